What follows belongs to an exercise in optimizing a design on an open flow for small area; a production flow would make more cautious choices. At most, simulation tests tie the RTL to the original design; equivalence was not proved. Order is by start time. A run may have started before the one above it ended, and the first run may already hold edits. The series may have gaps, and a smaller design here may also do less where the tests do not look. Only the layout flow was run in runs 17 to 19; the RTL was not checked for function there. Power figures rest on the tool's default switching activity, not on a simulated workload.

==> flow/design.v <==
`timescale 1ns / 1ps 
`default_nettype none 
module HardwareSubunit #(
	parameter DELAY = 25
) (
	clk,
	reset,
	in_data,
	next_ready,
	out_data,
	completion_status
);
	input	[34:0] 	in_data;
	input 	clk,
		reset,
		next_ready;
	output reg [31:0] out_data; 	
	output reg [3:0] completion_status;
	reg [63:0]	address; 
	reg [31:0]	middle_in_data,
			old_data;
	reg [9:0]		payload_length; 
	reg [7:0]		TLP_TFMT,	
						delay_counter;	
	reg [1:0]		TLP_counter;	
	reg 	middle_next_ready,
		broken,
		middle_reset,
		size;		
	reg [31:0] out_data_v;
	reg [3:0] completion_status_v;
	reg [63:0] address_v;
	reg [31:0] middle_in_data_v;
	reg [31:0] old_data_v;
	reg [9:0] payload_length_v;
	reg [7:0] TLP_TFMT_v;
	reg [7:0] delay_counter_v;
	reg [1:0] TLP_counter_v;
	reg  middle_next_ready_v;
	reg  broken_v;
	reg  middle_reset_v;
	reg  size_v;
always @(posedge clk)
	begin
		out_data_v = out_data;
		completion_status_v = completion_status;
		address_v = address;
		middle_in_data_v = middle_in_data;
		old_data_v = old_data;
		payload_length_v = payload_length;
		TLP_TFMT_v = TLP_TFMT;
		delay_counter_v = delay_counter;
		TLP_counter_v = TLP_counter;
		middle_next_ready_v = middle_next_ready;
		broken_v = broken;
		middle_reset_v = middle_reset;
		size_v = size;
		middle_in_data_v = in_data[31:0];
		middle_next_ready_v = next_ready;
		middle_reset_v = reset;
		if (middle_reset_v == 1'b1)
		begin
			address_v = 64'b0;
			middle_in_data_v = 32'b0;
			old_data_v = 32'b0;
			payload_length_v = 10'b0;
			TLP_TFMT_v = 8'b0;
			delay_counter_v = 0;
			TLP_counter_v = 2'b0;
			middle_next_ready_v = 1'b0;
			size_v = 1'b0;
			out_data_v = 32'b0;
			completion_status_v = 4'b0;
			broken_v = 1'b0;
		end
		else 
		begin
			if (middle_in_data_v != 0 && payload_length_v == 0 && TLP_counter_v == 0 && delay_counter_v == 0) 
			begin
				TLP_TFMT_v = middle_in_data_v[31:24];
				if (TLP_TFMT_v[4:0] == 5'b00000) 
				begin
					if (TLP_TFMT_v[7:5] == 3'b000) 
					begin
						TLP_counter_v = 2'b10;
						size_v = 1'b0;
					end
					else if (TLP_TFMT_v[7:5] == 3'b001) 
					begin
						TLP_counter_v = 2'b11;
						size_v = 1'b1;
					end
					else if (TLP_TFMT_v[7:5] == 3'b010) 
					begin
						TLP_counter_v = 2'b10;
						size_v = 1'b0;
					end
					else if (TLP_TFMT_v[7:5] == 3'b011) 
					begin
						TLP_counter_v = 2'b11;
						size_v = 1'b1;
					end
					payload_length_v = middle_in_data_v[9:0]; 
				end
				else if (TLP_TFMT_v[4:0] == 5'b00010) 
				begin
					size_v = 1'b0;
					TLP_counter_v = 2'b10;
					payload_length_v = 0;
				end
				else if (TLP_TFMT_v[4:0] == 5'b00100 || TLP_TFMT_v[4:0] == 5'b00101) 
				begin
					size_v = 1'b0;
					TLP_counter_v = 2'b10;
					payload_length_v = 0;
				end
				else 
				begin
					broken_v = 1'b1;
				end
			end
			else if (old_data_v != middle_in_data_v && middle_in_data_v != 0 && TLP_counter_v != 0) 
			begin
				TLP_counter_v = TLP_counter_v - 1'b1;
				if (TLP_TFMT_v[4:0] != 5'b00100 && TLP_TFMT_v[4:0] != 5'b00101) 
				begin
					if (size_v == 1'b1 && TLP_counter_v == 2'b01) 
					begin
						address_v[63:32] = middle_in_data_v;
					end
					if (TLP_counter_v == 2'b00)
					begin
							address_v[31:0] = middle_in_data_v;
							delay_counter_v = DELAY; 
					end
				end
				else 
				begin
					delay_counter_v = DELAY; 
				end
			end
			else if (TLP_counter_v == 0 && (payload_length_v != 0 || delay_counter_v !=0)) 
			begin
				if (TLP_TFMT_v[4:0] == 5'b00000 && (TLP_TFMT_v[7:5] == 3'b000 || TLP_TFMT_v[7:5] == 3'b001)) 
				begin
					if (delay_counter_v != 0)
					begin
						delay_counter_v = delay_counter_v - 1; 
					end
					else if (delay_counter_v == 0 && payload_length_v != 0 && middle_next_ready_v == 1 && out_data_v == 0)
					begin
						out_data_v = ~(address_v[47:16]);
						payload_length_v = payload_length_v - 1'b1;
						completion_status_v = 4'b1000;
					end
					if (payload_length_v == 0)
					begin
						address_v = 64'b0;
						TLP_TFMT_v = 8'b0;
						TLP_counter_v = 2'b0;
						size_v = 1'b0;
					end
				end
				else if ((TLP_TFMT_v[4:0] == 5'b00000 && (TLP_TFMT_v[7:5] == 3'b010 || TLP_TFMT_v[7:5] == 3'b011)) || TLP_TFMT_v[4:0] == 5'b00010 || TLP_TFMT_v[4:0] == 5'b00100 || TLP_TFMT_v[4:0] == 5'b00101) 
				begin
					if (old_data_v != middle_in_data_v && middle_in_data_v != 0 && delay_counter_v == DELAY && payload_length_v != 0)
					begin
						payload_length_v = payload_length_v - 1'b1;
					end
					else if (payload_length_v == 0)
					begin
						delay_counter_v = delay_counter_v - 1; 
					end
					if (middle_next_ready_v == 1 && delay_counter_v == 0)
					begin
						out_data_v = 32'b0;
						completion_status_v = 4'b1000;
						address_v = 64'b0;
						TLP_TFMT_v = 8'b0;
						TLP_counter_v = 2'b0;
						size_v = 1'b0;
					end
				end
			end
			if (old_data_v != middle_in_data_v)
			begin
				old_data_v = middle_in_data_v;
			end
			if (middle_next_ready_v == 0)
			begin
				out_data_v = 32'b0;
				completion_status_v = 4'b0;
			end
		end
		out_data <= out_data_v;
		completion_status <= completion_status_v;
		address <= address_v;
		middle_in_data <= middle_in_data_v;
		old_data <= old_data_v;
		payload_length <= payload_length_v;
		TLP_TFMT <= TLP_TFMT_v;
		delay_counter <= delay_counter_v;
		TLP_counter <= TLP_counter_v;
		middle_next_ready <= middle_next_ready_v;
		broken <= broken_v;
		middle_reset <= middle_reset_v;
		size <= size_v;
	end
endmodule
`timescale 1ns / 1ps 
`default_nettype none 
module OLR_Ingress(
	header_out,
	payload_out,
	ready1,
	ready2,
	payload_in,
	header_in,
	completionstatus_in,
	clk,
	reset,
	sorter_ready
);
	input [34:0] 	header_in;	
	input [31:0]	payload_in;	
	input [3:0]	completionstatus_in;	
	input		clk,	
			reset,	
			sorter_ready;	
	output reg [135:0]	header_out;		
	output reg [39:0]	payload_out;	
	output reg 		ready1,		
				ready2;			
	reg [135:0]	header_register;
	reg [39:0]	header_temp_register,
			payload_register;	
	reg [31:0]	payload_temp_register;
	reg [9:0]	payload_counter,
			mem_write_ready_counter;
	reg [3:0]	completionstatus_temp_register;
	reg [2:0]	header_counter;
	reg		reset_register,
			sorter_ready_register,
			header_control,
			payload_control,
			mem_write_ready_control,
			mem_write_compstatus_wait,
			ready_to_depart;
	reg [135:0] header_out_v;
	reg [39:0] payload_out_v;
	reg  ready1_v;
	reg  ready2_v;
	reg [135:0] header_register_v;
	reg [39:0] header_temp_register_v;
	reg [39:0] payload_register_v;
	reg [31:0] payload_temp_register_v;
	reg [9:0] payload_counter_v;
	reg [9:0] mem_write_ready_counter_v;
	reg [3:0] completionstatus_temp_register_v;
	reg [2:0] header_counter_v;
	reg  reset_register_v;
	reg  sorter_ready_register_v;
	reg  header_control_v;
	reg  payload_control_v;
	reg  mem_write_ready_control_v;
	reg  mem_write_compstatus_wait_v;
	reg  ready_to_depart_v;
always @(posedge clk)
begin
		header_out_v = header_out;
		payload_out_v = payload_out;
		ready1_v = ready1;
		ready2_v = ready2;
		header_register_v = header_register;
		header_temp_register_v = header_temp_register;
		payload_register_v = payload_register;
		payload_temp_register_v = payload_temp_register;
		payload_counter_v = payload_counter;
		mem_write_ready_counter_v = mem_write_ready_counter;
		completionstatus_temp_register_v = completionstatus_temp_register;
		header_counter_v = header_counter;
		reset_register_v = reset_register;
		sorter_ready_register_v = sorter_ready_register;
		header_control_v = header_control;
		payload_control_v = payload_control;
		mem_write_ready_control_v = mem_write_ready_control;
		mem_write_compstatus_wait_v = mem_write_compstatus_wait;
		ready_to_depart_v = ready_to_depart;
	reset_register_v = reset;
	sorter_ready_register_v = sorter_ready;
	header_temp_register_v = header_in;
	payload_temp_register_v = payload_in;
	completionstatus_temp_register_v = completionstatus_in;
	if(reset_register_v == 1'b1)
	begin
		header_out_v = 136'b0;
		payload_out_v = 40'b0;
		ready1_v = 1'b1;
		ready2_v = 1'b0;
		header_register_v = 136'b0;
		payload_register_v = 32'b0;
		payload_counter_v = 10'b0;
		completionstatus_temp_register_v = 3'b0;
		header_counter_v = 3'b0;
		reset_register_v = 1'b0;
		sorter_ready_register_v = 1'b0;
		header_control_v = 1'b0;
		payload_control_v = 1'b0;
		ready_to_depart_v = 1'b0;
		mem_write_ready_counter_v = 10'b0;
		mem_write_ready_control_v = 1'b0;
		mem_write_compstatus_wait_v = 1'b0;
	end	
	else
	begin
		if(header_control_v == 1'b0 && payload_control_v == 1'b0 && ready1_v == 1'b1 && header_temp_register_v != 1'b0 && mem_write_ready_control_v == 0)
		begin
			header_register_v [31:0] = header_temp_register_v[31:0];				
			header_register_v [135] = header_temp_register_v[34];				
			header_register_v [129:128] = header_temp_register_v[33:32];			
			header_counter_v = 3'b01;
			header_control_v = 1'b1;
			ready1_v = 1'b0;
			if(header_register_v [28:24] == 5'b00000 && (header_register_v [31:29] == 3'b000 || header_register_v [31:29] == 3'b001))
			begin
				payload_control_v = 1'b1;
				payload_counter_v = header_register_v[9:0];
			end
		end
		else if (header_control_v == 1'b1 && header_counter_v > 3'b0 && ready1_v == 1'b1 && header_temp_register_v != 1'b0)
		begin
			if(header_counter_v == 3'b001)
			begin
				header_register_v [63:32] = header_temp_register_v[31:0];
				header_counter_v = header_counter_v + 1'b1;
				ready1_v = 1;
			end
			else if(header_counter_v == 3'b010)
			begin
				header_register_v [95:64] = header_temp_register_v[31:0];
				if(header_register_v[29] == 1'b0)
				begin
					ready1_v = 1'b0;
					header_counter_v = 2'b0;
				end
				else if(header_register_v[29] == 1'b1)
				begin
					ready1_v = 1'b1;
					header_counter_v = header_counter_v + 1'b1;
				end
			end
			else if (header_counter_v == 2'b11)
			begin
				header_register_v [127:96] = header_temp_register_v[31:0];
				header_counter_v = 1'b0;
				ready1_v = 1'b0;
			end
			if (header_counter_v == 2'b00 && mem_write_ready_control_v == 1'b0)
			begin
				 ready2_v = 1'b1;
			end
		end
		if (mem_write_ready_control_v == 1'b1 && ready1_v == 1'b0 && mem_write_ready_counter_v != 10'b0)
		begin
			ready1_v = 1'b1;
			mem_write_ready_counter_v = mem_write_ready_counter_v - 1'b1;
			if(mem_write_ready_counter_v == 1'b0)
			begin
				mem_write_ready_control_v = 1'b0;
				mem_write_compstatus_wait_v = 1'b1;
				ready1_v = 1'b0;
			end
		end
		else if (mem_write_ready_control_v == 1'b1 && ready1_v == 1'b1 && header_temp_register_v != 40'b0)
		begin
			ready1_v = 1'b0;
		end
		else if(header_register_v [28:24] == 5'b00000 && (header_register_v [31:29] == 3'b010 || header_register_v [31:29] == 3'b011) && header_counter_v == 3'b0 && mem_write_ready_control_v == 1'b0 && mem_write_ready_counter_v == 10'b0 && mem_write_compstatus_wait_v == 1'b0)
		begin
			mem_write_ready_control_v = 1'b1;
			mem_write_ready_counter_v = header_register_v[9:0] + 1'b1;
		end
		if (completionstatus_temp_register_v != 4'b0 && ready2_v == 1'b1 && header_control_v == 1'b1)
		begin
			header_register_v[132:130] = completionstatus_temp_register_v[2:0];
			ready2_v = 1'b0;
			ready_to_depart_v = 1'b1;
			mem_write_compstatus_wait_v = 1'b0;
			if (payload_control_v == 1'b1)
			begin
				payload_register_v[31:0] = payload_temp_register_v;
				payload_register_v[33:32] = header_register_v[129:128];		
				payload_counter_v = payload_counter_v - 1'b1;
			end
		end
		else if (payload_temp_register_v != 32'b0 && payload_control_v == 1'b1 && ready2_v == 1'b1 && header_control_v == 1'b0)
		begin
			payload_register_v[31:0] = payload_temp_register_v;
			payload_register_v[33:32] = header_register_v[129:128];		
			payload_counter_v = payload_counter_v - 1'b1;
			ready_to_depart_v = 1'b1;
			if (payload_counter_v > 1'b0)
			begin
				payload_register_v[39] = 1'b1;
			end
			else if (payload_counter_v == 1'b0)
			begin
				payload_register_v[39] = 1'b0;
			end
		end
		if (ready_to_depart_v == 1'b1 && sorter_ready_register_v == 1'b1 && header_control_v == 1'b1)
		begin
			header_out_v = header_register_v;
			header_control_v = 1'b0;
			if(payload_control_v == 1'b1)
			begin
				ready_to_depart_v = 1'b1;
			end
			else if(payload_control_v == 1'b0)
			begin
				ready_to_depart_v = 1'b0;
				header_register_v = 1'b0;
				ready1_v = 1'b1;
			end
		end
		else if (ready_to_depart_v == 1'b1 && sorter_ready_register_v == 1'b1 && payload_control_v == 1'b1 && header_control_v == 1'b0 && header_out_v == 136'b0)
		begin
			payload_out_v = payload_register_v;
			payload_register_v = 0;
			ready_to_depart_v = 1'b0;
			if (payload_counter_v > 10'b0)
			begin
				ready2_v = 1'b1;
			end
			else if (payload_counter_v == 10'b0)
			begin
				payload_control_v = 1'b0;
				ready1_v = 1'b1;
				header_register_v = 1'b0;
			end
		end
		if (sorter_ready_register_v == 1'b0)
		begin
			header_out_v = 136'b0;
			payload_out_v = 40'b0;
		end
		if (ready1_v == 1'b1 && (header_counter_v > 0 || ready_to_depart_v == 1'b1) && header_temp_register_v != 40'b0)
		begin
			ready1_v = 1'b0;
		end
		else if(ready1_v == 1'b0 && header_counter_v > 0 && header_temp_register_v == 40'b0)
		begin
			ready1_v = 1'b1;
		end
		if (ready2_v == 1'b1 && payload_temp_register_v != 32'b0)
		begin
			ready2_v = 1'b0;
		end
	end
		header_out <= header_out_v;
		payload_out <= payload_out_v;
		ready1 <= ready1_v;
		ready2 <= ready2_v;
		header_register <= header_register_v;
		header_temp_register <= header_temp_register_v;
		payload_register <= payload_register_v;
		payload_temp_register <= payload_temp_register_v;
		payload_counter <= payload_counter_v;
		mem_write_ready_counter <= mem_write_ready_counter_v;
		completionstatus_temp_register <= completionstatus_temp_register_v;
		header_counter <= header_counter_v;
		reset_register <= reset_register_v;
		sorter_ready_register <= sorter_ready_register_v;
		header_control <= header_control_v;
		payload_control <= payload_control_v;
		mem_write_ready_control <= mem_write_ready_control_v;
		mem_write_compstatus_wait <= mem_write_compstatus_wait_v;
		ready_to_depart <= ready_to_depart_v;
	end
endmodule
`timescale 1ns / 1ps 
`default_nettype none 
module OLR_Sorter (
	sorted_header,
	pass_through_payload,
	ready,
	in_data_header,
	in_data_payload,
	next_ready,
	reset,
	clk
); 
	input [135:0]	in_data_header;		
	input [39:0]	in_data_payload;  
	input 		next_ready, 	  		
	      		reset,
	      		clk; 
	output reg [103:0]	sorted_header; 		
	output reg [39:0]	pass_through_payload;  	 
	output reg 		ready; 
	reg [135:0]	temporary_reg;
	reg [127:0]	header_holder;
	reg [103:0]	adjusted_completion_header; 		
	reg [39:0]	payload_holder,
		  	payload_register;
	reg [9:0]	payload_counter; 		
	reg 		reset_register; 
	reg 		use_next_ready,			
	    		payload_control,			
	    		header_control,
	    		ready_to_depart;						 
	reg [103:0] sorted_header_v;
	reg [39:0] pass_through_payload_v;
	reg  ready_v;
	reg [135:0] temporary_reg_v;
	reg [127:0] header_holder_v;
	reg [103:0] adjusted_completion_header_v;
	reg [39:0] payload_holder_v;
	reg [39:0] payload_register_v;
	reg [9:0] payload_counter_v;
	reg  reset_register_v;
	reg  use_next_ready_v;
	reg  payload_control_v;
	reg  header_control_v;
	reg  ready_to_depart_v;
always @(posedge clk)
	begin
		sorted_header_v = sorted_header;
		pass_through_payload_v = pass_through_payload;
		ready_v = ready;
		temporary_reg_v = temporary_reg;
		header_holder_v = header_holder;
		adjusted_completion_header_v = adjusted_completion_header;
		payload_holder_v = payload_holder;
		payload_register_v = payload_register;
		payload_counter_v = payload_counter;
		reset_register_v = reset_register;
		use_next_ready_v = use_next_ready;
		payload_control_v = payload_control;
		header_control_v = header_control;
		ready_to_depart_v = ready_to_depart;
		temporary_reg_v = in_data_header; 
		payload_holder_v = in_data_payload;
		use_next_ready_v = next_ready; 
		reset_register_v = reset; 
		if (reset_register_v)
		begin 
		sorted_header_v = 104'b0; 		
		pass_through_payload_v = 40'b0; 
		ready_v = 1'b1; 
		temporary_reg_v = 136'b0; 
		header_holder_v = 128'b0;
		adjusted_completion_header_v = 104'b0; 		 
		payload_holder_v = 40'b0;
		payload_register_v = 40'b0;
		payload_counter_v = 10'b0; 		
		reset_register_v = 1'b0;
		use_next_ready_v = 1'b0;			 
	   	payload_control_v = 1'b0;			
	    	header_control_v = 1'b0;
	   	ready_to_depart_v = 1'b0;
		end 
		if (temporary_reg_v != 1'b0 && ready_v == 1'b1 && header_control_v == 1'b0 && payload_control_v == 1'b0) 
		begin 
			header_holder_v = temporary_reg_v[127:0];
			header_control_v = 1'b1;  
			adjusted_completion_header_v[103] = temporary_reg_v[135];
			adjusted_completion_header_v[100:98] = temporary_reg_v[132:130]; 
			adjusted_completion_header_v[97:96] = temporary_reg_v[129:128];
			if (header_holder_v [28:24] == 5'b00000 && (header_holder_v [31:29] == 3'b000 || header_holder_v [31:29] == 3'b001))
			begin
				payload_control_v = 1'b1; 
				payload_counter_v[9:0] = header_holder_v[9:0]; 
				adjusted_completion_header_v [28:0] = header_holder_v [28:0];
				adjusted_completion_header_v [11:10] = 2'b00;
				adjusted_completion_header_v [31:29] = 3'b010; 
				casex (header_holder_v [39:32])
					8'b00001xx1: adjusted_completion_header_v [44:32] = 13'd4;
 					8'b000001x1: adjusted_completion_header_v [44:32] = 13'd3;
					8'b00001x10: adjusted_completion_header_v [44:32] = 13'd3;
					8'b00000011: adjusted_completion_header_v [44:32] = 13'd2;
					8'b00000110: adjusted_completion_header_v [44:32] = 13'd2;
					8'b00001100: adjusted_completion_header_v [44:32] = 13'd2;
					8'b00000001: adjusted_completion_header_v [44:32] = 13'd1;
					8'b00000010: adjusted_completion_header_v [44:32] = 13'd1;
					8'b00000100: adjusted_completion_header_v [44:32] = 13'd1;
					8'b00001000: adjusted_completion_header_v [44:32] = 13'd1;
					8'b00000000: adjusted_completion_header_v [44:32] = 13'd1;
					8'b1xxxxxx1: adjusted_completion_header_v [44:32] = (header_holder_v [9:0] * 3'd4);
					8'b01xxxxx1: adjusted_completion_header_v [44:32] = (header_holder_v [9:0] * 3'd4) - 13'd1;
					8'b001xxxx1: adjusted_completion_header_v [44:32] = (header_holder_v [9:0] * 3'd4) - 13'd2;
					8'b0001xxx1: adjusted_completion_header_v [44:32] = (header_holder_v [9:0] * 3'd4) - 13'd3;
					8'b1xxxxx10: adjusted_completion_header_v [44:32] = (header_holder_v [9:0] * 3'd4) - 13'd1;
					8'b01xxxx10: adjusted_completion_header_v [44:32] = (header_holder_v [9:0] * 3'd4) - 13'd2;
					8'b001xxx10: adjusted_completion_header_v [44:32] = (header_holder_v [9:0] * 3'd4) - 13'd3;
					8'b0001xx10: adjusted_completion_header_v [44:32] = (header_holder_v [9:0] * 3'd4) - 13'd4;
					8'b1xxxx100: adjusted_completion_header_v [44:32] = (header_holder_v [9:0] * 3'd4) - 13'd2;
					8'b01xxx100: adjusted_completion_header_v [44:32] = (header_holder_v [9:0] * 3'd4) - 13'd3;
					8'b001xx100: adjusted_completion_header_v [44:32] = (header_holder_v [9:0] * 3'd4) - 13'd4;
					8'b0001x100: adjusted_completion_header_v [44:32] = (header_holder_v [9:0] * 3'd4) - 13'd5;
					8'b1xxx1000: adjusted_completion_header_v [44:32] = (header_holder_v [9:0] * 3'd4) - 13'd3;
					8'b01xx1000: adjusted_completion_header_v [44:32] = (header_holder_v [9:0] * 3'd4) - 13'd4;
					8'b001x1000: adjusted_completion_header_v [44:32] = (header_holder_v [9:0] * 3'd4) - 13'd5;
					8'b00011000: adjusted_completion_header_v [44:32] = (header_holder_v [9:0] * 3'd4) - 13'd6;
					default: adjusted_completion_header_v [44:32] = 0;
				endcase
				adjusted_completion_header_v [47:45] = adjusted_completion_header_v [100:98];
				adjusted_completion_header_v [63:48] = 16'b1111111111111111;
				casex (header_holder_v [35:32])
					4'b0000: adjusted_completion_header_v [65:64] = 2'b00;  
					4'bxxx1: adjusted_completion_header_v [65:64] = 2'b00; 
					4'bxx10: adjusted_completion_header_v [65:64] = 2'b01; 
					4'bx100: adjusted_completion_header_v [65:64] = 2'b10;
					4'b1000: adjusted_completion_header_v [65:64] = 2'b11;
					default: adjusted_completion_header_v [65:64] = 2'b00; 
 				endcase 
				if (header_holder_v [29] == 1'b0) 
					begin
						adjusted_completion_header_v [70:66] = header_holder_v [70:66]; 
					end 	
				else 
					begin
						adjusted_completion_header_v [70:66] = header_holder_v [102:98]; 
					end 
				adjusted_completion_header_v [71] = 1'b0;
 				adjusted_completion_header_v [79:72] = header_holder_v [47:40];
				adjusted_completion_header_v [95:80] = header_holder_v [63:48];
				end
			else if (header_holder_v [28:24] == 5'b00000 && (header_holder_v [31:29] == 3'b010 || header_holder_v [31:29] == 3'b011))
			begin
				adjusted_completion_header_v [9:0] = header_holder_v [9:0];
				adjusted_completion_header_v [11:10] = 2'b00;
				adjusted_completion_header_v [28:12] = header_holder_v [28:12]; 
				adjusted_completion_header_v [31:29] = 3'b000; 
				adjusted_completion_header_v [44:32] = 13'b0000000000011;
				adjusted_completion_header_v [47:45] = adjusted_completion_header_v [100:98];
				adjusted_completion_header_v [63:48] = 16'b1111111111111111;
				adjusted_completion_header_v [70:64] = 7'b0000000;
				adjusted_completion_header_v [71] = 1'b0;
 				adjusted_completion_header_v [79:72] = header_holder_v [47:40];
				adjusted_completion_header_v [95:80] = header_holder_v [63:48];
			end 
			else if (header_holder_v [28:24] == 5'b00010)
			begin 
				adjusted_completion_header_v [9:0] = header_holder_v [9:0];
				adjusted_completion_header_v [11:10] = 2'b00;
				adjusted_completion_header_v [28:12] = header_holder_v [28:12]; 
				adjusted_completion_header_v [31:29] = 3'b000; 
				adjusted_completion_header_v [44:32] = 13'b0000000111111;
				adjusted_completion_header_v [47:45] = adjusted_completion_header_v [100:98];
				adjusted_completion_header_v [63:48] = 16'b1111111111111111;
				adjusted_completion_header_v [70:64] = 7'b0000000; 
				adjusted_completion_header_v [71] = 1'b0; 
 				adjusted_completion_header_v [79:72] = header_holder_v [47:40];
				adjusted_completion_header_v [95:80] = header_holder_v [63:48];
			end 
		        else if (header_holder_v [28:24] == 5'b00100 || header_holder_v [28:24] == 5'b00101) 
			begin 
				adjusted_completion_header_v [9:0] = header_holder_v [9:0];
				adjusted_completion_header_v [11:10] = 2'b00;
				adjusted_completion_header_v [28:12] = header_holder_v [28:12]; 
				adjusted_completion_header_v [31:29] = 3'b000; 
				adjusted_completion_header_v [44:32] = 13'b000000000011;
				adjusted_completion_header_v [47:45] = adjusted_completion_header_v [100:98];
				adjusted_completion_header_v [63:48] = 16'b1111111111111111;
				adjusted_completion_header_v [70:64] = 7'b0000000; 
				adjusted_completion_header_v [71] = 1'b0; 
	 			adjusted_completion_header_v [79:72] = header_holder_v [47:40];
				adjusted_completion_header_v [95:80] = header_holder_v [63:48];
			end
			ready_to_depart_v = 1'b1; 
			adjusted_completion_header_v[102:98] = 5'b0;
		end 
		if (ready_to_depart_v == 1'b1 && use_next_ready_v == 1'b1 && header_control_v == 1'b1)
		begin 
			sorted_header_v = adjusted_completion_header_v;
			adjusted_completion_header_v = 104'b0; 
			header_holder_v = 127'b0;
			header_control_v = 1'b0;
			ready_to_depart_v = 1'b0;
			ready_v = 1'b1; 
		end 
		if(payload_control_v == 1'b1 && payload_holder_v != 1'b0 && ready_v == 1'b1 && header_control_v == 1'b0)
		begin 
			payload_register_v = payload_holder_v; 
			ready_to_depart_v = 1'b1;  
			payload_counter_v = payload_counter_v - 1'b1; 
			ready_v = 1'b0;
		end 
		if (ready_to_depart_v == 1'b1 && use_next_ready_v == 1'b1 && payload_control_v == 1'b1 && header_control_v == 1'b0)
		begin 
			pass_through_payload_v = payload_register_v; 
			payload_register_v = 1'b0;
			ready_to_depart_v = 1'b0;
			ready_v = 1'b1; 
			if (payload_counter_v == 1'b0)
			begin 
				payload_control_v = 1'b0;
			end 
		end 
		if(ready_v == 1'b1 && (temporary_reg_v != 1'b0 || payload_holder_v != 1'b0))
		begin
			ready_v = 1'b0;
		end
		if(ready_v == 1'b0 && temporary_reg_v == 1'b0 && payload_holder_v == 1'b0 && payload_register_v == 1'b0 && adjusted_completion_header_v == 0)
		begin
			ready_v = 1'b1;
		end
		if(use_next_ready_v == 1'b0)
		begin
			sorted_header_v = 104'b0;
			pass_through_payload_v = 40'b0;
		end
		sorted_header <= sorted_header_v;
		pass_through_payload <= pass_through_payload_v;
		ready <= ready_v;
		temporary_reg <= temporary_reg_v;
		header_holder <= header_holder_v;
		adjusted_completion_header <= adjusted_completion_header_v;
		payload_holder <= payload_holder_v;
		payload_register <= payload_register_v;
		payload_counter <= payload_counter_v;
		reset_register <= reset_register_v;
		use_next_ready <= use_next_ready_v;
		payload_control <= payload_control_v;
		header_control <= header_control_v;
		ready_to_depart <= ready_to_depart_v;
	end 
endmodule
`timescale 1ns / 1ps 
`default_nettype none 
module OLR_Egress (
	data_out0,
	data_out1,
	data_out2,
	data_out3,
	ready,
	header_in,
	payload_in,
	clk,
	reset,
	buffer_ready0,
	buffer_ready1,
	buffer_ready2,
	buffer_ready3
);
	input [103:0] 	header_in;		
	input [39:0]	payload_in;		
	input		clk,				
			reset,					
			buffer_ready0,			
			buffer_ready1,			
			buffer_ready2,			
			buffer_ready3;			
	output reg [34:0]	data_out0,	
				data_out1,			
				data_out2,			
				data_out3;			
	output reg 		ready;			
	reg [103:0]	header_register,
			header_temp_register;	
	reg [39:0]	payload_temp_register,
			payload_register;
	reg [9:0]	payload_counter;
	reg [1:0]	header_counter,
			lane_number;
	reg		reset_register,
			header_control,
			payload_control,
			ready_to_depart,
			buffer0_register,
			buffer1_register,
			buffer2_register,
			buffer3_register,
			buffer_ready_stale0,
			buffer_ready_stale1,
			buffer_ready_stale2,
			buffer_ready_stale3;	
	reg [34:0] data_out0_v;
	reg [34:0] data_out1_v;
	reg [34:0] data_out2_v;
	reg [34:0] data_out3_v;
	reg  ready_v;
	reg [103:0] header_register_v;
	reg [103:0] header_temp_register_v;
	reg [39:0] payload_temp_register_v;
	reg [39:0] payload_register_v;
	reg [9:0] payload_counter_v;
	reg [1:0] header_counter_v;
	reg [1:0] lane_number_v;
	reg  reset_register_v;
	reg  header_control_v;
	reg  payload_control_v;
	reg  ready_to_depart_v;
	reg  buffer0_register_v;
	reg  buffer1_register_v;
	reg  buffer2_register_v;
	reg  buffer3_register_v;
	reg  buffer_ready_stale0_v;
	reg  buffer_ready_stale1_v;
	reg  buffer_ready_stale2_v;
	reg  buffer_ready_stale3_v;
always @(posedge clk)
begin
		data_out0_v = data_out0;
		data_out1_v = data_out1;
		data_out2_v = data_out2;
		data_out3_v = data_out3;
		ready_v = ready;
		header_register_v = header_register;
		header_temp_register_v = header_temp_register;
		payload_temp_register_v = payload_temp_register;
		payload_register_v = payload_register;
		payload_counter_v = payload_counter;
		header_counter_v = header_counter;
		lane_number_v = lane_number;
		reset_register_v = reset_register;
		header_control_v = header_control;
		payload_control_v = payload_control;
		ready_to_depart_v = ready_to_depart;
		buffer0_register_v = buffer0_register;
		buffer1_register_v = buffer1_register;
		buffer2_register_v = buffer2_register;
		buffer3_register_v = buffer3_register;
		buffer_ready_stale0_v = buffer_ready_stale0;
		buffer_ready_stale1_v = buffer_ready_stale1;
		buffer_ready_stale2_v = buffer_ready_stale2;
		buffer_ready_stale3_v = buffer_ready_stale3;
	reset_register_v = reset;
	buffer0_register_v = buffer_ready0;
	buffer1_register_v = buffer_ready1;
	buffer2_register_v = buffer_ready2;
	buffer3_register_v = buffer_ready3;
	header_temp_register_v = header_in;
	payload_temp_register_v = payload_in;
	if(reset_register_v == 1'b1)
	begin
		data_out0_v = 35'b0;
		data_out1_v = 35'b0;
		data_out2_v = 35'b0;
		data_out3_v = 35'b0;
		ready_v = 1'b0;
		header_register_v = 104'b0;
		payload_register_v = 40'b0;
		buffer0_register_v = 1'b0;
		buffer1_register_v = 1'b0;
		buffer2_register_v = 1'b0;
		buffer3_register_v = 1'b0;
		buffer_ready_stale0_v = 1'b0;
		buffer_ready_stale1_v = 1'b0;
		buffer_ready_stale2_v = 1'b0;
		buffer_ready_stale3_v = 1'b0;
		header_control_v = 1'b0;
		payload_control_v = 1'b0;
		ready_to_depart_v = 1'b0;
		ready_v = 1'b1;
		lane_number_v = 2'b0;
		header_counter_v = 2'b0;
		payload_counter_v = 10'b0;
	end
	else	
	begin	
		if(header_control_v == 1'b0 && payload_control_v == 1'b0 && ready_v == 1'b1 && header_temp_register_v != 104'b0)
		begin
			header_register_v = header_temp_register_v;
			lane_number_v = header_register_v[97:96];
			header_control_v = 1'b1;
			header_counter_v = 2'b11;
			ready_to_depart_v = 1'b1;
			if(header_register_v [28:24] == 5'b00000 && (header_register_v [31:29] == 3'b010 || header_register_v [31:29] == 3'b011))
			begin
				payload_counter_v = header_register_v[9:0];
				payload_control_v = 1'b1;
			end 
		end
		if (payload_temp_register_v != 32'b0 && payload_control_v == 1'b1 && ready_v == 1'b1)
		begin
			payload_register_v[31:0] = payload_temp_register_v[31:0];
			payload_register_v[33:32] = lane_number_v;		
			ready_to_depart_v = 1'b1;
		end
		if(buffer0_register_v == 1'b1 && ready_to_depart_v == 1'b1 && lane_number_v == 2'b00 && buffer_ready_stale0_v == 0)
		begin
			if (header_counter_v == 2'b11)
			begin
				data_out0_v = {3'b100, header_register_v[31:0]};
				header_counter_v = header_counter_v - 1'b1;
			end
			else if (header_counter_v == 2'b10)
			begin
				data_out0_v = {3'b100, header_register_v[63:32]};
				header_counter_v = header_counter_v - 1'b1;
			end
			else if (header_counter_v == 2'b01 && payload_control_v == 1'b1)
			begin
				data_out0_v = {3'b100, header_register_v[95:64]};
				header_counter_v = header_counter_v - 1'b1;
			end
			else if (header_counter_v == 2'b01 && payload_control_v == 1'b0)
			begin
				data_out0_v = {3'b0, header_register_v[95:64]};
				header_counter_v = header_counter_v - 1'b1;
			end
			else if (payload_control_v == 1'b1 && payload_counter_v > 0)
			begin
				payload_counter_v = payload_counter_v - 1'b1;
				if (payload_counter_v > 0)
				begin
					data_out0_v = {3'b100, payload_register_v[31:0]};
				end
				else if (payload_counter_v == 0)
				begin
					data_out0_v = {3'b0, payload_register_v[31:0]};
				end
				payload_register_v = 40'b0;
			end
			if (header_counter_v == 3'b0 && payload_counter_v != 10'b0)
			begin
				header_control_v = 1'b0;
				header_register_v = 104'b0;
				ready_to_depart_v = 1'b0;
				ready_v = 1;
			end
			else if (header_counter_v == 3'b0 && payload_counter_v == 10'b0)
			begin
				header_control_v = 1'b0;
				payload_control_v = 1'b0;
				lane_number_v = 2'b0;
				payload_register_v = 40'b0;
				ready_to_depart_v = 1'b0;
				ready_v = 1;
			end
		end
		if(buffer1_register_v == 1'b1 && ready_to_depart_v == 1'b1 && lane_number_v == 2'b01 && buffer_ready_stale1_v == 0)
		begin
			if (header_counter_v == 2'b11)
			begin
				data_out1_v = {3'b100, header_register_v[31:0]};
				header_counter_v = header_counter_v - 1'b1;
			end
			else if (header_counter_v == 2'b10)
			begin
				data_out1_v = {3'b100, header_register_v[63:32]};
				header_counter_v = header_counter_v - 1'b1;
			end
			else if (header_counter_v == 2'b01 && payload_control_v == 1'b1)
			begin
				data_out1_v = {3'b100, header_register_v[95:64]};
				header_counter_v = header_counter_v - 1'b1;
			end
			else if (header_counter_v == 2'b01 && payload_control_v == 1'b0)
			begin
				data_out1_v = {3'b0, header_register_v[95:64]};
				header_counter_v = header_counter_v - 1'b1;
			end
			else if (payload_control_v == 1'b1 && payload_counter_v > 0)
			begin
				payload_counter_v = payload_counter_v - 1'b1;
				if (payload_counter_v > 0)
				begin
					data_out1_v = {3'b100, payload_register_v[31:0]};
				end
				else if (payload_counter_v == 0)
				begin
					data_out1_v = {3'b0, payload_register_v[31:0]};
				end
				payload_register_v = 40'b0;
			end
			if (header_counter_v == 3'b0 && payload_counter_v != 10'b0)
			begin
				header_control_v = 1'b0;
				header_register_v = 104'b0;
				ready_to_depart_v = 1'b0;
				ready_v = 1;
			end
			else if (header_counter_v == 3'b0 && payload_counter_v == 10'b0)
			begin
				header_control_v = 1'b0;
				payload_control_v = 1'b0;
				lane_number_v = 2'b0;
				payload_register_v = 40'b0;
				ready_to_depart_v = 1'b0;
				ready_v = 1;
			end	
		end
		if(buffer2_register_v == 1'b1 && ready_to_depart_v == 1'b1 && lane_number_v == 2'b10 && buffer_ready_stale2_v == 0)
		begin
			if (header_counter_v == 2'b11)
			begin
				data_out2_v = {3'b100, header_register_v[31:0]};
				header_counter_v = header_counter_v - 1'b1;
			end
			else if (header_counter_v == 2'b10)
			begin
				data_out2_v = {3'b100, header_register_v[63:32]};
				header_counter_v = header_counter_v - 1'b1;
			end
			else if (header_counter_v == 2'b01 && payload_control_v == 1'b1)
			begin
				data_out2_v = {3'b100, header_register_v[95:64]};
				header_counter_v = header_counter_v - 1'b1;
			end
			else if (header_counter_v == 2'b01 && payload_control_v == 1'b0)
			begin
				data_out2_v = {3'b0, header_register_v[95:64]};
				header_counter_v = header_counter_v - 1'b1;
			end
			else if (payload_control_v == 1'b1 && payload_counter_v > 0)
			begin
				payload_counter_v = payload_counter_v - 1'b1;
				if (payload_counter_v > 0)
				begin
					data_out2_v = {3'b100, payload_register_v[31:0]};
				end
				else if (payload_counter_v == 0)
				begin
					data_out2_v = {3'b0, payload_register_v[31:0]};
				end
				payload_register_v = 40'b0;
			end
			if (header_counter_v == 3'b0 && payload_counter_v != 10'b0)
			begin
				header_control_v = 1'b0;
				header_register_v = 104'b0;
				ready_to_depart_v = 1'b0;
				ready_v = 1;
			end
			else if (header_counter_v == 3'b0 && payload_counter_v == 10'b0)
			begin
				header_control_v = 1'b0;
				payload_control_v = 1'b0;
				lane_number_v = 2'b0;
				payload_register_v = 40'b0;
				ready_to_depart_v = 1'b0;
				ready_v = 1;
			end	
		end
		if(buffer3_register_v == 1'b1 && ready_to_depart_v == 1'b1 && lane_number_v == 2'b11 && buffer_ready_stale3_v == 0)
		begin
			if (header_counter_v == 2'b11)
			begin
				data_out3_v = {3'b100, header_register_v[31:0]};
				header_counter_v = header_counter_v - 1'b1;
			end
			else if (header_counter_v == 2'b10)
			begin
				data_out3_v = {3'b100, header_register_v[63:32]};
				header_counter_v = header_counter_v - 1'b1;
			end
			else if (header_counter_v == 2'b01 && payload_control_v == 1'b1)
			begin
				data_out3_v = {3'b100, header_register_v[95:64]};
				header_counter_v = header_counter_v - 1'b1;
			end
			else if (header_counter_v == 2'b01 && payload_control_v == 1'b0)
			begin
				data_out3_v = {3'b0, header_register_v[95:64]};
				header_counter_v = header_counter_v - 1'b1;
			end
			else if (payload_control_v == 1'b1 && payload_counter_v > 0)
			begin
				payload_counter_v = payload_counter_v - 1'b1;
				if (payload_counter_v > 0)
				begin
					data_out3_v = {3'b100, payload_register_v[31:0]};
				end
				else if (payload_counter_v == 0)
				begin
					data_out3_v = {3'b0, payload_register_v[31:0]};
				end
				payload_register_v = 40'b0;
			end
			if (header_counter_v == 3'b0 && payload_counter_v != 10'b0)
			begin
				header_control_v = 1'b0;
				header_register_v = 104'b0;
				ready_to_depart_v = 1'b0;
				ready_v = 1;
			end
			else if (header_counter_v == 3'b0 && payload_counter_v == 10'b0)
			begin
				header_control_v = 1'b0;
				payload_control_v = 1'b0;
				lane_number_v = 2'b0;
				payload_register_v = 40'b0;
				ready_to_depart_v = 1'b0;
				ready_v = 1;
			end	
		end
		if(buffer0_register_v == 1'b0)
		begin
			data_out0_v = 35'b0;
		end
		if(buffer1_register_v == 1'b0)
		begin
			data_out1_v = 35'b0;
		end
		if(buffer2_register_v == 1'b0)
		begin
			data_out2_v = 35'b0;
		end
		if(buffer3_register_v == 1'b0)
		begin
			data_out3_v = 35'b0;
		end
		if(buffer0_register_v == 1'b1)
		begin
			buffer_ready_stale0_v = 1'b1;
		end
		else
		begin
			buffer_ready_stale0_v = 1'b0;
		end
		if(buffer1_register_v == 1'b1)
		begin
			buffer_ready_stale1_v = 1'b1;
		end
		else
		begin
			buffer_ready_stale1_v = 1'b0;
		end
		if(buffer2_register_v == 1'b1)
		begin
			buffer_ready_stale2_v = 1'b1;
		end
		else
		begin
			buffer_ready_stale2_v = 1'b0;
		end
		if(buffer3_register_v == 1'b1)
		begin
			buffer_ready_stale3_v = 1'b1;
		end
		else
		begin
			buffer_ready_stale3_v = 1'b0;
		end
		if(ready_v == 1'b1 && ready_to_depart_v == 1'b1)
		begin
			ready_v = 1'b0;
		end
		if(ready_to_depart_v == 1'b1 && header_control_v == 1'b1 && (data_out0_v != 0 || data_out1_v != 0 || data_out2_v != 0 || data_out3_v != 0))
		begin
			ready_to_depart_v = 1'b0;
		end
		else if(ready_to_depart_v == 1'b0 && header_control_v == 1'b1)
		begin
			ready_to_depart_v = 1'b1;
		end
	end
		data_out0 <= data_out0_v;
		data_out1 <= data_out1_v;
		data_out2 <= data_out2_v;
		data_out3 <= data_out3_v;
		ready <= ready_v;
		header_register <= header_register_v;
		header_temp_register <= header_temp_register_v;
		payload_temp_register <= payload_temp_register_v;
		payload_register <= payload_register_v;
		payload_counter <= payload_counter_v;
		header_counter <= header_counter_v;
		lane_number <= lane_number_v;
		reset_register <= reset_register_v;
		header_control <= header_control_v;
		payload_control <= payload_control_v;
		ready_to_depart <= ready_to_depart_v;
		buffer0_register <= buffer0_register_v;
		buffer1_register <= buffer1_register_v;
		buffer2_register <= buffer2_register_v;
		buffer3_register <= buffer3_register_v;
		buffer_ready_stale0 <= buffer_ready_stale0_v;
		buffer_ready_stale1 <= buffer_ready_stale1_v;
		buffer_ready_stale2 <= buffer_ready_stale2_v;
		buffer_ready_stale3 <= buffer_ready_stale3_v;
	end
endmodule
`timescale 1ns / 1ps
module OLR (
	clk,
	reset,
	header_in,
	payload_in,
	completion_status,
	buffer_ready0,
	buffer_ready1,
	buffer_ready2,
	buffer_ready3,
	data_out0,
	data_out1,
	data_out2,
	data_out3,
	ready_buffer,
	ready_subunit
);
	input [34:0]	header_in;
	input [31:0]	payload_in;
	input [3:0]	completion_status;
	input		clk,
			reset,
			buffer_ready0,
			buffer_ready1,
			buffer_ready2,
			buffer_ready3;
	output [34:0] 	data_out0,
			data_out1,
			data_out2,
			data_out3;
	output		ready_buffer,
			ready_subunit;
	wire [135:0]	header_data_IS;
	wire [39:0]	payload_data_IS;
	wire		sorter_ready;
	wire [103:0]	header_data_SE;
	wire [39:0]	payload_data_SE;
	wire		egress_ready;
	OLR_Ingress ingress(
		.header_out(header_data_IS),
		.payload_out(payload_data_IS),
		.ready1(ready_buffer),
		.ready2(ready_subunit),
		.payload_in(payload_in),
		.header_in(header_in),
		.completionstatus_in(completion_status),
		.clk(clk),
		.reset(reset),
		.sorter_ready(sorter_ready)
	);
	OLR_Sorter sorter(
		.sorted_header(header_data_SE),
		.pass_through_payload(payload_data_SE),
		.ready(sorter_ready),
		.in_data_header(header_data_IS),
		.in_data_payload(payload_data_IS),
		.next_ready(egress_ready),
		.reset(reset),
		.clk(clk)
	);
   	OLR_Egress egress(
		.data_out0(data_out0),
		.data_out1(data_out1),
		.data_out2(data_out2),
		.data_out3(data_out3),
		.ready(egress_ready),
		.header_in(header_data_SE),
		.payload_in(payload_data_SE),
		.clk(clk),
		.reset(reset),
		.buffer_ready0(buffer_ready0),
		.buffer_ready1(buffer_ready1),
		.buffer_ready2(buffer_ready2),
		.buffer_ready3(buffer_ready3)
	);
endmodule
`timescale 1ns / 1ps
`default_nettype none
module TLP_Completer (
	clk,
	reset,
	in_data,
	in_ready,
	buffer_ready0,
	buffer_ready1,
	buffer_ready2,
	buffer_ready3,
	out_data0,
	out_data1,
	out_data2,
	out_data3
);
	input		clk,
			reset,
			buffer_ready0,
			buffer_ready1,
			buffer_ready2,
			buffer_ready3;
	input [34:0]	in_data;		 
	output		in_ready;		 
	output [34:0]	out_data0,		 
			out_data1,
			out_data2,
			out_data3;
	wire [31:0]	payload;
	wire [3:0]	completion_status;
	wire		ready_subunit;
	HardwareSubunit #(
		25
	) HardwareSubunit1 (
		.clk(clk),
		.reset(reset),
		.in_data(in_data),
		.next_ready(ready_subunit),
		.out_data(payload),
		.completion_status(completion_status)
	);
	OLR OLR1 (
		.clk(clk),
		.reset(reset),
		.header_in(in_data),
		.payload_in(payload),
		.completion_status(completion_status),
		.buffer_ready0(buffer_ready0),
		.buffer_ready1(buffer_ready1),
		.buffer_ready2(buffer_ready2),
		.buffer_ready3(buffer_ready3),
		.data_out0(out_data0),
		.data_out1(out_data1),
		.data_out2(out_data2),
		.data_out3(out_data3),
		.ready_buffer(in_ready),
		.ready_subunit(ready_subunit)
	);
endmodule
==> flow/run.sh <==
#!/bin/bash
# synth_recipe.tcl (not shown) runs the flow's synth.tcl, then flattens the netlist and writes it again
# the make line also repeats each setting of config.mk as NAME=value (left out here)
make -C /OpenROAD-flow-scripts/flow DESIGN_CONFIG=/design/flow/config.mk WORK_HOME=/design/flow/orfs CLKGATE_MAP_FILE= SYNTH_SCRIPT=/design/flow/synth_recipe.tcl finish
==> flow/config.mk <==
export PLATFORM = sky130hd
export DESIGN_NAME = TLP_Completer
export DESIGN_NICKNAME = TLP_Completer
export VERILOG_FILES = /design/flow/design.v
export SDC_FILE = /design/flow/constraint.sdc
export NUM_CORES = 8
export LEC_CHECK = 0
export CAP_MARGIN = 20
export CORE_MARGIN = 2
export CORE_UTILIZATION = 40
export SLEW_MARGIN = 20
==> flow/constraint.sdc <==
create_clock -name core_clock -period 10.0 [get_ports {clk}]
set_input_delay 2.0000 -clock core_clock [delete_from_list [all_inputs] [get_ports {clk}]]
set_output_delay 2.0000 -clock core_clock [all_outputs]
set_load 0.01 [all_outputs]
==> results of run 1 <==
-- power by group --
| part | internal [uW] | switching [uW] | leakage, uW | total, uW |
|---|---|---|---|---|
| Sequential | 4470 | 146 | 0.00876 | 4610 |
| Combinational | 1830 | 4530 | 0.0121 | 6360 |
| Clock | 2660 | 1950 | 0.00197 | 4610 |
-- cells in the mapped netlist, types with 13 or more instances --
library cell  count  area (um2)
a21o_1           25         188
ha_1             31         388
a222oi_1         16         160
a22oi_1          63         473
o31ai_1          30         225
a221oi_1         58         508
nand2_1         585        2200
or4_1            27         203
nand4_1          64         400
mux2i_1         385        3850
nor3_1          155         776
o211ai_1         36         270
a31oi_1          40         250
clkbuf_1        414        1550
o221ai_1         25         219
xor2_1           57         499
a311oi_1         21         184
and2_1          105         657
or3_1            40         250
inv_1            53         199
o21ai_1          18        90.1
and3_1           50         313
nand2b_1         23         144
nor2_1         1125        4220
o31a_1           17         149
buf_2            22         110
mux2_2           23         259
xnor2_1          56         490
dfxtp_1        1085       21700
a211oi_1        296        2220
nor2b_1          62         388
a221o_1          22         220
a21oi_1         423        2120
nand3_1         115         576
buf_1            49         184
nor4_1          175        1090
o21ai_0         215        1080
o22ai_1          21         131
or2_2            20         125
o21a_1           13        97.6
-- flip-flops by register name (all words and copies together), names as in the netlist, 40 cells and up --
| name | cells |
|---|---|
| OLR1.sorter.adjusted_completion_header | 104 |
| OLR1.sorter.sorted_header | 104 |
| OLR1.ingress.header_out | 134 |
| OLR1.sorter.pass_through_payload | 40 |
| OLR1.egress.header_register | 96 |
| OLR1.ingress.header_register | 134 |
| OLR1.sorter.payload_register | 40 |
-- worst min-delay path, stage by stage, from the launching register on --
cell     delay, ps
dfxtp_1        310
nand2_1         50
nor2_1          30
-- cell families after synthesis --
family,Yosys count
multiplexers,414
buffers and inverters,557
AND/OR/NAND/NOR,2637
XOR/XNOR,114
AO/OA/AOI/OAI,1501
flip-flops,1085
adder cells (fa/ha/maj),33
-- layout make-up --
type,instances,area (um2),share of cell area [%]
inverters,56,211,0.349
diodes,10,25.0,0.0413
repair buffers,486,4170,6.88
well taps,1742,2180,3.60
clock inverters,47,661,1.09
multi-input cells,4699,28200,46.6
flip-flops and latches,1085,21700,35.9
clock buffers,169,3400,5.62
-- cells in the final DEF, fill, tap and decap left out, drive strengths merged, types with 59 or more instances in the layout --
cell type         n
and2            106
clkdlybuf4s50   180
a22oi            63
nor2b            68
buf             306
o21ai           236
clkbuf          169
inv              59
a21oi           428
nor3            168
nand4            65
nor2           1128
mux2i           388
dfxtp          1085
nand3           115
nor4            177
nand2           586
a211oi          296
-- per-stage QoR --
stage	hold slack, ps	std cells	power (uW)
after floorplan	410	6341	8440
after global placement	417	8067	10800
after detailed placement	419	8068	10700
after CTS	429	8284	15300
after global routing	457	8286	16000
final	429	8294	15600
-- path summary, 6_finish.rpt --
kind / end / cells past startpoint / slack (ps)
worst max-delay path: OLR1.egress.header_register[82]$_SDFF_PP0_ / 30 / 610
worst min-delay path: OLR1.ingress.header_register[130]$_SDFF_PP0_ / 2 / 430
worst max register to register: OLR1.egress.header_register[82]$_SDFF_PP0_ / 31 / 640
worst min register to register: OLR1.ingress.header_register[130]$_SDFF_PP0_ / 2 / 430
-- metal layers --
metal / up-vias / routed length, um
met2: 2796 / 106000
met4: 12 / 21300
met3: 798 / 22200
met1: 24700 / 98900
li1: 23100 / -
met5: - / 90
==> summary.txt, run 1 <==
Outcome
  • Status: no timing/DRC/antenna violations

GRT
  • GR peak layer: met2
  • Global Route Usage Sum: 36.6%
  • GR Util met1: 46.3%
  • Largest net degree at the start of global routing: 266
  • Vias in the first global route: 47700
  • Grt met2 use: 55.1%
  • Grt total ovfl: 0
  • Initial antenna violation count: 19
  • First-pass GRT wire length: ~350000 um
  • Met3 Use GR: 7.64%

Clocking
  • H-tree depth: 3
  • CTS Buffer Depth: 3
  • Clock Tree Root: clkbuf_16
  • Clock sinks: roughly 1100
  • CTS tree: built
  • Resized cells post-CTS: 0
  • Clock-pin slew on the worst setup and hold paths: 60 ps
  • TritonCTS buffer count: 117
  • CTS Hold Bufs: 0
  • Setup Buffers After CTS: 0
  • Clock Latency Late Sink: a little under 800 ps

Route
  • Initial DRC Count: approximately 6300
  • Vias per cell: roughly 6.2
  • Via count: slightly above 50000
  • DRT antenna net count: 0
  • Routed length per instance: 30.0 um
  • DRC Markers: 0
  • Overall routed net length: 249000 um
  • Pre-antenna DRT Iters: 6

Critical path
  • CP required: roughly 11000 ps
  • Worst Path Buf+Inv: 5
  • Slowest stage delay, CP: 570 ps
  • Worst r2r src: OLR1.egress.payload_control$_SDFF_PP0_
  • Worst Path Arrival: roughly 10000 ps
  • Critical Path Most Common Cell: a21oi_1
  • CP top delay family: compound AO/OA/AOI/OAI gates
  • CP Class: input pin to register
  • Worst setup path startpoint: buffer_ready0
  • CP startpoint kind: input pin
  • CP Max Fanout: 24
  • Crit. End Element: register
  • Crit-path slowest cell: or3_2

Synthesis
  • Xor/xnor share of the synthesized area: 1.94%
  • Largest family of logic cells by synthesized area: simple AND/OR/NAND/NOR gates
  • Post-synthesis sequential area ratio: 41.9%
  • Ys flop type: dfxtp_1
  • Post-Syn Area per Cell: ~8 um2
  • Warnings, synthesis: 4
  • Mapped Area: 0.0518 mm2
  • Async set or reset register ratio after synthesis: 0%
  • Yosys cell types: 112
  • Fraction of synthesized area in multiplexers: 8.13%
  • Synth Area in Adders: 0.787%
  • Syn Inst Count: roughly 6300
  • Simple-Gate Fraction of Synth Area: 23.5%
  • Compound-cell area share of the yosys netlist: 19.5%
  • EDFF count, synth: 0
  • #FFs+latches synth: between 1000 and 1500

Die
  • Core box area: 0.129 mm2
  • Cell Rows: 132
  • Die Width: 364 um
  • IO Pins: 182
  • Die area: 0.132 mm2
  • Initial core utilization: 40.2%
  • Die Y: 364 um

Power and ir drop
  • LEAKAGE: 0.0228 uW
  • Maximum vdd ir drop: 0.000471 V
  • Total power per unit cell area: 257 mW/mm2

Timing
  • Final Cycle Share: a little over nine tenths
  • Max transition margin: 11.2%
  • Final Max Tran Viols: 0
  • Setup_tns: 0 ps
  • Minimum clock period: about 9400 ps
  • Hold Fails Final Rpt: 0
  • RSZ-0062 raised after global routing: false
  • Setup violators final: 0
  • Highest Clock Rate: ~110 MHz
  • Slew @ Worst Pin: roughly 1300 ps
  • Post-route worst setup slack: 613 ps
  • Clock Skews: 71.5 ps

Placement
  • Post-DP HPWL: 185000 um
  • Gp weighted congestion: 1.06
  • Port Buffers: 181
  • Pre-CTS setup slack: 153 ps
  • Placed cell areas: 0.0565 mm2

Final layout
  • # nets final: 6517
  • Fillers: 12800
  • Final Core Density: 47.0%
  • Layout area overhead: 16.9%
  • Fin area: between 0.06 and 0.07 mm2
  • Layout cells sized above 1: approximately 10%

Hold path
  • Hold Crit Start: OLR1.ingress.header_register[130]$_SDFF_PP0_
  • Hold WC Path Type: register to register

Run
  • MaxCap Viol Count: 0
==> run 2: changes to the inputs <==
==> flow/design.v (replaced) <==
`timescale 1ns / 1ps 
`default_nettype none 
module HardwareSubunit #(
	parameter DELAY = 25
) (
	clk,
	reset,
	in_data,
	next_ready,
	out_data,
	completion_status
);
	input	[34:0] 	in_data;
	input 	clk,
		reset,
		next_ready;
	output reg [31:0] out_data; 	
	output reg [3:0] completion_status;
	reg [63:0]	address; 
	reg [31:0]	middle_in_data,
			old_data;
	reg [9:0]		payload_length; 
	reg [7:0]		TLP_TFMT,	
						delay_counter;	
	reg [1:0]		TLP_counter;	
	reg 	middle_next_ready,
		broken,
		middle_reset,
		size;		
	reg [31:0] out_data_v;
	reg [3:0] completion_status_v;
	reg [63:0] address_v;
	reg [31:0] middle_in_data_v;
	reg [31:0] old_data_v;
	reg [9:0] payload_length_v;
	reg [7:0] TLP_TFMT_v;
	reg [7:0] delay_counter_v;
	reg [1:0] TLP_counter_v;
	reg  middle_next_ready_v;
	reg  broken_v;
	reg  middle_reset_v;
	reg  size_v;
always @(posedge clk)
	begin
		out_data_v = out_data;
		completion_status_v = completion_status;
		address_v = address;
		middle_in_data_v = middle_in_data;
		old_data_v = old_data;
		payload_length_v = payload_length;
		TLP_TFMT_v = TLP_TFMT;
		delay_counter_v = delay_counter;
		TLP_counter_v = TLP_counter;
		middle_next_ready_v = middle_next_ready;
		broken_v = broken;
		middle_reset_v = middle_reset;
		size_v = size;
		middle_in_data_v = in_data[31:0];
		middle_next_ready_v = next_ready;
		middle_reset_v = reset;
		if (middle_reset_v == 1'b1)
		begin
			address_v = 64'b0;
			middle_in_data_v = 32'b0;
			old_data_v = 32'b0;
			payload_length_v = 10'b0;
			TLP_TFMT_v = 8'b0;
			delay_counter_v = 0;
			TLP_counter_v = 2'b0;
			middle_next_ready_v = 1'b0;
			size_v = 1'b0;
			out_data_v = 32'b0;
			completion_status_v = 4'b0;
			broken_v = 1'b0;
		end
		else 
		begin
			if (middle_in_data_v != 0 && payload_length_v == 0 && TLP_counter_v == 0 && delay_counter_v == 0) 
			begin
				TLP_TFMT_v = middle_in_data_v[31:24];
				if (TLP_TFMT_v[4:0] == 5'b00000) 
				begin
					if (TLP_TFMT_v[7:5] == 3'b000) 
					begin
						TLP_counter_v = 2'b10;
						size_v = 1'b0;
					end
					else if (TLP_TFMT_v[7:5] == 3'b001) 
					begin
						TLP_counter_v = 2'b11;
						size_v = 1'b1;
					end
					else if (TLP_TFMT_v[7:5] == 3'b010) 
					begin
						TLP_counter_v = 2'b10;
						size_v = 1'b0;
					end
					else if (TLP_TFMT_v[7:5] == 3'b011) 
					begin
						TLP_counter_v = 2'b11;
						size_v = 1'b1;
					end
					payload_length_v = middle_in_data_v[9:0]; 
				end
				else if (TLP_TFMT_v[4:0] == 5'b00010) 
				begin
					size_v = 1'b0;
					TLP_counter_v = 2'b10;
					payload_length_v = 0;
				end
				else if (TLP_TFMT_v[4:0] == 5'b00100 || TLP_TFMT_v[4:0] == 5'b00101) 
				begin
					size_v = 1'b0;
					TLP_counter_v = 2'b10;
					payload_length_v = 0;
				end
				else 
				begin
					broken_v = 1'b1;
				end
			end
			else if (old_data_v != middle_in_data_v && middle_in_data_v != 0 && TLP_counter_v != 0) 
			begin
				TLP_counter_v = TLP_counter_v - 1'b1;
				if (TLP_TFMT_v[4:0] != 5'b00100 && TLP_TFMT_v[4:0] != 5'b00101) 
				begin
					if (size_v == 1'b1 && TLP_counter_v == 2'b01) 
					begin
						address_v[63:32] = middle_in_data_v;
					end
					if (TLP_counter_v == 2'b00)
					begin
							address_v[31:0] = middle_in_data_v;
							delay_counter_v = DELAY; 
					end
				end
				else 
				begin
					delay_counter_v = DELAY; 
				end
			end
			else if (TLP_counter_v == 0 && (payload_length_v != 0 || delay_counter_v !=0)) 
			begin
				if (TLP_TFMT_v[4:0] == 5'b00000 && (TLP_TFMT_v[7:5] == 3'b000 || TLP_TFMT_v[7:5] == 3'b001)) 
				begin
					if (delay_counter_v != 0)
					begin
						delay_counter_v = delay_counter_v - 1; 
					end
					else if (delay_counter_v == 0 && payload_length_v != 0 && middle_next_ready_v == 1 && out_data_v == 0)
					begin
						out_data_v = ~(address_v[47:16]);
						payload_length_v = payload_length_v - 1'b1;
						completion_status_v = 4'b1000;
					end
					if (payload_length_v == 0)
					begin
						address_v = 64'b0;
						TLP_TFMT_v = 8'b0;
						TLP_counter_v = 2'b0;
						size_v = 1'b0;
					end
				end
				else if ((TLP_TFMT_v[4:0] == 5'b00000 && (TLP_TFMT_v[7:5] == 3'b010 || TLP_TFMT_v[7:5] == 3'b011)) || TLP_TFMT_v[4:0] == 5'b00010 || TLP_TFMT_v[4:0] == 5'b00100 || TLP_TFMT_v[4:0] == 5'b00101) 
				begin
					if (old_data_v != middle_in_data_v && middle_in_data_v != 0 && delay_counter_v == DELAY && payload_length_v != 0)
					begin
						payload_length_v = payload_length_v - 1'b1;
					end
					else if (payload_length_v == 0)
					begin
						delay_counter_v = delay_counter_v - 1; 
					end
					if (middle_next_ready_v == 1 && delay_counter_v == 0)
					begin
						out_data_v = 32'b0;
						completion_status_v = 4'b1000;
						address_v = 64'b0;
						TLP_TFMT_v = 8'b0;
						TLP_counter_v = 2'b0;
						size_v = 1'b0;
					end
				end
			end
			if (old_data_v != middle_in_data_v)
			begin
				old_data_v = middle_in_data_v;
			end
			if (middle_next_ready_v == 0)
			begin
				out_data_v = 32'b0;
				completion_status_v = 4'b0;
			end
		end
		out_data <= out_data_v;
		completion_status <= completion_status_v;
		address <= address_v;
		middle_in_data <= middle_in_data_v;
		old_data <= old_data_v;
		payload_length <= payload_length_v;
		TLP_TFMT <= TLP_TFMT_v;
		delay_counter <= delay_counter_v;
		TLP_counter <= TLP_counter_v;
		middle_next_ready <= middle_next_ready_v;
		broken <= broken_v;
		middle_reset <= middle_reset_v;
		size <= size_v;
	end
endmodule
`timescale 1ns / 1ps
`default_nettype none
module OLR_Ingress (
	clk,
	reset,
	header_in,
	payload_in,
	cs_in,
	sorter_ready,
	ready1,
	ready2,
	ho_valid,
	po_nz,
	h_w1,
	h_len,
	h_w2,
	h_la,
	h_b135,
	h_link,
	p_data
);
	input		clk, reset, cs_in, sorter_ready;
	input [34:0]	header_in;
	input [31:0]	payload_in;
	output reg	ready1, ready2, ho_valid, po_nz;
	output reg [19:0] h_w1;		 
	output reg [9:0] h_len;		 
	output reg [31:0] h_w2;
	output reg [4:0] h_la;		 
	output reg	h_b135;
	output reg [1:0] h_link;
	output reg [31:0] p_data;
	reg		hctl, pctl, rtd, mwctl, mww, hr_valid, p_lk, p_39;
	reg [1:0]	hcnt;
	reg [9:0]	pcnt, mwc;
	reg		r1_v, r2_v, ho_v, po_v, hctl_v, pctl_v, rtd_v, mwctl_v, mww_v, hrv_v, plk_v, p39_v;
	reg [19:0]	w1_v;
	reg [9:0]	len_v;
	reg [31:0]	w2_v, pd_v;
	reg [4:0]	la_v;
	reg		b135_v;
	reg [1:0]	link_v, hcnt_v;
	reg [9:0]	pcnt_v, mwc_v;
	wire		tnz = |header_in;
	wire		pnz = |payload_in;
	always @(posedge clk) begin
		r1_v = ready1; r2_v = ready2; ho_v = ho_valid; po_v = po_nz;
		hctl_v = hctl; pctl_v = pctl; rtd_v = rtd; mwctl_v = mwctl; mww_v = mww;
		hrv_v = hr_valid; plk_v = p_lk; p39_v = p_39;
		w1_v = h_w1; len_v = h_len; w2_v = h_w2; la_v = h_la; b135_v = h_b135; link_v = h_link;
		pd_v = p_data; hcnt_v = hcnt; pcnt_v = pcnt; mwc_v = mwc;
		if (reset) begin
			r1_v = 1'b1; r2_v = 1'b0; ho_v = 1'b0; po_v = 1'b0;
			hctl_v = 1'b0; pctl_v = 1'b0; rtd_v = 1'b0; mwctl_v = 1'b0; mww_v = 1'b0;
			hrv_v = 1'b0; p39_v = 1'b0; hcnt_v = 2'd0; pcnt_v = 10'd0; mwc_v = 10'd0;
		end else begin
			if (!hctl_v && !pctl_v && r1_v && tnz && !mwctl_v) begin
				w1_v = header_in[31:12];
				len_v = header_in[9:0];
				b135_v = header_in[34];
				link_v = header_in[33:32];
				hrv_v = 1'b1;
				hcnt_v = 2'd1;
				hctl_v = 1'b1;
				r1_v = 1'b0;
				if (header_in[28:24] == 5'b00000 && header_in[31:30] == 2'b00) begin
					pctl_v = 1'b1;
					pcnt_v = header_in[9:0];
				end
			end else if (hctl_v && hcnt_v != 2'd0 && r1_v && tnz) begin
				if (hcnt_v == 2'd1) begin
					w2_v = header_in[31:0];
					hcnt_v = 2'd2;
					r1_v = 1'b1;
				end else if (hcnt_v == 2'd2) begin
					if (w1_v[29-12] == 1'b0) begin
						la_v = header_in[6:2];
						r1_v = 1'b0;
						hcnt_v = 2'd0;
					end else begin
						la_v = 5'd0;
						r1_v = 1'b1;
						hcnt_v = 2'd3;
					end
				end else begin
					la_v = header_in[6:2];
					hcnt_v = 2'd0;
					r1_v = 1'b0;
				end
				if (hcnt_v == 2'd0 && !mwctl_v)
					r2_v = 1'b1;
			end
			if (mwctl_v && !r1_v && mwc_v != 10'd0) begin
				r1_v = 1'b1;
				mwc_v = mwc_v - 1'b1;
				if (mwc_v == 10'd0) begin
					mwctl_v = 1'b0;
					mww_v = 1'b1;
					r1_v = 1'b0;
				end
			end else if (mwctl_v && r1_v && tnz) begin
				r1_v = 1'b0;
			end else if (hrv_v && w1_v[28-12:24-12] == 5'b00000 && w1_v[31-12:30-12] == 2'b01 &&
				     hcnt_v == 2'd0 && !mwctl_v && mwc_v == 10'd0 && !mww_v) begin
				mwctl_v = 1'b1;
				mwc_v = len_v + 1'b1;
			end
			if (cs_in && r2_v && hctl_v) begin
				r2_v = 1'b0;
				rtd_v = 1'b1;
				mww_v = 1'b0;
				if (pctl_v) begin
					pd_v = payload_in;
					plk_v = |link_v;
					pcnt_v = pcnt_v - 1'b1;
				end
			end else if (pnz && pctl_v && r2_v && !hctl_v) begin
				pd_v = payload_in;
				plk_v = |link_v;
				pcnt_v = pcnt_v - 1'b1;
				rtd_v = 1'b1;
				p39_v = (pcnt_v != 10'd0);
			end
			if (rtd_v && sorter_ready && hctl_v) begin
				ho_v = 1'b1;
				hctl_v = 1'b0;
				if (!pctl_v) begin
					rtd_v = 1'b0;
					hrv_v = 1'b0;
					r1_v = 1'b1;
				end
			end else if (rtd_v && sorter_ready && pctl_v && !hctl_v && !ho_v) begin
				po_v = (|pd_v) | plk_v | p39_v;
				p39_v = 1'b0;
				rtd_v = 1'b0;
				if (pcnt_v != 10'd0)
					r2_v = 1'b1;
				else begin
					pctl_v = 1'b0;
					r1_v = 1'b1;
					hrv_v = 1'b0;
				end
			end
			if (!sorter_ready) begin
				ho_v = 1'b0;
				po_v = 1'b0;
			end
			if (r1_v && (hcnt_v != 2'd0 || rtd_v) && tnz)
				r1_v = 1'b0;
			else if (!r1_v && hcnt_v != 2'd0 && !tnz)
				r1_v = 1'b1;
			if (r2_v && pnz)
				r2_v = 1'b0;
		end
		ready1 <= r1_v; ready2 <= r2_v; ho_valid <= ho_v; po_nz <= po_v;
		hctl <= hctl_v; pctl <= pctl_v; rtd <= rtd_v; mwctl <= mwctl_v; mww <= mww_v;
		hr_valid <= hrv_v; p_lk <= plk_v; p_39 <= p39_v;
		h_w1 <= w1_v; h_len <= len_v; h_w2 <= w2_v; h_la <= la_v; h_b135 <= b135_v; h_link <= link_v;
		p_data <= pd_v; hcnt <= hcnt_v; pcnt <= pcnt_v; mwc <= mwc_v;
	end
endmodule
`timescale 1ns / 1ps
`default_nettype none
module OLR_Sorter (
	clk,
	reset,
	ho_valid,
	po_nz,
	h_w1,
	h_len,
	h_w2,
	h_la,
	h_b135,
	h_link,
	p_data,
	next_ready,
	ready,
	sorted_nz,
	pass_valid,
	c_known,
	c_mr,
	c_t,
	c_len,
	c_mid,
	c_be,
	c_la,
	c_tag,
	c_rid,
	c_link,
	q_data
);
	input		clk, reset, ho_valid, po_nz, next_ready;
	input [19:0]	h_w1;
	input [9:0]	h_len;
	input [31:0]	h_w2;
	input [4:0]	h_la;
	input		h_b135;
	input [1:0]	h_link;
	input [31:0]	p_data;
	output reg	ready;
	output		sorted_nz;
	output reg	pass_valid;
	output reg	c_known, c_mr;
	output reg [2:0] c_t;
	output reg [9:0] c_len;
	output reg [11:0] c_mid;
	output reg [7:0] c_be;
	output reg [4:0] c_la;
	output reg [7:0] c_tag;
	output reg [15:0] c_rid;
	output reg [1:0] c_link;
	output reg [31:0] q_data;
	reg		hc, pc, rtd, adj_held, anz, sorted_valid, q_nz;
	reg [9:0]	pcount;
	reg		ready_v, pass_v, hc_v, pc_v, rtd_v, held_v, anz_v, sv_v, qnz_v;
	reg		known_v, mr_v;
	reg [2:0]	t_v;
	reg [9:0]	len_v, pcount_v;
	reg [11:0]	mid_v;
	reg [7:0]	be_v, tag_v;
	reg [4:0]	la_v;
	reg [15:0]	rid_v;
	reg [1:0]	link_v;
	reg [31:0]	q_v;
	wire [4:0]	typ = h_w1[28-12:24-12];
	wire [2:0]	fmt = h_w1[31-12:29-12];
	wire		is_mr = typ == 5'b00000 && fmt[2:1] == 2'b00;
	wire		is_known = (typ == 5'b00000 && fmt[2] == 1'b0) || typ == 5'b00010 ||
				   typ == 5'b00100 || typ == 5'b00101;
	assign sorted_nz = sorted_valid & anz;
	always @(posedge clk) begin
		ready_v = ready; pass_v = pass_valid; hc_v = hc; pc_v = pc; rtd_v = rtd;
		held_v = adj_held; anz_v = anz; sv_v = sorted_valid; qnz_v = q_nz;
		known_v = c_known; mr_v = c_mr; t_v = c_t; len_v = c_len; pcount_v = pcount;
		mid_v = c_mid; be_v = c_be; tag_v = c_tag; la_v = c_la; rid_v = c_rid; link_v = c_link;
		q_v = q_data;
		if (reset) begin
			ready_v = 1'b1; pass_v = 1'b0; hc_v = 1'b0; pc_v = 1'b0; rtd_v = 1'b0;
			held_v = 1'b0; sv_v = 1'b0; qnz_v = 1'b0; pcount_v = 10'd0;
		end else begin
			if (ho_valid && ready_v && !hc_v && !pc_v) begin
				known_v = is_known;
				mr_v = is_mr;
				t_v = is_known ? typ[2:0] : 3'd0;
				len_v = is_known ? h_len : 10'd0;
				mid_v = is_known ? h_w1[23-12:12-12] : 12'd0;
				be_v = h_w2[7:0];
				la_v = h_la;
				tag_v = is_known ? h_w2[15:8] : 8'd0;
				rid_v = is_known ? h_w2[31:16] : 16'd0;
				link_v = h_link;
				anz_v = is_known | h_b135 | (|h_link);
				held_v = 1'b1;
				hc_v = 1'b1;
				if (is_mr) begin
					pc_v = 1'b1;
					pcount_v = h_len;
				end
				rtd_v = 1'b1;
			end
			if (rtd_v && next_ready && hc_v) begin
				sv_v = 1'b1;
				held_v = 1'b0;
				hc_v = 1'b0;
				rtd_v = 1'b0;
				ready_v = 1'b1;
			end
			if (pc_v && po_nz && ready_v && !hc_v) begin
				q_v = p_data;
				qnz_v = 1'b1;
				rtd_v = 1'b1;
				pcount_v = pcount_v - 1'b1;
				ready_v = 1'b0;
			end
			if (rtd_v && next_ready && pc_v && !hc_v) begin
				pass_v = 1'b1;
				qnz_v = 1'b0;
				rtd_v = 1'b0;
				ready_v = 1'b1;
				if (pcount_v == 10'd0)
					pc_v = 1'b0;
			end
			if (ready_v && (ho_valid || po_nz))
				ready_v = 1'b0;
			if (!ready_v && !ho_valid && !po_nz && !qnz_v && !(held_v && anz_v))
				ready_v = 1'b1;
			if (!next_ready) begin
				sv_v = 1'b0;
				pass_v = 1'b0;
			end
		end
		ready <= ready_v; pass_valid <= pass_v; hc <= hc_v; pc <= pc_v; rtd <= rtd_v;
		adj_held <= held_v; anz <= anz_v; sorted_valid <= sv_v; q_nz <= qnz_v;
		c_known <= known_v; c_mr <= mr_v; c_t <= t_v; c_len <= len_v; pcount <= pcount_v;
		c_mid <= mid_v; c_be <= be_v; c_tag <= tag_v; c_la <= la_v; c_rid <= rid_v; c_link <= link_v;
		q_data <= q_v;
	end
endmodule
`timescale 1ns / 1ps
`default_nettype none
module OLR_Egress (
	clk,
	reset,
	sorted_nz,
	pass_valid,
	c_known,
	c_mr,
	c_t,
	c_len,
	c_mid,
	c_be,
	c_la,
	c_tag,
	c_rid,
	c_link,
	q_data,
	buffer_ready0,
	buffer_ready1,
	buffer_ready2,
	buffer_ready3,
	ready,
	data_out0,
	data_out1,
	data_out2,
	data_out3
);
	input		clk, reset, sorted_nz, pass_valid;
	input		c_known, c_mr;
	input [2:0]	c_t;
	input [9:0]	c_len;
	input [11:0]	c_mid;
	input [7:0]	c_be;
	input [4:0]	c_la;
	input [7:0]	c_tag;
	input [15:0]	c_rid;
	input [1:0]	c_link;
	input [31:0]	q_data;
	input		buffer_ready0, buffer_ready1, buffer_ready2, buffer_ready3;
	output reg	ready;
	output [34:0]	data_out0, data_out1, data_out2, data_out3;
	reg [32:0]	out0, out1, out2, out3;	 
	assign data_out0 = {out0[32], 2'b00, out0[31:0]};
	assign data_out1 = {out1[32], 2'b00, out1[31:0]};
	assign data_out2 = {out2[32], 2'b00, out2[31:0]};
	assign data_out3 = {out3[32], 2'b00, out3[31:0]};
	reg		known, mr;
	reg [2:0]	t;
	reg [9:0]	len;
	reg [11:0]	mid;
	reg [7:0]	be, tag;
	reg [4:0]	la;
	reg [15:0]	rid;
	reg [31:0]	preg;
	reg [9:0]	pcnt;
	reg [1:0]	hcnt, lane;
	reg		hc, pc, rtd;
	reg [3:0]	stale;
	wire [3:0]	br = {buffer_ready3, buffer_ready2, buffer_ready1, buffer_ready0};
	function [12:0] f_bc;
		input [7:0] be;
		input [9:0] len;
		begin
			casex (be)
				8'b00001xx1: f_bc = 13'd4;
				8'b000001x1: f_bc = 13'd3;
				8'b00001x10: f_bc = 13'd3;
				8'b00000011: f_bc = 13'd2;
				8'b00000110: f_bc = 13'd2;
				8'b00001100: f_bc = 13'd2;
				8'b00000001: f_bc = 13'd1;
				8'b00000010: f_bc = 13'd1;
				8'b00000100: f_bc = 13'd1;
				8'b00001000: f_bc = 13'd1;
				8'b00000000: f_bc = 13'd1;
				8'b1xxxxxx1: f_bc = (len * 3'd4);
				8'b01xxxxx1: f_bc = (len * 3'd4) - 13'd1;
				8'b001xxxx1: f_bc = (len * 3'd4) - 13'd2;
				8'b0001xxx1: f_bc = (len * 3'd4) - 13'd3;
				8'b1xxxxx10: f_bc = (len * 3'd4) - 13'd1;
				8'b01xxxx10: f_bc = (len * 3'd4) - 13'd2;
				8'b001xxx10: f_bc = (len * 3'd4) - 13'd3;
				8'b0001xx10: f_bc = (len * 3'd4) - 13'd4;
				8'b1xxxx100: f_bc = (len * 3'd4) - 13'd2;
				8'b01xxx100: f_bc = (len * 3'd4) - 13'd3;
				8'b001xx100: f_bc = (len * 3'd4) - 13'd4;
				8'b0001x100: f_bc = (len * 3'd4) - 13'd5;
				8'b1xxx1000: f_bc = (len * 3'd4) - 13'd3;
				8'b01xx1000: f_bc = (len * 3'd4) - 13'd4;
				8'b001x1000: f_bc = (len * 3'd4) - 13'd5;
				8'b00011000: f_bc = (len * 3'd4) - 13'd6;
				default: f_bc = 13'd0;
			endcase
		end
	endfunction
	function [1:0] f_lo2;
		input [3:0] be;
		begin
			casex (be)
				4'b0000: f_lo2 = 2'b00;
				4'bxxx1: f_lo2 = 2'b00;
				4'bxx10: f_lo2 = 2'b01;
				4'bx100: f_lo2 = 2'b10;
				4'b1000: f_lo2 = 2'b11;
				default: f_lo2 = 2'b00;
			endcase
		end
	endfunction
	reg [32:0]	o0_v, o1_v, o2_v, o3_v, w_v;
	reg [12:0]	bcount;
	reg [31:0]	word1, word2, word3;
	reg		known_v, mr_v;
	reg [2:0]	t_v;
	reg [9:0]	len_v;
	reg [11:0]	mid_v;
	reg [7:0]	be_v, tag_v;
	reg [4:0]	la_v;
	reg [15:0]	rid_v;
	reg		ready_v, hc_v, pc_v, rtd_v, fire, wr;
	reg [1:0]	hcnt_v, lane_v, fl;
	reg [9:0]	pcnt_v;
	reg [31:0]	preg_v;
	always @(posedge clk) begin
		o0_v = out0; o1_v = out1; o2_v = out2; o3_v = out3;
		ready_v = ready; hc_v = hc; pc_v = pc; rtd_v = rtd;
		hcnt_v = hcnt; lane_v = lane; pcnt_v = pcnt; preg_v = preg;
		w_v = 33'd0; wr = 1'b0;
		known_v = known; mr_v = mr; t_v = t; len_v = len; mid_v = mid;
		be_v = be; la_v = la; tag_v = tag; rid_v = rid;
		if (reset) begin
			o0_v = 33'd0; o1_v = 33'd0; o2_v = 33'd0; o3_v = 33'd0;
			ready_v = 1'b1; hc_v = 1'b0; pc_v = 1'b0; rtd_v = 1'b0;
			hcnt_v = 2'd0; lane_v = 2'd0; pcnt_v = 10'd0; preg_v = 32'd0;
			stale <= 4'd0;
		end else begin
			if (!hc_v && !pc_v && ready_v && sorted_nz) begin
				known_v = c_known; mr_v = c_mr; t_v = c_t; len_v = c_len; mid_v = c_mid;
				be_v = c_be; la_v = c_la; tag_v = c_tag; rid_v = c_rid;
				lane_v = c_link;
				hc_v = 1'b1;
				hcnt_v = 2'd3;
				rtd_v = 1'b1;
				if (c_mr) begin
					pcnt_v = c_len;
					pc_v = 1'b1;
				end
			end
			if (pass_valid && pc_v && ready_v) begin
				preg_v = q_data;
				rtd_v = 1'b1;
			end
			bcount = mr_v ? f_bc(be_v, len_v) : (known_v ? ((t_v == 3'b010) ? 13'd63 : 13'd3) : 13'd0);
			word1 = {1'b0, mr_v, 3'b000, t_v, mid_v, 2'b00, len_v};
			word2 = {{16{known_v}}, 3'b000, bcount};
			word3 = {rid_v, tag_v, 1'b0, mr_v ? la_v : 5'd0, mr_v ? f_lo2(be_v[3:0]) : 2'b00};
			fl = lane_v;
			fire = br[lane_v] && rtd_v && !stale[lane_v];
			if (fire) begin
				if (hcnt_v == 2'd3) begin
					w_v = {1'b1, word1}; wr = 1'b1;
					hcnt_v = 2'd2;
				end else if (hcnt_v == 2'd2) begin
					w_v = {1'b1, word2}; wr = 1'b1;
					hcnt_v = 2'd1;
				end else if (hcnt_v == 2'd1) begin
					w_v = {pc_v, word3}; wr = 1'b1;
					hcnt_v = 2'd0;
				end else if (pc_v && pcnt_v != 10'd0) begin
					pcnt_v = pcnt_v - 1'b1;
					w_v = {pcnt_v != 10'd0, preg_v}; wr = 1'b1;
					preg_v = 32'd0;
				end
				if (hcnt_v == 2'd0 && pcnt_v != 10'd0) begin
					hc_v = 1'b0;
					rtd_v = 1'b0;
					ready_v = 1'b1;
				end else if (hcnt_v == 2'd0 && pcnt_v == 10'd0) begin
					hc_v = 1'b0;
					pc_v = 1'b0;
					lane_v = 2'd0;
					preg_v = 32'd0;
					rtd_v = 1'b0;
					ready_v = 1'b1;
				end
			end
			if (wr) begin
				case (fl)
				2'd0: o0_v = w_v;
				2'd1: o1_v = w_v;
				2'd2: o2_v = w_v;
				default: o3_v = w_v;
				endcase
			end
			o0_v = br[0] ? o0_v : 33'd0;
			o1_v = br[1] ? o1_v : 33'd0;
			o2_v = br[2] ? o2_v : 33'd0;
			o3_v = br[3] ? o3_v : 33'd0;
			stale <= br;
			if (ready_v && rtd_v)
				ready_v = 1'b0;
			if (rtd_v && hc_v && ((|o0_v) || (|o1_v) || (|o2_v) || (|o3_v)))
				rtd_v = 1'b0;
			else if (!rtd_v && hc_v)
				rtd_v = 1'b1;
		end
		out0 <= o0_v; out1 <= o1_v; out2 <= o2_v; out3 <= o3_v;
		ready <= ready_v; hc <= hc_v; pc <= pc_v; rtd <= rtd_v;
		hcnt <= hcnt_v; lane <= lane_v; pcnt <= pcnt_v; preg <= preg_v;
		known <= known_v; mr <= mr_v; t <= t_v; len <= len_v; mid <= mid_v;
		be <= be_v; la <= la_v; tag <= tag_v; rid <= rid_v;
	end
endmodule
`timescale 1ns / 1ps
`default_nettype none
module OLR (
	clk,
	reset,
	header_in,
	payload_in,
	completion_status,
	buffer_ready0,
	buffer_ready1,
	buffer_ready2,
	buffer_ready3,
	data_out0,
	data_out1,
	data_out2,
	data_out3,
	ready_buffer,
	ready_subunit
);
	input [34:0]	header_in;
	input [31:0]	payload_in;
	input [3:0]	completion_status;
	input		clk, reset, buffer_ready0, buffer_ready1, buffer_ready2, buffer_ready3;
	output [34:0]	data_out0, data_out1, data_out2, data_out3;
	output		ready_buffer, ready_subunit;
	wire		ho_valid, po_nz, sorter_ready, sorted_nz, pass_valid, egress_ready;
	wire [19:0]	h_w1;
	wire [9:0]	h_len;
	wire [31:0]	h_w2, p_data, q_data;
	wire [4:0]	h_la;
	wire		h_b135;
	wire [1:0]	h_link;
	wire		c_known, c_mr;
	wire [2:0]	c_t;
	wire [9:0]	c_len;
	wire [11:0]	c_mid;
	wire [7:0]	c_be, c_tag;
	wire [4:0]	c_la;
	wire [15:0]	c_rid;
	wire [1:0]	c_link;
	OLR_Ingress ingress (
		.clk(clk), .reset(reset),
		.header_in(header_in), .payload_in(payload_in), .cs_in(|completion_status),
		.sorter_ready(sorter_ready),
		.ready1(ready_buffer), .ready2(ready_subunit),
		.ho_valid(ho_valid), .po_nz(po_nz),
		.h_w1(h_w1), .h_len(h_len), .h_w2(h_w2), .h_la(h_la), .h_b135(h_b135), .h_link(h_link),
		.p_data(p_data)
	);
	OLR_Sorter sorter (
		.clk(clk), .reset(reset),
		.ho_valid(ho_valid), .po_nz(po_nz),
		.h_w1(h_w1), .h_len(h_len), .h_w2(h_w2), .h_la(h_la), .h_b135(h_b135), .h_link(h_link),
		.p_data(p_data),
		.next_ready(egress_ready),
		.ready(sorter_ready), .sorted_nz(sorted_nz), .pass_valid(pass_valid),
		.c_known(c_known), .c_mr(c_mr), .c_t(c_t), .c_len(c_len), .c_mid(c_mid), .c_be(c_be),
		.c_la(c_la), .c_tag(c_tag), .c_rid(c_rid), .c_link(c_link), .q_data(q_data)
	);
	OLR_Egress egress (
		.clk(clk), .reset(reset),
		.sorted_nz(sorted_nz), .pass_valid(pass_valid),
		.c_known(c_known), .c_mr(c_mr), .c_t(c_t), .c_len(c_len), .c_mid(c_mid), .c_be(c_be),
		.c_la(c_la), .c_tag(c_tag), .c_rid(c_rid), .c_link(c_link), .q_data(q_data),
		.buffer_ready0(buffer_ready0), .buffer_ready1(buffer_ready1),
		.buffer_ready2(buffer_ready2), .buffer_ready3(buffer_ready3),
		.ready(egress_ready),
		.data_out0(data_out0), .data_out1(data_out1), .data_out2(data_out2), .data_out3(data_out3)
	);
endmodule
`timescale 1ns / 1ps
`default_nettype none
module TLP_Completer (
	clk,
	reset,
	in_data,
	in_ready,
	buffer_ready0,
	buffer_ready1,
	buffer_ready2,
	buffer_ready3,
	out_data0,
	out_data1,
	out_data2,
	out_data3
);
	input		clk,
			reset,
			buffer_ready0,
			buffer_ready1,
			buffer_ready2,
			buffer_ready3;
	input [34:0]	in_data;		 
	output		in_ready;		 
	output [34:0]	out_data0,		 
			out_data1,
			out_data2,
			out_data3;
	wire [31:0]	payload;
	wire [3:0]	completion_status;
	wire		ready_subunit;
	HardwareSubunit #(
		25
	) HardwareSubunit1 (
		.clk(clk),
		.reset(reset),
		.in_data(in_data),
		.next_ready(ready_subunit),
		.out_data(payload),
		.completion_status(completion_status)
	);
	OLR OLR1 (
		.clk(clk),
		.reset(reset),
		.header_in(in_data),
		.payload_in(payload),
		.completion_status(completion_status),
		.buffer_ready0(buffer_ready0),
		.buffer_ready1(buffer_ready1),
		.buffer_ready2(buffer_ready2),
		.buffer_ready3(buffer_ready3),
		.data_out0(out_data0),
		.data_out1(out_data1),
		.data_out2(out_data2),
		.data_out3(out_data3),
		.ready_buffer(in_ready),
		.ready_subunit(ready_subunit)
	);
endmodule
==> run 2 against run 1 <==
  * Still clean on timing, DRC and antenna
  * Clock skew shrank 34 ps
  * Critical path depth shrank 16
  * Maximum frequency grew 52%
  * Non-clock buffer count shrank 253
  * Sequential power shrank 36%
  * Sequential share of layout area grew 7.2 points
  * Synthesized cell count shrank 46%
  * Wire length shrank 58%
  * Total power shrank 55%
  * Clock-buffer cell count shrank 70
  * Die area shrank 41%
  * Clock power shrank 42%
  * Critical endpoint is now OLR1.egress.rtd$_SDFF_PP0_
  * Highest routed layer is now met4
==> summary.txt, run 2 <==
Die
  • Die area: a little under 0.08 mm2
  • Die Width: 280 um
  • Cell Rows: 101
  • Initial core utilization: 40.2%
  • IO Pins: between 150 and 200
  • Die Y: 280 um
  • Core box area: 0.0757 mm2

Placement
  • Placed cell areas: roughly 0.033 mm2
  • Port Buffers: roughly 170
  • Gp weighted congestion: just under 1
  • Pre-CTS setup slack: 3500 ps
  • Post-DP HPWL: 72500 um

Synthesis
  • Synth cell count leaders: nand2_1 (636), dfxtp_1 (362), nor2_1 (329)
  • Most frequent cell after synthesis: nand2_1
  • Syn Inst Count: roughly 3400
  • #FFs+latches synth: 628
  • Post-synthesis sequential area ratio: 50.0%
  • Largest area contributor in the netlist: edfxtp_1
  • Yosys cell types: 94
  • Mapped Area: ~0.03 mm2
  • Largest cells by area after synthesis: edfxtp_1 (26%), dfxtp_1 (24%), nand2_1 (7.8%)
  • Warnings, synthesis: 4
  • Yosys top cell area share: about a quarter
  • EDFF count, synth: roughly 270
  • Async set or reset register ratio after synthesis: 0%
  • Ys flop type: dfxtp_1
  • Post-Syn Area per Cell: between 8 and 9 um2

Clocking
  • Setup Buffers After CTS: 0
  • Clock-pin slew on the worst setup and hold paths: 60 ps
  • Clock Latency Late Sink: 630 ps
  • H-tree depth: 3
  • TritonCTS buffer count: 70
  • Clock Tree Root: clkbuf_16
  • CTS tree: built
  • Resized cells post-CTS: 0
  • Clock sinks: 628
  • CTS Buffer Depth: 3
  • CTS Hold Bufs: 0

Timing
  • Final Max Tran Viols: 0
  • Post-route worst setup slack: 3840 ps
  • RSZ-0062 raised after global routing: false
  • Final Cycle Share: 61.6%
  • Hold Fails Final Rpt: 0
  • Setup violators final: 0
  • Setup_tns: 0 ps
  • Clock Skews: approximately 37 ps
  • Highest Clock Rate: between 150 and 200 MHz
  • Max transition margin: around 22%
  • Minimum clock period: 6160 ps
  • Slew @ Worst Pin: between 1000 and 1500 ps
  • Worst hold slack: 418 ps

Route
  • DRT antenna net count: 0
  • Overall routed net length: 104000 um
  • DRC Markers: 0
  • Routed length per instance: 23.0 um
  • Via count: 26300
  • Vias per cell: just under 6
  • Pre-antenna DRT Iters: 9
  • Initial DRC Count: 2877

GRT
  • Initial antenna violation count: 1
  • Vias in the first global route: approximately 25000
  • First-pass GRT wire length: roughly 160000 um
  • Largest net degree at the start of global routing: 85
  • Global Route Usage Sum: 26.0%
  • Grt total ovfl: 0

Final layout
  • Fin area: around 0.035 mm2
  • Layout area overhead: 16.3%
  • Layout cells sized above 1: under 10%
  • Commonest non-fill, non-tap cell in the layout: nand2_1
  • Most frequent cells in the layout: nand2_1 (633), dfxtp_1 (361), nor2_1 (324)
  • # nets final: 3531

Critical path
  • Crit. End Element: register
  • Slowest stage delay, CP: 580 ps
  • Worst Path Arrival: between 6000 and 7000 ps
  • CP top delay family: compound AO/OA/AOI/OAI gates
  • Crit-path slowest cell: dfxtp_1
  • CP startpoint kind: register
  • Worst Path Buf+Inv: 0
  • CP Cell Sequence: nor2b_2 > nand2_1 > mux2i_1 > ha_1 > nor3b_1 > a311o_1 > a21o_1 > o221ai_1 > o311ai_1 > o311ai_0 > a2111oi_0 > nand4_1 > or4_1 > o31ai_1
  • CP Max Fanout: 19
  • CP Class: register to register
  • CP required: 10520 ps

Power and ir drop
  • Overall Power: just over 7000 uW
  • Maximum vdd ir drop: between 0.0002 and 0.0003 V
  • Total power per unit cell area: 199 mW/mm2
  • LEAKAGE: 0.0128 uW

Run
  • MaxCap Viol Count: 0

Outcome
  • Status: no timing/DRC/antenna violations

Hold path
  • Hold WC Path Type: register to register
==> run 2: per-stage QoR <==
stage	util (%)	cells
floorplan	-	3401
CTS	46.7	4509
detailed placement	43.5	4381
finish	46.8	4510
global route	46.8	4510
global placement	43.5	4381
==> run 2: per-layer routing <==
metal | track usage [%] | share of wire (%) | up-vias
met1 | 35.8 | 43 | 12700
li1 | - | - | 12300
met4 | 9.38 | 3.7 | 0
met3 | 4.26 | 7.6 | 218
met2 | 41.2 | 46 | 1081
met5 | 0 | 0 | -
==> run 2: cell families after synthesis <==
group                    after synthesis  synth area share [%]
AO/OA/AOI/OAI                        710                  15.0
XOR/XNOR                              86                  2.47
adder cells (fa/ha/maj)               17                 0.682
buffers and inverters                282                  3.93
flip-flops                           628                  50.0
multiplexers                          99                  3.41
other                                  1                0.0123
AND/OR/NAND/NOR                     1571                  24.5
==> run 2: final timing paths <==
kind / endpoint / depth (start not counted) / startpoint / slack (ps)
worst max register to register: OLR1.egress.rtd$_SDFF_PP0_ / 14 / OLR1.egress.ready$_SDFF_PP1_ / 3840
worst max-delay path: OLR1.egress.rtd$_SDFF_PP0_ / 14 / OLR1.egress.ready$_SDFF_PP1_ / 3840
worst min-delay path: OLR1.sorter.c_be[7]$_DFFE_PP_ / 0 / OLR1.ingress.h_w2[7]$_DFFE_PP_ / 420
worst min register to register: OLR1.sorter.c_be[7]$_DFFE_PP_ / 0 / OLR1.ingress.h_w2[7]$_DFFE_PP_ / 420
==> run 2: cell type report <==
type,count,area (um2)
antenna,1,2.50
clock buffer,99,2080
timing repair buffer,233,2180
clock inverter,29,339
fill,7256,40300
tap,978,1220
inverter,51,196
multi-input combinational,2491,14100
sequential,628,15200
==> run 2: worst register-to-register path, delay by kind of cell (launching register included) <==
kind,cells,cell delay (ps)
AOI/OAI and AO/OA,7,2720
and+or+nand+nor,5,1980
DFF,1,580
muxes,1,440
adders and majority gates,1,360
==> run 2: report_power, final <==
group	internal [uW]	switching, uW
Combinational	443	954
Sequential	2840	124
Clock	1590	1090
Total	4870	2170
==> run 3: changes to the inputs <==
--- a/flow/design.v
+++ b/flow/design.v
@@ -1,5 +1,5 @@
-`timescale 1ns / 1ps 
-`default_nettype none 
+`timescale 1ns / 1ps
+`default_nettype none
 module HardwareSubunit #(
 	parameter DELAY = 25
 ) (
@@ -10,201 +10,114 @@
 	out_data,
 	completion_status
 );
-	input	[34:0] 	in_data;
-	input 	clk,
-		reset,
-		next_ready;
-	output reg [31:0] out_data; 	
-	output reg [3:0] completion_status;
-	reg [63:0]	address; 
-	reg [31:0]	middle_in_data,
-			old_data;
-	reg [9:0]		payload_length; 
-	reg [7:0]		TLP_TFMT,	
-						delay_counter;	
-	reg [1:0]		TLP_counter;	
-	reg 	middle_next_ready,
-		broken,
-		middle_reset,
-		size;		
-	reg [31:0] out_data_v;
-	reg [3:0] completion_status_v;
-	reg [63:0] address_v;
-	reg [31:0] middle_in_data_v;
-	reg [31:0] old_data_v;
-	reg [9:0] payload_length_v;
-	reg [7:0] TLP_TFMT_v;
-	reg [7:0] delay_counter_v;
-	reg [1:0] TLP_counter_v;
-	reg  middle_next_ready_v;
-	reg  broken_v;
-	reg  middle_reset_v;
-	reg  size_v;
-always @(posedge clk)
-	begin
-		out_data_v = out_data;
-		completion_status_v = completion_status;
-		address_v = address;
-		middle_in_data_v = middle_in_data;
-		old_data_v = old_data;
-		payload_length_v = payload_length;
-		TLP_TFMT_v = TLP_TFMT;
-		delay_counter_v = delay_counter;
-		TLP_counter_v = TLP_counter;
-		middle_next_ready_v = middle_next_ready;
-		broken_v = broken;
-		middle_reset_v = middle_reset;
-		size_v = size;
-		middle_in_data_v = in_data[31:0];
-		middle_next_ready_v = next_ready;
-		middle_reset_v = reset;
-		if (middle_reset_v == 1'b1)
-		begin
-			address_v = 64'b0;
-			middle_in_data_v = 32'b0;
-			old_data_v = 32'b0;
-			payload_length_v = 10'b0;
-			TLP_TFMT_v = 8'b0;
-			delay_counter_v = 0;
-			TLP_counter_v = 2'b0;
-			middle_next_ready_v = 1'b0;
-			size_v = 1'b0;
-			out_data_v = 32'b0;
-			completion_status_v = 4'b0;
-			broken_v = 1'b0;
-		end
-		else 
-		begin
-			if (middle_in_data_v != 0 && payload_length_v == 0 && TLP_counter_v == 0 && delay_counter_v == 0) 
-			begin
-				TLP_TFMT_v = middle_in_data_v[31:24];
-				if (TLP_TFMT_v[4:0] == 5'b00000) 
-				begin
-					if (TLP_TFMT_v[7:5] == 3'b000) 
-					begin
-						TLP_counter_v = 2'b10;
-						size_v = 1'b0;
-					end
-					else if (TLP_TFMT_v[7:5] == 3'b001) 
-					begin
-						TLP_counter_v = 2'b11;
-						size_v = 1'b1;
-					end
-					else if (TLP_TFMT_v[7:5] == 3'b010) 
-					begin
-						TLP_counter_v = 2'b10;
-						size_v = 1'b0;
-					end
-					else if (TLP_TFMT_v[7:5] == 3'b011) 
-					begin
-						TLP_counter_v = 2'b11;
-						size_v = 1'b1;
-					end
-					payload_length_v = middle_in_data_v[9:0]; 
-				end
-				else if (TLP_TFMT_v[4:0] == 5'b00010) 
-				begin
+	input	[34:0]	in_data;
+	input		clk, reset, next_ready;
+	output	[31:0]	out_data;
+	output	[3:0]	completion_status;
+	localparam [1:0] C_MR = 2'd0, C_MW = 2'd1, C_CFG = 2'd2, C_OTHER = 2'd3;
+	reg		cs, ov, ohv, hiv, size;
+	reg [15:0]	hi, lo;			 
+	reg [31:0]	old_data;
+	reg [9:0]	pl;
+	reg [1:0]	cls;			 
+	reg [7:0]	dc;
+	reg [1:0]	tc;
+	assign out_data = ov ? ~{ohv ? hi : 16'h0000, lo} : 32'h0;
+	assign completion_status = {cs, 3'b000};
+	wire [31:0]	d = in_data[31:0];
+	wire		dnz = |d;
+	wire		chg = old_data != d;
+	wire		onz = |out_data;
+	wire [4:0]	typ = d[28:24];
+	wire [2:0]	fmt = d[31:29];
+	reg		cs_v, ov_v, ohv_v, hiv_v, size_v;
+	reg [15:0]	hi_v, lo_v;
+	reg [9:0]	pl_v;
+	reg [1:0]	cls_v, tc_v;
+	reg [7:0]	dc_v;
+	always @(posedge clk) begin
+		cs_v = cs; ov_v = ov; ohv_v = ohv; hiv_v = hiv; size_v = size;
+		hi_v = hi; lo_v = lo; pl_v = pl; cls_v = cls; tc_v = tc; dc_v = dc;
+		if (reset) begin
+			cs_v = 1'b0; ov_v = 1'b0; hiv_v = 1'b0; size_v = 1'b0;
+			pl_v = 10'd0; cls_v = C_MR; tc_v = 2'd0; dc_v = 8'd0;
+			old_data <= 32'd0;
+		end else begin
+			if (dnz && pl_v == 10'd0 && tc_v == 2'd0 && dc_v == 8'd0) begin
+				if (typ == 5'b00000) begin
+					cls_v = (fmt[2:1] == 2'b00) ? C_MR : ((fmt[2:1] == 2'b01) ? C_MW : C_OTHER);
+					if (fmt[2] == 1'b0) begin
+						tc_v = fmt[0] ? 2'd3 : 2'd2;
+						size_v = fmt[0];
+					end
+					pl_v = d[9:0];
+				end else if (typ == 5'b00010) begin
+					cls_v = C_MW;
 					size_v = 1'b0;
-					TLP_counter_v = 2'b10;
-					payload_length_v = 0;
-				end
-				else if (TLP_TFMT_v[4:0] == 5'b00100 || TLP_TFMT_v[4:0] == 5'b00101) 
-				begin
+					tc_v = 2'd2;
+					pl_v = 10'd0;
+				end else if (typ == 5'b00100 || typ == 5'b00101) begin
+					cls_v = C_CFG;
 					size_v = 1'b0;
-					TLP_counter_v = 2'b10;
-					payload_length_v = 0;
+					tc_v = 2'd2;
+					pl_v = 10'd0;
+				end else begin
+					cls_v = C_OTHER;
 				end
-				else 
-				begin
-					broken_v = 1'b1;
-				end
-			end
-			else if (old_data_v != middle_in_data_v && middle_in_data_v != 0 && TLP_counter_v != 0) 
-			begin
-				TLP_counter_v = TLP_counter_v - 1'b1;
-				if (TLP_TFMT_v[4:0] != 5'b00100 && TLP_TFMT_v[4:0] != 5'b00101) 
-				begin
-					if (size_v == 1'b1 && TLP_counter_v == 2'b01) 
-					begin
-						address_v[63:32] = middle_in_data_v;
-					end
-					if (TLP_counter_v == 2'b00)
-					begin
-							address_v[31:0] = middle_in_data_v;
-							delay_counter_v = DELAY; 
+			end else if (chg && dnz && tc_v != 2'd0) begin
+				tc_v = tc_v - 1'b1;
+				if (cls_v != C_CFG) begin
+					if (size_v && tc_v == 2'd1) begin
+						hi_v = d[15:0];
+						hiv_v = 1'b1;
+					end
+					if (tc_v == 2'd0) begin
+						lo_v = d[31:16];
+						dc_v = DELAY;
 					end
+				end else begin
+					dc_v = DELAY;
 				end
-				else 
-				begin
-					delay_counter_v = DELAY; 
-				end
-			end
-			else if (TLP_counter_v == 0 && (payload_length_v != 0 || delay_counter_v !=0)) 
-			begin
-				if (TLP_TFMT_v[4:0] == 5'b00000 && (TLP_TFMT_v[7:5] == 3'b000 || TLP_TFMT_v[7:5] == 3'b001)) 
-				begin
-					if (delay_counter_v != 0)
-					begin
-						delay_counter_v = delay_counter_v - 1; 
-					end
-					else if (delay_counter_v == 0 && payload_length_v != 0 && middle_next_ready_v == 1 && out_data_v == 0)
-					begin
-						out_data_v = ~(address_v[47:16]);
-						payload_length_v = payload_length_v - 1'b1;
-						completion_status_v = 4'b1000;
-					end
-					if (payload_length_v == 0)
-					begin
-						address_v = 64'b0;
-						TLP_TFMT_v = 8'b0;
-						TLP_counter_v = 2'b0;
+			end else if (tc_v == 2'd0 && (pl_v != 10'd0 || dc_v != 8'd0)) begin
+				if (cls_v == C_MR) begin
+					if (dc_v != 8'd0) begin
+						dc_v = dc_v - 1'b1;
+					end else if (pl_v != 10'd0 && next_ready && !onz) begin
+						ov_v = ~&{hiv_v ? hi_v : 16'h0000, lo_v};
+						ohv_v = hiv_v;
+						pl_v = pl_v - 1'b1;
+						cs_v = 1'b1;
+					end
+					if (pl_v == 10'd0) begin
+						hiv_v = 1'b0;
+						cls_v = C_MR;
+						tc_v = 2'd0;
 						size_v = 1'b0;
 					end
-				end
-				else if ((TLP_TFMT_v[4:0] == 5'b00000 && (TLP_TFMT_v[7:5] == 3'b010 || TLP_TFMT_v[7:5] == 3'b011)) || TLP_TFMT_v[4:0] == 5'b00010 || TLP_TFMT_v[4:0] == 5'b00100 || TLP_TFMT_v[4:0] == 5'b00101) 
-				begin
-					if (old_data_v != middle_in_data_v && middle_in_data_v != 0 && delay_counter_v == DELAY && payload_length_v != 0)
-					begin
-						payload_length_v = payload_length_v - 1'b1;
-					end
-					else if (payload_length_v == 0)
-					begin
-						delay_counter_v = delay_counter_v - 1; 
-					end
-					if (middle_next_ready_v == 1 && delay_counter_v == 0)
-					begin
-						out_data_v = 32'b0;
-						completion_status_v = 4'b1000;
-						address_v = 64'b0;
-						TLP_TFMT_v = 8'b0;
-						TLP_counter_v = 2'b0;
+				end else if (cls_v != C_OTHER) begin
+					if (chg && dnz && dc_v == DELAY && pl_v != 10'd0) begin
+						pl_v = pl_v - 1'b1;
+					end else if (pl_v == 10'd0) begin
+						dc_v = dc_v - 1'b1;
+					end
+					if (next_ready && dc_v == 8'd0) begin
+						ov_v = 1'b0;
+						cs_v = 1'b1;
+						hiv_v = 1'b0;
+						cls_v = C_MR;
+						tc_v = 2'd0;
 						size_v = 1'b0;
 					end
 				end
 			end
-			if (old_data_v != middle_in_data_v)
-			begin
-				old_data_v = middle_in_data_v;
-			end
-			if (middle_next_ready_v == 0)
-			begin
-				out_data_v = 32'b0;
-				completion_status_v = 4'b0;
+			if (!next_ready) begin
+				ov_v = 1'b0;
+				cs_v = 1'b0;
 			end
+			old_data <= d;
 		end
-		out_data <= out_data_v;
-		completion_status <= completion_status_v;
-		address <= address_v;
-		middle_in_data <= middle_in_data_v;
-		old_data <= old_data_v;
-		payload_length <= payload_length_v;
-		TLP_TFMT <= TLP_TFMT_v;
-		delay_counter <= delay_counter_v;
-		TLP_counter <= TLP_counter_v;
-		middle_next_ready <= middle_next_ready_v;
-		broken <= broken_v;
-		middle_reset <= middle_reset_v;
-		size <= size_v;
+		cs <= cs_v; ov <= ov_v; ohv <= ohv_v; hiv <= hiv_v; size <= size_v;
+		hi <= hi_v; lo <= lo_v; pl <= pl_v; cls <= cls_v; tc <= tc_v; dc <= dc_v;
 	end
 endmodule
 `timescale 1ns / 1ps
@@ -563,7 +476,7 @@
 	reg [9:0]	pcnt;
 	reg [1:0]	hcnt, lane;
 	reg		hc, pc, rtd;
-	reg [3:0]	stale;
+	reg [3:0]	stale, onz, onz_v;
 	wire [3:0]	br = {buffer_ready3, buffer_ready2, buffer_ready1, buffer_ready0};
 	function [12:0] f_bc;
 		input [7:0] be;
@@ -632,13 +545,13 @@
 		o0_v = out0; o1_v = out1; o2_v = out2; o3_v = out3;
 		ready_v = ready; hc_v = hc; pc_v = pc; rtd_v = rtd;
 		hcnt_v = hcnt; lane_v = lane; pcnt_v = pcnt; preg_v = preg;
-		w_v = 33'd0; wr = 1'b0;
+		w_v = 33'd0; wr = 1'b0; onz_v = onz;
 		known_v = known; mr_v = mr; t_v = t; len_v = len; mid_v = mid;
 		be_v = be; la_v = la; tag_v = tag; rid_v = rid;
 		if (reset) begin
-			o0_v = 33'd0; o1_v = 33'd0; o2_v = 33'd0; o3_v = 33'd0;
+			o0_v = 33'd0; o1_v = 33'd0; o2_v = 33'd0; o3_v = 33'd0; onz_v = 4'd0;
 			ready_v = 1'b1; hc_v = 1'b0; pc_v = 1'b0; rtd_v = 1'b0;
-			hcnt_v = 2'd0; lane_v = 2'd0; pcnt_v = 10'd0; preg_v = 32'd0;
+			hcnt_v = 2'd0; lane_v = 2'd0; pcnt_v = 10'd0;
 			stale <= 4'd0;
 		end else begin
 			if (!hc_v && !pc_v && ready_v && sorted_nz) begin
@@ -676,7 +589,6 @@
 				end else if (pc_v && pcnt_v != 10'd0) begin
 					pcnt_v = pcnt_v - 1'b1;
 					w_v = {pcnt_v != 10'd0, preg_v}; wr = 1'b1;
-					preg_v = 32'd0;
 				end
 				if (hcnt_v == 2'd0 && pcnt_v != 10'd0) begin
 					hc_v = 1'b0;
@@ -686,34 +598,34 @@
 					hc_v = 1'b0;
 					pc_v = 1'b0;
 					lane_v = 2'd0;
-					preg_v = 32'd0;
 					rtd_v = 1'b0;
 					ready_v = 1'b1;
 				end
 			end
 			if (wr) begin
 				case (fl)
-				2'd0: o0_v = w_v;
-				2'd1: o1_v = w_v;
-				2'd2: o2_v = w_v;
-				default: o3_v = w_v;
+				2'd0: begin o0_v = w_v; onz_v[0] = |w_v; end
+				2'd1: begin o1_v = w_v; onz_v[1] = |w_v; end
+				2'd2: begin o2_v = w_v; onz_v[2] = |w_v; end
+				default: begin o3_v = w_v; onz_v[3] = |w_v; end
 				endcase
 			end
 			o0_v = br[0] ? o0_v : 33'd0;
 			o1_v = br[1] ? o1_v : 33'd0;
 			o2_v = br[2] ? o2_v : 33'd0;
 			o3_v = br[3] ? o3_v : 33'd0;
+			onz_v = onz_v & br;
 			stale <= br;
 			if (ready_v && rtd_v)
 				ready_v = 1'b0;
-			if (rtd_v && hc_v && ((|o0_v) || (|o1_v) || (|o2_v) || (|o3_v)))
+			if (rtd_v && hc_v && (|onz_v))
 				rtd_v = 1'b0;
 			else if (!rtd_v && hc_v)
 				rtd_v = 1'b1;
 		end
 		out0 <= o0_v; out1 <= o1_v; out2 <= o2_v; out3 <= o3_v;
 		ready <= ready_v; hc <= hc_v; pc <= pc_v; rtd <= rtd_v;
-		hcnt <= hcnt_v; lane <= lane_v; pcnt <= pcnt_v; preg <= preg_v;
+		hcnt <= hcnt_v; lane <= lane_v; pcnt <= pcnt_v; preg <= preg_v; onz <= onz_v;
 		known <= known_v; mr <= mr_v; t <= t_v; len <= len_v; mid <= mid_v;
 		be <= be_v; la <= la_v; tag <= tag_v; rid <= rid_v;
 	end
==> run 3 against run 2 <==
  * Still clean
  * Combinational power fell by 33%
  * First-iteration DRC count fell by 27%
  * Wire length down 15%
  * Maximum frequency is 11% lower
  * Via count decreased by 14%
  * Worst setup slack worse by 760 ps
  * Worst hold slack worse by 6.3 ps
  * Clock skew fell by 14 ps
  * Non-clock buffer count is 13 lower
  * Sequential power decreased by 3%
  * Register-to-register slack worse by 110 ps
  * Critical path type is now input pin to register
  * Largest power group unchanged
==> summary.txt, run 3 <==
Outcome
  • Status: no timing/DRC/antenna violations

Final layout
  • Ant. Diodes: 0
  • Final Non-Filler Cells: 4024
  • # nets final: approximately 3100
  • Fillers: 6545
  • Layout area overhead: 16.4%
  • Commonest non-fill, non-tap cell in the layout: nand2_1
  • Layout cells sized above 1: 7.65%
  • Most frequent cells in the layout: nand2_1 (618), edfxtp_1 (331), dfxtp_1 (267)

Clocking
  • Resized cells post-CTS: 0
  • Clock Latency Late Sink: roughly 620 ps
  • H-tree depth: 3
  • Setup Buffers After CTS: 0
  • CTS Hold Bufs: 0
  • Clock-pin slew on the worst setup and hold paths: 60 ps
  • CTS Buffer Depth: 3
  • Clock Tree Root: clkbuf_16
  • TritonCTS buffer count: between 60 and 70
  • CTS tree: built
  • Clock sinks: 598

Power and ir drop
  • Clock power share: 38.6%
  • Sequential fraction of design power: 46.2%
  • Switch Pwr: 1750 uW
  • Maximum vdd ir drop: 0.000141 V
  • Overall Power: ~6200 uW
  • Switching part of the total power: roughly 28%
  • Comb pwr share: 15.2%
  • Internal power: approximately 4500 uW
  • Total power per unit cell area: 189 mW/mm2
  • LEAKAGE: around 0.012 uW

Critical path
  • Slowest stage delay, CP: 980 ps
  • CP Max Fanout: 22
  • Critical Path Most Common Cell: nand2_1
  • Worst Path Buf+Inv: 1
  • Worst setup path startpoint: in_data[2]
  • Worst r2r src: OLR1.egress.ready$_SDFF_PP1_
  • CP startpoint kind: input pin
  • Crit-path slowest cell: nand2_1
  • Crit. End Element: register
  • CP required: 10460 ps
  • CP Cell Sequence: clkdlybuf4s50_1 > nor3_4 > and4_1 > nand4_1 > nand2_1 > nand2_1 > nand2_1 > or4b_2 > o21ai_2 > o21ai_0 > a22oi_1 > nor2_1
  • Worst Path Arrival: 7380 ps
  • CP top delay family: simple AND/OR/NAND/NOR gates
  • CP Class: input pin to register

GRT
  • Vias in the first global route: 21800
  • Global Route Usage Sum: 23.7%
  • Initial antenna violation count: 0
  • First-pass GRT wire length: 135000 um
  • Grt total ovfl: 0
  • Largest net degree at the start of global routing: 112

Route
  • Via count: 22700
  • Vias per cell: approximately 5.6
  • DRC Markers: 0
  • DRT antenna net count: 0
  • Pre-antenna DRT Iters: 5
  • Initial DRC Count: 2097
  • Routed length per instance: roughly 22 um
  • Overall routed net length: 88000 um

Synthesis
  • Largest cells by area after synthesis: edfxtp_1 (35%), dfxtp_1 (19%), nand2_1 (8.2%)
  • Fraction of synthesized area in multiplexers: 3.98%
  • Largest family of logic cells by synthesized area: simple AND/OR/NAND/NOR gates
  • Ys flop type: edfxtp_1
  • EDFF count, synth: 331
  • Post-Syn Area per Cell: 9.70 um2
  • Async set or reset register ratio after synthesis: 0%
  • Warnings, synthesis: 4
  • Largest area contributor in the netlist: edfxtp_1
  • Mapped Area: between 0.02 and 0.03 mm2
  • Yosys cell types: ~110
  • Compound-cell area share of the yosys netlist: 13.5%
  • Syn Inst Count: ~2900
  • Yosys top cell area share: 35.2%
  • #FFs+latches synth: between 500 and 600
  • Post-synthesis sequential area ratio: ~54%
  • Synth cell count leaders: nand2_1 (618), edfxtp_1 (331), dfxtp_1 (267)
  • Simple-Gate Fraction of Synth Area: 21.0%
  • Most frequent cell after synthesis: nand2_1
  • Xor/xnor share of the synthesized area: 2.85%
  • Synth Area in Adders: 0.789%

Timing
  • Minimum clock period: 6920 ps
  • Setup_tns: 0 ps
  • RSZ-0062 raised after global routing: false
  • Clock Skews: between 20 and 25 ps
  • Setup violators final: 0
  • Highest Clock Rate: 144 MHz
  • Max transition margin: 23.0%
  • Final Cycle Share: roughly 70%
  • Post-route worst setup slack: 3080 ps
  • Final Max Tran Viols: 0
  • Hold Fails Final Rpt: 0
  • Slew @ Worst Pin: 1140 ps

Die
  • Die area: 0.0727 mm2
  • Initial core utilization: between 40% and 50%
  • Die Width: 270 um
  • IO Pins: about 180
  • Die Y: 270 um
  • Cell Rows: 97
  • Core box area: 0.0699 mm2

Placement
  • Port Buffers: 173
  • Gp weighted congestion: 0.947
  • Pre-CTS setup slack: 2480 ps
  • Post-DP HPWL: 62900 um
  • Dpl cells: 3905

Hold path
  • Hold WC Path Type: register to register
  • Hold Crit Start: OLR1.ingress.h_w2[3]$_DFFE_PP_

Run
  • MaxCap Viol Count: 0
[run 3: cell type report]
| cell class | instances | area (um2) | share of cell area [%] |
|---|---|---|---|
| sequential | 598 | 15300 | 46.5 |
| multi-input combinational | 2081 | 12000 | 36.4 |
| timing repair buffer | 220 | 2090 | 6.37 |
| clock buffer | 102 | 1880 | 5.72 |
| tap | 940 | 1180 | 3.58 |
| inverter | 66 | 253 | 0.769 |
| clock inverter | 17 | 208 | 0.632 |
[run 3: cell families (layout without fill, tap and decap cells)]
family / after synthesis / in the layout
xor gates and xnor gates: 92 / 92
buffers and inverters: 239 / 405
and+or+nand+nor: 1260 / 1260
adders and majority gates: 18 / 18
AOI/OAI and AO/OA: 599 / 599
other: 1 / 8
muxes: 104 / 104
DFF: 598 / 598
[run 3: power groups by stage]
stage / registers, uW / clock network, uW / logic [uW]
CTS: 2870 / 2440 / 937
global placement: 2920 / 0 / 910
floorplan: 2870 / 0 / 695
finish: 2870 / 2390 / 944
detailed placement: 2920 / 0 / 930
global route: 2890 / 2540 / 1040
[run 3: worst paths after layout]
check / cells after the start / to / slack, ps
min reg2reg: 0 / OLR1.sorter.c_be[3]$_DFFE_PP_ / 410
max reg2reg: 16 / OLR1.egress.rtd$_SDFF_PP0_ / 3730
max: 12 / OLR1.ingress.mwc[2]$_SDFFE_PP0P_ / 3080
min: 0 / OLR1.sorter.c_be[3]$_DFFE_PP_ / 410
[run 3: metal layers]
metal	vias up	global-route usage (%)	part of all wire, %
met5	-	0	0
met2	886	38.8	47
li1	10600	-	-
met4	0	8.55	3.5
met1	11000	31.7	43
met3	166	3.74	6.1
[run 3: worst reg2reg max path, cell delays in order, from the launching register on]
cell       delay, ps
dfxtp_1          660
and2b_1          740
nand2_4          420
mux2i_1          420
ha_1             500
nor4b_2          320
nand3_1          330
a22oi_1          340
buf_4            270
o41ai_1          240
a2111oi_0        370
nand4_1          210
o41ai_1          400
nand4b_1         360
nor3_1           330
o22ai_1          140
a21oi_1          150
[run 3: through the flow]
stage / utilization, % / cell area, um2 / hold slack, ps
after floorplan: - / 28300 / 400
after global placement: 44.0 / 30800 / 405
after detailed placement: 44.0 / 30800 / 408
after CTS: 47.0 / 32900 / 413
after global routing: 47.0 / 32900 / 430
final: 47.0 / 32900 / 412
==> run 4: changes to the inputs <==
--- a/flow/config.mk
+++ b/flow/config.mk
@@ -5,6 +5,7 @@
 export SDC_FILE = /design/flow/constraint.sdc
 export NUM_CORES = 8
 export LEC_CHECK = 0
+export ABC_AREA = 1
 export CAP_MARGIN = 20
 export CORE_MARGIN = 2
 export CORE_UTILIZATION = 40
==> run 4 against run 3 <==
  * Maximum frequency up 5.8%
  * Clock-buffer cell count shrank 8
  * Combinational power rose by 42%
  * Sequential power shrank 2%
  * Worst setup slack better by 380 ps
  * Sequential share of layout area rose by 0.35 points
  * Non-clock buffer count decreased by 20
  * Area after synthesis is 1.0% lower
  * Largest cell class unchanged
  * Global-route usage down 1.5 points
  * Total power up 7.5%
  * Final cell count grew 7.5%
  * Critical endpoint is now OLR1.ingress.po_nz$_SDFFE_PP0P_
==> summary.txt, run 4 <==
Outcome
  • Status: no timing/DRC/antenna violations

Timing
  • Post-route worst setup slack: 3460 ps
  • Hold Fails Final Rpt: 0
  • Worst hold slack: approximately 420 ps
  • Highest Clock Rate: 153 MHz
  • Final Cycle Share: approximately 65%
  • Max transition margin: 35.7%
  • Final Max Tran Viols: 0
  • RSZ-0062 raised after global routing: false
  • Setup_tns: 0 ps
  • Slew @ Worst Pin: 962 ps
  • Minimum clock period: approximately 6500 ps
  • Clock Skews: 21.0 ps
  • Setup violators final: 0

Clocking
  • CTS Hold Bufs: 0
  • H-tree depth: 3
  • Clock Tree Root: clkbuf_16
  • Clock-pin slew on the worst setup and hold paths: 60 ps
  • CTS tree: built
  • CTS Buffer Depth: 3
  • Clock Latency Late Sink: 610 ps
  • Setup Buffers After CTS: 0
  • Clock sinks: 598
  • Resized cells post-CTS: 0
  • TritonCTS buffer count: 68

Critical path
  • CP Max Fanout: 61
  • Slowest stage delay, CP: 560 ps
  • CP Cell Sequence: clkdlybuf4s50_1 > nor2_1 > nand3_1 > nor2_1 > nand2_1 > nor2_2 > nand2_1 > nand3_2 > buf_4 > nand2_1 > inv_1 > nand2_1 > nor2_2 > inv_1 > nand2_2 > buf_4 > nand2_1 > o21ai_0 > nand4_1 > nor3b_1 > nand3_1 > nor2_1 > nor2_1
  • Worst Path Arrival: 7040 ps
  • Critical Path Most Common Cell: nand2_1
  • CP required: 10500 ps
  • Crit-path slowest cell: clkdlybuf4s50_1
  • Crit. End Element: register
  • CP startpoint kind: input pin
  • Flop-to-flop setup slack: 5160 ps
  • CP Class: input pin to register

Route
  • DRT antenna net count: 0
  • Via count: 22100
  • Initial DRC Count: 1893
  • Vias per cell: slightly above 5
  • Routed length per instance: around 19 um
  • Overall routed net length: 80100 um
  • DRC Markers: 0
  • Pre-antenna DRT Iters: 5

GRT
  • GR peak layer: met2
  • Largest net degree at the start of global routing: 143
  • Met3 Use GR: 4.23%
  • First-pass GRT wire length: 122000 um
  • Global Route Usage Sum: 22.1%
  • Vias in the first global route: 20600
  • Grt met2 use: 34.6%
  • Grt total ovfl: 0
  • GR Util met1: a little over 30%
  • Initial antenna violation count: 2

Synthesis
  • Syn Inst Count: 3210
  • Post-synthesis sequential area ratio: 54.7%
  • Yosys cell types: ~60
  • Largest cells by area after synthesis: edfxtp_1 (36%), dfxtp_1 (19%), nand2_1 (8.8%)
  • Most frequent cell after synthesis: nand2_1
  • Yosys top cell area share: 35.6%
  • Post-Syn Area per Cell: 8.71 um2
  • #FFs+latches synth: 598
  • EDFF count, synth: 331
  • Largest area contributor in the netlist: edfxtp_1
  • Ys flop type: edfxtp_1
  • Async set or reset register ratio after synthesis: 0%
  • Synth cell count leaders: nand2_1 (652), inv_1 (372), nor2_1 (339)
  • Mapped Area: 0.0280 mm2
  • Warnings, synthesis: 4

Final layout
  • Ant. Diodes: 0
  • Fin area: 0.0326 mm2
  • Final Non-Filler Cells: around 4300
  • Layout cells sized above 1: 8.16%
  • Most frequent cells in the layout: nand2_1 (651), inv_1 (367), nor2_1 (333)
  • # nets final: 3400
  • Layout area overhead: 16.8%
  • Commonest non-fill, non-tap cell in the layout: nand2_1

Die
  • Cell Rows: 96
  • IO Pins: 182
  • Core box area: 0.0689 mm2
  • Initial core utilization: about 40%
  • Die Y: about 270 um
  • Die area: 0.0720 mm2
  • Die Width: 268 um

Power and ir drop
  • Total power per unit cell area: 204 mW/mm2
  • Maximum vdd ir drop: 0.000194 V
  • LEAKAGE: between 0.01 and 0.015 uW

Run
  • MaxCap Viol Count: 0

Placement
  • Pre-CTS setup slack: 2960 ps
  • Post-DP HPWL: ~58000 um
  • Gp weighted congestion: 0.927
  • Port Buffers: between 150 and 200
  • Dpl cells: 4202
  • Placed cell areas: 0.0304 mm2

Hold path
  • Hold WC Path Type: register to register
run 4: cell types whose count changed in the layout (fill, tap and decap cells not counted), sizes merged, moves of 43 or more:
| cell | previous run | this run |
|---|---|---|
| and2 | 83 | 9 |
| inv | 71 | 385 |
| mux2i | 60 | 8 |
| nand2 | 620 | 684 |
| nand3 | 49 | 126 |
| nor2 | 188 | 364 |
| nor2b | 43 | 0 |
| nor3 | 85 | 41 |
| o21ai | 122 | 299 |
| xnor2 | 70 | 19 |
run 4: metal layers:
metal	vias to the layer above	wire, um
li1	10900	-
met1	10300	36400
met2	756	35600
met3	135	5520
met4	0	2570
met5	-	0
run 4: layout make-up:
type	count	area, um2
flip-flops and latches	598	15300
fillers	6746	36300
clock inverters	28	335
repair buffers	200	1960
multi-input cells	2089	10500
clock buffers	94	1900
inverters	385	1450
well taps	931	1160
run 4: critical path: cells and delay by family:
kind,cells,cell delay [ps]
buffers and inverters,5,1720
AND/OR/NAND/NOR,17,3180
AO/OA/AOI/OAI,1,110
run 4: cell families (layout without fill, tap and decap cells):
kind of cell             after synthesis  count (layout)  synth area share [%]
AND/OR/NAND/NOR                     1342            1342                  21.0
other                                  1               8                0.0134
buffers and inverters                530             707                  7.87
adder cells (fa/ha/maj)               17              17                 0.761
XOR/XNOR                              74              74                  2.32
flip-flops                           598             598                  54.7
multiplexers                          27              27                  1.05
AO/OA/AOI/OAI                        621             621                  12.3
run 4: where the power goes:
| group | total [uW] | internal [uW] | switching [uW] | leakage (uW) |
|---|---|---|---|---|
| logic | 1340 | 432 | 909 | 0.00720 |
| clock network | 2520 | 1490 | 1030 | 0.00109 |
| registers | 2810 | 2730 | 79.0 | 0.00528 |
run 4: through the flow:
step,power (uW),utilization [%]
2_1_floorplan,3830,-
3_3_place_gp,4180,44.1
3_5_place_dp,4180,44.1
4_1_cts,6700,47.3
5_1_grt,7000,47.3
6_report,6670,47.3
run 4: path summary, 6_finish.rpt:
check                                      start                               to  depth (start not counted)
hold / removal    OLR1.ingress.h_w2[1]$_DFFE_PP_    OLR1.sorter.c_be[1]$_DFFE_PP_                          0
hold reg to reg   OLR1.ingress.h_w2[1]$_DFFE_PP_    OLR1.sorter.c_be[1]$_DFFE_PP_                          0
setup / recovery                     in_data[30]  OLR1.ingress.po_nz$_SDFFE_PP0P_                         23
setup reg to reg       OLR1.egress.pc$_SDFF_PP0_       OLR1.egress.rtd$_SDFF_PP0_                         24
==> run 5: changes to the inputs <==
--- a/flow/design.v
+++ b/flow/design.v
@@ -8,42 +8,43 @@
 	in_data,
 	next_ready,
 	out_data,
-	completion_status
+	completion_status,
+	out_nz
 );
 	input	[34:0]	in_data;
 	input		clk, reset, next_ready;
 	output	[31:0]	out_data;
 	output	[3:0]	completion_status;
+	output		out_nz;
 	localparam [1:0] C_MR = 2'd0, C_MW = 2'd1, C_CFG = 2'd2, C_OTHER = 2'd3;
 	reg		cs, ov, ohv, hiv, size;
 	reg [15:0]	hi, lo;			 
 	reg [31:0]	old_data;
 	reg [9:0]	pl;
 	reg [1:0]	cls;			 
-	reg [7:0]	dc;
+	reg [4:0]	dc;			 
 	reg [1:0]	tc;
 	assign out_data = ov ? ~{ohv ? hi : 16'h0000, lo} : 32'h0;
 	assign completion_status = {cs, 3'b000};
+	assign out_nz = ov;			 
 	wire [31:0]	d = in_data[31:0];
 	wire		dnz = |d;
 	wire		chg = old_data != d;
-	wire		onz = |out_data;
 	wire [4:0]	typ = d[28:24];
 	wire [2:0]	fmt = d[31:29];
 	reg		cs_v, ov_v, ohv_v, hiv_v, size_v;
 	reg [15:0]	hi_v, lo_v;
 	reg [9:0]	pl_v;
 	reg [1:0]	cls_v, tc_v;
-	reg [7:0]	dc_v;
+	reg [4:0]	dc_v;
 	always @(posedge clk) begin
 		cs_v = cs; ov_v = ov; ohv_v = ohv; hiv_v = hiv; size_v = size;
 		hi_v = hi; lo_v = lo; pl_v = pl; cls_v = cls; tc_v = tc; dc_v = dc;
 		if (reset) begin
 			cs_v = 1'b0; ov_v = 1'b0; hiv_v = 1'b0; size_v = 1'b0;
-			pl_v = 10'd0; cls_v = C_MR; tc_v = 2'd0; dc_v = 8'd0;
-			old_data <= 32'd0;
+			pl_v = 10'd0; cls_v = C_MR; tc_v = 2'd0; dc_v = 5'd0;
 		end else begin
-			if (dnz && pl_v == 10'd0 && tc_v == 2'd0 && dc_v == 8'd0) begin
+			if (dnz && pl_v == 10'd0 && tc_v == 2'd0 && dc_v == 5'd0) begin
 				if (typ == 5'b00000) begin
 					cls_v = (fmt[2:1] == 2'b00) ? C_MR : ((fmt[2:1] == 2'b01) ? C_MW : C_OTHER);
 					if (fmt[2] == 1'b0) begin
@@ -78,11 +79,11 @@
 				end else begin
 					dc_v = DELAY;
 				end
-			end else if (tc_v == 2'd0 && (pl_v != 10'd0 || dc_v != 8'd0)) begin
+			end else if (tc_v == 2'd0 && (pl_v != 10'd0 || dc_v != 5'd0)) begin
 				if (cls_v == C_MR) begin
-					if (dc_v != 8'd0) begin
+					if (dc_v != 5'd0) begin
 						dc_v = dc_v - 1'b1;
-					end else if (pl_v != 10'd0 && next_ready && !onz) begin
+					end else if (pl_v != 10'd0 && next_ready && !ov) begin
 						ov_v = ~&{hiv_v ? hi_v : 16'h0000, lo_v};
 						ohv_v = hiv_v;
 						pl_v = pl_v - 1'b1;
@@ -100,7 +101,7 @@
 					end else if (pl_v == 10'd0) begin
 						dc_v = dc_v - 1'b1;
 					end
-					if (next_ready && dc_v == 8'd0) begin
+					if (next_ready && dc_v == 5'd0) begin
 						ov_v = 1'b0;
 						cs_v = 1'b1;
 						hiv_v = 1'b0;
@@ -114,8 +115,8 @@
 				ov_v = 1'b0;
 				cs_v = 1'b0;
 			end
-			old_data <= d;
 		end
+		old_data <= d;
 		cs <= cs_v; ov <= ov_v; ohv <= ohv_v; hiv <= hiv_v; size <= size_v;
 		hi <= hi_v; lo <= lo_v; pl <= pl_v; cls <= cls_v; tc <= tc_v; dc <= dc_v;
 	end
@@ -127,6 +128,7 @@
 	reset,
 	header_in,
 	payload_in,
+	payload_nz,
 	cs_in,
 	sorter_ready,
 	ready1,
@@ -141,7 +143,7 @@
 	h_link,
 	p_data
 );
-	input		clk, reset, cs_in, sorter_ready;
+	input		clk, reset, cs_in, sorter_ready, payload_nz;
 	input [34:0]	header_in;
 	input [31:0]	payload_in;
 	output reg	ready1, ready2, ho_valid, po_nz;
@@ -154,7 +156,7 @@
 	output reg [31:0] p_data;
 	reg		hctl, pctl, rtd, mwctl, mww, hr_valid, p_lk, p_39;
 	reg [1:0]	hcnt;
-	reg [9:0]	pcnt, mwc;
+	reg [9:0]	pcnt, mwc;		 
 	reg		r1_v, r2_v, ho_v, po_v, hctl_v, pctl_v, rtd_v, mwctl_v, mww_v, hrv_v, plk_v, p39_v;
 	reg [19:0]	w1_v;
 	reg [9:0]	len_v;
@@ -164,7 +166,7 @@
 	reg [1:0]	link_v, hcnt_v;
 	reg [9:0]	pcnt_v, mwc_v;
 	wire		tnz = |header_in;
-	wire		pnz = |payload_in;
+	wire		pnz = payload_nz;
 	always @(posedge clk) begin
 		r1_v = ready1; r2_v = ready2; ho_v = ho_valid; po_v = po_nz;
 		hctl_v = hctl; pctl_v = pctl; rtd_v = rtd; mwctl_v = mwctl; mww_v = mww;
@@ -174,7 +176,7 @@
 		if (reset) begin
 			r1_v = 1'b1; r2_v = 1'b0; ho_v = 1'b0; po_v = 1'b0;
 			hctl_v = 1'b0; pctl_v = 1'b0; rtd_v = 1'b0; mwctl_v = 1'b0; mww_v = 1'b0;
-			hrv_v = 1'b0; p39_v = 1'b0; hcnt_v = 2'd0; pcnt_v = 10'd0; mwc_v = 10'd0;
+			hrv_v = 1'b0; p39_v = 1'b0; hcnt_v = 2'd0; pcnt_v = 10'd0; mwc_v = 10'h3ff;
 		end else begin
 			if (!hctl_v && !pctl_v && r1_v && tnz && !mwctl_v) begin
 				w1_v = header_in[31:12];
@@ -212,10 +214,10 @@
 				if (hcnt_v == 2'd0 && !mwctl_v)
 					r2_v = 1'b1;
 			end
-			if (mwctl_v && !r1_v && mwc_v != 10'd0) begin
+			if (mwctl_v && !r1_v && mwc_v != 10'h3ff) begin
 				r1_v = 1'b1;
 				mwc_v = mwc_v - 1'b1;
-				if (mwc_v == 10'd0) begin
+				if (mwc_v == 10'h3ff) begin
 					mwctl_v = 1'b0;
 					mww_v = 1'b1;
 					r1_v = 1'b0;
@@ -223,9 +225,9 @@
 			end else if (mwctl_v && r1_v && tnz) begin
 				r1_v = 1'b0;
 			end else if (hrv_v && w1_v[28-12:24-12] == 5'b00000 && w1_v[31-12:30-12] == 2'b01 &&
-				     hcnt_v == 2'd0 && !mwctl_v && mwc_v == 10'd0 && !mww_v) begin
+				     hcnt_v == 2'd0 && !mwctl_v && mwc_v == 10'h3ff && !mww_v) begin
 				mwctl_v = 1'b1;
-				mwc_v = len_v + 1'b1;
+				mwc_v = len_v;
 			end
 			if (cs_in && r2_v && hctl_v) begin
 				r2_v = 1'b0;
@@ -233,12 +235,12 @@
 				mww_v = 1'b0;
 				if (pctl_v) begin
 					pd_v = payload_in;
-					plk_v = |link_v;
+					plk_v = pnz | (|link_v);
 					pcnt_v = pcnt_v - 1'b1;
 				end
 			end else if (pnz && pctl_v && r2_v && !hctl_v) begin
 				pd_v = payload_in;
-				plk_v = |link_v;
+				plk_v = 1'b1;
 				pcnt_v = pcnt_v - 1'b1;
 				rtd_v = 1'b1;
 				p39_v = (pcnt_v != 10'd0);
@@ -252,7 +254,7 @@
 					r1_v = 1'b1;
 				end
 			end else if (rtd_v && sorter_ready && pctl_v && !hctl_v && !ho_v) begin
-				po_v = (|pd_v) | plk_v | p39_v;
+				po_v = plk_v | p39_v;
 				p39_v = 1'b0;
 				rtd_v = 1'b0;
 				if (pcnt_v != 10'd0)
@@ -363,13 +365,13 @@
 			if (ho_valid && ready_v && !hc_v && !pc_v) begin
 				known_v = is_known;
 				mr_v = is_mr;
-				t_v = is_known ? typ[2:0] : 3'd0;
-				len_v = is_known ? h_len : 10'd0;
-				mid_v = is_known ? h_w1[23-12:12-12] : 12'd0;
+				t_v = typ[2:0];
+				len_v = h_len;
+				mid_v = h_w1[23-12:12-12];
 				be_v = h_w2[7:0];
 				la_v = h_la;
-				tag_v = is_known ? h_w2[15:8] : 8'd0;
-				rid_v = is_known ? h_w2[31:16] : 16'd0;
+				tag_v = h_w2[15:8];
+				rid_v = h_w2[31:16];
 				link_v = h_link;
 				anz_v = is_known | h_b135 | (|h_link);
 				held_v = 1'b1;
@@ -476,7 +478,7 @@
 	reg [9:0]	pcnt;
 	reg [1:0]	hcnt, lane;
 	reg		hc, pc, rtd;
-	reg [3:0]	stale, onz, onz_v;
+	reg [3:0]	stale, onz;
 	wire [3:0]	br = {buffer_ready3, buffer_ready2, buffer_ready1, buffer_ready0};
 	function [12:0] f_bc;
 		input [7:0] be;
@@ -527,107 +529,103 @@
 			endcase
 		end
 	endfunction
-	reg [32:0]	o0_v, o1_v, o2_v, o3_v, w_v;
+	reg [32:0]	w_v;
+	reg [3:0]	wr_v, onz_v;
 	reg [12:0]	bcount;
 	reg [31:0]	word1, word2, word3;
-	reg		known_v, mr_v;
+	reg		ld, pld, known_v, mr_v;
 	reg [2:0]	t_v;
 	reg [9:0]	len_v;
 	reg [11:0]	mid_v;
-	reg [7:0]	be_v, tag_v;
-	reg [4:0]	la_v;
-	reg [15:0]	rid_v;
 	reg		ready_v, hc_v, pc_v, rtd_v, fire, wr;
-	reg [1:0]	hcnt_v, lane_v, fl;
+	reg [1:0]	hcnt_v, lane_v;
 	reg [9:0]	pcnt_v;
 	reg [31:0]	preg_v;
-	always @(posedge clk) begin
-		o0_v = out0; o1_v = out1; o2_v = out2; o3_v = out3;
+	always @(*) begin
 		ready_v = ready; hc_v = hc; pc_v = pc; rtd_v = rtd;
 		hcnt_v = hcnt; lane_v = lane; pcnt_v = pcnt; preg_v = preg;
-		w_v = 33'd0; wr = 1'b0; onz_v = onz;
-		known_v = known; mr_v = mr; t_v = t; len_v = len; mid_v = mid;
-		be_v = be; la_v = la; tag_v = tag; rid_v = rid;
-		if (reset) begin
-			o0_v = 33'd0; o1_v = 33'd0; o2_v = 33'd0; o3_v = 33'd0; onz_v = 4'd0;
-			ready_v = 1'b1; hc_v = 1'b0; pc_v = 1'b0; rtd_v = 1'b0;
-			hcnt_v = 2'd0; lane_v = 2'd0; pcnt_v = 10'd0;
-			stale <= 4'd0;
-		end else begin
-			if (!hc_v && !pc_v && ready_v && sorted_nz) begin
-				known_v = c_known; mr_v = c_mr; t_v = c_t; len_v = c_len; mid_v = c_mid;
-				be_v = c_be; la_v = c_la; tag_v = c_tag; rid_v = c_rid;
-				lane_v = c_link;
-				hc_v = 1'b1;
-				hcnt_v = 2'd3;
-				rtd_v = 1'b1;
-				if (c_mr) begin
-					pcnt_v = c_len;
-					pc_v = 1'b1;
-				end
-			end
-			if (pass_valid && pc_v && ready_v) begin
-				preg_v = q_data;
-				rtd_v = 1'b1;
+		w_v = 33'd0; wr = 1'b0; wr_v = 4'd0; onz_v = onz;
+		ld = !hc_v && !pc_v && ready_v && sorted_nz;
+		if (ld) begin
+			lane_v = c_link;
+			hc_v = 1'b1;
+			hcnt_v = 2'd3;
+			rtd_v = 1'b1;
+			if (c_mr) begin
+				pcnt_v = c_len;
+				pc_v = 1'b1;
 			end
-			bcount = mr_v ? f_bc(be_v, len_v) : (known_v ? ((t_v == 3'b010) ? 13'd63 : 13'd3) : 13'd0);
-			word1 = {1'b0, mr_v, 3'b000, t_v, mid_v, 2'b00, len_v};
-			word2 = {{16{known_v}}, 3'b000, bcount};
-			word3 = {rid_v, tag_v, 1'b0, mr_v ? la_v : 5'd0, mr_v ? f_lo2(be_v[3:0]) : 2'b00};
-			fl = lane_v;
-			fire = br[lane_v] && rtd_v && !stale[lane_v];
-			if (fire) begin
-				if (hcnt_v == 2'd3) begin
-					w_v = {1'b1, word1}; wr = 1'b1;
-					hcnt_v = 2'd2;
-				end else if (hcnt_v == 2'd2) begin
-					w_v = {1'b1, word2}; wr = 1'b1;
-					hcnt_v = 2'd1;
-				end else if (hcnt_v == 2'd1) begin
-					w_v = {pc_v, word3}; wr = 1'b1;
-					hcnt_v = 2'd0;
-				end else if (pc_v && pcnt_v != 10'd0) begin
-					pcnt_v = pcnt_v - 1'b1;
-					w_v = {pcnt_v != 10'd0, preg_v}; wr = 1'b1;
-				end
-				if (hcnt_v == 2'd0 && pcnt_v != 10'd0) begin
-					hc_v = 1'b0;
-					rtd_v = 1'b0;
-					ready_v = 1'b1;
-				end else if (hcnt_v == 2'd0 && pcnt_v == 10'd0) begin
-					hc_v = 1'b0;
-					pc_v = 1'b0;
-					lane_v = 2'd0;
-					rtd_v = 1'b0;
-					ready_v = 1'b1;
-				end
+		end
+		known_v = ld ? c_known : known;
+		mr_v = ld ? c_mr : mr;
+		t_v = ld ? c_t : t;
+		len_v = ld ? c_len : len;
+		mid_v = ld ? c_mid : mid;
+		pld = pass_valid && pc_v && ready_v;
+		if (pld) begin
+			preg_v = q_data;
+			rtd_v = 1'b1;
+		end
+		bcount = mr ? f_bc(be, len) : ((t == 3'b010) ? 13'd63 : 13'd3);
+		word1 = {1'b0, mr_v, 3'b000, t_v, mid_v, 2'b00, len_v};
+		word2 = {16'hffff, 3'b000, bcount};
+		word3 = {rid, tag, 1'b0, mr ? la : 5'd0, mr ? f_lo2(be[3:0]) : 2'b00};
+		fire = br[lane_v] && rtd_v && !stale[lane_v];
+		case (hcnt_v)
+		2'd3: w_v = {1'b1, word1 & {32{known_v}}};
+		2'd2: w_v = {1'b1, word2 & {32{known}}};
+		2'd1: w_v = {pc_v, word3 & {32{known}}};
+		default: w_v = {pcnt_v != 10'd1, preg_v};
+		endcase
+		if (fire) begin
+			if (hcnt_v != 2'd0) begin
+				wr = 1'b1;
+				hcnt_v = hcnt_v - 1'b1;
+			end else if (pc_v && pcnt_v != 10'd0) begin
+				pcnt_v = pcnt_v - 1'b1;
+				wr = 1'b1;
 			end
-			if (wr) begin
-				case (fl)
-				2'd0: begin o0_v = w_v; onz_v[0] = |w_v; end
-				2'd1: begin o1_v = w_v; onz_v[1] = |w_v; end
-				2'd2: begin o2_v = w_v; onz_v[2] = |w_v; end
-				default: begin o3_v = w_v; onz_v[3] = |w_v; end
-				endcase
-			end
-			o0_v = br[0] ? o0_v : 33'd0;
-			o1_v = br[1] ? o1_v : 33'd0;
-			o2_v = br[2] ? o2_v : 33'd0;
-			o3_v = br[3] ? o3_v : 33'd0;
-			onz_v = onz_v & br;
-			stale <= br;
-			if (ready_v && rtd_v)
-				ready_v = 1'b0;
-			if (rtd_v && hc_v && (|onz_v))
+			wr_v[lane_v] = wr;
+			if (hcnt_v == 2'd0 && pcnt_v != 10'd0) begin
+				hc_v = 1'b0;
 				rtd_v = 1'b0;
-			else if (!rtd_v && hc_v)
-				rtd_v = 1'b1;
+				ready_v = 1'b1;
+			end else if (hcnt_v == 2'd0 && pcnt_v == 10'd0) begin
+				hc_v = 1'b0;
+				pc_v = 1'b0;
+				lane_v = 2'd0;
+				rtd_v = 1'b0;
+				ready_v = 1'b1;
+			end
+		end
+		onz_v = ((wr_v & {4{|w_v}}) | (~wr_v & onz)) & br;
+		if (ready_v && rtd_v)
+			ready_v = 1'b0;
+		if (rtd_v && hc_v && (|onz_v))
+			rtd_v = 1'b0;
+		else if (!rtd_v && hc_v)
+			rtd_v = 1'b1;
+	end
+	wire [3:0]	keep = br & ~wr_v & {4{~reset}};
+	wire [3:0]	put = br & wr_v & {4{~reset}};
+	always @(posedge clk) begin
+		out0 <= ({33{put[0]}} & w_v) | ({33{keep[0]}} & out0);
+		out1 <= ({33{put[1]}} & w_v) | ({33{keep[1]}} & out1);
+		out2 <= ({33{put[2]}} & w_v) | ({33{keep[2]}} & out2);
+		out3 <= ({33{put[3]}} & w_v) | ({33{keep[3]}} & out3);
+		if (reset) begin
+			ready <= 1'b1; hc <= 1'b0; pc <= 1'b0; rtd <= 1'b0;
+			hcnt <= 2'd0; lane <= 2'd0; pcnt <= 10'd0; onz <= 4'd0; stale <= 4'd0;
+		end else begin
+			ready <= ready_v; hc <= hc_v; pc <= pc_v; rtd <= rtd_v;
+			hcnt <= hcnt_v; lane <= lane_v; pcnt <= pcnt_v; onz <= onz_v; stale <= br;
+		end
+		if (pld)
+			preg <= q_data;
+		if (ld) begin
+			known <= c_known; mr <= c_mr; t <= c_t; len <= c_len; mid <= c_mid;
+			be <= c_be; la <= c_la; tag <= c_tag; rid <= c_rid;
 		end
-		out0 <= o0_v; out1 <= o1_v; out2 <= o2_v; out3 <= o3_v;
-		ready <= ready_v; hc <= hc_v; pc <= pc_v; rtd <= rtd_v;
-		hcnt <= hcnt_v; lane <= lane_v; pcnt <= pcnt_v; preg <= preg_v; onz <= onz_v;
-		known <= known_v; mr <= mr_v; t <= t_v; len <= len_v; mid <= mid_v;
-		be <= be_v; la <= la_v; tag <= tag_v; rid <= rid_v;
 	end
 endmodule
 `timescale 1ns / 1ps
@@ -637,6 +635,7 @@
 	reset,
 	header_in,
 	payload_in,
+	payload_nz,
 	completion_status,
 	buffer_ready0,
 	buffer_ready1,
@@ -652,6 +651,7 @@
 	input [34:0]	header_in;
 	input [31:0]	payload_in;
 	input [3:0]	completion_status;
+	input		payload_nz;
 	input		clk, reset, buffer_ready0, buffer_ready1, buffer_ready2, buffer_ready3;
 	output [34:0]	data_out0, data_out1, data_out2, data_out3;
 	output		ready_buffer, ready_subunit;
@@ -672,7 +672,7 @@
 	wire [1:0]	c_link;
 	OLR_Ingress ingress (
 		.clk(clk), .reset(reset),
-		.header_in(header_in), .payload_in(payload_in), .cs_in(|completion_status),
+		.header_in(header_in), .payload_in(payload_in), .payload_nz(payload_nz), .cs_in(|completion_status),
 		.sorter_ready(sorter_ready),
 		.ready1(ready_buffer), .ready2(ready_subunit),
 		.ho_valid(ho_valid), .po_nz(po_nz),
@@ -731,6 +731,7 @@
 	wire [31:0]	payload;
 	wire [3:0]	completion_status;
 	wire		ready_subunit;
+	wire		payload_nz;
 	HardwareSubunit #(
 		25
 	) HardwareSubunit1 (
@@ -739,13 +740,15 @@
 		.in_data(in_data),
 		.next_ready(ready_subunit),
 		.out_data(payload),
-		.completion_status(completion_status)
+		.completion_status(completion_status),
+		.out_nz(payload_nz)
 	);
 	OLR OLR1 (
 		.clk(clk),
 		.reset(reset),
 		.header_in(in_data),
 		.payload_in(payload),
+		.payload_nz(payload_nz),
 		.completion_status(completion_status),
 		.buffer_ready0(buffer_ready0),
 		.buffer_ready1(buffer_ready1),
--- a/flow/config.mk
+++ b/flow/config.mk
@@ -5,7 +5,6 @@
 export SDC_FILE = /design/flow/constraint.sdc
 export NUM_CORES = 8
 export LEC_CHECK = 0
-export ABC_AREA = 1
 export CAP_MARGIN = 20
 export CORE_MARGIN = 2
 export CORE_UTILIZATION = 40
==> run 5 against run 4 <==
  * Combinational power fell by 29%
  * Flip-flop and latch count decreased by 3
  * Critical path depth shrank 7
  * Highest routed layer unchanged
  * First-iteration DRC count shrank 16%
  * Sequential share of layout area increased by 1.8 points
  * Still clean on timing, DRC and antenna
  * Total power decreased by 6.1%
  * Worst hold slack lost 3.4 ps
  * Via count down 14%
  * Wire length fell by 9.7%
  * Maximum frequency increased by 12%
  * Clock skew barely moved
==> summary.txt, run 5 <==
Run
  • MaxCap Viol Count: 0

Placement
  • Dpl cells: 3375
  • Port Buffers: 173
  • Post-DP HPWL: 51100 um
  • Gp weighted congestion: between 0.9 and 1

Critical path
  • Critical Path Most Common Cell: mux2i_1
  • RR Endpoint: OLR1.egress.onz[2]$_SDFF_PP0_
  • Crit-path slowest cell: nor4_1
  • CP required: around 11000 ps
  • Worst r2r src: OLR1.egress.ready$_SDFF_PP1_
  • CP startpoint kind: input pin
  • CP Class: input pin to register
  • Slowest stage delay, CP: 680 ps
  • Worst Path Arrival: 6360 ps
  • CP Cell Sequence: clkdlybuf4s50_1 > buf_4 > nor4_1 > nand4_1 > o21bai_2 > buf_4 > mux2i_1 > ha_1 > nor2b_1 > nand2_1 > mux2i_1 > nand3_1 > mux2i_1 > nand4_1 > nor3_2 > o32a_1
  • Worst Reg-to-Reg Cells: 13
  • CP Max Fanout: 26
  • Crit. End Element: register
  • Flop-to-flop setup slack: between 4000 and 5000 ps

Hold path
  • Hold WC Path Type: register to register
  • Worst Hold End: OLR1.egress.tag[0]$_DFFE_PP_
  • Hold Path Stages: 0
  • Hold Crit Start: OLR1.sorter.c_tag[0]$_DFFE_PP_

Synthesis
  • Largest area contributor in the netlist: edfxtp_1
  • Mapped Area: 0.0252 mm2
  • Post-synthesis sequential area ratio: 58.0%
  • Yosys cell types: 97
  • Yosys top cell area share: 32.4%
  • Async set or reset register ratio after synthesis: 0%
  • EDFF count, synth: 272
  • Largest cells by area after synthesis: edfxtp_1 (32%), dfxtp_1 (26%), nand2_1 (5.2%)
  • #FFs+latches synth: 595
  • Post-Syn Area per Cell: 10.3 um2
  • Syn Inst Count: 2445
  • Synth cell count leaders: nand2_1 (352), dfxtp_1 (323), edfxtp_1 (272)
  • Warnings, synthesis: 4
  • Most frequent cell after synthesis: nand2_1
  • Ys flop type: dfxtp_1

GRT
  • Vias in the first global route: 18100
  • Grt total ovfl: 0
  • Largest net degree at the start of global routing: 60
  • Global Route Usage Sum: 22.0%
  • First-pass GRT wire length: 110000 um
  • Initial antenna violation count: 1

Timing
  • Highest Clock Rate: 172 MHz
  • Worst hold slack: 413 ps
  • Slew @ Worst Pin: approximately 1100 ps
  • Clock Skews: roughly 21 ps
  • Final Cycle Share: 58.2%
  • RSZ-0062 raised after global routing: false
  • Setup_tns: 0 ps
  • Final Max Tran Viols: 0
  • Max transition margin: 25.3%
  • Setup violators final: 0
  • Minimum clock period: 5820 ps
  • Hold Fails Final Rpt: 0

Route
  • Pre-antenna DRT Iters: 5
  • DRT antenna net count: 0
  • Routed length per instance: 20.7 um
  • Initial DRC Count: 1593
  • Vias per cell: 5.44
  • DRC Markers: 0
  • Overall routed net length: between 70000 and 80000 um
  • Via count: 19000

Final layout
  • Layout cells sized above 1: 8.26%
  • Final Core Density: 47.9%
  • Layout area overhead: 19.2%
  • Most frequent cells in the layout: nand2_1 (351), dfxtp_1 (323), edfxtp_1 (272)
  • Fillers: 5668
  • Final Non-Filler Cells: 3497
  • # nets final: roughly 2700
  • Commonest non-fill, non-tap cell in the layout: nand2_1

Power and ir drop
  • Switch Pwr: approximately 1700 uW
  • Internal power: between 4000 and 5000 uW
  • Comb pwr share: 15.1%
  • Sequential fraction of design power: 44.3%
  • Clock power share: ~41%
  • Maximum vdd ir drop: 0.000251 V
  • Switching part of the total power: 26.8%
  • LEAKAGE: 0.0108 uW
  • Total power per unit cell area: between 200 and 250 mW/mm2

Die
  • Cell Rows: 92
  • IO Pins: 182
  • Die Width: ~260 um
  • Die area: about 0.065 mm2
  • Die Y: ~260 um
  • Core box area: 0.0627 mm2
  • Initial core utilization: 40.2%

Clocking
  • Clock-pin slew on the worst setup and hold paths: 60 ps
  • CTS Buffer Depth: 3
  • Clock Latency Late Sink: between 600 and 700 ps
  • CTS tree: built
  • CTS Hold Bufs: 0
  • Clock sinks: 595
  • TritonCTS buffer count: 66
  • Clock Tree Root: clkbuf_16
  • H-tree depth: 3
  • Setup Buffers After CTS: 0
  • Resized cells post-CTS: 0

Outcome
  • Status: no timing/DRC/antenna violations
-- run 5: changes by cell type in the layout (fill, tap and decap cells not counted), sizes merged, moves of 73 or more --
cell | before | now
nand3 | 126 | 46
nor2 | 364 | 215
nand2 | 684 | 353
inv | 385 | 77
o21ai | 299 | 68
mux2i | 8 | 81
-- run 5: layout make-up --
cell class              instances  area, um2  area share, %
multi-input cells            1644       9740           32.4
diodes                          1       2.50        0.00832
flip-flops and latches        595      14600           48.7
well taps                     846       1060           3.52
repair buffers                220       2090           6.94
clock inverters                28        413           1.37
inverters                      71        267          0.886
clock buffers                  92       1870           6.23
-- run 5: how the worst max path moves through the flow --
stage,end,start
5_1_grt,OLR1.ingress.ready1$_SDFF_PP1_,in_data[9]
3_3_place_gp,OLR1.ingress.ready1$_SDFF_PP1_,in_data[9]
4_1_cts,OLR1.ingress.ready1$_SDFF_PP1_,in_data[9]
3_5_place_dp,OLR1.ingress.ready1$_SDFF_PP1_,in_data[9]
6_report,OLR1.ingress.ready1$_SDFF_PP1_,in_data[9]
2_1_floorplan,OLR1.ingress.h_w2[0]$_DFFE_PP_,in_data[2]
-- run 5: cells by family (layout without fill, tap and decap cells) --
family                   after synthesis  count (layout)  share of synthesized area (%)
multiplexers                         106             106                           4.34
buffers and inverters                213             411                           3.66
flip-flops                           595             595                           58.0
adder cells (fa/ha/maj)               19              19                          0.942
AO/OA/AOI/OAI                        495             495                           12.5
AND/OR/NAND/NOR                      940             940                           17.9
XOR/XNOR                              76              76                           2.64
other                                  1               9                         0.0149
-- run 5: per-stage QoR --
step / cell area (um2) / power, uW / setup slack [ps]
floorplan: 25300 / 3500 / 4190
global placement: 27800 / 3750 / 3720
detailed placement: 27800 / 3760 / 3660
CTS: 30100 / 6310 / 4290
global route: 30100 / 6520 / 3910
finish: 30100 / 6260 / 4180
-- run 5: power groups by stage --
stage	clock network, uW	registers, uW	logic [uW]
2_1_floorplan	0	2780	719
3_3_place_gp	0	2820	923
3_5_place_dp	0	2830	931
4_1_cts	2590	2770	939
5_1_grt	2680	2790	1050
6_report	2540	2770	945
-- run 5: per-layer routing --
metal  up-vias  global-route usage [%]  share of wire, %
met5         -                       0                 0
met4         0                    7.30               3.0
met3       126                    3.57               6.1
met2       648                    36.0                47
met1      9170                    29.8                44
li1       9064                       -                 -
-- run 5: worst max-delay path: cells and delay by family --
family                     cells  cell delay (ps)
and+or+nand+nor                7             1940
buffers and inverters          3              960
muxes                          3              760
AOI/OAI and AO/OA              2              380
adders and majority gates      1              290
==> run 6: changes to the inputs <==
--- a/flow/config.mk
+++ b/flow/config.mk
@@ -5,7 +5,9 @@
 export SDC_FILE = /design/flow/constraint.sdc
 export NUM_CORES = 8
 export LEC_CHECK = 0
+export ABC_AREA = 1
 export CAP_MARGIN = 20
 export CORE_MARGIN = 2
 export CORE_UTILIZATION = 40
+export CTS_BUF_LIST = sky130_fd_sc_hd__clkbuf_4
 export SLEW_MARGIN = 20
==> run 6 against run 5 <==
  * Still clean on timing, DRC and antenna
  * Via count rose by 6.2%
  * Final cell count rose by 12%
  * Clock power is 13% lower
  * Critical path depth rose by 2
  * Worst hold slack lost 33 ps
  * Sequential power decreased by 3%
  * Combinational power is 21% lower
  * Synthesized cell count increased by 11%
  * Global-route usage increased by 0.29 points
  * Worst setup slack better by 620 ps
  * Clock skew is 39 ps higher
  * Critical path type unchanged
==> summary.txt, run 6 <==
Critical path
  • Worst Path Arrival: 6040 ps
  • CP Class: input pin to register
  • Crit-path slowest cell: clkdlybuf4s50_1
  • CP startpoint kind: input pin
  • Crit. End Element: register
  • Slowest stage delay, CP: 600 ps
  • CP Cell Sequence: clkdlybuf4s50_1 > nor2_2 > nand2_1 > nor2_1 > nand2_1 > nor2_2 > nand2_2 > nand2_2 > buf_4 > inv_1 > nand2_1 > o21ai_0 > nor4_1 > nand3_1 > nand2_2 > inv_1 > nand2_1 > nand3_1
  • CP required: 10840 ps
  • Critical Path Most Common Cell: nand2_1
  • CP Max Fanout: 49

Route
  • Routed length per instance: approximately 18 um
  • Vias per cell: about 5
  • Via count: 20200
  • DRT antenna net count: 0
  • Overall routed net length: 72100 um
  • Pre-antenna DRT Iters: 7
  • DRC Markers: 0
  • Initial DRC Count: about 1500

Power and ir drop
  • Maximum vdd ir drop: 0.000128 V
  • Total power per unit cell area: 191 mW/mm2
  • Overall Power: between 5000 and 6000 uW
  • LEAKAGE: 0.0121 uW

Clocking
  • CTS Hold Bufs: 0
  • H-tree depth: 4
  • Clock sinks: between 500 and 600
  • Clock Latency Late Sink: 1010 ps
  • CTS tree: built
  • Resized cells post-CTS: 0
  • CTS Buffer Depth: 3
  • Clock Tree Root: clkbuf_4
  • Clock-pin slew on the worst setup and hold paths: 60 ps
  • TritonCTS buffer count: 157
  • Setup Buffers After CTS: 0

Timing
  • Final Max Tran Viols: 0
  • Minimum clock period: just over 5000 ps
  • Slew @ Worst Pin: 980 ps
  • Highest Clock Rate: a little under 200 MHz
  • RSZ-0062 raised after global routing: false
  • Setup_tns: 0 ps
  • Final Cycle Share: 52.0%
  • Max transition margin: 34.4%
  • Clock Skews: between 60 and 70 ps
  • Hold Fails Final Rpt: 0
  • Setup violators final: 0

Outcome
  • Status: no timing/DRC/antenna violations

Final layout
  • # nets final: 3024
  • Fillers: between 5000 and 6000
  • Layout cells sized above 1: 13.4%
  • Fin area: 0.0295 mm2
  • Commonest non-fill, non-tap cell in the layout: nand2_1
  • Final Core Density: 47.9%
  • Layout area overhead: 18.2%
  • Most frequent cells in the layout: nand2_1 (512), dfxtp_1 (323), nand3_1 (278)

GRT
  • Largest net degree at the start of global routing: 57
  • Grt total ovfl: 0
  • Initial antenna violation count: 3
  • Vias in the first global route: 19500
  • First-pass GRT wire length: 110000 um
  • Global Route Usage Sum: between 20 and 25%

Synthesis
  • Async set or reset register ratio after synthesis: 0%
  • Yosys cell types: 66
  • Syn Inst Count: 2708
  • Yosys top cell area share: 32.7%
  • EDFF count, synth: 272
  • Post-synthesis sequential area ratio: 58.6%
  • Most frequent cell after synthesis: nand2_1
  • #FFs+latches synth: 595
  • Post-Syn Area per Cell: 9.22 um2
  • Largest cells by area after synthesis: edfxtp_1 (33%), dfxtp_1 (26%), nand2_1 (7.7%)
  • Mapped Area: 0.0250 mm2
  • Largest area contributor in the netlist: edfxtp_1
  • Warnings, synthesis: 4
  • Synth cell count leaders: nand2_1 (515), dfxtp_1 (323), nand3_1 (278)
  • Ys flop type: dfxtp_1

Placement
  • Port Buffers: about 170
  • Gp weighted congestion: 0.906
  • Placed cell areas: 0.0274 mm2
  • Post-DP HPWL: about 50000 um

Die
  • Die area: 0.0645 mm2
  • IO Pins: 182
  • Initial core utilization: 40.5%
  • Die Y: 254 um
  • Cell Rows: 91
  • Core box area: 0.0617 mm2
  • Die Width: 254 um

Hold path
  • Hold WC Path Type: register to register

Run
  • MaxCap Viol Count: 0
run 6: layer usage:
layer | wire length [um] | track usage [%] | part of all wire (%) | vias up
met5 | 13 | 0 | 0.018 | -
met4 | 1710 | 9.04 | 2.4 | 2
met3 | 5210 | 4.35 | 7.2 | 120
met2 | 33600 | 36.3 | 47 | 782
met1 | 31600 | 29.2 | 44 | 9606
li1 | - | - | - | 9683
run 6: logic make-up (layout without fill, tap and decap cells):
| family | count (synthesis) | in the layout | share of synthesized area (%) |
|---|---|---|---|
| and+or+nand+nor | 1218 | 1218 | 22.0 |
| DFF | 595 | 595 | 58.6 |
| AOI/OAI and AO/OA | 406 | 406 | 8.94 |
| buffers and inverters | 390 | 764 | 6.64 |
| xor gates and xnor gates | 70 | 70 | 2.45 |
| adders and majority gates | 19 | 19 | 0.952 |
| muxes | 9 | 9 | 0.431 |
| other | 1 | 15 | 0.0150 |
run 6: layout make-up:
class	count	area (um2)	area share, %
flip-flops and latches	595	14600	49.6
well taps	837	1050	3.55
repair buffers	191	1870	6.33
diodes	7	17.5	0.0593
clock buffers	252	1890	6.41
clock inverters	32	213	0.720
multi-input cells	1730	8760	29.7
inverters	289	1090	3.71
run 6: worst paths after layout:
kind | from | end | slack [ps] | cells after the start
worst min-delay path | OLR1.ingress.p_data[21]$_SDFFCE_PN0P_ | OLR1.sorter.q_data[21]$_DFFE_PP_ | 380 | 0
worst max-delay path | in_data[26] | OLR1.ingress.mwc[3]$_SDFFE_PP1P_ | 4800 | 18
worst max register to register | OLR1.egress.ready$_SDFF_PP1_ | OLR1.egress.out0[12]$_DFF_P_ | 5680 | 15
worst min register to register | OLR1.ingress.p_data[21]$_SDFFCE_PN0P_ | OLR1.sorter.q_data[21]$_DFFE_PP_ | 380 | 0
run 6: worst max-delay path: cells and delay by family:
family / cells / cell delay, ps
AOI/OAI and AO/OA: 1 / 120
and+or+nand+nor: 13 / 2400
buffers and inverters: 4 / 1510
run 6: through the flow:
stage	hold WS (ps)	worst slack (ps)	std cells
CTS	370	4870	3925
global placement	405	3980	3641
global route	375	4580	3933
finish	380	4800	3933
detailed placement	405	3800	3641
floorplan	400	4110	2715
run 6: power by group:
part	switching (uW)	internal (uW)
logic	520	223
clock network	1020	1200
registers	59.8	2630
==> run 7: changes to the inputs <==
==> flow/flow/run.sh (new file) <==
#!/bin/bash
# The standard layout, with single-strength port buffers and a clock tree
# without dummy loads. Each tool's output goes to standard.log.
set -euo pipefail
export BUFFER_PORTS_ARGS="-buffer_cell sky130_fd_sc_hd__buf_1"
export CTS_ARGS="-sink_clustering_enable -repair_clock_nets -dont_use_dummy_load"
bash standard.sh finish > standard.log 2>&1
==> flow/standard.sh (new file) <==
#!/bin/bash
# synth_recipe.tcl (not shown) runs the flow's synth.tcl, then flattens the netlist and writes it again
# the make line also repeats each setting of config.mk as NAME=value (left out here)
make -C /OpenROAD-flow-scripts/flow DESIGN_CONFIG=/design/flow/config.mk WORK_HOME=/design/flow/orfs CLKGATE_MAP_FILE= SYNTH_SCRIPT=/design/flow/synth_recipe.tcl "${@:-finish}"
--- a/flow/config.mk
+++ b/flow/config.mk
@@ -9,5 +9,4 @@
 export CAP_MARGIN = 20
 export CORE_MARGIN = 2
 export CORE_UTILIZATION = 40
-export CTS_BUF_LIST = sky130_fd_sc_hd__clkbuf_4
 export SLEW_MARGIN = 20
removed: flow/run.sh
==> run 7 against run 6 <==
  * Critical path depth did not move
  * Die area did not move
  * Clock skew rose by 16 ps
  * Worst hold slack got worse by 0.98 ps
==> summary.txt, run 7 <==
Die
  • Core box area: between 0.06 and 0.07 mm2
  • IO Pins: 182
  • Die Y: 254 um
  • Die Width: 254 um
  • Die area: 0.0645 mm2
  • Initial core utilization: between 40% and 50%
  • Cell Rows: 91

Hold path
  • Hold Crit Start: OLR1.ingress.h_w2[29]$_DFFE_PP_
  • Hold WC Path Type: register to register
  • Hold Path Stages: 0
  • Worst Hold End: OLR1.sorter.c_rid[13]$_DFFE_PP_

Clocking
  • CTS Buffer Depth: 3
  • Setup Buffers After CTS: 0
  • CTS Hold Bufs: 0
  • CTS tree: built
  • TritonCTS buffer count: 66
  • Clock-pin slew on the worst setup and hold paths: roughly 60 ps
  • Resized cells post-CTS: 0
  • Clock Tree Root: clkbuf_16
  • Clock sinks: 595
  • H-tree depth: 3
  • Clock Latency Late Sink: 620 ps

Synthesis
  • Largest cells by area after synthesis: edfxtp_1 (33%), dfxtp_1 (26%), nand2_1 (7.7%)
  • Syn Inst Count: 2708
  • Yosys top cell area share: 32.7%
  • Async set or reset register ratio after synthesis: 0%
  • Post-Syn Area per Cell: 9.22 um2
  • Ys flop type: dfxtp_1
  • EDFF count, synth: 272
  • Yosys cell types: 66
  • Post-synthesis sequential area ratio: slightly below 60%
  • Most frequent cell after synthesis: nand2_1
  • #FFs+latches synth: 595
  • Warnings, synthesis: 4
  • Synth cell count leaders: nand2_1 (515), dfxtp_1 (323), nand3_1 (278)
  • Mapped Area: 0.0250 mm2
  • Largest area contributor in the netlist: edfxtp_1

Route
  • Overall routed net length: 70200 um
  • Via count: 19300
  • Pre-antenna DRT Iters: 5
  • DRT antenna net count: 0
  • Initial DRC Count: 1621
  • DRC Markers: 0
  • Routed length per instance: 18.9 um
  • Max Used Layer: met5
  • WL met3: between 4000 and 5000 um
  • Met2 routed WL: 32500 um
  • Vias per cell: 5.21
  • Met1 WL: 31400 um

GRT
  • Grt total ovfl: 0
  • Initial antenna violation count: 1
  • Largest net degree at the start of global routing: 53
  • First-pass GRT wire length: 108000 um
  • Vias in the first global route: 18500
  • Global Route Usage Sum: 21.7%

Power and ir drop
  • Overall Power: 5440 uW
  • LEAKAGE: approximately 0.011 uW
  • Total power per unit cell area: approximately 200 mW/mm2
  • Maximum vdd ir drop: roughly 0.00016 V

Final layout
  • # nets final: between 2000 and 3000
  • Fillers: between 5000 and 6000
  • Layout cells sized above 1: 7.38%
  • Final Core Density: between 40% and 50%
  • Final Non-Filler Cells: approximately 3700
  • Layout area overhead: 12.2%
  • Commonest non-fill, non-tap cell in the layout: nand2_1
  • Ant. Diodes: 0
  • Most frequent cells in the layout: nand2_1 (512), dfxtp_1 (323), nand3_1 (278)

Timing
  • RSZ-0062 raised after global routing: false
  • Worst hold slack: between 300 and 400 ps
  • Clock Skews: 76.6 ps
  • Max transition margin: a little under two fifths
  • Final Cycle Share: 50.9%
  • Setup violators final: 0
  • Final Max Tran Viols: 0
  • Setup_tns: 0 ps
  • Slew @ Worst Pin: 941 ps
  • Highest Clock Rate: about 200 MHz
  • Minimum clock period: about 5100 ps
  • Hold Fails Final Rpt: 0

Critical path
  • Crit-path slowest cell: buf_4
  • CP Cell Sequence: buf_1 > nor2_1 > nand2_1 > nor2_1 > nand2_1 > nor2_2 > nand2_2 > nand2_2 > buf_4 > inv_1 > nand2_1 > o21ai_0 > nor4_1 > nand3_1 > nand2_2 > inv_1 > nand2_1 > nand3_1
  • CP required: 10450 ps
  • CP startpoint kind: input pin
  • Flop-to-flop setup slack: a little under 6000 ps
  • Critical Path Most Common Cell: nand2_1
  • Slowest stage delay, CP: 500 ps
  • Crit. End Element: register
  • Worst Reg-to-Reg Cells: 15
  • Worst r2r src: OLR1.egress.ready$_SDFF_PP1_
  • Worst Path Arrival: 5540 ps
  • RR Endpoint: OLR1.egress.out0[25]$_DFF_P_
  • CP Class: input pin to register
  • CP Max Fanout: 49

Placement
  • Dpl cells: 3645
  • Port Buffers: 173
  • Post-DP HPWL: roughly 50000 um
  • Gp weighted congestion: 0.921

Run
  • MaxCap Viol Count: 0

Outcome
  • Status: no timing/DRC/antenna violations
[run 7: cell counts after synthesis]
Identical to the previous run, type by type.
[run 7: critical path: cells and delay by family]
| kind | cells | cell delay, ps |
|---|---|---|
| AOI/OAI and AO/OA | 1 | 110 |
| buffers and inverters | 4 | 1020 |
| and+or+nand+nor | 13 | 2380 |
[run 7: metrics by stage]
stage | area (um2) | worst slack (ps)
after global placement | 26300 | 4370
after CTS | 28000 | 4880
after detailed placement | 26400 | 4250
after global routing | 28000 | 4570
after floorplan | 25000 | 4110
final | 28000 | 4910
[run 7: routing by layer]
metal	vias up	global-route usage [%]
met5	-	0
met4	2	7.36
met3	135	3.79
met2	591	35.6
met1	9255	29.1
li1	9335	-
[run 7: how the worst max path moves through the flow]
| stage | startpoint | end | slack, ps |
|---|---|---|---|
| 6_report | in_data[19] | OLR1.ingress.mwc[3]$_SDFFE_PP1P_ | 4910 |
| 3_5_place_dp | in_data[19] | OLR1.ingress.mwc[9]$_SDFFE_PP1P_ | 4250 |
| 2_1_floorplan | reset | OLR1.sorter.c_be[0]$_DFFE_PP_ | 4110 |
| 3_3_place_gp | in_data[21] | OLR1.ingress.mwc[9]$_SDFFE_PP1P_ | 4370 |
| 4_1_cts | in_data[19] | OLR1.ingress.mwc[9]$_SDFFE_PP1P_ | 4880 |
| 5_1_grt | in_data[2] | OLR1.ingress.mwc[3]$_SDFFE_PP1P_ | 4570 |
[run 7: cell families (layout without fill, tap and decap cells)]
logic type / after synthesis / in the layout / synth area share, %
fa+ha+maj: 19 / 19 / 0.952
compound gates: 406 / 406 / 8.94
mux: 9 / 9 / 0.431
buf+inv: 390 / 549 / 6.64
other cells: 1 / 8 / 0.0150
flops: 595 / 595 / 58.6
xor+xnor: 70 / 70 / 2.45
simple gates: 1218 / 1218 / 22.0
[run 7: power breakdown]
| part | internal [uW] | switching [uW] |
|---|---|---|
| sequential | 2630 | 60.2 |
| combinational | 212 | 510 |
| clock | 1160 | 873 |
[run 7: final cells by class]
| type | instances | area [um2] | area share, % |
|---|---|---|---|
| timing repair buffer | 194 | 828 | 2.96 |
| clock buffer | 66 | 1650 | 5.89 |
| tap | 837 | 1050 | 3.74 |
| sequential | 595 | 14600 | 52.2 |
| multi-input combinational | 1730 | 8760 | 31.3 |
| inverter | 289 | 1090 | 3.91 |
==> run 8: changes to the inputs <==
==> flow/run.sh (new file) <==
#!/bin/bash
# synth_recipe.tcl (not shown) runs the flow's synth.tcl, then flattens the netlist and writes it again
# the make line also repeats each setting of config.mk as NAME=value (left out here)
make -C /OpenROAD-flow-scripts/flow DESIGN_CONFIG=/design/flow/config.mk WORK_HOME=/design/flow/orfs CLKGATE_MAP_FILE= SYNTH_SCRIPT=/design/flow/synth_recipe.tcl finish
--- a/flow/config.mk
+++ b/flow/config.mk
@@ -9,4 +9,7 @@
 export CAP_MARGIN = 20
 export CORE_MARGIN = 2
 export CORE_UTILIZATION = 40
+export CTS_BUF_LIST = sky130_fd_sc_hd__clkbuf_16
+export CTS_CLUSTER_DIAMETER = 60
+export CTS_CLUSTER_SIZE = 30
 export SLEW_MARGIN = 20
removed: flow/flow/run.sh
removed: flow/standard.sh
==> run 8 against run 7 <==
  * Sequential power barely moved
  * Still clean on timing, DRC and antenna
  * Utilization increased by 1.8 points
  * Worst setup slack got worse by 470 ps
  * Worst hold slack better by 26 ps
  * Flip-flop and latch count stayed put
  * Highest routed layer unchanged
  * Clock-buffer cell count fell by 20
  * Maximum frequency shrank 8.5%
==> summary.txt, run 8 <==
Critical path
  • CP startpoint kind: input pin
  • Worst Path Arrival: 6030 ps
  • Worst Reg-to-Reg Cells: 15
  • CP Max Fanout: 49
  • Crit-path slowest cell: clkdlybuf4s50_1
  • Crit. End Element: register
  • Critical Path Most Common Cell: nand2_1
  • CP Cell Sequence: clkdlybuf4s50_1 > nor2_2 > nand2_1 > nor2_1 > nand2_1 > nor2_2 > nand2_2 > nand2_2 > buf_4 > inv_1 > nand2_1 > o21ai_0 > nor4_1 > nand3_1 > nand2_2 > inv_1 > nand2_1 > nand3_1
  • RR Endpoint: OLR1.egress.out0[12]$_DFF_P_
  • Worst r2r src: OLR1.egress.ready$_SDFF_PP1_
  • CP required: about 10000 ps
  • Flop-to-flop setup slack: 5720 ps
  • CP Class: input pin to register
  • Slowest stage delay, CP: just over 600 ps

Power and ir drop
  • Internal power: 3850 uW
  • Comb pwr share: 13.6%
  • Switching part of the total power: ~30%
  • Sequential fraction of design power: 49.0%
  • Total power per unit cell area: 188 mW/mm2
  • Maximum vdd ir drop: 0.000215 V
  • Clock power share: 37.4%
  • LEAKAGE: around 0.012 uW
  • Switch Pwr: 1640 uW

Hold path
  • Hold Path Stages: 0
  • Hold WC Path Type: register to register
  • Hold Crit Start: OLR1.ingress.p_data[11]$_SDFFCE_PN0P_
  • Worst Hold End: OLR1.sorter.q_data[11]$_DFFE_PP_

Route
  • Initial DRC Count: 1661
  • Routed length per instance: 18.9 um
  • Vias per cell: 5.21
  • DRC Markers: 0
  • Via count: 19400
  • DRT antenna net count: 0
  • Overall routed net length: 70500 um
  • Pre-antenna DRT Iters: 8

Final layout
  • Layout cells sized above 1: between 7 and 8%
  • Multi-input gate area: just under 0.009 mm2
  • Reg area: 0.0146 mm2
  • Layout area overhead: 16.6%
  • Final Core Density: 47.2%
  • Fillers: 5872
  • # nets final: 2910
  • Ant. Diodes: 0
  • Most frequent cells in the layout: nand2_1 (511), dfxtp_1 (323), nand3_1 (278)
  • Commonest non-fill, non-tap cell in the layout: nand2_1
  • Final Non-Filler Cells: 3721

Timing
  • Slew @ Worst Pin: 1020 ps
  • RSZ-0062 raised after global routing: false
  • Highest Clock Rate: 180 MHz
  • Hold Fails Final Rpt: 0
  • Max transition margin: 31.6%
  • Setup violators final: 0
  • Minimum clock period: 5570 ps
  • Clock Skews: 31.2 ps
  • Worst hold slack: 406 ps
  • Final Max Tran Viols: 0
  • Setup_tns: 0 ps
  • Final Cycle Share: 55.7%

Synthesis
  • #FFs+latches synth: between 500 and 600
  • Syn Inst Count: 2708
  • Warnings, synthesis: 4
  • Post-synthesis sequential area ratio: between 50% and 60%
  • Ys flop type: dfxtp_1
  • Yosys top cell area share: between 30 and 40%
  • Post-Syn Area per Cell: 9.22 um2
  • Largest cells by area after synthesis: edfxtp_1 (33%), dfxtp_1 (26%), nand2_1 (7.7%)
  • Async set or reset register ratio after synthesis: 0%
  • EDFF count, synth: around 270
  • Mapped Area: between 0.02 and 0.025 mm2
  • Yosys cell types: 66
  • Synth cell count leaders: nand2_1 (515), dfxtp_1 (323), nand3_1 (278)
  • Most frequent cell after synthesis: nand2_1
  • Largest area contributor in the netlist: edfxtp_1

Die
  • Die Width: 254 um
  • Die area: between 0.06 and 0.07 mm2
  • Core box area: 0.0617 mm2
  • Initial core utilization: 40.5%
  • Die Y: between 200 and 300 um
  • Cell Rows: 91
  • IO Pins: 182

Clocking
  • Clock Tree Root: clkbuf_16
  • CTS tree: built
  • H-tree depth: 2
  • TritonCTS buffer count: 43
  • CTS Hold Bufs: 0
  • Setup Buffers After CTS: 0
  • Resized cells post-CTS: 0
  • Clock-pin slew on the worst setup and hold paths: 100 ps
  • Clock sinks: 595
  • Clock Latency Late Sink: roughly 610 ps
  • CTS Buffer Depth: 3

GRT
  • Grt total ovfl: 0
  • Vias in the first global route: 18300
  • Initial antenna violation count: 1
  • First-pass GRT wire length: 108000 um
  • Global Route Usage Sum: 21.6%
  • Largest net degree at the start of global routing: 57

Run
  • MaxCap Viol Count: 0

Placement
  • Post-DP HPWL: 51300 um
  • Port Buffers: 173
  • Gp weighted congestion: a little over 0.9
  • Dpl cells: around 3600

Outcome
  • Status: no timing/DRC/antenna violations
[run 8: layer usage]
layer | vias to the layer above | track usage (%) | wire length [um] | share of wire (%)
met4 | 2 | 6.00 | 1770 | 2.5
met3 | 90 | 3.10 | 4600 | 6.5
met5 | - | 0 | 13 | 0.018
met1 | 9297 | 29.7 | 31100 | 44
li1 | 9324 | - | - | -
met2 | 668 | 35.5 | 33000 | 47
[run 8: logic make-up after synthesis]
family / share of synthesized area, %
buf+inv: 6.64
mux: 0.431
compound gates: 8.94
fa+ha+maj: 0.952
simple gates: 22.0
other cells: 0.0150
flops: 58.6
xor+xnor: 2.45
[run 8: area by class of cell]
type,instances,share of cell area [%]
clock inverters,33,1.89
well taps,837,3.60
flip-flops and latches,595,50.2
inverters,289,3.76
clock buffers,46,3.95
repair buffers,191,6.46
multi-input cells,1730,30.1
[run 8: power groups by stage]
| stage | registers [uW] | logic (uW) | clock network, uW |
|---|---|---|---|
| 2_1_floorplan | 2720 | 532 | 0 |
| 3_3_place_gp | 2740 | 710 | 0 |
| 5_1_grt | 2700 | 832 | 2180 |
| 3_5_place_dp | 2740 | 730 | 0 |
| 6_report | 2690 | 745 | 2050 |
| 4_1_cts | 2690 | 734 | 2090 |
[run 8: through the flow]
| step | total power (uW) | setup WS [ps] | cell area (um2) |
|---|---|---|---|
| after floorplan | 3250 | 4110 | 25000 |
| after global placement | 3450 | 3980 | 27400 |
| after detailed placement | 3470 | 3800 | 27400 |
| after CTS | 5510 | 4430 | 29100 |
| after global routing | 5710 | 4150 | 29100 |
| final | 5480 | 4430 | 29100 |
[run 8: how the worst max path moves through the flow]
stage                           start                          endpoint  slack [ps]  cells after the start
after floorplan                 reset     OLR1.sorter.c_be[0]$_DFFE_PP_        4110                      4
after global placement    in_data[26]  OLR1.ingress.mwc[9]$_SDFFE_PP1P_        3980                     18
after detailed placement  in_data[26]  OLR1.ingress.mwc[3]$_SDFFE_PP1P_        3800                     18
after CTS                 in_data[26]  OLR1.ingress.mwc[3]$_SDFFE_PP1P_        4430                     18
after global routing      in_data[26]  OLR1.ingress.mwc[3]$_SDFFE_PP1P_        4150                     18
final                     in_data[26]  OLR1.ingress.mwc[3]$_SDFFE_PP1P_        4430                     18
[run 8: critical path: cells and delay by family]
family,cells,cell delay [ps]
AOI/OAI and AO/OA,1,120
buffers and inverters,4,1520
and+or+nand+nor,13,2370
==> run 9: changes to the inputs <==
--- a/flow/config.mk
+++ b/flow/config.mk
@@ -9,7 +9,7 @@
 export CAP_MARGIN = 20
 export CORE_MARGIN = 2
 export CORE_UTILIZATION = 40
-export CTS_BUF_LIST = sky130_fd_sc_hd__clkbuf_16
-export CTS_CLUSTER_DIAMETER = 60
-export CTS_CLUSTER_SIZE = 30
+export CTS_BUF_LIST = sky130_fd_sc_hd__clkbuf_8
+export CTS_CLUSTER_DIAMETER = 50
+export CTS_CLUSTER_SIZE = 18
 export SLEW_MARGIN = 20
==> run 9 against run 8 <==
  * Register-to-register slack worse by 20 ps
  * Still clean
  * Total power decreased by 5.8%
  * Critical path depth unchanged
  * Die area did not move
==> summary.txt, run 9 <==
Outcome
  • Status: no timing/DRC/antenna violations

Die
  • IO Pins: 182
  • Initial core utilization: 40.5%
  • Die Y: 254 um
  • Core box area: 0.0617 mm2
  • Die Width: between 200 and 300 um
  • Die area: 0.0645 mm2
  • Cell Rows: between 90 and 100

Final layout
  • Commonest non-fill, non-tap cell in the layout: nand2_1
  • Most frequent cells in the layout: nand2_1 (511), dfxtp_1 (323), nand3_1 (278)
  • Layout cells sized above 1: 8.55%
  • # nets final: about 3000
  • Layout area overhead: 15.3%

Clocking
  • H-tree depth: 2
  • Setup Buffers After CTS: 0
  • Clock Latency Late Sink: just over 700 ps
  • Clock sinks: 595
  • Resized cells post-CTS: 0
  • CTS Buffer Depth: 3
  • Clock Tree Root: clkbuf_8
  • TritonCTS buffer count: 58
  • CTS tree: built
  • Clock-pin slew on the worst setup and hold paths: 110 ps
  • CTS Hold Bufs: 0

Timing
  • Minimum clock period: 5480 ps
  • Setup_tns: 0 ps
  • Max transition margin: around a third
  • RSZ-0062 raised after global routing: false
  • Final Cycle Share: a little over half
  • Setup violators final: 0
  • Slew @ Worst Pin: 1000 ps
  • Final Max Tran Viols: 0
  • Post-route worst setup slack: 4520 ps
  • Hold Fails Final Rpt: 0
  • Highest Clock Rate: 183 MHz
  • Clock Skews: 40.8 ps

Synthesis
  • EDFF count, synth: 272
  • Largest area contributor in the netlist: edfxtp_1
  • Most frequent cell after synthesis: nand2_1
  • Async set or reset register ratio after synthesis: 0%
  • Syn Inst Count: 2708
  • Largest cells by area after synthesis: edfxtp_1 (33%), dfxtp_1 (26%), nand2_1 (7.7%)
  • Mapped Area: 0.0250 mm2
  • Post-synthesis sequential area ratio: 58.6%
  • Ys flop type: dfxtp_1
  • Yosys cell types: between 60 and 70
  • Synth cell count leaders: nand2_1 (515), dfxtp_1 (323), nand3_1 (278)
  • Warnings, synthesis: 4
  • #FFs+latches synth: 595
  • Yosys top cell area share: 32.7%
  • Post-Syn Area per Cell: roughly 9.2 um2

Critical path
  • Critical Path Most Common Cell: nand2_1
  • CP startpoint kind: input pin
  • CP Max Fanout: 49
  • Slowest stage delay, CP: 620 ps
  • CP required: approximately 11000 ps
  • CP Cell Sequence: clkdlybuf4s50_1 > nor2_2 > nand2_1 > nor2_1 > nand2_1 > nor2_2 > nand2_2 > nand2_2 > buf_4 > inv_1 > nand2_1 > o21ai_0 > nor4_1 > nand3_1 > nand2_2 > inv_1 > nand2_1 > nand3_1
  • Crit. End Element: register
  • Worst Path Arrival: 6050 ps
  • Crit-path slowest cell: clkdlybuf4s50_1
  • CP Class: input pin to register

Placement
  • Gp weighted congestion: 0.906
  • Post-DP HPWL: 51300 um
  • Pre-CTS setup slack: 3800 ps
  • Port Buffers: 173

GRT
  • Initial antenna violation count: 2
  • Global Route Usage Sum: 21.6%
  • Grt total ovfl: 0
  • Largest net degree at the start of global routing: 57
  • First-pass GRT wire length: 108000 um
  • Vias in the first global route: 18400

Power and ir drop
  • Total power per unit cell area: 179 mW/mm2
  • Maximum vdd ir drop: 0.000196 V
  • LEAKAGE: 0.0115 uW

Route
  • Via count: 19400
  • Overall routed net length: 70500 um
  • Vias per cell: about 5.2
  • Routed length per instance: ~19 um
  • Initial DRC Count: 1668
  • DRC Markers: 0
  • DRT antenna net count: 0
  • Pre-antenna DRT Iters: 6

Hold path
  • Hold WC Path Type: register to register

Run
  • MaxCap Viol Count: 0
run 9: cell types whose count changed in the layout (fill, tap and decap cells not counted), moves of 4 or more:
cell / delta
clkbuf_16: -46
clkbuf_8: +62
clkinv_2: +4
clkinv_8: +6
clkinvlp_4: +7
inv_12: -6
inv_16: -7
inv_6: +4
inv_8: +4
run 9: report_power, final:
group | switching (uW) | total [uW] | internal [uW]
registers | 59.2 | 2690 | 2630
clock network | 987 | 1730 | 747
logic | 520 | 744 | 223
run 9: worst max-delay path: cells and delay by family:
family / cells / cell delay, ps
compound gates: 1 / 120
buf+inv: 4 / 1530
simple gates: 13 / 2400
run 9: final cells by class:
type | count | area (um2)
multi-input combinational | 1730 | 8770
clock inverter | 47 | 546
tap | 837 | 1050
timing repair buffer | 190 | 1850
antenna | 2 | 5.00
sequential | 595 | 14600
fill | 5915 | 32900
inverter | 289 | 1090
clock buffer | 62 | 853
run 9: per-stage QoR:
step | power, uW | std cells | utilization, % | hold slack [ps] | area (um2)
2_1_floorplan | 3250 | 2715 | - | 400 | 25000
3_3_place_gp | 3450 | 3641 | 44.4 | 405 | 27400
3_5_place_dp | 3470 | 3641 | 44.4 | 405 | 27400
4_1_cts | 5180 | 3750 | 46.7 | 414 | 28800
5_1_grt | 5390 | 3752 | 46.7 | 424 | 28800
6_report | 5160 | 3752 | 46.7 | 415 | 28800
run 9: cells by family (layout without fill, tap and decap cells):
family,count (synthesis),count (layout),synth area share [%]
AND/OR/NAND/NOR,1218,1218,22.0
flip-flops,595,595,58.6
AO/OA/AOI/OAI,406,406,8.94
buffers and inverters,390,588,6.64
XOR/XNOR,70,70,2.45
adder cells (fa/ha/maj),19,19,0.952
multiplexers,9,9,0.431
other,1,10,0.0150
run 9: routing by layer:
metal | up-vias | share of wire, % | GRT usage [%]
li1 | 9354 | - | -
met1 | 9295 | 44 | 29.6
met2 | 671 | 47 | 35.6
met3 | 104 | 6.5 | 2.87
met4 | 2 | 2.5 | 6.54
met5 | - | 0.018 | 0
run 9: path summary, 6_finish.rpt:
| check | from | endpoint | slack (ps) | cells after the start |
|---|---|---|---|---|
| max | in_data[26] | OLR1.ingress.mwc[3]$_SDFFE_PP1P_ | 4520 | 18 |
| min | OLR1.sorter.c_rid[15]$_DFFE_PP_ | OLR1.egress.rid[15]$_DFFE_PP_ | 420 | 0 |
| max reg2reg | OLR1.egress.ready$_SDFF_PP1_ | OLR1.egress.out0[12]$_DFF_P_ | 5700 | 15 |
| min reg2reg | OLR1.sorter.c_rid[15]$_DFFE_PP_ | OLR1.egress.rid[15]$_DFFE_PP_ | 420 | 0 |
==> run 10: changes to the inputs <==
==> flow/flow/run.sh (new file) <==
#!/bin/bash
# The standard layout, with single-strength port buffers and a clock tree
# without dummy loads. Each tool's output goes to standard.log.
set -euo pipefail
export BUFFER_PORTS_ARGS="-buffer_cell sky130_fd_sc_hd__buf_1"
export CTS_ARGS="-sink_clustering_enable -repair_clock_nets -dont_use_dummy_load -buf_list sky130_fd_sc_hd__clkbuf_16 -sink_clustering_size 30 -sink_clustering_max_diameter 100"
bash standard.sh finish > standard.log 2>&1
==> flow/standard.sh (new file) <==
#!/bin/bash
# synth_recipe.tcl (not shown) runs the flow's synth.tcl, then flattens the netlist and writes it again
# the make line also repeats each setting of config.mk as NAME=value (left out here)
make -C /OpenROAD-flow-scripts/flow DESIGN_CONFIG=/design/flow/config.mk WORK_HOME=/design/flow/orfs CLKGATE_MAP_FILE= SYNTH_SCRIPT=/design/flow/synth_recipe.tcl "${@:-finish}"
--- a/flow/config.mk
+++ b/flow/config.mk
@@ -9,7 +9,4 @@
 export CAP_MARGIN = 20
 export CORE_MARGIN = 2
 export CORE_UTILIZATION = 40
-export CTS_BUF_LIST = sky130_fd_sc_hd__clkbuf_8
-export CTS_CLUSTER_DIAMETER = 50
-export CTS_CLUSTER_SIZE = 18
 export SLEW_MARGIN = 20
removed: flow/run.sh
==> run 10 against run 9 <==
  * Sequential share of layout area up 3.3 points
  * Total power down 11%
  * Sequential power about the same
  * Area after synthesis unchanged
  * Still clean on timing, DRC and antenna
  * Worst setup slack better by 370 ps
  * Maximum frequency up 7.3%
  * Via count down 1.9%
  * Synthesized cell count unchanged
  * Worst hold slack worse by 27 ps
  * Clock power down 31%
  * Wire length down 1.8%
==> summary.txt, run 10 <==
Critical path
  • Worst Reg-to-Reg Cells: 15
  • CP Cell Sequence: buf_1 > nor2_1 > nand2_1 > nor2_1 > nand2_1 > nor2_2 > nand2_2 > nand2_2 > buf_4 > inv_1 > nand2_1 > o21ai_0 > nor4_1 > nand3_1 > nand2_2 > inv_1 > nand2_1 > nand3_1
  • CP Class: input pin to register
  • Crit. End Element: register
  • Worst Path Buf+Inv: 4
  • Slowest stage delay, CP: 490 ps
  • Worst r2r src: OLR1.egress.ready$_SDFF_PP1_
  • Critical Path Most Common Cell: nand2_1
  • Crit-path slowest cell: buf_4
  • CP top delay family: simple AND/OR/NAND/NOR gates
  • Flop-to-flop setup slack: 5760 ps
  • CP Max Fanout: 49
  • CP required: 10470 ps
  • CP startpoint kind: input pin
  • Worst Path Arrival: 5570 ps
  • RR Endpoint: OLR1.egress.out0[2]$_DFF_P_

Timing
  • Slew @ Worst Pin: 922 ps
  • Final Cycle Share: 51.1%
  • Hold Fails Final Rpt: 0
  • Clock Skews: 48.3 ps
  • Highest Clock Rate: 196 MHz
  • Setup violators final: 0
  • Final Max Tran Viols: 0
  • Minimum clock period: 5110 ps
  • Setup_tns: 0 ps
  • RSZ-0062 raised after global routing: false
  • Max transition margin: a little under two fifths

Synthesis
  • Largest area contributor in the netlist: edfxtp_1
  • Mapped Area: 0.0250 mm2
  • Synth cell count leaders: nand2_1 (515), dfxtp_1 (323), nand3_1 (278)
  • Syn Inst Count: roughly 2700
  • Post-synthesis sequential area ratio: 58.6%
  • Yosys cell types: 66
  • EDFF count, synth: 272
  • Post-Syn Area per Cell: 9.22 um2
  • Warnings, synthesis: 4
  • Ys flop type: dfxtp_1
  • Async set or reset register ratio after synthesis: 0%
  • Largest cells by area after synthesis: edfxtp_1 (33%), dfxtp_1 (26%), nand2_1 (7.7%)
  • Most frequent cell after synthesis: nand2_1
  • Yosys top cell area share: 32.7%
  • #FFs+latches synth: 595

Run
  • MaxCap Viol Count: 0

Power and ir drop
  • Overall Power: 4600 uW
  • Maximum vdd ir drop: 0.000115 V
  • Total power per unit cell area: around 170 mW/mm2
  • LEAKAGE: 0.0108 uW

Route
  • Pre-antenna DRT Iters: 6
  • Routed length per instance: 18.9 um
  • Overall routed net length: 69200 um
  • DRC Markers: 0
  • Initial DRC Count: 1592
  • Vias per cell: between 5 and 6
  • DRT antenna net count: 0
  • Via count: 19100

Die
  • Die Width: 254 um
  • Cell Rows: a little over 90
  • IO Pins: 182
  • Initial core utilization: between 40% and 50%
  • Core box area: 0.0617 mm2
  • Die Y: 254 um
  • Die area: 0.0645 mm2

Hold path
  • Hold Crit Start: OLR1.ingress.h_w2[1]$_DFFE_PP_
  • Worst Hold End: OLR1.sorter.c_be[1]$_DFFE_PP_
  • Hold Path Stages: 0
  • Hold WC Path Type: register to register

Placement
  • Port Buffers: 173
  • Gp weighted congestion: 0.921
  • Post-DP HPWL: a little over 50000 um
  • Placed cell areas: about 0.026 mm2
  • Dpl cells: approximately 3600

Final layout
  • Most frequent cells in the layout: nand2_1 (512), dfxtp_1 (323), nand3_1 (278)
  • Layout area overhead: 8.28%
  • Fin area: 0.0270 mm2
  • # nets final: roughly 2900
  • Final Non-Filler Cells: 3672
  • Fillers: ~6100
  • Ant. Diodes: 0
  • Commonest non-fill, non-tap cell in the layout: nand2_1
  • Layout cells sized above 1: 6.07%

GRT
  • Largest net degree at the start of global routing: 53
  • Global Route Usage Sum: 21.2%
  • Grt total ovfl: 0
  • First-pass GRT wire length: 106000 um
  • Initial antenna violation count: 1
  • Vias in the first global route: ~18000

Clocking
  • Setup Buffers After CTS: 0
  • Clock Tree Root: clkbuf_16
  • CTS tree: built
  • Resized cells post-CTS: 0
  • CTS Buffer Depth: 3
  • Clock sinks: 595
  • Clock-pin slew on the worst setup and hold paths: 120 ps
  • H-tree depth: 1
  • CTS Hold Bufs: 0
  • Clock Latency Late Sink: 600 ps
  • TritonCTS buffer count: 26

Outcome
  • Status: no timing/DRC/antenna violations
-- run 10: cell counts after synthesis --
No cell type changed its count.
-- run 10: area by class of cell --
| type | instances | area [um2] | share of cell area, % |
|---|---|---|---|
| timing repair buffer | 195 | 856 | 3.16 |
| sequential | 595 | 14600 | 54.1 |
| inverter | 289 | 1090 | 4.05 |
| multi-input combinational | 1730 | 8760 | 32.4 |
| clock buffer | 26 | 651 | 2.41 |
| tap | 837 | 1050 | 3.87 |
-- run 10: stage by stage --
stage,hold slack (ps),worst slack (ps),utilization (%)
floorplan,400,4110,-
global placement,403,4370,42.7
detailed placement,405,4250,42.7
CTS,387,4890,43.8
global route,387,4590,43.8
finish,388,4890,43.8
-- run 10: cell families after synthesis --
| family | share of synthesized area, % |
|---|---|
| and+or+nand+nor | 22.0 |
| DFF | 58.6 |
| AOI/OAI and AO/OA | 8.94 |
| buffers and inverters | 6.64 |
| xor gates and xnor gates | 2.45 |
| adders and majority gates | 0.952 |
| muxes | 0.431 |
| other | 0.0150 |
-- run 10: worst max-delay path by stage --
stage,start,end,cells past startpoint
floorplan,reset,OLR1.sorter.c_be[0]$_DFFE_PP_,4
global route,in_data[2],OLR1.ingress.mwc[3]$_SDFFE_PP1P_,18
global placement,in_data[21],OLR1.ingress.mwc[9]$_SDFFE_PP1P_,18
finish,in_data[19],OLR1.ingress.mwc[9]$_SDFFE_PP1P_,18
CTS,in_data[19],OLR1.ingress.mwc[9]$_SDFFE_PP1P_,18
detailed placement,in_data[19],OLR1.ingress.mwc[9]$_SDFFE_PP1P_,18
-- run 10: report_power, final --
group	internal [uW]	total [uW]	switching, uW
logic	212	723	510
registers	2630	2690	60.2
clock network	467	1190	720
-- run 10: per-layer routing --
layer  vias to the layer above  track usage, %  wire, um
met5                         -               0        11
met4                         2            4.30      1390
met3                        70            2.88      4060
met2                       564            35.4     32300
met1                      9175            29.4     31400
li1                       9247               -         -
==> run 11: changes to the inputs <==
--- a/flow/design.v
+++ b/flow/design.v
@@ -483,37 +483,21 @@
 	function [12:0] f_bc;
 		input [7:0] be;
 		input [9:0] len;
+		reg [1:0] fz, lz;
 		begin
-			casex (be)
-				8'b00001xx1: f_bc = 13'd4;
-				8'b000001x1: f_bc = 13'd3;
-				8'b00001x10: f_bc = 13'd3;
-				8'b00000011: f_bc = 13'd2;
-				8'b00000110: f_bc = 13'd2;
-				8'b00001100: f_bc = 13'd2;
-				8'b00000001: f_bc = 13'd1;
-				8'b00000010: f_bc = 13'd1;
-				8'b00000100: f_bc = 13'd1;
-				8'b00001000: f_bc = 13'd1;
-				8'b00000000: f_bc = 13'd1;
-				8'b1xxxxxx1: f_bc = (len * 3'd4);
-				8'b01xxxxx1: f_bc = (len * 3'd4) - 13'd1;
-				8'b001xxxx1: f_bc = (len * 3'd4) - 13'd2;
-				8'b0001xxx1: f_bc = (len * 3'd4) - 13'd3;
-				8'b1xxxxx10: f_bc = (len * 3'd4) - 13'd1;
-				8'b01xxxx10: f_bc = (len * 3'd4) - 13'd2;
-				8'b001xxx10: f_bc = (len * 3'd4) - 13'd3;
-				8'b0001xx10: f_bc = (len * 3'd4) - 13'd4;
-				8'b1xxxx100: f_bc = (len * 3'd4) - 13'd2;
-				8'b01xxx100: f_bc = (len * 3'd4) - 13'd3;
-				8'b001xx100: f_bc = (len * 3'd4) - 13'd4;
-				8'b0001x100: f_bc = (len * 3'd4) - 13'd5;
-				8'b1xxx1000: f_bc = (len * 3'd4) - 13'd3;
-				8'b01xx1000: f_bc = (len * 3'd4) - 13'd4;
-				8'b001x1000: f_bc = (len * 3'd4) - 13'd5;
-				8'b00011000: f_bc = (len * 3'd4) - 13'd6;
-				default: f_bc = 13'd0;
-			endcase
+			fz = be[0] ? 2'd0 : (be[1] ? 2'd1 : (be[2] ? 2'd2 : 2'd3));
+			lz = be[7] ? 2'd0 : (be[6] ? 2'd1 : (be[5] ? 2'd2 : 2'd3));
+			if (be[7:4] == 4'b0000) begin
+				casex (be[3:0])
+					4'b1xx1: f_bc = 13'd4;
+					4'b01x1, 4'b1x10: f_bc = 13'd3;
+					4'b0011, 4'b0110, 4'b1100: f_bc = 13'd2;
+					default: f_bc = 13'd1;
+				endcase
+			end else if (be[3:0] == 4'b0000)
+				f_bc = 13'd0;
+			else
+				f_bc = {1'b0, len, 2'b00} - (fz + lz);
 		end
 	endfunction
 	function [1:0] f_lo2;
@@ -613,12 +597,13 @@
 		out1 <= ({33{put[1]}} & w_v) | ({33{keep[1]}} & out1);
 		out2 <= ({33{put[2]}} & w_v) | ({33{keep[2]}} & out2);
 		out3 <= ({33{put[3]}} & w_v) | ({33{keep[3]}} & out3);
+		stale <= br;
 		if (reset) begin
 			ready <= 1'b1; hc <= 1'b0; pc <= 1'b0; rtd <= 1'b0;
-			hcnt <= 2'd0; lane <= 2'd0; pcnt <= 10'd0; onz <= 4'd0; stale <= 4'd0;
+			hcnt <= 2'd0; lane <= 2'd0; pcnt <= 10'd0; onz <= 4'd0;
 		end else begin
 			ready <= ready_v; hc <= hc_v; pc <= pc_v; rtd <= rtd_v;
-			hcnt <= hcnt_v; lane <= lane_v; pcnt <= pcnt_v; onz <= onz_v; stale <= br;
+			hcnt <= hcnt_v; lane <= lane_v; pcnt <= pcnt_v; onz <= onz_v;
 		end
 		if (pld)
 			preg <= q_data;
==> flow/flow/run.sh (replaced) <==
#!/bin/bash
# The standard layout, with single-strength port buffers and a clock tree
# without dummy loads. Each tool's output goes to standard.log.
set -euo pipefail
export BUFFER_PORTS_ARGS="-buffer_cell sky130_fd_sc_hd__buf_1"
export CTS_ARGS="-sink_clustering_enable -repair_clock_nets -dont_use_dummy_load -buf_list sky130_fd_sc_hd__clkbuf_16 -sink_clustering_size 24 -sink_clustering_max_diameter 100"
bash standard.sh finish > standard.log 2>&1
==> run 11 against run 10 <==
  * Total power grew 3.5%
  * Maximum frequency fell by 5.2%
  * Sequential share of layout area rose by 1.3 points
  * Highest routed layer unchanged
  * Non-clock buffer count decreased by 3
  * Wire length decreased by 7.6%
  * Global-route usage down 1.3 points
  * Critical path depth fell by 3
  * Final cell count is 4.8% lower
  * Flip-flop and latch count did not move
==> summary.txt, run 11 <==
Timing
  • Minimum clock period: around 5400 ps
  • Hold Fails Final Rpt: 0
  • Final Max Tran Viols: 0
  • Setup_tns: 0 ps
  • Final Cycle Share: a little over half
  • Post-route worst setup slack: 4620 ps
  • Max transition margin: 28.1%
  • RSZ-0062 raised after global routing: false
  • Highest Clock Rate: 186 MHz
  • Clock Skews: 26.0 ps
  • Slew @ Worst Pin: 1080 ps
  • Setup violators final: 0

Route
  • Vias per cell: 5.16
  • Routed length per instance: 18.3 um
  • Initial DRC Count: 1340
  • DRT antenna net count: 0
  • Via count: 18000
  • Pre-antenna DRT Iters: 7
  • DRC Markers: 0
  • Overall routed net length: 64000 um

Synthesis
  • Synth cell count leaders: nand2_1 (520), dfxtp_1 (323), inv_1 (288)
  • Xor/xnor share of the synthesized area: 2.40%
  • Yosys cell types: 67
  • Async set or reset register ratio after synthesis: 0%
  • Post-synthesis sequential area ratio: 60.0%
  • #FFs+latches synth: 595
  • Post-Syn Area per Cell: 9.46 um2
  • Yosys top cell area share: about a third
  • Mapped Area: 0.0244 mm2
  • Synth Area in Adders: 1.06%
  • Simple-Gate Fraction of Synth Area: 19.5%
  • EDFF count, synth: between 200 and 300
  • Largest cells by area after synthesis: edfxtp_1 (33%), dfxtp_1 (26%), nand2_1 (8.0%)
  • Largest family of logic cells by synthesized area: simple AND/OR/NAND/NOR gates
  • Fraction of synthesized area in multiplexers: less than 1%
  • Warnings, synthesis: 4
  • Largest area contributor in the netlist: edfxtp_1
  • Ys flop type: dfxtp_1
  • Most frequent cell after synthesis: nand2_1
  • Syn Inst Count: 2580
  • Compound-cell area share of the yosys netlist: 9.58%

Die
  • Core box area: 0.0604 mm2
  • Initial core utilization: 40.4%
  • Cell Rows: 90
  • Die area: 0.0630 mm2
  • Die Width: 251 um
  • Die Y: 251 um
  • IO Pins: 182

Hold path
  • Hold Crit Start: OLR1.ingress.p_data[0]$_SDFFCE_PN0P_
  • Hold WC Path Type: register to register

Clocking
  • CTS tree: built
  • TritonCTS buffer count: 29
  • Setup Buffers After CTS: 0
  • H-tree depth: 1
  • Clock sinks: 595
  • CTS Buffer Depth: 3
  • Clock-pin slew on the worst setup and hold paths: 100 ps
  • Clock Tree Root: clkbuf_16
  • CTS Hold Bufs: 0
  • Clock Latency Late Sink: 610 ps
  • Resized cells post-CTS: 0

Placement
  • Port Buffers: 173
  • Post-DP HPWL: 46100 um
  • Gp weighted congestion: 0.901
  • Pre-CTS setup slack: 4140 ps

Critical path
  • Worst r2r src: OLR1.egress.pc$_SDFF_PP0_
  • Crit. End Element: register
  • CP Class: register to register
  • CP startpoint kind: register
  • Worst setup path startpoint: OLR1.egress.pc$_SDFF_PP0_
  • CP Max Fanout: 40
  • CP required: 10500 ps
  • Worst Path Arrival: between 5000 and 6000 ps

GRT
  • Largest net degree at the start of global routing: 59
  • Initial antenna violation count: 7
  • Grt total ovfl: 0
  • First-pass GRT wire length: 99200 um
  • Vias in the first global route: 17300
  • Global Route Usage Sum: 19.9%

Run
  • MaxCap Viol Count: 0

Final layout
  • Commonest non-fill, non-tap cell in the layout: nand2_1
  • Layout cells sized above 1: 6.31%
  • Most frequent cells in the layout: nand2_1 (519), dfxtp_1 (323), inv_1 (287)
  • Fillers: between 5000 and 6000
  • Layout area overhead: 8.32%
  • # nets final: approximately 2800

Power and ir drop
  • LEAKAGE: 0.0103 uW
  • Maximum vdd ir drop: 0.000115 V
  • Total power per unit cell area: around 180 mW/mm2

Outcome
  • Status: no timing/DRC/antenna violations
-- run 11: cells by family after synthesis --
logic type | after synthesis
AOI/OAI and AO/OA | 404
xor gates and xnor gates | 67
adders and majority gates | 20
buffers and inverters | 411
DFF | 595
muxes | 10
other | 1
and+or+nand+nor | 1072
-- run 11: area by class of cell --
cell class / count / area [um2] / area share (%)
Clock buffer: 29 / 726 / 2.75
Tap cell: 782 / 978 / 3.70
Multi-Input combinational cell: 1581 / 8110 / 30.7
Sequential cell: 595 / 14600 / 55.4
Timing Repair Buffer: 192 / 801 / 3.03
Inverter: 314 / 1180 / 4.47
Antenna cell: 2 / 5.00 / 0.0189
-- run 11: where the power goes --
part / switching, uW / leakage (uW) / internal (uW)
logic: 564 / 0.00487 / 250
registers: 59.3 / 0.00511 / 2630
clock network: 736 / 0.000357 / 516
-- run 11: layer usage --
metal  global-route usage (%)  vias up  wire [um]
met5                        0        -         40
met4                     4.06        6       1180
met3                     2.57       70       3680
met2                     33.1      554      29600
met1                     27.9     8585      29500
li1                         -     8815          -
-- run 11: final timing paths --
check	endpoint	slack (ps)	cells after the start
max	OLR1.egress.out0[7]$_DFF_P_	4620	15
min	OLR1.sorter.q_data[0]$_DFFE_PP_	410	0
max reg2reg	OLR1.egress.out0[7]$_DFF_P_	4620	15
min reg2reg	OLR1.sorter.q_data[0]$_DFFE_PP_	410	0
-- run 11: metrics by stage --
stage               area [um2]  power [uW]  hold WS (ps)  utilization (%)  std cells
floorplan                24400        3340           400                -       2587
global placement         25700        3530           402             42.6       3463
detailed placement       25700        3550           405             42.6       3463
CTS                      26400        4780           421             43.8       3492
global route             26400        4990           432             43.8       3493
finish                   26400        4760           413             43.8       3495
-- run 11: critical path, stage by stage (launching register included) --
cell and delay [ps]:
dfxtp_1 340, nor2_2 180, nand4_4 80, buf_4 300
nor2_4 430, nor2_4 110, nor2_8 440, inv_4 280
nand2_1 200, nand3_1 570, nor2_1 370, and3_1 220
nand2_2 420, inv_2 210, nand2_1 640, o21ai_0 470
==> run 12: changes to the inputs <==
==> flow/flow/run.sh (replaced) <==
#!/bin/bash
# The standard layout, with single-strength port buffers and a clock tree
# without dummy loads. Each tool's output goes to standard.log.
set -euo pipefail
export BUFFER_PORTS_ARGS="-buffer_cell sky130_fd_sc_hd__buf_1"
export CTS_ARGS="-sink_clustering_enable -repair_clock_nets -dont_use_dummy_load -buf_list sky130_fd_sc_hd__clkbuf_8 -sink_clustering_size 14 -sink_clustering_max_diameter 80"
bash standard.sh finish > standard.log 2>&1
--- a/flow/config.mk
+++ b/flow/config.mk
@@ -6,6 +6,7 @@
 export NUM_CORES = 8
 export LEC_CHECK = 0
 export ABC_AREA = 1
+export ABC_CLOCK_PERIOD_IN_PS = 10000
 export CAP_MARGIN = 20
 export CORE_MARGIN = 2
 export CORE_UTILIZATION = 40
==> run 12 against run 11 <==
  * Still clean on timing, DRC and antenna
  * Register-to-register slack barely moved
  * Sequential share of layout area rose by 0.16 points
  * Global-route usage rose by 0.22 points
  * Die area did not move
  * Synthesized cell count did not move
  * Flip-flop and latch count did not move
  * Cell area fell by 0.29%
==> summary.txt, run 12 <==
Outcome
  • Status: no timing/DRC/antenna violations

Placement
  • Placed cell areas: roughly 0.026 mm2
  • Gp weighted congestion: 0.901
  • Port Buffers: around 170
  • Pre-CTS setup slack: 4140 ps
  • Post-DP HPWL: 46100 um

Critical path
  • CP required: 10490 ps
  • CP startpoint kind: register
  • Crit. End Element: register
  • CP Max Fanout: 40
  • CP Class: register to register
  • Worst Path Arrival: 5880 ps

Clocking
  • Resized cells post-CTS: 0
  • CTS Buffer Depth: 3
  • CTS Hold Bufs: 0
  • Clock-pin slew on the worst setup and hold paths: around 90 ps
  • CTS tree: built
  • Clock Latency Late Sink: 660 ps
  • Setup Buffers After CTS: 0
  • TritonCTS buffer count: 48
  • Clock sinks: around 600
  • Clock Tree Root: clkbuf_8
  • H-tree depth: 2

Timing
  • Worst hold slack: 413 ps
  • Final Max Tran Viols: 0
  • Setup_tns: 0 ps
  • Slew @ Worst Pin: 1060 ps
  • Final Cycle Share: a little over half
  • Setup violators final: 0
  • Clock Skews: 75.4 ps
  • Post-route worst setup slack: 4610 ps
  • Minimum clock period: about 5400 ps
  • RSZ-0062 raised after global routing: false
  • Highest Clock Rate: 185 MHz
  • Hold Fails Final Rpt: 0
  • Max transition margin: 29.4%

Die
  • Initial core utilization: 40.4%
  • Die Y: 251 um
  • Die Width: approximately 250 um
  • Cell Rows: 90
  • IO Pins: 182
  • Die area: approximately 0.063 mm2
  • Core box area: about 0.06 mm2

Final layout
  • Most frequent cells in the layout: nand2_1 (519), dfxtp_1 (323), inv_1 (287)
  • Layout cells sized above 1: 6.96%
  • Layout area overhead: 8.00%
  • Final Core Density: 43.7%
  • # nets final: approximately 2800
  • Fin area: 0.0264 mm2
  • Reg area: about 0.015 mm2
  • Multi-input gate area: 0.00811 mm2
  • Fillers: 5856
  • Commonest non-fill, non-tap cell in the layout: nand2_1

Synthesis
  • Mapped Area: 0.0244 mm2
  • Ys flop type: dfxtp_1
  • Largest area contributor in the netlist: edfxtp_1
  • EDFF count, synth: 272
  • #FFs+latches synth: 595
  • Syn Inst Count: 2580
  • Largest cells by area after synthesis: edfxtp_1 (33%), dfxtp_1 (26%), nand2_1 (8.0%)
  • Yosys cell types: 67
  • Warnings, synthesis: 4
  • Post-synthesis sequential area ratio: 60.0%
  • Most frequent cell after synthesis: nand2_1
  • Yosys top cell area share: 33.5%
  • Async set or reset register ratio after synthesis: 0%
  • Post-Syn Area per Cell: 9.46 um2
  • Synth cell count leaders: nand2_1 (520), dfxtp_1 (323), inv_1 (288)

Hold path
  • Hold WC Path Type: register to register

GRT
  • Grt met2 use: 33.1%
  • GR peak layer: met2
  • Vias in the first global route: 17500
  • Met3 Use GR: under 10%
  • Largest net degree at the start of global routing: 59
  • Grt total ovfl: 0
  • GR Util met1: between 20% and 30%
  • Global Route Usage Sum: 20.1%
  • Initial antenna violation count: 8
  • First-pass GRT wire length: 99700 um

Route
  • Vias per cell: 5.15
  • Initial DRC Count: 1364
  • Pre-antenna DRT Iters: 5
  • Via count: 18100
  • Routed length per instance: 18.3 um
  • DRT antenna net count: 0
  • DRC Markers: 0
  • Overall routed net length: 64300 um

Run
  • MaxCap Viol Count: 0

Power and ir drop
  • Maximum vdd ir drop: 0.000126 V
  • Total power per unit cell area: between 150 and 200 mW/mm2
  • LEAKAGE: 0.0103 uW
run 12: cell counts after synthesis:
No cell type changed its count.
run 12: area by class of cell:
type,count,area share [%]
diodes,3,0.0285
inverters,314,4.48
multi-input cells,1581,30.8
clock buffers,48,2.51
well taps,782,3.71
flip-flops and latches,595,55.5
repair buffers,191,2.98
run 12: logic make-up after synthesis:
kind of cell	share of synthesized area, %
XOR/XNOR	2.40
adder cells (fa/ha/maj)	1.06
flip-flops	60.0
other	0.0154
AO/OA/AOI/OAI	9.58
AND/OR/NAND/NOR	19.5
buffers and inverters	7.07
multiplexers	0.431
run 12: through the flow:
stage / instances / total power, uW
after global placement: 3463 / 3530
after CTS: 3511 / 4710
final: 3514 / 4680
after global routing: 3513 / 4920
after floorplan: 2587 / 3340
after detailed placement: 3463 / 3550
run 12: layer usage:
layer,share of wire (%),vias to the layer above,wire (um)
met4,2.0,6,1260
met1,46,8609,29400
met2,46,548,29600
met3,6.1,92,3950
met5,0.059,-,38
li1,-,8838,-
run 12: path summary, 6_finish.rpt:
path,from,to,slack (ps),cells past startpoint
hold / removal,OLR1.ingress.p_data[26]$_SDFFCE_PN0P_,OLR1.sorter.q_data[26]$_DFFE_PP_,410,0
hold reg to reg,OLR1.ingress.p_data[26]$_SDFFCE_PN0P_,OLR1.sorter.q_data[26]$_DFFE_PP_,410,0
setup / recovery,OLR1.egress.pc$_SDFF_PP0_,OLR1.egress.out0[1]$_DFF_P_,4610,15
setup reg to reg,OLR1.egress.pc$_SDFF_PP0_,OLR1.egress.out0[1]$_DFF_P_,4610,15
run 12: worst max-delay path, stage by stage, from the launching register on:
cell and delay (ps):
dfxtp_1 350, nor2_2 180, nand4_4 80, buf_4 300, nor2_4 430, nor2_4 110
nor2_8 430, inv_4 280, nand2_1 200, nand3_1 570, nor2_1 360, and3_1 220
nand2_2 430, inv_2 220, nand2_1 630, o21ai_0 450
run 12: where the power goes:
| group | switching, uW | total (uW) | internal, uW |
|---|---|---|---|
| Clock | 743 | 1170 | 430 |
| Sequential | 59.2 | 2690 | 2630 |
| Combinational | 564 | 814 | 250 |
| Total | 1370 | 4680 | 3310 |
==> run 13: changes to the inputs <==
--- a/flow/config.mk
+++ b/flow/config.mk
@@ -5,7 +5,7 @@
 export SDC_FILE = /design/flow/constraint.sdc
 export NUM_CORES = 8
 export LEC_CHECK = 0
-export ABC_AREA = 1
+export ABC_AREA = 0
 export ABC_CLOCK_PERIOD_IN_PS = 10000
 export CAP_MARGIN = 20
 export CORE_MARGIN = 2
==> run 13 against run 12 <==
  * Still clean
  * Synthesized cell count down 6.6%
  * Clock skew fell by 17 ps
  * Wire length is 9.9% higher
  * Non-clock buffer count up 23
  * Worst setup slack got worse by 1800 ps
  * Clock power about the same
  * Global-route usage rose by 1.6 points
  * Largest cell class unchanged
==> summary.txt, run 13 <==
Outcome
  • Status: no timing/DRC/antenna violations

Synthesis
  • Syn Inst Count: 2410
  • Yosys top cell area share: 32.7%
  • Synth cell count leaders: dfxtp_1 (323), nand2_1 (300), nor2_1 (275)
  • EDFF count, synth: between 200 and 300
  • Async set or reset register ratio after synthesis: 0%
  • Synth Area in Adders: 1.07%
  • Ys flop type: dfxtp_1
  • Yosys cell types: 95
  • Post-synthesis sequential area ratio: 58.6%
  • Compound-cell area share of the yosys netlist: 11.6%
  • Post-Syn Area per Cell: 10.4 um2
  • Simple-Gate Fraction of Synth Area: 18.6%
  • Xor/xnor share of the synthesized area: 3.05%
  • Largest family of logic cells by synthesized area: simple AND/OR/NAND/NOR gates
  • Largest area contributor in the netlist: edfxtp_1
  • Fraction of synthesized area in multiplexers: 3.96%
  • Mapped Area: approximately 0.025 mm2
  • Largest cells by area after synthesis: edfxtp_1 (33%), dfxtp_1 (26%), nand2_1 (4.5%)
  • #FFs+latches synth: about 600
  • Most frequent cell after synthesis: dfxtp_1
  • Warnings, synthesis: 4

Timing
  • Minimum clock period: about 7200 ps
  • Final Max Tran Viols: 0
  • Setup_tns: 0 ps
  • Max transition margin: a little over a quarter
  • Hold Fails Final Rpt: 0
  • RSZ-0062 raised after global routing: false
  • Final Cycle Share: 72.4%
  • Clock Skews: 58.4 ps
  • Highest Clock Rate: around 140 MHz
  • Setup violators final: 0
  • Slew @ Worst Pin: 1080 ps

Die
  • Cell Rows: 91
  • Die Y: 254 um
  • Die Width: 254 um
  • IO Pins: 182
  • Initial core utilization: 40.5%
  • Core box area: 0.0617 mm2
  • Die area: 0.0645 mm2

Critical path
  • CP Cell Sequence: buf_1 > or4_1 > or3_1 > nand4bb_1 > o2111ai_2 > buf_4 > mux2_2 > inv_1 > ha_1 > nor3b_1 > nand2b_1 > or4_1 > o41a_1 > nand2_1 > o21ai_0 > o22a_1 > a311oi_1 > nand4_1 > nor3b_1
  • CP Max Fanout: 24
  • CP top delay family: simple AND/OR/NAND/NOR gates
  • CP startpoint kind: input pin
  • Worst Path Arrival: 7770 ps
  • CP Class: input pin to register
  • Crit. End Element: register
  • CP required: 10540 ps
  • Worst Path Buf+Inv: 3
  • Slowest stage delay, CP: 620 ps
  • Crit-path slowest cell: or4_1

Run
  • MaxCap Viol Count: 0

Clocking
  • Clock-pin slew on the worst setup and hold paths: 100 ps
  • Clock Latency Late Sink: 670 ps
  • Clock Tree Root: clkbuf_8
  • Clock sinks: ~600
  • Setup Buffers After CTS: 0
  • TritonCTS buffer count: 49
  • CTS Buffer Depth: 3
  • Resized cells post-CTS: 0
  • CTS tree: built
  • H-tree depth: 2
  • CTS Hold Bufs: 0

GRT
  • Initial antenna violation count: 1
  • First-pass GRT wire length: 107000 um
  • Global Route Usage Sum: a little over a fifth
  • Grt total ovfl: 0
  • Vias in the first global route: 17500
  • Largest net degree at the start of global routing: 64

Power and ir drop
  • Maximum vdd ir drop: 0.000273 V
  • Total power per unit cell area: 182 mW/mm2
  • LEAKAGE: 0.00921 uW

Route
  • Pre-antenna DRT Iters: 5
  • Via count: about 18000
  • DRC Markers: 0
  • Routed length per instance: 20.9 um
  • Initial DRC Count: 1679
  • Vias per cell: 5.46
  • Overall routed net length: 70600 um
  • DRT antenna net count: 0

Placement
  • Gp weighted congestion: roughly 0.9
  • Post-DP HPWL: between 50000 and 60000 um
  • Port Buffers: 173

Final layout
  • Layout area overhead: 8.60%
  • Final Core Density: 44.0%
  • # nets final: 2598
  • Layout cells sized above 1: just under 7%
  • Commonest non-fill, non-tap cell in the layout: dfxtp_1
  • Most frequent cells in the layout: dfxtp_1 (322), nand2_1 (300), nor2_1 (274)
  • Fillers: roughly 6000

Hold path
  • Hold WC Path Type: register to register
-- run 13: cell types whose count changed after synthesis, sizes merged, moves of 71 or more --
cell	delta
clkbuf	+84
o22ai	-71
a21oi	+82
o21ai	-134
nand3	-138
nand2	-233
inv	-267
nor3	+86
-- run 13: worst paths after layout --
path                                                      startpoint                               to  slack [ps]  depth (start not counted)
worst min register to register  OLR1.ingress.p_data[9]$_SDFFCE_PN0P_  OLR1.sorter.q_data[9]$_DFFE_PP_         420                          0
worst min-delay path            OLR1.ingress.p_data[9]$_SDFFCE_PN0P_  OLR1.sorter.q_data[9]$_DFFE_PP_         420                          0
worst max-delay path                                      in_data[9]     OLR1.ingress.pctl$_SDFF_PP0_        2760                         19
worst max register to register          OLR1.ingress.hctl$_SDFF_PP0_     OLR1.ingress.pctl$_SDFF_PP0_        5310                         16
-- run 13: per-stage QoR --
step	setup slack [ps]	total power (uW)	hold slack [ps]	instance area, um2	cells
global placement	2240	3760	404	26500	3323
floorplan	3270	3500	400	25000	2417
detailed placement	2120	3770	405	26500	3323
CTS	2840	4960	422	27100	3372
finish	2760	4940	422	27100	3373
global route	2400	5170	426	27100	3373
-- run 13: cells by family after synthesis --
| kind of cell | Yosys count |
|---|---|
| mux | 93 |
| fa+ha+maj | 21 |
| other cells | 1 |
| compound gates | 453 |
| buf+inv | 188 |
| xor+xnor | 87 |
| simple gates | 972 |
| flops | 595 |
-- run 13: where the power goes --
| group | internal [uW] | leakage [uW] | total (uW) | switching [uW] |
|---|---|---|---|---|
| Clock | 438 | 0.000352 | 1200 | 761 |
| Combinational | 366 | 0.00379 | 960 | 594 |
| Sequential | 2670 | 0.00507 | 2780 | 112 |
-- run 13: area by class of cell --
cell class / count / area [um2] / area share [%]
Antenna cell: 1 / 2.50 / 0.00922
Sequential cell: 595 / 14600 / 53.9
Timing Repair Buffer: 214 / 958 / 3.53
Tap cell: 837 / 1050 / 3.86
Multi-Input combinational cell: 1634 / 9660 / 35.6
Clock buffer: 49 / 674 / 2.48
Inverter: 43 / 163 / 0.599
-- run 13: layer usage --
| layer | GRT usage, % | vias up | part of all wire [%] |
|---|---|---|---|
| li1 | - | 8819 | - |
| met1 | 30.6 | 8876 | 45 |
| met2 | 34.9 | 612 | 46 |
| met3 | 2.63 | 106 | 6.0 |
| met4 | 6.54 | 0 | 2.7 |
| met5 | 0 | - | 0 |
==> run 14: changes to the inputs <==
--- a/flow/config.mk
+++ b/flow/config.mk
@@ -5,8 +5,7 @@
 export SDC_FILE = /design/flow/constraint.sdc
 export NUM_CORES = 8
 export LEC_CHECK = 0
-export ABC_AREA = 0
-export ABC_CLOCK_PERIOD_IN_PS = 10000
+export ABC_AREA = 1
 export CAP_MARGIN = 20
 export CORE_MARGIN = 2
 export CORE_UTILIZATION = 40
==> run 14 against run 13 <==
  * Largest cell class unchanged
  * Global-route usage down 1.6 points
  * Die area down 2.3%
  * Via count down 1.7%
  * Worst setup slack better by 1800 ps
  * Worst hold slack worse by 8.3 ps
  * Clock-buffer cell count down 1
  * Still clean on timing, DRC and antenna
  * Register-to-register slack worse by 700 ps
==> summary.txt, run 14 <==
Power and ir drop
  • Total power per unit cell area: 178 mW/mm2
  • LEAKAGE: 0.0103 uW
  • Overall Power: roughly 4700 uW
  • Maximum vdd ir drop: approximately 0.00013 V

GRT
  • Global Route Usage Sum: 20.1%
  • Largest net degree at the start of global routing: 59
  • First-pass GRT wire length: 99700 um
  • Grt total ovfl: 0
  • Vias in the first global route: about 18000
  • Initial antenna violation count: 8

Placement
  • Port Buffers: 173
  • Gp weighted congestion: about 0.9
  • Post-DP HPWL: 46100 um
  • Pre-CTS setup slack: 4140 ps

Critical path
  • CP Class: register to register
  • CP required: 10490 ps
  • Flop-to-flop setup slack: 4610 ps
  • Worst Path Arrival: just under 6000 ps
  • CP Max Fanout: 40
  • Crit. End Element: register
  • CP startpoint kind: register

Timing
  • Clock Skews: 75.4 ps
  • Slew @ Worst Pin: ~1100 ps
  • Max transition margin: between 20% and 30%
  • RSZ-0062 raised after global routing: false
  • Final Max Tran Viols: 0
  • Final Cycle Share: 53.9%
  • Highest Clock Rate: ~190 MHz
  • Hold Fails Final Rpt: 0
  • Post-route worst setup slack: 4610 ps
  • Setup_tns: 0 ps
  • Minimum clock period: between 5000 and 6000 ps
  • Setup violators final: 0

Route
  • DRT antenna net count: 0
  • Routed length per instance: 18.3 um
  • Pre-antenna DRT Iters: 5
  • Vias per cell: 5.15
  • Initial DRC Count: 1364
  • Via count: 18100
  • DRC Markers: 0
  • Overall routed net length: 64300 um

Die
  • Die area: 0.0630 mm2
  • Cell Rows: 90
  • Die Y: 251 um
  • IO Pins: 182
  • Initial core utilization: 40.4%
  • Die Width: 251 um
  • Core box area: about 0.060 mm2

Final layout
  • Commonest non-fill, non-tap cell in the layout: nand2_1
  • Layout area overhead: 8.00%
  • Layout cells sized above 1: 6.96%
  • # nets final: ~2800
  • Multi-input gate area: just over 0.008 mm2
  • Most frequent cells in the layout: nand2_1 (519), dfxtp_1 (323), inv_1 (287)
  • Reg area: about 0.015 mm2
  • Fillers: 5856

Synthesis
  • #FFs+latches synth: 595
  • Fraction of synthesized area in multiplexers: 0.431%
  • Compound-cell area share of the yosys netlist: 9.58%
  • Async set or reset register ratio after synthesis: 0%
  • Yosys cell types: 67
  • Largest cells by area after synthesis: edfxtp_1 (33%), dfxtp_1 (26%), nand2_1 (8.0%)
  • Mapped Area: roughly 0.024 mm2
  • EDFF count, synth: 272
  • Largest family of logic cells by synthesized area: simple AND/OR/NAND/NOR gates
  • Synth Area in Adders: 1.06%
  • Xor/xnor share of the synthesized area: between 2 and 2.5%
  • Yosys top cell area share: between 30% and 40%
  • Most frequent cell after synthesis: nand2_1
  • Post-synthesis sequential area ratio: 60.0%
  • Simple-Gate Fraction of Synth Area: 19.5%
  • Warnings, synthesis: 4
  • Ys flop type: dfxtp_1
  • Largest area contributor in the netlist: edfxtp_1
  • Synth cell count leaders: nand2_1 (520), dfxtp_1 (323), inv_1 (288)
  • Post-Syn Area per Cell: between 9 and 10 um2
  • Syn Inst Count: 2580

Clocking
  • Clock Latency Late Sink: approximately 660 ps
  • Clock sinks: 595
  • H-tree depth: 2
  • Clock-pin slew on the worst setup and hold paths: roughly 90 ps
  • CTS Hold Bufs: 0
  • Setup Buffers After CTS: 0
  • Resized cells post-CTS: 0
  • Clock Tree Root: clkbuf_8
  • CTS tree: built
  • CTS Buffer Depth: 3
  • TritonCTS buffer count: 48

Hold path
  • Hold WC Path Type: register to register

Run
  • MaxCap Viol Count: 0

Outcome
  • Status: no timing/DRC/antenna violations
-- run 14: cell count changes after synthesis, moves of 53 or more --
cell      previous run  this run
a21oi_1            158        70
nand3_1             39       171
nand2_1            300       520
nor2_1             275       218
clkbuf_1           116        34
o21ai_0             68       145
inv_1               41       288
a211oi_1            55         2
nor3_1             108        22
o22ai_1              4        73
-- run 14: kinds of logic after synthesis --
group | after synthesis
other | 1
buffers and inverters | 411
muxes | 10
AOI/OAI and AO/OA | 404
DFF | 595
adders and majority gates | 20
and+or+nand+nor | 1072
xor gates and xnor gates | 67
-- run 14: routing by layer --
metal | share of wire (%) | vias to the layer above | GRT usage [%] | routed length [um]
met5 | 0.059 | - | 0 | 38
met1 | 46 | 8609 | 27.9 | 29400
li1 | - | 8838 | - | -
met4 | 2.0 | 6 | 5.15 | 1260
met3 | 6.1 | 92 | 3.02 | 3950
met2 | 46 | 548 | 33.1 | 29600
-- run 14: worst paths after layout --
check,from,end,cells past startpoint
worst max-delay path,OLR1.egress.pc$_SDFF_PP0_,OLR1.egress.out0[1]$_DFF_P_,15
worst min-delay path,OLR1.ingress.p_data[26]$_SDFFCE_PN0P_,OLR1.sorter.q_data[26]$_DFFE_PP_,0
worst max register to register,OLR1.egress.pc$_SDFF_PP0_,OLR1.egress.out0[1]$_DFF_P_,15
worst min register to register,OLR1.ingress.p_data[26]$_SDFFCE_PN0P_,OLR1.sorter.q_data[26]$_DFFE_PP_,0
-- run 14: where the power goes --
group	switching [uW]	internal [uW]	total (uW)	leakage (uW)
clock	743	430	1170	0.000345
sequential	59.2	2630	2690	0.00511
combinational	564	250	814	0.00486
total	1370	3310	4680	0.0103
-- run 14: stage by stage --
stage	instances	utilization, %	cell area [um2]	hold WS [ps]
after floorplan	2587	-	24400	400
after global placement	3463	42.6	25700	402
after detailed placement	3463	42.6	25700	405
after CTS	3511	43.7	26300	419
after global routing	3513	43.7	26400	432
final	3514	43.7	26400	413
-- run 14: worst max-delay path, stage by stage, from the launching register on --
cell and delay (ps):
dfxtp_1 350, nor2_2 180, nand4_4 80, buf_4 300, nor2_4 430, nor2_4 110, nor2_8 430, inv_4 280
nand2_1 200, nand3_1 570, nor2_1 360, and3_1 220, nand2_2 430, inv_2 220, nand2_1 630, o21ai_0 450
-- run 14: final cells by class --
class	instances	area share (%)
Clock buffer	48	2.51
Inverter	314	4.48
Tap cell	782	3.71
Sequential cell	595	55.5
Antenna cell	3	0.0285
Timing Repair Buffer	191	2.98
Multi-Input combinational cell	1581	30.8
==> run 15: changes to the inputs <==
==> flow/run.sh (new file) <==
#!/bin/bash
# synth_recipe.tcl (not shown) runs the flow's synth.tcl, then flattens the netlist and writes it again
# the make line also repeats each setting of config.mk as NAME=value (left out here)
make -C /OpenROAD-flow-scripts/flow DESIGN_CONFIG=/design/flow/config.mk WORK_HOME=/design/flow/orfs CLKGATE_MAP_FILE= SYNTH_SCRIPT=/design/flow/synth_recipe.tcl finish
--- a/flow/config.mk
+++ b/flow/config.mk
@@ -9,4 +9,7 @@
 export CAP_MARGIN = 20
 export CORE_MARGIN = 2
 export CORE_UTILIZATION = 40
+export CTS_BUF_LIST = sky130_fd_sc_hd__clkbuf_8
+export CTS_CLUSTER_DIAMETER = 80
+export CTS_CLUSTER_SIZE = 14
 export SLEW_MARGIN = 20
removed: flow/flow/run.sh
removed: flow/standard.sh
==> run 15 against run 14 <==
  * Clock power rose by 8%
  * Area after synthesis did not move
  * Synthesized cell count unchanged
  * Flip-flop and latch count did not move
  * Worst hold slack improved by 5.1 ps
  * Sequential share of layout area down 2.5 points
  * Die area is the same
  * Maximum frequency down 3.3%
  * Worst setup slack got worse by 180 ps
==> summary.txt, run 15 <==
Clocking
  • CTS Hold Bufs: 0
  • CTS Buffer Depth: 3
  • Resized cells post-CTS: 0
  • Clock sinks: 595
  • TritonCTS buffer count: 48
  • CTS tree: built
  • Clock Latency Late Sink: 670 ps
  • Clock-pin slew on the worst setup and hold paths: 90 ps
  • H-tree depth: 2
  • Setup Buffers After CTS: 0
  • Clock Tree Root: clkbuf_8

Critical path
  • Critical Path Most Common Cell: nand2_1
  • CP Cell Sequence: clkdlybuf4s50_1 > nor2_1 > nand2_1 > nor2_1 > nand2_1 > nor2_4 > nand2_4 > nand3_4 > inv_2 > nand2_1 > o21ai_2 > inv_2 > ha_1 > nand3_1 > nor2_1 > nand3_1 > nand2_1 > nand2_1 > a21oi_1 > nand3_1 > nor2_2 > nand3_1 > and3_1
  • Crit-path slowest cell: clkdlybuf4s50_1
  • CP required: 10560 ps
  • Slowest stage delay, CP: 520 ps
  • Worst setup path startpoint: in_data[21]
  • Worst r2r src: OLR1.egress.ready$_SDFF_PP1_
  • CP Max Fanout: between 50 and 60
  • Worst Path Arrival: between 6000 and 7000 ps
  • CP startpoint kind: input pin
  • CP Class: input pin to register
  • Crit. End Element: register

Synthesis
  • Async set or reset register ratio after synthesis: 0%
  • Largest area contributor in the netlist: edfxtp_1
  • Yosys cell types: 67
  • Yosys top cell area share: 33.5%
  • Largest cells by area after synthesis: edfxtp_1 (33%), dfxtp_1 (26%), nand2_1 (8.0%)
  • Mapped Area: 0.0244 mm2
  • Post-synthesis sequential area ratio: between 50% and 60%
  • EDFF count, synth: approximately 270
  • Synth cell count leaders: nand2_1 (520), dfxtp_1 (323), inv_1 (288)
  • Syn Inst Count: 2580
  • Ys flop type: dfxtp_1
  • #FFs+latches synth: 595
  • Post-Syn Area per Cell: roughly 9.5 um2
  • Warnings, synthesis: 4
  • Most frequent cell after synthesis: nand2_1

GRT
  • Initial antenna violation count: 2
  • Global Route Usage Sum: 20.2%
  • Vias in the first global route: between 15000 and 20000
  • Largest net degree at the start of global routing: 67
  • Grt total ovfl: 0
  • First-pass GRT wire length: 100000 um

Timing
  • Max transition margin: 29.8%
  • Hold Fails Final Rpt: 0
  • Setup_tns: 0 ps
  • Slew @ Worst Pin: 1050 ps
  • RSZ-0062 raised after global routing: false
  • Final Max Tran Viols: 0
  • Final Cycle Share: 55.7%
  • Highest Clock Rate: 179 MHz
  • Setup violators final: 0
  • Minimum clock period: 5570 ps
  • Clock Skews: 26.5 ps

Route
  • Routed length per instance: 18.2 um
  • DRC Markers: 0
  • Via count: 18200
  • Vias per cell: 5.13
  • Pre-antenna DRT Iters: 5
  • Initial DRC Count: 1559
  • DRT antenna net count: 0
  • Overall routed net length: 64500 um

Die
  • Initial core utilization: about two fifths
  • Die Y: ~250 um
  • IO Pins: 182
  • Core box area: 0.0604 mm2
  • Die Width: 251 um
  • Die area: 0.0630 mm2
  • Cell Rows: 90

Placement
  • Gp weighted congestion: 0.897
  • Port Buffers: 173
  • Post-DP HPWL: 46600 um
  • Placed cell areas: 0.0268 mm2

Power and ir drop
  • Maximum vdd ir drop: 0.000167 V
  • LEAKAGE: 0.0109 uW
  • Switch Pwr: roughly 1400 uW
  • Switching part of the total power: 29.4%
  • Total power per unit cell area: 173 mW/mm2
  • Sequential fraction of design power: 56.4%
  • Clock power share: between 20% and 30%
  • Internal power: 3370 uW
  • Comb pwr share: between 10% and 20%

Final layout
  • Layout cells sized above 1: 7.02%
  • Multi-input gate area: between 0.008 and 0.009 mm2
  • Fin area: approximately 0.028 mm2
  • Fillers: 5775
  • Commonest non-fill, non-tap cell in the layout: nand2_1
  • # nets final: 2793
  • Final Core Density: between 40% and 50%
  • Most frequent cells in the layout: nand2_1 (519), dfxtp_1 (323), inv_1 (315)
  • Layout area overhead: 13.1%
  • Reg area: 0.0146 mm2

Hold path
  • Hold Crit Start: OLR1.ingress.h_w2[12]$_DFFE_PP_
  • Hold WC Path Type: register to register

Run
  • MaxCap Viol Count: 0

Outcome
  • Status: no timing/DRC/antenna violations
==> run 15: worst paths after layout <==
path                                                       end  slack [ps]  cells after the start
worst max-delay path              OLR1.ingress.pctl$_SDFF_PP0_        4430                     23
worst min register to register  OLR1.sorter.c_tag[4]$_DFFE_PP_         420                      0
worst max register to register    OLR1.egress.out0[24]$_DFF_P_        4560                     15
worst min-delay path            OLR1.sorter.c_tag[4]$_DFFE_PP_         420                      0
==> run 15: cell type report <==
class / count / share of cell area [%]
well taps: 782 / 3.55
multi-input cells: 1581 / 29.4
flip-flops and latches: 595 / 53.0
clock buffers: 48 / 2.39
diodes: 2 / 0.0181
clock inverters: 32 / 0.567
inverters: 314 / 4.28
repair buffers: 192 / 6.77
==> run 15: power groups by stage <==
stage / registers (uW) / logic [uW] / clock network (uW)
after CTS: 2690 / 815 / 1300
final: 2690 / 823 / 1260
after global placement: 2750 / 793 / 0
after detailed placement: 2750 / 813 / 0
after global routing: 2700 / 935 / 1380
after floorplan: 2730 / 618 / 0
==> run 15: cell families after synthesis <==
logic type / Yosys count / synth area share (%)
mux: 10 / 0.431
compound gates: 404 / 9.58
fa+ha+maj: 20 / 1.06
flops: 595 / 60.0
buf+inv: 411 / 7.07
other cells: 1 / 0.0154
xor+xnor: 67 / 2.40
simple gates: 1072 / 19.5
==> run 15: worst max-delay path: cells and delay by family <==
family                   cells  cell delay (ps)
AO/OA/AOI/OAI                2              280
AND/OR/NAND/NOR             17             2730
adder cells (fa/ha/maj)      1              200
buffers and inverters        3              870
==> run 15: routing by layer <==
layer / track usage (%) / share of wire [%]
met1: 27.7 / 45
met2: 33.5 / 47
met3: 3.69 / 6.4
met4: 4.51 / 1.7
met5: 0 / 0.020
==> run 15: per-stage QoR <==
stage | power (uW) | setup slack [ps] | instances | hold WS [ps]
floorplan | 3340 | 4170 | 2587 | 400
global placement | 3540 | 3810 | 3464 | 401
detailed placement | 3560 | 3680 | 3464 | 405
CTS | 4800 | 4390 | 3544 | 421
global route | 5020 | 4050 | 3545 | 423
finish | 4770 | 4430 | 3546 | 418
==> run 16: changes to the inputs <==
==> flow/flow/run.sh (new file) <==
#!/bin/bash
# The standard layout with three changes: the combinational logic is re-mapped
# for area after the floorplan, the port buffers are single strength, and the
# clock tree has no dummy loads. Each tool writes its output to a log here.
set -euo pipefail
export BUFFER_PORTS_ARGS="-buffer_cell sky130_fd_sc_hd__buf_1"
export CTS_ARGS="-sink_clustering_enable -repair_clock_nets -dont_use_dummy_load -buf_list sky130_fd_sc_hd__clkbuf_8 -sink_clustering_size 14 -sink_clustering_max_diameter 80"
bash standard.sh floorplan > standard_floorplan.log 2>&1
export RES_DIR=$PWD/orfs/results/sky130hd/TLP_Completer/base
export RMP_DIR=$PWD/rmp
export RMP_LIB=$PWD/rmp/cells.lib
mkdir -p rmp
python3 flow/filter_lib.py "$FLOW_HOME/platforms/sky130hd/config.mk" \
	"$FLOW_HOME/platforms/sky130hd/lib/sky130_fd_sc_hd__tt_025C_1v80.lib" "$RMP_LIB" > filter_lib.log 2>&1
openroad -no_init -exit flow/restructure.tcl > restructure.log 2>&1
rm -f "$RMP_LIB"
bash standard.sh finish > standard_finish.log 2>&1
==> flow/flow/filter_lib.py (new file) <==
#!/usr/bin/env python3
"""Copy a liberty file without the cells the platform marks don't-use.

usage: filter_lib.py platform_config.mk in.lib out.lib
"""
import re
import sys

cfg, src, dst = sys.argv[1:4]
text = open(cfg).read()
m = re.search(r"DONT_USE_CELLS\s*\+?=((?:[^\n]*\\\n)*[^\n]*)", text)
dont = set(m.group(1).replace("\\", " ").split())
lines = open(src).read().split("\n")
out = []
skip = 0
depth = 0
for line in lines:
    if skip:
        depth += line.count("{") - line.count("}")
        if depth <= 0:
            skip = 0
        continue
    c = re.match(r'\s*cell\s*\(\s*"?([\w]+)"?\s*\)', line)
    if c and (c.group(1) in dont or "lpflow" in c.group(1) or "probe" in c.group(1)):
        depth = line.count("{") - line.count("}")
        skip = 1
        continue
    out.append(line)
open(dst, "w").write("\n".join(out))
==> flow/flow/restructure.tcl (new file) <==
# Re-map the combinational logic of the floorplanned design for area.
# Registers, ports, tap cells and the power grid are left as they are.
set res $::env(RES_DIR)
read_db $res/2_floorplan.odb
read_liberty $::env(FLOW_HOME)/platforms/sky130hd/lib/sky130_fd_sc_hd__tt_025C_1v80.lib
read_sdc $res/2_floorplan.sdc
report_design_area
restructure -target area -liberty_file $::env(RMP_LIB) \
	-tielo_port sky130_fd_sc_hd__conb_1/LO -tiehi_port sky130_fd_sc_hd__conb_1/HI \
	-work_dir $::env(RMP_DIR) -abc_logfile $::env(RMP_DIR)/abc.log
report_design_area
write_db $res/2_floorplan.odb
==> flow/standard.sh (new file) <==
#!/bin/bash
# synth_recipe.tcl (not shown) runs the flow's synth.tcl, then flattens the netlist and writes it again
# the make line also repeats each setting of config.mk as NAME=value (left out here)
make -C /OpenROAD-flow-scripts/flow DESIGN_CONFIG=/design/flow/config.mk WORK_HOME=/design/flow/orfs CLKGATE_MAP_FILE= SYNTH_SCRIPT=/design/flow/synth_recipe.tcl "${@:-finish}"
--- a/flow/config.mk
+++ b/flow/config.mk
@@ -9,7 +9,4 @@
 export CAP_MARGIN = 20
 export CORE_MARGIN = 2
 export CORE_UTILIZATION = 40
-export CTS_BUF_LIST = sky130_fd_sc_hd__clkbuf_8
-export CTS_CLUSTER_DIAMETER = 80
-export CTS_CLUSTER_SIZE = 14
 export SLEW_MARGIN = 20
removed: flow/run.sh
==> run 16 against run 15 <==
  * Maximum frequency shrank 31%
  * Register-to-register slack lost 1000 ps
  * Highest routed layer unchanged
  * Cell area shrank 13%
  * Wire length shrank 4.2%
  * Die area is the same
  * Largest power group unchanged
==> summary.txt, run 16 <==
Outcome
  • Status: no timing/DRC/antenna violations

Synthesis
  • Ys flop type: dfxtp_1
  • Mapped Area: 0.0244 mm2
  • Largest area contributor in the netlist: edfxtp_1
  • Warnings, synthesis: 4
  • Post-Syn Area per Cell: 9.46 um2
  • Synth cell count leaders: nand2_1 (520), dfxtp_1 (323), inv_1 (288)
  • Async set or reset register ratio after synthesis: 0%
  • Yosys cell types: 67
  • Largest cells by area after synthesis: edfxtp_1 (33%), dfxtp_1 (26%), nand2_1 (8.0%)
  • Yosys top cell area share: around a third
  • Most frequent cell after synthesis: nand2_1
  • Syn Inst Count: around 2600
  • EDFF count, synth: 272
  • #FFs+latches synth: 595
  • Post-synthesis sequential area ratio: 60.0%

Timing
  • Final Cycle Share: 80.8%
  • RSZ-0062 raised after global routing: false
  • Clock Skews: 36.9 ps
  • Hold Fails Final Rpt: 0
  • Minimum clock period: between 8000 and 9000 ps
  • Setup violators final: 0
  • Highest Clock Rate: roughly 120 MHz
  • Final Max Tran Viols: 0
  • Setup_tns: 0 ps
  • Max transition margin: 24.4%
  • Slew @ Worst Pin: about 1100 ps
  • Post-route worst setup slack: 1920 ps

Placement
  • Pre-CTS setup slack: approximately 1400 ps
  • Port Buffers: 173
  • Post-DP HPWL: 44000 um
  • Gp weighted congestion: 0.912

GRT
  • Grt met2 use: 30.6%
  • GR peak layer: met2
  • GR Util met1: 27.2%
  • Vias in the first global route: 14900
  • Largest net degree at the start of global routing: 67
  • Initial antenna violation count: 3
  • Grt total ovfl: 0
  • First-pass GRT wire length: between 90000 and 100000 um
  • Met3 Use GR: 3.69%
  • Global Route Usage Sum: 19.3%

Final layout
  • Most frequent cells in the layout: dfxtp_1 (323), clkinv_1 (283), edfxtp_1 (272)
  • Layout cells sized above 1: 4.36%
  • Layout area overhead: -1.32%
  • # nets final: 2130
  • Commonest non-fill, non-tap cell in the layout: dfxtp_1

Route
  • Routed length per instance: approximately 22 um
  • Vias per cell: 5.47
  • Pre-antenna DRT Iters: 6
  • Initial DRC Count: between 1500 and 2000
  • DRC Markers: 0
  • Overall routed net length: 61800 um
  • Via count: 15700
  • DRT antenna net count: 0

Run
  • MaxCap Viol Count: 0

Clocking
  • Clock Tree Root: clkbuf_8
  • Clock Latency Late Sink: 660 ps
  • CTS tree: built
  • Clock-pin slew on the worst setup and hold paths: 90 ps
  • H-tree depth: 2
  • Setup Buffers After CTS: 0
  • Clock sinks: between 500 and 600
  • CTS Buffer Depth: 3
  • Resized cells post-CTS: 0
  • CTS Hold Bufs: 0
  • TritonCTS buffer count: 49

Critical path
  • Worst Path Buf+Inv: 6
  • Slowest stage delay, CP: 580 ps
  • CP Max Fanout: 8
  • Flop-to-flop setup slack: 3530 ps
  • CP required: 10580 ps
  • CP Class: input pin to register
  • Crit. End Element: register
  • Crit-path slowest cell: or4_1
  • Worst Reg-to-Reg Cells: 20
  • CP top delay family: simple AND/OR/NAND/NOR gates
  • Worst r2r src: OLR1.sorter.anz$_DFFE_PN_
  • CP startpoint kind: input pin
  • Worst Path Arrival: just under 9000 ps
  • RR Endpoint: OLR1.egress.rtd$_SDFF_PP0_

Hold path
  • Hold Path Stages: 0
  • Hold WC Path Type: register to register
  • Worst Hold End: OLR1.sorter.q_data[29]$_DFFE_PP_
  • Hold Crit Start: OLR1.ingress.p_data[29]$_SDFFCE_PN0P_

Power and ir drop
  • Maximum vdd ir drop: 0.0000911 V
  • Total power per unit cell area: ~190 mW/mm2
  • Overall Power: 4490 uW
  • LEAKAGE: 0.00774 uW

Die
  • Cell Rows: 90
  • Core box area: between 0.06 and 0.07 mm2
  • Initial core utilization: 40.4%
  • Die area: roughly 0.063 mm2
  • Die Y: between 200 and 300 um
  • IO Pins: 182
  • Die Width: roughly 250 um
[run 16: changes by cell type in the layout (fill, tap and decap cells not counted), sizes merged, moves of 26 or more]
| cell | previous run | this run |
|---|---|---|
| nand2 | 534 | 43 |
| inv | 339 | 1 |
| clkinv | 5 | 283 |
| buf | 20 | 203 |
| clkdlybuf4s50 | 172 | 0 |
| nand3 | 177 | 21 |
| o21ai | 207 | 62 |
| o22ai | 75 | 201 |
| nor2 | 240 | 157 |
| xor2 | 46 | 4 |
| a22o | 3 | 43 |
| o21a | 2 | 31 |
| o22a | 0 | 26 |
[run 16: area by class of cell]
type / instances / area (um2)
Antenna cell: 1 / 2.50
Clock buffer: 49 / 674
Fill cell: 5803 / 36300
Inverter: 284 / 1070
Multi-Input combinational cell: 955 / 5840
Sequential cell: 595 / 14600
Tap cell: 782 / 978
Timing Repair Buffer: 204 / 883
[run 16: power by group]
part	switching (uW)	total [uW]	internal, uW
combinational	400	602	202
clock	754	1190	438
sequential	70.1	2700	2630
[run 16: worst max-delay path by stage]
stage	start	to	slack [ps]	cells after the start
floorplan	reset	OLR1.sorter.c_be[0]$_DFFE_PP_	4170	4
global placement	in_data[24]	OLR1.ingress.ready1$_SDFF_PP1_	1620	26
detailed placement	in_data[24]	OLR1.ingress.ready1$_SDFF_PP1_	1440	26
CTS	in_data[24]	OLR1.ingress.ready1$_SDFF_PP1_	2140	26
global route	in_data[27]	OLR1.ingress.ready1$_SDFF_PP1_	1290	26
finish	in_data[24]	OLR1.ingress.ready1$_SDFF_PP1_	1920	26
[run 16: cells by family (layout without fill, tap and decap cells)]
group                      Yosys count  in the layout  synth area share, %
and+or+nand+nor                   1072            364                 19.5
xor gates and xnor gates            67              4                 2.40
AOI/OAI and AO/OA                  404            571                 9.58
adders and majority gates           20              0                 1.06
other                                1             17               0.0154
muxes                               10              0                0.431
buffers and inverters              411            537                 7.07
DFF                                595            595                 60.0
[run 16: worst reg2reg max path, delay by kind of cell, from the launching register on]
kind	cells	cell delay (ps)
and+or+nand+nor	11	2430
AOI/OAI and AO/OA	4	1590
buffers and inverters	5	1980
DFF	1	410
[run 16: layer usage]
layer | vias to the layer above | routed length [um]
li1 | 7323 | -
met1 | 7625 | 27700
met2 | 626 | 28100
met3 | 107 | 4430
met4 | 4 | 1510
met5 | - | 25
[run 16: per-stage QoR]
stage	hold slack [ps]	util, %	std cells	area (um2)
2_1_floorplan	400	-	2587	24400
3_3_place_gp	405	38.8	2820	23400
3_5_place_dp	405	38.8	2820	23400
4_1_cts	419	39.9	2869	24100
5_1_grt	425	39.9	2870	24100
6_report	418	39.9	2870	24100
==> run 17: changes to the inputs <==
--- a/flow/design.v
+++ b/flow/design.v
@@ -135,7 +135,8 @@
 	ready2,
 	ho_valid,
 	po_nz,
-	h_w1,
+	h_kind,
+	h_mid,
 	h_len,
 	h_w2,
 	h_la,
@@ -147,49 +148,57 @@
 	input [34:0]	header_in;
 	input [31:0]	payload_in;
 	output reg	ready1, ready2, ho_valid, po_nz;
-	output reg [19:0] h_w1;		 
+	output reg [2:0] h_kind;		 
+	output reg [11:0] h_mid;		 
 	output reg [9:0] h_len;		 
 	output reg [31:0] h_w2;
 	output reg [4:0] h_la;		 
 	output reg	h_b135;
 	output reg [1:0] h_link;
 	output reg [31:0] p_data;
-	reg		hctl, pctl, rtd, mwctl, mww, hr_valid, p_lk, p_39;
+	reg		hctl, pctl, rtd, mwctl, mww, p_lk, p_39, h_4dw;
 	reg [1:0]	hcnt;
-	reg [9:0]	pcnt, mwc;		 
-	reg		r1_v, r2_v, ho_v, po_v, hctl_v, pctl_v, rtd_v, mwctl_v, mww_v, hrv_v, plk_v, p39_v;
-	reg [19:0]	w1_v;
+	reg [9:0]	cnt;
+	reg		r1_v, r2_v, ho_v, po_v, hctl_v, pctl_v, rtd_v, mwctl_v, mww_v, plk_v, p39_v, dw4_v;
+	reg [2:0]	kind_v;
+	reg [11:0]	mid_v;
 	reg [9:0]	len_v;
 	reg [31:0]	w2_v, pd_v;
 	reg [4:0]	la_v;
 	reg		b135_v;
 	reg [1:0]	link_v, hcnt_v;
-	reg [9:0]	pcnt_v, mwc_v;
+	reg [9:0]	cnt_v;
 	wire		tnz = |header_in;
+	localparam [2:0] K_OTHER = 3'd0, K_MR = 3'd1, K_MW = 3'd2, K_IO = 3'd3, K_CFG0 = 3'd4, K_CFG1 = 3'd5;
+	wire [4:0]	typ = header_in[28:24];
+	wire [2:0]	fmt = header_in[31:29];
+	wire [2:0]	in_kind = (typ == 5'b00000) ? ((fmt[2:1] == 2'b00) ? K_MR : ((fmt[2:1] == 2'b01) ? K_MW : K_OTHER)) :
+				  (typ == 5'b00010) ? K_IO : (typ == 5'b00100) ? K_CFG0 : (typ == 5'b00101) ? K_CFG1 : K_OTHER;
 	wire		pnz = payload_nz;
 	always @(posedge clk) begin
 		r1_v = ready1; r2_v = ready2; ho_v = ho_valid; po_v = po_nz;
 		hctl_v = hctl; pctl_v = pctl; rtd_v = rtd; mwctl_v = mwctl; mww_v = mww;
-		hrv_v = hr_valid; plk_v = p_lk; p39_v = p_39;
-		w1_v = h_w1; len_v = h_len; w2_v = h_w2; la_v = h_la; b135_v = h_b135; link_v = h_link;
-		pd_v = p_data; hcnt_v = hcnt; pcnt_v = pcnt; mwc_v = mwc;
+		plk_v = p_lk; p39_v = p_39; dw4_v = h_4dw;
+		kind_v = h_kind; mid_v = h_mid; len_v = h_len; w2_v = h_w2; la_v = h_la; b135_v = h_b135; link_v = h_link;
+		pd_v = p_data; hcnt_v = hcnt; cnt_v = cnt;
 		if (reset) begin
 			r1_v = 1'b1; r2_v = 1'b0; ho_v = 1'b0; po_v = 1'b0;
 			hctl_v = 1'b0; pctl_v = 1'b0; rtd_v = 1'b0; mwctl_v = 1'b0; mww_v = 1'b0;
-			hrv_v = 1'b0; p39_v = 1'b0; hcnt_v = 2'd0; pcnt_v = 10'd0; mwc_v = 10'h3ff;
+			p39_v = 1'b0; hcnt_v = 2'd0;
 		end else begin
 			if (!hctl_v && !pctl_v && r1_v && tnz && !mwctl_v) begin
-				w1_v = header_in[31:12];
+				kind_v = in_kind;
+				dw4_v = header_in[29];
+				mid_v = header_in[23:12];
 				len_v = header_in[9:0];
 				b135_v = header_in[34];
 				link_v = header_in[33:32];
-				hrv_v = 1'b1;
 				hcnt_v = 2'd1;
 				hctl_v = 1'b1;
 				r1_v = 1'b0;
-				if (header_in[28:24] == 5'b00000 && header_in[31:30] == 2'b00) begin
+				if (in_kind == K_MR) begin
 					pctl_v = 1'b1;
-					pcnt_v = header_in[9:0];
+					cnt_v = header_in[9:0];
 				end
 			end else if (hctl_v && hcnt_v != 2'd0 && r1_v && tnz) begin
 				if (hcnt_v == 2'd1) begin
@@ -197,7 +206,7 @@
 					hcnt_v = 2'd2;
 					r1_v = 1'b1;
 				end else if (hcnt_v == 2'd2) begin
-					if (w1_v[29-12] == 1'b0) begin
+					if (!dw4_v) begin
 						la_v = header_in[6:2];
 						r1_v = 1'b0;
 						hcnt_v = 2'd0;
@@ -214,20 +223,20 @@
 				if (hcnt_v == 2'd0 && !mwctl_v)
 					r2_v = 1'b1;
 			end
-			if (mwctl_v && !r1_v && mwc_v != 10'h3ff) begin
+			if (mwctl_v && !r1_v && cnt_v != 10'h3ff) begin
 				r1_v = 1'b1;
-				mwc_v = mwc_v - 1'b1;
-				if (mwc_v == 10'h3ff) begin
+				cnt_v = cnt_v - 1'b1;
+				if (cnt_v == 10'h3ff) begin
 					mwctl_v = 1'b0;
 					mww_v = 1'b1;
 					r1_v = 1'b0;
 				end
 			end else if (mwctl_v && r1_v && tnz) begin
 				r1_v = 1'b0;
-			end else if (hrv_v && w1_v[28-12:24-12] == 5'b00000 && w1_v[31-12:30-12] == 2'b01 &&
-				     hcnt_v == 2'd0 && !mwctl_v && mwc_v == 10'h3ff && !mww_v) begin
+			end else if ((hctl_v || pctl_v) && kind_v == K_MW &&
+				     hcnt_v == 2'd0 && !mwctl_v && !mww_v) begin
 				mwctl_v = 1'b1;
-				mwc_v = len_v;
+				cnt_v = len_v;
 			end
 			if (cs_in && r2_v && hctl_v) begin
 				r2_v = 1'b0;
@@ -236,33 +245,31 @@
 				if (pctl_v) begin
 					pd_v = payload_in;
 					plk_v = pnz | (|link_v);
-					pcnt_v = pcnt_v - 1'b1;
+					cnt_v = cnt_v - 1'b1;
 				end
 			end else if (pnz && pctl_v && r2_v && !hctl_v) begin
 				pd_v = payload_in;
 				plk_v = 1'b1;
-				pcnt_v = pcnt_v - 1'b1;
+				cnt_v = cnt_v - 1'b1;
 				rtd_v = 1'b1;
-				p39_v = (pcnt_v != 10'd0);
+				p39_v = (cnt_v != 10'd0);
 			end
 			if (rtd_v && sorter_ready && hctl_v) begin
 				ho_v = 1'b1;
 				hctl_v = 1'b0;
 				if (!pctl_v) begin
 					rtd_v = 1'b0;
-					hrv_v = 1'b0;
 					r1_v = 1'b1;
 				end
 			end else if (rtd_v && sorter_ready && pctl_v && !hctl_v && !ho_v) begin
 				po_v = plk_v | p39_v;
 				p39_v = 1'b0;
 				rtd_v = 1'b0;
-				if (pcnt_v != 10'd0)
+				if (cnt_v != 10'd0)
 					r2_v = 1'b1;
 				else begin
 					pctl_v = 1'b0;
 					r1_v = 1'b1;
-					hrv_v = 1'b0;
 				end
 			end
 			if (!sorter_ready) begin
@@ -278,9 +285,9 @@
 		end
 		ready1 <= r1_v; ready2 <= r2_v; ho_valid <= ho_v; po_nz <= po_v;
 		hctl <= hctl_v; pctl <= pctl_v; rtd <= rtd_v; mwctl <= mwctl_v; mww <= mww_v;
-		hr_valid <= hrv_v; p_lk <= plk_v; p_39 <= p39_v;
-		h_w1 <= w1_v; h_len <= len_v; h_w2 <= w2_v; h_la <= la_v; h_b135 <= b135_v; h_link <= link_v;
-		p_data <= pd_v; hcnt <= hcnt_v; pcnt <= pcnt_v; mwc <= mwc_v;
+		p_lk <= plk_v; p_39 <= p39_v; h_4dw <= dw4_v;
+		h_kind <= kind_v; h_mid <= mid_v; h_len <= len_v; h_w2 <= w2_v; h_la <= la_v; h_b135 <= b135_v; h_link <= link_v;
+		p_data <= pd_v; hcnt <= hcnt_v; cnt <= cnt_v;
 	end
 endmodule
 `timescale 1ns / 1ps
@@ -290,7 +297,8 @@
 	reset,
 	ho_valid,
 	po_nz,
-	h_w1,
+	h_kind,
+	h_mid,
 	h_len,
 	h_w2,
 	h_la,
@@ -301,9 +309,7 @@
 	ready,
 	sorted_nz,
 	pass_valid,
-	c_known,
-	c_mr,
-	c_t,
+	c_kind,
 	c_len,
 	c_mid,
 	c_be,
@@ -314,7 +320,8 @@
 	q_data
 );
 	input		clk, reset, ho_valid, po_nz, next_ready;
-	input [19:0]	h_w1;
+	input [2:0]	h_kind;
+	input [11:0]	h_mid;
 	input [9:0]	h_len;
 	input [31:0]	h_w2;
 	input [4:0]	h_la;
@@ -324,8 +331,7 @@
 	output reg	ready;
 	output		sorted_nz;
 	output reg	pass_valid;
-	output reg	c_known, c_mr;
-	output reg [2:0] c_t;
+	output reg [2:0] c_kind;
 	output reg [9:0] c_len;
 	output reg [11:0] c_mid;
 	output reg [7:0] c_be;
@@ -334,11 +340,10 @@
 	output reg [15:0] c_rid;
 	output reg [1:0] c_link;
 	output reg [31:0] q_data;
-	reg		hc, pc, rtd, adj_held, anz, sorted_valid, q_nz;
+	reg		hc, pc, rtd, anz, sorted_valid;
 	reg [9:0]	pcount;
-	reg		ready_v, pass_v, hc_v, pc_v, rtd_v, held_v, anz_v, sv_v, qnz_v;
-	reg		known_v, mr_v;
-	reg [2:0]	t_v;
+	reg		ready_v, pass_v, hc_v, pc_v, rtd_v, anz_v, sv_v;
+	reg [2:0]	kind_v;
 	reg [9:0]	len_v, pcount_v;
 	reg [11:0]	mid_v;
 	reg [7:0]	be_v, tag_v;
@@ -346,35 +351,29 @@
 	reg [15:0]	rid_v;
 	reg [1:0]	link_v;
 	reg [31:0]	q_v;
-	wire [4:0]	typ = h_w1[28-12:24-12];
-	wire [2:0]	fmt = h_w1[31-12:29-12];
-	wire		is_mr = typ == 5'b00000 && fmt[2:1] == 2'b00;
-	wire		is_known = (typ == 5'b00000 && fmt[2] == 1'b0) || typ == 5'b00010 ||
-				   typ == 5'b00100 || typ == 5'b00101;
+	wire		is_mr = h_kind == 3'd1;
+	wire		is_known = h_kind != 3'd0;
 	assign sorted_nz = sorted_valid & anz;
 	always @(posedge clk) begin
 		ready_v = ready; pass_v = pass_valid; hc_v = hc; pc_v = pc; rtd_v = rtd;
-		held_v = adj_held; anz_v = anz; sv_v = sorted_valid; qnz_v = q_nz;
-		known_v = c_known; mr_v = c_mr; t_v = c_t; len_v = c_len; pcount_v = pcount;
+		anz_v = anz; sv_v = sorted_valid;
+		kind_v = c_kind; len_v = c_len; pcount_v = pcount;
 		mid_v = c_mid; be_v = c_be; tag_v = c_tag; la_v = c_la; rid_v = c_rid; link_v = c_link;
 		q_v = q_data;
 		if (reset) begin
 			ready_v = 1'b1; pass_v = 1'b0; hc_v = 1'b0; pc_v = 1'b0; rtd_v = 1'b0;
-			held_v = 1'b0; sv_v = 1'b0; qnz_v = 1'b0; pcount_v = 10'd0;
+			sv_v = 1'b0; pcount_v = 10'd0;
 		end else begin
 			if (ho_valid && ready_v && !hc_v && !pc_v) begin
-				known_v = is_known;
-				mr_v = is_mr;
-				t_v = typ[2:0];
+				kind_v = h_kind;
 				len_v = h_len;
-				mid_v = h_w1[23-12:12-12];
+				mid_v = h_mid;
 				be_v = h_w2[7:0];
 				la_v = h_la;
 				tag_v = h_w2[15:8];
 				rid_v = h_w2[31:16];
 				link_v = h_link;
 				anz_v = is_known | h_b135 | (|h_link);
-				held_v = 1'b1;
 				hc_v = 1'b1;
 				if (is_mr) begin
 					pc_v = 1'b1;
@@ -384,21 +383,18 @@
 			end
 			if (rtd_v && next_ready && hc_v) begin
 				sv_v = 1'b1;
-				held_v = 1'b0;
 				hc_v = 1'b0;
 				rtd_v = 1'b0;
 				ready_v = 1'b1;
 			end
 			if (pc_v && po_nz && ready_v && !hc_v) begin
 				q_v = p_data;
-				qnz_v = 1'b1;
 				rtd_v = 1'b1;
 				pcount_v = pcount_v - 1'b1;
 				ready_v = 1'b0;
 			end
 			if (rtd_v && next_ready && pc_v && !hc_v) begin
 				pass_v = 1'b1;
-				qnz_v = 1'b0;
 				rtd_v = 1'b0;
 				ready_v = 1'b1;
 				if (pcount_v == 10'd0)
@@ -406,7 +402,7 @@
 			end
 			if (ready_v && (ho_valid || po_nz))
 				ready_v = 1'b0;
-			if (!ready_v && !ho_valid && !po_nz && !qnz_v && !(held_v && anz_v))
+			if (!ready_v && !ho_valid && !po_nz && !(rtd_v && !hc_v) && !(hc_v && anz_v))
 				ready_v = 1'b1;
 			if (!next_ready) begin
 				sv_v = 1'b0;
@@ -414,8 +410,8 @@
 			end
 		end
 		ready <= ready_v; pass_valid <= pass_v; hc <= hc_v; pc <= pc_v; rtd <= rtd_v;
-		adj_held <= held_v; anz <= anz_v; sorted_valid <= sv_v; q_nz <= qnz_v;
-		c_known <= known_v; c_mr <= mr_v; c_t <= t_v; c_len <= len_v; pcount <= pcount_v;
+		anz <= anz_v; sorted_valid <= sv_v;
+		c_kind <= kind_v; c_len <= len_v; pcount <= pcount_v;
 		c_mid <= mid_v; c_be <= be_v; c_tag <= tag_v; c_la <= la_v; c_rid <= rid_v; c_link <= link_v;
 		q_data <= q_v;
 	end
@@ -427,9 +423,7 @@
 	reset,
 	sorted_nz,
 	pass_valid,
-	c_known,
-	c_mr,
-	c_t,
+	c_kind,
 	c_len,
 	c_mid,
 	c_be,
@@ -449,8 +443,7 @@
 	data_out3
 );
 	input		clk, reset, sorted_nz, pass_valid;
-	input		c_known, c_mr;
-	input [2:0]	c_t;
+	input [2:0]	c_kind;		 
 	input [9:0]	c_len;
 	input [11:0]	c_mid;
 	input [7:0]	c_be;
@@ -467,15 +460,16 @@
 	assign data_out1 = {out1[32], 2'b00, out1[31:0]};
 	assign data_out2 = {out2[32], 2'b00, out2[31:0]};
 	assign data_out3 = {out3[32], 2'b00, out3[31:0]};
-	reg		known, mr;
-	reg [2:0]	t;
+	reg [2:0]	kind;
+	wire		known = kind != 3'd0;
+	wire		mr = kind == 3'd1;
+	wire [2:0]	t = {kind[2], kind == 3'd3, kind[2] & kind[0]};	 
 	reg [9:0]	len;
 	reg [11:0]	mid;
 	reg [7:0]	be, tag;
 	reg [4:0]	la;
 	reg [15:0]	rid;
 	reg [31:0]	preg;
-	reg [9:0]	pcnt;
 	reg [1:0]	hcnt, lane;
 	reg		hc, pc, rtd;
 	reg [3:0]	stale, onz;
@@ -518,16 +512,17 @@
 	reg [12:0]	bcount;
 	reg [31:0]	word1, word2, word3;
 	reg		ld, pld, known_v, mr_v;
-	reg [2:0]	t_v;
+	reg [2:0]	t_v, kind_v;
 	reg [9:0]	len_v;
 	reg [11:0]	mid_v;
 	reg		ready_v, hc_v, pc_v, rtd_v, fire, wr;
 	reg [1:0]	hcnt_v, lane_v;
-	reg [9:0]	pcnt_v;
+	reg [9:0]	pcnt_v, len_n;
 	reg [31:0]	preg_v;
 	always @(*) begin
 		ready_v = ready; hc_v = hc; pc_v = pc; rtd_v = rtd;
-		hcnt_v = hcnt; lane_v = lane; pcnt_v = pcnt; preg_v = preg;
+		hcnt_v = hcnt; lane_v = lane; pcnt_v = pc ? len : 10'd0; preg_v = preg;
+		len_n = len;
 		w_v = 33'd0; wr = 1'b0; wr_v = 4'd0; onz_v = onz;
 		ld = !hc_v && !pc_v && ready_v && sorted_nz;
 		if (ld) begin
@@ -535,15 +530,18 @@
 			hc_v = 1'b1;
 			hcnt_v = 2'd3;
 			rtd_v = 1'b1;
-			if (c_mr) begin
+			if (c_kind == 3'd1) begin
 				pcnt_v = c_len;
 				pc_v = 1'b1;
 			end
 		end
-		known_v = ld ? c_known : known;
-		mr_v = ld ? c_mr : mr;
-		t_v = ld ? c_t : t;
+		kind_v = ld ? c_kind : kind;
+		known_v = kind_v != 3'd0;
+		mr_v = kind_v == 3'd1;
+		t_v = {kind_v[2], kind_v == 3'd3, kind_v[2] & kind_v[0]};
 		len_v = ld ? c_len : len;
+		if (ld)
+			len_n = c_len;
 		mid_v = ld ? c_mid : mid;
 		pld = pass_valid && pc_v && ready_v;
 		if (pld) begin
@@ -567,6 +565,7 @@
 				hcnt_v = hcnt_v - 1'b1;
 			end else if (pc_v && pcnt_v != 10'd0) begin
 				pcnt_v = pcnt_v - 1'b1;
+				len_n = pcnt_v;
 				wr = 1'b1;
 			end
 			wr_v[lane_v] = wr;
@@ -590,7 +589,7 @@
 		else if (!rtd_v && hc_v)
 			rtd_v = 1'b1;
 	end
-	wire [3:0]	keep = br & ~wr_v & {4{~reset}};
+	wire [3:0]	keep = br & {4{~reset}};
 	wire [3:0]	put = br & wr_v & {4{~reset}};
 	always @(posedge clk) begin
 		out0 <= ({33{put[0]}} & w_v) | ({33{keep[0]}} & out0);
@@ -600,15 +599,16 @@
 		stale <= br;
 		if (reset) begin
 			ready <= 1'b1; hc <= 1'b0; pc <= 1'b0; rtd <= 1'b0;
-			hcnt <= 2'd0; lane <= 2'd0; pcnt <= 10'd0; onz <= 4'd0;
+			hcnt <= 2'd0; lane <= 2'd0; onz <= 4'd0;
 		end else begin
 			ready <= ready_v; hc <= hc_v; pc <= pc_v; rtd <= rtd_v;
-			hcnt <= hcnt_v; lane <= lane_v; pcnt <= pcnt_v; onz <= onz_v;
+			hcnt <= hcnt_v; lane <= lane_v; onz <= onz_v;
 		end
 		if (pld)
 			preg <= q_data;
+		len <= len_n;
 		if (ld) begin
-			known <= c_known; mr <= c_mr; t <= c_t; len <= c_len; mid <= c_mid;
+			kind <= c_kind; mid <= c_mid;
 			be <= c_be; la <= c_la; tag <= c_tag; rid <= c_rid;
 		end
 	end
@@ -641,14 +641,13 @@
 	output [34:0]	data_out0, data_out1, data_out2, data_out3;
 	output		ready_buffer, ready_subunit;
 	wire		ho_valid, po_nz, sorter_ready, sorted_nz, pass_valid, egress_ready;
-	wire [19:0]	h_w1;
+	wire [2:0]	h_kind, c_kind;
+	wire [11:0]	h_mid;
 	wire [9:0]	h_len;
 	wire [31:0]	h_w2, p_data, q_data;
 	wire [4:0]	h_la;
 	wire		h_b135;
 	wire [1:0]	h_link;
-	wire		c_known, c_mr;
-	wire [2:0]	c_t;
 	wire [9:0]	c_len;
 	wire [11:0]	c_mid;
 	wire [7:0]	c_be, c_tag;
@@ -661,23 +660,23 @@
 		.sorter_ready(sorter_ready),
 		.ready1(ready_buffer), .ready2(ready_subunit),
 		.ho_valid(ho_valid), .po_nz(po_nz),
-		.h_w1(h_w1), .h_len(h_len), .h_w2(h_w2), .h_la(h_la), .h_b135(h_b135), .h_link(h_link),
+		.h_kind(h_kind), .h_mid(h_mid), .h_len(h_len), .h_w2(h_w2), .h_la(h_la), .h_b135(h_b135), .h_link(h_link),
 		.p_data(p_data)
 	);
 	OLR_Sorter sorter (
 		.clk(clk), .reset(reset),
 		.ho_valid(ho_valid), .po_nz(po_nz),
-		.h_w1(h_w1), .h_len(h_len), .h_w2(h_w2), .h_la(h_la), .h_b135(h_b135), .h_link(h_link),
+		.h_kind(h_kind), .h_mid(h_mid), .h_len(h_len), .h_w2(h_w2), .h_la(h_la), .h_b135(h_b135), .h_link(h_link),
 		.p_data(p_data),
 		.next_ready(egress_ready),
 		.ready(sorter_ready), .sorted_nz(sorted_nz), .pass_valid(pass_valid),
-		.c_known(c_known), .c_mr(c_mr), .c_t(c_t), .c_len(c_len), .c_mid(c_mid), .c_be(c_be),
+		.c_kind(c_kind), .c_len(c_len), .c_mid(c_mid), .c_be(c_be),
 		.c_la(c_la), .c_tag(c_tag), .c_rid(c_rid), .c_link(c_link), .q_data(q_data)
 	);
 	OLR_Egress egress (
 		.clk(clk), .reset(reset),
 		.sorted_nz(sorted_nz), .pass_valid(pass_valid),
-		.c_known(c_known), .c_mr(c_mr), .c_t(c_t), .c_len(c_len), .c_mid(c_mid), .c_be(c_be),
+		.c_kind(c_kind), .c_len(c_len), .c_mid(c_mid), .c_be(c_be),
 		.c_la(c_la), .c_tag(c_tag), .c_rid(c_rid), .c_link(c_link), .q_data(q_data),
 		.buffer_ready0(buffer_ready0), .buffer_ready1(buffer_ready1),
 		.buffer_ready2(buffer_ready2), .buffer_ready3(buffer_ready3),
==> run 17 against run 16 <==
  * Clock skew grew 12 ps
  * Cell area fell by 3.1%
  * Wire length is 4.2% lower
  * Maximum frequency down 7.7%
  * Utilization is 0.78 points higher
  * Total power grew 5.8%
  * Sequential share of layout area is 0.55 points lower
  * Clock-buffer cell count shrank 3
  * Worst hold slack got worse by 35 ps
  * Worst setup slack worse by 670 ps
  * Critical endpoint unchanged
  * Global-route usage about the same
  * Critical path type unchanged
==> summary.txt, run 17 <==
Synthesis
  • Largest area contributor in the netlist: edfxtp_1
  • Syn Inst Count: roughly 2400
  • Most frequent cell after synthesis: nand2_1
  • Yosys top cell area share: between 30% and 40%
  • EDFF count, synth: 276
  • Mapped Area: around 0.023 mm2
  • Warnings, synthesis: 4
  • Largest cells by area after synthesis: edfxtp_1 (36%), dfxtp_1 (25%), nand2_1 (7.9%)
  • Synth cell count leaders: nand2_1 (484), dfxtp_1 (288), edfxtp_1 (276)
  • Async set or reset register ratio after synthesis: 0%
  • Ys flop type: dfxtp_1
  • Post-synthesis sequential area ratio: 60.9%
  • Post-Syn Area per Cell: 9.50 um2
  • Yosys cell types: 63
  • #FFs+latches synth: 564

Final layout
  • Fin area: 0.0233 mm2
  • Layout area overhead: 1.12%
  • Fillers: 5515
  • Commonest non-fill, non-tap cell in the layout: dfxtp_1
  • Layout cells sized above 1: 4.44%
  • Final Core Density: between 40% and 50%
  • # nets final: 2091
  • Most frequent cells in the layout: dfxtp_1 (288), edfxtp_1 (276), clkinv_1 (225)

Critical path
  • CP Max Fanout: 27
  • Worst Path Buf+Inv: 7
  • Critical Path Most Common Cell: clkinv_1
  • CP Class: input pin to register
  • CP top delay family: simple AND/OR/NAND/NOR gates
  • Slowest stage delay, CP: 570 ps
  • Worst Path Arrival: 9240 ps
  • CP required: approximately 10000 ps
  • Crit-path slowest cell: or4_1
  • Crit. End Element: register
  • CP startpoint kind: input pin

GRT
  • Vias in the first global route: 14300
  • First-pass GRT wire length: 89000 um
  • Largest net degree at the start of global routing: 65
  • Global Route Usage Sum: 19.4%
  • Grt total ovfl: 0
  • Initial antenna violation count: 1

Timing
  • Final Cycle Share: 87.5%
  • Post-route worst setup slack: around 1200 ps
  • Setup_tns: 0 ps
  • Slew @ Worst Pin: 1160 ps
  • RSZ-0062 raised after global routing: false
  • Hold Fails Final Rpt: 0
  • Setup violators final: 0
  • Highest Clock Rate: 114 MHz
  • Max transition margin: 21.9%
  • Final Max Tran Viols: 0
  • Clock Skews: roughly 49 ps
  • Minimum clock period: 8750 ps

Run
  • MaxCap Viol Count: 0

Clocking
  • Clock Latency Late Sink: 650 ps
  • Clock sinks: roughly 560
  • Resized cells post-CTS: 0
  • CTS Hold Bufs: 0
  • CTS Buffer Depth: 3
  • CTS tree: built
  • H-tree depth: 2
  • Clock Tree Root: clkbuf_8
  • Setup Buffers After CTS: 0
  • Clock-pin slew on the worst setup and hold paths: 100 ps
  • TritonCTS buffer count: 46

Route
  • Max Used Layer: met4
  • Via count: 15300
  • Pre-antenna DRT Iters: 6
  • Routed length per instance: 21.0 um
  • WL met3: 4580 um
  • DRC Markers: 0
  • Met2 routed WL: 26100 um
  • DRT antenna net count: 0
  • Initial DRC Count: 1570
  • Vias per cell: ~5.4
  • Met1 WL: 27200 um
  • Overall routed net length: roughly 60000 um

Power and ir drop
  • Comb pwr share: a little over a fifth
  • Total power per unit cell area: 204 mW/mm2
  • Switching part of the total power: 30.6%
  • Maximum vdd ir drop: 0.000173 V
  • Switch Pwr: 1450 uW
  • Internal power: 3300 uW
  • LEAKAGE: 0.00745 uW
  • Overall Power: 4750 uW
  • Clock power share: between 20% and 30%
  • Sequential fraction of design power: 55.3%

Placement
  • Post-DP HPWL: 42800 um
  • Pre-CTS setup slack: 792 ps
  • Port Buffers: approximately 170
  • Gp weighted congestion: 0.943
  • Placed cell areas: roughly 0.023 mm2

Die
  • Initial core utilization: 40.2%
  • Cell Rows: 88
  • Die area: around 0.06 mm2
  • Die Y: 244 um
  • Die Width: 244 um
  • IO Pins: 182
  • Core box area: 0.0574 mm2

Outcome
  • Status: no timing/DRC/antenna violations

Hold path
  • Hold WC Path Type: register to register
run 17: cell types whose count changed in the layout (fill, tap and decap cells not counted), sizes merged, moves of 16 or more:
cell    before  now
o22ai      201  113
nor2       157  225
clkinv     283  225
a21oi       60  112
dfxtp      323  288
a32o         0   22
nand3       21   37
run 17: path summary, 6_finish.rpt:
path,to,slack (ps),cells after the start,startpoint
max,OLR1.ingress.ready1$_SDFF_PP1_,1250,28,in_data[13]
max reg2reg,OLR1.ingress.ready1$_SDFF_PP1_,3940,23,OLR1.ingress.ready1$_SDFF_PP1_
min,OLR1.egress.be[3]$_DFFE_PP_,380,0,OLR1.sorter.c_be[3]$_DFFE_PP_
min reg2reg,OLR1.egress.be[3]$_DFFE_PP_,380,0,OLR1.sorter.c_be[3]$_DFFE_PP_
run 17: kinds of logic (layout without fill, tap and decap cells):
group,after synthesis,in the layout,synth area share [%]
other cells,1,17,0.0163
fa+ha+maj,20,0,1.12
simple gates,1072,446,20.5
flops,564,564,60.9
compound gates,379,543,9.04
xor+xnor,63,1,2.39
buf+inv,321,478,5.69
mux,8,0,0.347
run 17: power groups by stage:
stage	registers, uW	clock network, uW	logic [uW]
floorplan	2620	0	840
global placement	2680	0	980
detailed placement	2680	0	985
CTS	2620	1150	989
global route	2640	1230	1110
finish	2630	1120	1010
run 17: area by class of cell:
type / instances / area (um2) / area share [%]
antenna: 1 / 2.50 / 0.0107
timing repair buffer: 206 / 898 / 3.85
inverter: 226 / 848 / 3.64
clock buffer: 46 / 633 / 2.71
sequential: 564 / 14100 / 60.2
tap: 765 / 957 / 4.10
multi-input combinational: 1006 / 5940 / 25.5
run 17: metal layers:
metal  up-vias  GRT usage (%)
met5         -              0
li1       7208              -
met4         0           5.33
met3        82           3.51
met2       611           29.8
met1      7418           28.0
run 17: per-stage QoR:
step / cells / hold WS [ps]
global placement: 2767 / 402
global route: 2814 / 396
CTS: 2813 / 386
detailed placement: 2767 / 405
finish: 2814 / 383
floorplan: 2435 / 400
==> run 18: changes to the inputs <==
--- a/flow/config.mk
+++ b/flow/config.mk
@@ -6,7 +6,7 @@
 export NUM_CORES = 8
 export LEC_CHECK = 0
 export ABC_AREA = 1
-export CAP_MARGIN = 20
+export CAP_MARGIN = 0
 export CORE_MARGIN = 2
 export CORE_UTILIZATION = 40
-export SLEW_MARGIN = 20
+export SLEW_MARGIN = 0
==> run 18 against run 17 <==
  * Wire length did not move
  * Largest cell class unchanged
  * Highest routed layer unchanged
  * Largest power group unchanged
  * Synthesized cell count did not move
  * Worst hold slack did not move
==> summary.txt, run 18 <==
Outcome
  • Status: no timing/DRC/antenna violations

Timing
  • Setup_tns: 0 ps
  • Final Max Tran Viols: 0
  • Hold Fails Final Rpt: 0
  • Highest Clock Rate: approximately 110 MHz
  • Minimum clock period: 8750 ps
  • Setup violators final: 0
  • Slew @ Worst Pin: 1160 ps
  • Clock Skews: slightly below 50 ps
  • Worst hold slack: 383 ps
  • RSZ-0062 raised after global routing: false
  • Final Cycle Share: ~88%
  • Max transition margin: 21.9%
  • Post-route worst setup slack: approximately 1200 ps

Synthesis
  • #FFs+latches synth: 564
  • EDFF count, synth: 276
  • Largest area contributor in the netlist: edfxtp_1
  • Post-synthesis sequential area ratio: 60.9%
  • Syn Inst Count: 2428
  • Ys flop type: dfxtp_1
  • Most frequent cell after synthesis: nand2_1
  • Warnings, synthesis: 4
  • Synth cell count leaders: nand2_1 (484), dfxtp_1 (288), edfxtp_1 (276)
  • Post-Syn Area per Cell: 9.50 um2
  • Async set or reset register ratio after synthesis: 0%
  • Yosys top cell area share: 35.9%
  • Mapped Area: 0.0231 mm2
  • Largest cells by area after synthesis: edfxtp_1 (36%), dfxtp_1 (25%), nand2_1 (7.9%)
  • Yosys cell types: 63

Route
  • DRC Markers: 0
  • DRT antenna net count: 0
  • Overall routed net length: 59200 um
  • Via count: 15300
  • Routed length per instance: 21.0 um
  • Pre-antenna DRT Iters: 6
  • Initial DRC Count: approximately 1600
  • Vias per cell: 5.44

Final layout
  • Layout cells sized above 1: ~4.4%
  • Most frequent cells in the layout: dfxtp_1 (288), edfxtp_1 (276), clkinv_1 (225)
  • Fillers: 5515
  • Commonest non-fill, non-tap cell in the layout: dfxtp_1
  • Reg area: 0.0141 mm2
  • Fin area: roughly 0.023 mm2
  • Multi-input gate area: 0.00594 mm2
  • Layout area overhead: 1.12%
  • # nets final: between 2000 and 2500

Critical path
  • CP startpoint kind: input pin
  • Crit. End Element: register
  • Flop-to-flop setup slack: 3940 ps
  • CP Class: input pin to register
  • Worst Path Arrival: 9240 ps
  • CP required: ~10000 ps
  • CP Max Fanout: 27

Clocking
  • Clock-pin slew on the worst setup and hold paths: 100 ps
  • Clock Tree Root: clkbuf_8
  • Clock sinks: 564
  • CTS Hold Bufs: 0
  • Clock Latency Late Sink: between 600 and 700 ps
  • CTS Buffer Depth: 3
  • Setup Buffers After CTS: 0
  • CTS tree: built
  • Resized cells post-CTS: 0
  • H-tree depth: 2
  • TritonCTS buffer count: 46

GRT
  • Largest net degree at the start of global routing: 65
  • Global Route Usage Sum: around a fifth
  • Initial antenna violation count: 1
  • Grt total ovfl: 0
  • First-pass GRT wire length: about 90000 um
  • Vias in the first global route: 14300

Placement
  • Port Buffers: 173
  • Post-DP HPWL: 42800 um
  • Gp weighted congestion: 0.943
  • Placed cell areas: 0.0227 mm2
  • Pre-CTS setup slack: 792 ps

Die
  • IO Pins: 182
  • Die area: slightly below 0.06 mm2
  • Cell Rows: 88
  • Initial core utilization: 40.2%
  • Die Width: 244 um
  • Core box area: 0.0574 mm2
  • Die Y: ~240 um

Power and ir drop
  • Maximum vdd ir drop: 0.000173 V
  • Total power per unit cell area: 204 mW/mm2
  • LEAKAGE: roughly 0.0074 uW

Hold path
  • Hold WC Path Type: register to register

Run
  • MaxCap Viol Count: 0
[run 18: cell counts after synthesis]
Identical to the previous run, type by type.
[run 18: worst max-delay path: stages]
cell and delay (ps):
buf_1 140, or4_1 560, or4_1 570, or4_1 560, nor4_1 350, clkinv_1 190, nand2_1 100, buf_4 270
clkinv_1 470, a221oi_1 490, nand2_1 160, nor3_1 220, nand2_1 300, clkinv_1 300, o22ai_1 110, o21ai_0 420
nand3b_1 240, nor2_1 160, nand2_1 110, or3_1 430, nor2_1 160, clkinv_1 100, nor2_1 160, clkinv_1 100
o21ai_0 150, nor4_1 120, nor4_1 180, o21ai_0 100
[run 18: layer usage]
metal	routed length (um)	share of wire [%]	global-route usage (%)
met5	0	0	0
met4	1350	2.3	5.33
met3	4580	7.7	3.51
met2	26100	44	29.8
met1	27200	46	28.0
[run 18: path summary, 6_finish.rpt]
path,from,endpoint,depth (start not counted)
hold / removal,OLR1.sorter.c_be[3]$_DFFE_PP_,OLR1.egress.be[3]$_DFFE_PP_,0
setup / recovery,in_data[13],OLR1.ingress.ready1$_SDFF_PP1_,28
hold reg to reg,OLR1.sorter.c_be[3]$_DFFE_PP_,OLR1.egress.be[3]$_DFFE_PP_,0
setup reg to reg,OLR1.ingress.ready1$_SDFF_PP1_,OLR1.ingress.ready1$_SDFF_PP1_,23
[run 18: report_power, final]
part	total (uW)	internal, uW	switching, uW
Sequential	2630	2540	85.9
Combinational	1010	347	661
Clock	1120	412	705
Total	4750	3300	1450
[run 18: kinds of logic after synthesis]
| family | after synthesis | synth area share (%) |
|---|---|---|
| other | 1 | 0.0163 |
| multiplexers | 8 | 0.347 |
| buffers and inverters | 321 | 5.69 |
| XOR/XNOR | 63 | 2.39 |
| AND/OR/NAND/NOR | 1072 | 20.5 |
| AO/OA/AOI/OAI | 379 | 9.04 |
| adder cells (fa/ha/maj) | 20 | 1.12 |
| flip-flops | 564 | 60.9 |
[run 18: final cells by class]
class / count / area share, %
sequential: 564 / 60.2
multi-input combinational: 1006 / 25.5
tap: 765 / 4.10
timing repair buffer: 206 / 3.85
inverter: 226 / 3.64
clock buffer: 46 / 2.71
antenna: 1 / 0.0107
[run 18: per-stage QoR]
stage               total power (uW)  std cells  utilization (%)
CTS                             4770       2813             40.7
floorplan                       3460       2435                -
detailed placement              3660       2767             39.6
finish                          4750       2814             40.7
global placement                3660       2767             39.6
global route                    4990       2814             40.7
==> run 19: changes to the inputs <==
--- a/flow/design.v
+++ b/flow/design.v
@@ -156,10 +156,10 @@
 	output reg	h_b135;
 	output reg [1:0] h_link;
 	output reg [31:0] p_data;
-	reg		hctl, pctl, rtd, mwctl, mww, p_lk, p_39, h_4dw;
+	reg		hctl, pctl, rtd, mwctl, mww, p_lk, h_4dw;
 	reg [1:0]	hcnt;
 	reg [9:0]	cnt;
-	reg		r1_v, r2_v, ho_v, po_v, hctl_v, pctl_v, rtd_v, mwctl_v, mww_v, plk_v, p39_v, dw4_v;
+	reg		r1_v, r2_v, ho_v, po_v, hctl_v, pctl_v, rtd_v, mwctl_v, mww_v, plk_v, dw4_v;
 	reg [2:0]	kind_v;
 	reg [11:0]	mid_v;
 	reg [9:0]	len_v;
@@ -178,13 +178,13 @@
 	always @(posedge clk) begin
 		r1_v = ready1; r2_v = ready2; ho_v = ho_valid; po_v = po_nz;
 		hctl_v = hctl; pctl_v = pctl; rtd_v = rtd; mwctl_v = mwctl; mww_v = mww;
-		plk_v = p_lk; p39_v = p_39; dw4_v = h_4dw;
+		plk_v = p_lk; dw4_v = h_4dw;
 		kind_v = h_kind; mid_v = h_mid; len_v = h_len; w2_v = h_w2; la_v = h_la; b135_v = h_b135; link_v = h_link;
 		pd_v = p_data; hcnt_v = hcnt; cnt_v = cnt;
 		if (reset) begin
 			r1_v = 1'b1; r2_v = 1'b0; ho_v = 1'b0; po_v = 1'b0;
 			hctl_v = 1'b0; pctl_v = 1'b0; rtd_v = 1'b0; mwctl_v = 1'b0; mww_v = 1'b0;
-			p39_v = 1'b0; hcnt_v = 2'd0;
+			hcnt_v = 2'd0;
 		end else begin
 			if (!hctl_v && !pctl_v && r1_v && tnz && !mwctl_v) begin
 				kind_v = in_kind;
@@ -252,7 +252,6 @@
 				plk_v = 1'b1;
 				cnt_v = cnt_v - 1'b1;
 				rtd_v = 1'b1;
-				p39_v = (cnt_v != 10'd0);
 			end
 			if (rtd_v && sorter_ready && hctl_v) begin
 				ho_v = 1'b1;
@@ -262,8 +261,7 @@
 					r1_v = 1'b1;
 				end
 			end else if (rtd_v && sorter_ready && pctl_v && !hctl_v && !ho_v) begin
-				po_v = plk_v | p39_v;
-				p39_v = 1'b0;
+				po_v = plk_v;
 				rtd_v = 1'b0;
 				if (cnt_v != 10'd0)
 					r2_v = 1'b1;
@@ -285,7 +283,7 @@
 		end
 		ready1 <= r1_v; ready2 <= r2_v; ho_valid <= ho_v; po_nz <= po_v;
 		hctl <= hctl_v; pctl <= pctl_v; rtd <= rtd_v; mwctl <= mwctl_v; mww <= mww_v;
-		p_lk <= plk_v; p_39 <= p39_v; h_4dw <= dw4_v;
+		p_lk <= plk_v; h_4dw <= dw4_v;
 		h_kind <= kind_v; h_mid <= mid_v; h_len <= len_v; h_w2 <= w2_v; h_la <= la_v; h_b135 <= b135_v; h_link <= link_v;
 		p_data <= pd_v; hcnt <= hcnt_v; cnt <= cnt_v;
 	end
--- a/flow/config.mk
+++ b/flow/config.mk
@@ -6,7 +6,7 @@
 export NUM_CORES = 8
 export LEC_CHECK = 0
 export ABC_AREA = 1
-export CAP_MARGIN = 0
+export CAP_MARGIN = 20
 export CORE_MARGIN = 2
 export CORE_UTILIZATION = 40
-export SLEW_MARGIN = 0
+export SLEW_MARGIN = 20
==> run 19 against run 18 <==
  * Cell area down 0.53%
  * Die area is 0.34% higher
  * Final cell count rose by 0.68%
  * Still clean on timing, DRC and antenna
  * Clock-buffer cell count unchanged
  * Combinational power shrank 11%
  * Total power fell by 2.4%
  * Wire length up 2.5%
  * Non-clock buffer count grew 5
  * Register-to-register slack worse by 1000 ps
  * Highest routed layer unchanged
  * Sequential power hardly changed
  * Largest cell class unchanged
==> summary.txt, run 19 <==
Final layout
  • Fin area: 0.0232 mm2
  • Reg area: between 0.01 and 0.015 mm2
  • Layout area overhead: 0.249%
  • Layout cells sized above 1: between 4 and 5%
  • Multi-input gate area: 0.00600 mm2
  • Most frequent cells in the layout: nor2_1 (302), dfxtp_1 (287), edfxtp_1 (276)
  • Fillers: approximately 5600
  • # nets final: 2110
  • Commonest non-fill, non-tap cell in the layout: nor2_1

Critical path
  • Crit. End Element: register
  • Critical Path Most Common Cell: nor4_1
  • Flop-to-flop setup slack: 2920 ps
  • Worst Path Arrival: about 8900 ps
  • Crit-path slowest cell: nor4_1
  • CP Cell Sequence: buf_1 > nor4_1 > nand4_1 > nor4_1 > clkinv_1 > nor4_1 > nor2_1 > nand2_1 > clkinv_1 > a22oi_1 > nor4_1 > a311oi_1 > buf_4 > clkinv_1 > o22a_1 > or2_0 > or3_1 > or3_1 > or3_1 > a21o_1 > nor4_1 > nor4_1 > o21ai_0
  • Slowest stage delay, CP: between 500 and 600 ps
  • CP required: ~11000 ps
  • CP Max Fanout: 14
  • CP startpoint kind: input pin
  • CP Class: input pin to register

Route
  • Via count: ~15000
  • DRT antenna net count: 0
  • Initial DRC Count: 1585
  • Vias per cell: around 5.5
  • Overall routed net length: 60700 um
  • Pre-antenna DRT Iters: 5
  • DRC Markers: 0
  • Routed length per instance: 21.4 um

Power and ir drop
  • Internal power: 3240 uW
  • Total power per unit cell area: 200 mW/mm2
  • Switch Pwr: 1390 uW
  • Comb pwr share: 19.5%
  • Switching part of the total power: 30.1%
  • Sequential fraction of design power: 56.4%
  • LEAKAGE: 0.00763 uW
  • Maximum vdd ir drop: roughly 0.00012 V
  • Clock power share: 24.1%

Synthesis
  • Largest area contributor in the netlist: edfxtp_1
  • #FFs+latches synth: 563
  • Mapped Area: around 0.023 mm2
  • Warnings, synthesis: 4
  • Yosys cell types: 66
  • Largest cells by area after synthesis: edfxtp_1 (36%), dfxtp_1 (25%), nand2_1 (7.0%)
  • Most frequent cell after synthesis: nand2_1
  • Synth cell count leaders: nand2_1 (429), dfxtp_1 (287), edfxtp_1 (276)
  • Async set or reset register ratio after synthesis: 0%
  • Ys flop type: dfxtp_1
  • Post-synthesis sequential area ratio: roughly 61%
  • Syn Inst Count: about 2400
  • EDFF count, synth: about 280
  • Post-Syn Area per Cell: a little under 10 um2
  • Yosys top cell area share: between 30% and 40%

GRT
  • Largest net degree at the start of global routing: 65
  • Grt total ovfl: 0
  • First-pass GRT wire length: 90000 um
  • Global Route Usage Sum: 19.7%
  • Vias in the first global route: 14500
  • Initial antenna violation count: 0

Timing
  • Setup_tns: 0 ps
  • Clock Skews: roughly 25 ps
  • Slew @ Worst Pin: about 1000 ps
  • Max transition margin: 30.3%
  • RSZ-0062 raised after global routing: false
  • Minimum clock period: 8300 ps
  • Setup violators final: 0
  • Final Cycle Share: just over 80%
  • Highest Clock Rate: 120 MHz
  • Final Max Tran Viols: 0
  • Hold Fails Final Rpt: 0

Die
  • Initial core utilization: 40.3%
  • Die area: roughly 0.06 mm2
  • Die Y: 245 um
  • Die Width: 245 um
  • Cell Rows: 88
  • IO Pins: roughly 180
  • Core box area: 0.0575 mm2

Placement
  • Port Buffers: 173
  • Gp weighted congestion: 0.971
  • Post-DP HPWL: between 40000 and 50000 um
  • Placed cell areas: approximately 0.023 mm2

Clocking
  • CTS tree: built
  • Setup Buffers After CTS: 0
  • CTS Hold Bufs: 0
  • Clock sinks: 563
  • H-tree depth: 2
  • Clock-pin slew on the worst setup and hold paths: 90 ps
  • Clock Tree Root: clkbuf_8
  • CTS Buffer Depth: 3
  • Resized cells post-CTS: 0
  • Clock Latency Late Sink: around 630 ps
  • TritonCTS buffer count: 46

Hold path
  • Hold WC Path Type: register to register

Outcome
  • Status: no timing/DRC/antenna violations

Run
  • MaxCap Viol Count: 0
run 19: cell type report:
type | instances | share of cell area (%)
Sequential cell | 563 | 60.5
Clock buffer | 46 | 2.73
Tap cell | 765 | 4.12
Inverter | 174 | 2.81
Multi-Input combinational cell | 1073 | 25.8
Antenna cell | 1 | 0.0108
Timing Repair Buffer | 211 | 4.03
run 19: power groups by stage:
stage | Clock [uW] | Sequential (uW) | Combinational [uW]
finish | 1120 | 2620 | 903
global route | 1240 | 2630 | 971
CTS | 1150 | 2620 | 877
detailed placement | 0 | 2670 | 873
global placement | 0 | 2670 | 869
floorplan | 0 | 2700 | 1140
run 19: critical path: cells and delay by family:
kind	cells	cell delay (ps)
buffers and inverters	5	1270
and+or+nand+nor	13	4230
AOI/OAI and AO/OA	5	1360
run 19: through the flow:
step / total power (uW) / hold slack, ps / std cells / utilization [%] / setup slack (ps)
CTS: 4650 / 403 / 2831 / 40.4 / 1930
floorplan: 3830 / 400 / 2390 / - / 4410
detailed placement: 3540 / 405 / 2785 / 39.3 / 1260
global placement: 3540 / 406 / 2785 / 39.3 / 1440
global route: 4840 / 433 / 2832 / 40.4 / 1100
finish: 4640 / 409 / 2833 / 40.4 / 1700
run 19: path summary, 6_finish.rpt:
| check | cells past startpoint | endpoint | startpoint |
|---|---|---|---|
| hold / removal | 0 | OLR1.egress.be[6]$_DFFE_PP_ | OLR1.sorter.c_be[6]$_DFFE_PP_ |
| setup / recovery | 23 | OLR1.ingress.ready1$_SDFF_PP1_ | in_data[31] |
| setup reg to reg | 19 | OLR1.egress.rtd$_SDFF_PP0_ | OLR1.egress.ready$_SDFF_PP1_ |
| hold reg to reg | 0 | OLR1.egress.be[6]$_DFFE_PP_ | OLR1.sorter.c_be[6]$_DFFE_PP_ |
run 19: cell families after synthesis:
kind of cell / synth area share (%)
AOI/OAI and AO/OA: 9.62
xor gates and xnor gates: 2.45
adders and majority gates: 1.06
buffers and inverters: 5.88
DFF: 60.6
muxes: 0.875
other: 0.0162
and+or+nand+nor: 19.5
run 19: metal layers:
| metal | part of all wire [%] | vias to the layer above | routed length [um] | track usage, % |
|---|---|---|---|---|
| met1 | 45 | 7448 | 27000 | 27.9 |
| met2 | 44 | 711 | 26900 | 30.8 |
| met3 | 8.2 | 119 | 4950 | 3.08 |
| met5 | 0 | - | 0 | 0 |
| met4 | 3.0 | 0 | 1810 | 6.76 |
| li1 | - | 7181 | - | - |
==> run 20: changes to the inputs <==
--- a/flow/design.v
+++ b/flow/design.v
@@ -467,7 +467,6 @@
 	reg [7:0]	be, tag;
 	reg [4:0]	la;
 	reg [15:0]	rid;
-	reg [31:0]	preg;
 	reg [1:0]	hcnt, lane;
 	reg		hc, pc, rtd;
 	reg [3:0]	stale, onz;
@@ -519,7 +518,8 @@
 	reg [31:0]	preg_v;
 	always @(*) begin
 		ready_v = ready; hc_v = hc; pc_v = pc; rtd_v = rtd;
-		hcnt_v = hcnt; lane_v = lane; pcnt_v = pc ? len : 10'd0; preg_v = preg;
+		hcnt_v = hcnt; lane_v = lane; pcnt_v = pc ? len : 10'd0;
+		preg_v = {rid, tag, be};
 		len_n = len;
 		w_v = 33'd0; wr = 1'b0; wr_v = 4'd0; onz_v = onz;
 		ld = !hc_v && !pc_v && ready_v && sorted_nz;
@@ -602,8 +602,8 @@
 			ready <= ready_v; hc <= hc_v; pc <= pc_v; rtd <= rtd_v;
 			hcnt <= hcnt_v; lane <= lane_v; onz <= onz_v;
 		end
-		if (pld)
-			preg <= q_data;
+		if (pld && !ld)
+			{rid, tag, be} <= q_data;
 		len <= len_n;
 		if (ld) begin
 			kind <= c_kind; mid <= c_mid;
==> run 20 against run 19 <==
  * Worst hold slack improved by 8.2 ps
  * Maximum frequency fell by 1.3%
  * Cell area fell by 2.4%
  * Area after synthesis shrank 1.7%
  * Die area decreased by 1.7%
  * Utilization shrank 0.13 points
  * Synthesized cell count increased by 2.8%
  * Flip-flop and latch count fell by 32
  * Total power decreased by 9.1%
  * First-iteration DRC count is 12% lower
  * Critical endpoint unchanged
==> summary.txt, run 20 <==
Outcome
  • Status: no timing/DRC/antenna violations

Timing
  • Clock Skews: 47.7 ps
  • Setup_tns: 0 ps
  • Post-route worst setup slack: roughly 1600 ps
  • Highest Clock Rate: 119 MHz
  • Max transition margin: 26.0%
  • Setup violators final: 0
  • RSZ-0062 raised after global routing: false
  • Hold Fails Final Rpt: 0
  • Minimum clock period: 8410 ps
  • Final Max Tran Viols: 0
  • Slew @ Worst Pin: 1100 ps
  • Final Cycle Share: 84.1%

Final layout
  • Commonest non-fill, non-tap cell in the layout: nor2_1
  • # nets final: 2088
  • Layout cells sized above 1: 4.50%
  • Layout area overhead: -0.434%
  • Most frequent cells in the layout: nor2_1 (291), edfxtp_1 (276), dfxtp_1 (255)

Clocking
  • TritonCTS buffer count: 44
  • Resized cells post-CTS: 0
  • Clock Tree Root: clkbuf_8
  • Clock sinks: roughly 530
  • CTS Hold Bufs: 0
  • Clock-pin slew on the worst setup and hold paths: around 90 ps
  • Clock Latency Late Sink: 660 ps
  • H-tree depth: 2
  • CTS Buffer Depth: 3
  • CTS tree: built
  • Setup Buffers After CTS: 0

Die
  • Initial core utilization: 40.4%
  • Die area: just under 0.06 mm2
  • Core box area: 0.0563 mm2
  • Die Width: 242 um
  • Cell Rows: between 80 and 90
  • IO Pins: 182
  • Die Y: between 200 and 250 um

Synthesis
  • Post-synthesis sequential area ratio: between 50% and 60%
  • Yosys cell types: 70
  • Ys flop type: edfxtp_1
  • Synth cell count leaders: nand2_1 (495), edfxtp_1 (276), dfxtp_1 (255)
  • Largest cells by area after synthesis: edfxtp_1 (36%), dfxtp_1 (22%), nand2_1 (8.2%)
  • Mapped Area: 0.0228 mm2
  • Syn Inst Count: between 2000 and 2500
  • Yosys top cell area share: between 30% and 40%
  • #FFs+latches synth: roughly 530
  • Most frequent cell after synthesis: nand2_1
  • Async set or reset register ratio after synthesis: 0%
  • Largest area contributor in the netlist: edfxtp_1
  • Warnings, synthesis: 4
  • EDFF count, synth: roughly 280
  • Post-Syn Area per Cell: 9.29 um2

GRT
  • Initial antenna violation count: 2
  • First-pass GRT wire length: 91100 um
  • Vias in the first global route: 14500
  • Largest net degree at the start of global routing: 65
  • Grt total ovfl: 0
  • Global Route Usage Sum: 20.0%

Placement
  • Gp weighted congestion: 0.977
  • Post-DP HPWL: around 43000 um
  • Pre-CTS setup slack: roughly 1300 ps
  • Port Buffers: 173

Route
  • DRC Markers: 0
  • Routed length per instance: about 22 um
  • Via count: 15300
  • DRT antenna net count: 0
  • Initial DRC Count: 1387
  • Vias per cell: 5.48
  • Pre-antenna DRT Iters: 5
  • Overall routed net length: between 60000 and 70000 um

Hold path
  • Hold Crit Start: OLR1.sorter.c_la[1]$_DFFE_PP_
  • Hold Path Stages: 0
  • Hold WC Path Type: register to register
  • Worst Hold End: OLR1.egress.la[1]$_DFFE_PP_

Run
  • MaxCap Viol Count: 0

Critical path
  • CP startpoint kind: input pin
  • Crit. End Element: register
  • CP Max Fanout: 21
  • Worst r2r src: OLR1.ingress.ready1$_SDFF_PP1_
  • Flop-to-flop setup slack: 3080 ps
  • Worst setup path startpoint: in_data[8]
  • CP required: about 11000 ps
  • Worst Reg-to-Reg Cells: 24
  • RR Endpoint: OLR1.ingress.ready1$_SDFF_PP1_
  • Worst Path Arrival: between 8000 and 9000 ps
  • CP Class: input pin to register

Power and ir drop
  • LEAKAGE: 0.00736 uW
  • Maximum vdd ir drop: 0.000146 V
  • Total power per unit cell area: 186 mW/mm2
## run 20: layer usage
layer | track usage, % | share of wire (%) | vias to the layer above
met1 | 29.0 | 46 | 7409
met3 | 3.26 | 7.2 | 107
met2 | 30.7 | 44 | 646
met5 | 0 | 0.020 | -
met4 | 6.01 | 2.8 | 2
li1 | - | - | 7183
## run 20: report_power, final
part           internal (uW)  leakage, uW  switching (uW)
logic                    226      0.00241             457
registers               2390      0.00463            69.9
clock network            395     0.000316             678
total                   3010      0.00736            1210
## run 20: worst max-delay path by stage
stage / to / cells after the start
final: OLR1.ingress.ready1$_SDFF_PP1_ / 28
after detailed placement: OLR1.ingress.ready1$_SDFF_PP1_ / 28
after CTS: OLR1.ingress.ready1$_SDFF_PP1_ / 28
after global placement: OLR1.ingress.ready1$_SDFF_PP1_ / 28
after global routing: OLR1.ingress.ready1$_SDFF_PP1_ / 28
after floorplan: OLR1.sorter.c_be[0]$_DFFE_PP_ / 3
## run 20: area by class of cell
type	instances	area, um2
diodes	1	2.50
clock buffers	44	606
fillers	5509	33600
inverters	145	544
multi-input cells	1116	6240
flip-flops and latches	531	13400
well taps	756	946
repair buffers	209	921
## run 20: logic make-up (layout without fill, tap and decap cells)
logic type      count (synthesis)  in the layout  share of synthesized area, %
compound gates                430            574                          10.5
xor+xnor                       59              5                          2.27
fa+ha+maj                      19              0                          1.08
buf+inv                       343            398                          6.09
flops                         531            531                          58.9
mux                             5              0                         0.220
other cells                     1             17                        0.0165
simple gates                 1061            521                          20.9
## run 20: per-stage QoR
step / util, % / instance area [um2] / hold slack [ps] / std cells / power (uW)
floorplan: - / 22800 / 400 / 2456 / 3900
CTS: 40.2 / 22700 / 424 / 2801 / 4240
finish: 40.3 / 22700 / 417 / 2802 / 4210
global placement: 39.2 / 22000 / 408 / 2757 / 3170
global route: 40.2 / 22700 / 435 / 2801 / 4400
detailed placement: 39.2 / 22000 / 405 / 2757 / 3180
## run 20: critical path: stages
cell	delay, ps
buf_1	160
clkinv_1	320
nand3_1	180
nor4_1	80
nand4b_1	260
nor4_1	130
nor2_1	160
clkinv_1	480
nor2_1	710
clkinv_1	430
a22oi_1	430
nor3_1	110
nand4_1	100
nor4_1	60
nor3_1	170
buf_4	220
clkinv_1	240
o22a_1	290
or3_1	400
or2_0	270
or3_1	390
or2_0	260
nand2_1	70
nand2_1	80
nor4_1	470
nor2b_1	250
nor3_1	60
o21ai_0	170
==> run 21: changes to the inputs <==
--- a/flow/config.mk
+++ b/flow/config.mk
@@ -9,4 +9,5 @@
 export CAP_MARGIN = 20
 export CORE_MARGIN = 2
 export CORE_UTILIZATION = 40
+export GPL_TIMING_DRIVEN = 0
 export SLEW_MARGIN = 20
==> run 21 against run 20 <==
  * Still clean on timing, DRC and antenna
  * Critical path depth is 1 lower
  * Maximum frequency shrank 10%
  * Combinational power is 1% lower
  * Synthesized cell count stayed put
  * Clock-buffer cell count is the same
  * Clock skew grew 42 ps
==> summary.txt, run 21 <==
Outcome
  • Status: no timing/DRC/antenna violations

Synthesis
  • Syn Inst Count: 2449
  • Ys flop type: edfxtp_1
  • #FFs+latches synth: approximately 530
  • Post-Syn Area per Cell: 9.29 um2
  • Post-synthesis sequential area ratio: 58.9%
  • Warnings, synthesis: 4
  • Largest area contributor in the netlist: edfxtp_1
  • Yosys cell types: 70
  • Most frequent cell after synthesis: nand2_1
  • Largest cells by area after synthesis: edfxtp_1 (36%), dfxtp_1 (22%), nand2_1 (8.2%)
  • Mapped Area: about 0.023 mm2
  • Synth cell count leaders: nand2_1 (495), edfxtp_1 (276), dfxtp_1 (255)
  • EDFF count, synth: 276
  • Async set or reset register ratio after synthesis: 0%
  • Yosys top cell area share: ~36%

Placement
  • Gp weighted congestion: 0.893
  • Post-DP HPWL: around 42000 um
  • Placed cell areas: about 0.022 mm2
  • Port Buffers: 173
  • Pre-CTS setup slack: -858 ps

Power and ir drop
  • Comb pwr share: 16.1%
  • Clock power share: 25.4%
  • Switch Pwr: 1180 uW
  • Maximum vdd ir drop: 0.0000925 V
  • Sequential fraction of design power: 58.5%
  • Overall Power: approximately 4200 uW
  • LEAKAGE: 0.00745 uW
  • Total power per unit cell area: 182 mW/mm2
  • Internal power: 3000 uW
  • Switching part of the total power: 28.2%

Clocking
  • CTS Buffer Depth: 3
  • Clock Latency Late Sink: 650 ps
  • Clock Tree Root: clkbuf_8
  • H-tree depth: 2
  • TritonCTS buffer count: 44
  • Clock-pin slew on the worst setup and hold paths: 90 ps
  • Clock sinks: ~530
  • CTS tree: built

GRT
  • Global Route Usage Sum: between 10% and 20%
  • First-pass GRT wire length: 88500 um
  • Initial antenna violation count: 2
  • Vias in the first global route: 14500
  • Largest net degree at the start of global routing: 38
  • Grt total ovfl: 0

Final layout
  • Multi-input gate area: about 0.0063 mm2
  • Fillers: 5473
  • Most frequent cells in the layout: nor2_1 (286), edfxtp_1 (276), dfxtp_1 (255)
  • Fin area: 0.0229 mm2
  • Layout cells sized above 1: 5.33%
  • # nets final: 2088
  • Commonest non-fill, non-tap cell in the layout: nor2_1
  • Reg area: 0.0134 mm2
  • Layout area overhead: 0.797%

Route
  • Initial DRC Count: 1305
  • Routed length per instance: 20.9 um
  • Pre-antenna DRT Iters: 7
  • Overall routed net length: 58600 um
  • Via count: 15400
  • DRC Markers: 0
  • DRT antenna net count: 0
  • Vias per cell: 5.49

Timing
  • Slew @ Worst Pin: between 1000 and 1500 ps
  • Max transition margin: between 20% and 30%
  • Post-route worst setup slack: 624 ps
  • Setup violators final: 0
  • Hold Fails Final Rpt: 0
  • Final Cycle Share: 93.8%
  • Setup_tns: 0 ps
  • Clock Skews: 89.6 ps
  • Highest Clock Rate: 107 MHz
  • RSZ-0062 raised after global routing: false
  • Minimum clock period: 9380 ps
  • Final Max Tran Viols: 0
  • Worst hold slack: 377 ps

Die
  • Die Width: 242 um
  • IO Pins: 182
  • Cell Rows: 87
  • Core box area: 0.0563 mm2
  • Die area: 0.0588 mm2
  • Die Y: 242 um
  • Initial core utilization: 40.4%

Critical path
  • Critical Path Most Common Cell: nor4_1
  • CP Max Fanout: 21
  • Slowest stage delay, CP: 640 ps
  • Crit-path slowest cell: nor3_2
  • CP Class: input pin to register
  • CP top delay family: simple AND/OR/NAND/NOR gates
  • Critical path depth: 27
  • Worst Path Buf+Inv: 5
  • Crit. End Element: register
  • CP startpoint kind: input pin
  • Worst Reg-to-Reg Cells: 19
  • Worst Path Arrival: 9950 ps
  • CP required: 10570 ps

Run
  • MaxCap Viol Count: 0

Hold path
  • Hold Path Stages: 0
  • Hold WC Path Type: register to register
run 21: power groups by stage:
stage	Combinational, uW	Clock, uW	Sequential [uW]
global route	750	1180	2460
finish	674	1060	2450
floorplan	1350	0	2560
global placement	631	0	2490
CTS	664	1100	2450
detailed placement	661	0	2500
run 21: cells by family (layout without fill, tap and decap cells):
family | after synthesis | after routing | share of synthesized area [%]
flops | 531 | 531 | 58.9
other cells | 1 | 17 | 0.0165
buf+inv | 343 | 398 | 6.09
mux | 5 | 0 | 0.220
simple gates | 1061 | 521 | 20.9
compound gates | 430 | 574 | 10.5
xor+xnor | 59 | 5 | 2.27
fa+ha+maj | 19 | 0 | 1.08
run 21: worst paths after layout:
kind,endpoint,slack (ps),start
max,OLR1.ingress.ready1$_SDFF_PP1_,620,in_data[5]
min,OLR1.sorter.q_data[21]$_DFFE_PP_,380,OLR1.ingress.p_data[21]$_SDFFCE_PN0P_
max reg2reg,OLR1.egress.rtd$_SDFF_PP0_,1570,OLR1.egress.ready$_SDFF_PP1_
min reg2reg,OLR1.sorter.q_data[21]$_DFFE_PP_,380,OLR1.ingress.p_data[21]$_SDFFCE_PN0P_
run 21: metal layers:
| layer | vias to the layer above | wire, um | global-route usage [%] |
|---|---|---|---|
| met4 | 0 | 1250 | 5.46 |
| met1 | 7510 | 26200 | 27.3 |
| li1 | 7188 | - | - |
| met5 | - | 0 | 0 |
| met3 | 78 | 4410 | 3.16 |
| met2 | 596 | 26700 | 30.8 |
run 21: stage by stage:
step / utilization (%) / instances
after CTS: 40.7 / 2800
after detailed placement: 39.6 / 2756
final: 40.8 / 2802
after global placement: 38.6 / 2722
after floorplan: - / 2456
after global routing: 40.8 / 2802
run 21: layout make-up:
type	instances	area share, %
Tap cell	756	4.12
Sequential cell	531	58.4
Inverter	145	2.39
Antenna cell	1	0.0109
Timing Repair Buffer	208	4.85
Clock buffer	44	2.64
Multi-Input combinational cell	1116	27.6
Buffer	1	0.0164
run 21: what timing repair did:
item,in CTS,in global routing
resized for setup,1,2
setup endpoints to repair,4,6
setup buffers,0,0
hold buffers,0,0
pin swaps,0,0
==> run 22: changes to the inputs <==
--- a/flow/config.mk
+++ b/flow/config.mk
@@ -8,6 +8,5 @@
 export ABC_AREA = 1
 export CAP_MARGIN = 20
 export CORE_MARGIN = 2
-export CORE_UTILIZATION = 40
-export GPL_TIMING_DRIVEN = 0
+export CORE_UTILIZATION = 60
 export SLEW_MARGIN = 20
==> run 22 against run 21 <==
  * Cell area fell by 2.6%
  * Critical path type unchanged
  * First-iteration DRC count up 18%
  * Maximum frequency increased by 19%
  * Via count is 0.16% lower
  * Global-route usage increased by 9.6 points
  * Die area down 33%
  * Sequential share of layout area rose by 1.6 points
  * Largest power group unchanged
  * Worst setup slack improved by 1500 ps
  * Register-to-register slack gained 1800 ps
  * Synthesized cell count is the same
==> summary.txt, run 22 <==
Final layout
  • Final Core Density: 59.6%
  • Most frequent cells in the layout: nor2_1 (291), edfxtp_1 (276), dfxtp_1 (255)
  • Layout area overhead: -1.85%
  • Layout cells sized above 1: under 10%
  • Ant. Diodes: 0
  • Commonest non-fill, non-tap cell in the layout: nor2_1
  • # nets final: between 2000 and 2500

Placement
  • Port Buffers: 173
  • Post-DP HPWL: 41500 um
  • Gp weighted congestion: 0.910
  • Pre-CTS setup slack: around 1700 ps

Run
  • MaxCap Viol Count: 0

Clocking
  • Clock Latency Late Sink: 640 ps
  • Clock Tree Root: clkbuf_8
  • Clock sinks: 531
  • CTS Buffer Depth: 3
  • TritonCTS buffer count: 43
  • Setup Buffers After CTS: 0
  • Resized cells post-CTS: 0
  • Clock-pin slew on the worst setup and hold paths: about 90 ps
  • CTS Hold Bufs: 0
  • CTS tree: built
  • H-tree depth: 2

Timing
  • Final Max Tran Viols: 0
  • Setup_tns: 0 ps
  • Minimum clock period: 7880 ps
  • Setup violators final: 0
  • Clock Skews: approximately 56 ps
  • Slew @ Worst Pin: 1060 ps
  • Max transition margin: 28.7%
  • RSZ-0062 raised after global routing: false
  • Final Cycle Share: 78.8%
  • Highest Clock Rate: 127 MHz
  • Post-route worst setup slack: approximately 2100 ps
  • Hold Fails Final Rpt: 0

Die
  • Die Width: approximately 200 um
  • Core box area: approximately 0.037 mm2
  • Die Y: 199 um
  • Initial core utilization: 60.7%
  • Cell Rows: just over 70
  • Die area: 0.0395 mm2
  • IO Pins: 182

GRT
  • Initial antenna violation count: 0
  • First-pass GRT wire length: 86100 um
  • Largest net degree at the start of global routing: 65
  • Met3 Use GR: 4.66%
  • GR peak layer: met2
  • Vias in the first global route: 14200
  • Grt total ovfl: 0
  • Global Route Usage Sum: 28.9%
  • GR Util met1: between 40% and 50%
  • Grt met2 use: approximately 46%

Route
  • Overall routed net length: roughly 57000 um
  • Via count: 15300
  • Routed length per instance: 22.3 um
  • Pre-antenna DRT Iters: 6
  • Vias per cell: 6.01
  • DRC Markers: 0
  • DRT antenna net count: 0
  • Initial DRC Count: 1543

Synthesis
  • Post-synthesis sequential area ratio: 58.9%
  • #FFs+latches synth: 531
  • Post-Syn Area per Cell: 9.29 um2
  • Mapped Area: 0.0228 mm2
  • Compound-cell area share of the yosys netlist: 10.5%
  • Xor/xnor share of the synthesized area: between 2 and 2.5%
  • Largest family of logic cells by synthesized area: simple AND/OR/NAND/NOR gates
  • Yosys top cell area share: 36.4%
  • Warnings, synthesis: 4
  • Yosys cell types: 70
  • Most frequent cell after synthesis: nand2_1
  • Ys flop type: edfxtp_1
  • Synth cell count leaders: nand2_1 (495), edfxtp_1 (276), dfxtp_1 (255)
  • EDFF count, synth: 276
  • Fraction of synthesized area in multiplexers: 0.220%
  • Largest cells by area after synthesis: edfxtp_1 (36%), dfxtp_1 (22%), nand2_1 (8.2%)
  • Synth Area in Adders: 1.08%
  • Simple-Gate Fraction of Synth Area: 20.9%
  • Syn Inst Count: 2449
  • Async set or reset register ratio after synthesis: 0%
  • Largest area contributor in the netlist: edfxtp_1

Critical path
  • Worst r2r src: OLR1.egress.ready$_SDFF_PP1_
  • Crit path capture: OLR1.ingress.ready1$_SDFF_PP1_
  • Worst setup path startpoint: in_data[27]
  • CP Max Fanout: 13
  • CP required: 10550 ps
  • Worst Reg-to-Reg Cells: 19
  • RR Endpoint: OLR1.egress.rtd$_SDFF_PP0_
  • Worst Path Arrival: around 8400 ps
  • CP Class: input pin to register
  • Crit. End Element: register
  • CP startpoint kind: input pin
  • Flop-to-flop setup slack: 3350 ps

Power and ir drop
  • Total power per unit cell area: 188 mW/mm2
  • Comb pwr share: approximately 17%
  • Sequential fraction of design power: 58.5%
  • Switching part of the total power: 28.4%
  • Maximum vdd ir drop: 0.000162 V
  • Switch Pwr: 1190 uW
  • Internal power: 3000 uW
  • Clock power share: roughly 25%
  • LEAKAGE: 0.00736 uW

Hold path
  • Hold WC Path Type: register to register
  • Hold Path Stages: 0

Outcome
  • Status: no timing/DRC/antenna violations
==> run 22: cell counts after synthesis <==
No cell type changed its count.
==> run 22: logic make-up (layout without fill, tap and decap cells) <==
family                     after synthesis  in the layout
and+or+nand+nor                       1061            521
DFF                                    531            531
AOI/OAI and AO/OA                      430            574
buffers and inverters                  343            397
xor gates and xnor gates                59              5
adders and majority gates               19              0
muxes                                    5              0
other                                    1             16
==> run 22: worst min path at each step <==
stage / startpoint / end / slack [ps]
floorplan: OLR1.sorter.c_la[0]$_DFFE_PP_ / OLR1.egress.la[0]$_DFFE_PP_ / 400
global placement: OLR1.ingress.h_w2[22]$_DFFE_PP_ / OLR1.sorter.c_rid[6]$_DFFE_PP_ / 400
detailed placement: OLR1.ingress.h_la[2]$_DFFE_PP_ / OLR1.sorter.c_la[2]$_DFFE_PP_ / 400
CTS: OLR1.ingress.h_w2[17]$_DFFE_PP_ / OLR1.sorter.c_rid[1]$_DFFE_PP_ / 420
global route: OLR1.ingress.p_data[7]$_SDFFCE_PN0P_ / OLR1.sorter.q_data[7]$_DFFE_PP_ / 430
finish: OLR1.ingress.p_data[7]$_SDFFCE_PN0P_ / OLR1.sorter.q_data[7]$_DFFE_PP_ / 420
==> run 22: power by group through the flow <==
stage | Sequential (uW) | Clock [uW] | Combinational, uW
after floorplan | 2560 | 0 | 1350
after global placement | 2500 | 0 | 680
after detailed placement | 2500 | 0 | 682
after CTS | 2450 | 1070 | 685
after global routing | 2460 | 1140 | 764
final | 2450 | 1040 | 698
==> run 22: area by class of cell <==
cell class / instances / area (um2)
clock buffers: 43 / 592
repair buffers: 209 / 921
well taps: 511 / 639
flip-flops and latches: 531 / 13400
multi-input cells: 1116 / 6240
fillers: 3276 / 15200
inverters: 145 / 544
==> run 22: stage by stage <==
step                      hold WS (ps)  instance area (um2)  total power [uW]  std cells
after floorplan                    400                22800              3900       2456
after global placement             404                21700              3180       2512
after detailed placement           405                21700              3190       2512
after CTS                          423                22300              4210       2555
after global routing               432                22300              4370       2555
final                              424                22300              4190       2555
==> run 22: per-layer routing <==
metal / vias to the layer above / part of all wire, %
li1: 7192 / -
met1: 7391 / 44
met2: 655 / 46
met3: 109 / 7.2
met4: 0 / 3.1
met5: - / 0
==> run 22: worst max-delay path, cell delays in order <==
cell and delay [ps]:
buf_1 180, nor4_1 550, nand3_1 220, nor2_1 320
clkinv_1 220, nor2_1 530, clkinv_1 440, a22oi_1 440
nor3_1 110, nand4_1 110, nor4_1 60, nor3_1 220
buf_4 240, clkinv_1 240, o22a_1 310, or3_1 400
or2_0 280, or3_1 380, or2_0 260, nand2_1 70
nand2_1 60, nor4_1 370, nor2b_1 240, nor3_1 60
o21ai_0 130
==> run 23: changes to the inputs <==
--- a/flow/config.mk
+++ b/flow/config.mk
@@ -8,5 +8,5 @@
 export ABC_AREA = 1
 export CAP_MARGIN = 20
 export CORE_MARGIN = 2
-export CORE_UTILIZATION = 60
+export CORE_UTILIZATION = 70
 export SLEW_MARGIN = 20
==> run 23 against run 22 <==
  * Critical path depth decreased by 4
  * Highest routed layer unchanged
  * Critical path type unchanged
  * Non-clock buffer count decreased by 2
  * Cell area decreased by 0.45%
==> summary.txt, run 23 <==
Critical path
  • Critical Path Most Common Cell: or3_1
  • CP Cell Sequence: buf_1 > nor4_1 > nand3_1 > nor2_1 > clkinv_1 > nor2_1 > clkinv_1 > a22oi_1 > nor3_1 > nand4_1 > nor4_1 > nor3_1 > buf_4 > clkinv_1 > o22a_1 > or3_1 > or2_0 > or3_1 > or3_1 > or3_1 > xnor2_1
  • CP startpoint kind: input pin
  • Crit-path slowest cell: nor4_1
  • Slowest stage delay, CP: 530 ps
  • Worst Path Arrival: 8110 ps
  • CP Class: input pin to register
  • CP required: 10310 ps
  • CP Max Fanout: 13
  • Crit. End Element: register

Power and ir drop
  • LEAKAGE: 0.00735 uW
  • Total power per unit cell area: 188 mW/mm2
  • Maximum vdd ir drop: 0.000182 V

Placement
  • Post-DP HPWL: 39300 um
  • Port Buffers: about 170
  • Dpl cells: 2441
  • Gp weighted congestion: 0.986

Synthesis
  • Mapped Area: 0.0228 mm2
  • Yosys cell types: 70
  • Post-synthesis sequential area ratio: 58.9%
  • Async set or reset register ratio after synthesis: 0%
  • Largest area contributor in the netlist: edfxtp_1
  • Yosys top cell area share: 36.4%
  • Post-Syn Area per Cell: 9.29 um2
  • Ys flop type: edfxtp_1
  • Synth cell count leaders: nand2_1 (495), edfxtp_1 (276), dfxtp_1 (255)
  • Syn Inst Count: 2449
  • Largest cells by area after synthesis: edfxtp_1 (36%), dfxtp_1 (22%), nand2_1 (8.2%)
  • Warnings, synthesis: 4
  • Most frequent cell after synthesis: nand2_1
  • #FFs+latches synth: 531
  • EDFF count, synth: 276

Run
  • MaxCap Viol Count: 0

Route
  • Routed length per instance: 21.9 um
  • Vias per cell: roughly 6.3
  • Via count: 15600
  • DRC Markers: 0
  • Pre-antenna DRT Iters: 5
  • Initial DRC Count: 1650
  • DRT antenna net count: 0
  • Overall routed net length: ~54000 um

Die
  • Core box area: 0.0323 mm2
  • Die area: 0.0340 mm2
  • Die Width: 184 um
  • Initial core utilization: a little over two thirds
  • Die Y: 184 um
  • Cell Rows: 66
  • IO Pins: 182

Timing
  • Highest Clock Rate: 128 MHz
  • Setup_tns: 0 ps
  • Final Max Tran Viols: 0
  • Minimum clock period: 7790 ps
  • Clock Skews: 46.5 ps
  • Slew @ Worst Pin: about 1100 ps
  • RSZ-0062 raised after global routing: false
  • Final Cycle Share: just under 80%
  • Max transition margin: between 20% and 30%
  • Hold Fails Final Rpt: 0
  • Setup violators final: 0

GRT
  • Initial antenna violation count: 0
  • Met3 Use GR: under 10%
  • GR Util met1: 44.6%
  • Global Route Usage Sum: about a third
  • Grt total ovfl: 0
  • Largest net degree at the start of global routing: 69
  • First-pass GRT wire length: 82700 um
  • Grt met2 use: between 50% and 60%
  • Vias in the first global route: about 14000
  • GR peak layer: met2

Clocking
  • Clock sinks: 531
  • Clock Tree Root: clkbuf_8
  • Clock-pin slew on the worst setup and hold paths: 90 ps
  • H-tree depth: 2
  • CTS tree: built
  • TritonCTS buffer count: 43
  • Setup Buffers After CTS: 0
  • Resized cells post-CTS: 0
  • CTS Buffer Depth: 3
  • Clock Latency Late Sink: 590 ps
  • CTS Hold Bufs: 0

Final layout
  • # nets final: 2085
  • Final Non-Filler Cells: 2484
  • Most frequent cells in the layout: nor2_1 (291), edfxtp_1 (276), dfxtp_1 (255)
  • Layout area overhead: -2.30%
  • Commonest non-fill, non-tap cell in the layout: nor2_1
  • Ant. Diodes: 0
  • Layout cells sized above 1: 4.36%
  • Final Core Density: 68.8%

Outcome
  • Status: no timing/DRC/antenna violations

Hold path
  • Hold WC Path Type: register to register
-- run 23: worst max-delay path: cells and delay by family --
family / cells / cell delay, ps
AND/OR/NAND/NOR: 13 / 3960
buffers and inverters: 5 / 1260
AO/OA/AOI/OAI: 2 / 720
XOR/XNOR: 1 / 150
-- run 23: path summary, 6_finish.rpt --
kind	from	end	slack, ps	cells after the start
min reg2reg	OLR1.ingress.h_w2[1]$_DFFE_PP_	OLR1.sorter.c_be[1]$_DFFE_PP_	420	0
min	OLR1.ingress.h_w2[1]$_DFFE_PP_	OLR1.sorter.c_be[1]$_DFFE_PP_	420	0
max	in_data[26]	OLR1.ingress.cnt[9]$_DFFE_PN_	2210	21
max reg2reg	OLR1.egress.ready$_SDFF_PP1_	OLR1.egress.rtd$_SDFF_PP0_	2720	18
-- run 23: cell families (layout without fill, tap and decap cells) --
family	after synthesis	after routing	synth area share, %
adders and majority gates	19	0	1.08
DFF	531	531	58.9
AOI/OAI and AO/OA	430	574	10.5
and+or+nand+nor	1061	521	20.9
muxes	5	0	0.220
buffers and inverters	343	395	6.09
xor gates and xnor gates	59	5	2.27
other	1	16	0.0165
-- run 23: area by class of cell --
cell class              count  area (um2)
well taps                 442         553
multi-input cells        1116        6240
flip-flops and latches    531       13400
inverters                 145         544
fillers                  2465       10100
clock buffers              43         592
repair buffers            207         906
-- run 23: metrics by stage --
step           total power, uW  instance area, um2  setup WS (ps)  hold slack, ps
2_1_floorplan             3900               22800           4410             400
3_3_place_gp              3170               21600           1990             403
3_5_place_dp              3180               21600           1790             405
4_1_cts                   4180               22200           2370             418
5_1_grt                   4340               22200           1710             420
6_report                  4170               22200           2210             419
-- run 23: metal layers --
layer	vias up	wire (um)
met5	-	0
met4	0	1890
met3	131	4460
met2	819	25200
met1	7505	22900
li1	7187	-
-- run 23: where the power goes --
part / internal [uW] / switching [uW] / leakage [uW]
registers: 2390 / 69.4 / 0.00463
logic: 228 / 463 / 0.00240
clock network: 386 / 639 / 0.000309
==> run 24: changes to the inputs <==
==> flow/flow/run.sh (replaced) <==
#!/bin/bash
# The standard layout with three changes. After the standard synthesis, its
# combinational logic is re-mapped for area by Yosys and ABC (the registers
# keep their names and cells); the port buffers are single strength; and the
# clock tree has no dummy loads. Each tool writes its output to a log here.
set -euo pipefail
export BUFFER_PORTS_ARGS="-buffer_cell sky130_fd_sc_hd__buf_1"
export CTS_ARGS="-sink_clustering_enable -repair_clock_nets -dont_use_dummy_load -buf_list sky130_fd_sc_hd__clkbuf_8 -sink_clustering_size 14 -sink_clustering_max_diameter 80"
bash standard.sh synth > standard_synth.log 2>&1
RES=$PWD/orfs/results/sky130hd/TLP_Completer/base
mkdir -p resyn
python3 flow/filter_lib.py "$FLOW_HOME/platforms/sky130hd/config.mk" \
	"$FLOW_HOME/platforms/sky130hd/lib/sky130_fd_sc_hd__tt_025C_1v80.lib" resyn/cells.lib > filter_lib.log 2>&1
python3 flow/split_lib.py resyn/cells.lib resyn/comb.lib resyn/seq.lib > split_lib.log 2>&1
cp "$RES/1_2_yosys.v" resyn/standard.v
sed "s/@T@/${RESYN_SECONDS:-60}/" flow/abc.script > resyn/abc.script
sed -e "s|@SEQLIB@|resyn/seq.lib|g" -e "s|@COMBLIB@|resyn/comb.lib|g" -e "s|@IN@|resyn/standard.v|" \
	-e "s|@OUT@|resyn/remapped.v|" -e "s|@STAT0@|resyn/stat0.txt|" -e "s|@SCRIPT@|resyn/abc.script|" \
	flow/resyn.ys.in > resyn/resyn.ys
YOSYS=$(command -v yosys || echo "$FLOW_HOME/../tools/install/yosys/bin/yosys")
"$YOSYS" -l resyn.log -s resyn/resyn.ys > /dev/null 2>&1
cp resyn/remapped.v "$RES/1_2_yosys.v"
rm -f resyn/cells.lib resyn/comb.lib resyn/seq.lib
bash standard.sh finish > standard_finish.log 2>&1
==> flow/flow/abc.script (new file) <==
strash
&get -n
&deepsyn -T @T@
&put
dch -f
amap
topo
==> flow/flow/resyn.ys.in (new file) <==
# Re-map the combinational logic of the standard synthesis for area. The
# registers are black boxes here, so they keep their names and cells.
read_liberty -lib @SEQLIB@
read_liberty -ignore_miss_func @COMBLIB@
read_verilog @IN@
hierarchy -top TLP_Completer
flatten
delete t:$scopeinfo
rename -hide w:*.*
opt_clean
tee -o @STAT0@ stat
abc -liberty @COMBLIB@ -script @SCRIPT@
opt_clean -purge
hilomap -hicell sky130_fd_sc_hd__conb_1 HI -locell sky130_fd_sc_hd__conb_1 LO
splitnets
opt_clean -purge
select TLP_Completer
write_verilog -noattr -nohex -nodec -selected @OUT@
==> flow/flow/split_lib.py (new file) <==
#!/usr/bin/env python3
"""Split a liberty file into its combinational cells and its sequential cells.

usage: split_lib.py in.lib comb.lib seq.lib
"""
import re
import sys

src, comb_out, seq_out = sys.argv[1:4]
lines = open(src).read().split("\n")
head, cells, tail = [], [], []
i = 0
while i < len(lines) and not re.match(r'\s*cell\s*\(', lines[i]):
    head.append(lines[i])
    i += 1
while i < len(lines):
    if re.match(r'\s*cell\s*\(', lines[i]):
        depth = 0
        body = []
        while True:
            body.append(lines[i])
            depth += lines[i].count("{") - lines[i].count("}")
            i += 1
            if depth <= 0:
                break
        cells.append(body)
    else:
        tail.append(lines[i])
        i += 1
def is_seq(body):
    return any(re.match(r'\s*(ff|latch|statetable)\s*\(', l) for l in body)
for out, want in ((comb_out, False), (seq_out, True)):
    with open(out, "w") as f:
        f.write("\n".join(head) + "\n")
        for b in cells:
            if is_seq(b) == want:
                f.write("\n".join(b) + "\n")
        f.write("\n".join(tail) + "\n")
--- a/flow/config.mk
+++ b/flow/config.mk
@@ -8,5 +8,5 @@
 export ABC_AREA = 1
 export CAP_MARGIN = 20
 export CORE_MARGIN = 2
-export CORE_UTILIZATION = 70
+export CORE_UTILIZATION = 40
 export SLEW_MARGIN = 20
removed: flow/flow/restructure.tcl
==> run 24 against run 23 <==
  * Global-route usage is 10 points lower
  * Worst hold slack got worse by 11 ps
  * Largest power group unchanged
  * Clock-buffer cell count up 1
  * Still clean on timing, DRC and antenna
==> summary.txt, run 24 <==
Critical path
  • Worst Path Buf+Inv: 5
  • Crit. End Element: register
  • CP required: 10600 ps
  • Worst Path Arrival: 9230 ps
  • CP startpoint kind: input pin
  • CP top delay family: simple AND/OR/NAND/NOR gates
  • CP Max Fanout: 30
  • Critical Path Most Common Cell: nand2_1
  • Crit-path slowest cell: clkinv_1
  • Slowest stage delay, CP: 690 ps
  • CP Class: input pin to register

Final layout
  • # nets final: 2044
  • Layout cells sized above 1: between 4 and 5%
  • Commonest non-fill, non-tap cell in the layout: edfxtp_1
  • Layout area overhead: 11.9%
  • Most frequent cells in the layout: edfxtp_1 (276), clkinv_1 (259), dfxtp_1 (255)
  • Final Core Density: 45.5%
  • Fin area: 0.0218 mm2

Timing
  • Slew @ Worst Pin: 1070 ps
  • Setup_tns: 0 ps
  • Clock Skews: 76.2 ps
  • Max transition margin: 28.3%
  • Hold Fails Final Rpt: 0
  • Worst hold slack: 408 ps
  • Minimum clock period: 8630 ps
  • Setup violators final: 0
  • Post-route worst setup slack: between 1000 and 1500 ps
  • RSZ-0062 raised after global routing: false
  • Final Max Tran Viols: 0
  • Final Cycle Share: 86.3%
  • Highest Clock Rate: 116 MHz

Hold path
  • Hold WC Path Type: register to register

Clocking
  • Setup Buffers After CTS: 0
  • H-tree depth: 2
  • CTS tree: built
  • CTS Hold Bufs: 0
  • Resized cells post-CTS: 0
  • Clock Latency Late Sink: approximately 660 ps
  • TritonCTS buffer count: 44
  • Clock sinks: 531
  • Clock-pin slew on the worst setup and hold paths: around 90 ps
  • CTS Buffer Depth: 3
  • Clock Tree Root: clkbuf_8

Placement
  • Port Buffers: 173
  • Pre-CTS setup slack: 879 ps
  • Post-DP HPWL: ~39000 um
  • Placed cell areas: 0.0212 mm2
  • Gp weighted congestion: 0.941

Run
  • MaxCap Viol Count: 0

Power and ir drop
  • LEAKAGE: around 0.0070 uW
  • Clock power share: 27.3%
  • Maximum vdd ir drop: ~0.00011 V
  • Comb pwr share: 9.1%
  • Switch Pwr: approximately 990 uW
  • Sequential fraction of design power: 63.6%
  • Internal power: between 2000 and 3000 uW
  • Switching part of the total power: about a quarter
  • Total power per unit cell area: 178 mW/mm2

Die
  • Die Width: 225 um
  • IO Pins: 182
  • Die Y: 225 um
  • Initial core utilization: roughly two fifths
  • Cell Rows: 80
  • Die area: 0.0506 mm2
  • Core box area: roughly 0.048 mm2

GRT
  • Grt total ovfl: 0
  • Initial antenna violation count: 4
  • First-pass GRT wire length: 82200 um
  • Global Route Usage Sum: 21.5%
  • Largest net degree at the start of global routing: 83
  • Vias in the first global route: 13500

Synthesis
  • Warnings, synthesis: 4
  • Post-Syn Area per Cell: 11.1 um2
  • Mapped Area: between 0.015 and 0.02 mm2
  • Syn Inst Count: 1752

Outcome
  • Status: no timing/DRC/antenna violations

Route
  • DRT antenna net count: 0
  • Overall routed net length: approximately 55000 um
  • Via count: 14300
  • Pre-antenna DRT Iters: 7
  • Vias per cell: 5.45
  • Initial DRC Count: roughly 1200
  • DRC Markers: 0
  • Routed length per instance: 20.8 um
run 24: path summary, 6_finish.rpt:
check / from / end / slack [ps] / cells after the start
hold / removal: OLR1.ingress.h_w2[27]$_DFFE_PP_ / OLR1.sorter.c_rid[11]$_DFFE_PP_ / 410 / 0
hold reg to reg: OLR1.ingress.h_w2[27]$_DFFE_PP_ / OLR1.sorter.c_rid[11]$_DFFE_PP_ / 410 / 0
setup reg to reg: OLR1.egress.ready$_SDFF_PP1_ / OLR1.egress.rtd$_SDFF_PP0_ / 3590 / 24
setup / recovery: in_data[27] / OLR1.ingress.ready1$_SDFF_PP1_ / 1370 / 31
run 24: cell type report:
cell class	count	area (um2)
Antenna cell	1	2.50
Clock buffer	44	606
Fill cell	4468	26100
Inverter	260	976
Multi-Input combinational cell	961	5200
Sequential cell	531	13400
Tap cell	615	769
Timing Repair Buffer	205	891
run 24: metrics by stage:
stage               cells  power, uW
finish               2617       3880
global route         2617       4040
CTS                  2616       3920
detailed placement   2572       2870
global placement     2572       2860
floorplan            1752       2720
run 24: power by group through the flow:
stage          Sequential (uW)  Combinational (uW)  Clock, uW
2_1_floorplan             2480                 239          0
3_3_place_gp              2520                 345          0
3_5_place_dp              2520                 352          0
4_1_cts                   2470                 353       1100
5_1_grt                   2480                 398       1160
6_report                  2470                 354       1060
run 24: per-layer routing:
metal	vias up	global-route usage, %	wire length, um
met5	-	0	9
met2	532	32.1	23600
met1	6801	30.6	24700
li1	6823	-	-
met3	97	5.04	4510
met4	2	7.43	1750
==> run 25: changes to the inputs <==
--- a/flow/config.mk
+++ b/flow/config.mk
@@ -8,5 +8,5 @@
 export ABC_AREA = 1
 export CAP_MARGIN = 20
 export CORE_MARGIN = 2
-export CORE_UTILIZATION = 40
+export CORE_UTILIZATION = 60
 export SLEW_MARGIN = 20
==> run 25 against run 24 <==
  * Still clean
  * Critical path depth is 7 higher
  * Register-to-register slack got worse by 150 ps
  * Non-clock buffer count is the same
  * Clock power fell by 4%
  * Worst hold slack lost 14 ps
==> summary.txt, run 25 <==
Critical path
  • Crit-path slowest cell: nor4_1
  • Slowest stage delay, CP: between 400 and 500 ps
  • Worst Path Arrival: 8890 ps
  • CP Class: input pin to register
  • CP required: 10500 ps
  • Crit. End Element: register
  • CP Max Fanout: 11
  • CP top delay family: simple AND/OR/NAND/NOR gates
  • CP startpoint kind: input pin
  • Worst Path Buf+Inv: 9

Power and ir drop
  • Maximum vdd ir drop: 0.000133 V
  • Overall Power: 3850 uW
  • Total power per unit cell area: 178 mW/mm2
  • LEAKAGE: 0.00700 uW

Outcome
  • Status: no timing/DRC/antenna violations

Final layout
  • # nets final: ~2000
  • Final Non-Filler Cells: around 2400
  • Most frequent cells in the layout: edfxtp_1 (276), clkinv_1 (259), dfxtp_1 (255)
  • Layout cells sized above 1: around 4.4%
  • Commonest non-fill, non-tap cell in the layout: edfxtp_1
  • Layout area overhead: 10.7%
  • Fin area: 0.0216 mm2
  • Ant. Diodes: 0

Clocking
  • CTS Buffer Depth: 3
  • Clock Tree Root: clkbuf_8
  • CTS tree: built
  • Clock sinks: roughly 530
  • Clock Latency Late Sink: 610 ps
  • Setup Buffers After CTS: 0
  • CTS Hold Bufs: 0
  • TritonCTS buffer count: 43
  • H-tree depth: 2
  • Clock-pin slew on the worst setup and hold paths: 90 ps
  • Resized cells post-CTS: 0

Timing
  • Highest Clock Rate: 119 MHz
  • Final Max Tran Viols: 0
  • Slew @ Worst Pin: between 1000 and 1500 ps
  • Max transition margin: 31.5%
  • Hold Fails Final Rpt: 0
  • Post-route worst setup slack: 1610 ps
  • Minimum clock period: between 8000 and 9000 ps
  • RSZ-0062 raised after global routing: false
  • Clock Skews: around 65 ps
  • Setup violators final: 0
  • Setup_tns: 0 ps
  • Final Cycle Share: 83.9%

Die
  • IO Pins: 182
  • Die Y: approximately 180 um
  • Die Width: 184 um
  • Cell Rows: 66
  • Die area: 0.0340 mm2
  • Initial core utilization: between 60% and 70%
  • Core box area: 0.0323 mm2

Placement
  • Placed cell areas: 0.0210 mm2
  • Pre-CTS setup slack: 1170 ps
  • Post-DP HPWL: between 30000 and 40000 um
  • Dpl cells: 2399
  • Port Buffers: 173
  • Gp weighted congestion: 0.972

Run
  • MaxCap Viol Count: 0

Synthesis
  • Post-Syn Area per Cell: about 11 um2
  • Syn Inst Count: 1752
  • Warnings, synthesis: 4
  • Mapped Area: 0.0195 mm2

Route
  • Pre-antenna DRT Iters: 5
  • Overall routed net length: roughly 50000 um
  • DRT antenna net count: 0
  • Via count: 14300
  • Initial DRC Count: 1402
  • Vias per cell: between 5 and 6
  • Routed length per instance: a little over 20 um
  • DRC Markers: 0

Hold path
  • Hold WC Path Type: register to register

GRT
  • Vias in the first global route: 13300
  • Global Route Usage Sum: 29.7%
  • First-pass GRT wire length: 76700 um
  • Largest net degree at the start of global routing: 63
  • Grt total ovfl: 0
  • Initial antenna violation count: 0
run 25: cell types whose count changed in the layout (fill, tap and decap cells not counted), sizes merged:
cell and change:
clkbuf -1, diode -1
run 25: stage by stage:
stage               hold slack [ps]  util (%)
CTS                             405      66.9
finish                          394      66.9
global route                    422      66.9
global placement                401      65.0
detailed placement              405      65.0
floorplan                       400         -
run 25: worst reg2reg max path: cells and delay by family (launching register included):
| kind | cells | cell delay, ps |
|---|---|---|
| AO/OA/AOI/OAI | 4 | 1400 |
| buffers and inverters | 9 | 2250 |
| flip-flops | 1 | 380 |
| AND/OR/NAND/NOR | 11 | 2460 |
run 25: per-layer routing:
layer	track usage (%)	vias up	part of all wire (%)
met5	0	-	0
met4	8.29	0	2.6
met3	5.30	76	8.2
met2	46.6	648	45
met1	42.8	6786	44
li1	-	6817	-
run 25: final timing paths:
check / endpoint / slack, ps / cells after the start / start
setup / recovery: OLR1.ingress.ready1$_SDFF_PP1_ / 1610 / 38 / in_data[28]
hold / removal: OLR1.sorter.q_data[24]$_DFFE_PP_ / 390 / 0 / OLR1.ingress.p_data[24]$_SDFFCE_PN0P_
setup reg to reg: OLR1.egress.rtd$_SDFF_PP0_ / 3440 / 24 / OLR1.egress.ready$_SDFF_PP1_
hold reg to reg: OLR1.sorter.q_data[24]$_DFFE_PP_ / 390 / 0 / OLR1.ingress.p_data[24]$_SDFFCE_PN0P_
run 25: final cells by class:
class	instances	area [um2]
flip-flops and latches	531	13400
repair buffers	205	891
well taps	442	553
clock buffers	43	592
inverters	260	976
multi-input cells	961	5190
fillers	2583	10700
run 25: report_power, final:
| part | switching [uW] | internal, uW |
|---|---|---|
| Sequential | 73.0 | 2390 |
| Clock | 638 | 386 |
| Combinational | 252 | 109 |
==> run 26: changes to the inputs <==
--- a/flow/flow/run.sh
+++ b/flow/flow/run.sh
@@ -12,13 +12,16 @@
 python3 flow/filter_lib.py "$FLOW_HOME/platforms/sky130hd/config.mk" \
 	"$FLOW_HOME/platforms/sky130hd/lib/sky130_fd_sc_hd__tt_025C_1v80.lib" resyn/cells.lib > filter_lib.log 2>&1
 python3 flow/split_lib.py resyn/cells.lib resyn/comb.lib resyn/seq.lib > split_lib.log 2>&1
+# the cells ABC maps to: o22ai is left out, as ABC then maps the lane registers'
+# hold logic to a22o instead of o22ai with an inverter on the register output
+python3 flow/mklib.py resyn/comb.lib resyn/map.lib 'sky130_fd_sc_hd__o22ai_' > mklib.log 2>&1
 cp "$RES/1_2_yosys.v" resyn/standard.v
 sed "s/@T@/${RESYN_SECONDS:-60}/" flow/abc.script > resyn/abc.script
-sed -e "s|@SEQLIB@|resyn/seq.lib|g" -e "s|@COMBLIB@|resyn/comb.lib|g" -e "s|@IN@|resyn/standard.v|" \
+sed -e "s|@SEQLIB@|resyn/seq.lib|g" -e "s|@COMBLIB@|resyn/comb.lib|g" -e "s|@MAPLIB@|resyn/map.lib|g" -e "s|@IN@|resyn/standard.v|" \
 	-e "s|@OUT@|resyn/remapped.v|" -e "s|@STAT0@|resyn/stat0.txt|" -e "s|@SCRIPT@|resyn/abc.script|" \
 	flow/resyn.ys.in > resyn/resyn.ys
 YOSYS=$(command -v yosys || echo "$FLOW_HOME/../tools/install/yosys/bin/yosys")
 "$YOSYS" -l resyn.log -s resyn/resyn.ys > /dev/null 2>&1
 cp resyn/remapped.v "$RES/1_2_yosys.v"
-rm -f resyn/cells.lib resyn/comb.lib resyn/seq.lib
+rm -f resyn/cells.lib resyn/comb.lib resyn/seq.lib resyn/map.lib
 bash standard.sh finish > standard_finish.log 2>&1
==> flow/flow/abc.script (replaced) <==
strash
&get -n
&deepsyn -T @T@
&put
dch -f
amap
topo
strash
dch -f
amap
topo
==> flow/flow/mklib.py (new file) <==
#!/usr/bin/env python3
"""Copy a liberty file without the cells whose names match any of the patterns.

usage: mklib.py in.lib out.lib pattern...
"""
import re
import sys

src, dst = sys.argv[1:3]
pats = sys.argv[3:]
out = []
skip = 0
depth = 0
for line in open(src).read().split("\n"):
    if skip:
        depth += line.count("{") - line.count("}")
        if depth <= 0:
            skip = 0
        continue
    m = re.match(r'\s*cell\s*\(\s*"?(\w+)"?\s*\)', line)
    if m and any(re.match(p, m.group(1)) for p in pats):
        depth = line.count("{") - line.count("}")
        skip = 1
        continue
    out.append(line)
open(dst, "w").write("\n".join(out))
--- a/flow/flow/resyn.ys.in
+++ b/flow/flow/resyn.ys.in
@@ -9,7 +9,7 @@
 rename -hide w:*.*
 opt_clean
 tee -o @STAT0@ stat
-abc -liberty @COMBLIB@ -script @SCRIPT@
+abc -liberty @MAPLIB@ -script @SCRIPT@
 opt_clean -purge
 hilomap -hicell sky130_fd_sc_hd__conb_1 HI -locell sky130_fd_sc_hd__conb_1 LO
 splitnets
==> run 26 against run 25 <==
  * Sequential power about the same
  * Global-route usage hardly changed
  * Wire length grew 0.51%
  * Utilization increased by 0.66 points
  * Critical path depth down 8
  * Clock-buffer cell count rose by 1
  * Critical endpoint unchanged
==> summary.txt, run 26 <==
Outcome
  • Status: no timing/DRC/antenna violations

Run
  • MaxCap Viol Count: 0

Final layout
  • Fin area: approximately 0.021 mm2
  • Final Core Density: 67.5%
  • # nets final: between 1500 and 2000
  • Fillers: 2449
  • Layout cells sized above 1: 4.39%
  • Final Non-Filler Cells: 2272
  • Layout area overhead: 10.4%
  • Commonest non-fill, non-tap cell in the layout: edfxtp_1
  • Most frequent cells in the layout: edfxtp_1 (276), dfxtp_1 (255), nor2_1 (247)

Placement
  • Port Buffers: 173
  • Placed cell areas: 0.0208 mm2
  • Gp weighted congestion: a little over 0.9
  • Post-DP HPWL: around 36000 um
  • Dpl cells: 2227

Critical path
  • Flop-to-flop setup slack: 3580 ps
  • Slowest stage delay, CP: between 500 and 600 ps
  • Crit. End Element: register
  • CP required: 10490 ps
  • Crit-path slowest cell: or4_1
  • Worst setup path startpoint: in_data[28]
  • Worst r2r src: OLR1.egress.ready$_SDFF_PP1_
  • Worst Reg-to-Reg Cells: 22
  • CP Class: input pin to register
  • Critical Path Most Common Cell: o21ai_0
  • CP Max Fanout: 12
  • CP startpoint kind: input pin
  • RR Endpoint: OLR1.egress.rtd$_SDFF_PP0_
  • Worst Path Arrival: 9030 ps

GRT
  • Global Route Usage Sum: 29.7%
  • First-pass GRT wire length: 76400 um
  • Largest net degree at the start of global routing: 57
  • Vias in the first global route: 13100
  • Grt total ovfl: 0
  • Initial antenna violation count: 3

Power and ir drop
  • Switch Pwr: 984 uW
  • Maximum vdd ir drop: 0.000149 V
  • Comb pwr share: 9.7%
  • Total power per unit cell area: approximately 180 mW/mm2
  • LEAKAGE: 0.00725 uW
  • Sequential fraction of design power: 63.6%
  • Switching part of the total power: 25.3%
  • Internal power: 2900 uW
  • Clock power share: about a quarter

Die
  • Die Y: around 180 um
  • Core box area: 0.0317 mm2
  • Die Width: 184 um
  • Die area: 0.0338 mm2
  • IO Pins: 182
  • Initial core utilization: 61.2%
  • Cell Rows: 65

Hold path
  • Worst Hold End: OLR1.sorter.c_rid[1]$_DFFE_PP_
  • Hold WC Path Type: register to register
  • Hold Crit Start: OLR1.ingress.h_w2[17]$_DFFE_PP_
  • Hold Path Stages: 0

Timing
  • Max transition margin: approximately a third
  • Setup_tns: 0 ps
  • Final Cycle Share: 85.4%
  • Final Max Tran Viols: 0
  • RSZ-0062 raised after global routing: false
  • Setup violators final: 0
  • Highest Clock Rate: 117 MHz
  • Hold Fails Final Rpt: 0
  • Minimum clock period: ~8500 ps
  • Clock Skews: 55.0 ps
  • Slew @ Worst Pin: a little under 1000 ps

Synthesis
  • Warnings, synthesis: 4
  • Post-Syn Area per Cell: roughly 12 um2
  • Mapped Area: 0.0194 mm2
  • Syn Inst Count: 1631

Clocking
  • Clock Latency Late Sink: 590 ps
  • CTS Hold Bufs: 0
  • Clock-pin slew on the worst setup and hold paths: around 90 ps
  • CTS Buffer Depth: 3
  • Clock sinks: 531
  • Clock Tree Root: clkbuf_8
  • Setup Buffers After CTS: 0
  • H-tree depth: 2
  • CTS tree: built
  • Resized cells post-CTS: 0
  • TritonCTS buffer count: between 40 and 50

Route
  • Initial DRC Count: between 1000 and 1500
  • DRT antenna net count: 0
  • Pre-antenna DRT Iters: 8
  • Vias per cell: 6.22
  • Routed length per instance: ~22 um
  • Overall routed net length: 50100 um
  • DRC Markers: 0
  • Via count: ~14000
==> run 26: worst max-delay path, delay by kind of cell <==
family                 cells  cell delay [ps]
AO/OA/AOI/OAI             12             2410
buffers and inverters      4              800
AND/OR/NAND/NOR           14             3820
==> run 26: cell type report <==
| cell class | count | area, um2 | share of cell area, % |
|---|---|---|---|
| clock buffers | 44 | 606 | 2.83 |
| multi-input cells | 966 | 5610 | 26.2 |
| well taps | 402 | 503 | 2.35 |
| diodes | 1 | 2.50 | 0.0117 |
| flip-flops and latches | 531 | 13400 | 62.5 |
| inverters | 134 | 503 | 2.35 |
| repair buffers | 194 | 808 | 3.77 |
==> run 26: stage by stage <==
step	setup WS (ps)	power [uW]	hold slack, ps
detailed placement	1040	2890	405
CTS	1600	3890	392
global placement	1310	2880	401
floorplan	1210	2730	400
finish	1460	3880	393
global route	927	4030	416
==> run 26: metal layers <==
metal / part of all wire, % / track usage, % / vias up
li1: - / - / 6557
met5: 0 / 0 / -
met1: 44 / 43.7 / 6810
met4: 3.1 / 9.47 / 0
met2: 44 / 45.2 / 653
met3: 8.4 / 5.05 / 102
==> run 26: how the worst max path moves through the flow <==
| stage | to | slack [ps] | cells after the start |
|---|---|---|---|
| 2_1_floorplan | OLR1.ingress.ready1$_SDFF_PP1_ | 1210 | 26 |
| 3_3_place_gp | OLR1.ingress.ready1$_SDFF_PP1_ | 1310 | 30 |
| 3_5_place_dp | OLR1.ingress.ready1$_SDFF_PP1_ | 1040 | 30 |
| 4_1_cts | OLR1.ingress.ready1$_SDFF_PP1_ | 1600 | 30 |
| 5_1_grt | OLR1.ingress.ready1$_SDFF_PP1_ | 930 | 30 |
| 6_report | OLR1.ingress.ready1$_SDFF_PP1_ | 1460 | 30 |
==> run 26: power by group through the flow <==
stage	logic [uW]	clock network, uW	registers, uW
detailed placement	371	0	2520
floorplan	244	0	2480
global route	425	1130	2480
finish	377	1040	2470
global placement	367	0	2520
CTS	373	1050	2470
==> run 27: changes to the inputs <==
--- a/flow/flow/run.sh
+++ b/flow/flow/run.sh
@@ -5,7 +5,7 @@
 # clock tree has no dummy loads. Each tool writes its output to a log here.
 set -euo pipefail
 export BUFFER_PORTS_ARGS="-buffer_cell sky130_fd_sc_hd__buf_1"
-export CTS_ARGS="-sink_clustering_enable -repair_clock_nets -dont_use_dummy_load -buf_list sky130_fd_sc_hd__clkbuf_8 -sink_clustering_size 14 -sink_clustering_max_diameter 80"
+export CTS_ARGS="-sink_clustering_enable -repair_clock_nets -dont_use_dummy_load -buf_list sky130_fd_sc_hd__clkbuf_4 -sink_clustering_size 9 -sink_clustering_max_diameter 60"
 bash standard.sh synth > standard_synth.log 2>&1
 RES=$PWD/orfs/results/sky130hd/TLP_Completer/base
 mkdir -p resyn
==> run 27 against run 26 <==
  * Still clean
  * Area after synthesis unchanged
  * Maximum frequency increased by 1.9%
  * Sequential power about the same
  * Synthesized cell count stayed put
==> summary.txt, run 27 <==
Outcome
  • Status: no timing/DRC/antenna violations

Clocking
  • TritonCTS buffer count: 70
  • H-tree depth: 3
  • Clock sinks: 531
  • Clock Latency Late Sink: approximately 730 ps
  • CTS Buffer Depth: 3
  • Setup Buffers After CTS: 0
  • Clock Tree Root: clkbuf_4
  • CTS Hold Bufs: 0
  • Resized cells post-CTS: 0
  • CTS tree: built
  • Clock-pin slew on the worst setup and hold paths: ~100 ps

Final layout
  • Most frequent cells in the layout: edfxtp_1 (276), dfxtp_1 (255), nor2_1 (247)
  • Commonest non-fill, non-tap cell in the layout: edfxtp_1
  • Layout area overhead: 9.97%
  • Fin area: approximately 0.021 mm2
  • Fillers: approximately 2500
  • # nets final: 1938
  • Layout cells sized above 1: under 10%

Route
  • Vias per cell: 6.21
  • Pre-antenna DRT Iters: 5
  • DRT antenna net count: 0
  • Routed length per instance: 21.9 um
  • Via count: 14300
  • Initial DRC Count: ~1400
  • Overall routed net length: between 50000 and 60000 um
  • DRC Markers: 0

Placement
  • Port Buffers: 173
  • Gp weighted congestion: 0.934
  • Post-DP HPWL: 35900 um
  • Placed cell areas: between 0.02 and 0.025 mm2

Critical path
  • CP Class: input pin to register
  • Critical Path Most Common Cell: o21ai_0
  • Slowest stage delay, CP: 560 ps
  • Worst Path Arrival: 9040 ps
  • Crit. End Element: register
  • Crit-path slowest cell: nor3_1
  • CP startpoint kind: input pin
  • CP required: between 10000 and 15000 ps
  • CP Max Fanout: 12

Run
  • MaxCap Viol Count: 0

Synthesis
  • Warnings, synthesis: 4
  • Mapped Area: 0.0194 mm2
  • Post-Syn Area per Cell: ~12 um2
  • Syn Inst Count: around 1600

Die
  • Die area: around 0.034 mm2
  • Die Y: 184 um
  • IO Pins: 182
  • Initial core utilization: 61.2%
  • Core box area: 0.0317 mm2
  • Cell Rows: 65
  • Die Width: 184 um

Timing
  • Max transition margin: between 20% and 30%
  • Final Cycle Share: 83.8%
  • Hold Fails Final Rpt: 0
  • Final Max Tran Viols: 0
  • RSZ-0062 raised after global routing: false
  • Setup_tns: 0 ps
  • Worst hold slack: approximately 370 ps
  • Setup violators final: 0
  • Slew @ Worst Pin: about 1100 ps
  • Clock Skews: 104 ps
  • Highest Clock Rate: between 100 and 150 MHz
  • Minimum clock period: 8380 ps

GRT
  • Global Route Usage Sum: 30.0%
  • Vias in the first global route: 13300
  • Grt total ovfl: 0
  • Largest net degree at the start of global routing: 57
  • Initial antenna violation count: 3
  • First-pass GRT wire length: 77000 um

Power and ir drop
  • Overall Power: between 3000 and 4000 uW
  • Total power per unit cell area: 179 mW/mm2
  • LEAKAGE: roughly 0.0073 uW
  • Maximum vdd ir drop: 0.000137 V

Hold path
  • Hold WC Path Type: register to register
-- run 27: through the flow --
stage	utilization, %	setup WS [ps]	std cells
2_1_floorplan	-	1210	1631
3_3_place_gp	65.6	1310	2227
3_5_place_dp	65.6	1040	2227
4_1_cts	67.3	1800	2297
5_1_grt	67.3	1120	2298
6_report	67.3	1620	2299
-- run 27: cell type report --
class / instances / area [um2] / area share, %
multi-input combinational: 966 / 5610 / 26.3
antenna: 2 / 5.00 / 0.0234
inverter: 134 / 503 / 2.36
clock buffer: 70 / 526 / 2.46
sequential: 531 / 13400 / 62.7
tap: 402 / 503 / 2.36
timing repair buffer: 194 / 808 / 3.79
-- run 27: worst paths after layout --
kind / from / endpoint / slack, ps / depth (start not counted)
setup reg to reg: OLR1.egress.ready$_SDFF_PP1_ / OLR1.egress.rtd$_SDFF_PP0_ / 3660 / 22
hold reg to reg: OLR1.ingress.h_mid[7]$_DFFE_PP_ / OLR1.sorter.c_mid[7]$_DFFE_PP_ / 370 / 0
hold / removal: OLR1.ingress.h_mid[7]$_DFFE_PP_ / OLR1.sorter.c_mid[7]$_DFFE_PP_ / 370 / 0
setup / recovery: in_data[28] / OLR1.ingress.ready1$_SDFF_PP1_ / 1620 / 30
-- run 27: worst max-delay path, delay by kind of cell --
family / cells / cell delay (ps)
simple gates: 14 / 3830
compound gates: 12 / 2400
buf+inv: 4 / 790
-- run 27: routing by layer --
layer	GRT usage, %	share of wire (%)	vias up
li1	-	-	6643
met1	43.7	44	6838
met2	45.6	45	698
met3	5.65	9.0	98
met5	0	0	-
met4	10.1	2.7	0
-- run 27: where the power goes --
| group | switching, uW | internal [uW] |
|---|---|---|
| combinational | 264 | 112 |
| sequential | 76.7 | 2390 |
| clock | 654 | 323 |
| total | 995 | 2830 |
==> run 28: changes to the inputs <==
--- a/flow/flow/run.sh
+++ b/flow/flow/run.sh
@@ -5,7 +5,7 @@
 # clock tree has no dummy loads. Each tool writes its output to a log here.
 set -euo pipefail
 export BUFFER_PORTS_ARGS="-buffer_cell sky130_fd_sc_hd__buf_1"
-export CTS_ARGS="-sink_clustering_enable -repair_clock_nets -dont_use_dummy_load -buf_list sky130_fd_sc_hd__clkbuf_4 -sink_clustering_size 9 -sink_clustering_max_diameter 60"
+export CTS_ARGS="-sink_clustering_enable -repair_clock_nets -dont_use_dummy_load -buf_list sky130_fd_sc_hd__clkbuf_4 -sink_clustering_size 8 -sink_clustering_max_diameter 50"
 bash standard.sh synth > standard_synth.log 2>&1
 RES=$PWD/orfs/results/sky130hd/TLP_Completer/base
 mkdir -p resyn
==> run 28 against run 27 <==
  * Die area unchanged
  * Critical path type unchanged
  * Worst setup slack worse by 21 ps
  * Largest cell class unchanged
  * Via count decreased by 0.26%
  * Wire length up 0.11%
  * First-iteration DRC count increased by 0.42%
  * Clock-buffer cell count rose by 7
==> summary.txt, run 28 <==
Die
  • Initial core utilization: about three fifths
  • Core box area: 0.0317 mm2
  • Die Width: 184 um
  • IO Pins: roughly 180
  • Cell Rows: 65
  • Die area: ~0.034 mm2
  • Die Y: approximately 180 um

Route
  • Initial DRC Count: between 1000 and 1500
  • Overall routed net length: approximately 51000 um
  • Routed length per instance: 21.9 um
  • Pre-antenna DRT Iters: 6
  • DRC Markers: 0
  • Via count: 14200
  • DRT antenna net count: 0
  • Vias per cell: between 6 and 7

Placement
  • Gp weighted congestion: around 0.93
  • Port Buffers: 173
  • Post-DP HPWL: approximately 36000 um

Clocking
  • Clock Latency Late Sink: 730 ps
  • Resized cells post-CTS: 0
  • Setup Buffers After CTS: 0
  • CTS tree: built
  • H-tree depth: 3
  • Clock-pin slew on the worst setup and hold paths: 80 ps
  • TritonCTS buffer count: 77
  • Clock sinks: around 530
  • CTS Hold Bufs: 0
  • Clock Tree Root: clkbuf_4
  • CTS Buffer Depth: 3

Final layout
  • Most frequent cells in the layout: edfxtp_1 (276), dfxtp_1 (255), nor2_1 (247)
  • Reg area: 0.0134 mm2
  • Fillers: roughly 2500
  • # nets final: a little under 2000
  • Multi-input gate area: between 0.005 and 0.006 mm2
  • Layout cells sized above 1: 6.05%
  • Commonest non-fill, non-tap cell in the layout: edfxtp_1
  • Final Core Density: 67.5%
  • Layout area overhead: 10.2%

Synthesis
  • Mapped Area: about 0.019 mm2
  • Post-Syn Area per Cell: 11.9 um2
  • Syn Inst Count: 1631
  • Warnings, synthesis: 4

Power and ir drop
  • Maximum vdd ir drop: between 0.00015 and 0.0002 V
  • LEAKAGE: approximately 0.0073 uW
  • Total power per unit cell area: 181 mW/mm2

Critical path
  • Crit. End Element: register
  • CP startpoint kind: input pin
  • Crit-path slowest cell: or4_1
  • Flop-to-flop setup slack: roughly 3600 ps
  • Worst Path Buf+Inv: 4
  • Worst setup path startpoint: in_data[28]
  • CP top delay family: simple AND/OR/NAND/NOR gates
  • Slowest stage delay, CP: 560 ps
  • Worst Path Arrival: ~9000 ps
  • Crit path capture: OLR1.ingress.ready1$_SDFF_PP1_
  • RR Endpoint: OLR1.egress.rtd$_SDFF_PP0_
  • CP Max Fanout: 12
  • CP required: roughly 11000 ps
  • Worst r2r src: OLR1.egress.ready$_SDFF_PP1_
  • CP Class: input pin to register
  • Critical Path Most Common Cell: o21ai_0
  • Critical path depth: 30
  • Worst Reg-to-Reg Cells: 22

GRT
  • Largest net degree at the start of global routing: 57
  • Global Route Usage Sum: 30.0%
  • Met3 Use GR: 5.27%
  • Grt met2 use: 45.2%
  • First-pass GRT wire length: 77100 um
  • Initial antenna violation count: 3
  • Grt total ovfl: 0
  • Vias in the first global route: 13400
  • GR peak layer: met2
  • GR Util met1: 43.8%

Timing
  • Worst hold slack: 414 ps
  • Minimum clock period: around 8400 ps
  • Max transition margin: 25.6%
  • Setup violators final: 0
  • Setup_tns: 0 ps
  • Slew @ Worst Pin: 1100 ps
  • Clock Skews: 113 ps
  • Final Cycle Share: 84.0%
  • Final Max Tran Viols: 0
  • Hold Fails Final Rpt: 0
  • RSZ-0062 raised after global routing: false
  • Highest Clock Rate: ~120 MHz

Hold path
  • Hold WC Path Type: register to register
  • Hold Path Stages: 0

Outcome
  • Status: no timing/DRC/antenna violations

Run
  • MaxCap Viol Count: 0
==> run 28: metrics by stage <==
stage | std cells | area [um2] | setup WS (ps) | total power, uW
global route | 2305 | 21400 | 1070 | 4030
finish | 2306 | 21400 | 1600 | 3870
floorplan | 1631 | 19400 | 1210 | 2730
global placement | 2227 | 20800 | 1310 | 2880
detailed placement | 2227 | 20800 | 1040 | 2890
CTS | 2304 | 21400 | 1740 | 3880
==> run 28: area by class of cell <==
type	count	share of cell area (%)
multi-input cells	966	26.2
inverters	134	2.35
diodes	2	0.0234
well taps	402	2.35
repair buffers	194	3.78
clock buffers	77	2.70
flip-flops and latches	531	62.6
==> run 28: per-layer routing <==
layer  vias up  part of all wire [%]
met5         -                     0
met4         0                   3.0
met3       100                   8.8
met2       698                    44
met1      6776                    44
li1       6666                     -
==> run 28: report_power, final <==
part	internal [uW]	leakage, uW	total, uW	switching, uW
sequential	2390	0.00459	2470	77.2
clock	355	0.000354	1020	666
combinational	112	0.00235	378	266
total	2860	0.00729	3870	1010
==> run 28: how the worst min path moves through the flow <==
stage	start	end	slack (ps)
floorplan	OLR1.sorter.c_la[0]$_DFFE_PP_	OLR1.egress.la[0]$_DFFE_PP_	400
global placement	OLR1.ingress.p_data[10]$_SDFFCE_PN0P_	OLR1.sorter.q_data[10]$_DFFE_PP_	400
detailed placement	OLR1.ingress.h_w2[5]$_DFFE_PP_	OLR1.sorter.c_be[5]$_DFFE_PP_	400
CTS	OLR1.ingress.p_data[12]$_SDFFCE_PN0P_	OLR1.sorter.q_data[12]$_DFFE_PP_	410
global route	OLR1.ingress.h_la[1]$_DFFE_PP_	OLR1.sorter.c_la[1]$_DFFE_PP_	420
finish	OLR1.ingress.h_w2[13]$_DFFE_PP_	OLR1.sorter.c_tag[5]$_DFFE_PP_	410
==> run 29: changes to the inputs <==
--- a/flow/design.v
+++ b/flow/design.v
@@ -18,28 +18,29 @@
 	output		out_nz;
 	localparam [1:0] C_MR = 2'd0, C_MW = 2'd1, C_CFG = 2'd2, C_OTHER = 2'd3;
 	reg		cs, ov, ohv, hiv, size;
-	reg [15:0]	hi, lo;			 
-	reg [31:0]	old_data;
+	reg [15:0]	hi, lw;
+	reg [15:0]	old_lo;			 
 	reg [9:0]	pl;
 	reg [1:0]	cls;			 
 	reg [4:0]	dc;			 
 	reg [1:0]	tc;
-	assign out_data = ov ? ~{ohv ? hi : 16'h0000, lo} : 32'h0;
+	assign out_data = ov ? ~{ohv ? hi : 16'h0000, lw} : 32'h0;
 	assign completion_status = {cs, 3'b000};
 	assign out_nz = ov;			 
 	wire [31:0]	d = in_data[31:0];
 	wire		dnz = |d;
-	wire		chg = old_data != d;
+	wire		chg = {lw, old_lo} != d;
 	wire [4:0]	typ = d[28:24];
 	wire [2:0]	fmt = d[31:29];
 	reg		cs_v, ov_v, ohv_v, hiv_v, size_v;
-	reg [15:0]	hi_v, lo_v;
+	reg [15:0]	hi_v;
+	reg		lo_wr, emit, hold;
 	reg [9:0]	pl_v;
 	reg [1:0]	cls_v, tc_v;
 	reg [4:0]	dc_v;
 	always @(posedge clk) begin
 		cs_v = cs; ov_v = ov; ohv_v = ohv; hiv_v = hiv; size_v = size;
-		hi_v = hi; lo_v = lo; pl_v = pl; cls_v = cls; tc_v = tc; dc_v = dc;
+		hi_v = hi; lo_wr = 1'b0; emit = 1'b0; pl_v = pl; cls_v = cls; tc_v = tc; dc_v = dc;
 		if (reset) begin
 			cs_v = 1'b0; ov_v = 1'b0; hiv_v = 1'b0; size_v = 1'b0;
 			pl_v = 10'd0; cls_v = C_MR; tc_v = 2'd0; dc_v = 5'd0;
@@ -73,7 +74,7 @@
 						hiv_v = 1'b1;
 					end
 					if (tc_v == 2'd0) begin
-						lo_v = d[31:16];
+						lo_wr = 1'b1;
 						dc_v = DELAY;
 					end
 				end else begin
@@ -84,8 +85,9 @@
 					if (dc_v != 5'd0) begin
 						dc_v = dc_v - 1'b1;
 					end else if (pl_v != 10'd0 && next_ready && !ov) begin
-						ov_v = ~&{hiv_v ? hi_v : 16'h0000, lo_v};
+						ov_v = ~&{hiv_v ? hi_v : 16'h0000, lw};
 						ohv_v = hiv_v;
+						emit = 1'b1;
 						pl_v = pl_v - 1'b1;
 						cs_v = 1'b1;
 					end
@@ -116,9 +118,12 @@
 				cs_v = 1'b0;
 			end
 		end
-		old_data <= d;
+		hold = !reset && !lo_wr && (emit || (tc_v == 2'd0 && cls_v == C_MR && (pl_v != 10'd0 || dc_v != 5'd0)));
+		if (!hold)
+			lw <= d[31:16];
+		old_lo <= d[15:0];
 		cs <= cs_v; ov <= ov_v; ohv <= ohv_v; hiv <= hiv_v; size <= size_v;
-		hi <= hi_v; lo <= lo_v; pl <= pl_v; cls <= cls_v; tc <= tc_v; dc <= dc_v;
+		hi <= hi_v; pl <= pl_v; cls <= cls_v; tc <= tc_v; dc <= dc_v;
 	end
 endmodule
 `timescale 1ns / 1ps
==> run 29 against run 28 <==
  * Maximum frequency grew 16%
  * Area after synthesis shrank 1.4%
  * First-iteration DRC count shrank 4.6%
  * Flip-flop and latch count shrank 16
  * Final cell count shrank 0.95%
  * Utilization shrank 0.32 points
  * Still clean on timing, DRC and antenna
  * Sequential power shrank 3%
  * Non-clock buffer count grew 4
  * Global-route usage grew 0.74 points
  * Clock power is essentially flat
  * Cell area shrank 1.2%
  * Combinational power shrank about 10%
==> summary.txt, run 29 <==
Die
  • IO Pins: 182
  • Core box area: around 0.031 mm2
  • Cell Rows: 65
  • Die Width: ~180 um
  • Initial core utilization: roughly three fifths
  • Die Y: 183 um
  • Die area: about 0.033 mm2

Critical path
  • Flop-to-flop setup slack: 4060 ps
  • Worst Path Arrival: 7690 ps
  • CP Max Fanout: 10
  • Worst Reg-to-Reg Cells: 15
  • CP required: between 10000 and 15000 ps
  • Critical Path Most Common Cell: nand2_1
  • Crit. End Element: register
  • CP startpoint kind: input pin
  • CP Class: input pin to register
  • Slowest stage delay, CP: ~540 ps
  • Crit-path slowest cell: or4_1

GRT
  • Vias in the first global route: 13700
  • Initial antenna violation count: 2
  • First-pass GRT wire length: 78500 um
  • Grt total ovfl: 0
  • Largest net degree at the start of global routing: 65
  • Global Route Usage Sum: 30.7%

Timing
  • Post-route worst setup slack: around 2700 ps
  • Setup violators final: 0
  • RSZ-0062 raised after global routing: false
  • Hold Fails Final Rpt: 0
  • Max transition margin: 28.5%
  • Slew @ Worst Pin: 1070 ps
  • Setup_tns: 0 ps
  • Clock Skews: 106 ps
  • Highest Clock Rate: 138 MHz
  • Final Max Tran Viols: 0
  • Minimum clock period: approximately 7300 ps
  • Final Cycle Share: 72.6%

Hold path
  • Hold Path Stages: 0
  • Hold WC Path Type: register to register

Route
  • DRT antenna net count: 0
  • Initial DRC Count: 1374
  • Max Used Layer: met4
  • Vias per cell: 6.22
  • Pre-antenna DRT Iters: 5
  • Met1 WL: 21900 um
  • DRC Markers: 0
  • Overall routed net length: 51000 um
  • WL met3: 5030 um
  • Via count: about 14000
  • Met2 routed WL: 22200 um
  • Routed length per instance: 22.3 um

Clocking
  • CTS tree: built
  • CTS Hold Bufs: 0
  • Clock sinks: around 520
  • TritonCTS buffer count: between 70 and 80
  • Clock Latency Late Sink: about 720 ps
  • CTS Buffer Depth: 3
  • Resized cells post-CTS: 0
  • Clock-pin slew on the worst setup and hold paths: ~90 ps
  • Clock Tree Root: clkbuf_4
  • Setup Buffers After CTS: 0
  • H-tree depth: 3

Synthesis
  • Post-Syn Area per Cell: ~12 um2
  • Syn Inst Count: ~1600
  • Mapped Area: 0.0191 mm2
  • Warnings, synthesis: 4

Power and ir drop
  • Comb pwr share: 9.1%
  • Maximum vdd ir drop: 0.000142 V
  • Total power per unit cell area: 177 mW/mm2
  • Internal power: ~2800 uW
  • Switch Pwr: 971 uW
  • Overall Power: 3740 uW
  • LEAKAGE: around 0.0073 uW
  • Sequential fraction of design power: 64.0%
  • Clock power share: 27.0%
  • Switching part of the total power: 25.9%

Final layout
  • Layout cells sized above 1: 6.38%
  • Commonest non-fill, non-tap cell in the layout: edfxtp_1
  • Reg area: between 0.01 and 0.015 mm2
  • Most frequent cells in the layout: edfxtp_1 (276), dfxtp_1 (239), nor2_1 (206)
  • # nets final: 1923
  • Multi-input gate area: 0.00558 mm2
  • Fillers: 2485
  • Layout area overhead: 10.4%

Run
  • MaxCap Viol Count: 0

Placement
  • Pre-CTS setup slack: 2070 ps
  • Post-DP HPWL: 36100 um
  • Gp weighted congestion: 0.939
  • Port Buffers: 173

Outcome
  • Status: no timing/DRC/antenna violations
## run 29: routing by layer
layer,vias up,global-route usage [%]
li1,6594,-
met5,-,0
met2,748,45.6
met3,123,7.78
met1,6748,43.6
met4,0,12.4
## run 29: layout make-up
type	instances	share of cell area [%]
Tap cell	402	2.38
Timing Repair Buffer	198	3.97
Clock buffer	76	2.70
Antenna cell	2	0.0237
Inverter	149	2.65
Multi-Input combinational cell	942	26.4
Sequential cell	515	61.9
## run 29: worst max-delay path: cells and delay by family
kind,cells,cell delay (ps)
AOI/OAI and AO/OA,5,960
buffers and inverters,5,960
and+or+nand+nor,19,3740
## run 29: through the flow
step,hold WS (ps),instances,cell area (um2),utilization (%)
after floorplan,400,1606,19100,-
after global placement,401,2206,20600,65.3
after detailed placement,405,2206,20600,65.3
after CTS,378,2282,21100,67.1
after global routing,382,2283,21100,67.1
final,376,2284,21100,67.1
## run 29: power by group through the flow
| stage | clock network [uW] | registers (uW) | logic, uW |
|---|---|---|---|
| global placement | 0 | 2440 | 331 |
| global route | 1120 | 2400 | 379 |
| floorplan | 0 | 2400 | 230 |
| detailed placement | 0 | 2440 | 334 |
| finish | 1010 | 2390 | 339 |
| CTS | 1020 | 2390 | 337 |
## run 29: worst paths after layout
check | startpoint | endpoint
hold reg to reg | OLR1.sorter.c_la[0]$_DFFE_PP_ | OLR1.egress.la[0]$_DFFE_PP_
setup / recovery | in_data[23] | OLR1.ingress.cnt[9]$_DFFE_PN_
setup reg to reg | OLR1.egress.ready$_SDFF_PP1_ | OLR1.egress.rtd$_SDFF_PP0_
hold / removal | OLR1.sorter.c_la[0]$_DFFE_PP_ | OLR1.egress.la[0]$_DFFE_PP_
==> run 30: changes to the inputs <==
--- a/flow/flow/run.sh
+++ b/flow/flow/run.sh
@@ -5,7 +5,7 @@
 # clock tree has no dummy loads. Each tool writes its output to a log here.
 set -euo pipefail
 export BUFFER_PORTS_ARGS="-buffer_cell sky130_fd_sc_hd__buf_1"
-export CTS_ARGS="-sink_clustering_enable -repair_clock_nets -dont_use_dummy_load -buf_list sky130_fd_sc_hd__clkbuf_4 -sink_clustering_size 8 -sink_clustering_max_diameter 50"
+export CTS_ARGS="-sink_clustering_enable -repair_clock_nets -dont_use_dummy_load -buf_list sky130_fd_sc_hd__clkbuf_4 -sink_clustering_size 9 -sink_clustering_max_diameter 60"
 bash standard.sh synth > standard_synth.log 2>&1
 RES=$PWD/orfs/results/sky130hd/TLP_Completer/base
 mkdir -p resyn
==> run 30 against run 29 <==
  * Still clean
  * Wire length down 0.75%
  * Register-to-register slack about the same
  * Synthesized cell count unchanged
  * Sequential share of layout area up 0.20 points
  * Utilization down 0.21 points
  * Die area unchanged
  * Critical path depth unchanged
  * Combinational power about the same
  * First-iteration DRC count down 6.3%
  * Worst hold slack better by 24 ps
  * Critical path type unchanged
  * Largest power group unchanged
  * Highest routed layer unchanged
==> summary.txt, run 30 <==
Placement
  • Post-DP HPWL: 36100 um
  • Port Buffers: 173
  • Placed cell areas: 0.0206 mm2
  • Gp weighted congestion: 0.939

Route
  • WL met3: 5330 um
  • Routed length per instance: 22.2 um
  • Met1 WL: around 21000 um
  • Via count: 14200
  • DRC Markers: 0
  • Pre-antenna DRT Iters: 6
  • Vias per cell: 6.25
  • Met2 routed WL: roughly 22000 um
  • Initial DRC Count: 1287
  • Overall routed net length: 50600 um
  • DRT antenna net count: 0
  • Max Used Layer: met4

Critical path
  • CP Max Fanout: 10
  • Crit-path slowest cell: or4_1
  • Slowest stage delay, CP: 550 ps
  • CP required: around 10000 ps
  • Critical Path Most Common Cell: nand2_1
  • CP startpoint kind: input pin
  • CP Class: input pin to register
  • Crit. End Element: register
  • Worst Path Arrival: 7690 ps

Timing
  • Highest Clock Rate: 138 MHz
  • Clock Skews: 60.8 ps
  • Minimum clock period: 7240 ps
  • Hold Fails Final Rpt: 0
  • Final Cycle Share: between 70% and 80%
  • Setup_tns: 0 ps
  • RSZ-0062 raised after global routing: false
  • Max transition margin: a little over a quarter
  • Final Max Tran Viols: 0
  • Slew @ Worst Pin: roughly 1100 ps
  • Setup violators final: 0

Die
  • Core box area: 0.0315 mm2
  • Cell Rows: 65
  • IO Pins: 182
  • Die area: 0.0333 mm2
  • Initial core utilization: 60.8%
  • Die Width: 183 um
  • Die Y: 183 um

Final layout
  • # nets final: 1914
  • Layout cells sized above 1: under 10%
  • Commonest non-fill, non-tap cell in the layout: edfxtp_1
  • Layout area overhead: 10.1%
  • Fin area: between 0.02 and 0.025 mm2
  • Fillers: 2490
  • Most frequent cells in the layout: edfxtp_1 (276), dfxtp_1 (239), nor2_1 (206)

Synthesis
  • Syn Inst Count: 1606
  • Mapped Area: around 0.019 mm2
  • Post-Syn Area per Cell: 11.9 um2
  • Warnings, synthesis: 4

Clocking
  • Clock Latency Late Sink: about 740 ps
  • CTS tree: built
  • H-tree depth: 3
  • Clock-pin slew on the worst setup and hold paths: 90 ps
  • Setup Buffers After CTS: 0
  • CTS Buffer Depth: 3
  • TritonCTS buffer count: 67
  • Resized cells post-CTS: 0
  • Clock sinks: slightly above 500
  • CTS Hold Bufs: 0
  • Clock Tree Root: clkbuf_4

GRT
  • First-pass GRT wire length: between 70000 and 80000 um
  • Global Route Usage Sum: approximately 30%
  • Initial antenna violation count: 2
  • Largest net degree at the start of global routing: 65
  • Grt total ovfl: 0
  • Vias in the first global route: 13600

Power and ir drop
  • Total power per unit cell area: 175 mW/mm2
  • Overall Power: 3690 uW
  • LEAKAGE: just over 0.007 uW
  • Maximum vdd ir drop: 0.000146 V

Outcome
  • Status: no timing/DRC/antenna violations

Hold path
  • Hold WC Path Type: register to register

Run
  • MaxCap Viol Count: 0
run 30: worst paths after layout:
| kind | startpoint | end | slack [ps] | cells past startpoint |
|---|---|---|---|---|
| min reg2reg | OLR1.ingress.h_w2[20]$_DFFE_PP_ | OLR1.sorter.c_rid[4]$_DFFE_PP_ | 400 | 0 |
| min | OLR1.ingress.h_w2[20]$_DFFE_PP_ | OLR1.sorter.c_rid[4]$_DFFE_PP_ | 400 | 0 |
| max | in_data[23] | OLR1.ingress.cnt[9]$_DFFE_PN_ | 2760 | 29 |
| max reg2reg | OLR1.egress.ready$_SDFF_PP1_ | OLR1.egress.rtd$_SDFF_PP0_ | 4050 | 15 |
run 30: critical path: cells and delay by family:
| family | cells | cell delay [ps] |
|---|---|---|
| AO/OA/AOI/OAI | 5 | 940 |
| buffers and inverters | 5 | 950 |
| AND/OR/NAND/NOR | 19 | 3760 |
run 30: layout make-up:
cell class              instances  area, um2  share of cell area (%)
flip-flops and latches        515      13100                    62.1
multi-input cells             942       5580                    26.5
repair buffers                198        838                    3.98
inverters                     149        559                    2.66
clock buffers                  67        503                    2.39
well taps                     402        503                    2.39
diodes                          2       5.00                  0.0238
run 30: routing by layer:
metal  global-route usage [%]  vias up
li1                         -     6578
met1                     43.2     6726
met2                     45.8      788
met3                     8.28      121
met4                     11.8        0
met5                        0        -
run 30: power by group:
| group | total, uW | switching, uW | internal, uW | leakage, uW |
|---|---|---|---|---|
| Sequential | 2400 | 81.6 | 2310 | 0.00451 |
| Clock | 955 | 645 | 310 | 0.000308 |
| Combinational | 338 | 229 | 109 | 0.00239 |
| Total | 3690 | 955 | 2730 | 0.00721 |
run 30: per-stage QoR:
step	std cells	setup slack (ps)	hold WS (ps)	utilization, %
detailed placement	2206	2070	405	65.3
CTS	2273	2810	394	66.9
floorplan	1606	921	400	-
global placement	2206	2180	401	65.3
finish	2275	2760	399	66.9
global route	2274	1880	416	66.9
==> run 31: changes to the inputs <==
--- a/flow/flow/run.sh
+++ b/flow/flow/run.sh
@@ -5,7 +5,7 @@
 # clock tree has no dummy loads. Each tool writes its output to a log here.
 set -euo pipefail
 export BUFFER_PORTS_ARGS="-buffer_cell sky130_fd_sc_hd__buf_1"
-export CTS_ARGS="-sink_clustering_enable -repair_clock_nets -dont_use_dummy_load -buf_list sky130_fd_sc_hd__clkbuf_4 -sink_clustering_size 9 -sink_clustering_max_diameter 60"
+export CTS_ARGS="-sink_clustering_enable -repair_clock_nets -dont_use_dummy_load -buf_list sky130_fd_sc_hd__clkbuf_4 -sink_clustering_size 8 -sink_clustering_max_diameter 50"
 bash standard.sh synth > standard_synth.log 2>&1
 RES=$PWD/orfs/results/sky130hd/TLP_Completer/base
 mkdir -p resyn
--- a/flow/config.mk
+++ b/flow/config.mk
@@ -8,5 +8,5 @@
 export ABC_AREA = 1
 export CAP_MARGIN = 20
 export CORE_MARGIN = 2
-export CORE_UTILIZATION = 60
+export CORE_UTILIZATION = 70
 export SLEW_MARGIN = 20
==> run 31 against run 30 <==
  * First-iteration DRC count increased by 58%
  * Die area down 14%
  * Clock power increased by 3.2%
  * Final cell count decreased by 2.5%
  * Largest power group unchanged
==> summary.txt, run 31 <==
Outcome
  • Status: no timing/DRC/antenna violations

Clocking
  • Clock sinks: 515
  • H-tree depth: 3
  • Clock-pin slew on the worst setup and hold paths: around 90 ps
  • Clock Tree Root: clkbuf_4
  • CTS tree: built
  • Resized cells post-CTS: 0
  • CTS Hold Bufs: 0
  • TritonCTS buffer count: 75
  • Clock Latency Late Sink: ~740 ps
  • Setup Buffers After CTS: 0
  • CTS Buffer Depth: 3

Hold path
  • Hold Crit Start: OLR1.ingress.p_data[4]$_SDFFCE_PN0P_
  • Hold WC Path Type: register to register
  • Worst Hold End: OLR1.sorter.q_data[4]$_DFFE_PP_
  • Hold Path Stages: 0

Final layout
  • Fillers: ~1700
  • # nets final: 1919
  • Layout cells sized above 1: 6.18%
  • Commonest non-fill, non-tap cell in the layout: edfxtp_1
  • Layout area overhead: 9.86%
  • Final Core Density: 78.2%
  • Most frequent cells in the layout: edfxtp_1 (276), dfxtp_1 (239), nor2_1 (206)

Route
  • Via count: 14700
  • Routed length per instance: between 20 and 25 um
  • WL met3: 5850 um
  • Overall routed net length: 50500 um
  • DRT antenna net count: 0
  • DRC Markers: 0
  • Met2 routed WL: 22600 um
  • Pre-antenna DRT Iters: 9
  • Vias per cell: 6.62
  • Initial DRC Count: 2035
  • Met1 WL: 20200 um
  • Max Used Layer: met4

Power and ir drop
  • Maximum vdd ir drop: roughly 0.00016 V
  • Internal power: 2770 uW
  • Total power per unit cell area: ~180 mW/mm2
  • Switch Pwr: 957 uW
  • Sequential fraction of design power: 64.3%
  • Overall Power: around 3700 uW
  • Switching part of the total power: about a quarter
  • Clock power share: 26.5%
  • LEAKAGE: about 0.0072 uW
  • Comb pwr share: under 10%

Placement
  • Gp weighted congestion: 0.952
  • Post-DP HPWL: around 36000 um
  • Port Buffers: 173

Die
  • IO Pins: 182
  • Initial core utilization: 71.2%
  • Cell Rows: 60
  • Die area: 0.0287 mm2
  • Die Y: 169 um
  • Die Width: 169 um
  • Core box area: 0.0269 mm2

GRT
  • Largest net degree at the start of global routing: 66
  • Vias in the first global route: 13800
  • Grt total ovfl: 0
  • Initial antenna violation count: 1
  • Global Route Usage Sum: 35.1%
  • First-pass GRT wire length: 77100 um

Critical path
  • Flop-to-flop setup slack: approximately 4400 ps
  • Worst r2r src: OLR1.egress.ready$_SDFF_PP1_
  • CP required: 10410 ps
  • CP Max Fanout: 26
  • Worst Reg-to-Reg Cells: 17
  • RR Endpoint: OLR1.egress.rtd$_SDFF_PP0_
  • Crit. End Element: register
  • CP startpoint kind: input pin
  • CP Class: input pin to register
  • Worst Path Arrival: 7790 ps

Timing
  • Slew @ Worst Pin: 1080 ps
  • Highest Clock Rate: 135 MHz
  • Final Cycle Share: between 70% and 80%
  • Setup_tns: 0 ps
  • RSZ-0062 raised after global routing: false
  • Worst hold slack: 385 ps
  • Hold Fails Final Rpt: 0
  • Minimum clock period: 7380 ps
  • Setup violators final: 0
  • Max transition margin: roughly 28%
  • Clock Skews: between 90 and 100 ps
  • Final Max Tran Viols: 0

Synthesis
  • Syn Inst Count: 1606
  • Post-Syn Area per Cell: 11.9 um2
  • Warnings, synthesis: 4
  • Mapped Area: 0.0191 mm2

Run
  • MaxCap Viol Count: 0
==> run 31: power by group through the flow <==
stage | Sequential [uW] | Clock, uW | Combinational, uW
2_1_floorplan | 2400 | 0 | 230
3_3_place_gp | 2440 | 0 | 322
3_5_place_dp | 2440 | 0 | 332
4_1_cts | 2390 | 995 | 336
5_1_grt | 2400 | 1070 | 379
6_report | 2400 | 986 | 342
==> run 31: critical path: stages <==
cell      delay (ps)
buf_1            180
or4_1            560
nor4_1           290
nand4_1          220
nor4_1           410
clkinv_1         180
nand4_1          700
or2_0            230
nor2_1            90
nor2_1           470
clkinv_1         380
o221ai_1         250
nand2_1          100
o21ai_0          220
nand2_1          120
nor2_1           190
and2_0           200
nand2_1           80
clkinv_1          70
nand3_1           80
o21ai_0          220
nand2_1          100
nor2_1           170
nand2_1          100
nand2_1           90
o21ai_0           70
==> run 31: metrics by stage <==
step,setup WS [ps],std cells,cell area (um2)
floorplan,921,1606,19100
global placement,2170,2142,20500
detailed placement,2050,2142,20500
CTS,2740,2217,21000
global route,1850,2218,21000
finish,2620,2218,21000
==> run 31: cell type report <==
type / instances / area [um2] / area share (%)
clock buffers: 75 / 563 / 2.68
well taps: 341 / 427 / 2.03
repair buffers: 195 / 816 / 3.88
diodes: 1 / 2.50 / 0.0119
flip-flops and latches: 515 / 13100 / 62.2
multi-input cells: 942 / 5590 / 26.6
inverters: 149 / 559 / 2.66
==> run 31: worst max-delay path by stage <==
| stage | startpoint | to | slack [ps] | cells past startpoint |
|---|---|---|---|---|
| after floorplan | OLR1.egress.ready$_SDFF_PP1_ | OLR1.egress.rtd$_SDFF_PP0_ | 920 | 14 |
| after global placement | in_data[23] | OLR1.ingress.cnt[9]$_DFFE_PN_ | 2170 | 26 |
| after detailed placement | in_data[23] | OLR1.ingress.cnt[9]$_DFFE_PN_ | 2050 | 26 |
| after CTS | in_data[23] | OLR1.ingress.cnt[9]$_DFFE_PN_ | 2740 | 26 |
| after global routing | in_data[27] | OLR1.ingress.cnt[9]$_DFFE_PN_ | 1850 | 28 |
| final | in_data[23] | OLR1.ingress.cnt[9]$_DFFE_PN_ | 2620 | 26 |
==> run 31: per-layer routing <==
layer | global-route usage, % | vias to the layer above
li1 | - | 6582
met1 | 49.8 | 6887
met2 | 53.8 | 1044
met3 | 7.67 | 167
met4 | 13.5 | 0
met5 | 0 | -
==> run 32: changes to the inputs <==
--- a/flow/flow/run.sh
+++ b/flow/flow/run.sh
@@ -5,7 +5,7 @@
 # clock tree has no dummy loads. Each tool writes its output to a log here.
 set -euo pipefail
 export BUFFER_PORTS_ARGS="-buffer_cell sky130_fd_sc_hd__buf_1"
-export CTS_ARGS="-sink_clustering_enable -repair_clock_nets -dont_use_dummy_load -buf_list sky130_fd_sc_hd__clkbuf_4 -sink_clustering_size 8 -sink_clustering_max_diameter 50"
+export CTS_ARGS="-sink_clustering_enable -repair_clock_nets -dont_use_dummy_load -buf_list sky130_fd_sc_hd__clkbuf_4 -sink_clustering_size 9 -sink_clustering_max_diameter 60"
 bash standard.sh synth > standard_synth.log 2>&1
 RES=$PWD/orfs/results/sky130hd/TLP_Completer/base
 mkdir -p resyn
==> run 32 against run 31 <==
  * Still clean
  * Clock power down 4.2%
  * Cell area shrank 0.29%
  * Wire length is 0.34% lower
  * Utilization down 0.22 points
  * Maximum frequency grew 0.94%
  * Flip-flop and latch count stayed put
  * Combinational power hardly changed
  * Clock skew down 21 ps
  * Non-clock buffer count stayed put
  * Register-to-register slack is essentially flat
  * Critical endpoint unchanged
==> summary.txt, run 32 <==
Die
  • Die Width: 169 um
  • IO Pins: about 180
  • Cell Rows: 60
  • Core box area: 0.0269 mm2
  • Die Y: 169 um
  • Die area: around 0.029 mm2
  • Initial core utilization: 71.2%

Placement
  • Post-DP HPWL: 35900 um
  • Pre-CTS setup slack: 2050 ps
  • Gp weighted congestion: 0.952
  • Dpl cells: 2142
  • Placed cell areas: 0.0205 mm2
  • Port Buffers: 173

Timing
  • Setup_tns: 0 ps
  • Max transition margin: 29.8%
  • Setup violators final: 0
  • Final Max Tran Viols: 0
  • Final Cycle Share: between 70% and 80%
  • Worst hold slack: 390 ps
  • Minimum clock period: 7310 ps
  • Clock Skews: roughly 74 ps
  • Post-route worst setup slack: 2690 ps
  • RSZ-0062 raised after global routing: false
  • Hold Fails Final Rpt: 0
  • Highest Clock Rate: 137 MHz
  • Slew @ Worst Pin: 1050 ps

GRT
  • Vias in the first global route: 13700
  • First-pass GRT wire length: 77000 um
  • Largest net degree at the start of global routing: 66
  • Grt total ovfl: 0
  • Global Route Usage Sum: a little over a third
  • Initial antenna violation count: 1

Synthesis
  • Syn Inst Count: 1606
  • Warnings, synthesis: 4
  • Post-Syn Area per Cell: 11.9 um2
  • Mapped Area: 0.0191 mm2

Final layout
  • Most frequent cells in the layout: edfxtp_1 (276), dfxtp_1 (239), nor2_1 (206)
  • Layout cells sized above 1: 5.78%
  • Final Non-Filler Cells: 2210
  • Fin area: 0.0210 mm2
  • Commonest non-fill, non-tap cell in the layout: edfxtp_1
  • Layout area overhead: 9.55%
  • # nets final: roughly 1900

Clocking
  • CTS Buffer Depth: 3
  • Clock sinks: 515
  • CTS tree: built
  • H-tree depth: 3
  • Setup Buffers After CTS: 0
  • Clock Tree Root: clkbuf_4
  • Resized cells post-CTS: 0
  • TritonCTS buffer count: 67
  • CTS Hold Bufs: 0
  • Clock-pin slew on the worst setup and hold paths: 100 ps
  • Clock Latency Late Sink: 730 ps

Power and ir drop
  • LEAKAGE: 0.00719 uW
  • Total power per unit cell area: 175 mW/mm2
  • Maximum vdd ir drop: roughly 0.00015 V

Critical path
  • CP top delay family: simple AND/OR/NAND/NOR gates
  • Worst Path Arrival: roughly 7800 ps
  • Critical Path Most Common Cell: nand2_1
  • Crit-path slowest cell: nand4_1
  • CP Class: input pin to register
  • CP required: 10460 ps
  • CP startpoint kind: input pin
  • Worst Path Buf+Inv: 4
  • Crit. End Element: register
  • CP Max Fanout: 26
  • Slowest stage delay, CP: 690 ps

Route
  • Overall routed net length: 50300 um
  • Vias per cell: around 6.6
  • Via count: 14600
  • Initial DRC Count: ~2100
  • Routed length per instance: 22.8 um
  • DRT antenna net count: 0
  • Pre-antenna DRT Iters: 10
  • DRC Markers: 0

Outcome
  • Status: no timing/DRC/antenna violations

Run
  • MaxCap Viol Count: 0

Hold path
  • Hold WC Path Type: register to register
run 32: path summary, 6_finish.rpt:
kind	start	endpoint	slack (ps)	cells past startpoint
worst max-delay path	in_data[23]	OLR1.ingress.cnt[9]$_DFFE_PN_	2690	26
worst min-delay path	OLR1.ingress.p_data[4]$_SDFFCE_PN0P_	OLR1.sorter.q_data[4]$_DFFE_PP_	390	0
worst max register to register	OLR1.egress.ready$_SDFF_PP1_	OLR1.egress.rtd$_SDFF_PP0_	4400	17
worst min register to register	OLR1.ingress.p_data[4]$_SDFFCE_PN0P_	OLR1.sorter.q_data[4]$_DFFE_PP_	390	0
run 32: power breakdown:
group          switching [uW]  internal [uW]
clock                     635            310
combinational             231            108
sequential               81.4           2310
run 32: layout make-up:
type | count | area (um2)
clock buffer | 67 | 503
tap | 341 | 427
fill | 1691 | 5910
antenna | 1 | 2.50
timing repair buffer | 195 | 816
sequential | 515 | 13100
multi-input combinational | 942 | 5590
inverter | 149 | 559
run 32: metal layers:
metal  global-route usage, %  routed length [um]  vias up
li1                        -                   -     6578
met1                    50.1               20100     6863
met2                    54.1               22700     1034
met3                    7.16                5730      157
met4                    12.6                1740        0
met5                       0                   0        -
run 32: through the flow:
stage | utilization (%) | total power (uW)
after floorplan | - | 2630
after global placement | 76.1 | 2760
after detailed placement | 76.1 | 2770
after CTS | 78.0 | 3670
after global routing | 78.0 | 3800
final | 78.0 | 3680
==> run 33: changes to the inputs <==
--- a/flow/design.v
+++ b/flow/design.v
@@ -155,7 +155,7 @@
 	output reg	ready1, ready2, ho_valid, po_nz;
 	output reg [2:0] h_kind;		 
 	output reg [11:0] h_mid;		 
-	output reg [9:0] h_len;		 
+	output [9:0]	h_len;		 
 	output reg [31:0] h_w2;
 	output reg [4:0] h_la;		 
 	output reg	h_b135;
@@ -164,10 +164,10 @@
 	reg		hctl, pctl, rtd, mwctl, mww, p_lk, h_4dw;
 	reg [1:0]	hcnt;
 	reg [9:0]	cnt;
+	assign h_len = cnt;
 	reg		r1_v, r2_v, ho_v, po_v, hctl_v, pctl_v, rtd_v, mwctl_v, mww_v, plk_v, dw4_v;
 	reg [2:0]	kind_v;
 	reg [11:0]	mid_v;
-	reg [9:0]	len_v;
 	reg [31:0]	w2_v, pd_v;
 	reg [4:0]	la_v;
 	reg		b135_v;
@@ -184,7 +184,7 @@
 		r1_v = ready1; r2_v = ready2; ho_v = ho_valid; po_v = po_nz;
 		hctl_v = hctl; pctl_v = pctl; rtd_v = rtd; mwctl_v = mwctl; mww_v = mww;
 		plk_v = p_lk; dw4_v = h_4dw;
-		kind_v = h_kind; mid_v = h_mid; len_v = h_len; w2_v = h_w2; la_v = h_la; b135_v = h_b135; link_v = h_link;
+		kind_v = h_kind; mid_v = h_mid; w2_v = h_w2; la_v = h_la; b135_v = h_b135; link_v = h_link;
 		pd_v = p_data; hcnt_v = hcnt; cnt_v = cnt;
 		if (reset) begin
 			r1_v = 1'b1; r2_v = 1'b0; ho_v = 1'b0; po_v = 1'b0;
@@ -195,16 +195,14 @@
 				kind_v = in_kind;
 				dw4_v = header_in[29];
 				mid_v = header_in[23:12];
-				len_v = header_in[9:0];
 				b135_v = header_in[34];
 				link_v = header_in[33:32];
 				hcnt_v = 2'd1;
 				hctl_v = 1'b1;
 				r1_v = 1'b0;
-				if (in_kind == K_MR) begin
+				cnt_v = header_in[9:0];
+				if (in_kind == K_MR)
 					pctl_v = 1'b1;
-					cnt_v = header_in[9:0];
-				end
 			end else if (hctl_v && hcnt_v != 2'd0 && r1_v && tnz) begin
 				if (hcnt_v == 2'd1) begin
 					w2_v = header_in[31:0];
@@ -228,10 +226,10 @@
 				if (hcnt_v == 2'd0 && !mwctl_v)
 					r2_v = 1'b1;
 			end
-			if (mwctl_v && !r1_v && cnt_v != 10'h3ff) begin
+			if (mwctl_v && !r1_v && pd_v[9:0] != 10'h3ff) begin
 				r1_v = 1'b1;
-				cnt_v = cnt_v - 1'b1;
-				if (cnt_v == 10'h3ff) begin
+				pd_v[9:0] = pd_v[9:0] - 1'b1;
+				if (pd_v[9:0] == 10'h3ff) begin
 					mwctl_v = 1'b0;
 					mww_v = 1'b1;
 					r1_v = 1'b0;
@@ -241,7 +239,7 @@
 			end else if ((hctl_v || pctl_v) && kind_v == K_MW &&
 				     hcnt_v == 2'd0 && !mwctl_v && !mww_v) begin
 				mwctl_v = 1'b1;
-				cnt_v = len_v;
+				pd_v[9:0] = cnt_v;
 			end
 			if (cs_in && r2_v && hctl_v) begin
 				r2_v = 1'b0;
@@ -250,12 +248,10 @@
 				if (pctl_v) begin
 					pd_v = payload_in;
 					plk_v = pnz | (|link_v);
-					cnt_v = cnt_v - 1'b1;
 				end
 			end else if (pnz && pctl_v && r2_v && !hctl_v) begin
 				pd_v = payload_in;
 				plk_v = 1'b1;
-				cnt_v = cnt_v - 1'b1;
 				rtd_v = 1'b1;
 			end
 			if (rtd_v && sorter_ready && hctl_v) begin
@@ -268,6 +264,7 @@
 			end else if (rtd_v && sorter_ready && pctl_v && !hctl_v && !ho_v) begin
 				po_v = plk_v;
 				rtd_v = 1'b0;
+				cnt_v = cnt_v - 1'b1;
 				if (cnt_v != 10'd0)
 					r2_v = 1'b1;
 				else begin
@@ -289,7 +286,7 @@
 		ready1 <= r1_v; ready2 <= r2_v; ho_valid <= ho_v; po_nz <= po_v;
 		hctl <= hctl_v; pctl <= pctl_v; rtd <= rtd_v; mwctl <= mwctl_v; mww <= mww_v;
 		p_lk <= plk_v; h_4dw <= dw4_v;
-		h_kind <= kind_v; h_mid <= mid_v; h_len <= len_v; h_w2 <= w2_v; h_la <= la_v; h_b135 <= b135_v; h_link <= link_v;
+		h_kind <= kind_v; h_mid <= mid_v; h_w2 <= w2_v; h_la <= la_v; h_b135 <= b135_v; h_link <= link_v;
 		p_data <= pd_v; hcnt <= hcnt_v; cnt <= cnt_v;
 	end
 endmodule
--- a/flow/flow/run.sh
+++ b/flow/flow/run.sh
@@ -5,7 +5,7 @@
 # clock tree has no dummy loads. Each tool writes its output to a log here.
 set -euo pipefail
 export BUFFER_PORTS_ARGS="-buffer_cell sky130_fd_sc_hd__buf_1"
-export CTS_ARGS="-sink_clustering_enable -repair_clock_nets -dont_use_dummy_load -buf_list sky130_fd_sc_hd__clkbuf_4 -sink_clustering_size 9 -sink_clustering_max_diameter 60"
+export CTS_ARGS="-sink_clustering_enable -repair_clock_nets -dont_use_dummy_load -buf_list sky130_fd_sc_hd__clkbuf_4 -sink_clustering_size 8 -sink_clustering_max_diameter 50"
 bash standard.sh synth > standard_synth.log 2>&1
 RES=$PWD/orfs/results/sky130hd/TLP_Completer/base
 mkdir -p resyn
==> run 33 against run 32 <==
  * Still clean on timing, DRC and antenna
  * Utilization shrank 0.32 points
  * Highest routed layer unchanged
  * Cell area fell by 0.97%
  * Largest cell class unchanged
  * Critical endpoint is now OLR1.ingress.p_data[1]$_DFFE_PN_
  * Clock power up 2.3%
  * First-iteration DRC count shrank 13%
==> summary.txt, run 33 <==
Route
  • DRC Markers: 0
  • Overall routed net length: roughly 51000 um
  • Via count: approximately 15000
  • Vias per cell: about 6.6
  • Routed length per instance: 22.7 um
  • Pre-antenna DRT Iters: 8
  • Initial DRC Count: 1841
  • DRT antenna net count: 0

Power and ir drop
  • Total power per unit cell area: 188 mW/mm2
  • Switch Pwr: between 1000 and 1500 uW
  • Switching part of the total power: between 20% and 30%
  • Sequential fraction of design power: 62.8%
  • Clock power share: around 25%
  • Internal power: 2810 uW
  • Maximum vdd ir drop: 0.000237 V
  • Comb pwr share: 12.5%
  • LEAKAGE: 0.00711 uW

Final layout
  • Fin area: 0.0208 mm2
  • Layout area overhead: 9.85%
  • Most frequent cells in the layout: edfxtp_1 (266), nor2_1 (243), dfxtp_1 (239)
  • Layout cells sized above 1: 5.93%
  • Commonest non-fill, non-tap cell in the layout: edfxtp_1
  • Final Non-Filler Cells: 2232
  • # nets final: 1932

Placement
  • Port Buffers: ~170
  • Gp weighted congestion: ~1.1
  • Pre-CTS setup slack: 2220 ps
  • Dpl cells: 2157
  • Placed cell areas: 0.0202 mm2
  • Post-DP HPWL: 36500 um

Clocking
  • Clock sinks: roughly 510
  • CTS Buffer Depth: 3
  • Clock Tree Root: clkbuf_4
  • Clock-pin slew on the worst setup and hold paths: 80 ps
  • Setup Buffers After CTS: 0
  • Resized cells post-CTS: 0
  • Clock Latency Late Sink: 730 ps
  • CTS tree: built
  • TritonCTS buffer count: 73
  • H-tree depth: 3
  • CTS Hold Bufs: 0

Timing
  • Hold Fails Final Rpt: 0
  • Final Cycle Share: 71.8%
  • Post-route worst setup slack: between 2000 and 3000 ps
  • Final Max Tran Viols: 0
  • Setup_tns: 0 ps
  • Highest Clock Rate: between 100 and 150 MHz
  • Minimum clock period: a little over 7000 ps
  • RSZ-0062 raised after global routing: false
  • Setup violators final: 0
  • Clock Skews: 84.1 ps
  • Max transition margin: 24.8%
  • Slew @ Worst Pin: 1130 ps
  • Worst hold slack: 387 ps

GRT
  • Largest net degree at the start of global routing: 61
  • Initial antenna violation count: 2
  • Vias in the first global route: 14100
  • Global Route Usage Sum: 36.2%
  • First-pass GRT wire length: between 70000 and 80000 um
  • Grt total ovfl: 0

Critical path
  • Crit. End Element: register
  • CP required: 10340 ps
  • Worst Path Arrival: 7520 ps
  • CP Max Fanout: 32
  • CP Class: input pin to register
  • CP startpoint kind: input pin

Die
  • Die Y: 168 um
  • IO Pins: 182
  • Die area: ~0.028 mm2
  • Cell Rows: 60
  • Die Width: between 150 and 200 um
  • Core box area: about 0.027 mm2
  • Initial core utilization: 70.7%

Outcome
  • Status: no timing/DRC/antenna violations

Synthesis
  • Post-Syn Area per Cell: approximately 12 um2
  • Mapped Area: 0.0189 mm2
  • Syn Inst Count: 1619
  • Warnings, synthesis: 4

Hold path
  • Hold WC Path Type: register to register

Run
  • MaxCap Viol Count: 0
run 33: cell type report:
| class | count | area, um2 |
|---|---|---|
| Timing Repair Buffer | 197 | 831 |
| Antenna cell | 2 | 5.00 |
| Tap cell | 341 | 427 |
| Multi-Input combinational cell | 958 | 5600 |
| Inverter | 156 | 586 |
| Fill cell | 1724 | 5960 |
| Sequential cell | 505 | 12800 |
| Clock buffer | 73 | 548 |
run 33: critical path, stage by stage:
cell	delay, ps
buf_1	190
or3_1	410
nor2_1	120
o21ai_0	230
or2_0	290
nor2_1	220
clkinv_1	140
nor3_1	370
nand2_1	200
nand4_1	620
clkinv_1	660
o21ai_0	410
nor2b_1	110
a21oi_1	200
nor2_1	230
nand2_1	890
o32ai_1	210
run 33: layer usage:
metal	share of wire (%)	vias to the layer above	global-route usage, %
met5	0	-	0
met4	4.2	0	15.4
met3	11	161	6.58
met2	46	989	57.4
met1	38	6889	49.8
li1	-	6620	-
run 33: worst paths after layout:
check | startpoint | end | slack, ps | cells past startpoint
max | in_data[27] | OLR1.ingress.p_data[1]$_DFFE_PN_ | 2820 | 17
min | OLR1.ingress.h_w2[23]$_DFFE_PP_ | OLR1.sorter.c_rid[7]$_DFFE_PP_ | 390 | 0
max reg2reg | OLR1.egress.ready$_SDFF_PP1_ | OLR1.egress.rtd$_SDFF_PP0_ | 3770 | 20
min reg2reg | OLR1.ingress.h_w2[23]$_DFFE_PP_ | OLR1.sorter.c_rid[7]$_DFFE_PP_ | 390 | 0
run 33: power groups by stage:
stage,Clock (uW),Combinational [uW],Sequential [uW]
after floorplan,0,329,2430
after global placement,0,464,2490
after detailed placement,0,477,2500
after CTS,973,479,2450
after global routing,1060,538,2460
final,967,489,2460
run 33: stage by stage:
step,utilization [%],power [uW]
finish,77.7,3910
global route,77.7,4060
CTS,77.7,3900
detailed placement,75.6,2970
global placement,75.6,2960
floorplan,-,2760
==> run 34: changes to the inputs <==
--- a/flow/config.mk
+++ b/flow/config.mk
@@ -9,4 +9,5 @@
 export CAP_MARGIN = 20
 export CORE_MARGIN = 2
 export CORE_UTILIZATION = 70
+export GPL_ROUTABILITY_DRIVEN = 0
 export SLEW_MARGIN = 20
==> run 34 against run 33 <==
  * Die area unchanged
  * Sequential power about the same
  * Wire length decreased by 1.8%
  * Highest routed layer is now met5
  * Maximum frequency about the same
  * Final cell count decreased by 0.18%
  * Via count increased by 0.40%
  * Clock power about the same
==> summary.txt, run 34 <==
Outcome
  • Status: no timing/DRC/antenna violations

Critical path
  • CP top delay family: simple AND/OR/NAND/NOR gates
  • Worst setup path startpoint: in_data[31]
  • CP startpoint kind: input pin
  • Worst Reg-to-Reg Cells: 19
  • CP required: 10390 ps
  • Slowest stage delay, CP: a little over 600 ps
  • Critical path depth: 26
  • CP Class: input pin to register
  • Worst r2r src: OLR1.egress.ready$_SDFF_PP1_
  • Crit-path slowest cell: nand4_1
  • Flop-to-flop setup slack: 4310 ps
  • Crit. End Element: register
  • Crit path capture: OLR1.ingress.cnt[9]$_DFFE_PN_
  • Worst Path Buf+Inv: 5
  • RR Endpoint: OLR1.egress.rtd$_SDFF_PP0_
  • CP Max Fanout: 19
  • Worst Path Arrival: 7560 ps

Timing
  • Clock Skews: a little over 90 ps
  • Setup violators final: 0
  • Highest Clock Rate: 139 MHz
  • Final Cycle Share: 71.8%
  • Minimum clock period: 7180 ps
  • Slew @ Worst Pin: 1080 ps
  • Setup_tns: 0 ps
  • Hold Fails Final Rpt: 0
  • RSZ-0062 raised after global routing: false
  • Max transition margin: 27.9%
  • Final Max Tran Viols: 0

Route
  • Max Used Layer: met5
  • WL met3: 5530 um
  • Overall routed net length: 49600 um
  • Vias per cell: 6.61
  • Met1 WL: 19700 um
  • Initial DRC Count: roughly 2100
  • DRT antenna net count: 0
  • Met2 routed WL: roughly 22000 um
  • Via count: 14700
  • Routed length per instance: 22.3 um
  • DRC Markers: 0
  • Pre-antenna DRT Iters: 6

Hold path
  • Hold WC Path Type: register to register

Clocking
  • Setup Buffers After CTS: 0
  • Resized cells post-CTS: 0
  • CTS Buffer Depth: 3
  • Clock sinks: just over 500
  • Clock Tree Root: clkbuf_4
  • Clock Latency Late Sink: 740 ps
  • H-tree depth: 3
  • CTS tree: built
  • Clock-pin slew on the worst setup and hold paths: 90 ps
  • CTS Hold Bufs: 0
  • TritonCTS buffer count: 73

Synthesis
  • Syn Inst Count: 1619
  • Mapped Area: 0.0189 mm2
  • Post-Syn Area per Cell: 11.7 um2
  • Warnings, synthesis: 4

Die
  • Initial core utilization: 70.7%
  • Core box area: 0.0267 mm2
  • Cell Rows: 60
  • Die Width: 168 um
  • IO Pins: 182
  • Die Y: 168 um
  • Die area: 0.0283 mm2

GRT
  • Vias in the first global route: 13800
  • Largest net degree at the start of global routing: 71
  • Grt total ovfl: 0
  • First-pass GRT wire length: 76900 um
  • Global Route Usage Sum: 35.1%
  • Initial antenna violation count: 2

Final layout
  • Final Non-Filler Cells: 2228
  • Multi-input gate area: 0.00561 mm2
  • Commonest non-fill, non-tap cell in the layout: edfxtp_1
  • # nets final: between 1500 and 2000
  • Reg area: 0.0128 mm2
  • Fin area: 0.0208 mm2
  • Layout cells sized above 1: 5.73%
  • Fillers: 1790
  • Most frequent cells in the layout: edfxtp_1 (266), nor2_1 (243), dfxtp_1 (239)
  • Layout area overhead: 9.81%

Run
  • MaxCap Viol Count: 0

Power and ir drop
  • Overall Power: 3920 uW
  • Total power per unit cell area: 189 mW/mm2
  • Maximum vdd ir drop: 0.000173 V
  • LEAKAGE: between 0.007 and 0.008 uW

Placement
  • Post-DP HPWL: 34900 um
  • Port Buffers: 173
  • Dpl cells: 2154
  • Placed cell areas: 0.0202 mm2
==> run 34: cell types whose count changed in the layout (fill, tap and decap cells not counted) <==
cell      previous run  this run
buf_4               24        21
nand2_2              1         0
o311ai_0             2         3
diode_2              2         1
nor2_2               8         4
o311ai_1             1         0
nor2_4               1         5
nand2_1             61        62
==> run 34: cell type report <==
class                   count  share of cell area [%]
well taps                 341                    2.06
multi-input cells         958                    27.0
repair buffers            194                    3.89
diodes                      1                  0.0121
flip-flops and latches    505                    61.5
clock buffers              73                    2.64
inverters                 156                    2.82
==> run 34: per-stage QoR <==
stage	utilization [%]	setup slack (ps)	hold slack [ps]
finish	77.7	2820	411
global route	77.7	2120	405
CTS	77.7	3050	404
detailed placement	75.6	2390	405
global placement	75.6	2630	401
floorplan	-	2860	400
==> run 34: routing by layer <==
| layer | vias up | track usage, % |
|---|---|---|
| met1 | 6974 | 50.0 |
| met2 | 951 | 54.0 |
| met4 | 2 | 14.1 |
| met3 | 164 | 6.86 |
| met5 | - | 0 |
| li1 | 6627 | - |
==> run 34: worst min path at each step <==
stage,start,to,slack (ps),cells after the start
floorplan,OLR1.sorter.c_la[0]$_DFFE_PP_,OLR1.egress.la[0]$_DFFE_PP_,400,0
global placement,OLR1.ingress.h_w2[23]$_DFFE_PP_,OLR1.sorter.c_rid[7]$_DFFE_PP_,400,0
detailed placement,OLR1.sorter.c_la[2]$_DFFE_PP_,OLR1.egress.la[2]$_DFFE_PP_,400,0
CTS,OLR1.sorter.c_la[0]$_DFFE_PP_,OLR1.egress.la[0]$_DFFE_PP_,400,0
global route,OLR1.ingress.h_w2[18]$_DFFE_PP_,OLR1.sorter.c_rid[2]$_DFFE_PP_,400,0
finish,OLR1.sorter.c_la[1]$_DFFE_PP_,OLR1.egress.la[1]$_DFFE_PP_,410,0
==> run 34: where the power goes <==
| part | total (uW) | internal (uW) | leakage (uW) | switching (uW) |
|---|---|---|---|---|
| sequential | 2460 | 2320 | 0.00444 | 140 |
| combinational | 488 | 153 | 0.00231 | 336 |
| clock | 965 | 336 | 0.000336 | 628 |
==> run 34: worst register-to-register path: cells and delay by family (launching register included) <==
kind,cells,cell delay (ps)
and+or+nand+nor,10,2510
DFF,1,320
buffers and inverters,5,1240
AOI/OAI and AO/OA,4,1550
==> run 35: changes to the inputs <==
--- a/flow/flow/run.sh
+++ b/flow/flow/run.sh
@@ -5,7 +5,7 @@
 # clock tree has no dummy loads. Each tool writes its output to a log here.
 set -euo pipefail
 export BUFFER_PORTS_ARGS="-buffer_cell sky130_fd_sc_hd__buf_1"
-export CTS_ARGS="-sink_clustering_enable -repair_clock_nets -dont_use_dummy_load -buf_list sky130_fd_sc_hd__clkbuf_4 -sink_clustering_size 8 -sink_clustering_max_diameter 50"
+export CTS_ARGS="-sink_clustering_enable -repair_clock_nets -dont_use_dummy_load -buf_list sky130_fd_sc_hd__clkbuf_4 -sink_clustering_size 9 -sink_clustering_max_diameter 60"
 bash standard.sh synth > standard_synth.log 2>&1
 RES=$PWD/orfs/results/sky130hd/TLP_Completer/base
 mkdir -p resyn
--- a/flow/config.mk
+++ b/flow/config.mk
@@ -9,5 +9,4 @@
 export CAP_MARGIN = 20
 export CORE_MARGIN = 2
 export CORE_UTILIZATION = 70
-export GPL_ROUTABILITY_DRIVEN = 0
 export SLEW_MARGIN = 20
==> run 35 against run 34 <==
  * First-iteration DRC count down 3.3%
  * Sequential power about the same
  * Worst setup slack worse by 2.3 ps
  * Combinational power about the same
  * Global-route usage up 0.81 points
  * Register-to-register slack worse by 540 ps
  * Sequential share of layout area up 0.14 points
  * Total power down 1.2%
  * Clock skew down 23 ps
  * Non-clock buffer count up 3
  * Final cell count down 0.18%
  * Area after synthesis unchanged
  * Critical path type unchanged
  * Largest cell class unchanged
  * Largest power group unchanged
==> summary.txt, run 35 <==
Timing
  • Hold Fails Final Rpt: 0
  • Final Max Tran Viols: 0
  • Highest Clock Rate: 139 MHz
  • Max transition margin: 27.1%
  • Minimum clock period: 7180 ps
  • Final Cycle Share: slightly above 70%
  • Clock Skews: 68.4 ps
  • Post-route worst setup slack: 2820 ps
  • Setup_tns: 0 ps
  • RSZ-0062 raised after global routing: false
  • Slew @ Worst Pin: 1090 ps
  • Setup violators final: 0

Clocking
  • H-tree depth: 3
  • Clock sinks: 505
  • Clock Tree Root: clkbuf_4
  • TritonCTS buffer count: 66
  • Resized cells post-CTS: 0
  • Clock Latency Late Sink: 710 ps
  • CTS Buffer Depth: 3
  • Clock-pin slew on the worst setup and hold paths: 90 ps
  • Setup Buffers After CTS: 0
  • CTS tree: built
  • CTS Hold Bufs: 0

GRT
  • Grt total ovfl: 0
  • Global Route Usage Sum: 35.9%
  • Largest net degree at the start of global routing: 61
  • Initial antenna violation count: 1
  • First-pass GRT wire length: around 78000 um
  • Vias in the first global route: roughly 14000

Synthesis
  • Mapped Area: 0.0189 mm2
  • Syn Inst Count: ~1600
  • Post-Syn Area per Cell: 11.7 um2
  • Warnings, synthesis: 4

Critical path
  • CP top delay family: simple AND/OR/NAND/NOR gates
  • Worst Reg-to-Reg Cells: 19
  • Crit-path slowest cell: nand4_1
  • CP Class: input pin to register
  • Crit. End Element: register
  • Critical path depth: 26
  • CP required: approximately 10000 ps
  • CP startpoint kind: input pin
  • CP Max Fanout: 19
  • Slowest stage delay, CP: 630 ps
  • Worst Path Arrival: 7590 ps
  • Worst Path Buf+Inv: 5

Power and ir drop
  • Total power per unit cell area: 187 mW/mm2
  • Internal power: 2780 uW
  • Maximum vdd ir drop: 0.000196 V
  • Clock power share: about a quarter
  • Switching part of the total power: 28.1%
  • Comb pwr share: 12.6%
  • Sequential fraction of design power: 63.4%
  • LEAKAGE: around 0.0071 uW
  • Switch Pwr: 1090 uW

Die
  • Core box area: 0.0267 mm2
  • Initial core utilization: 70.7%
  • Die Width: 168 um
  • IO Pins: 182
  • Die Y: roughly 170 um
  • Die area: between 0.02 and 0.03 mm2
  • Cell Rows: 60

Placement
  • Gp weighted congestion: 1.05
  • Dpl cells: 2157
  • Port Buffers: 173
  • Placed cell areas: 0.0202 mm2
  • Post-DP HPWL: 36500 um
  • Pre-CTS setup slack: 2220 ps

Route
  • Vias per cell: 6.59
  • Met2 routed WL: 23500 um
  • WL met3: 5440 um
  • DRC Markers: 0
  • Initial DRC Count: 2053
  • Pre-antenna DRT Iters: 6
  • Max Used Layer: met4
  • Via count: 14600
  • Met1 WL: 19400 um
  • DRT antenna net count: 0
  • Overall routed net length: 50500 um
  • Routed length per instance: 22.7 um

Hold path
  • Hold Path Stages: 0
  • Hold WC Path Type: register to register

Final layout
  • Final Non-Filler Cells: 2224
  • Most frequent cells in the layout: edfxtp_1 (266), nor2_1 (243), dfxtp_1 (239)
  • Commonest non-fill, non-tap cell in the layout: edfxtp_1
  • Fillers: around 1700
  • Reg area: between 0.01 and 0.015 mm2
  • Fin area: 0.0207 mm2
  • Layout cells sized above 1: about 5.6%
  • # nets final: 1925
  • Layout area overhead: 9.56%
  • Final Core Density: 77.5%
  • Multi-input gate area: 0.00560 mm2

Outcome
  • Status: no timing/DRC/antenna violations

Run
  • MaxCap Viol Count: 0
-- run 35: changes by cell type in the layout (fill, tap and decap cells not counted), moves of 3 or more --
cell / previous run / this run
nor2_4: 5 / 1
buf_4: 21 / 24
clkbuf_4: 73 / 66
nor2_2: 4 / 8
-- run 35: stage by stage --
step	hold slack [ps]	total power (uW)
final	361	3870
after global routing	367	4010
after CTS	361	3860
after detailed placement	405	2970
after global placement	401	2960
after floorplan	400	2760
-- run 35: worst register-to-register path, stage by stage, from the launching register on --
cell and delay [ps]:
dfxtp_1 320, clkinv_1 260, nor3_1 410, nand3_2 330, clkinv_1 110, buf_4 530, nor2_1 330, o21ai_0 160
buf_4 250, clkinv_1 260, or2_0 620, a221oi_1 460, o21ai_0 330, nor4_1 520, nand3b_1 240, nor3_1 190
nand4_1 220, o221ai_1 370, nand4_1 150, a21oi_1 140
-- run 35: per-layer routing --
layer | vias up | track usage [%]
met3 | 173 | 6.65
met1 | 6901 | 49.1
li1 | 6608 | -
met4 | 0 | 14.6
met5 | - | 0
met2 | 964 | 57.7
-- run 35: final timing paths --
path                                        start                        endpoint  slack [ps]
setup / recovery                      in_data[31]   OLR1.ingress.cnt[9]$_DFFE_PN_        2820
hold / removal    OLR1.ingress.h_mid[6]$_DFFE_PP_  OLR1.sorter.c_mid[6]$_DFFE_PP_         360
setup reg to reg     OLR1.egress.ready$_SDFF_PP1_      OLR1.egress.rtd$_SDFF_PP0_        3770
hold reg to reg   OLR1.ingress.h_mid[6]$_DFFE_PP_  OLR1.sorter.c_mid[6]$_DFFE_PP_         360
-- run 35: power by group through the flow --
stage	sequential [uW]	combinational (uW)	clock [uW]
2_1_floorplan	2430	329	0
3_3_place_gp	2490	464	0
3_5_place_dp	2500	477	0
4_1_cts	2450	478	928
5_1_grt	2460	536	1010
6_report	2450	488	926
-- run 35: area by class of cell --
class                      instances  share of cell area (%)
antenna                            1                  0.0121
clock buffer                      66                    2.39
inverter                         156                    2.83
multi-input combinational        958                    27.0
sequential                       505                    61.7
tap                              341                    2.06
timing repair buffer             197                    4.01

## re-timing with driven ports
The results above use ideal ports. As a check the final layouts listed here were re-extracted and re-timed, cells and wires unchanged. Step 1 (the two cells are an assumption about what drives the block):
set clk [get_ports {clk}]
set_driving_cell -lib_cell sky130_fd_sc_hd__clkbuf_16 $clk
set_driving_cell -lib_cell sky130_fd_sc_hd__buf_2 [delete_from_list [all_inputs] $clk]
Step 2 times the ports against the registers' clock, not the clock port: input delays grow and output delays shrink by t, the midpoint of the rising clock arrivals with the driver on. a / b / c = ideal / step 1 / step 2; a / b = the first two.
| run | t, ns | setup slack, ns | clock arrival spread, ns | worst register clock-pin slew, ns |
|---|---|---|---|---|
| run 1 | 0.823 | 0.613 / 0.644 / -0.164 | 0.072 / 0.071 | 0.08 / 0.08 |
| run 2 | 0.674 | 3.839 / 3.839 / 3.442 | 0.038 / 0.038 | 0.07 / 0.07 |
| run 3 | 0.667 | 3.079 / 3.118 / 2.451 | 0.024 / 0.024 | 0.06 / 0.06 |
| run 4 | 0.663 | 3.457 / 3.497 / 2.834 | 0.023 / 0.022 | 0.07 / 0.07 |
| run 5 | 0.652 | 4.181 / 4.217 / 3.565 | 0.022 / 0.022 | 0.06 / 0.06 |
| run 6 | 1.034 | 4.803 / 4.838 / 3.804 | 0.060 / 0.061 | 0.07 / 0.07 |
| run 7 | 0.644 | 4.909 / 4.945 / 4.301 | 0.077 / 0.078 | 0.06 / 0.06 |
| run 8 | 0.656 | 4.435 / 4.472 / 3.816 | 0.032 / 0.032 | 0.10 / 0.10 |
| run 9 | 0.750 | 4.522 / 4.554 / 3.805 | 0.045 / 0.045 | 0.11 / 0.11 |
| run 10 | 0.636 | 4.894 / 4.929 / 4.293 | 0.052 / 0.052 | 0.12 / 0.12 |
| run 11 | 0.655 | 4.616 / 4.616 / 4.118 | 0.029 / 0.029 | 0.10 / 0.10 |
| run 12 | 0.680 | 4.609 / 4.609 / 4.150 | 0.076 / 0.076 | 0.10 / 0.10 |
| run 13 | 0.695 | 2.762 / 2.801 / 2.106 | 0.059 / 0.058 | 0.11 / 0.11 |
| run 14 | 0.680 | 4.609 / 4.609 / 4.150 | 0.076 / 0.076 | 0.10 / 0.10 |
| run 15 | 0.709 | 4.428 / 4.462 / 3.753 | 0.028 / 0.028 | 0.11 / 0.11 |
| run 16 | 0.696 | 1.920 / 1.953 / 1.257 | 0.037 / 0.037 | 0.10 / 0.10 |
| run 17 | 0.686 | 1.247 / 1.278 / 0.592 | 0.054 / 0.053 | 0.10 / 0.10 |
| run 18 | 0.686 | 1.247 / 1.278 / 0.592 | 0.054 / 0.053 | 0.10 / 0.10 |
| run 19 | 0.676 | 1.700 / 1.735 / 1.059 | 0.025 / 0.025 | 0.10 / 0.10 |
| run 20 | 0.682 | 1.591 / 1.613 / 0.931 | 0.055 / 0.054 | 0.10 / 0.10 |
| run 21 | 0.655 | 0.624 / 0.646 / -0.009 | 0.094 / 0.094 | 0.10 / 0.10 |
| run 22 | 0.669 | 2.118 / 2.147 / 1.477 | 0.066 / 0.065 | 0.10 / 0.10 |
| run 23 | 0.617 | 2.209 / 2.236 / 1.618 | 0.047 / 0.047 | 0.10 / 0.10 |
| run 24 | 0.679 | 1.370 / 1.403 / 0.724 | 0.076 / 0.076 | 0.11 / 0.11 |
| run 25 | 0.625 | 1.608 / 1.636 / 1.011 | 0.069 / 0.068 | 0.10 / 0.10 |
| run 26 | 0.609 | 1.460 / 1.484 / 0.875 | 0.060 / 0.060 | 0.10 / 0.10 |
| run 27 | 0.739 | 1.622 / 1.649 / 0.911 | 0.125 / 0.125 | 0.11 / 0.11 |
| run 28 | 0.731 | 1.601 / 1.629 / 0.898 | 0.132 / 0.133 | 0.10 / 0.10 |
| run 29 | 0.723 | 2.737 / 2.759 / 2.036 | 0.111 / 0.112 | 0.10 / 0.10 |
| run 30 | 0.764 | 2.761 / 2.778 / 2.014 | 0.068 / 0.068 | 0.11 / 0.11 |
| run 31 | 0.731 | 2.619 / 2.645 / 1.915 | 0.109 / 0.109 | 0.10 / 0.10 |
| run 32 | 0.738 | 2.688 / 2.713 / 1.976 | 0.075 / 0.075 | 0.11 / 0.11 |
| run 33 | 0.736 | 2.822 / 2.842 / 2.106 | 0.089 / 0.089 | 0.11 / 0.11 |
| run 34 | 0.731 | 2.824 / 2.835 / 2.104 | 0.105 / 0.104 | 0.10 / 0.10 |
| run 35 | 0.715 | 2.822 / 2.843 / 2.129 | 0.077 / 0.077 | 0.12 / 0.12 |
With both steps, setup timing fails in run 1 and run 21, where it was met with ideal ports. For run 6, which loses most, drivers alone change the setup slack by +0.035 ns; drivers and shift together by -0.999 ns.
